What follows belongs to an exercise in optimizing a design on an open flow for a short achievable clock period and few clock cycles; a production flow would make more cautious choices. At most, simulation tests tie the RTL to the original design; equivalence was not proved. Order is by start time. A run may have started before the one above it ended, and the first run may already hold edits. Not every run is shown, and edits may drop behaviour that the tests do not exercise. Function not checked in runs 2 to 7, 11, 12, 14 to 20, 23, 29, 30, 35 to 37, 40 to 42, 44 to 47, 50 to 54, 57 and 60 to 66: the RTL went through the layout flow alone. The flow treats the clock pin as an ideal source, which a real chip does not have. No activity file was given, so power comes from the tool's default toggle rates.

$ cat flow/config.mk
export PLATFORM = sky130hd
export DESIGN_NAME = ARMLEG
export DESIGN_NICKNAME = ARMLEG
export VERILOG_FILES = /design/flow/design.v
export SDC_FILE = /design/flow/constraint.sdc
export NUM_CORES = 8
export LEC_CHECK = 0
export CAP_MARGIN = 20
export CORE_MARGIN = 2
export CORE_UTILIZATION = 40
export SLEW_MARGIN = 20
$ cat flow/constraint.sdc
create_clock -name core_clock -period 8.0 [get_ports {CLOCK}]
set_input_delay 1.6000 -clock core_clock [delete_from_list [all_inputs] [get_ports {CLOCK}]]
set_output_delay 1.6000 -clock core_clock [all_outputs]
set_load 0.01 [all_outputs]
$ cat flow/design.v
module ALU
(
	input [63:0] A,
	input [63:0] B,
	input [3:0] control,
	output reg [63:0] result,
	output reg zeroFlag
);
	always @(*) begin
		case (control)
			4'b0000 : result = A & B;
			4'b0001 : result = A | B;
			4'b0010 : result = A + B;
			4'b0110 : result = A - B;
			4'b0111 : result = B;
			4'b1100 : result = ~(A | B);
			default : result = B;
		endcase
		if (result == 0) begin
			zeroFlag = 1'b1;
		end else begin
			zeroFlag = 1'b0;
		end
	end
endmodule
module ALUControl
(
	input [1:0] ALUop,
	input [10:0] opcodeField,
	output reg [3:0] ALUoperation
);
	always @(*) case (ALUop)
		2'b00 : ALUoperation = 4'b0010;  
		2'b01 : ALUoperation = 4'b0111;
		2'b10 : case (opcodeField)
			11'b10001011000 : ALUoperation = 4'b0010;  
			11'b11001011000 : ALUoperation = 4'b0110;  
			11'b10001010000 : ALUoperation = 4'b0000;  
			11'b10101010000 : ALUoperation = 4'b0001;  
			default : ALUoperation = 4'b0010;
		endcase
		default : ALUoperation = 4'b0010;
	endcase
endmodule
module ALUMux
(
	input [63:0] registerData,
	input [63:0] signExtendedData,
	input ALUsrc,
	output reg [63:0] ALUMUXout
);
	always @(*) case (ALUsrc)
		0: ALUMUXout = registerData;
		1: ALUMUXout = signExtendedData;
		default: ALUMUXout = registerData;
	endcase
endmodule
module Adder (
	input [63:0] incrementBy,
	input [63:0] programCounter,
	output reg[63:0] adderResult
);
	always @ (*) begin
		adderResult = programCounter + incrementBy;
	end
endmodule
module ControlUnit(
	input [10:0] controlInstruction_in,
	output reg reg2Loc,
	output reg ALUsrc,
	output reg memtoReg,
	output reg regWrite,
	output reg memRead,
	output reg memWrite,
	output reg branch,
	output reg uncondBranch,
	output reg [1:0] ALUop
);
	always @(*) begin
		if (controlInstruction_in[10:5] == 6'b000101) begin  
			reg2Loc = 0;
			ALUsrc = 0;
			memtoReg = 0;
			regWrite = 0;
			memRead = 0;
			memWrite = 0;
			branch = 0;
			uncondBranch = 1;
			ALUop = 2'b01;
		end else if (controlInstruction_in[10:3] == 8'b10110100) begin  
			reg2Loc = 1;
			ALUsrc = 0;
			memtoReg = 0;
			regWrite = 0;
			memRead = 0;
			memWrite = 0;
			branch = 1;
			uncondBranch = 0;
			ALUop = 2'b01;
		end else case(controlInstruction_in)	
			'b11111000010: begin              
				reg2Loc = 1;
				ALUsrc = 1;
				memtoReg = 1;
				regWrite = 1;
				memRead = 1;
				memWrite = 0;
				branch = 0;
				uncondBranch = 0;
				ALUop = 2'b00;
			end
			'b11111000000: begin	             
				reg2Loc = 1;
				ALUsrc = 1;
				memtoReg = 0;
				regWrite = 0;
				memRead = 0;
				memWrite = 1;
				branch = 0;
				uncondBranch = 0;
				ALUop = 2'b00;
			end
			'b10001011000,
			'b11001011000,
			'b10001010000,
			'b10101010000: begin                
				reg2Loc = 0;
				ALUsrc = 0;
				memtoReg = 0;
				regWrite = 1;
				memRead = 0;
				memWrite = 0;
				branch = 0;
				uncondBranch = 0;
				ALUop = 2'b10;
			end
			default: begin
				reg2Loc = 1'h0;
				ALUsrc = 1'h0;
				memtoReg = 1'h0;
				regWrite = 1'h0;
				memRead = 1'h0;
				memWrite = 1'h0;
				branch = 1'h0;
				uncondBranch = 1'h0;
				ALUop = 2'h0;
			end
		endcase
	end
endmodule
module ControlUnitMUX
(
	input [10:0] controlInstruction_in,
	input ControlWire,
	output reg [10:0] controlMuxout
);
	wire [10:0] zeroData = 11'b0;
	always @(*)  case (ControlWire)
		0: controlMuxout = zeroData;
		1: controlMuxout = controlInstruction_in;
		default: controlMuxout = controlInstruction_in;
	endcase
endmodule
module DataMemoryMUX
(
	input [63:0] readData,
	input [63:0] ALUresult,
	input memToReg,
	output reg [63:0] dataMemoryMUXout
);
	always @(*) case (memToReg)
		0: dataMemoryMUXout = ALUresult;
		1: dataMemoryMUXout = readData;
		default: dataMemoryMUXout = ALUresult;
	endcase
endmodule
module EXMEM
(
	input CLOCK,
	input RESET,
	input flush,
	input isBranch_in,  
	input uncondBranch_in,  
	input memRead_in,  
	input memWrite_in,  
	input regWrite_in,  
	input memToReg_in,  
	input [63:0] shiftedProgramCounter_in,
	input ALUzero_in,
	input [63:0] ALUresult_in,
	input [63:0] writeDataMem_in,
	input [4:0] writeReg_in,
	output reg isBranch_out,  
	output reg uncondBranch_out,  
	output reg memRead_out,  
	output reg memWrite_out,  
	output reg regWrite_out,  
	output reg memToReg_out,  
	output reg [63:0] shiftedProgramCounter_out,
	output reg ALUzero_out,
	output reg [63:0] ALUresult_out,
	output reg [63:0] writeDataMem_out,
	output reg [4:0] writeReg_out
);
	always @(posedge CLOCK) begin
		isBranch_out <= isBranch_in;
		uncondBranch_out <= uncondBranch_in;
		memRead_out <= memRead_in;
		memWrite_out <= memWrite_in;
		regWrite_out <= regWrite_in;
		memToReg_out <= memToReg_in;
		shiftedProgramCounter_out <= shiftedProgramCounter_in;
		ALUzero_out <= ALUzero_in;
		ALUresult_out <= ALUresult_in;
		writeDataMem_out <= writeDataMem_in;
		writeReg_out <= writeReg_in;
		if (RESET || flush) begin
			isBranch_out <= 1'b0;
			uncondBranch_out <= 1'b0;
			memRead_out <= 1'b0;
			memWrite_out <= 1'b0;
			regWrite_out <= 1'b0;
		end
	end
endmodule
module ForwardingUnit
(
	input [4:0] IDEX_RegisterRm,
	input [4:0] IDEX_RegisterRn,
	input [4:0] EXMEM_RegisterRd,
	input [4:0] MEMWB_RegisterRd,
	input EXMEM_RegWrite,
	input MEMWB_RegWrite,
	output reg [1:0] ForwardA,
	output reg [1:0] ForwardB
);
	always @(*) begin
		ForwardA = 2'b00;
		ForwardB = 2'b00;
		if ((MEMWB_RegWrite) && (MEMWB_RegisterRd != 31) && (MEMWB_RegisterRd == IDEX_RegisterRn)) begin
			ForwardA = 2'b01;
		end
		if ((MEMWB_RegWrite) && (MEMWB_RegisterRd != 31) && (MEMWB_RegisterRd == IDEX_RegisterRm)) begin
			ForwardB = 2'b01;
		end
		if ((EXMEM_RegWrite) && (EXMEM_RegisterRd != 31) && (EXMEM_RegisterRd == IDEX_RegisterRn)) begin
			ForwardA = 2'b10;
		end
		if ((EXMEM_RegWrite) && (EXMEM_RegisterRd != 31) && (EXMEM_RegisterRd == IDEX_RegisterRm)) begin
			ForwardB = 2'b10;
		end
	end
endmodule
module ForwardingUnitALUMuxA
(
	input [63:0] regData1,
	input [63:0] dataMemoryMUXout,
	input [63:0] EXMEM_InputAddress,
	input [1:0] ForwardA,
	output reg [63:0] ForwardingUnitALUMUXoutA
);
	always @(*) case (ForwardA)
		2'b00: ForwardingUnitALUMUXoutA = regData1;
		2'b01: ForwardingUnitALUMUXoutA = dataMemoryMUXout;
		2'b10: ForwardingUnitALUMUXoutA = EXMEM_InputAddress;
		default: ForwardingUnitALUMUXoutA = regData1;
	endcase
endmodule
module ForwardingUnitALUMuxB
(
	input [63:0] regData2,
	input [63:0] dataMemoryMUXout,
	input [63:0] EXMEM_InputAddress,
	input [1:0] ForwardB,
	output reg [63:0] ForwardingUnitALUMUXoutB
);
	always @(*) case (ForwardB)
		2'b00: ForwardingUnitALUMUXoutB = regData2;
		2'b01: ForwardingUnitALUMUXoutB = dataMemoryMUXout;
		2'b10: ForwardingUnitALUMUXoutB = EXMEM_InputAddress;
		default: ForwardingUnitALUMUXoutB = regData2;
	endcase
endmodule
module HazardDetectionUnit
(
	input IDEX_MemRead,
	input [4:0] IDEX_RegisterRd,
	input [4:0] IFID_RegisterRm,
	input [4:0] IFID_RegisterRn,
	output reg IFID_Write,
	output reg PCWire,
	output reg ControlWire
);
	always @(*) begin
		if (IDEX_MemRead && ((IDEX_RegisterRd == IFID_RegisterRn) || (IDEX_RegisterRd == IFID_RegisterRm))) begin
			IFID_Write = 1'b0;
			PCWire = 1'b0;
			ControlWire = 1'b0;
		end else begin
			IFID_Write = 1'b1;
			PCWire = 1'b1;
			ControlWire = 1'b1;
		end
	end
endmodule
module IDEX
(
	input CLOCK,
	input RESET,
	input flush,
	input [1:0] ALUop_in,  
	input ALUsrc_in,  
	input isBranch_in,  
	input uncondBranch_in,  
	input memRead_in,  
	input memWrite_in,  
	input regWrite_in,  
	input memToReg_in,  
	input [63:0] programCounter_in,
	input [63:0] regData1_in,
	input [63:0] regData2_in,
	input [63:0] signExtend_in,
	input [10:0] ALUcontrol_in,
	input [4:0] registerRm_in,
	input [4:0] registerRn_in,
	input [4:0] writeReg_in,
	(* fsm_encoding = "none" *) output reg [1:0] ALUop_out,  
	output reg ALUsrc_out,  
	output reg isBranch_out,  
	output reg uncondBranch_out,  
	output reg memRead_out,  
	output reg memWrite_out,  
	output reg regWrite_out,  
	output reg memToReg_out,  
	output reg [63:0] programCounter_out,
	output reg [63:0] regData1_out,
	output reg [63:0] regData2_out,
	output reg [63:0] signExtend_out,
	output reg [10:0] ALUcontrol_out,
	output reg [4:0] registerRm_out,
	output reg [4:0] registerRn_out,
	output reg [4:0] writeReg_out
);
	always @(posedge CLOCK) begin
		ALUop_out <= ALUop_in;
		ALUsrc_out <= ALUsrc_in;
		isBranch_out <= isBranch_in;
		uncondBranch_out <= uncondBranch_in;
		memRead_out <= memRead_in;
		memWrite_out <= memWrite_in;
		regWrite_out <= regWrite_in;
		memToReg_out <= memToReg_in;
		if (RESET || flush) begin
			isBranch_out <= 1'b0;
			uncondBranch_out <= 1'b0;
			memRead_out <= 1'b0;
			memWrite_out <= 1'b0;
			regWrite_out <= 1'b0;
		end
		programCounter_out <= programCounter_in;
		regData1_out <= regData1_in;
		regData2_out <= regData2_in;
		signExtend_out <= signExtend_in;
		ALUcontrol_out <= ALUcontrol_in;
		writeReg_out <= writeReg_in;
		registerRm_out <= registerRm_in;
	    registerRn_out <= registerRn_in;
	end
endmodule
module IFID
(
	input CLOCK,
	input RESET,
	input flush,
	input IFID_Write,
	input [63:0] programCounter_in,
	input [31:0] CPUInstruction_in,
	output reg [63:0] programCounter_out,
	output reg [31:0] CPUInstruction_out
);
	always @(posedge CLOCK) begin
		if (RESET || flush) begin
			CPUInstruction_out <= 32'b0;
		end else if(IFID_Write) begin
			programCounter_out <= programCounter_in;
			CPUInstruction_out <= CPUInstruction_in;
		end
	end
endmodule
module MEMWB
(
	input CLOCK,
	input RESET,
	input [63:0] memAddress_in,
	input [63:0] memData_in,
	input [4:0] writeReg_in,
	input regWrite_in,
	input memToReg_in,
	output reg [63:0] memAddress_out,
	output reg [63:0] memData_out,
	output reg [4:0] writeReg_out,
	output reg regWrite_out,
	output reg memToReg_out
);
	always @(posedge CLOCK) begin
		regWrite_out <= regWrite_in;
		memToReg_out <= memToReg_in;
		memAddress_out <= memAddress_in;
		memData_out <= memData_in;
		writeReg_out <= writeReg_in;
		if (RESET) begin
			regWrite_out <= 1'b0;
		end
	end
endmodule
module ProgramCounter
(
	input CLOCK,
	input RESET,
	input PCWire,
	input [63:0] programCounter_in,
	output reg [63:0] programCounter_out
);
	always @(posedge CLOCK) begin
		if (RESET) begin
			programCounter_out <= 0;
		end else if (PCWire) begin
			programCounter_out <= programCounter_in;
		end
	end
endmodule
module ProgramCounterMUX
(
	input [63:0] adderResult,
	input [63:0] branch,
	input PCsrc,
	output reg [63:0] programCounterMUXout
);
	always @(*) case (PCsrc)
		0: programCounterMUXout = adderResult;
		1: programCounterMUXout = branch;
		default: programCounterMUXout = adderResult;
	endcase
endmodule
module RegisterModule
(
	input CLOCK,
	input [4:0] readAddress1,
	input [4:0] readAddress2,
	input [4:0] writeAddress,
	input [63:0] writeData,
	input regWrite,
	output reg [63:0] regData1,
	output reg [63:0] regData2
);
	reg [63:0] registerData[30:0];
	always @(posedge CLOCK) begin
		if (regWrite == 1 && writeAddress != 31) begin
			registerData[writeAddress] <= writeData;
		end
	end
	always @(*) begin
		if (readAddress1 == 31)
			regData1 = 64'b0;
		else if (regWrite == 1 && writeAddress == readAddress1)
			regData1 = writeData;
		else
			regData1 = registerData[readAddress1];
		if (readAddress2 == 31)
			regData2 = 64'b0;
		else if (regWrite == 1 && writeAddress == readAddress2)
			regData2 = writeData;
		else
			regData2 = registerData[readAddress2];
	end
endmodule
module RegisterMux
(
	input [4:0] instructionMemory,
	input [4:0] targetAddress,
	input reg2Loc,
	output reg [4:0] registerMUXout
);
	always @(*) case (reg2Loc)
		0: registerMUXout = instructionMemory;
		1: registerMUXout = targetAddress;
		default: registerMUXout = instructionMemory;
	endcase
endmodule
module ShiftLeft2
(
	input [63:0] inputData,
	output reg [63:0] outputData
);
	always @(*) begin
		outputData = inputData << 2;
	end
endmodule
module SignExtend
(
	input [31:0] inputInstruction,
	output reg [63:0] signExtendedInstruction
);
	always @(*) begin
		if (inputInstruction[31:26] == 6'b000101) begin  
			signExtendedInstruction[25:0] = inputInstruction[25:0];
			signExtendedInstruction[63:26] = {38{inputInstruction[25]}};
		end else if (inputInstruction[31:24] == 8'b10110100) begin  
			signExtendedInstruction[18:0] = inputInstruction[23:5];
			signExtendedInstruction[63:19] = {45{inputInstruction[23]}};
		end else begin  
			signExtendedInstruction[8:0] = inputInstruction[20:12];
			signExtendedInstruction[63:9] = {55{inputInstruction[20]}};
		end
	end
endmodule
module ARMLEG (
	input CLOCK,
	input RESET,
	output [63:0] imem_addr,
	input [31:0] imem_data,
	output [63:0] dmem_addr,
	output [63:0] dmem_wdata,
	output dmem_we,
	output dmem_re,
	input [63:0] dmem_rdata
);
	wire reg2Loc;
	wire ALUsrc;
	wire memToReg;
	wire regWrite;
	wire memRead;
	wire memWrite;
	wire branch;
	wire uncondBranch;
	wire zeroFlag;
	wire [63:0] adderResult;
	wire [31:0] CPUInstruction;
	wire [1:0] ALUop;
	wire [4:0] regMUX;
	wire [63:0] regData1;
	wire [63:0] regData2;
	wire [63:0] signExtendedResult;
	wire [3:0] ALUoperation;
	wire [63:0] ALUmux;
	wire [63:0] ALUresult;
	wire [63:0] shiftedResult;
	wire [63:0] branchAddress;
	wire [63:0] readData;
	wire [63:0] dataMemoryMUXresult;
	wire [63:0] programCounter_in;
	wire [63:0] programCounter_out;
	wire [10:0] ControlUnitMUXout;
	wire PCsrc;
	wire [63:0] IFID_ProgramCounter;
	wire [31:0] IFID_CPUInstruction;
	wire [1:0] IDEX_ALUop;  
	wire IDEX_ALUsrc;  
	wire IDEX_isBranch;  
	wire IDEX_uncondBranch;  
	wire IDEX_MemRead;  
	wire IDEX_MemWrite;  
	wire IDEX_RegWrite;  
	wire IDEX_MemToReg;  
	wire [63:0] IDEX_ProgramCounter;
	wire [63:0] IDEX_RegData1;
	wire [63:0] IDEX_RegData2;
	wire [63:0] IDEX_SignExtend;
	wire [10:0] IDEX_ALUcontrol;
	wire  [4:0] IDEX_WriteReg;
	wire  [4:0] IDEX_RegisterRm;
	wire  [4:0] IDEX_RegisterRn;
	wire EXMEM_MemRead;  
	wire EXMEM_MemWrite;  
	wire EXMEM_RegWrite;  
	wire EXMEM_MemToReg;  
	wire EXMEM_ALUzero;  
	wire EXMEM_isBranch;  
	wire EXMEM_uncondBranch;  
	wire [63:0] EXMEM_shiftedprogramCounter_out;  
	wire [63:0] EXMEM_InputAddress;
	wire [63:0] EXMEM_InputData;
	wire  [4:0] EXMEM_WriteReg;
	wire [63:0] MEMWB_Address;
	wire [63:0] MEMWB_ReadData;
	wire  [4:0] MEMWB_WriteAddress;
	wire MEMWB_RegWrite;
	wire MEMWB_MemToReg;
	wire [1:0] ForwardA;
	wire [1:0] ForwardB;
	wire [63:0] ForwardingUnitALUMUXoutA;
	wire [63:0] ForwardingUnitALUMUXoutB;
	wire IFID_Write;
	wire PCWire;
	wire ControlWire;
	assign imem_addr = programCounter_out;
	assign CPUInstruction = imem_data;
	assign dmem_addr = EXMEM_InputAddress;
	assign dmem_wdata = EXMEM_InputData;
	assign dmem_we = EXMEM_MemWrite;
	assign dmem_re = EXMEM_MemRead;
	assign readData = dmem_rdata;
	assign PCsrc = (EXMEM_isBranch & EXMEM_ALUzero) | EXMEM_uncondBranch;
	HazardDetectionUnit hazardDetectionUnit(IDEX_MemRead, IDEX_WriteReg, regMUX, IFID_CPUInstruction[9:5], IFID_Write, PCWire, ControlWire);
	ForwardingUnit forwardingUnit(IDEX_RegisterRm, IDEX_RegisterRn, EXMEM_WriteReg, MEMWB_WriteAddress, EXMEM_RegWrite, MEMWB_RegWrite, ForwardA, ForwardB);
	ForwardingUnitALUMuxA forwardingUnitALUMuxA(IDEX_RegData1, dataMemoryMUXresult, EXMEM_InputAddress, ForwardA, ForwardingUnitALUMUXoutA);
	ForwardingUnitALUMuxB forwardingUnitALUMuxB(IDEX_RegData2, dataMemoryMUXresult, EXMEM_InputAddress, ForwardB, ForwardingUnitALUMUXoutB);
	ProgramCounter programCounter (CLOCK, RESET, PCWire | PCsrc, programCounter_in, programCounter_out);
	Adder fourAdder (64'b0100, programCounter_out, adderResult);
	ProgramCounterMUX programCounterMUX(adderResult, EXMEM_shiftedprogramCounter_out, PCsrc, programCounter_in);
	IFID IFID (CLOCK, RESET, PCsrc, IFID_Write, programCounter_out, CPUInstruction,
		IFID_ProgramCounter, IFID_CPUInstruction
	);
	ControlUnit controlUnit(IFID_CPUInstruction[31:21], reg2Loc, ALUsrc, memToReg, regWrite, memRead, memWrite, branch, uncondBranch, ALUop);
	ControlUnitMUX controlUnitMUX({2'b0, ALUop, ALUsrc, branch, uncondBranch, memRead, memWrite, regWrite, memToReg}, ControlWire, ControlUnitMUXout);
	RegisterMux registerMUX(IFID_CPUInstruction[20:16], IFID_CPUInstruction[4:0], reg2Loc, regMUX);
	RegisterModule registerModule(CLOCK, IFID_CPUInstruction[9:5], regMUX, MEMWB_WriteAddress, dataMemoryMUXresult, MEMWB_RegWrite, regData1, regData2);
	SignExtend signExtend(IFID_CPUInstruction, signExtendedResult);
	IDEX IDEX(CLOCK, RESET, PCsrc, ControlUnitMUXout[8:7], ControlUnitMUXout[6], ControlUnitMUXout[5], ControlUnitMUXout[4], ControlUnitMUXout[3], ControlUnitMUXout[2], ControlUnitMUXout[1], ControlUnitMUXout[0],
		IFID_ProgramCounter, regData1, regData2, signExtendedResult, IFID_CPUInstruction[31:21], regMUX, IFID_CPUInstruction[9:5], IFID_CPUInstruction[4:0],
		IDEX_ALUop, IDEX_ALUsrc, IDEX_isBranch, IDEX_uncondBranch, IDEX_MemRead, IDEX_MemWrite, IDEX_RegWrite, IDEX_MemToReg, IDEX_ProgramCounter, IDEX_RegData1, IDEX_RegData2, IDEX_SignExtend, IDEX_ALUcontrol, IDEX_RegisterRm, IDEX_RegisterRn, IDEX_WriteReg
	);
	ALUControl ALUcontrol(IDEX_ALUop, IDEX_ALUcontrol, ALUoperation);
	ALUMux ALUMUX(ForwardingUnitALUMUXoutB, IDEX_SignExtend, IDEX_ALUsrc, ALUmux);
	ALU ALU(ForwardingUnitALUMUXoutA, ALUmux, ALUoperation, ALUresult, zeroFlag);
	ShiftLeft2 shiftLeft2(IDEX_SignExtend, shiftedResult);
	Adder branchAdder(IDEX_ProgramCounter, shiftedResult,  branchAddress);
	EXMEM EXMEM(CLOCK, RESET, PCsrc, IDEX_isBranch, IDEX_uncondBranch, IDEX_MemRead, IDEX_MemWrite, IDEX_RegWrite, IDEX_MemToReg, branchAddress, zeroFlag, ALUresult, ForwardingUnitALUMUXoutB, IDEX_WriteReg,
		EXMEM_isBranch, EXMEM_uncondBranch, EXMEM_MemRead, EXMEM_MemWrite, EXMEM_RegWrite, EXMEM_MemToReg, EXMEM_shiftedprogramCounter_out, EXMEM_ALUzero, EXMEM_InputAddress, EXMEM_InputData, EXMEM_WriteReg
	);
	MEMWB MEMWB(CLOCK, RESET, EXMEM_InputAddress, readData, EXMEM_WriteReg, EXMEM_RegWrite, EXMEM_MemToReg,
		MEMWB_Address, MEMWB_ReadData, MEMWB_WriteAddress, MEMWB_RegWrite, MEMWB_MemToReg
	);
	DataMemoryMUX dataMemoryMUX(MEMWB_ReadData, MEMWB_Address, MEMWB_MemToReg, dataMemoryMUXresult);
endmodule
$ cat flow/run.sh
#!/bin/bash
# synth_recipe.tcl (not shown) runs the flow's synth.tcl, then flattens the netlist and writes it again
# the make line also repeats each setting of config.mk as NAME=value (left out here)
make -C /OpenROAD-flow-scripts/flow DESIGN_CONFIG=/design/flow/config.mk WORK_HOME=/design/flow/orfs CLKGATE_MAP_FILE= SYNTH_SCRIPT=/design/flow/synth_recipe.tcl finish
==> flow_metrics.env, run 1 <==
export IMPL_status="complete, no violations"
export IMPL_port_buffer_count=291
export IMPL_fin_skew_ns=0.0710
export IMPL_dominantRegCellSynth="edfxtp_1"
export IMPL_layout_drive_gt1_share_pct=15.5
export IMPL_top_register="registerModule.registerData"
export IMPL_fin_crit_ns=7.72
export IMPL_critPathArrivalTime_ns=8.54
export IMPL_cp_start_kind="flip-flop"
export IMPL_clk_latency_ns=0.91
export IMPL_rsz0062_at_grt="no"
export IMPL_grt_max_degree=147
export IMPL_cts_root_buf="clkbuf_16"
export IMPL_syn_to_final_growth_pct=14.9
export IMPL_crit_fanout=25
export IMPL_antenna_found_initial=37
export IMPL_grt_overflow_total=0
export IMPL_syn_cell_area_um2=129000
export IMPL_largest_reg_flops=1984
export IMPL_critPathMaxStageDelay_ns=0.60
export IMPL_dp_hpwl_um=296000
export IMPL_max_freq_mhz=129
export IMPL_dieArea_um2=328000
export IMPL_p_leak_nw=50.7
export IMPL_postSynthCellCount=10500
export IMPL_setup_viol=0
export IMPL_cts_tree="built"
export IMPL_grt_total_usage_pct=28.9
export IMPL_grt_pass1_vias=92700
export IMPL_synth_edf_count=2048
export IMPL_grt_pass1_wl_um=685000
export IMPL_cts_sinks=2736
export IMPL_yosysSeqAreaShare_pct=58.2
export IMPL_muxShareOfSynthArea_pct=14.3
export IMPL_drt_iter0_drc=13400
export IMPL_gp_congestion=0.989
export IMPL_drv_slew=0
export IMPL_dieWidth_um=573
export IMPL_dr_total_vias=97000
export IMPL_rows=208
export IMPL_num_io_pins=292
export IMPL_htree_num_levels=5
export IMPL_cp_end_kind="flip-flop"
export IMPL_yosys_area_share_xor_xnor_pct=1.75
export IMPL_design_core_area_um2=321000
export IMPL_async_flop_share_pct=0
export IMPL_drc_errors=0
export IMPL_ant_nets=0
export IMPL_worst_setup_path_type="reg -> reg"
export IMPL_cts_buffers=298
export IMPL_viasPerCell=6.35
export IMPL_hold_violations=0
export IMPL_synthAdderAreaFrac_pct=1.42
export IMPL_synth_compound_area_share_pct=9.81
export IMPL_path_clk_slew_ns=0.06
export IMPL_power_total_mw=39.4
export IMPL_cts_buffer_depth=4
export IMPL_synth_seq_cells=2736
export IMPL_dr_pass1_iters=6
export IMPL_synth_area_per_cell_um2=12.3
export IMPL_drv_cap=0
export IMPL_start_util_pct=40.2
export IMPL_powerDensity_nw_per_um2=265
export IMPL_synth_warnings=21
export IMPL_ir_worst_vdd_mv=0.254
export IMPL_synth_top_family_by_area="multiplexers"
export IMPL_nets=11000
export IMPL_synth_simple_gate_area_share_pct=12.0
export IMPL_worst_r2r_setup_slack_ns=0.28
export IMPL_synth_distinct_cells=92
export IMPL_holdWs_ns=0.326
export IMPL_hp_class="reg -> reg"
export IMPL_slew_headroom_pct=15.9
export IMPL_die_h_um=573
export IMPL_wire_per_inst_um=32.0
export IMPL_period_share_pct=96.5
export IMPL_slowest_stage="or4b_4"
export IMPL_routed_wl_um=488000
export IMPL_cp_required_ns=8.82
export IMPL_worstMarginPinSlew_ns=1.25
==> worst paths after layout <==
kind                                            startpoint                                  to  cells after the start
worst min register to register  IDEX.programCounter_out[1]  EXMEM.shiftedProgramCounter_out[1]                      0
worst min-delay path            IDEX.programCounter_out[1]  EXMEM.shiftedProgramCounter_out[1]                      0
worst max-delay path                 MEMWB.writeReg_out[3]                   EXMEM.ALUzero_out                     29
worst max register to register       MEMWB.writeReg_out[3]                   EXMEM.ALUzero_out                     29
==> synth_stat cells, drive strengths merged (17+ instances only) <==
master | count | area [µm²]
xor2 | 118 | 1030
a221o | 18 | 180
a221oi | 59 | 517
nand2 | 2024 | 7600
a311oi | 241 | 2110
buf | 128 | 507
nor2 | 492 | 1850
o211ai | 29 | 223
mux2 | 82 | 923
nand2b | 27 | 176
mux4 | 665 | 15000
o21ai | 406 | 2030
nand3 | 531 | 2660
mux2i | 261 | 2610
a21oi | 473 | 2370
a22oi | 19 | 143
a21boi | 17 | 128
inv | 85 | 319
clkbuf | 636 | 2390
ha | 140 | 1750
o21a | 23 | 173
nand4 | 75 | 475
and2 | 28 | 175
nor3 | 81 | 405
o21bai | 21 | 158
a2111oi | 61 | 534
and3 | 192 | 1200
nor4 | 24 | 180
nor2b | 25 | 156
o31ai | 50 | 380
edfxtp | 2048 | 61500
a31oi | 105 | 657
xnor2 | 140 | 1230
dfxtp | 688 | 13800
a211o | 20 | 175
a21o | 94 | 706
or3 | 30 | 188
a211oi | 162 | 1220
==> worst max-delay path: cells and delay by family, from the launching register on <==
family,cells,cell delay [ns]
AO/OA/AOI/OAI,9,2.22
adder cells (fa/ha/maj),1,0.32
AND/OR/NAND/NOR,15,3.88
XOR/XNOR,1,0.18
buffers and inverters,3,0.68
flip-flops,1,0.41
==> cells in the final DEF (no fill, tap or decap), types with 94 or more instances in the layout <==
master and count:
o21ai_0 393, a31oi_1 103, xnor2_1 140, clkbuf_16 309, buf_4 361, edfxtp_1 2048, a21o_1 94, nand2_1 2024
nand3_1 528, ha_1 140, a211oi_1 161, dfxtp_1 680, clkdlybuf4s50_1 290, a21oi_1 472, mux2i_1 252, nor2_1 454
and3_1 190, a311oi_1 240, mux4_2 665, xor2_1 118
==> per-stage QoR <==
stage / utilization (%) / area (µm²) / setup TNS (ns) / cells / setup WS, ns
after floorplan: - / 129000 / 0 / 10500 / 0.717
after global placement: 43.2 / 139000 / -0.428 / 14700 / -0.428
after detailed placement: 43.2 / 139000 / -0.120 / 14700 / -0.120
after CTS: 46.2 / 148000 / 0 / 15300 / 0.0730
after global routing: 46.2 / 149000 / 0 / 15300 / 0.0371
final: 46.2 / 149000 / 0 / 15300 / 0.277
==> kinds of logic (layout without fill, tap and decap cells) <==
group / count (synthesis) / in the layout
AOI/OAI and AO/OA: 1908 / 1908
xor gates and xnor gates: 258 / 258
adders and majority gates: 147 / 147
buffers and inverters: 849 / 1313
DFF: 2736 / 2736
muxes: 1008 / 1008
other: 0 / 11
and+or+nand+nor: 3588 / 3588
==> repair_timing <==
action / in CTS / in global routing
buffers inserted: 0 / 1
endpoints found under the setup margin: 1 / 3
pin swaps: 0 / 1
hold buffers: 0 / 0
gates resized for setup: 2 / 11
==> metal layers <==
layer,wire length [µm],GRT usage (%)
met1,191000,39.7
met5,83,0
met4,21800,11.5
met3,60300,7.33
met2,215000,43.8
==> power breakdown <==
part / switching (mW) / internal, mW / total [mW]
Combinational: 5.17 / 2.27 / 7.44
Clock: 5.83 / 7.98 / 13.8
Sequential: 0.741 / 17.4 / 18.1
Total: 11.7 / 27.6 / 39.4
==> final cells by class <==
class,instances,area [µm²]
Clock buffer,391,8230
Fill cell,28300,173000
Sequential cell,2736,75300
Timing Repair Buffer,696,6510
Tap cell,4305,5390
Antenna cell,11,27.5
Multi-Input combinational cell,6909,51500
Inverter,85,347
Clock inverter,141,1360
Testbench counts, summed over its fixed seeds: cycles 172,792.
==> inputs of run 2 (changes only) <==
==> flow/design.v (replaced) <==
module ARMLEG (
	input CLOCK,
	input RESET,
	output [63:0] imem_addr,
	input [31:0] imem_data,
	output [63:0] dmem_addr,
	output [63:0] dmem_wdata,
	output dmem_we,
	output dmem_re,
	input [63:0] dmem_rdata
);
	reg [9:0] pc;
	assign imem_addr = {52'b0, pc, 2'b00};
	wire [31:0] inst = imem_data;
	wire [10:0] op11 = inst[31:21];
	wire f_isB   = inst[31:26] == 6'b000101;
	wire f_isCBZ = inst[31:24] == 8'hB4;
	wire f_rt31  = inst[4:0] == 5'd31;
	wire f_isADD = op11 == 11'h458;
	wire f_isSUB = op11 == 11'h658;
	wire f_isAND = op11 == 11'h450;
	wire f_isORR = op11 == 11'h550;
	wire f_isLD  = op11 == 11'h7C2;
	wire f_isST  = op11 == 11'h7C0;
	wire f_isR   = f_isADD | f_isSUB | f_isAND | f_isORR;
	wire f_take = f_isB | (f_isCBZ & f_rt31);
	wire [9:0] f_off = f_isB ? inst[9:0] : inst[14:5];
	wire [9:0] f_tgt = pc + f_off;
	wire [9:0] f_seq = pc + 10'd1;
	reg d_isR, d_sub, d_and, d_orr, d_isLD, d_isST, d_isCBZ, d_wr;
	reg [4:0] d_rn, d_r2, d_rd;
	reg [8:0] d_imm;
	reg [9:0] d_tgt;
	reg x_isLD, x_isST, x_sub, x_and, x_orr, x_wr;
	reg [4:0] x_rd;
	reg [63:0] x_a, x_b, x_addr;
	reg w_wr;
	reg [4:0] w_rd;
	reg [63:0] w_res;
	reg w_z;
	reg [63:0] rf [0:30];
	reg [30:0] zf;
	wire [63:0] x_beff = x_b ^ {64{x_sub}};
	wire [63:0] x_sum = x_a + x_beff + {63'b0, x_sub};
	wire [63:0] x_andv = x_a & x_b;
	wire [63:0] x_orv = x_a | x_b;
	wire [63:0] x_out = x_isLD ? dmem_rdata : x_and ? x_andv : x_orr ? x_orv : x_sum;
	wire [63:0] x_p = x_a ^ x_beff;
	wire [63:0] x_g = x_a | x_beff;
	wire x_zsum = (x_p[0] == x_sub) & (&(x_p[63:1] ~^ x_g[62:0]));
	wire x_z = x_isLD ? ~|dmem_rdata : x_and ? ~|x_andv : x_orr ? ~|x_orv : x_zsum;
	assign dmem_addr = x_addr;
	assign dmem_wdata = x_b;
	assign dmem_we = x_isST;
	assign dmem_re = x_isLD;
	wire fx1 = x_wr & (x_rd == d_rn);
	wire fx2 = x_wr & (x_rd == d_r2);
	wire fw1 = w_wr & (w_rd == d_rn);
	wire fw2 = w_wr & (w_rd == d_r2);
	wire [63:0] rd1 = (d_rn == 5'd31) ? 64'b0 : fw1 ? w_res : rf[d_rn];
	wire [63:0] rd2 = (d_r2 == 5'd31) ? 64'b0 : fw2 ? w_res : rf[d_r2];
	wire [63:0] opa = fx1 ? x_out : rd1;
	wire [63:0] opb = fx2 ? x_out : rd2;
	wire stall = (d_isLD | d_isST) & fx1;
	wire [63:0] addr = rd1 + {{55{d_imm[8]}}, d_imm};
	wire zt = fx2 ? x_z : fw2 ? w_z : zf[d_r2];
	wire redirect = d_isCBZ & zt;
	always @(posedge CLOCK) begin
		if (RESET)
			pc <= 10'd0;
		else if (redirect)
			pc <= d_tgt;
		else if (!stall)
			pc <= f_take ? f_tgt : f_seq;
		if (RESET || redirect) begin
			d_isR <= 1'b0;
			d_isLD <= 1'b0;
			d_isST <= 1'b0;
			d_isCBZ <= 1'b0;
			d_wr <= 1'b0;
		end else if (!stall) begin
			d_isR <= f_isR;
			d_isLD <= f_isLD;
			d_isST <= f_isST;
			d_isCBZ <= f_isCBZ & ~f_rt31;
			d_wr <= (f_isR | f_isLD) & ~f_rt31;
		end
		if (!stall) begin
			d_sub <= f_isSUB;
			d_and <= f_isAND;
			d_orr <= f_isORR;
			d_rn <= inst[9:5];
			d_r2 <= f_isR ? inst[20:16] : inst[4:0];
			d_rd <= inst[4:0];
			d_imm <= inst[20:12];
			d_tgt <= f_tgt;
		end
		if (RESET || stall) begin
			x_isLD <= 1'b0;
			x_isST <= 1'b0;
			x_wr <= 1'b0;
		end else begin
			x_isLD <= d_isLD;
			x_isST <= d_isST;
			x_wr <= d_wr;
		end
		x_sub <= d_sub;
		x_and <= d_and;
		x_orr <= d_orr;
		x_rd <= d_rd;
		x_a <= opa;
		x_b <= opb;
		x_addr <= addr;
		if (RESET)
			w_wr <= 1'b0;
		else
			w_wr <= x_wr;
		w_rd <= x_rd;
		w_res <= x_out;
		w_z <= x_z;
		if (w_wr) begin
			rf[w_rd] <= w_res;
			zf[w_rd] <= w_z;
		end
	end
endmodule
==> flow_metrics.env, run 2 <==
export IMPL_status="complete, no violations"
export IMPL_met1_usage_pct=36.6
export IMPL_cts_root_buf="clkbuf_16"
export IMPL_met2_usage_pct=40.2
export IMPL_syn_cell_area_um2=117000
export IMPL_grt_total_usage_pct=26.1
export IMPL_cts_tree="built"
export IMPL_viasPerCell=6.39
export IMPL_synth_top_area_cell="edfxtp_1"
export IMPL_grt_use_met3_pct=6.11
export IMPL_nets=7801
export IMPL_power_internal_mw=23.9
export IMPL_switching_share_pct=29.5
export IMPL_port_buffer_count=237
export IMPL_num_io_pins=292
export IMPL_synth_distinct_cells=94
export IMPL_ir_worst_vdd_mv=0.172
export IMPL_yosysTopAreaCellShare_pct=52.5
export IMPL_cts_buffer_depth=4
export IMPL_drc_errors=0
export IMPL_post_route_util_pct=45.5
export IMPL_p_leak_nw=44.4
export IMPL_design_core_area_um2=292000
export IMPL_grt_pass1_vias=72300
export IMPL_top_layer="met5"
export IMPL_cp_required_ns=8.73
export IMPL_busiest_layer="met2"
export IMPL_dieArea_um2=298000
export IMPL_start_util_pct=40.3
export IMPL_max_freq_mhz=146
export IMPL_crit_fanout=52
export IMPL_powerSeq_mw=16.8
export IMPL_path_clk_slew_ns=0.07
export IMPL_period_share_pct=85.6
export IMPL_layout_commonest_cell="edfxtp_1"
export IMPL_worst_setup_path_type="reg -> reg"
export IMPL_largestPowerGroup="sequential cells"
export IMPL_clk_latency_ns=0.95
export IMPL_async_flop_share_pct=0
export IMPL_pg_clk_mw=11.4
export IMPL_htree_num_levels=4
export IMPL_cts_sinks=2350
export IMPL_gp_congestion=0.984
export IMPL_synth_simple_gate_area_share_pct=4.28
export IMPL_routed_wl_um=398000
export IMPL_ant_nets=0
export IMPL_netlist_top_cells_count="edfxtp_1 (2052), mux4_2 (1157), nand2_1 (500)"
export IMPL_antenna_found_initial=16
export IMPL_multi_input_area_um2=47100
export IMPL_largest_reg_flops=1984
export IMPL_postSynthCellCount=7365
export IMPL_synth_seq_cells=2350
export IMPL_syn_to_final_growth_pct=12.9
export IMPL_yosysSeqAreaShare_pct=57.6
export IMPL_grt_pass1_wl_um=557000
export IMPL_synth_warnings=1
export IMPL_cts_buffers=241
export IMPL_dr_total_vias=74100
export IMPL_cp_end_kind="flip-flop"
export IMPL_yosysMostFrequentCell="edfxtp_1"
export IMPL_hp_class="reg -> reg"
export IMPL_final_cell_mix="edfxtp_1 (2052), mux4_2 (1157), nand2_1 (500)"
export IMPL_fin_crit_ns=6.85
export IMPL_dominantRegCellSynth="edfxtp_1"
export IMPL_critPathArrivalTime_ns=7.57
export IMPL_powerDensity_nw_per_um2=256
export IMPL_netlist_top_cells_area="edfxtp_1 (52%), mux4_2 (22%), dfxtp_1 (5.1%), mux2i_1 (2.3%), ha_1 (2.2%)"
export IMPL_p_comb_mw=5.67
export IMPL_rsz0062_at_grt="no"
export IMPL_post_cts_buffers=0
export IMPL_drt_iter0_drc=10500
-- run 2: cell types whose count changed after synthesis, moves of 83 or more --
cell      delta
a21oi_1    -182
a311oi_1   -241
a31oi_1     -83
and3_1     -176
clkbuf_1   -287
dfxtp_1    -390
inv_1      +124
mux4_2     +492
nand2_1   -1524
nand3_1    -494
nor2_1     -209
-- run 2: path summary, 6_finish.rpt --
| path | end | slack (ns) | depth (start not counted) |
|---|---|---|---|
| setup / recovery | x_addr[63] | 1.15 | 18 |
| setup reg to reg | x_addr[63] | 1.15 | 18 |
| hold reg to reg | x_rd[4] | 0.34 | 0 |
| hold / removal | x_rd[4] | 0.34 | 0 |
-- run 2: area by class of cell --
cell class | count | share of cell area (%)
antenna | 3 | 0.00566
clock buffer | 292 | 4.76
clock inverter | 146 | 1.19
inverter | 208 | 0.590
multi-input combinational | 4280 | 35.5
sequential | 2350 | 51.0
tap | 3900 | 3.68
timing repair buffer | 417 | 3.22
-- run 2: worst max-delay path: stages (launching register included) --
cell and delay (ns):
dfxtp_4 0.86, buf_12 0.34, mux4_2 0.35, mux4_2 0.48
mux2i_1 0.76, a211oi_1 0.26, ha_1 0.49, nand3_1 0.12
o211ai_1 0.34, a41o_1 0.30, o21ai_1 0.16, a2111oi_1 0.46
buf_4 0.21, o31a_1 0.34, o21a_1 0.28, a31oi_2 0.25
o31ai_1 0.27, a21oi_1 0.12, xnor2_1 0.13
-- run 2: stage by stage --
stage	worst slack, ns	cells	hold WS [ns]	area [µm²]
global placement	1.32	11200	0.329	125000
detailed placement	1.43	11200	0.327	125000
CTS	1.33	11600	0.339	133000
finish	1.15	11600	0.339	133000
floorplan	1.55	7418	0.323	118000
global route	0.852	11600	0.348	133000
==> inputs of run 3 (changes only) <==
--- a/flow/config.mk
+++ b/flow/config.mk
@@ -5,7 +5,10 @@
 export SDC_FILE = /design/flow/constraint.sdc
 export NUM_CORES = 8
 export LEC_CHECK = 0
+export ABC_CLOCK_PERIOD_IN_PS = 2500
 export CAP_MARGIN = 20
 export CORE_MARGIN = 2
 export CORE_UTILIZATION = 40
+export GPL_TIMING_DRIVEN = 1
+export SETUP_SLACK_MARGIN = 5
 export SLEW_MARGIN = 20
==> flow_metrics.env, run 3 <==
export IMPL_synth_distinct_cells=94
export IMPL_dominantRegCellSynth="edfxtp_1"
export IMPL_post_cts_buffers=475
export IMPL_synth_seq_cells=2350
export IMPL_setup_viol=0
export IMPL_yosysSeqAreaShare_pct=57.6
export IMPL_grt_pass1_vias=77300
export IMPL_worst_setup_path_type="reg -> reg"
export IMPL_yosysTopAreaCellShare_pct=52.5
export IMPL_p_comb_mw=8.67
export IMPL_yosysMostFrequentCell="edfxtp_1"
export IMPL_fin_ws_ns=2.49
export IMPL_pg_clk_mw=11.6
export IMPL_dr_total_vias=79300
export IMPL_max_freq_mhz=181
export IMPL_path_delay_family="compound AO/OA/AOI/OAI gates"
export IMPL_final_cell_mix="edfxtp_1 (2052), mux4_2 (1157), buf_4 (488)"
export IMPL_p_leak_nw=50.7
export IMPL_switching_share_pct=30.4
export IMPL_design_core_area_um2=292000
export IMPL_cp_end_kind="flip-flop"
export IMPL_finalSetupTns_ns=0
export IMPL_crit_fanout=11
export IMPL_rsz0062_at_grt="yes"
export IMPL_grt_pass1_wl_um=606000
export IMPL_cts_root_buf="clkbuf_16"
export IMPL_ir_worst_vdd_mv=0.208
export IMPL_critPathArrivalTime_ns=6.29
export IMPL_cts_buffer_depth=4
export IMPL_crit_buf_inv=4
export IMPL_synth_warnings=1
export IMPL_drt_iter0_drc=11100
export IMPL_postSynthCellCount=7365
export IMPL_async_flop_share_pct=0
export IMPL_netlist_top_cells_count="edfxtp_1 (2052), mux4_2 (1157), nand2_1 (500)"
export IMPL_status="complete, no violations"
export IMPL_path_clk_slew_ns=0.07
export IMPL_worst_r2r_setup_slack_ns=2.49
export IMPL_pre_cts_ws_ns=1.51
export IMPL_htree_num_levels=4
export IMPL_drc_errors=0
export IMPL_cts_buffers=247
export IMPL_gp_congestion=1.01
export IMPL_hp_class="reg -> reg"
export IMPL_viasPerCell=6.42
export IMPL_layout_commonest_cell="edfxtp_1"
export IMPL_powerSeq_mw=16.7
export IMPL_antenna_found_initial=17
export IMPL_syn_to_final_growth_pct=26.0
export IMPL_netlist_top_cells_area="edfxtp_1 (52%), mux4_2 (22%), dfxtp_1 (5.1%), mux2i_1 (2.3%), ha_1 (2.2%)"
export IMPL_num_io_pins=292
export IMPL_dieArea_um2=298000
export IMPL_cts_sinks=2350
export IMPL_synth_top_area_cell="edfxtp_1"
export IMPL_powerDensity_nw_per_um2=250
export IMPL_cts_tree="built"
export IMPL_syn_cell_area_um2=117000
export IMPL_largest_reg_flops=1984
export IMPL_period_share_pct=68.9
export IMPL_grt_total_usage_pct=28.7
export IMPL_clk_latency_ns=0.96
export IMPL_port_buffer_count=237
export IMPL_routed_wl_um=441000
export IMPL_top_register="rf"
export IMPL_nets=8546
export IMPL_ant_nets=0
export IMPL_path_cells="buf_12 -> buf_16 -> buf_12 -> mux4_2 -> mux4_2 -> mux2i_4 -> a211oi_2 -> ha_1 -> and4_1 -> a41o_1 -> o21ai_2 -> a2111oi_2 -> buf_4 -> o31a_1 -> o21a_4 -> a31oi_4 -> o21bai_2 -> a31oi_1 -> xnor2_1"
export IMPL_slowest_stage="mux4_2"
export IMPL_critPathMaxStageDelay_ns=0.52
export IMPL_cp_required_ns=8.78
export IMPL_largestPowerGroup="sequential cells"
==> run 3: per-stage QoR <==
| stage | power, mW | utilization (%) | hold slack [ns] | cell area (µm²) | cells |
|---|---|---|---|---|---|
| 2_1_floorplan | 19.6 | - | 0.322 | 119000 | 7418 |
| 3_3_place_gp | 22.6 | 43.0 | 0.328 | 125000 | 11200 |
| 3_5_place_dp | 22.7 | 43.0 | 0.334 | 125000 | 11200 |
| 4_1_cts | 36.0 | 49.4 | 0.350 | 144000 | 12100 |
| 5_1_grt | 37.9 | 50.7 | 0.358 | 148000 | 12300 |
| 6_report | 37.0 | 50.7 | 0.347 | 148000 | 12400 |
==> run 3: cells by family after synthesis <==
logic type	share of synthesized area, %
xor+xnor	2.07
fa+ha+maj	2.20
mux	24.9
simple gates	4.28
flops	57.6
other cells	0.00319
buf+inv	2.75
compound gates	6.19
==> run 3: path summary, 6_finish.rpt <==
path	startpoint	end	cells after the start
max	flip-flop	x_addr[57]	19
min	d_rd[0]	x_rd[0]	0
max reg2reg	flip-flop	x_addr[57]	19
min reg2reg	d_rd[0]	x_rd[0]	0
==> run 3: routing by layer <==
metal  global-route usage (%)  routed length (µm)  vias to the layer above
li1                         -                   -                    31500
met1                     39.3              168000                    41600
met2                     44.3              201000                     5279
met3                     6.11               49300                      972
met4                     12.4               23300                        6
met5                        0                  34                        -
==> run 3: cell type report <==
cell class / instances / area [µm²]
tap: 3900 / 4880
multi-input combinational: 4285 / 53100
clock buffer: 302 / 6600
inverter: 208 / 783
fill: 23600 / 144000
timing repair buffer: 1151 / 13000
antenna: 5 / 12.5
sequential: 2350 / 68100
clock inverter: 150 / 1460
--- run 4: outline of the changes from run 3 ---
flow/design.v: 126 -> 167 lines; modules unchanged: 0
  ARMLEG: edited, 126 -> 167 lines, not shown
--- a/flow/config.mk
+++ b/flow/config.mk
@@ -5,7 +5,7 @@
 export SDC_FILE = /design/flow/constraint.sdc
 export NUM_CORES = 8
 export LEC_CHECK = 0
-export ABC_CLOCK_PERIOD_IN_PS = 2500
+export ABC_CLOCK_PERIOD_IN_PS = 1000
 export CAP_MARGIN = 20
 export CORE_MARGIN = 2
 export CORE_UTILIZATION = 40
==> flow_metrics.env, run 4 <==
export IMPL_status="complete, no violations"
export IMPL_async_flop_share_pct=0
export IMPL_synth_seq_cells=2494
export IMPL_cts_buffer_depth=4
export IMPL_synth_compound_area_share_pct=19.3
export IMPL_cp_required_ns=8.83
export IMPL_cts_tree="built"
export IMPL_drv_slew=0
export IMPL_timing_rr_end="x_addr[27]"
export IMPL_synth_top_family_by_area="compound AO/OA/AOI/OAI gates"
export IMPL_synth_top_area_cell="edfxtp_1"
export IMPL_dieArea_um2=279000
export IMPL_post_cts_buffers=427
export IMPL_design_core_area_um2=274000
export IMPL_layout_commonest_cell="edfxtp_1"
export IMPL_viasPerCell=7.78
export IMPL_yosysMostFrequentCell="edfxtp_1"
export IMPL_cp_end_kind="flip-flop"
export IMPL_final_cell_mix="edfxtp_1 (2078), a22oi_1 (1262), buf_4 (581)"
export IMPL_syn_to_final_growth_pct=26.1
export IMPL_grt_total_usage_pct=45.3
export IMPL_p_clk_share_pct=42.0
export IMPL_netlist_top_cells_count="edfxtp_1 (2078), a22oi_1 (1270), dfxtp_1 (416)"
export IMPL_setup_viol=0
export IMPL_cts_root_buf="clkbuf_16"
export IMPL_grt_pass1_vias=92600
export IMPL_htree_num_levels=5
export IMPL_grt_pass1_wl_um=850000
export IMPL_clk_latency_ns=0.92
export IMPL_pre_cts_ws_ns=2.41
export IMPL_nets=9316
export IMPL_crit_fanout=14
export IMPL_power_total_mw=31.9
export IMPL_postSynthCellCount=8239
export IMPL_synth_simple_gate_area_share_pct=7.55
export IMPL_synth_warnings=1
export IMPL_yosys_area_share_xor_xnor_pct=2.17
export IMPL_max_freq_mhz=227
export IMPL_yosysTopAreaCellShare_pct=56.7
export IMPL_switching_share_pct=26.9
export IMPL_whs_path_depth=0
export IMPL_powerDensity_nw_per_um2=230
export IMPL_worst_r2r_setup_slack_ns=3.60
export IMPL_ant_nets=0
export IMPL_hp_class="reg -> reg"
export IMPL_fin_ws_ns=3.60
export IMPL_period_share_pct=55.0
export IMPL_path_clk_slew_ns=0.06
export IMPL_routed_wl_um=658000
export IMPL_cts_sinks=2494
export IMPL_critPathArrivalTime_ns=5.23
export IMPL_gp_congestion=1.03
export IMPL_placed_cells=11800
export IMPL_num_io_pins=292
export IMPL_holdWs_ns=0.419
export IMPL_layoutNonFillerInstCount=12900
export IMPL_place_area_um2=117000
export IMPL_muxShareOfSynthArea_pct=0.717
export IMPL_drt_iter0_drc=24500
export IMPL_syn_cell_area_um2=110000
export IMPL_top_register="rf"
export IMPL_timing_rr_start="d_sel1[10]"
export IMPL_p_leak_nw=46.6
export IMPL_reg2regPathDepth=17
export IMPL_dominantRegCellSynth="edfxtp_1"
export IMPL_holdPathEnd="x_and"
export IMPL_stdcell_area_um2=139000
export IMPL_largest_reg_flops=1984
export IMPL_start_util_pct=40.2
export IMPL_ir_worst_vdd_mv=0.144
export IMPL_yosysSeqAreaShare_pct=64.3
==> run 4: area by class of cell <==
type	count	area, µm²	share of cell area, %
inverter	232	1000	0.723
sequential	2494	71600	51.6
tap	3589	4490	3.24
clock inverter	139	1710	1.23
antenna	81	203	0.146
clock buffer	347	7480	5.39
multi-input combinational	4906	40600	29.3
timing repair buffer	1145	11700	8.41
==> run 4: how the worst max path moves through the flow <==
stage,start,slack (ns),cells after the start,end
after floorplan,d_sel1[23],3.37,22,x_addr[58]
after global placement,dmem_rdata[15],2.28,8,pc[9]
after detailed placement,w_res[0],2.41,15,x_addr[58]
after CTS,rf[14][1],3.77,16,x_addr[38]
after global routing,d_sel1[22],3.59,17,x_addr[60]
final,d_sel1[10],3.60,17,x_addr[27]
==> run 4: metal layers <==
metal | global-route usage [%] | wire [µm] | vias to the layer above
li1 | - | - | 35400
met1 | 50.1 | 204000 | 48900
met2 | 63.2 | 262000 | 12200
met3 | 23.9 | 116000 | 4042
met4 | 39.0 | 74800 | 50
met5 | 0.519 | 778 | -
==> run 4: worst max-delay path, cell delays in order, from the launching register on <==
cell and delay [ns]:
dfxtp_4 0.50, buf_6 0.27, a22oi_1 0.20, nand3_1 0.12, or4_4 0.58, ha_4 0.25
nor2_1 0.23, nor2_4 0.09, nor2_4 0.39, o31a_4 0.40, buf_12 0.15, buf_6 0.09
nand3_4 0.10, buf_12 0.16, nor3_4 0.19, nand2_2 0.13, o32ai_2 0.27, xnor2_1 0.17
==> run 4: power by group through the flow <==
stage               clock network (mW)  registers [mW]  logic (mW)
detailed placement                   0            14.7        2.84
floorplan                            0            14.5        1.39
CTS                               13.3            14.4        3.61
global placement                     0            14.7        2.84
global route                      13.8            14.4        4.07
finish                            13.4            14.4        4.07
==> inputs of run 5 (changes only) <==
--- a/flow/config.mk
+++ b/flow/config.mk
@@ -5,7 +5,7 @@
 export SDC_FILE = /design/flow/constraint.sdc
 export NUM_CORES = 8
 export LEC_CHECK = 0
-export ABC_CLOCK_PERIOD_IN_PS = 1000
+export ABC_CLOCK_PERIOD_IN_PS = 2500
 export CAP_MARGIN = 20
 export CORE_MARGIN = 2
 export CORE_UTILIZATION = 40
==> flow_metrics.env, run 5 <==
export IMPL_port_buffer_count=237
export IMPL_p_leak_nw=46.6
export IMPL_final_cell_mix="edfxtp_1 (2078), a22oi_1 (1262), buf_4 (581)"
export IMPL_yosysMostFrequentCell="edfxtp_1"
export IMPL_grt_pass1_vias=92600
export IMPL_clk_latency_ns=0.92
export IMPL_cts_buffer_depth=4
export IMPL_cts_tree="built"
export IMPL_largest_reg_flops=1984
export IMPL_n_fill_cell=22900
export IMPL_fin_ws_ns=3.60
export IMPL_hp_class="reg -> reg"
export IMPL_grt_pass1_wl_um=850000
export IMPL_num_io_pins=292
export IMPL_stdcell_area_um2=139000
export IMPL_synth_seq_cells=2494
export IMPL_drv_cap=0
export IMPL_design_core_area_um2=274000
export IMPL_path_cells="buf_6 -> a22oi_1 -> nand3_1 -> or4_4 -> ha_4 -> nor2_1 -> nor2_4 -> nor2_4 -> o31a_4 -> buf_12 -> buf_6 -> nand3_4 -> buf_12 -> nor3_4 -> nand2_2 -> o32ai_2 -> xnor2_1"
export IMPL_drv_slew=0
export IMPL_cts_root_buf="clkbuf_16"
export IMPL_synth_warnings=1
export IMPL_critPathArrivalTime_ns=5.23
export IMPL_dr_total_vias=101000
export IMPL_dominantRegCellSynth="edfxtp_1"
export IMPL_critPathMaxStageDelay_ns=0.58
export IMPL_fin_skew_ns=0.0715
export IMPL_setup_viol=0
export IMPL_layout_commonest_cell="edfxtp_1"
export IMPL_syn_cell_area_um2=110000
export IMPL_yosysSeqAreaShare_pct=64.3
export IMPL_netlist_top_cells_count="edfxtp_1 (2078), a22oi_1 (1270), dfxtp_1 (416)"
export IMPL_routed_wl_um=658000
export IMPL_post_cts_buffers=427
export IMPL_grt_total_usage_pct=45.3
export IMPL_placed_cells=11800
export IMPL_period_share_pct=55.0
export IMPL_path_clk_slew_ns=0.06
export IMPL_slowest_stage="or4_4"
export IMPL_dieArea_um2=279000
export IMPL_cp_end_kind="flip-flop"
export IMPL_postSynthCellCount=8239
export IMPL_htree_num_levels=5
export IMPL_async_flop_share_pct=0
export IMPL_yosysTopAreaCellShare_pct=56.7
export IMPL_cp_required_ns=8.83
export IMPL_layout_drive_gt1_share_pct=27.6
export IMPL_syn_to_final_growth_pct=26.1
export IMPL_ant_nets=0
export IMPL_nets=9316
export IMPL_gp_congestion=1.03
export IMPL_antenna_found_initial=57
export IMPL_top_register="rf"
export IMPL_holdWs_ns=0.419
export IMPL_cts_sinks=2494
export IMPL_powerDensity_nw_per_um2=230
export IMPL_start_util_pct=40.2
export IMPL_drt_iter0_drc=24500
export IMPL_viasPerCell=7.78
export IMPL_pre_cts_ws_ns=2.41
export IMPL_layoutNonFillerInstCount=12900
export IMPL_crit_fanout=14
export IMPL_ir_worst_vdd_mv=0.144
export IMPL_whs_path_depth=0
export IMPL_status="complete, no violations"
export IMPL_rows=192
export IMPL_place_area_um2=117000
export IMPL_reg2regPathDepth=17
export IMPL_synth_top_area_cell="edfxtp_1"
export IMPL_max_freq_mhz=227
export IMPL_power_total_mw=31.9
run 5: cells by family after synthesis:
group	after synthesis	share of synthesized area, %
flops	2494	64.3
compound gates	2831	19.3
simple gates	1506	7.55
buf+inv	893	4.04
other cells	1	0.00341
xor+xnor	272	2.17
fa+ha+maj	166	1.92
mux	76	0.717
run 5: worst paths after layout:
check,from,to,slack [ns]
worst max-delay path,d_sel1[10],x_addr[27],3.60
worst min-delay path,d_and,x_and,0.42
worst max register to register,d_sel1[10],x_addr[27],3.60
worst min register to register,d_and,x_and,0.42
run 5: report_power, final:
part           internal (mW)  leakage, nW  switching (mW)  total (mW)
clock network           7.76         4.45            5.62        13.4
logic                   1.48         20.2            2.59        4.07
registers               14.1         22.0           0.358        14.4
total                   23.3         46.6            8.57        31.9
run 5: worst max-delay path, delay by kind of cell (launching register included):
| family | cells | cell delay [ns] |
|---|---|---|
| AOI/OAI and AO/OA | 3 | 0.87 |
| adders and majority gates | 1 | 0.25 |
| DFF | 1 | 0.50 |
| buffers and inverters | 4 | 0.67 |
| xor gates and xnor gates | 1 | 0.17 |
| and+or+nand+nor | 8 | 1.83 |
run 5: layout make-up:
cell class                      instances  area (µm²)  share of cell area, %
Antenna cell                           81         203                  0.146
Clock buffer                          347        7480                   5.39
Clock inverter                        139        1710                   1.23
Inverter                              232        1000                  0.723
Multi-Input combinational cell       4906       40600                   29.3
Sequential cell                      2494       71600                   51.6
Tap cell                             3589        4490                   3.24
Timing Repair Buffer                 1145       11700                   8.41
run 5: metal layers:
layer	part of all wire [%]	GRT usage (%)	routed length, µm	up-vias
met5	0.12	0.519	778	-
met1	31	50.1	204000	48900
met3	18	23.9	116000	4042
met2	40	63.2	262000	12200
li1	-	-	-	35400
met4	11	39.0	74800	50
--- run 6: outline of the changes from run 5 ---
flow/design.v: 167 -> 299 lines; modules unchanged: 0
  ALU: new, 48 lines, not shown
  Adder: new, 31 lines, not shown
  RegisterModule: new, 25 lines, not shown
  PreI: new, 4 lines, not shown
  PreN: new, 4 lines, not shown
  GenI: new, 3 lines, not shown
  GenN: new, 3 lines, not shown
  AndI: new, 3 lines
  AndN: new, 3 lines
  ARMLEG: edited, 167 -> 175 lines, not shown
==> module AndI as of run 6 <==
module AndI (input a1, input a0, output yn);
	assign yn = ~(a1 & a0);
endmodule
==> module AndN as of run 6 <==
module AndN (input an1, input an0, output y);
	assign y = ~(an1 | an0);
endmodule
==> flow/config.mk (replaced) <==
export PLATFORM = sky130hd
export DESIGN_NAME = ARMLEG
export DESIGN_NICKNAME = ARMLEG
export VERILOG_FILES = /design/flow/design.v
export SDC_FILE = /design/flow/constraint.sdc
export NUM_CORES = 8
export LEC_CHECK = 0
export CAP_MARGIN = 20
export CORE_MARGIN = 2
export CORE_UTILIZATION = 30
export GPL_TIMING_DRIVEN = 1
export SETUP_SLACK_MARGIN = 5
export SLEW_MARGIN = 20
export SYNTH_HIERARCHICAL = 1
==> flow_metrics.env, run 6 <==
export IMPL_placed_cells=16600
export IMPL_syn_to_final_growth_pct=23.5
export IMPL_layoutNonFillerInstCount=17600
export IMPL_cp_end_kind="flip-flop"
export IMPL_critPathArrivalTime_ns=4.38
export IMPL_antenna_found_initial=72
export IMPL_crit_buf_inv=3
export IMPL_routed_wl_um=644000
export IMPL_holdPathEnd="x_orr"
export IMPL_port_buffer_count=237
export IMPL_wl_met1_um=231000
export IMPL_worst_r2r_setup_slack_ns=4.49
export IMPL_timing_rr_end="pc[2]"
export IMPL_num_io_pins=292
export IMPL_dp_hpwl_um=379000
export IMPL_pre_cts_ws_ns=1.97
export IMPL_timing_rr_start="x_a[41]"
export IMPL_largest_reg_flops=1984
export IMPL_ir_worst_vdd_mv=0.180
export IMPL_top_layer="met5"
export IMPL_hp_class="reg -> reg"
export IMPL_synth_warnings=8
export IMPL_n_fill_cell=42400
export IMPL_design_core_area_um2=442000
export IMPL_holdWs_ns=0.350
export IMPL_path_clk_slew_ns=0.06
export IMPL_powerDensity_nw_per_um2=216
export IMPL_drt_iter0_drc=18100
export IMPL_path_cells="dlygate4sd2_1 -> nor4_2 -> nand2_2 -> nor4_4 -> nand4_1 -> o211ai_1 -> buf_4 -> buf_6 -> nor4b_4 -> or4_1 -> a31oi_1 -> nor4_1"
export IMPL_setup_viol=0
export IMPL_place_area_um2=143000
export IMPL_max_freq_mhz=280
export IMPL_cts_tree="built"
export IMPL_fin_ws_ns=4.43
export IMPL_status="complete, no violations"
export IMPL_start_util_pct=30.2
export IMPL_rows=244
export IMPL_clk_latency_ns=0.93
export IMPL_cp_required_ns=8.82
export IMPL_dr_total_vias=109000
export IMPL_stdcell_area_um2=165000
export IMPL_layout_commonest_cell="edfxtp_1"
export IMPL_syn_cell_area_um2=133000
export IMPL_cts_root_buf="clkbuf_16"
export IMPL_nets=11700
export IMPL_ant_nets=0
export IMPL_crit_fanout=6
export IMPL_min_delay_start="d_orr"
export IMPL_p_leak_nw=60.1
export IMPL_dieArea_um2=450000
export IMPL_critPathMaxStageDelay_ns=0.48
export IMPL_cts_buffer_depth=4
export IMPL_gp_congestion=1.01
export IMPL_whs_path_depth=0
export IMPL_power_total_mw=35.5
export IMPL_hold_violations=0
export IMPL_fin_skew_ns=0.0714
export IMPL_cts_sinks=2607
export IMPL_period_share_pct=44.6
export IMPL_slowest_stage="or4_1"
export IMPL_postSynthCellCount=10900
export IMPL_viasPerCell=6.17
export IMPL_path_delay_family="simple AND/OR/NAND/NOR gates"
export IMPL_final_seq_area_um2=72900
export IMPL_layout_drive_gt1_share_pct=25.7
export IMPL_grt_pass1_wl_um=852000
export IMPL_htree_num_levels=5
export IMPL_grt_total_usage_pct=27.0
export IMPL_drv_slew=0
export IMPL_wl_met3_um=78900
export IMPL_reg2regPathDepth=12
run 6: cell type report:
class | count | share of cell area (%)
diodes | 33 | 0.0501
multi-input cells | 7054 | 36.7
inverters | 491 | 1.20
clock buffers | 388 | 4.89
well taps | 5904 | 4.49
flip-flops and latches | 2607 | 44.3
repair inverters | 10 | 0.0836
clock inverters | 142 | 0.898
repair buffers | 1005 | 7.41
run 6: repair_timing:
item,CTS,global route
endpoints found under the setup margin,1587,471
resized for setup,2051,425
cloned,81,29
pin swaps,165,141
hold buffers,0,0
setup buffers,300,95
run 6: worst max-delay path by stage:
stage	slack [ns]	to	from	depth (start not counted)
floorplan	4.15	pc[4]	imem_data[0]	12
global placement	1.93	pc[9]	dmem_rdata[13]	10
detailed placement	1.97	pc[9]	dmem_rdata[13]	10
CTS	4.50	pc[2]	dmem_rdata[13]	11
global route	4.40	pc[2]	dmem_rdata[56]	11
finish	4.43	pc[2]	dmem_rdata[56]	12
run 6: metal layers:
| metal | vias up | GRT usage, % |
|---|---|---|
| met4 | 22 | 18.7 |
| met2 | 8268 | 41.2 |
| met5 | - | 0 |
| li1 | 43600 | - |
| met1 | 55000 | 33.0 |
| met3 | 1896 | 7.37 |
run 6: worst register-to-register path: stages (launching register included):
cell,delay (ns)
dfxtp_2,0.46
inv_1,0.11
ha_2,0.52
o22ai_1,0.15
a221o_1,0.28
nor4_1,0.39
nand4b_1,0.22
nor3_4,0.19
buf_12,0.15
nor4b_4,0.07
or3_4,0.46
and3b_1,0.20
nor4_1,0.23
run 6: power breakdown:
group / leakage [nW] / internal, mW / total, mW / switching [mW]
registers: 27.9 / 14.7 / 15.2 / 0.482
logic: 27.5 / 2.38 / 6.71 / 4.33
clock network: 4.66 / 7.80 / 13.7 / 5.88
==> inputs of run 7 (changes only) <==
--- a/flow/config.mk
+++ b/flow/config.mk
@@ -7,7 +7,7 @@
 export LEC_CHECK = 0
 export CAP_MARGIN = 20
 export CORE_MARGIN = 2
-export CORE_UTILIZATION = 30
+export CORE_UTILIZATION = 40
 export GPL_TIMING_DRIVEN = 1
 export SETUP_SLACK_MARGIN = 5
 export SLEW_MARGIN = 20
==> flow_metrics.env, run 7 <==
export IMPL_cts_buffers=288
export IMPL_fin_ws_ns=4.22
export IMPL_top_register="rf"
export IMPL_port_buffer_count=237
export IMPL_postSynthCellCount=10900
export IMPL_finalSetupTns_ns=0
export IMPL_design_core_area_um2=333000
export IMPL_ir_worst_vdd_mv=0.165
export IMPL_drv_cap=0
export IMPL_dr_pass1_iters=14
export IMPL_cts_tree="built"
export IMPL_p_leak_nw=61.1
export IMPL_postCtsHoldBufs=0
export IMPL_path_cells="nor4_4 -> nand4_1 -> nor4_4 -> nand3_1 -> o211ai_1 -> clkbuf_16 -> nor4b_2 -> buf_4 -> or3_4 -> a221o_1 -> o21ai_2"
export IMPL_cts_sinks=2607
export IMPL_start_util_pct=40.1
export IMPL_syn_cell_area_um2=133000
export IMPL_rsz0062_at_grt="yes"
export IMPL_drt_iter0_drc=20500
export IMPL_routed_wl_um=667000
export IMPL_post_route_util_pct=49.9
export IMPL_path_delay_family="simple AND/OR/NAND/NOR gates"
export IMPL_dr_total_vias=112000
export IMPL_wire_per_inst_um=41.0
export IMPL_path_clk_slew_ns=0.06
export IMPL_setup_viol=0
export IMPL_layoutNonFillerInstCount=16300
export IMPL_place_area_um2=141000
export IMPL_viasPerCell=6.88
export IMPL_crit_buf_inv=2
export IMPL_worst_setup_path_type="reg -> reg"
export IMPL_grt_total_usage_pct=37.4
export IMPL_num_io_pins=292
export IMPL_switching_share_pct=30.3
export IMPL_critPathMaxStageDelay_ns=0.66
export IMPL_antenna_found_initial=45
export IMPL_gp_congestion=1.08
export IMPL_grt_overflow_total=0
export IMPL_final_cell_mix="edfxtp_1 (2015), mux2i_1 (1383), nand2_1 (721)"
export IMPL_power_internal_mw=24.8
export IMPL_fin_crit_ns=3.78
export IMPL_cts_buffer_depth=4
export IMPL_holdWs_ns=0.388
export IMPL_cts_resized_gates=2171
export IMPL_grt_max_degree=118
export IMPL_dieArea_um2=338000
export IMPL_rows=212
export IMPL_cp_end_kind="flip-flop"
export IMPL_htree_num_levels=5
export IMPL_die_h_um=581
export IMPL_largest_reg_flops=1984
export IMPL_nets=11900
export IMPL_power_total_mw=35.6
export IMPL_critPathArrivalTime_ns=4.64
export IMPL_hold_violations=0
export IMPL_fin_skew_ns=0.0798
export IMPL_period_share_pct=47.2
export IMPL_cp_start_kind="flip-flop"
export IMPL_placed_cells=15100
export IMPL_p_sw_mw=10.8
export IMPL_syn_to_final_growth_pct=24.4
export IMPL_worstMarginPinSlew_ns=1.17
export IMPL_drc_errors=0
export IMPL_powerDensity_nw_per_um2=215
export IMPL_slowest_stage="nor4_4"
export IMPL_layout_commonest_cell="edfxtp_1"
export IMPL_synth_area_per_cell_um2=12.2
export IMPL_status="complete, no violations"
export IMPL_cp_required_ns=8.86
export IMPL_grt_pass1_wl_um=879000
export IMPL_ant_nets=0
export IMPL_grt_pass1_vias=106000
export IMPL_synth_warnings=8
export IMPL_hp_class="reg -> reg"
export IMPL_dieWidth_um=581
export IMPL_post_cts_buffers=376
export IMPL_max_freq_mhz=265
export IMPL_drv_slew=0
export IMPL_combinationalPowerShare_pct=19.8
export IMPL_layout_drive_gt1_share_pct=28.9
export IMPL_slew_headroom_pct=21.7
export IMPL_p_seq_share_pct=42.5
export IMPL_pre_cts_ws_ns=2.01
export IMPL_stdcell_area_um2=166000
export IMPL_p_clk_share_pct=37.7
export IMPL_crit_fanout=7
export IMPL_cp_common_cell="nor4_4"
export IMPL_clk_latency_ns=0.96
export IMPL_dp_hpwl_um=375000
export IMPL_cts_root_buf="clkbuf_16"
==> run 7: cell count changes in the layout (fill, tap and decap cells not counted), moves of 35 or more <==
cell,previous run,this run
buf_4,448,563
nor2_1,384,333
a21oi_2,136,186
a21oi_1,355,307
inv_1,469,426
nor2_2,45,87
dfxtp_2,121,84
o22ai_1,485,448
o221ai_1,332,296
buf_2,43,78
==> run 7: layout make-up <==
type	count	area, µm²
multi-input cells	7048	62000
fillers	28500	167000
repair inverters	12	181
clock buffers	389	7940
diodes	26	65.1
flip-flops and latches	2607	72900
well taps	4387	5490
clock inverters	132	1270
inverters	491	2060
repair buffers	1179	14100
==> run 7: per-layer routing <==
layer  track usage, %  wire length [µm]  vias up
li1                 -                 -    44000
met3             11.5             94900     2454
met1             45.9            228000    55800
met5                0               125        -
met4             27.7             61000       20
met2             55.3            284000     9707
==> run 7: power by group through the flow <==
| stage | clock network [mW] | logic [mW] | registers (mW) |
|---|---|---|---|
| 4_1_cts | 13.4 | 6.15 | 15.1 |
| 2_1_floorplan | 0 | 2.85 | 15.1 |
| 5_1_grt | 13.9 | 7.09 | 15.1 |
| 3_3_place_gp | 0 | 4.90 | 15.4 |
| 6_report | 13.4 | 7.05 | 15.1 |
| 3_5_place_dp | 0 | 4.91 | 15.4 |
==> run 7: final timing paths <==
| check | startpoint | endpoint | slack, ns | cells after the start |
|---|---|---|---|---|
| setup / recovery | x_b[16] | pc[9] | 4.22 | 11 |
| hold reg to reg | d_and | x_and | 0.39 | 0 |
| hold / removal | d_and | x_and | 0.39 | 0 |
| setup reg to reg | x_b[16] | pc[9] | 4.22 | 11 |
==> inputs of run 8 (changes only) <==
--- a/flow/design.v
+++ b/flow/design.v
@@ -46,6 +46,25 @@
 	wire down = ~c9 & imm[8];
 	assign addr = {hi ^ (({55{up}} & ones) | ({55{down}} & zeros)), lo_sum};
 endmodule
+module ALUControl (
+	input [63:0] a,
+	input [63:0] b,       
+	input [63:0] braw,    
+	input cin,
+	input add,
+	input and_,
+	input orr,
+	output z
+);
+	wire [63:0] p = a ^ b;
+	wire [63:0] g = a | b;
+	wire [63:0] bad = {p[63:1] ^ g[62:0], p[0] ^ cin};
+	wire nz_add, nz_and, nz_orr;
+	SignExtend t_add (.v(bad), .nz(nz_add));
+	SignExtend t_and (.v(a & braw), .nz(nz_and));
+	SignExtend t_orr (.v(a | braw), .nz(nz_orr));
+	assign z = (add & ~nz_add) | (and_ & ~nz_and) | (orr & ~nz_orr);
+endmodule
 module Adder (
 	input [63:0] a,
 	input [63:0] b,
@@ -77,6 +96,29 @@
 	assign sum = p ^ g6;
 	assign sumn = ~p ^ g6;
 endmodule
+module ProgramCounter (
+	input [9:0] a,
+	input [9:0] b,
+	output [9:0] sum
+);
+	wire [9:0] p = a ^ b;
+	wire [9:0] g = a & b;
+	wire [9:0] g1, p1, g2, p2, g3, p3, c;
+	genvar i;
+	generate
+		for (i = 0; i < 10; i = i + 1) begin : l
+			if (i >= 1) PreI c1 (g[i], p[i], g[i-1], p[i-1], g1[i], p1[i]);
+			else begin assign g1[i] = ~g[i]; assign p1[i] = ~p[i]; end
+			if (i >= 2) PreN c2 (g1[i], p1[i], g1[i-2], p1[i-2], g2[i], p2[i]);
+			else begin assign g2[i] = ~g1[i]; assign p2[i] = ~p1[i]; end
+			if (i >= 4) PreI c3 (g2[i], p2[i], g2[i-4], p2[i-4], g3[i], p3[i]);
+			else begin assign g3[i] = ~g2[i]; assign p3[i] = ~p2[i]; end
+			if (i >= 8) GenN c4 (g3[i], p3[i], g3[i-8], c[i]);
+			else assign c[i] = ~g3[i];
+		end
+	endgenerate
+	assign sum = p ^ {c[8:0], 1'b0};
+endmodule
 module RegisterModule (
 	input [31*64-1:0] regs,
 	input [4:0] sel,
@@ -122,6 +164,35 @@
 module AndN (input an1, input an0, output y);
 	assign y = ~(an1 | an0);
 endmodule
+module SignExtend (
+	input [63:0] v,
+	output nz
+);
+	wire [31:0] l1;
+	wire [15:0] l2;
+	wire [7:0] l3;
+	wire [3:0] l4;
+	wire [1:0] l5;
+	genvar i;
+	generate
+		for (i = 0; i < 32; i = i + 1) begin : a
+			AndN c (v[2*i], v[2*i+1], l1[i]);         
+		end
+		for (i = 0; i < 16; i = i + 1) begin : b
+			AndI c (l1[2*i], l1[2*i+1], l2[i]);       
+		end
+		for (i = 0; i < 8; i = i + 1) begin : c
+			AndN c (l2[2*i], l2[2*i+1], l3[i]);
+		end
+		for (i = 0; i < 4; i = i + 1) begin : d
+			AndI c (l3[2*i], l3[2*i+1], l4[i]);
+		end
+		for (i = 0; i < 2; i = i + 1) begin : e
+			AndN c (l4[2*i], l4[2*i+1], l5[i]);
+		end
+	endgenerate
+	AndI f (l5[0], l5[1], nz);
+endmodule
 module ARMLEG (
 	input CLOCK,
 	input RESET,
@@ -160,10 +231,10 @@
 	wire [63:0] x_orv = x_a | x_b;
 	wire [63:0] x_out = ({64{x_isLD}} & dmem_rdata) | ({64{x_and}} & x_andv) |
 	                    ({64{x_orr}} & x_orv) | ({64{x_add}} & x_sum);
-	wire [63:0] x_p = x_a ^ x_bi;
-	wire [63:0] x_g = x_a | x_bi;
-	wire x_zsum = (x_p[0] == x_sub) & (&(x_p[63:1] ~^ x_g[62:0]));
-	wire x_z = (x_isLD & ~|dmem_rdata) | (x_and & ~|x_andv) | (x_orr & ~|x_orv) | (x_add & x_zsum);
+	wire x_zalu, rdata_nz;
+	ALUControl zt_alu (.a(x_a), .b(x_bi), .braw(x_b), .cin(x_sub), .add(x_add), .and_(x_and), .orr(x_orr), .z(x_zalu));
+	SignExtend zt_ld (.v(dmem_rdata), .nz(rdata_nz));
+	wire x_z = x_zalu | (x_isLD & ~rdata_nz);
 	assign dmem_addr = x_addr;
 	assign dmem_wdata = x_b;
 	assign dmem_we = x_isST;
@@ -224,8 +295,9 @@
 	wire f_cbzD = f_isCBZ & ~f_rt31 & f_xt;    
 	wire f_take = f_isB | (f_isCBZ & (f_rt31 | (~f_xt & f_zt)));
 	wire stall = (f_isLD | f_isST) & f_xa;
-	wire [9:0] f_tgtB = pc + inst[9:0];
-	wire [9:0] f_tgtC = pc + inst[14:5];
+	wire [9:0] f_tgtB, f_tgtC;
+	ProgramCounter add_b (.a(pc), .b(inst[9:0]), .sum(f_tgtB));
+	ProgramCounter add_c (.a(pc), .b(inst[14:5]), .sum(f_tgtC));
 	wire [9:0] f_seq = pc + 10'd1;
 	always @(posedge CLOCK) begin
 		if (RESET)
==> flow_metrics.env, run 8 <==
export IMPL_slew_headroom_pct=9.74
export IMPL_worstMarginPinSlew_ns=1.34
export IMPL_whs_path_depth=0
export IMPL_cts_root_buf="clkbuf_16"
export IMPL_non_clock_buffer_area_share_pct=7.45
export IMPL_status="complete, no violations"
export IMPL_p_leak_nw=61.7
export IMPL_n_fill_cell=28700
export IMPL_met2WireLength_um=268000
export IMPL_critPathArrivalTime_ns=4.18
export IMPL_rows=212
export IMPL_die_h_um=582
export IMPL_min_delay_start="d_add"
export IMPL_inverters=540
export IMPL_wire_per_inst_um=38.2
export IMPL_place_area_um2=141000
export IMPL_gp_congestion=0.994
export IMPL_htree_num_levels=5
export IMPL_drc_errors=0
export IMPL_port_buffer_count=237
export IMPL_postSynthCellCount=10900
export IMPL_dieWidth_um=582
export IMPL_cp_end_kind="flip-flop"
export IMPL_cp_start_kind="flip-flop"
export IMPL_setup_worst_path_start="x_b[55]"
export IMPL_layout_drive_gt1_share_pct=27.5
export IMPL_reg2regPathDepth=18
export IMPL_cts_buffers=288
export IMPL_routed_wl_um=619000
export IMPL_placed_cells=15000
export IMPL_synth_area_per_cell_um2=12.2
export IMPL_stdcell_area_um2=162000
export IMPL_drv_slew=0
export IMPL_num_io_pins=292
export IMPL_wl_met3_um=81700
export IMPL_wl_met1_um=216000
export IMPL_ant_nets=0
export IMPL_grt_max_degree=75
export IMPL_multi_input_area_um2=59800
export IMPL_top_register="rf"
export IMPL_fin_skew_ns=0.0758
export IMPL_cts_sinks=2607
export IMPL_top_layer="met5"
export IMPL_cts_buffer_depth=4
export IMPL_grt_pass1_vias=106000
export IMPL_dp_hpwl_um=341000
export IMPL_fin_crit_ns=3.37
export IMPL_layoutNonFillerInstCount=16200
export IMPL_grt_pass1_wl_um=831000
export IMPL_layout_commonest_cell="edfxtp_1"
export IMPL_synth_warnings=8
export IMPL_period_share_pct=42.2
export IMPL_path_clk_slew_ns=0.06
export IMPL_area_share_clock_buf_inv_pct=5.85
export IMPL_n_all_buffers=1067
export IMPL_dr_total_vias=110000
export IMPL_nWellTaps=4387
export IMPL_syn_cell_area_um2=134000
export IMPL_rsz0062_at_grt="yes"
export IMPL_drv_cap=0
export IMPL_holdWs_ns=0.362
export IMPL_hp_class="reg -> reg"
export IMPL_cp_required_ns=8.81
export IMPL_antenna_found_initial=42
export IMPL_powerDensity_nw_per_um2=225
export IMPL_hold_violations=0
export IMPL_multi_input_area_share_pct=36.8
export IMPL_dieArea_um2=339000
export IMPL_timing_rr_start="x_b[55]"
export IMPL_drt_iter0_drc=18800
export IMPL_finalSetupTns_ns=0
export IMPL_worst_r2r_setup_slack_ns=4.63
export IMPL_final_cell_mix="edfxtp_1 (2015), mux2i_1 (1378), nand2_1 (727)"
export IMPL_design_core_area_um2=333000
export IMPL_viasPerCell=6.77
export IMPL_crit_fanout=7
export IMPL_syn_to_final_growth_pct=21.5
export IMPL_clkbuf_count=387
export IMPL_n_antenna_cell=24
export IMPL_postCtsHoldBufs=0
export IMPL_setup_viol=0
export IMPL_cts_tree="built"
export IMPL_comb_multi_input_count=7031
export IMPL_start_util_pct=40.1
export IMPL_dr_pass1_iters=13
export IMPL_seq_area_share_pct=45.0
export IMPL_nets=11800
export IMPL_ir_worst_vdd_mv=0.160
export IMPL_largest_reg_flops=1984
export IMPL_grt_overflow_total=0
export IMPL_grt_total_usage_pct=34.9
export IMPL_largest_class="registers"
export IMPL_nFlopsAndLatches=2607
export IMPL_max_freq_mhz=296
export IMPL_final_seq_area_um2=73000
export IMPL_worst_setup_path_type="reg -> reg"
export IMPL_clk_latency_ns=0.96
[run 8: through the flow]
step | util, % | setup slack [ns] | power (mW)
floorplan | - | 4.59 | 18.8
global placement | 42.3 | 2.15 | 21.1
detailed placement | 42.3 | 2.04 | 21.1
CTS | 48.0 | 4.80 | 35.8
global route | 48.8 | 4.61 | 37.2
finish | 48.8 | 4.63 | 36.5
[run 8: critical path, cell delays in order, from the launching register on]
cell and delay [ns]:
dfxtp_4 0.36, buf_4 0.16, and2_1 0.15, nor2_1 0.10, nand2_1 0.07, nor2_2 0.27
nand2_2 0.18, nor2_4 0.27, nand2_2 0.10, o221ai_4 0.29, buf_6 0.20, buf_6 0.11
a211o_1 0.13, buf_6 0.11, nor3_4 0.04, buf_4 0.14, o32a_1 0.30, nor3_2 0.15
nor3_1 0.08
[run 8: repair_timing]
action / CTS / global route
cloned: 89 / 16
setup endpoints to repair: 1627 / 508
pin swaps: 249 / 84
hold endpoints to repair: 0 / 0
gates resized for setup: 1994 / 377
setup buffers: 425 / 66
[run 8: routing by layer]
metal / up-vias / global-route usage, %
met2: 8884 / 52.6
met5: - / 0
met4: 18 / 25.6
li1: 43600 / -
met1: 54700 / 42.3
met3: 2269 / 10.3
[run 8: power by group]
| group | switching (mW) | internal (mW) | total (mW) |
|---|---|---|---|
| clock | 5.85 | 7.85 | 13.7 |
| combinational | 4.76 | 2.83 | 7.59 |
| sequential | 0.494 | 14.7 | 15.2 |
[run 8: final timing paths]
| path | end |
|---|---|
| min | x_add |
| min reg2reg | x_add |
| max reg2reg | pc[7] |
| max | pc[7] |
Testbench counts for the RTL of run 8, summed over its fixed seeds: cycles 124,386.
==> inputs of run 9 (changes only) <==
--- a/flow/design.v
+++ b/flow/design.v
@@ -253,6 +253,9 @@
 	wire [63:0] addr;
 	ALU agu (.base(va), .imm(d_imm), .addr(addr));
 	wire redirect = d_valid & d_cbz & x_z;
+	wire d_zv;
+	ALUControl zt_d (.a(va), .b(vb ^ {64{d_sub}}), .braw(vb), .cin(d_sub), .add(d_add), .and_(d_and), .orr(d_orr), .z(d_zv));
+	wire d_zok = ~d_xa & ~d_xb & (d_add | d_and | d_orr);
 	assign imem_addr = {52'b0, pc, 2'b00};
 	wire [31:0] inst = imem_data;
 	wire [10:0] op11 = inst[31:21];
@@ -292,8 +295,8 @@
 	wire f_w2t = w_wr & (w_rd == f_rt);
 	wire zf_rt = (f_rt == 5'd31) | zf[f_rt];
 	wire f_zt = f_wt ? x_z : f_w2t ? w_z : zf_rt;
-	wire f_cbzD = f_isCBZ & ~f_rt31 & f_xt;    
-	wire f_take = f_isB | (f_isCBZ & (f_rt31 | (~f_xt & f_zt)));
+	wire f_cbzD = f_isCBZ & ~f_rt31 & f_xt & ~d_zok;    
+	wire f_take = f_isB | (f_isCBZ & (f_rt31 | (f_xt ? (d_zok & d_zv) : f_zt)));
 	wire stall = (f_isLD | f_isST) & f_xa;
 	wire [9:0] f_tgtB, f_tgtC;
 	ProgramCounter add_b (.a(pc), .b(inst[9:0]), .sum(f_tgtB));
==> flow/flow/run.sh (new file) <==
#!/bin/bash
# Layout flow: the standard synthesis, unchanged, then the standard ORFS
# steps with one setting changed: the resizer may swap a cell for one of the
# same function with another footprint (the platform default allows only the
# same footprint, which keeps the slow delay cells that port buffering puts in).
# Each step's output is kept in a log of its own here.
set -euo pipefail
bash standard.sh synth > synth.log 2>&1
bash standard.sh MATCH_CELL_FOOTPRINT=0 finish > layout.log 2>&1
==> flow/standard.sh (new file) <==
#!/bin/bash
# synth_recipe.tcl (not shown) runs the flow's synth.tcl, then flattens the netlist and writes it again
# the make line also repeats each setting of config.mk as NAME=value (left out here)
make -C /OpenROAD-flow-scripts/flow DESIGN_CONFIG=/design/flow/config.mk WORK_HOME=/design/flow/orfs CLKGATE_MAP_FILE= SYNTH_SCRIPT=/design/flow/synth_recipe.tcl "${@:-finish}"
removed: flow/run.sh
==> flow_metrics.env, run 9 <==
export IMPL_htree_num_levels=5
export IMPL_crit_fanout=15
export IMPL_path_delay_family="compound AO/OA/AOI/OAI gates"
export IMPL_antenna_found_initial=59
export IMPL_p_leak_nw=63.3
export IMPL_critPathMaxStageDelay_ns=0.64
export IMPL_cts_root_buf="clkbuf_16"
export IMPL_hold_violations=0
export IMPL_clk_latency_ns=0.95
export IMPL_dp_hpwl_um=354000
export IMPL_fin_ws_ns=3.90
export IMPL_grt_total_usage_pct=33.9
export IMPL_ir_worst_vdd_mv=0.164
export IMPL_cts_tree="built"
export IMPL_path_clk_slew_ns=0.06
export IMPL_dieArea_um2=348000
export IMPL_finalSetupTns_ns=0
export IMPL_drt_iter0_drc=19800
export IMPL_routed_wl_um=622000
export IMPL_largest_reg_flops=1984
export IMPL_holdWs_ns=0.429
export IMPL_place_area_um2=145000
export IMPL_gp_congestion=0.979
export IMPL_cts_resized_gates=1500
export IMPL_postCtsHoldBufs=0
export IMPL_viasPerCell=6.66
export IMPL_hp_class="reg -> reg"
export IMPL_slew_headroom_pct=17.5
export IMPL_grt_overflow_total=0
export IMPL_num_io_pins=292
export IMPL_die_h_um=590
export IMPL_design_core_area_um2=342000
export IMPL_rows=215
export IMPL_drv_slew=0
export IMPL_grt_max_degree=96
export IMPL_cts_buffers=298
export IMPL_p_seq_share_pct=42.6
export IMPL_dr_pass1_iters=13
export IMPL_ant_nets=0
export IMPL_cts_buffer_depth=4
export IMPL_layout_commonest_cell="edfxtp_1"
export IMPL_crit_buf_inv=4
export IMPL_rsz0062_at_grt="yes"
export IMPL_syn_cell_area_um2=137000
export IMPL_start_util_pct=40.1
export IMPL_p_sw_mw=10.6
export IMPL_layout_drive_gt1_share_pct=24.9
export IMPL_switching_share_pct=29.6
export IMPL_drc_errors=0
export IMPL_status="complete, no violations"
export IMPL_cp_required_ns=8.86
export IMPL_worst_setup_path_type="reg -> reg"
export IMPL_final_cell_mix="edfxtp_1 (2015), mux2i_1 (1379), nand2_1 (895)"
export IMPL_postSynthCellCount=11600
export IMPL_stdcell_area_um2=165000
export IMPL_p_clk_share_pct=39.1
export IMPL_drv_cap=0
export IMPL_placed_cells=15800
export IMPL_grt_pass1_wl_um=836000
export IMPL_cp_end_kind="flip-flop"
export IMPL_wire_per_inst_um=36.7
export IMPL_slowest_stage="a222oi_1"
export IMPL_powerDensity_nw_per_um2=216
export IMPL_dieWidth_um=590
export IMPL_worstMarginPinSlew_ns=1.23
export IMPL_setup_viol=0
export IMPL_layoutNonFillerInstCount=17000
export IMPL_period_share_pct=51.3
export IMPL_max_freq_mhz=244
export IMPL_cts_sinks=2607
export IMPL_top_register="rf"
==> run 9: routing by layer <==
| metal | track usage [%] | vias up | part of all wire, % |
|---|---|---|---|
| li1 | - | 45300 | - |
| met1 | 42.3 | 56200 | 35 |
| met2 | 50.8 | 9235 | 43 |
| met3 | 9.48 | 2341 | 14 |
| met4 | 24.1 | 48 | 8.5 |
| met5 | 0 | - | 0.057 |
==> run 9: area by class of cell <==
| cell class | count | area [µm²] |
|---|---|---|
| well taps | 4557 | 5700 |
| clock buffers | 394 | 8210 |
| inverters | 770 | 3070 |
| multi-input cells | 7427 | 62100 |
| flip-flops and latches | 2607 | 72900 |
| diodes | 21 | 52.6 |
| repair buffers | 1036 | 11700 |
| clock inverters | 155 | 1510 |
| repair inverters | 12 | 139 |
| fillers | 29900 | 177000 |
==> run 9: final timing paths <==
check | startpoint | endpoint | slack, ns | cells after the start
worst max register to register | d_wb | pc[9] | 3.90 | 20
worst min register to register | x_rd[0] | w_rd[0] | 0.43 | 0
worst max-delay path | d_wb | pc[9] | 3.90 | 20
worst min-delay path | x_rd[0] | w_rd[0] | 0.43 | 0
==> run 9: power groups by stage <==
stage / Clock, mW / Combinational, mW / Sequential (mW)
2_1_floorplan: 0 / 3.37 / 15.1
3_3_place_gp: 0 / 5.05 / 15.4
3_5_place_dp: 0 / 5.10 / 15.4
4_1_cts: 13.9 / 5.93 / 15.2
5_1_grt: 14.5 / 6.74 / 15.2
6_report: 13.9 / 6.54 / 15.2
==> run 9: stage by stage <==
stage	power (mW)	util [%]
2_1_floorplan	18.5	-
3_3_place_gp	20.5	42.2
3_5_place_dp	20.5	42.2
4_1_cts	35.0	47.3
5_1_grt	36.4	48.3
6_report	35.7	48.3
Testbench counts for the RTL of run 9, summed over its fixed seeds: cycles 121,474.
==> inputs of run 10 (changes only) <==
==> flow/run.sh (new file) <==
#!/bin/bash
# synth_recipe.tcl (not shown) runs the flow's synth.tcl, then flattens the netlist and writes it again
# the make line also repeats each setting of config.mk as NAME=value (left out here)
make -C /OpenROAD-flow-scripts/flow DESIGN_CONFIG=/design/flow/config.mk WORK_HOME=/design/flow/orfs CLKGATE_MAP_FILE= SYNTH_SCRIPT=/design/flow/synth_recipe.tcl finish
removed: flow/flow/run.sh
removed: flow/standard.sh
==> flow_metrics.env, run 10 <==
export IMPL_status="complete, no violations"
export IMPL_stdcell_area_um2=170000
export IMPL_cts_tree="built"
export IMPL_path_clk_slew_ns=0.07
export IMPL_cts_root_buf="clkbuf_16"
export IMPL_drv_cap=0
export IMPL_n_fill_cell=29300
export IMPL_rows=215
export IMPL_cp_depth=18
export IMPL_slowest_stage="nor2_2"
export IMPL_max_freq_mhz=237
export IMPL_routed_wl_um=655000
export IMPL_cp_common_cell="nand2_1"
export IMPL_grt_max_degree=72
export IMPL_grt_overflow_total=0
export IMPL_dieArea_um2=348000
export IMPL_grt_total_usage_pct=35.3
export IMPL_finalSetupTns_ns=0
export IMPL_top_register="rf"
export IMPL_dr_pass1_iters=12
export IMPL_hold_violations=0
export IMPL_largest_reg_flops=1984
export IMPL_powerDensity_nw_per_um2=214
export IMPL_slew_headroom_pct=16.2
export IMPL_crit_buf_inv=5
export IMPL_path_cells="buf_6 -> buf_16 -> a222oi_1 -> buf_4 -> inv_1 -> and2_1 -> nor2_1 -> nand2_1 -> nor2_1 -> nand2_1 -> nor2_2 -> nand2_1 -> o221ai_4 -> buf_12 -> a31o_4 -> nor2_4 -> or2_1 -> o221ai_1"
export IMPL_clk_latency_ns=0.96
export IMPL_final_cell_mix="edfxtp_1 (2015), mux2i_1 (1383), nand2_1 (866)"
export IMPL_rsz0062_at_grt="yes"
export IMPL_critPathArrivalTime_ns=5.01
export IMPL_cp_end_kind="flip-flop"
export IMPL_fin_ws_ns=3.79
export IMPL_drt_iter0_drc=21800
export IMPL_pre_cts_ws_ns=2.07
export IMPL_hp_class="reg -> reg"
export IMPL_whs_path_depth=0
export IMPL_final_seq_area_um2=73000
export IMPL_critPathMaxStageDelay_ns=0.48
export IMPL_gp_congestion=1.10
export IMPL_nets=12700
export IMPL_reg2regPathDepth=18
export IMPL_port_buffer_count=237
export IMPL_antenna_found_initial=60
export IMPL_worstMarginPinSlew_ns=1.26
export IMPL_setup_viol=0
export IMPL_cts_buffer_depth=4
export IMPL_dp_hpwl_um=367000
export IMPL_cts_sinks=2607
export IMPL_die_h_um=590
export IMPL_num_io_pins=292
export IMPL_dieWidth_um=590
export IMPL_cts_buffers=290
export IMPL_fin_skew_ns=0.0754
export IMPL_design_core_area_um2=342000
export IMPL_syn_cell_area_um2=137000
export IMPL_layout_drive_gt1_share_pct=27.1
export IMPL_place_area_um2=144000
export IMPL_viasPerCell=6.71
export IMPL_htree_num_levels=5
export IMPL_cp_required_ns=8.80
export IMPL_p_leak_nw=65.0
export IMPL_wire_per_inst_um=38.1
export IMPL_drc_errors=0
export IMPL_drv_slew=0
export IMPL_grt_pass1_wl_um=862000
export IMPL_synth_area_per_cell_um2=11.8
export IMPL_layoutNonFillerInstCount=17200
export IMPL_syn_to_final_growth_pct=23.6
export IMPL_crit_fanout=17
export IMPL_synth_warnings=8
export IMPL_path_delay_family="simple AND/OR/NAND/NOR gates"
export IMPL_power_total_mw=36.3
export IMPL_dr_total_vias=115000
export IMPL_cp_start_kind="flip-flop"
export IMPL_multi_input_area_um2=63500
export IMPL_fin_crit_ns=4.21
export IMPL_postSynthCellCount=11600
export IMPL_period_share_pct=52.7
export IMPL_start_util_pct=40.1
export IMPL_ir_worst_vdd_mv=0.147
export IMPL_ant_nets=0
export IMPL_placed_cells=15800
export IMPL_worst_setup_path_type="reg -> reg"
export IMPL_layout_commonest_cell="edfxtp_1"
export IMPL_grt_pass1_vias=108000
==> run 10: stage by stage <==
stage	hold slack (ns)	utilization [%]
floorplan	0.367	-
global placement	0.414	42.2
detailed placement	0.412	42.2
CTS	0.420	48.0
global route	0.432	49.5
finish	0.421	49.6
==> run 10: what timing repair did <==
action | 4_1_cts | 5_1_grt
setup buffers | 440 | 206
gates resized for setup | 1908 | 538
cloned | 84 | 36
hold buffers | 0 | 0
pin swaps | 232 | 223
setup endpoints to repair | 1448 | 615
==> run 10: final cells by class <==
class	count	share of cell area (%)
well taps	4557	3.36
repair inverters	13	0.0989
clock buffers	393	4.80
inverters	770	1.85
multi-input cells	7427	37.4
flip-flops and latches	2607	43.1
diodes	39	0.0575
repair buffers	1219	8.46
clock inverters	141	0.883
==> run 10: where the power goes <==
group	internal, mW	leakage, nW	switching (mW)
clock network	7.96	4.66	5.90
logic	2.81	32.4	4.38
registers	14.7	27.9	0.539
==> run 10: path summary, 6_finish.rpt <==
path	start	slack, ns	endpoint
min	d_rd[3]	0.42	x_rd[3]
max reg2reg	d_wa	3.79	pc[2]
min reg2reg	d_rd[3]	0.42	x_rd[3]
max	d_wa	3.79	pc[2]
==> run 10: routing by layer <==
layer  up-vias  global-route usage [%]  routed length (µm)
met5         -                       0                 149
met4        24                    26.8               62500
met3      2575                    10.7               91800
met2      9643                    54.3              283000
met1     57100                    41.6              217000
li1      45800                       -                   -
--- run 11: outline of the changes from run 10 ---
flow/design.v: 374 -> 424 lines; modules unchanged: 12
  DataMemoryMUX: new, 18 lines, not shown
  MEMWB: new, 8 lines
  ProgramCounterMUX: new, 8 lines
  ARMLEG: edited, 179 -> 195 lines, not shown
==> module MEMWB as of run 11 <==
module MEMWB (
	input CLOCK,
	input [63:0] d,
	output reg [63:0] q
);
	always @(posedge CLOCK)
		q <= d;
endmodule
==> module ProgramCounterMUX as of run 11 <==
module ProgramCounterMUX (
	input [10:0] if_zero,
	input [10:0] if_nonzero,
	input zero,
	output [10:0] out
);
	assign out = zero ? if_zero : if_nonzero;
endmodule
==> flow_metrics.env, run 11 <==
export IMPL_hp_class="reg -> reg"
export IMPL_final_cell_mix="edfxtp_1 (2015), mux2i_1 (1396), nand2_1 (785)"
export IMPL_timing_rr_start="x_a[32]"
export IMPL_syn_to_final_growth_pct=21.9
export IMPL_dp_hpwl_um=357000
export IMPL_n_fill_cell=29900
export IMPL_drv_slew=0
export IMPL_postCtsHoldBufs=0
export IMPL_dieWidth_um=595
export IMPL_timing_rr_end="pc[4]"
export IMPL_dieArea_um2=354000
export IMPL_grt_pass1_wl_um=850000
export IMPL_slew_headroom_pct=13.0
export IMPL_dr_pass1_iters=11
export IMPL_cts_tree="built"
export IMPL_max_freq_mhz=263
export IMPL_p_leak_nw=65.0
export IMPL_critPathArrivalTime_ns=4.53
export IMPL_ant_nets=0
export IMPL_critPathCapture="pc[4]"
export IMPL_cts_sinks=2672
export IMPL_path_cells="buf_4 -> and2_1 -> nor2_1 -> nand2_1 -> nor2_2 -> nand2_1 -> nor2_4 -> nand2_1 -> o221ai_4 -> buf_12 -> nor2_4 -> nor4_4 -> o31ai_4 -> buf_12 -> mux2_4 -> a22o_1 -> mux2_4 -> nor2b_1"
export IMPL_fin_skew_ns=0.0713
export IMPL_layoutNonFillerInstCount=17200
export IMPL_num_io_pins=292
export IMPL_wire_per_inst_um=36.6
export IMPL_ir_worst_vdd_mv=0.167
export IMPL_synth_area_per_cell_um2=11.9
export IMPL_period_share_pct=47.5
export IMPL_drc_errors=0
export IMPL_drt_iter0_drc=19200
export IMPL_die_h_um=595
export IMPL_cp_depth=18
export IMPL_synth_warnings=9
export IMPL_worst_r2r_setup_slack_ns=4.20
export IMPL_drv_cap=0
export IMPL_syn_cell_area_um2=140000
export IMPL_grt_total_usage_pct=33.9
export IMPL_setup_worst_path_start="x_a[32]"
export IMPL_min_delay_start="w_res[39]"
export IMPL_placed_cells=16000
export IMPL_cp_end_kind="flip-flop"
export IMPL_top_register="rf"
export IMPL_path_delay_family="simple AND/OR/NAND/NOR gates"
export IMPL_cts_root_buf="clkbuf_16"
export IMPL_postSynthCellCount=11800
export IMPL_viasPerCell=6.62
export IMPL_setup_viol=0
export IMPL_whs_path_depth=0
export IMPL_cts_buffers=295
export IMPL_dr_total_vias=114000
export IMPL_rsz0062_at_grt="yes"
export IMPL_start_util_pct=40.2
export IMPL_design_core_area_um2=347000
export IMPL_worstMarginPinSlew_ns=1.30
export IMPL_crit_buf_inv=3
export IMPL_reg2regPathDepth=18
export IMPL_power_total_mw=36.7
export IMPL_antenna_found_initial=77
export IMPL_finalSetupTns_ns=0
export IMPL_holdPathEnd="w2_res[39]"
export IMPL_slowest_stage="dfxtp_4"
export IMPL_grt_pass1_vias=110000
export IMPL_layout_commonest_cell="edfxtp_1"
export IMPL_clk_latency_ns=0.92
export IMPL_grt_max_degree=97
export IMPL_port_buffer_count=237
export IMPL_largest_reg_flops=1984
export IMPL_routed_wl_um=629000
export IMPL_critPathMaxStageDelay_ns=0.36
export IMPL_fin_crit_ns=3.80
export IMPL_powerDensity_nw_per_um2=216
export IMPL_hold_violations=0
export IMPL_crit_fanout=5
export IMPL_status="complete, no violations"
export IMPL_cp_common_cell="nand2_1"
export IMPL_holdWs_ns=0.349
export IMPL_gp_congestion=1.00
export IMPL_path_clk_slew_ns=0.06
export IMPL_worst_setup_path_type="reg -> reg"
export IMPL_layout_drive_gt1_share_pct=26.2
export IMPL_cp_required_ns=8.73
export IMPL_rows=216
export IMPL_cp_start_kind="flip-flop"
export IMPL_nets=12700
export IMPL_cts_buffer_depth=4
export IMPL_grt_overflow_total=0
export IMPL_htree_num_levels=5
[run 11: cell types whose count changed in the layout (fill, tap and decap cells not counted), sizes merged, moves of 64 or more]
cell    change
a222oi     -64
and2       -72
buf       -143
dfxtp      +65
ha         +65
nor2      +134
nor2b      +73
o22ai      +69
xnor2     -130
[run 11: metrics by stage]
| step | setup WS, ns | util [%] | area (µm²) |
|---|---|---|---|
| floorplan | 3.89 | - | 141000 |
| global placement | 1.97 | 42.3 | 147000 |
| detailed placement | 1.92 | 42.3 | 147000 |
| CTS | 4.37 | 48.3 | 167000 |
| global route | 4.22 | 49.0 | 170000 |
| finish | 4.20 | 49.0 | 170000 |
[run 11: per-layer routing]
metal / global-route usage, % / part of all wire (%)
met4: 24.4 / 8.8
met2: 52.4 / 44
met1: 40.3 / 34
met3: 9.77 / 13
met5: 0 / 0.029
[run 11: report_power, final]
| part | total (mW) | switching [mW] | internal [mW] |
|---|---|---|---|
| registers | 15.5 | 0.525 | 15.0 |
| logic | 6.85 | 4.20 | 2.65 |
| clock network | 14.3 | 5.93 | 8.34 |
| total | 36.7 | 10.7 | 26.0 |
[run 11: area by class of cell]
type	instances	area, µm²	share of cell area, %
timing repair buffer	1055	12000	7.08
multi-input combinational	7582	65000	38.2
antenna	35	87.6	0.0515
sequential	2672	74400	43.7
clock buffer	395	8180	4.81
timing repair inverter	15	191	0.113
clock inverter	138	1670	0.984
inverter	710	2810	1.65
tap	4578	5730	3.37
[run 11: repair_timing]
action,in CTS,in global routing
cloned,92,11
pin swaps,251,199
gates resized for setup,2182,308
endpoints found under the setup margin,1666,429
setup buffers,412,112
hold endpoints to repair,0,0
==> run 12: too many edits to list; what changed since run 11 <==
flow/design.v: 424 -> 458 lines; modules unchanged: 12
  ALUControl: edited, 19 -> 17 lines
  ControlUnit: new, 45 lines, not shown
  DataMemoryMUX: edited, 18 -> 17 lines, not shown
  ProgramCounterMUX: edited, 8 -> 22 lines, not shown
  ARMLEG: edited, 195 -> 173 lines, not shown
==> module ALUControl as of run 12 <==
module ALUControl (
	input [63:0] a,
	input [63:0] b,       
	input cin,
	input add,
	input and_,
	input orr,
	output z
);
	wire [63:0] p = a ^ b;
	wire [63:0] g = a | b;
	wire [63:0] bad_add = {p[63:1] ^ g[62:0], p[0] ^ cin};
	wire [63:0] bad = ({64{add}} & bad_add) | ({64{and_}} & (a & b)) | ({64{orr}} & g);
	wire nz;
	SignExtend t (.v(bad), .nz(nz));
	assign z = (add | and_ | orr) & ~nz;
endmodule
--- a/flow/config.mk
+++ b/flow/config.mk
@@ -7,7 +7,7 @@
 export LEC_CHECK = 0
 export CAP_MARGIN = 20
 export CORE_MARGIN = 2
-export CORE_UTILIZATION = 40
+export CORE_UTILIZATION = 30
 export GPL_TIMING_DRIVEN = 1
 export SETUP_SLACK_MARGIN = 5
 export SLEW_MARGIN = 20
==> flow_metrics.env, run 12 <==
export IMPL_powerDensity_nw_per_um2=209
export IMPL_cp_end_kind="flip-flop"
export IMPL_fin_crit_ns=3.37
export IMPL_synth_area_per_cell_um2=12.1
export IMPL_grt_pass1_wl_um=817000
export IMPL_syn_to_final_growth_pct=22.6
export IMPL_slowest_stage="dfxtp_4"
export IMPL_finalSetupTns_ns=0
export IMPL_period_share_pct=42.2
export IMPL_port_buffer_count=237
export IMPL_power_total_mw=35.5
export IMPL_cts_tree="built"
export IMPL_final_cell_mix="edfxtp_1 (2015), mux2i_1 (1396), inv_1 (671)"
export IMPL_wire_per_inst_um=33.3
export IMPL_postCtsHoldBufs=0
export IMPL_dieWidth_um=683
export IMPL_clk_latency_ns=0.93
export IMPL_design_core_area_um2=460000
export IMPL_p_comb_mw=6.37
export IMPL_met1_usage_pct=30.3
export IMPL_p_leak_nw=64.1
export IMPL_dieArea_um2=467000
export IMPL_worstMarginPinSlew_ns=1.33
export IMPL_syn_cell_area_um2=138000
export IMPL_ir_worst_vdd_mv=0.179
export IMPL_synth_warnings=9
export IMPL_grt_use_met3_pct=7.28
export IMPL_grt_overflow_total=0
export IMPL_worst_setup_path_type="reg -> reg"
export IMPL_timing_rr_end="pc[2]"
export IMPL_cp_required_ns=8.83
export IMPL_hold_violations=0
export IMPL_antenna_found_initial=54
export IMPL_cp_start_kind="flip-flop"
export IMPL_fin_ws_ns=4.63
export IMPL_path_cells="buf_16 -> a221o_1 -> nor2_1 -> nand2_1 -> nor2_4 -> nand2_4 -> nor2_4 -> nand2_4 -> nor2_4 -> a21o_1 -> a221oi_2 -> buf_4 -> buf_8 -> mux2i_1 -> a21oi_1 -> nor2b_1"
export IMPL_dr_pass1_iters=11
export IMPL_crit_fanout=24
export IMPL_critPathMaxStageDelay_ns=0.52
export IMPL_ant_nets=0
export IMPL_postSynthCellCount=11400
export IMPL_dp_hpwl_um=343000
export IMPL_critPathArrivalTime_ns=4.20
export IMPL_pg_clk_mw=13.9
export IMPL_busiest_layer="met2"
export IMPL_p_sw_mw=10.3
export IMPL_routed_wl_um=610000
export IMPL_path_clk_slew_ns=0.07
export IMPL_cts_buffers=287
export IMPL_powerSeq_mw=15.2
export IMPL_gp_congestion=0.990
export IMPL_start_util_pct=30.1
export IMPL_cp_common_cell="nor2_4"
export IMPL_worst_r2r_setup_slack_ns=4.63
export IMPL_grt_total_usage_pct=24.5
export IMPL_cts_buffer_depth=4
export IMPL_setup_viol=0
export IMPL_crit_buf_inv=3
export IMPL_drt_iter0_drc=18400
export IMPL_cp_depth=16
export IMPL_nets=12400
export IMPL_cts_root_buf="clkbuf_16"
export IMPL_drc_errors=0
export IMPL_htree_num_levels=5
export IMPL_die_h_um=683
export IMPL_rows=249
export IMPL_cts_sinks=2607
export IMPL_p_seq_share_pct=42.8
export IMPL_pre_cts_ws_ns=2.26
export IMPL_p_clk_share_pct=39.3
export IMPL_status="complete, no violations"
-- run 12: final cells by class --
class / count / area [µm²] / share of cell area, %
diodes: 22 / 55.1 / 0.0324
clock buffers: 395 / 8260 / 4.86
clock inverters: 131 / 1470 / 0.868
inverters: 710 / 2840 / 1.67
multi-input cells: 7300 / 64000 / 37.7
flip-flops and latches: 2607 / 73100 / 43.0
well taps: 6149 / 7690 / 4.53
repair buffers: 1015 / 12200 / 7.20
repair inverters: 14 / 225 / 0.133
-- run 12: how the worst min path moves through the flow --
| stage | end | slack [ns] | cells after the start |
|---|---|---|---|
| after CTS | w2_res[6] | 0.36 | 0 |
| after floorplan | w2_res[62] | 0.35 | 0 |
| after global placement | w2_res[61] | 0.35 | 0 |
| final | w2_res[58] | 0.36 | 0 |
| after global routing | w2_res[46] | 0.37 | 0 |
| after detailed placement | w2_res[52] | 0.36 | 0 |
-- run 12: timing repair --
action | in CTS | in global routing
buffers inserted | 347 | 140
pin swaps | 117 | 214
cloned | 73 | 22
setup endpoints to repair | 1432 | 722
endpoints found under the hold margin | 0 | 0
resized for setup | 1835 | 696
-- run 12: stage by stage --
| step | hold slack, ns | area, µm² |
|---|---|---|
| 5_1_grt | 0.370 | 170000 |
| 2_1_floorplan | 0.349 | 140000 |
| 3_5_place_dp | 0.357 | 147000 |
| 3_3_place_gp | 0.353 | 147000 |
| 6_report | 0.356 | 170000 |
| 4_1_cts | 0.356 | 165000 |
-- run 12: metal layers --
layer,routed length [µm],up-vias
met1,221000,55000
met2,265000,7751
met3,77800,1719
met4,46100,14
met5,88,-
li1,-,45200
-- run 12: worst reg2reg max path: cells and delay by family, from the launching register on --
family,cells,cell delay (ns)
simple gates,8,1.27
compound gates,4,0.79
buf+inv,3,0.59
flops,1,0.52
mux,1,0.12
==> inputs of run 13 (changes only) <==
--- a/flow/design.v
+++ b/flow/design.v
@@ -49,6 +49,7 @@
 module ALUControl (
 	input [63:0] a,
 	input [63:0] b,       
+	input [63:0] braw,    
 	input cin,
 	input add,
 	input and_,
@@ -57,11 +58,12 @@
 );
 	wire [63:0] p = a ^ b;
 	wire [63:0] g = a | b;
-	wire [63:0] bad_add = {p[63:1] ^ g[62:0], p[0] ^ cin};
-	wire [63:0] bad = ({64{add}} & bad_add) | ({64{and_}} & (a & b)) | ({64{orr}} & g);
-	wire nz;
-	SignExtend t (.v(bad), .nz(nz));
-	assign z = (add | and_ | orr) & ~nz;
+	wire [63:0] bad = {p[63:1] ^ g[62:0], p[0] ^ cin};
+	wire nz_add, nz_and, nz_orr;
+	SignExtend t_add (.v(bad), .nz(nz_add));
+	SignExtend t_and (.v(a & braw), .nz(nz_and));
+	SignExtend t_orr (.v(a | braw), .nz(nz_orr));
+	assign z = (add & ~nz_add) | (and_ & ~nz_and) | (orr & ~nz_orr);
 endmodule
 module Adder (
 	input [63:0] a,
@@ -150,11 +152,12 @@
 );
 	wire [63:0] p = a ^ b;
 	wire [63:0] g = (a | b) & {64{~sub}};
-	wire [63:0] bad_as = {p[63:1] ^ g[62:0], p[0]};
-	wire [63:0] bad = ({64{add}} & bad_as) | ({64{and_}} & (a & b)) | ({64{orr}} & (a | b));
-	wire nz;
-	SignExtend t (.v(bad), .nz(nz));
-	assign z = (add | and_ | orr) & ~nz;
+	wire [63:0] bad = {p[63:1] ^ g[62:0], p[0]};
+	wire nz_as, nz_and, nz_orr;
+	SignExtend t_as (.v(bad), .nz(nz_as));
+	SignExtend t_and (.v(a & b), .nz(nz_and));
+	SignExtend t_orr (.v(a | b), .nz(nz_orr));
+	assign z = (add & ~nz_as) | (and_ & ~nz_and) | (orr & ~nz_orr);
 endmodule
 module MEMWB (
 	input CLOCK,
@@ -303,13 +306,13 @@
 	reg d_xa, d_wa, d_w2a, d_ra;    
 	reg d_xb, d_wb, d_w2b, d_rb;    
 	reg d_xa_add, d_xa_and, d_xa_orr, d_xa_ld;    
-	reg d_xb_and, d_xb_orr, d_xb_ld, d_xb_addp, d_xb_addn;
+	reg d_xb_add, d_xb_and, d_xb_orr, d_xb_ld, d_xb_addp, d_xb_addn;
 	reg [8:0] d_imm;
 	reg [9:0] d_tgt;
 	reg d_zok;
 	reg x_isLD, x_isST, x_add, x_and, x_orr, x_sub, x_wr;
 	reg [4:0] x_rd;
-	reg [63:0] x_a, x_bi, x_addr;     
+	reg [63:0] x_a, x_b, x_bi, x_addr;
 	reg w_wr, w2_wr;
 	reg [4:0] w_rd, w2_rd;
 	reg [63:0] w_res, w2_res;
@@ -319,17 +322,17 @@
 	reg [30:0] zf;
 	wire [63:0] x_sum, x_sumn;
 	Adder alu_add (.a(x_a), .b(x_bi), .cin(x_sub), .sum(x_sum), .sumn(x_sumn));
-	wire [63:0] x_andv = x_a & x_bi;
-	wire [63:0] x_orv = x_a | x_bi;
+	wire [63:0] x_andv = x_a & x_b;
+	wire [63:0] x_orv = x_a | x_b;
 	wire [63:0] x_out = ({64{x_isLD}} & dmem_rdata) | ({64{x_and}} & x_andv) |
 	                    ({64{x_orr}} & x_orv) | ({64{x_add}} & x_sum);
 	wire x_zalu, rdata_nz;
-	ALUControl zt_alu (.a(x_a), .b(x_bi), .cin(x_sub), .add(x_add), .and_(x_and), .orr(x_orr), .z(x_zalu));
+	ALUControl zt_alu (.a(x_a), .b(x_bi), .braw(x_b), .cin(x_sub), .add(x_add), .and_(x_and), .orr(x_orr), .z(x_zalu));
 	SignExtend zt_ld (.v(dmem_rdata), .nz(rdata_nz));
 	wire x_ldz = ~rdata_nz;
 	wire x_z = x_zalu | (x_isLD & x_ldz);
 	assign dmem_addr = x_addr;
-	assign dmem_wdata = x_bi;    
+	assign dmem_wdata = x_b;
 	assign dmem_we = x_isST;
 	assign dmem_re = x_isLD;
 	MEMWB w_copy (.CLOCK(CLOCK), .d(x_out), .q(w_data));
@@ -338,8 +341,11 @@
 	wire [63:0] sub64 = {64{d_sub}};
 	wire [63:0] opa = ({64{d_xa_add}} & x_sum) | ({64{d_xa_and}} & x_andv) |
 	                  ({64{d_xa_orr}} & x_orv) | ({64{d_xa_ld}} & dmem_rdata) | ({64{~d_xa}} & va);
+	wire [63:0] opb_early = ({64{d_xb_and}} & x_andv) | ({64{d_xb_orr}} & x_orv) |
+	                        ({64{d_xb_ld}} & dmem_rdata) | ({64{~d_xb}} & vb);
 	wire [63:0] opbi_early = ({64{d_xb_and}} & (x_andv ^ sub64)) | ({64{d_xb_orr}} & (x_orv ^ sub64)) |
 	                         ({64{d_xb_ld}} & (dmem_rdata ^ sub64)) | ({64{~d_xb}} & (vb ^ sub64));
+	wire [63:0] opb = opb_early | ({64{d_xb_add}} & x_sum);
 	wire [63:0] opbi = opbi_early | ({64{d_xb_addp}} & x_sum) | ({64{d_xb_addn}} & x_sumn);
 	wire [63:0] addr;
 	ALU agu (.base(va), .imm(d_imm), .addr(addr));
@@ -418,6 +424,7 @@
 		d_xa_and <= f_xa & d_and;
 		d_xa_orr <= f_xa & d_orr;
 		d_xa_ld <= f_xa & d_isLD;
+		d_xb_add <= f_xb & d_add;
 		d_xb_and <= f_xb & d_and;
 		d_xb_orr <= f_xb & d_orr;
 		d_xb_ld <= f_xb & d_isLD;
@@ -441,6 +448,7 @@
 		x_orr <= d_orr;
 		x_rd <= d_rd;
 		x_a <= opa;
+		x_b <= opb;
 		x_bi <= opbi;
 		x_addr <= addr;
 		w_wr <= ~RESET & x_wr;
==> flow_metrics.env, run 13 <==
export IMPL_dp_hpwl_um=349000
export IMPL_drc_errors=0
export IMPL_postSynthCellCount=11700
export IMPL_design_core_area_um2=463000
export IMPL_cts_sinks=2672
export IMPL_combinationalPowerShare_pct=18.3
export IMPL_routed_wl_um=618000
export IMPL_grt_pass1_vias=104000
export IMPL_status="complete, no violations"
export IMPL_fin_skew_ns=0.0712
export IMPL_final_cell_mix="edfxtp_1 (2015), mux2i_1 (1394), nor2_1 (821)"
export IMPL_finalSetupTns_ns=0
export IMPL_layout_drive_gt1_share_pct=26.0
export IMPL_rsz0062_at_grt="yes"
export IMPL_largest_reg_flops=1984
export IMPL_nets=12600
export IMPL_layout_commonest_cell="edfxtp_1"
export IMPL_timing_rr_end="x_addr[63]"
export IMPL_hp_class="reg -> reg"
export IMPL_drt_iter0_drc=19600
export IMPL_cts_buffers=299
export IMPL_viasPerCell=5.94
export IMPL_worstMarginPinSlew_ns=1.33
export IMPL_postCtsHoldBufs=0
export IMPL_period_share_pct=41.0
export IMPL_grt_total_usage_pct=24.8
export IMPL_grt_overflow_total=0
export IMPL_reg2regPathDepth=13
export IMPL_dieArea_um2=469000
export IMPL_layoutNonFillerInstCount=18700
export IMPL_wire_per_inst_um=33.1
export IMPL_setup_worst_path_start="d_ra"
export IMPL_whs_path_depth=0
export IMPL_synth_warnings=9
export IMPL_ir_worst_vdd_mv=0.161
export IMPL_crit_fanout=38
export IMPL_clk_latency_ns=0.97
export IMPL_stdcell_area_um2=171000
export IMPL_powerDensity_nw_per_um2=214
export IMPL_port_buffer_count=237
export IMPL_hold_violations=0
export IMPL_drv_cap=0
export IMPL_cp_start_kind="flip-flop"
export IMPL_synth_area_per_cell_um2=11.9
export IMPL_grt_use_met3_pct=7.83
export IMPL_antenna_found_initial=69
export IMPL_num_io_pins=292
export IMPL_cp_end_kind="flip-flop"
export IMPL_rows=250
export IMPL_power_total_mw=36.7
export IMPL_start_util_pct=30.1
export IMPL_p_clk_share_pct=39.3
export IMPL_dr_total_vias=111000
export IMPL_gp_congestion=0.988
export IMPL_ant_nets=0
export IMPL_syn_cell_area_um2=139000
export IMPL_grt_max_degree=66
export IMPL_place_area_um2=148000
export IMPL_drv_slew=0
export IMPL_placed_cells=17500
export IMPL_critPathArrivalTime_ns=4.11
export IMPL_timing_rr_start="d_ra"
export IMPL_htree_num_levels=5
export IMPL_dieWidth_um=685
export IMPL_setup_viol=0
export IMPL_p_sw_mw=10.6
export IMPL_top_register="rf"
export IMPL_multi_input_area_um2=64200
export IMPL_dr_pass1_iters=15
export IMPL_syn_to_final_growth_pct=23.3
export IMPL_cp_required_ns=8.83
export IMPL_n_fill_cell=44100
export IMPL_worst_r2r_setup_slack_ns=4.72
export IMPL_switching_share_pct=29.0
export IMPL_p_leak_nw=64.6
export IMPL_holdPathEnd="w2_res[20]"
export IMPL_min_delay_start="w_res[20]"
export IMPL_busiest_layer="met2"
export IMPL_worst_setup_path_type="reg -> reg"
export IMPL_path_clk_slew_ns=0.06
export IMPL_cts_root_buf="clkbuf_16"
export IMPL_die_h_um=685
export IMPL_met1_usage_pct=30.5
export IMPL_slew_headroom_pct=11.2
export IMPL_met2_usage_pct=37.1
export IMPL_fin_crit_ns=3.28
export IMPL_cts_tree="built"
export IMPL_power_internal_mw=26.1
export IMPL_cts_buffer_depth=4
export IMPL_max_freq_mhz=305
export IMPL_critPathCapture="x_addr[63]"
export IMPL_grt_pass1_wl_um=826000
export IMPL_p_seq_share_pct=42.4
export IMPL_final_seq_area_um2=74400
==> run 13: routing by layer <==
metal,vias up,wire length [µm],share of wire [%]
li1,45700,-,-
met2,8233,264000,43
met1,55300,220000,36
met3,1900,84100,14
met5,-,234,0.038
met4,32,50200,8.1
==> run 13: layout make-up <==
cell class              count  share of cell area [%]
clock inverters           143                   0.983
multi-input cells        7507                    37.4
diodes                     38                  0.0555
clock buffers             409                    4.91
repair buffers           1042                    6.97
well taps                6174                    4.51
repair inverters           11                  0.0810
inverters                 713                    1.65
flip-flops and latches   2672                    43.4
==> run 13: what timing repair did <==
action	in CTS	in global routing
cloned	81	20
pin swaps	176	192
gates resized for setup	1995	526
setup buffers	344	182
setup endpoints to repair	1471	767
==> run 13: through the flow <==
step	setup slack (ns)	utilization [%]	hold WS (ns)
after detailed placement	2.29	32.0	0.356
after floorplan	4.49	-	0.349
final	4.72	37.1	0.346
after global routing	4.66	37.1	0.365
after global placement	2.34	32.0	0.355
after CTS	4.75	36.1	0.351
==> run 13: power by group through the flow <==
stage | Combinational (mW) | Sequential, mW | Clock (mW)
after floorplan | 3.29 | 15.5 | 0
after global placement | 4.90 | 15.8 | 0
after detailed placement | 4.93 | 15.8 | 0
after CTS | 6.02 | 15.5 | 14.5
after global routing | 6.93 | 15.6 | 15.0
final | 6.71 | 15.6 | 14.4
==> run 13: critical path: stages (launching register included) <==
cell and delay, ns:
dfxtp_4 0.40, buf_4 0.16, buf_6 0.18, a222oi_1 1.12
inv_1 0.32, inv_1 0.13, nand2_1 0.07, nor2_1 0.13
nand2_1 0.09, nor2_1 0.10, nand2_1 0.08, nor2_1 0.12
a22oi_2 0.08, xnor2_1 0.13
Testbench counts for the RTL of run 13, summed over its fixed seeds: cycles 121,605.
--- run 14: outline of the changes from run 13 ---
flow/design.v: 466 -> 483 lines; modules unchanged: 14
  ALUControl: edited, 19 -> 17 lines, not shown
  DataMemoryMUX: edited, 18 -> 17 lines, not shown
  ForwardingUnitALUMuxA: new, 17 lines
  Nand3: new, 3 lines
  ARMLEG: edited, 178 -> 178 lines, not shown
==> module ForwardingUnitALUMuxA as of run 14 <==
module ForwardingUnitALUMuxA (
	input s0, input [63:0] d0,
	input s1, input [63:0] d1,
	input s2, input [63:0] d2,
	output [63:0] y
);
	wire [63:0] n0, n1, n2;
	genvar i;
	generate
		for (i = 0; i < 64; i = i + 1) begin : b
			AndI c0 (s0, d0[i], n0[i]);
			AndI c1 (s1, d1[i], n1[i]);
			AndI c2 (s2, d2[i], n2[i]);
			Nand3 o (n0[i], n1[i], n2[i], y[i]);
		end
	endgenerate
endmodule
==> module Nand3 as of run 14 <==
module Nand3 (input a, input b, input c, output y);
	assign y = ~(a & b & c);
endmodule
==> flow_metrics.env, run 14 <==
export IMPL_rows=249
export IMPL_layoutNonFillerInstCount=18600
export IMPL_final_seq_area_um2=73800
export IMPL_rsz0062_at_grt="yes"
export IMPL_worstMarginPinSlew_ns=1.29
export IMPL_port_buffer_count=237
export IMPL_htree_num_levels=5
export IMPL_multi_input_area_um2=65600
export IMPL_fin_ws_ns=4.77
export IMPL_num_io_pins=292
export IMPL_grt_max_degree=92
export IMPL_viasPerCell=5.97
export IMPL_postSynthCellCount=11600
export IMPL_p_seq_share_pct=43.2
export IMPL_max_freq_mhz=310
export IMPL_largest_reg_flops=1984
export IMPL_drc_errors=0
export IMPL_p_leak_nw=64.7
export IMPL_p_comb_mw=6.64
export IMPL_cp_required_ns=8.80
export IMPL_setup_viol=0
export IMPL_cts_buffer_depth=4
export IMPL_ant_nets=0
export IMPL_drv_cap=0
export IMPL_period_share_pct=40.4
export IMPL_clk_latency_ns=0.95
export IMPL_routed_wl_um=609000
export IMPL_die_h_um=684
export IMPL_setup_worst_path_start="imem_data[0]"
export IMPL_powerSeq_mw=15.3
export IMPL_cp_end_kind="flip-flop"
export IMPL_worst_setup_path_type="in -> reg"
export IMPL_cts_tree="built"
export IMPL_p_sw_mw=10.4
export IMPL_syn_to_final_growth_pct=23.4
export IMPL_drt_iter0_drc=17000
export IMPL_grt_overflow_total=0
export IMPL_n_fill_cell=43800
export IMPL_slew_headroom_pct=13.6
export IMPL_start_util_pct=30.1
export IMPL_cts_buffers=285
export IMPL_powerDensity_nw_per_um2=207
export IMPL_dr_total_vias=111000
export IMPL_cts_root_buf="clkbuf_16"
export IMPL_wire_per_inst_um=32.8
export IMPL_status="complete, no violations"
export IMPL_synth_warnings=10
export IMPL_switching_share_pct=29.2
export IMPL_dieWidth_um=684
export IMPL_gp_congestion=0.969
export IMPL_finalSetupTns_ns=0
export IMPL_placed_cells=17400
export IMPL_layout_commonest_cell="edfxtp_1"
export IMPL_hold_violations=0
export IMPL_synth_area_per_cell_um2=11.9
export IMPL_p_clk_share_pct=38.1
export IMPL_combinationalPowerShare_pct=18.7
export IMPL_cp_start_kind="input port"
export IMPL_whs_path_depth=0
export IMPL_layout_drive_gt1_share_pct=25.9
export IMPL_critPathArrivalTime_ns=4.02
export IMPL_reg2regPathDepth=16
export IMPL_power_internal_mw=25.1
export IMPL_min_delay_start="w_res[15]"
export IMPL_antenna_found_initial=60
export IMPL_cts_sinks=2638
export IMPL_largestPowerGroup="sequential cells"
export IMPL_top_register="rf"
export IMPL_fin_crit_ns=3.23
export IMPL_dieArea_um2=468000
export IMPL_nets=12600
export IMPL_dr_pass1_iters=7
export IMPL_ir_worst_vdd_mv=0.169
export IMPL_pg_clk_mw=13.5
export IMPL_fin_skew_ns=0.0810
export IMPL_timing_rr_start="x_orr"
export IMPL_grt_pass1_wl_um=808000
export IMPL_pre_cts_ws_ns=2.33
export IMPL_dp_hpwl_um=339000
export IMPL_final_cell_mix="edfxtp_1 (2015), mux2i_1 (1397), nand2_1 (972)"
export IMPL_grt_total_usage_pct=24.1
export IMPL_drv_slew=0
export IMPL_hp_class="reg -> reg"
export IMPL_syn_cell_area_um2=139000
export IMPL_design_core_area_um2=460000
export IMPL_crit_fanout=9
export IMPL_path_clk_slew_ns=0.06
export IMPL_grt_pass1_vias=104000
## run 14: worst max-delay path: stages
cell and delay (ns):
buf_12 0.11, buf_16 0.12, buf_4 0.14, mux2i_4 0.20, buf_6 0.14, buf_12 0.13, buf_12 0.17, clkinv_16 0.09
buf_12 0.14, buf_4 0.15, nand2_8 0.19, buf_4 0.25, o22ai_1 0.10, nor3_1 0.36, a211oi_2 0.07
## run 14: what timing repair did
action / CTS / global route
setup buffers: 301 / 173
gates cloned: 81 / 39
endpoints found under the setup margin: 543 / 301
hold buffers: 0 / 0
gates resized for setup: 1994 / 571
endpoints found under the hold margin: 0 / 0
pin swaps: 134 / 229
## run 14: per-stage QoR
stage | util (%) | hold slack, ns | instance area (µm²) | total power, mW
floorplan | - | 0.351 | 140000 | 18.5
global placement | 32.0 | 0.353 | 147000 | 20.3
detailed placement | 32.0 | 0.356 | 147000 | 20.4
CTS | 36.0 | 0.349 | 166000 | 34.7
global route | 37.2 | 0.357 | 171000 | 36.2
finish | 37.2 | 0.353 | 171000 | 35.5
## run 14: cell type report
class                   count  share of cell area [%]
inverters                 579                    1.36
well taps                6149                    4.50
clock buffers             390                    4.68
clock inverters           126                   0.753
repair inverters           11                  0.0885
repair buffers           1001                    7.08
diodes                     32                  0.0468
multi-input cells        7639                    38.3
flip-flops and latches   2638                    43.2
## run 14: per-layer routing
metal,part of all wire (%),vias to the layer above,GRT usage [%]
met5,0.026,-,0
met4,7.7,24,15.0
met3,12,1823,5.88
met2,44,7901,37.8
met1,36,55600,29.7
li1,-,45500,-
## run 14: worst paths after layout
path                endpoint  slack [ns]
setup / recovery     d_vb[5]        4.77
hold / removal    w2_res[15]        0.35
setup reg to reg       pc[3]        4.79
hold reg to reg   w2_res[15]        0.35
==> inputs of run 15 (changes only) <==
--- a/flow/design.v
+++ b/flow/design.v
@@ -363,8 +363,11 @@
 	wire [63:0] opbi_early = ({64{d_xb_and}} & (x_andv ^ sub64)) | ({64{d_xb_orr}} & (x_orv ^ sub64)) |
 	                         ({64{d_xb_ld}} & (dmem_rdata ^ sub64)) | ({64{~d_xb}} & (vb ^ sub64));
 	wire [63:0] opbi = opbi_early | ({64{d_xb_addp}} & x_sum) | ({64{d_xb_addn}} & x_sumn);
-	wire [63:0] addr;
-	ALU agu (.base(va), .imm(d_imm), .addr(addr));
+	wire [63:0] addr, addr_w, addr_w2, addr_rf;
+	ALU agu_w (.base(w_res), .imm(d_imm), .addr(addr_w));
+	ALU agu_w2 (.base(w2_res), .imm(d_imm), .addr(addr_w2));
+	ALU agu_rf (.base(d_vn), .imm(d_imm), .addr(addr_rf));
+	ForwardingUnitALUMuxA mux_addr (.s0(d_wa), .d0(addr_w), .s1(d_w2a), .d1(addr_w2), .s2(d_ra), .d2(addr_rf), .y(addr));
 	wire d_zv;
 	DataMemoryMUX zt_d (.a(d_vn), .b(d_vb), .add(d_add), .sub(d_sub), .and_(d_and), .orr(d_orr), .z(d_zv));
 	assign imem_addr = {52'b0, pc, 2'b00};
==> flow_metrics.env, run 15 <==
export IMPL_status="complete, no violations"
export IMPL_p_clk_share_pct=38.4
export IMPL_p_seq_share_pct=43.3
export IMPL_postSynthCellCount=13500
export IMPL_multi_input_area_um2=72000
export IMPL_drt_iter0_drc=18400
export IMPL_drc_errors=0
export IMPL_grt_overflow_total=0
export IMPL_path_clk_slew_ns=0.06
export IMPL_slew_headroom_pct=16.7
export IMPL_synth_area_per_cell_um2=11.0
export IMPL_critPathArrivalTime_ns=1.60
export IMPL_start_util_pct=30.1
export IMPL_period_share_pct=40.0
export IMPL_fin_crit_ns=3.20
export IMPL_dieArea_um2=497000
export IMPL_dr_pass1_iters=8
export IMPL_htree_num_levels=5
export IMPL_cts_tree="built"
export IMPL_drv_cap=0
export IMPL_n_fill_cell=47700
export IMPL_critPathMaxStageDelay_ns=0.37
export IMPL_fin_ws_ns=4.80
export IMPL_syn_cell_area_um2=147000
export IMPL_hp_class="reg -> reg"
export IMPL_path_delay_family="flip-flops"
export IMPL_combinationalPowerShare_pct=18.4
export IMPL_pre_cts_ws_ns=2.26
export IMPL_worst_r2r_setup_slack_ns=4.85
export IMPL_dieWidth_um=705
export IMPL_worst_setup_path_type="reg -> out"
export IMPL_largest_reg_flops=1984
export IMPL_fin_skew_ns=0.0842
export IMPL_syn_to_final_growth_pct=20.2
export IMPL_wire_per_inst_um=33.0
export IMPL_ir_worst_vdd_mv=0.198
export IMPL_ant_nets=0
export IMPL_path_cells="buf_6 -> buf_6"
export IMPL_viasPerCell=5.91
export IMPL_p_leak_nw=67.8
export IMPL_postCtsHoldBufs=0
export IMPL_setup_viol=0
export IMPL_final_cell_mix="edfxtp_1 (2015), nand2_1 (1753), mux2i_1 (1401)"
export IMPL_crit_fanout=8
export IMPL_slowest_stage="dfxtp_4"
export IMPL_dr_total_vias=122000
export IMPL_cts_root_buf="clkbuf_16"
export IMPL_synth_warnings=10
export IMPL_cp_common_cell="buf_6"
export IMPL_top_register="rf"
export IMPL_dp_hpwl_um=414000
export IMPL_crit_buf_inv=2
export IMPL_cp_start_kind="flip-flop"
export IMPL_cp_end_kind="primary output"
export IMPL_finalSetupTns_ns=0
export IMPL_num_io_pins=292
export IMPL_design_core_area_um2=490000
export IMPL_cp_required_ns=6.40
export IMPL_power_internal_mw=25.1
export IMPL_rows=257
export IMPL_die_h_um=705
export IMPL_layout_drive_gt1_share_pct=22.7
export IMPL_powerDensity_nw_per_um2=201
export IMPL_routed_wl_um=679000
export IMPL_hold_violations=0
export IMPL_max_freq_mhz=313
export IMPL_worstMarginPinSlew_ns=1.25
export IMPL_drv_slew=0
export IMPL_antenna_found_initial=63
export IMPL_layout_commonest_cell="edfxtp_1"
export IMPL_cts_buffers=284
export IMPL_p_sw_mw=10.5
export IMPL_cts_buffer_depth=4
export IMPL_gp_congestion=1.03
export IMPL_cts_sinks=2638
export IMPL_final_seq_area_um2=73900
export IMPL_switching_share_pct=29.4
export IMPL_grt_max_degree=110
export IMPL_clk_latency_ns=1.00
export IMPL_rsz0062_at_grt="yes"
export IMPL_port_buffer_count=237
export IMPL_grt_pass1_vias=116000
export IMPL_grt_total_usage_pct=25.8
export IMPL_grt_pass1_wl_um=918000
export IMPL_nets=14300
[run 15: metrics by stage]
step	hold slack, ns	power (mW)	instance area (µm²)	cells	utilization (%)
final	0.375	35.6	177000	20600	36.2
after CTS	0.391	35.0	174000	20400	35.5
after global routing	0.402	36.4	177000	20600	36.2
after detailed placement	0.383	20.7	156000	19600	31.9
after floorplan	0.362	18.7	148000	13500	-
after global placement	0.380	20.7	156000	19600	31.9
[run 15: worst paths after layout]
kind / startpoint / to / cells after the start
hold / removal: d_orr / x_orr / 0
setup reg to reg: x_a[29] / w_copy.q[33] / 10
setup / recovery: x_bi[17] / dmem_wdata[17] / 2
hold reg to reg: d_orr / x_orr / 0
[run 15: layout make-up]
type                            count  share of cell area, %
Inverter                          759                   1.71
Tap cell                         6475                   4.57
Timing Repair inverter             14                 0.0840
Clock buffer                      396                   4.52
Clock inverter                    123                  0.777
Timing Repair Buffer              880                   5.92
Antenna cell                       29                 0.0410
Sequential cell                  2638                   41.7
Multi-Input combinational cell   9264                   40.6
[run 15: what timing repair did]
item,4_1_cts,5_1_grt
gates resized for setup,2023,477
endpoints found under the setup margin,560,358
setup buffers,248,114
cloned,82,12
pin swaps,94,112
[run 15: power groups by stage]
stage / clock (mW) / combinational (mW) / sequential, mW
floorplan: 0 / 3.36 / 15.3
global route: 14.2 / 6.75 / 15.4
global placement: 0 / 5.02 / 15.7
finish: 13.6 / 6.53 / 15.4
CTS: 13.7 / 5.95 / 15.4
detailed placement: 0 / 5.07 / 15.7
[run 15: layer usage]
metal,track usage [%],vias up,wire [µm]
li1,-,50800,-
met4,18.1,34,59000
met1,31.0,60400,243000
met2,40.0,8305,296000
met5,0,-,359
met3,7.27,2077,79900
==> inputs of run 16 (changes only) <==
--- a/flow/design.v
+++ b/flow/design.v
@@ -363,11 +363,8 @@
 	wire [63:0] opbi_early = ({64{d_xb_and}} & (x_andv ^ sub64)) | ({64{d_xb_orr}} & (x_orv ^ sub64)) |
 	                         ({64{d_xb_ld}} & (dmem_rdata ^ sub64)) | ({64{~d_xb}} & (vb ^ sub64));
 	wire [63:0] opbi = opbi_early | ({64{d_xb_addp}} & x_sum) | ({64{d_xb_addn}} & x_sumn);
-	wire [63:0] addr, addr_w, addr_w2, addr_rf;
-	ALU agu_w (.base(w_res), .imm(d_imm), .addr(addr_w));
-	ALU agu_w2 (.base(w2_res), .imm(d_imm), .addr(addr_w2));
-	ALU agu_rf (.base(d_vn), .imm(d_imm), .addr(addr_rf));
-	ForwardingUnitALUMuxA mux_addr (.s0(d_wa), .d0(addr_w), .s1(d_w2a), .d1(addr_w2), .s2(d_ra), .d2(addr_rf), .y(addr));
+	wire [63:0] addr;
+	ALU agu (.base(va), .imm(d_imm), .addr(addr));
 	wire d_zv;
 	DataMemoryMUX zt_d (.a(d_vn), .b(d_vb), .add(d_add), .sub(d_sub), .and_(d_and), .orr(d_orr), .z(d_zv));
 	assign imem_addr = {52'b0, pc, 2'b00};
==> flow/flow/run.sh (new file) <==
#!/bin/bash
# Layout flow: the standard synthesis, unchanged, then the standard ORFS
# steps with two settings changed:
#  - ports are buffered with a plain buffer (by default the port buffering
#    picks a delay cell, which the footprint-bound sizing then mostly keeps);
#  - the resizer may swap a cell for one of the same function with another
#    footprint.
# Each step's output is kept in a log of its own here.
set -euo pipefail
bash standard.sh synth > synth.log 2>&1
bash standard.sh "BUFFER_PORTS_ARGS=-buffer_cell sky130_fd_sc_hd__buf_6" MATCH_CELL_FOOTPRINT=0 finish > layout.log 2>&1
==> flow/standard.sh (new file) <==
#!/bin/bash
# synth_recipe.tcl (not shown) runs the flow's synth.tcl, then flattens the netlist and writes it again
# the make line also repeats each setting of config.mk as NAME=value (left out here)
make -C /OpenROAD-flow-scripts/flow DESIGN_CONFIG=/design/flow/config.mk WORK_HOME=/design/flow/orfs CLKGATE_MAP_FILE= SYNTH_SCRIPT=/design/flow/synth_recipe.tcl "${@:-finish}"
removed: flow/run.sh
==> flow_metrics.env, run 16 <==
export IMPL_period_share_pct=40.1
export IMPL_largest_class="registers"
export IMPL_clk_latency_ns=0.92
export IMPL_grt_overflow_total=0
export IMPL_setup_worst_path_start="x_bi[51]"
export IMPL_postCtsHoldBufs=0
export IMPL_layout_drive_gt1_share_pct=24.2
export IMPL_n_fill_cell=44100
export IMPL_worst_setup_path_type="reg -> reg"
export IMPL_cts_tree="built"
export IMPL_cp_start_kind="flip-flop"
export IMPL_ant_nets=0
export IMPL_slew_headroom_pct=18.9
export IMPL_cts_root_buf="clkbuf_16"
export IMPL_start_util_pct=30.1
export IMPL_cp_depth=11
export IMPL_inverters=588
export IMPL_drv_slew=0
export IMPL_crit_fanout=5
export IMPL_multi_input_area_share_pct=38.0
export IMPL_fin_skew_ns=0.0651
export IMPL_grt_use_met3_pct=5.75
export IMPL_path_delay_family="compound AO/OA/AOI/OAI gates"
export IMPL_p_sw_mw=10.2
export IMPL_rows=249
export IMPL_grt_pass1_wl_um=801000
export IMPL_hold_violations=0
export IMPL_ir_worst_vdd_mv=0.184
export IMPL_critPathMaxStageDelay_ns=0.54
export IMPL_nFlopsAndLatches=2638
export IMPL_cts_sinks=2638
export IMPL_layout_commonest_cell="edfxtp_1"
export IMPL_busiest_layer="met2"
export IMPL_grt_max_degree=118
export IMPL_viasPerCell=5.93
export IMPL_final_cell_mix="edfxtp_1 (2015), mux2i_1 (1400), nand2_1 (980)"
export IMPL_top_register="rf"
export IMPL_cp_end_kind="flip-flop"
export IMPL_grt_pass1_vias=103000
export IMPL_dieWidth_um=684
export IMPL_path_clk_slew_ns=0.06
export IMPL_dp_hpwl_um=342000
export IMPL_fin_crit_ns=3.21
export IMPL_design_core_area_um2=460000
export IMPL_status="complete, no violations"
export IMPL_power_total_mw=35.4
export IMPL_worstMarginPinSlew_ns=1.21
export IMPL_cts_buffers=289
export IMPL_dr_total_vias=109000
export IMPL_cp_required_ns=8.68
export IMPL_syn_cell_area_um2=139000
export IMPL_p_seq_share_pct=43.4
export IMPL_antenna_found_initial=43
export IMPL_non_clock_buffer_area_share_pct=5.97
export IMPL_switching_share_pct=28.7
export IMPL_nets=12500
export IMPL_met2_usage_pct=37.5
export IMPL_rsz0062_at_grt="yes"
export IMPL_finalSetupTns_ns=0
export IMPL_layoutNonFillerInstCount=18400
export IMPL_comb_multi_input_count=7644
export IMPL_post_route_util_pct=36.4
export IMPL_wire_per_inst_um=32.2
export IMPL_area_share_clock_buf_inv_pct=5.73
export IMPL_max_freq_mhz=312
export IMPL_critPathCapture="w_res[59]"
export IMPL_n_antenna_cell=25
export IMPL_cts_buffer_depth=4
export IMPL_drt_iter0_drc=16400
export IMPL_p_clk_share_pct=39.2
export IMPL_grt_total_usage_pct=23.8
-- run 16: metal layers --
layer | vias to the layer above | wire length, µm
met3 | 1815 | 71300
met5 | - | 346
li1 | 45200 | -
met4 | 22 | 45600
met1 | 54400 | 212000
met2 | 7779 | 264000
-- run 16: power groups by stage --
stage	clock network, mW	registers (mW)	logic [mW]
final	13.9	15.4	6.18
after global routing	14.5	15.4	6.40
after CTS	13.9	15.3	5.59
after detailed placement	0	15.7	4.71
after global placement	0	15.7	4.67
after floorplan	0	15.3	3.19
-- run 16: worst min path at each step --
stage	from	to	slack (ns)	cells past startpoint
floorplan	w_res[0]	w2_res[0]	0.35	0
global placement	w_res[30]	w2_res[30]	0.35	0
detailed placement	w_res[15]	w2_res[15]	0.36	0
CTS	w_res[10]	w2_res[10]	0.35	0
global route	w_res[55]	w2_res[55]	0.37	0
finish	w_res[6]	w2_res[6]	0.35	0
-- run 16: worst reg2reg max path: stages, from the launching register on --
cell,delay [ns]
dfxtp_4,0.37
ha_2,0.44
nand2_2,0.16
nor2_4,0.23
nand2_2,0.20
nor2_2,0.21
nand2_1,0.12
o21ai_4,0.18
buf_12,0.15
xor2_1,0.12
a222oi_1,0.54
o21ai_4,0.28
-- run 16: through the flow --
step,instance area [µm²],setup slack (ns),hold slack (ns)
after floorplan,139000,4.55,0.351
after global placement,147000,3.01,0.354
final,167000,4.79,0.353
after global routing,167000,4.75,0.371
after CTS,164000,4.81,0.348
after detailed placement,147000,2.99,0.356
-- run 16: repair_timing --
| item | CTS | global route |
|---|---|---|
| hold endpoints to repair | 0 | 0 |
| setup endpoints to repair | 519 | 321 |
| buffers inserted | 250 | 109 |
| pin swaps | 65 | 106 |
| resized for setup | 1017 | 440 |
| cloned | 77 | 21 |
--- run 17: outline of the changes from run 16 ---
flow/design.v: 483 -> 535 lines; modules unchanged: 16
  ALU: edited, 48 -> 49 lines, not shown
  Adder: edited, 31 -> 41 lines, not shown
  ForwardingUnitALUMuxB: new, 24 lines, not shown
  Xor2: new, 3 lines
  Xnor2: new, 3 lines
  And2: new, 3 lines
  And4: new, 3 lines
  ARMLEG: edited, 178 -> 183 lines, not shown
==> module Xor2 as of run 17 <==
module Xor2 (input a, input b, output y);
	assign y = a ^ b;
endmodule
==> module Xnor2 as of run 17 <==
module Xnor2 (input a, input b, output y);
	assign y = ~(a ^ b);
endmodule
==> module And2 as of run 17 <==
module And2 (input a, input b, output y);
	assign y = a & b;
endmodule
==> module And4 as of run 17 <==
module And4 (input a, input b, input c, input d, output y);
	assign y = a & b & c & d;
endmodule
removed: flow/flow/run.sh
removed: flow/standard.sh
==> flow/run.sh (new file) <==
#!/bin/bash
# synth_recipe.tcl (not shown) runs the flow's synth.tcl, then flattens the netlist and writes it again
# the make line also repeats each setting of config.mk as NAME=value (left out here)
make -C /OpenROAD-flow-scripts/flow DESIGN_CONFIG=/design/flow/config.mk WORK_HOME=/design/flow/orfs CLKGATE_MAP_FILE= SYNTH_SCRIPT=/design/flow/synth_recipe.tcl finish
==> flow_metrics.env, run 17 <==
export IMPL_status="complete, no violations"
export IMPL_cp_end_kind="primary output"
export IMPL_ir_worst_vdd_mv=0.170
export IMPL_clk_latency_ns=1.01
export IMPL_htree_num_levels=5
export IMPL_crit_fanout=3
export IMPL_ant_nets=0
export IMPL_powerDensity_nw_per_um2=216
export IMPL_drv_cap=0
export IMPL_grt_pass1_wl_um=934000
export IMPL_n_fill_cell=48600
export IMPL_fin_crit_ns=3.22
export IMPL_cts_buffers=287
export IMPL_crit_buf_inv=1
export IMPL_cts_tree="built"
export IMPL_routed_wl_um=698000
export IMPL_drv_slew=0
export IMPL_hp_class="reg -> reg"
export IMPL_p_leak_nw=66.9
export IMPL_grt_max_degree=126
export IMPL_final_cell_mix="nand2_1 (2878), edfxtp_1 (2015), mux2i_1 (1402)"
export IMPL_fin_skew_ns=0.0961
export IMPL_cts_sinks=2638
export IMPL_cts_root_buf="clkbuf_16"
export IMPL_slowest_stage="dfxtp_4"
export IMPL_fin_ws_ns=4.78
export IMPL_layout_drive_gt1_share_pct=21.1
export IMPL_holdWs_ns=0.399
export IMPL_worst_setup_path_type="reg -> out"
export IMPL_rsz0062_at_grt="yes"
export IMPL_grt_pass1_vias=117000
export IMPL_cts_buffer_depth=4
export IMPL_syn_to_final_growth_pct=22.4
export IMPL_post_route_util_pct=36.8
export IMPL_critPathMaxStageDelay_ns=0.43
export IMPL_hold_violations=0
export IMPL_cp_start_kind="flip-flop"
export IMPL_grt_overflow_total=0
export IMPL_viasPerCell=5.65
export IMPL_num_io_pins=292
export IMPL_design_core_area_um2=497000
export IMPL_postSynthCellCount=14100
export IMPL_start_util_pct=30.1
export IMPL_power_total_mw=39.6
export IMPL_period_share_pct=40.3
export IMPL_worstMarginPinSlew_ns=1.29
export IMPL_path_cells="buf_6"
export IMPL_cp_required_ns=6.40
export IMPL_drt_iter0_drc=17200
export IMPL_synth_warnings=10
export IMPL_finalSetupTns_ns=0
export IMPL_dieArea_um2=504000
export IMPL_gp_congestion=1.02
export IMPL_nets=15500
export IMPL_port_buffer_count=237
export IMPL_dp_hpwl_um=423000
export IMPL_die_h_um=710
export IMPL_setup_viol=0
export IMPL_max_freq_mhz=311
export IMPL_path_clk_slew_ns=0.06
export IMPL_layout_commonest_cell="nand2_1"
export IMPL_worst_r2r_setup_slack_ns=4.91
export IMPL_drc_errors=0
export IMPL_dieWidth_um=710
export IMPL_dr_pass1_iters=28
export IMPL_critPathArrivalTime_ns=1.62
export IMPL_syn_cell_area_um2=150000
export IMPL_largest_reg_flops=1984
export IMPL_grt_total_usage_pct=26.2
export IMPL_synth_area_per_cell_um2=10.6
export IMPL_rows=259
export IMPL_slew_headroom_pct=14.2
export IMPL_dr_total_vias=125000
export IMPL_path_delay_family="flip-flops"
export IMPL_top_register="rf"
export IMPL_postCtsHoldBufs=0
export IMPL_pre_cts_ws_ns=2.29
export IMPL_antenna_found_initial=68
export IMPL_wire_per_inst_um=31.7
==> run 17: through the flow <==
stage	cells	instance area, µm²
after floorplan	14600	152000
after global placement	21000	161000
after detailed placement	21000	161000
after CTS	21800	178000
after global routing	22000	183000
final	22000	183000
==> run 17: cell type report <==
type	instances	area, µm²	area share, %
Multi-Input combinational cell	10600	77200	42.2
Sequential cell	2638	73800	40.3
Timing Repair Buffer	896	11000	6.03
Tap cell	6655	8330	4.55
Clock buffer	378	7850	4.29
Inverter	710	2900	1.58
Clock inverter	143	1730	0.943
Timing Repair inverter	14	140	0.0766
Antenna cell	38	95.1	0.0520
==> run 17: power by group <==
| group | internal [mW] | switching, mW | total [mW] |
|---|---|---|---|
| Clock | 7.97 | 5.94 | 13.9 |
| Combinational | 3.57 | 5.87 | 9.44 |
| Sequential | 15.2 | 1.02 | 16.2 |
| Total | 26.7 | 12.8 | 39.6 |
==> run 17: routing by layer <==
metal / vias up / GRT usage, % / part of all wire [%]
met5: - / 0 / 0.020
met2: 8260 / 40.2 / 43
li1: 52500 / - / -
met1: 61700 / 32.0 / 36
met4: 22 / 18.4 / 8.7
met3: 2100 / 6.98 / 12
==> run 17: repair_timing <==
| item | in CTS | in global routing |
|---|---|---|
| cloned | 75 | 27 |
| resized for setup | 1896 | 554 |
| buffers inserted | 204 | 150 |
| pin swaps | 71 | 155 |
| endpoints found under the setup margin | 569 | 441 |
==> run 17: worst paths after layout <==
kind / endpoint / depth (start not counted) / from
max: dmem_re / 1 / x_isLD
min reg2reg: w2_res[1] / 0 / w_res[1]
min: w2_res[1] / 0 / w_res[1]
max reg2reg: pc[4] / 17 / d_sub
==> inputs of run 18 (changes only) <==
--- a/flow/design.v
+++ b/flow/design.v
@@ -377,6 +377,7 @@
 	reg x_isLD, x_isST, x_add, x_and, x_orr, x_sub, x_wr;
 	reg [4:0] x_rd;
 	reg [63:0] x_a, x_bi, x_addr;     
+	wire [63:0] x_wd;                 
 	reg w_wr, w2_wr;
 	reg [4:0] w_rd, w2_rd;
 	reg [63:0] w_res, w2_res;
@@ -398,7 +399,7 @@
 	wire x_ldz = ~rdata_nz;
 	wire x_z = x_zalu | (x_isLD & x_ldz);
 	assign dmem_addr = x_addr;
-	assign dmem_wdata = x_bi;    
+	assign dmem_wdata = x_wd;
 	assign dmem_we = x_isST;
 	assign dmem_re = x_isLD;
 	MEMWB w_copy (.CLOCK(CLOCK), .d(x_out), .q(w_data));
@@ -412,6 +413,7 @@
 	ForwardingUnitALUMuxB mux_opb (.e0s(d_xb_and), .e0(x_andv ^ sub64), .e1s(d_xb_orr), .e1(x_orv ^ sub64),
 		.e2s(d_xb_ld), .e2(dmem_rdata ^ sub64), .e3s(~d_xb), .e3(vb ^ sub64),
 		.l0s(d_xb_addp), .l0(x_sum), .l1s(d_xb_addn), .l1(x_sumn), .y(opbi));
+	MEMWB wd_copy (.CLOCK(CLOCK), .d(opbi), .q(x_wd));    
 	wire [63:0] addr, addr_w, addr_w2, addr_rf;
 	ALU agu_w (.base(w_res), .imm(d_imm), .addr(addr_w));
 	ALU agu_w2 (.base(w2_res), .imm(d_imm), .addr(addr_w2));
==> flow/flow/run.sh (new file) <==
#!/bin/bash
# Layout flow: the standard synthesis, unchanged, then the standard ORFS
# steps with two settings changed:
#  - ports are buffered with a plain buffer (by default the port buffering
#    picks a delay cell, which the footprint-bound sizing then mostly keeps);
#  - the resizer may swap a cell for one of the same function with another
#    footprint.
# Each step's output is kept in a log of its own here.
set -euo pipefail
bash standard.sh synth > synth.log 2>&1
bash standard.sh "BUFFER_PORTS_ARGS=-buffer_cell sky130_fd_sc_hd__buf_6" MATCH_CELL_FOOTPRINT=0 finish > layout.log 2>&1
==> flow/standard.sh (new file) <==
#!/bin/bash
# synth_recipe.tcl (not shown) runs the flow's synth.tcl, then flattens the netlist and writes it again
# the make line also repeats each setting of config.mk as NAME=value (left out here)
make -C /OpenROAD-flow-scripts/flow DESIGN_CONFIG=/design/flow/config.mk WORK_HOME=/design/flow/orfs CLKGATE_MAP_FILE= SYNTH_SCRIPT=/design/flow/synth_recipe.tcl "${@:-finish}"
removed: flow/run.sh
==> flow_metrics.env, run 18 <==
export IMPL_dr_total_vias=124000
export IMPL_cp_required_ns=8.81
export IMPL_placed_cells=21100
export IMPL_hp_class="reg -> reg"
export IMPL_layout_commonest_cell="nand2_1"
export IMPL_top_layer="met5"
export IMPL_critPathArrivalTime_ns=4.06
export IMPL_met2WireLength_um=301000
export IMPL_dieArea_um2=508000
export IMPL_finalSetupTns_ns=0
export IMPL_powerSeq_mw=16.7
export IMPL_grt_max_degree=121
export IMPL_layoutNonFillerInstCount=22000
export IMPL_postSynthCellCount=14200
export IMPL_setup_viol=0
export IMPL_drc_errors=0
export IMPL_p_seq_share_pct=41.8
export IMPL_p_leak_nw=66.1
export IMPL_top_register="rf"
export IMPL_path_delay_family="compound AO/OA/AOI/OAI gates"
export IMPL_post_route_util_pct=36.3
export IMPL_largest_reg_flops=1984
export IMPL_power_internal_mw=26.9
export IMPL_cts_sinks=2702
export IMPL_wl_met3_um=80100
export IMPL_max_freq_mhz=308
export IMPL_p_sw_mw=12.9
export IMPL_period_share_pct=40.6
export IMPL_die_h_um=713
export IMPL_p_comb_mw=9.03
export IMPL_worstMarginPinSlew_ns=1.25
export IMPL_rows=260
export IMPL_final_cell_mix="nand2_1 (2890), edfxtp_1 (2015), mux2i_1 (1401)"
export IMPL_cts_buffer_depth=4
export IMPL_num_io_pins=292
export IMPL_fin_ws_ns=4.75
export IMPL_start_util_pct=30.1
export IMPL_dr_pass1_iters=6
export IMPL_dieWidth_um=713
export IMPL_slowest_stage="o221ai_1"
export IMPL_slew_headroom_pct=16.9
export IMPL_design_core_area_um2=501000
export IMPL_cts_tree="built"
export IMPL_drv_cap=0
export IMPL_grt_total_usage_pct=25.8
export IMPL_path_cells="buf_8 -> mux2i_4 -> buf_12 -> clkinv_16 -> nand2b_4 -> buf_12 -> o221ai_1 -> o211ai_1 -> a211oi_2"
export IMPL_wire_per_inst_um=31.5
export IMPL_combinationalPowerShare_pct=22.7
export IMPL_status="complete, no violations"
export IMPL_clk_latency_ns=0.99
export IMPL_power_total_mw=39.9
export IMPL_ir_worst_vdd_mv=0.159
export IMPL_grt_pass1_wl_um=932000
export IMPL_synth_area_per_cell_um2=10.6
export IMPL_fin_skew_ns=0.100
export IMPL_path_clk_slew_ns=0.06
export IMPL_hold_violations=0
export IMPL_crit_fanout=56
export IMPL_rsz0062_at_grt="yes"
export IMPL_dp_hpwl_um=429000
export IMPL_htree_num_levels=5
export IMPL_worst_setup_path_type="in -> reg"
export IMPL_synth_warnings=10
export IMPL_syn_cell_area_um2=151000
export IMPL_routed_wl_um=693000
export IMPL_critPathMaxStageDelay_ns=0.42
export IMPL_ant_nets=0
export IMPL_cp_start_kind="input port"
export IMPL_cts_root_buf="clkbuf_16"
export IMPL_p_clk_share_pct=35.5
export IMPL_nets=15400
[run 18: cell count changes in the layout (fill, tap and decap cells not counted), sizes merged, moves of 4 or more]
cell,delta
buf,-51
bufbuf,-25
bufinv,-10
clkbuf,+27
clkdlybuf4s15,-16
clkdlybuf4s50,-11
clkinv,+12
clkinvlp,+4
dfxtp,+64
diode,-7
dlygate4sd2,-48
[run 18: area by class of cell]
cell class / instances / area (µm²)
fill: 49100 / 319000
multi-input combinational: 10600 / 76100
sequential: 2702 / 75300
timing repair buffer: 761 / 9320
tap: 6681 / 8360
clock buffer: 386 / 8160
inverter: 710 / 2840
clock inverter: 156 / 1650
timing repair inverter: 8 / 82.6
antenna: 31 / 77.6
[run 18: worst paths after layout]
kind / from / end / slack, ns / depth (start not counted)
max: imem_data[28] / d_vb[28] / 4.75 / 9
min: w_res[63] / w2_res[63] / 0.40 / 0
max reg2reg: x_add / pc[0] / 4.82 / 15
min reg2reg: w_res[63] / w2_res[63] / 0.40 / 0
[run 18: timing repair]
action                                  4_1_cts  5_1_grt
pin swaps                                    50      110
gates resized for setup                     934      578
endpoints found under the setup margin      558      413
hold endpoints to repair                      0        0
hold buffers                                  0        0
setup buffers                               113      125
cloned                                       62       17
[run 18: worst register-to-register path: stages, from the launching register on]
cell,delay (ns)
dfxtp_4,0.35
buf_12,0.15
a221o_1,0.65
nor2_1,0.14
nand2_1,0.10
nor2_4,0.20
nand2_8,0.14
nor2_4,0.20
nand2_4,0.10
nor2_4,0.19
a21o_1,0.17
a221oi_4,0.10
buf_6,0.19
mux2i_1,0.16
a21oi_1,0.08
nor2b_2,0.15
[run 18: metal layers]
layer  global-route usage (%)  vias up
li1                         -    52400
met3                     6.67     1920
met2                     39.7     8002
met5                        0        -
met1                     31.6    61600
met4                     17.9       14
==> inputs of run 19 (changes only) <==
--- a/flow/design.v
+++ b/flow/design.v
@@ -59,10 +59,11 @@
 	wire [63:0] p = a ^ b;
 	wire [63:0] g = a | b;
 	wire [63:0] bad_add = {p[63:1] ^ g[62:0], p[0] ^ cin};
-	wire [63:0] bad = ({64{add}} & bad_add) | ({64{and_}} & (a & b)) | ({64{orr}} & g);
-	wire nz;
-	SignExtend t (.v(bad), .nz(nz));
-	assign z = (add | and_ | orr) & ~nz;
+	wire nz_add, nz_and, nz_orr;
+	SignExtend t_add (.v(bad_add), .nz(nz_add));
+	SignExtend t_and (.v(a & b), .nz(nz_and));
+	SignExtend t_orr (.v(g), .nz(nz_orr));
+	assign z = (add & ~nz_add) | (and_ & ~nz_and) | (orr & ~nz_orr);
 endmodule
 module Adder (
 	input [63:0] a,
@@ -160,12 +161,14 @@
 	output z
 );
 	wire [63:0] p = a ^ b;
-	wire [63:0] g = (a | b) & {64{~sub}};
-	wire [63:0] bad_as = {p[63:1] ^ g[62:0], p[0]};
-	wire [63:0] bad = ({64{add}} & bad_as) | ({64{and_}} & (a & b)) | ({64{orr}} & (a | b));
-	wire nz;
-	SignExtend t (.v(bad), .nz(nz));
-	assign z = (add | and_ | orr) & ~nz;
+	wire [63:0] g = a | b;
+	wire [63:0] bad_add = {p[63:1] ^ g[62:0], p[0]};
+	wire nz_add, nz_sub, nz_and, nz_orr;
+	SignExtend t_add (.v(bad_add), .nz(nz_add));
+	SignExtend t_sub (.v(p), .nz(nz_sub));
+	SignExtend t_and (.v(a & b), .nz(nz_and));
+	SignExtend t_orr (.v(g), .nz(nz_orr));
+	assign z = (add & ~nz_add) | (sub & ~nz_sub) | (and_ & ~nz_and) | (orr & ~nz_orr);
 endmodule
 module ForwardingUnitALUMuxA (
 	input s0, input [63:0] d0,
@@ -420,7 +423,7 @@
 	ALU agu_rf (.base(d_vn), .imm(d_imm), .addr(addr_rf));
 	ForwardingUnitALUMuxA mux_addr (.s0(d_wa), .d0(addr_w), .s1(d_w2a), .d1(addr_w2), .s2(d_ra), .d2(addr_rf), .y(addr));
 	wire d_zv;
-	DataMemoryMUX zt_d (.a(d_vn), .b(d_vb), .add(d_add), .sub(d_sub), .and_(d_and), .orr(d_orr), .z(d_zv));
+	DataMemoryMUX zt_d (.a(d_vn), .b(d_vb), .add(d_add & ~d_sub), .sub(d_sub), .and_(d_and), .orr(d_orr), .z(d_zv));
 	assign imem_addr = {52'b0, pc, 2'b00};
 	wire [31:0] inst = imem_data;
 	wire [10:0] op11 = inst[31:21];
==> flow_metrics.env, run 19 <==
export IMPL_critPathMaxStageDelay_ns=0.46
export IMPL_grt_use_met3_pct=6.20
export IMPL_drv_cap=0
export IMPL_syn_cell_area_um2=150000
export IMPL_slew_headroom_pct=14.7
export IMPL_rows=259
export IMPL_num_io_pins=292
export IMPL_design_core_area_um2=497000
export IMPL_pre_cts_ws_ns=2.72
export IMPL_finalSetupTns_ns=0
export IMPL_met2_usage_pct=39.5
export IMPL_grt_overflow_total=0
export IMPL_fin_crit_ns=3.17
export IMPL_status="complete, no violations"
export IMPL_antenna_found_initial=57
export IMPL_hp_class="reg -> reg"
export IMPL_path_delay_family="flip-flops"
export IMPL_wl_met1_um=246000
export IMPL_period_share_pct=39.6
export IMPL_port_buffer_count=237
export IMPL_viasPerCell=5.55
export IMPL_start_util_pct=30.1
export IMPL_die_h_um=710
export IMPL_postSynthCellCount=14200
export IMPL_cp_required_ns=6.40
export IMPL_setup_viol=0
export IMPL_synth_area_per_cell_um2=10.5
export IMPL_wl_met3_um=74700
export IMPL_dieWidth_um=710
export IMPL_path_clk_slew_ns=0.06
export IMPL_max_freq_mhz=316
export IMPL_htree_num_levels=5
export IMPL_hold_violations=0
export IMPL_grt_max_degree=99
export IMPL_routed_wl_um=676000
export IMPL_critPathArrivalTime_ns=1.57
export IMPL_drt_iter0_drc=16900
export IMPL_grt_pass1_wl_um=907000
export IMPL_syn_to_final_growth_pct=20.2
export IMPL_top_register="rf"
export IMPL_cts_root_buf="clkbuf_16"
export IMPL_dr_total_vias=122000
export IMPL_path_cells="buf_6"
export IMPL_powerDensity_nw_per_um2=222
export IMPL_cts_sinks=2702
export IMPL_gp_congestion=1.01
export IMPL_ir_worst_vdd_mv=0.185
export IMPL_largest_reg_flops=1984
export IMPL_clk_latency_ns=1.01
export IMPL_p_leak_nw=65.6
export IMPL_ant_nets=0
export IMPL_worstMarginPinSlew_ns=1.28
export IMPL_cp_end_kind="primary output"
export IMPL_rsz0062_at_grt="yes"
export IMPL_cts_tree="built"
export IMPL_dieArea_um2=504000
export IMPL_dr_pass1_iters=30
export IMPL_cts_buffer_depth=4
export IMPL_grt_total_usage_pct=25.4
export IMPL_layout_drive_gt1_share_pct=19.5
export IMPL_cp_start_kind="flip-flop"
export IMPL_cts_buffers=290
export IMPL_grt_pass1_vias=116000
export IMPL_final_cell_mix="nand2_1 (2937), edfxtp_1 (2015), mux2i_1 (1400)"
export IMPL_crit_buf_inv=1
export IMPL_nets=15400
export IMPL_wire_per_inst_um=30.8
export IMPL_drc_errors=0
export IMPL_layout_commonest_cell="nand2_1"
export IMPL_met2WireLength_um=296000
export IMPL_postCtsHoldBufs=0
export IMPL_top_layer="met5"
export IMPL_crit_fanout=2
export IMPL_busiest_layer="met2"
export IMPL_drv_slew=0
export IMPL_dp_hpwl_um=424000
export IMPL_slowest_stage="dfxtp_4"
export IMPL_fin_ws_ns=4.83
export IMPL_worst_setup_path_type="reg -> out"
export IMPL_synth_warnings=10
export IMPL_met1_usage_pct=31.0
export IMPL_fin_skew_ns=0.115
-- run 19: repair_timing --
| item | CTS | global route |
|---|---|---|
| endpoints found under the setup margin | 566 | 408 |
| cloned | 53 | 17 |
| setup buffers | 120 | 62 |
| gates resized for setup | 1117 | 325 |
| pin swaps | 68 | 75 |
-- run 19: cell type report --
cell class              instances  area [µm²]
repair buffers                686        8400
inverters                     840        3320
fillers                     49000      317000
clock buffers                 382        8100
repair inverters                7        61.3
multi-input cells           10500       74500
diodes                         28        70.1
clock inverters               151        1750
well taps                    6655        8330
flip-flops and latches       2702       75200
-- run 19: per-stage QoR --
stage / cells / hold slack [ns] / instance area, µm² / util (%) / total power [mW]
finish: 22000 / 0.378 / 180000 / 36.2 / 40.0
global route: 21900 / 0.377 / 180000 / 36.2 / 41.0
CTS: 21800 / 0.379 / 177000 / 35.6 / 39.4
detailed placement: 21100 / 0.377 / 161000 / 32.4 / 24.4
global placement: 21100 / 0.378 / 161000 / 32.4 / 24.4
floorplan: 14600 / 0.331 / 152000 / - / 21.2
-- run 19: report_power, final --
| group | total [mW] | internal, mW | switching, mW |
|---|---|---|---|
| clock | 14.3 | 8.22 | 6.05 |
| sequential | 16.7 | 15.6 | 1.13 |
| combinational | 8.98 | 3.28 | 5.69 |
| total | 40.0 | 27.1 | 12.9 |
-- run 19: final timing paths --
| check | cells after the start | from | slack (ns) | endpoint |
|---|---|---|---|---|
| max | 1 | x_isLD | 4.83 | dmem_re |
| min | 0 | d_add | 0.38 | x_add |
| max reg2reg | 18 | x_a[15] | 4.92 | pc[3] |
| min reg2reg | 0 | d_add | 0.38 | x_add |
==> inputs of run 20 (changes only) <==
==> flow/flow/run.sh (replaced) <==
#!/bin/bash
# Layout flow: the standard synthesis, unchanged, then the standard ORFS
# steps with these settings changed:
#  - ports are buffered with a plain buffer (by default the port buffering
#    picks a delay cell, which the footprint-bound sizing then mostly keeps);
#  - the resizer may swap a cell for one of the same function with another
#    footprint;
set -euo pipefail
bash standard.sh synth > synth.log 2>&1
bash standard.sh "BUFFER_PORTS_ARGS=-buffer_cell sky130_fd_sc_hd__buf_6" MATCH_CELL_FOOTPRINT=0 SETUP_SLACK_MARGIN=5.3 finish > layout.log 2>&1
==> flow_metrics.env, run 20 <==
export IMPL_p_seq_share_pct=39.5
export IMPL_drv_slew=0
export IMPL_dieArea_um2=504000
export IMPL_dr_total_vias=128000
export IMPL_postCtsHoldBufs=0
export IMPL_p_clk_share_pct=33.9
export IMPL_start_util_pct=30.1
export IMPL_hold_violations=0
export IMPL_stdcell_area_um2=194000
export IMPL_routed_wl_um=721000
export IMPL_period_share_pct=39.9
export IMPL_p_sw_mw=14.0
export IMPL_cts_root_buf="clkbuf_16"
export IMPL_layoutNonFillerInstCount=22500
export IMPL_cts_buffer_depth=4
export IMPL_fin_ws_ns=4.81
export IMPL_max_freq_mhz=313
export IMPL_cp_required_ns=6.40
export IMPL_ant_nets=0
export IMPL_power_total_mw=42.3
export IMPL_port_buffer_count=237
export IMPL_cp_end_kind="primary output"
export IMPL_synth_warnings=10
export IMPL_holdWs_ns=0.345
export IMPL_setup_viol=0
export IMPL_nets=16000
export IMPL_multi_input_area_um2=80300
export IMPL_grt_overflow_total=0
export IMPL_worst_setup_path_type="reg -> out"
export IMPL_drc_errors=0
export IMPL_gp_congestion=1.02
export IMPL_status="complete, no violations"
export IMPL_antenna_found_initial=53
export IMPL_design_core_area_um2=497000
export IMPL_path_cells="buf_8"
export IMPL_htree_num_levels=5
export IMPL_die_h_um=710
export IMPL_p_leak_nw=71.0
export IMPL_crit_fanout=2
export IMPL_ir_worst_vdd_mv=0.172
export IMPL_cts_buffers=293
export IMPL_post_route_util_pct=39.0
export IMPL_power_internal_mw=28.3
export IMPL_largest_reg_flops=1984
export IMPL_dr_pass1_iters=27
export IMPL_layout_commonest_cell="nand2_1"
export IMPL_postSynthCellCount=14200
export IMPL_syn_cell_area_um2=150000
export IMPL_worstMarginPinSlew_ns=1.24
export IMPL_place_area_um2=161000
export IMPL_rsz0062_at_grt="yes"
export IMPL_clk_latency_ns=1.01
export IMPL_n_fill_cell=47400
export IMPL_placed_cells=21100
export IMPL_powerDensity_nw_per_um2=218
export IMPL_cp_start_kind="flip-flop"
export IMPL_wire_per_inst_um=32.0
export IMPL_top_register="rf"
export IMPL_grt_pass1_wl_um=947000
export IMPL_cts_sinks=2702
export IMPL_critPathArrivalTime_ns=1.59
export IMPL_grt_max_degree=107
export IMPL_cts_tree="built"
export IMPL_path_clk_slew_ns=0.06
export IMPL_fin_crit_ns=3.19
export IMPL_combinationalPowerShare_pct=26.6
export IMPL_drv_cap=0
export IMPL_dieWidth_um=710
export IMPL_viasPerCell=5.67
export IMPL_crit_buf_inv=1
export IMPL_fin_skew_ns=0.0820
export IMPL_finalSetupTns_ns=0
export IMPL_final_cell_mix="nand2_1 (2797), edfxtp_1 (2015), mux2i_1 (1383)"
export IMPL_switching_share_pct=33.1
export IMPL_num_io_pins=292
export IMPL_drt_iter0_drc=18700
export IMPL_final_seq_area_um2=75400
export IMPL_hp_class="reg -> reg"
export IMPL_grt_total_usage_pct=26.7
export IMPL_critPathMaxStageDelay_ns=0.44
export IMPL_syn_to_final_growth_pct=29.7
export IMPL_rows=259
export IMPL_dp_hpwl_um=415000
export IMPL_pre_cts_ws_ns=2.85
export IMPL_slew_headroom_pct=17.2
export IMPL_slowest_stage="dfxtp_4"
export IMPL_path_delay_family="flip-flops"
export IMPL_grt_pass1_vias=119000
export IMPL_synth_area_per_cell_um2=10.5
export IMPL_layout_drive_gt1_share_pct=26.8
==> run 20: worst paths after layout <==
path             from          to  slack, ns  cells past startpoint
max            x_isLD     dmem_re       4.81                      1
min             d_add       x_add       0.34                      0
max reg2reg  d_imm[6]  x_addr[52]       4.92                     15
min reg2reg     d_add       x_add       0.34                      0
==> run 20: worst register-to-register path, stage by stage (launching register included) <==
cell and delay, ns:
dfxtp_4 0.49, xor2_4 0.26, nand2_4 0.09, nor2_4 0.14, buf_6 0.11, a21oi_4 0.05
o21ai_4 0.07, buf_12 0.15, clkinv_4 0.05, ha_4 0.19, clkbuf_16 0.18, buf_6 0.12
a22oi_2 0.54, xnor2_1 0.16, nand2_1 0.15, nand3_4 0.16
==> run 20: repair_timing <==
item | 4_1_cts | 5_1_grt
gates resized for setup | 1773 | 1048
pin swaps | 281 | 449
setup endpoints to repair | 621 | 505
cloned | 135 | 42
setup buffers | 369 | 329
==> run 20: layer usage <==
metal  share of wire (%)  vias up  track usage [%]
met5               0.017        -                0
met1                  35    63000             32.9
met2                  42     9358             40.2
met4                 9.2       16             19.2
met3                  13     2339             7.19
li1                    -    53100                -
==> run 20: layout make-up <==
class                           count  area share [%]
Inverter                          840            1.75
Multi-Input combinational cell  10500            41.4
Timing Repair Buffer             1282            8.39
Tap cell                         6655            4.29
Clock buffer                      376            4.17
Antenna cell                       20          0.0258
Sequential cell                  2702            38.9
Timing Repair inverter             18           0.135
Clock inverter                    155           0.929
==> run 20: power by group through the flow <==
stage	sequential [mW]	combinational (mW)	clock, mW
after global routing	16.7	11.6	14.9
after floorplan	16.3	4.89	0
after CTS	16.7	9.43	14.4
after global placement	16.8	7.48	0
final	16.7	11.2	14.3
after detailed placement	16.8	7.51	0
==> inputs of run 21 (changes only) <==
--- a/flow/design.v
+++ b/flow/design.v
@@ -170,6 +170,14 @@
 	SignExtend t_orr (.v(g), .nz(nz_orr));
 	assign z = (add & ~nz_add) | (sub & ~nz_sub) | (and_ & ~nz_and) | (orr & ~nz_orr);
 endmodule
+module EXMEM (
+	input CLOCK,
+	input d,
+	output reg q
+);
+	always @(posedge CLOCK)
+		q <= d;
+endmodule
 module ForwardingUnitALUMuxA (
 	input s0, input [63:0] d0,
 	input s1, input [63:0] d1,
@@ -211,6 +219,14 @@
 		end
 	endgenerate
 endmodule
+module IFID (
+	input CLOCK,
+	input [9:0] d,
+	output reg [9:0] q
+);
+	always @(posedge CLOCK)
+		q <= d;
+endmodule
 module MEMWB (
 	input CLOCK,
 	input [63:0] d,
@@ -381,6 +397,8 @@
 	reg [4:0] x_rd;
 	reg [63:0] x_a, x_bi, x_addr;     
 	wire [63:0] x_wd;                 
+	wire x_we, x_re;                  
+	wire [9:0] pc_out;                
 	reg w_wr, w2_wr;
 	reg [4:0] w_rd, w2_rd;
 	reg [63:0] w_res, w2_res;
@@ -403,8 +421,8 @@
 	wire x_z = x_zalu | (x_isLD & x_ldz);
 	assign dmem_addr = x_addr;
 	assign dmem_wdata = x_wd;
-	assign dmem_we = x_isST;
-	assign dmem_re = x_isLD;
+	assign dmem_we = x_we;
+	assign dmem_re = x_re;
 	MEMWB w_copy (.CLOCK(CLOCK), .d(x_out), .q(w_data));
 	wire [63:0] va, vb;
 	ForwardingUnitALUMuxA mux_a (.s0(d_wa), .d0(w_res), .s1(d_w2a), .d1(w2_res), .s2(d_ra), .d2(d_vn), .y(va));
@@ -424,7 +442,7 @@
 	ForwardingUnitALUMuxA mux_addr (.s0(d_wa), .d0(addr_w), .s1(d_w2a), .d1(addr_w2), .s2(d_ra), .d2(addr_rf), .y(addr));
 	wire d_zv;
 	DataMemoryMUX zt_d (.a(d_vn), .b(d_vb), .add(d_add & ~d_sub), .sub(d_sub), .and_(d_and), .orr(d_orr), .z(d_zv));
-	assign imem_addr = {52'b0, pc, 2'b00};
+	assign imem_addr = {52'b0, pc_out, 2'b00};
 	wire [31:0] inst = imem_data;
 	wire [10:0] op11 = inst[31:21];
 	wire f_isB   = inst[31:26] == 6'b000101;
@@ -468,11 +486,14 @@
 	ProgramCounterMUX pc_mux (.q_t(q_t), .q_nt(q_nt), .d_tgt(d_tgt), .t0(c_t0), .ta(c_ta), .tb(c_tb),
 		.r1(d_valid & d_cbz), .stall(stall), .d_zv(d_zv), .x_zalu(x_zalu), .x_isLD(x_isLD), .x_ldz(x_ldz),
 		.pc_next(pc_next), .d_valid_next(dv_next));
+	wire x_ld_next = ~RESET & d_valid & d_isLD;
+	wire x_st_next = ~RESET & d_valid & d_isST;
+	wire [9:0] pc_d = RESET ? 10'd0 : pc_next;
+	EXMEM re_copy (.CLOCK(CLOCK), .d(x_ld_next), .q(x_re));
+	EXMEM we_copy (.CLOCK(CLOCK), .d(x_st_next), .q(x_we));
+	IFID pc_copy (.CLOCK(CLOCK), .d(pc_d), .q(pc_out));
 	always @(posedge CLOCK) begin
-		if (RESET)
-			pc <= 10'd0;
-		else
-			pc <= pc_next;
+		pc <= pc_d;
 		d_valid <= ~RESET & dv_next;
 		d_isLD <= f_isLD;
 		d_isST <= f_isST;
@@ -505,15 +526,12 @@
 		d_wb <= f_wb;
 		d_w2b <= f_w2b & ~f_wb;
 		d_rb <= ~f_wb & ~f_w2b;
-		if (RESET || !d_valid) begin
-			x_isLD <= 1'b0;
-			x_isST <= 1'b0;
+		x_isLD <= x_ld_next;
+		x_isST <= x_st_next;
+		if (RESET || !d_valid)
 			x_wr <= 1'b0;
-		end else begin
-			x_isLD <= d_isLD;
-			x_isST <= d_isST;
+		else
 			x_wr <= d_wr;
-		end
 		x_add <= d_add;
 		x_sub <= d_sub;
 		x_and <= d_and;
==> flow/flow/run.sh (replaced) <==
#!/bin/bash
# Layout flow: the standard synthesis, unchanged, then the standard ORFS
# steps with two settings changed:
#  - ports are buffered with a plain buffer (by default the port buffering
#    picks a delay cell, which the footprint-bound sizing then mostly keeps);
#  - the resizer may swap a cell for one of the same function with another
#    footprint.
# Each step's output is kept in a log of its own here.
set -euo pipefail
bash standard.sh synth > synth.log 2>&1
bash standard.sh "BUFFER_PORTS_ARGS=-buffer_cell sky130_fd_sc_hd__buf_6" MATCH_CELL_FOOTPRINT=0 finish > layout.log 2>&1
--- a/flow/config.mk
+++ b/flow/config.mk
@@ -9,6 +9,7 @@
 export CORE_MARGIN = 2
 export CORE_UTILIZATION = 30
 export GPL_TIMING_DRIVEN = 1
+export PLACE_DENSITY = 0.7
 export SETUP_SLACK_MARGIN = 5
 export SLEW_MARGIN = 20
 export SYNTH_HIERARCHICAL = 1
==> flow_metrics.env, run 21 <==
export IMPL_p_sw_mw=12.7
export IMPL_cp_required_ns=8.84
export IMPL_crit_buf_inv=4
export IMPL_start_util_pct=30.1
export IMPL_slowest_stage="a22oi_1"
export IMPL_pg_clk_mw=13.9
export IMPL_final_cell_mix="nand2_1 (2956), edfxtp_1 (2015), mux2i_1 (1402)"
export IMPL_cp_start_kind="flip-flop"
export IMPL_worst_setup_path_type="reg -> reg"
export IMPL_power_total_mw=39.7
export IMPL_p_comb_mw=9.02
export IMPL_design_core_area_um2=497000
export IMPL_num_io_pins=292
export IMPL_p_seq_share_pct=42.1
export IMPL_timing_rr_start="d_imm[6]"
export IMPL_antenna_found_initial=57
export IMPL_grt_overflow_total=0
export IMPL_power_internal_mw=26.9
export IMPL_critPathMaxStageDelay_ns=0.54
export IMPL_n_fill_cell=48000
export IMPL_p_leak_nw=65.7
export IMPL_drt_iter0_drc=19400
export IMPL_rows=259
export IMPL_status="complete, no violations"
export IMPL_layout_commonest_cell="nand2_1"
export IMPL_fin_crit_ns=3.19
export IMPL_cts_sinks=2713
export IMPL_stdcell_area_um2=180000
export IMPL_reg2regPathDepth=14
export IMPL_ir_worst_vdd_mv=0.186
export IMPL_grt_total_usage_pct=24.4
export IMPL_path_delay_family="compound AO/OA/AOI/OAI gates"
export IMPL_fin_skew_ns=0.0847
export IMPL_drv_slew=0
export IMPL_hold_violations=0
export IMPL_hp_class="reg -> reg"
export IMPL_timing_rr_end="x_addr[23]"
export IMPL_die_h_um=711
export IMPL_grt_pass1_vias=117000
export IMPL_largest_reg_flops=1984
export IMPL_drv_cap=0
export IMPL_grt_max_degree=104
export IMPL_drc_errors=0
export IMPL_syn_cell_area_um2=150000
export IMPL_post_cts_buffers=51
export IMPL_worst_r2r_setup_slack_ns=4.81
export IMPL_min_delay_start="w_res[63]"
export IMPL_cp_end_kind="flip-flop"
export IMPL_whs_path_depth=0
export IMPL_dp_hpwl_um=412000
export IMPL_dieWidth_um=711
export IMPL_cts_resized_gates=756
export IMPL_port_buffer_count=237
export IMPL_critPathArrivalTime_ns=4.04
export IMPL_synth_area_per_cell_um2=10.5
export IMPL_rsz0062_at_grt="yes"
export IMPL_dr_total_vias=124000
export IMPL_viasPerCell=5.66
export IMPL_worstMarginPinSlew_ns=1.25
export IMPL_largestPowerGroup="sequential cells"
export IMPL_powerDensity_nw_per_um2=220
export IMPL_period_share_pct=39.9
export IMPL_layout_drive_gt1_share_pct=19.6
export IMPL_setup_viol=0
export IMPL_dr_pass1_iters=10
export IMPL_clk_latency_ns=1.01
export IMPL_syn_to_final_growth_pct=20.2
export IMPL_cts_tree="built"
export IMPL_grt_pass1_wl_um=883000
export IMPL_ant_nets=0
export IMPL_synth_warnings=12
run 21: cell count changes in the layout (fill, tap and decap cells not counted), sizes merged, moves of 2 or more:
cell	previous run	this run
buf	1181	686
clkbuf	477	418
clkinv	110	84
clkinvlp	17	19
dfxtp	687	698
nand2	2984	2982
run 21: how the worst max path moves through the flow:
stage | endpoint | slack [ns] | cells after the start | from
detailed placement | d_vb[38] | 2.67 | 8 | imem_data[28]
finish | x_addr[23] | 4.81 | 14 | d_imm[6]
global route | x_addr[23] | 4.73 | 14 | d_imm[6]
CTS | pc_copy.q[8] | 4.86 | 17 | d_vn[30]
global placement | d_vb[38] | 2.75 | 8 | imem_data[28]
floorplan | pc[0] | 4.54 | 11 | imem_data[1]
run 21: per-stage QoR:
stage / util [%] / instances / hold WS [ns] / setup WS, ns
after floorplan: - / 14700 / 0.331 / 4.54
after global routing: 36.2 / 22000 / 0.416 / 4.73
after global placement: 32.4 / 21100 / 0.387 / 2.75
after detailed placement: 32.4 / 21100 / 0.387 / 2.67
final: 36.2 / 22000 / 0.408 / 4.81
after CTS: 35.3 / 21800 / 0.405 / 4.86
run 21: routing by layer:
layer,global-route usage (%),part of all wire (%)
met4,18.8,9.4
met1,29.0,34
met2,37.0,43
met3,7.41,14
met5,0,0.023
run 21: layout make-up:
cell class | count | area [µm²] | area share [%]
Sequential cell | 2713 | 75500 | 41.9
Antenna cell | 21 | 52.6 | 0.0292
Timing Repair Buffer | 721 | 8440 | 4.69
Multi-Input combinational cell | 10500 | 74700 | 41.5
Tap cell | 6655 | 8330 | 4.63
Clock buffer | 383 | 8030 | 4.46
Clock inverter | 138 | 1590 | 0.883
Inverter | 840 | 3350 | 1.86
Timing Repair inverter | 9 | 86.3 | 0.0480
Testbench counts for the RTL of run 21, summed over its fixed seeds: cycles 121,605.
==> inputs of run 22 (changes only) <==
--- a/flow/config.mk
+++ b/flow/config.mk
@@ -9,7 +9,6 @@
 export CORE_MARGIN = 2
 export CORE_UTILIZATION = 30
 export GPL_TIMING_DRIVEN = 1
-export PLACE_DENSITY = 0.7
-export SETUP_SLACK_MARGIN = 5
+export SETUP_SLACK_MARGIN = 4.85
 export SLEW_MARGIN = 20
 export SYNTH_HIERARCHICAL = 1
==> flow_metrics.env, run 22 <==
export IMPL_drv_slew=0
export IMPL_cts_buffer_depth=4
export IMPL_largest_reg_flops=1984
export IMPL_die_h_um=711
export IMPL_crit_buf_inv=3
export IMPL_dr_total_vias=121000
export IMPL_max_freq_mhz=304
export IMPL_layout_drive_gt1_share_pct=17.3
export IMPL_p_leak_nw=64.6
export IMPL_cp_start_kind="input port"
export IMPL_rsz0062_at_grt="yes"
export IMPL_nets=15300
export IMPL_cp_required_ns=8.86
export IMPL_syn_to_final_growth_pct=18.1
export IMPL_grt_max_degree=111
export IMPL_port_buffer_count=237
export IMPL_power_total_mw=39.7
export IMPL_clk_latency_ns=1.01
export IMPL_path_cells="buf_6 -> mux2i_4 -> bufinv_16 -> buf_8 -> or2_2 -> or3_1 -> o211a_1"
export IMPL_grt_overflow_total=0
export IMPL_htree_num_levels=5
export IMPL_dieArea_um2=505000
export IMPL_dr_pass1_iters=6
export IMPL_dp_hpwl_um=438000
export IMPL_cts_tree="built"
export IMPL_stdcell_area_um2=177000
export IMPL_powerDensity_nw_per_um2=225
export IMPL_layoutNonFillerInstCount=21900
export IMPL_grt_pass1_wl_um=910000
export IMPL_grt_total_usage_pct=25.5
export IMPL_synth_warnings=12
export IMPL_setup_viol=0
export IMPL_period_share_pct=41.1
export IMPL_gp_congestion=1.06
export IMPL_wire_per_inst_um=30.9
export IMPL_hp_class="reg -> reg"
export IMPL_final_seq_area_um2=75100
export IMPL_start_util_pct=30.1
export IMPL_post_route_util_pct=35.6
export IMPL_fin_crit_ns=3.29
export IMPL_worst_setup_path_type="in -> reg"
export IMPL_slowest_stage="or2_2"
export IMPL_path_delay_family="simple AND/OR/NAND/NOR gates"
export IMPL_ant_nets=0
export IMPL_cts_root_buf="clkbuf_16"
export IMPL_crit_fanout=39
export IMPL_path_clk_slew_ns=0.06
export IMPL_ir_worst_vdd_mv=0.180
export IMPL_grt_pass1_vias=115000
export IMPL_viasPerCell=5.55
export IMPL_multi_input_area_um2=73300
export IMPL_drt_iter0_drc=16700
export IMPL_layout_commonest_cell="nand2_1"
export IMPL_holdWs_ns=0.384
export IMPL_routed_wl_um=677000
export IMPL_status="complete, no violations"
export IMPL_syn_cell_area_um2=150000
export IMPL_rows=259
export IMPL_dieWidth_um=711
export IMPL_critPathArrivalTime_ns=4.14
export IMPL_antenna_found_initial=66
export IMPL_hold_violations=0
export IMPL_slew_headroom_pct=16.1
export IMPL_drc_errors=0
export IMPL_cts_sinks=2713
export IMPL_critPathMaxStageDelay_ns=0.66
export IMPL_fin_skew_ns=0.107
export IMPL_design_core_area_um2=497000
export IMPL_placed_cells=21200
export IMPL_place_area_um2=161000
export IMPL_cts_buffers=298
export IMPL_final_cell_mix="nand2_1 (2963), edfxtp_1 (2015), mux2i_1 (1401)"
export IMPL_synth_area_per_cell_um2=10.5
export IMPL_finalSetupTns_ns=0
export IMPL_drv_cap=0
export IMPL_top_register="rf"
export IMPL_worstMarginPinSlew_ns=1.26
export IMPL_n_fill_cell=49200
export IMPL_pre_cts_ws_ns=2.82
export IMPL_num_io_pins=292
export IMPL_cp_end_kind="flip-flop"
export IMPL_fin_ws_ns=4.71
export IMPL_postSynthCellCount=14200
run 22: area by class of cell:
class / instances / share of cell area, %
clock inverter: 147 / 0.941
inverter: 840 / 1.87
sequential: 2713 / 42.5
clock buffer: 395 / 4.65
timing repair buffer: 583 / 3.88
tap: 6655 / 4.71
antenna: 25 / 0.0354
multi-input combinational: 10500 / 41.4
timing repair inverter: 8 / 0.0453
run 22: worst paths after layout:
path	start	slack, ns	to	cells past startpoint
setup / recovery	imem_data[28]	4.71	d_vb[51]	7
hold / removal	d_add	0.38	x_add	0
setup reg to reg	x_bi[24]	4.79	w_copy.q[25]	11
hold reg to reg	d_add	0.38	x_add	0
run 22: power breakdown:
group,switching [mW],internal (mW)
logic,5.56,3.06
clock network,6.18,8.17
registers,1.16,15.6
total,12.9,26.9
run 22: repair_timing:
action / CTS / global route
gates resized for setup: 587 / 339
buffers inserted: 51 / 44
pin swaps: 26 / 19
cloned: 39 / 14
setup endpoints to repair: 475 / 278
hold buffers: 0 / 0
run 22: per-layer routing:
| metal | part of all wire [%] | track usage [%] | up-vias |
|---|---|---|---|
| met3 | 11 | 6.03 | 1706 |
| met4 | 7.7 | 16.3 | 26 |
| met1 | 37 | 31.6 | 60400 |
| met5 | 0.024 | 0 | - |
| li1 | - | - | 51700 |
| met2 | 44 | 39.7 | 7604 |
==> inputs of run 23 (changes only) <==
--- a/flow/design.v
+++ b/flow/design.v
@@ -285,25 +285,38 @@
 	input [4:0] sel,
 	output [63:0] q
 );
-	wire [63:0] e [0:31];
-	genvar i;
+	wire [31:0] line;
+	RegisterMux dec (.sel(sel), .line(line));
+	genvar i, j;
 	generate
-		for (i = 0; i < 31; i = i + 1) begin : ent
-			assign e[i] = regs[i*64 +: 64];
+		for (j = 0; j < 64; j = j + 1) begin : b
+			wire [31:0] n;       
+			for (i = 0; i < 31; i = i + 1) begin : r
+				AndI c (line[i], regs[i*64 + j], n[i]);
+			end
+			assign n[31] = 1'b1;
+			wire [7:0] o;        
+			for (i = 0; i < 8; i = i + 1) begin : g4
+				Nand4 c (n[4*i], n[4*i+1], n[4*i+2], n[4*i+3], o[i]);
+			end
+			wire [3:0] p;        
+			for (i = 0; i < 4; i = i + 1) begin : g8
+				Nor2 c (o[2*i], o[2*i+1], p[i]);
+			end
+			Nand4 out (p[0], p[1], p[2], p[3], q[j]);
 		end
 	endgenerate
-	assign e[31] = 64'b0;
-	wire [63:0] m1 [0:7];
-	wire [63:0] m2 [0:1];
+endmodule
+module RegisterMux (
+	input [4:0] sel,
+	output [31:0] line
+);
+	genvar i;
 	generate
-		for (i = 0; i < 8; i = i + 1) begin : l1
-			assign m1[i] = sel[1] ? (sel[0] ? e[4*i+3] : e[4*i+2]) : (sel[0] ? e[4*i+1] : e[4*i]);
-		end
-		for (i = 0; i < 2; i = i + 1) begin : l2
-			assign m2[i] = sel[3] ? (sel[2] ? m1[4*i+3] : m1[4*i+2]) : (sel[2] ? m1[4*i+1] : m1[4*i]);
+		for (i = 0; i < 32; i = i + 1) begin : l
+			assign line[i] = sel == i;
 		end
 	endgenerate
-	assign q = sel[4] ? m2[1] : m2[0];
 endmodule
 module PreI (input g1, input p1, input g0, input p0, output gn, output pn);
 	assign gn = ~(g1 | (p1 & g0));
@@ -340,6 +353,12 @@
 module And4 (input a, input b, input c, input d, output y);
 	assign y = a & b & c & d;
 endmodule
+module Nand4 (input a, input b, input c, input d, output y);
+	assign y = ~(a & b & c & d);
+endmodule
+module Nor2 (input a, input b, output y);
+	assign y = ~(a | b);
+endmodule
 module SignExtend (
 	input [63:0] v,
 	output nz
--- a/flow/config.mk
+++ b/flow/config.mk
@@ -9,6 +9,6 @@
 export CORE_MARGIN = 2
 export CORE_UTILIZATION = 30
 export GPL_TIMING_DRIVEN = 1
-export SETUP_SLACK_MARGIN = 4.85
+export SETUP_SLACK_MARGIN = 5
 export SLEW_MARGIN = 20
 export SYNTH_HIERARCHICAL = 1
==> flow_metrics.env, run 23 <==
export IMPL_status="failed layout checks"
export IMPL_so_violations="antenna violations"
export IMPL_hold_violations=0
export IMPL_rows=251
export IMPL_critPathMaxStageDelay_ns=0.45
export IMPL_grt_overflow_total=0
export IMPL_switching_share_pct=29.8
export IMPL_cts_buffer_depth=4
export IMPL_slew_headroom_pct=19.7
export IMPL_cts_tree="built"
export IMPL_cts_root_buf="clkbuf_16"
export IMPL_p_leak_nw=61.0
export IMPL_worst_r2r_setup_slack_ns=4.92
export IMPL_num_io_pins=292
export IMPL_power_internal_mw=26.3
export IMPL_n_fill_cell=46500
export IMPL_worst_setup_path_type="reg -> out"
export IMPL_dp_hpwl_um=450000
export IMPL_cts_sinks=2713
export IMPL_syn_cell_area_um2=141000
export IMPL_path_cells="buf_6"
export IMPL_combinationalPowerShare_pct=16.6
export IMPL_finalSetupTns_ns=0
export IMPL_clk_latency_ns=0.96
export IMPL_grt_max_degree=130
export IMPL_final_cell_mix="nand2_1 (6899), edfxtp_1 (2015), nor2_1 (1705)"
export IMPL_pre_cts_ws_ns=2.99
export IMPL_dr_total_vias=131000
export IMPL_gp_congestion=1.07
export IMPL_wire_per_inst_um=28.0
export IMPL_drv_slew=0
export IMPL_htree_num_levels=5
export IMPL_start_util_pct=30.2
export IMPL_top_register="rf"
export IMPL_grt_pass1_vias=121000
export IMPL_synth_area_per_cell_um2=8.71
export IMPL_setup_viol=0
export IMPL_crit_fanout=1
export IMPL_postSynthCellCount=16200
export IMPL_fin_skew_ns=0.0491
export IMPL_dr_pass1_iters=13
export IMPL_dieWidth_um=690
export IMPL_period_share_pct=39.3
export IMPL_drt_iter0_drc=19000
export IMPL_postCtsHoldBufs=0
export IMPL_critPathArrivalTime_ns=1.54
export IMPL_cp_start_kind="flip-flop"
export IMPL_nets=18000
export IMPL_rsz0062_at_grt="yes"
export IMPL_p_sw_mw=11.2
export IMPL_path_clk_slew_ns=0.06
export IMPL_crit_buf_inv=1
export IMPL_routed_wl_um=675000
export IMPL_die_h_um=690
export IMPL_design_core_area_um2=468000
export IMPL_slowest_stage="dfxtp_4"
export IMPL_final_seq_area_um2=75500
export IMPL_cp_end_kind="primary output"
export IMPL_max_freq_mhz=318
export IMPL_ant_nets=1
export IMPL_hp_class="reg -> reg"
export IMPL_p_clk_share_pct=39.1
export IMPL_layout_commonest_cell="nand2_1"
export IMPL_multi_input_area_um2=68900
export IMPL_worstMarginPinSlew_ns=1.20
export IMPL_path_delay_family="flip-flops"
export IMPL_layout_drive_gt1_share_pct=14.9
export IMPL_largest_reg_flops=1984
export IMPL_drc_errors=0
export IMPL_viasPerCell=5.41
export IMPL_p_seq_share_pct=44.2
export IMPL_drv_cap=0
export IMPL_grt_pass1_wl_um=916000
export IMPL_fin_ws_ns=4.86
export IMPL_fin_crit_ns=3.14
export IMPL_synth_warnings=11
export IMPL_port_buffer_count=237
export IMPL_antenna_found_initial=50
export IMPL_ir_worst_vdd_mv=0.194
export IMPL_powerDensity_nw_per_um2=216
export IMPL_grt_total_usage_pct=27.0
export IMPL_syn_to_final_growth_pct=22.8
export IMPL_cp_required_ns=6.40
export IMPL_dieArea_um2=476000
export IMPL_cts_buffers=301
[run 23: cell type report]
class / instances / share of cell area [%]
timing repair inverter: 1 / 0.00650
tap: 6198 / 4.48
clock inverter: 157 / 1.12
inverter: 710 / 1.58
timing repair buffer: 715 / 4.54
sequential: 2713 / 43.6
multi-input combinational: 13200 / 39.8
antenna: 44 / 0.0635
clock buffer: 395 / 4.83
[run 23: worst paths after layout]
check / start / to / cells after the start
worst max-delay path: x_addr[63] / dmem_addr[63] / 1
worst min-delay path: d_add / x_add / 0
worst max register to register: x_a[23] / pc[4] / 17
worst min register to register: d_add / x_add / 0
[run 23: repair_timing]
item                        CTS  global route
cloned                        6            13
gates resized for setup    1071           323
pin swaps                    98            75
setup endpoints to repair   583           354
buffers inserted            170            60
[run 23: power groups by stage]
stage          registers [mW]  clock network (mW)  logic (mW)
2_1_floorplan            16.3                   0        3.26
3_3_place_gp             16.8                   0        5.31
3_5_place_dp             16.8                   0        5.33
4_1_cts                  16.5                14.7        5.84
5_1_grt                  16.6                15.3        6.54
6_report                 16.6                14.7        6.23
[run 23: through the flow]
stage | std cells | power, mW | area [µm²] | hold WS (ns) | util, %
floorplan | 16800 | 19.5 | 144000 | 0.331 | -
global placement | 23300 | 22.1 | 155000 | 0.350 | 33.2
detailed placement | 23300 | 22.1 | 155000 | 0.351 | 33.2
CTS | 24000 | 37.1 | 171000 | 0.356 | 36.5
global route | 24100 | 38.4 | 173000 | 0.362 | 37.0
finish | 24100 | 37.5 | 173000 | 0.344 | 37.0
[run 23: routing by layer]
metal | share of wire [%] | vias up | global-route usage, %
met2 | 43 | 9108 | 41.6
met5 | 0.014 | - | 0
met1 | 36 | 62200 | 32.5
met4 | 8.9 | 16 | 19.7
met3 | 12 | 2279 | 7.17
li1 | - | 56900 | -
==> inputs of run 24 (changes only) <==
--- a/flow/design.v
+++ b/flow/design.v
@@ -285,38 +285,25 @@
 	input [4:0] sel,
 	output [63:0] q
 );
-	wire [31:0] line;
-	RegisterMux dec (.sel(sel), .line(line));
-	genvar i, j;
+	wire [63:0] e [0:31];
+	genvar i;
 	generate
-		for (j = 0; j < 64; j = j + 1) begin : b
-			wire [31:0] n;       
-			for (i = 0; i < 31; i = i + 1) begin : r
-				AndI c (line[i], regs[i*64 + j], n[i]);
-			end
-			assign n[31] = 1'b1;
-			wire [7:0] o;        
-			for (i = 0; i < 8; i = i + 1) begin : g4
-				Nand4 c (n[4*i], n[4*i+1], n[4*i+2], n[4*i+3], o[i]);
-			end
-			wire [3:0] p;        
-			for (i = 0; i < 4; i = i + 1) begin : g8
-				Nor2 c (o[2*i], o[2*i+1], p[i]);
-			end
-			Nand4 out (p[0], p[1], p[2], p[3], q[j]);
+		for (i = 0; i < 31; i = i + 1) begin : ent
+			assign e[i] = regs[i*64 +: 64];
 		end
 	endgenerate
-endmodule
-module RegisterMux (
-	input [4:0] sel,
-	output [31:0] line
-);
-	genvar i;
+	assign e[31] = 64'b0;
+	wire [63:0] m1 [0:7];
+	wire [63:0] m2 [0:1];
 	generate
-		for (i = 0; i < 32; i = i + 1) begin : l
-			assign line[i] = sel == i;
+		for (i = 0; i < 8; i = i + 1) begin : l1
+			assign m1[i] = sel[1] ? (sel[0] ? e[4*i+3] : e[4*i+2]) : (sel[0] ? e[4*i+1] : e[4*i]);
+		end
+		for (i = 0; i < 2; i = i + 1) begin : l2
+			assign m2[i] = sel[3] ? (sel[2] ? m1[4*i+3] : m1[4*i+2]) : (sel[2] ? m1[4*i+1] : m1[4*i]);
 		end
 	endgenerate
+	assign q = sel[4] ? m2[1] : m2[0];
 endmodule
 module PreI (input g1, input p1, input g0, input p0, output gn, output pn);
 	assign gn = ~(g1 | (p1 & g0));
@@ -353,12 +340,6 @@
 module And4 (input a, input b, input c, input d, output y);
 	assign y = a & b & c & d;
 endmodule
-module Nand4 (input a, input b, input c, input d, output y);
-	assign y = ~(a & b & c & d);
-endmodule
-module Nor2 (input a, input b, output y);
-	assign y = ~(a | b);
-endmodule
 module SignExtend (
 	input [63:0] v,
 	output nz
==> flow_metrics.env, run 24 <==
export IMPL_drv_slew=0
export IMPL_p_leak_nw=65.9
export IMPL_powerDensity_nw_per_um2=223
export IMPL_dr_total_vias=122000
export IMPL_num_io_pins=292
export IMPL_rows=259
export IMPL_design_core_area_um2=497000
export IMPL_cp_required_ns=6.40
export IMPL_grt_max_degree=111
export IMPL_n_fill_cell=48800
export IMPL_dr_pass1_iters=7
export IMPL_setup_viol=0
export IMPL_layout_drive_gt1_share_pct=20.2
export IMPL_viasPerCell=5.56
export IMPL_cp_end_kind="primary output"
export IMPL_max_freq_mhz=322
export IMPL_cts_buffers=298
export IMPL_cts_root_buf="clkbuf_16"
export IMPL_pre_cts_ws_ns=2.82
export IMPL_path_cells="buf_6"
export IMPL_port_buffer_count=237
export IMPL_syn_to_final_growth_pct=20.7
export IMPL_cts_tree="built"
export IMPL_stdcell_area_um2=181000
export IMPL_power_total_mw=40.4
export IMPL_cp_start_kind="flip-flop"
export IMPL_status="complete, no violations"
export IMPL_crit_buf_inv=1
export IMPL_fin_crit_ns=3.11
export IMPL_synth_area_per_cell_um2=10.5
export IMPL_placed_cells=21200
export IMPL_grt_overflow_total=0
export IMPL_hp_class="reg -> reg"
export IMPL_syn_cell_area_um2=150000
export IMPL_critPathMaxStageDelay_ns=0.39
export IMPL_final_cell_mix="nand2_1 (2955), edfxtp_1 (2015), mux2i_1 (1401)"
export IMPL_fin_ws_ns=4.89
export IMPL_worstMarginPinSlew_ns=1.30
export IMPL_path_delay_family="flip-flops"
export IMPL_post_route_util_pct=36.3
export IMPL_path_clk_slew_ns=0.06
export IMPL_antenna_found_initial=60
export IMPL_synth_warnings=12
export IMPL_largest_reg_flops=1984
export IMPL_place_area_um2=161000
export IMPL_wire_per_inst_um=31.3
export IMPL_rsz0062_at_grt="yes"
export IMPL_layout_commonest_cell="nand2_1"
export IMPL_ant_nets=0
export IMPL_grt_pass1_wl_um=925000
export IMPL_grt_total_usage_pct=26.0
export IMPL_crit_fanout=1
export IMPL_hold_violations=0
export IMPL_ir_worst_vdd_mv=0.179
export IMPL_holdWs_ns=0.385
export IMPL_dieWidth_um=711
export IMPL_finalSetupTns_ns=0
export IMPL_worst_setup_path_type="reg -> out"
export IMPL_die_h_um=711
export IMPL_period_share_pct=38.8
export IMPL_slowest_stage="dfxtp_4"
export IMPL_postCtsHoldBufs=0
export IMPL_drt_iter0_drc=16700
export IMPL_critPathArrivalTime_ns=1.51
export IMPL_cts_buffer_depth=4
export IMPL_drv_cap=0
export IMPL_postSynthCellCount=14200
export IMPL_routed_wl_um=690000
export IMPL_layoutNonFillerInstCount=22000
export IMPL_grt_pass1_vias=116000
export IMPL_slew_headroom_pct=13.1
export IMPL_gp_congestion=1.06
export IMPL_dp_hpwl_um=438000
export IMPL_nets=15500
export IMPL_htree_num_levels=5
export IMPL_clk_latency_ns=1.01
export IMPL_drc_errors=0
export IMPL_top_register="rf"
export IMPL_dieArea_um2=505000
export IMPL_start_util_pct=30.1
export IMPL_cts_sinks=2713
export IMPL_fin_skew_ns=0.112
[run 24: worst paths after layout]
path / startpoint / endpoint / slack [ns] / cells past startpoint
max: x_addr[63] / dmem_addr[63] / 4.89 / 1
max reg2reg: x_bi[3] / w_copy.q[58] / 4.92 / 10
min: d_add / x_add / 0.38 / 0
min reg2reg: d_add / x_add / 0.38 / 0
[run 24: final cells by class]
type	count	area (µm²)	area share, %
antenna	24	60.1	0.0332
clock buffer	395	8220	4.55
timing repair buffer	737	8850	4.90
multi-input combinational	10500	74600	41.3
tap	6655	8330	4.61
inverter	840	3340	1.85
sequential	2713	75600	41.8
clock inverter	147	1660	0.921
timing repair inverter	10	103	0.0568
[run 24: routing by layer]
metal	vias up	part of all wire, %	routed length (µm)	GRT usage (%)
li1	52000	-	-	-
met1	60900	37	253000	31.9
met2	7726	44	303000	40.3
met3	1765	11	77500	6.57
met4	24	8.1	56000	17.3
met5	-	0.023	159	0
[run 24: timing repair]
item	in CTS	in global routing
gates resized for setup	1047	458
pin swaps	71	96
setup endpoints to repair	578	432
buffers inserted	120	116
hold endpoints to repair	0	0
cloned	58	11
[run 24: where the power goes]
group	total (mW)	switching [mW]	internal, mW
registers	16.8	1.12	15.7
clock network	14.3	6.17	8.17
logic	9.22	5.83	3.39
total	40.4	13.1	27.2
Testbench counts for the RTL of run 24, summed over its fixed seeds: cycles 121,605.
==> inputs of run 25 (changes only) <==
--- a/flow/config.mk
+++ b/flow/config.mk
@@ -8,6 +8,8 @@
 export CAP_MARGIN = 20
 export CORE_MARGIN = 2
 export CORE_UTILIZATION = 30
+export CTS_CLUSTER_DIAMETER = 80
+export CTS_CLUSTER_SIZE = 30
 export GPL_TIMING_DRIVEN = 1
 export SETUP_SLACK_MARGIN = 5
 export SLEW_MARGIN = 20
==> flow_metrics.env, run 25 <==
export IMPL_grt_total_usage_pct=25.8
export IMPL_start_util_pct=30.1
export IMPL_grt_overflow_total=0
export IMPL_dp_hpwl_um=438000
export IMPL_num_io_pins=292
export IMPL_post_cts_buffers=112
export IMPL_cp_start_kind="input port"
export IMPL_cts_resized_gates=1020
export IMPL_routed_wl_um=684000
export IMPL_clk_latency_ns=0.95
export IMPL_n_fill_cell=49200
export IMPL_period_share_pct=39.0
export IMPL_synth_warnings=12
export IMPL_worstMarginPinSlew_ns=1.31
export IMPL_drc_errors=0
export IMPL_path_clk_slew_ns=0.11
export IMPL_dieArea_um2=505000
export IMPL_p_leak_nw=63.4
export IMPL_path_delay_family="simple AND/OR/NAND/NOR gates"
export IMPL_dr_pass1_iters=8
export IMPL_cts_buffers=149
export IMPL_ir_worst_vdd_mv=0.158
export IMPL_max_freq_mhz=321
export IMPL_crit_fanout=33
export IMPL_viasPerCell=5.59
export IMPL_slowest_stage="nand2b_2"
export IMPL_largest_reg_flops=1984
export IMPL_worst_r2r_setup_slack_ns=4.94
export IMPL_dr_total_vias=121000
export IMPL_cts_buffer_depth=4
export IMPL_slew_headroom_pct=12.9
export IMPL_design_core_area_um2=497000
export IMPL_cts_sinks=2713
export IMPL_worst_setup_path_type="in -> reg"
export IMPL_synth_area_per_cell_um2=10.5
export IMPL_hp_class="reg -> reg"
export IMPL_cts_tree="built"
export IMPL_wire_per_inst_um=31.5
export IMPL_grt_pass1_wl_um=918000
export IMPL_powerDensity_nw_per_um2=201
export IMPL_status="complete, no violations"
export IMPL_drt_iter0_drc=17100
export IMPL_drv_slew=0
export IMPL_final_cell_mix="nand2_1 (2954), edfxtp_1 (2015), mux2i_1 (1401)"
export IMPL_grt_max_degree=111
export IMPL_nets=15300
export IMPL_layout_drive_gt1_share_pct=18.8
export IMPL_postCtsHoldBufs=0
export IMPL_rsz0062_at_grt="yes"
export IMPL_setup_viol=0
export IMPL_fin_crit_ns=3.12
export IMPL_cp_end_kind="flip-flop"
export IMPL_cp_required_ns=8.82
export IMPL_critPathArrivalTime_ns=3.93
export IMPL_grt_pass1_vias=114000
export IMPL_postSynthCellCount=14200
export IMPL_cts_root_buf="clkbuf_16"
export IMPL_gp_congestion=1.06
export IMPL_top_register="rf"
export IMPL_rows=259
export IMPL_fin_skew_ns=0.130
export IMPL_layout_commonest_cell="nand2_1"
export IMPL_path_cells="buf_8 -> mux2i_4 -> inv_6 -> nand2b_2 -> nor3_1 -> a211oi_2"
export IMPL_port_buffer_count=237
export IMPL_finalSetupTns_ns=0
export IMPL_antenna_found_initial=68
export IMPL_syn_to_final_growth_pct=17.3
export IMPL_dieWidth_um=711
export IMPL_critPathMaxStageDelay_ns=0.75
export IMPL_die_h_um=711
export IMPL_multi_input_area_um2=74700
export IMPL_post_route_util_pct=35.3
export IMPL_drv_cap=0
export IMPL_hold_violations=0
export IMPL_syn_cell_area_um2=150000
export IMPL_ant_nets=0
export IMPL_crit_buf_inv=2
export IMPL_htree_num_levels=4
export IMPL_final_seq_area_um2=75600
==> run 25: per-layer routing <==
| metal | share of wire [%] | GRT usage (%) | vias up |
|---|---|---|---|
| met4 | 8.0 | 16.7 | 28 |
| li1 | - | - | 51500 |
| met3 | 11 | 6.01 | 1734 |
| met5 | 0.027 | 0 | - |
| met2 | 44 | 40.3 | 7534 |
| met1 | 37 | 31.9 | 60500 |
==> run 25: area by class of cell <==
cell class,count,share of cell area [%]
sequential,2713,43.0
multi-input combinational,10500,42.5
timing repair buffer,697,4.84
tap,6655,4.74
clock buffer,195,2.35
inverter,840,1.89
clock inverter,69,0.583
timing repair inverter,9,0.0562
antenna,32,0.0456
==> run 25: final timing paths <==
path	cells past startpoint	end	from
setup / recovery	6	d_vb[36]	imem_data[28]
hold / removal	0	x_add	d_add
setup reg to reg	12	w_res[57]	x_bi[19]
hold reg to reg	0	x_add	d_add
==> run 25: stage by stage <==
| stage | hold slack [ns] | total power [mW] | setup WS, ns | cells | cell area, µm² |
|---|---|---|---|---|---|
| after floorplan | 0.331 | 21.2 | 4.54 | 14700 | 152000 |
| after global placement | 0.368 | 24.6 | 2.82 | 21200 | 161000 |
| after detailed placement | 0.366 | 24.6 | 2.82 | 21200 | 161000 |
| after CTS | 0.360 | 34.6 | 4.90 | 21600 | 173000 |
| after global routing | 0.362 | 36.2 | 4.89 | 21700 | 176000 |
| final | 0.376 | 35.3 | 4.88 | 21700 | 176000 |
==> run 25: power by group <==
group | total (mW) | internal, mW | switching [mW]
combinational | 9.14 | 3.34 | 5.79
clock | 9.37 | 4.05 | 5.32
sequential | 16.8 | 15.6 | 1.14
==> inputs of run 26 (changes only) <==
--- a/flow/config.mk
+++ b/flow/config.mk
@@ -7,9 +7,7 @@
 export LEC_CHECK = 0
 export CAP_MARGIN = 20
 export CORE_MARGIN = 2
-export CORE_UTILIZATION = 30
-export CTS_CLUSTER_DIAMETER = 80
-export CTS_CLUSTER_SIZE = 30
+export CORE_UTILIZATION = 25
 export GPL_TIMING_DRIVEN = 1
 export SETUP_SLACK_MARGIN = 5
 export SLEW_MARGIN = 20
==> flow_metrics.env, run 26 <==
export IMPL_postSynthCellCount=14200
export IMPL_finalSetupTns_ns=0
export IMPL_cp_common_cell="nand2_1"
export IMPL_setup_viol=0
export IMPL_crit_buf_inv=2
export IMPL_slew_headroom_pct=12.3
export IMPL_path_clk_slew_ns=0.06
export IMPL_start_util_pct=25.1
export IMPL_dieWidth_um=778
export IMPL_layout_drive_gt1_share_pct=20.4
export IMPL_final_cell_mix="nand2_1 (2947), edfxtp_1 (2015), mux2i_1 (1402)"
export IMPL_final_seq_area_um2=75600
export IMPL_port_buffer_count=237
export IMPL_grt_max_degree=122
export IMPL_cts_buffers=313
export IMPL_drv_cap=0
export IMPL_pre_cts_ws_ns=2.56
export IMPL_slowest_stage="dfxtp_4"
export IMPL_dp_hpwl_um=442000
export IMPL_worstMarginPinSlew_ns=1.32
export IMPL_grt_pass1_vias=118000
export IMPL_largest_reg_flops=1984
export IMPL_grt_overflow_total=0
export IMPL_cts_root_buf="clkbuf_16"
export IMPL_p_leak_nw=66.3
export IMPL_cp_depth=15
export IMPL_period_share_pct=39.7
export IMPL_drt_iter0_drc=17300
export IMPL_whs_path_depth=0
export IMPL_cts_tree="built"
export IMPL_htree_num_levels=5
export IMPL_n_fill_cell=60900
export IMPL_design_core_area_um2=598000
export IMPL_ant_nets=0
export IMPL_status="complete, no violations"
export IMPL_drc_errors=0
export IMPL_path_cells="buf_4 -> ha_1 -> nor2_1 -> nand2_1 -> nor2_2 -> nand2_1 -> nor2_1 -> nand2_1 -> nand2b_1 -> o2111ai_4 -> a221oi_4 -> buf_6 -> mux2i_1 -> a21oi_1 -> nor2b_4"
export IMPL_synth_area_per_cell_um2=10.5
export IMPL_critPathMaxStageDelay_ns=0.39
export IMPL_dr_pass1_iters=8
export IMPL_reg2regPathDepth=15
export IMPL_hp_class="reg -> reg"
export IMPL_viasPerCell=5.29
export IMPL_cp_start_kind="flip-flop"
export IMPL_num_io_pins=292
export IMPL_critPathArrivalTime_ns=4.04
export IMPL_crit_fanout=5
export IMPL_routed_wl_um=707000
export IMPL_antenna_found_initial=39
export IMPL_cts_buffer_depth=4
export IMPL_ir_worst_vdd_mv=0.181
export IMPL_powerDensity_nw_per_um2=223
export IMPL_syn_to_final_growth_pct=22.2
export IMPL_grt_use_met3_pct=5.57
export IMPL_cp_end_kind="flip-flop"
export IMPL_worst_setup_path_type="reg -> reg"
export IMPL_multi_input_area_um2=74500
export IMPL_cp_required_ns=8.86
export IMPL_hold_violations=0
export IMPL_nets=15500
export IMPL_busiest_layer="met2"
export IMPL_rsz0062_at_grt="yes"
export IMPL_wire_per_inst_um=30.1
export IMPL_dieArea_um2=605000
export IMPL_syn_cell_area_um2=150000
export IMPL_fin_skew_ns=0.0972
export IMPL_drv_slew=0
export IMPL_grt_total_usage_pct=22.0
export IMPL_layout_commonest_cell="nand2_1"
export IMPL_grt_pass1_wl_um=942000
export IMPL_gp_congestion=1.04
export IMPL_die_h_um=778
export IMPL_met2_usage_pct=34.1
export IMPL_met1_usage_pct=26.8
export IMPL_fin_ws_ns=4.82
export IMPL_postCtsHoldBufs=0
export IMPL_synth_warnings=12
export IMPL_max_freq_mhz=315
export IMPL_dr_total_vias=124000
export IMPL_rows=284
export IMPL_cts_sinks=2713
export IMPL_fin_crit_ns=3.18
export IMPL_path_delay_family="simple AND/OR/NAND/NOR gates"
export IMPL_clk_latency_ns=0.98
export IMPL_top_register="rf"
## run 26: layout make-up
cell class,instances,share of cell area (%)
flip-flops and latches,2713,41.3
multi-input cells,10500,40.7
well taps,8008,5.47
repair buffers,783,4.89
clock buffers,408,4.61
inverters,840,1.82
clock inverters,173,1.13
repair inverters,8,0.0424
diodes,27,0.0369
## run 26: what timing repair did
action                                   CTS  global route
buffers inserted                         148           132
pin swaps                                 84            92
gates resized for setup                 1048           437
gates cloned                              56            18
endpoints found under the setup margin   597           372
## run 26: stage by stage
step	cells	cell area (µm²)	hold WS [ns]	utilization, %	power, mW
after floorplan	14700	152000	0.331	-	21.2
after global placement	22500	163000	0.333	27.3	24.5
after detailed placement	22500	163000	0.337	27.3	24.5
after CTS	23300	180000	0.345	30.0	40.0
after global routing	23400	183000	0.358	30.6	41.7
final	23500	183000	0.345	30.6	40.8
## run 26: per-layer routing
| layer | vias up | routed length, µm |
|---|---|---|
| met5 | - | 83 |
| met4 | 12 | 58700 |
| met3 | 2009 | 81500 |
| met2 | 8323 | 308000 |
| met1 | 61700 | 259000 |
| li1 | 52100 | - |
## run 26: final timing paths
kind | slack, ns | start | to
setup / recovery | 4.82 | d_vn[32] | pc[1]
hold / removal | 0.35 | d_add | x_add
setup reg to reg | 4.82 | d_vn[32] | pc[1]
hold reg to reg | 0.35 | d_add | x_add
## run 26: report_power, final
part | switching [mW] | internal [mW] | leakage, nW
combinational | 5.77 | 3.34 | 36.9
clock | 6.37 | 8.54 | 5.09
sequential | 1.12 | 15.7 | 24.3
==> inputs of run 27 (changes only) <==
--- a/flow/config.mk
+++ b/flow/config.mk
@@ -7,7 +7,8 @@
 export LEC_CHECK = 0
 export CAP_MARGIN = 20
 export CORE_MARGIN = 2
-export CORE_UTILIZATION = 25
+export CORE_UTILIZATION = 30
+export GPL_ROUTABILITY_DRIVEN = 0
 export GPL_TIMING_DRIVEN = 1
 export SETUP_SLACK_MARGIN = 5
 export SLEW_MARGIN = 20
==> flow_metrics.env, run 27 <==
export IMPL_drt_iter0_drc=18200
export IMPL_multi_input_area_um2=75000
export IMPL_critPathMaxStageDelay_ns=0.46
export IMPL_synth_area_per_cell_um2=10.5
export IMPL_syn_to_final_growth_pct=20.4
export IMPL_cp_end_kind="primary output"
export IMPL_p_leak_nw=65.6
export IMPL_crit_buf_inv=1
export IMPL_syn_cell_area_um2=150000
export IMPL_design_core_area_um2=497000
export IMPL_cp_depth=1
export IMPL_hold_violations=0
export IMPL_drc_errors=0
export IMPL_cts_buffers=289
export IMPL_finalSetupTns_ns=0
export IMPL_final_cell_mix="nand2_1 (2946), edfxtp_1 (2015), mux2i_1 (1401)"
export IMPL_drv_slew=0
export IMPL_path_delay_family="flip-flops"
export IMPL_nets=15400
export IMPL_grt_pass1_vias=116000
export IMPL_nWellTaps=6655
export IMPL_ant_nets=0
export IMPL_wire_per_inst_um=30.2
export IMPL_rows=259
export IMPL_layout_drive_gt1_share_pct=19.9
export IMPL_nFlopsAndLatches=2713
export IMPL_cts_sinks=2713
export IMPL_inverters=849
export IMPL_htree_num_levels=5
export IMPL_routed_wl_um=662000
export IMPL_worstMarginPinSlew_ns=1.27
export IMPL_setup_viol=0
export IMPL_hp_class="reg -> reg"
export IMPL_dp_hpwl_um=398000
export IMPL_synth_warnings=12
export IMPL_cp_start_kind="flip-flop"
export IMPL_cts_tree="built"
export IMPL_path_cells="buf_6"
export IMPL_path_clk_slew_ns=0.08
export IMPL_ir_worst_vdd_mv=0.163
export IMPL_cts_buffer_depth=4
export IMPL_dr_pass1_iters=10
export IMPL_critPathArrivalTime_ns=1.63
export IMPL_clk_latency_ns=1.03
export IMPL_comb_multi_input_count=10500
export IMPL_slowest_stage="dfxtp_4"
export IMPL_start_util_pct=30.1
export IMPL_dieWidth_um=711
export IMPL_num_io_pins=292
export IMPL_n_fill_cell=48300
export IMPL_multi_input_area_share_pct=41.6
export IMPL_clkbuf_count=386
export IMPL_fin_skew_ns=0.0893
export IMPL_worst_setup_path_type="reg -> out"
export IMPL_powerDensity_nw_per_um2=221
export IMPL_port_buffer_count=237
export IMPL_final_seq_area_um2=75600
export IMPL_postSynthCellCount=14200
export IMPL_layout_commonest_cell="nand2_1"
export IMPL_reg2regPathDepth=11
export IMPL_period_share_pct=40.3
export IMPL_cts_root_buf="clkbuf_16"
export IMPL_n_all_buffers=680
export IMPL_rsz0062_at_grt="yes"
export IMPL_antenna_found_initial=60
export IMPL_slew_headroom_pct=15.5
export IMPL_power_total_mw=39.8
export IMPL_largest_reg_flops=1984
export IMPL_die_h_um=711
export IMPL_dieArea_um2=505000
export IMPL_area_share_clock_buf_inv_pct=5.34
export IMPL_holdWs_ns=0.330
export IMPL_non_clock_buffer_area_share_pct=4.56
export IMPL_grt_overflow_total=0
export IMPL_grt_total_usage_pct=24.6
export IMPL_fin_crit_ns=3.23
export IMPL_largest_class="registers"
export IMPL_crit_fanout=1
export IMPL_seq_area_share_pct=41.9
export IMPL_max_freq_mhz=310
export IMPL_drv_cap=0
export IMPL_whs_path_depth=0
export IMPL_grt_pass1_wl_um=887000
export IMPL_viasPerCell=5.61
export IMPL_dr_total_vias=123000
export IMPL_cp_required_ns=6.40
export IMPL_n_antenna_cell=23
export IMPL_grt_max_degree=118
export IMPL_top_register="rf"
export IMPL_status="complete, no violations"
-- run 27: routing by layer --
layer / track usage, % / up-vias / routed length [µm]
met1: 29.9 / 60200 / 234000
met5: 0 / - / 156
met4: 17.6 / 22 / 58200
met3: 6.96 / 2281 / 86300
li1: - / 51800 / -
met2: 37.6 / 8820 / 283000
-- run 27: through the flow --
stage	instances	utilization [%]	cell area, µm²	setup slack, ns
3_3_place_gp	21100	32.4	161000	2.80
2_1_floorplan	14700	-	152000	4.54
4_1_cts	21800	35.5	176000	4.79
6_report	21900	36.3	180000	4.77
3_5_place_dp	21100	32.4	161000	2.79
5_1_grt	21900	36.2	180000	4.80
-- run 27: power breakdown --
group	internal, mW	total [mW]	switching [mW]	leakage, nW
clock network	8.02	14.0	6.03	4.67
registers	15.7	16.8	1.14	24.3
logic	3.32	8.96	5.64	36.6
-- run 27: repair_timing --
action	in CTS	in global routing
buffers inserted	88	113
hold buffers	0	0
cloned	53	26
resized for setup	1085	441
endpoints found under the setup margin	596	378
pin swaps	105	121
endpoints found under the hold margin	0	0
-- run 27: worst paths after layout --
path	endpoint	slack, ns	start
setup / recovery	dmem_addr[39]	4.77	x_addr[39]
hold / removal	x_add	0.33	d_add
setup reg to reg	wd_copy.q[49]	4.88	x_a[4]
hold reg to reg	x_add	0.33	d_add
-- run 27: worst reg2reg max path: stages, from the launching register on --
cell	delay [ns]
dfxtp_4	0.39
buf_12	0.11
xor2_4	0.26
nand2_1	0.25
nor2_4	0.27
nand2_1	0.15
nor2_1	0.25
a21oi_4	0.17
o21ai_1	0.49
xor2_1	0.34
nand2_1	0.08
nand3_1	0.24
==> inputs of run 28 (changes only) <==
==> flow/flow/run.sh (replaced) <==
#!/bin/bash
# Layout flow: the standard synthesis, unchanged, then the standard ORFS
# steps with two settings changed:
#  - ports are buffered with a plain buffer (by default the port buffering
#    picks a delay cell, which the footprint-bound sizing then mostly keeps);
#  - the resizer may swap a cell for one of the same function with another
#    footprint;
set -euo pipefail
bash standard.sh synth > synth.log 2>&1
bash standard.sh "BUFFER_PORTS_ARGS=-buffer_cell sky130_fd_sc_hd__buf_6" MATCH_CELL_FOOTPRINT=0 SETUP_SLACK_MARGIN=5.3 finish > layout.log 2>&1
--- a/flow/config.mk
+++ b/flow/config.mk
@@ -8,7 +8,6 @@
 export CAP_MARGIN = 20
 export CORE_MARGIN = 2
 export CORE_UTILIZATION = 30
-export GPL_ROUTABILITY_DRIVEN = 0
 export GPL_TIMING_DRIVEN = 1
 export SETUP_SLACK_MARGIN = 5
 export SLEW_MARGIN = 20
==> flow_metrics.env, run 28 <==
export IMPL_critPathMaxStageDelay_ns=0.50
export IMPL_fin_crit_ns=3.22
export IMPL_hp_class="reg -> reg"
export IMPL_cp_depth=1
export IMPL_busiest_layer="met2"
export IMPL_drt_iter0_drc=19200
export IMPL_critPathArrivalTime_ns=1.62
export IMPL_die_h_um=711
export IMPL_status="complete, no violations"
export IMPL_p_clk_share_pct=34.6
export IMPL_holdWs_ns=0.382
export IMPL_dieArea_um2=505000
export IMPL_dieWidth_um=711
export IMPL_cts_root_buf="clkbuf_16"
export IMPL_met2_usage_pct=39.5
export IMPL_cts_tree="built"
export IMPL_grt_overflow_total=0
export IMPL_clk_latency_ns=0.96
export IMPL_critPathCapture="dmem_addr[11]"
export IMPL_combinationalPowerShare_pct=25.2
export IMPL_grt_use_met3_pct=7.32
export IMPL_final_cell_mix="nand2_1 (2851), edfxtp_1 (2015), mux2i_1 (1380)"
export IMPL_largestPowerGroup="sequential cells"
export IMPL_cp_end_kind="primary output"
export IMPL_timing_rr_start="d_imm[4]"
export IMPL_powerSeq_mw=16.8
export IMPL_grt_pass1_vias=118000
export IMPL_num_io_pins=292
export IMPL_setup_worst_path_start="x_addr[11]"
export IMPL_setup_viol=0
export IMPL_ir_worst_vdd_mv=0.167
export IMPL_min_delay_start="d_add"
export IMPL_grt_pass1_wl_um=927000
export IMPL_p_leak_nw=69.8
export IMPL_cts_sinks=2713
export IMPL_ant_nets=0
export IMPL_switching_share_pct=32.3
export IMPL_pg_clk_mw=14.4
export IMPL_path_cells="buf_6"
export IMPL_viasPerCell=5.68
export IMPL_n_fill_cell=47300
export IMPL_nets=15900
export IMPL_crit_fanout=1
export IMPL_powerDensity_nw_per_um2=218
export IMPL_cp_required_ns=6.40
export IMPL_dr_pass1_iters=8
export IMPL_timing_rr_end="x_addr[51]"
export IMPL_slew_headroom_pct=13.3
export IMPL_hold_violations=0
export IMPL_p_sw_mw=13.5
export IMPL_synth_warnings=12
export IMPL_worst_setup_path_type="reg -> out"
export IMPL_start_util_pct=30.1
export IMPL_crit_buf_inv=1
export IMPL_design_core_area_um2=497000
export IMPL_syn_to_final_growth_pct=27.6
export IMPL_power_internal_mw=28.2
export IMPL_layout_commonest_cell="nand2_1"
export IMPL_synth_area_per_cell_um2=10.5
export IMPL_dr_total_vias=128000
export IMPL_drv_cap=0
export IMPL_layout_drive_gt1_share_pct=25.5
export IMPL_p_seq_share_pct=40.2
export IMPL_met1_usage_pct=30.9
export IMPL_wire_per_inst_um=31.2
export IMPL_path_delay_family="flip-flops"
export IMPL_rows=259
export IMPL_port_buffer_count=237
export IMPL_dp_hpwl_um=399000
export IMPL_max_freq_mhz=311
export IMPL_antenna_found_initial=64
[run 28: timing repair]
action / in CTS / in global routing
gates resized for setup: 1658 / 871
pin swaps: 264 / 329
gates cloned: 130 / 37
setup endpoints to repair: 631 / 514
buffers inserted: 334 / 288
[run 28: worst register-to-register path: stages, from the launching register on]
cell       delay (ns)
dfxtp_4          0.41
buf_6            0.13
buf_12           0.09
xor2_4           0.20
nand2_4          0.10
nor2_4           0.13
nand2_2          0.08
o21ai_4          0.15
buf_12           0.16
clkinv_8         0.05
ha_4             0.19
buf_4            0.15
buf_4            0.13
clkbuf_16        0.15
a22oi_2          0.55
xnor2_1          0.17
nand2_1          0.11
nand3_2          0.12
[run 28: worst min-delay path by stage]
stage | end | depth (start not counted)
floorplan | x_add | 0
global placement | x_add | 0
detailed placement | x_add | 0
CTS | x_add | 0
global route | x_add | 0
finish | x_add | 0
[run 28: through the flow]
step	cells	utilization [%]	power, mW	area, µm²	worst slack, ns
global placement	21100	32.4	24.2	161000	2.66
floorplan	14700	-	21.3	153000	4.54
global route	22400	38.4	42.6	191000	4.78
CTS	22100	37.0	40.1	184000	4.76
finish	22500	38.4	41.7	191000	4.78
detailed placement	21100	32.4	24.2	161000	2.66
[run 28: layout make-up]
type,instances,area (µm²),area share [%]
Clock inverter,141,1690,0.885
Tap cell,6655,8330,4.36
Multi-Input combinational cell,10500,79000,41.3
Timing Repair Buffer,1167,14500,7.60
Sequential cell,2713,75700,39.6
Clock buffer,395,8200,4.29
Inverter,840,3420,1.79
Antenna cell,26,65.1,0.0340
Timing Repair inverter,16,216,0.113
[run 28: per-layer routing]
layer	part of all wire (%)	vias to the layer above
met1	34	62500
met5	0.034	-
met2	43	9433
met3	13	2605
met4	9.9	32
li1	-	52900
==> inputs of run 29 (changes only) <==
--- a/flow/design.v
+++ b/flow/design.v
@@ -285,25 +285,39 @@
 	input [4:0] sel,
 	output [63:0] q
 );
-	wire [63:0] e [0:31];
-	genvar i;
+	wire [31:0] line_lo, line_hi;
+	RegisterMux dec_lo (.sel(sel), .line(line_lo));
+	RegisterMux dec_hi (.sel(sel), .line(line_hi));
+	genvar i, j;
 	generate
-		for (i = 0; i < 31; i = i + 1) begin : ent
-			assign e[i] = regs[i*64 +: 64];
+		for (j = 0; j < 64; j = j + 1) begin : b
+			wire [31:0] n;       
+			for (i = 0; i < 31; i = i + 1) begin : r
+				AndI c (j < 32 ? line_lo[i] : line_hi[i], regs[i*64 + j], n[i]);
+			end
+			assign n[31] = 1'b1;
+			wire [7:0] o;        
+			for (i = 0; i < 8; i = i + 1) begin : g4
+				Nand4 c (n[4*i], n[4*i+1], n[4*i+2], n[4*i+3], o[i]);
+			end
+			wire [3:0] p;        
+			for (i = 0; i < 4; i = i + 1) begin : g8
+				Nor2 c (o[2*i], o[2*i+1], p[i]);
+			end
+			Nand4 out (p[0], p[1], p[2], p[3], q[j]);
 		end
 	endgenerate
-	assign e[31] = 64'b0;
-	wire [63:0] m1 [0:7];
-	wire [63:0] m2 [0:1];
+endmodule
+module RegisterMux (
+	input [4:0] sel,
+	output [31:0] line
+);
+	genvar i;
 	generate
-		for (i = 0; i < 8; i = i + 1) begin : l1
-			assign m1[i] = sel[1] ? (sel[0] ? e[4*i+3] : e[4*i+2]) : (sel[0] ? e[4*i+1] : e[4*i]);
-		end
-		for (i = 0; i < 2; i = i + 1) begin : l2
-			assign m2[i] = sel[3] ? (sel[2] ? m1[4*i+3] : m1[4*i+2]) : (sel[2] ? m1[4*i+1] : m1[4*i]);
+		for (i = 0; i < 32; i = i + 1) begin : l
+			assign line[i] = sel == i;
 		end
 	endgenerate
-	assign q = sel[4] ? m2[1] : m2[0];
 endmodule
 module PreI (input g1, input p1, input g0, input p0, output gn, output pn);
 	assign gn = ~(g1 | (p1 & g0));
@@ -340,6 +354,12 @@
 module And4 (input a, input b, input c, input d, output y);
 	assign y = a & b & c & d;
 endmodule
+module Nand4 (input a, input b, input c, input d, output y);
+	assign y = ~(a & b & c & d);
+endmodule
+module Nor2 (input a, input b, output y);
+	assign y = ~(a | b);
+endmodule
 module SignExtend (
 	input [63:0] v,
 	output nz
==> flow/flow/run.sh (replaced) <==
#!/bin/bash
# Layout flow: the standard synthesis, unchanged, then the standard ORFS
# steps with two settings changed:
#  - ports are buffered with a plain buffer (by default the port buffering
#    picks a delay cell, which the footprint-bound sizing then mostly keeps);
#  - the resizer may swap a cell for one of the same function with another
#    footprint.
# Each step's output is kept in a log of its own here.
set -euo pipefail
bash standard.sh synth > synth.log 2>&1
bash standard.sh "BUFFER_PORTS_ARGS=-buffer_cell sky130_fd_sc_hd__buf_6" MATCH_CELL_FOOTPRINT=0 finish > layout.log 2>&1
==> flow_metrics.env, run 29 <==
export IMPL_fin_ws_ns=4.77
export IMPL_design_core_area_um2=470000
export IMPL_dieWidth_um=691
export IMPL_htree_num_levels=5
export IMPL_fin_skew_ns=0.0762
export IMPL_setup_viol=0
export IMPL_drv_cap=0
export IMPL_placed_cells=23400
export IMPL_dp_hpwl_um=446000
export IMPL_dr_pass1_iters=8
export IMPL_nets=18200
export IMPL_die_h_um=691
export IMPL_grt_pass1_wl_um=892000
export IMPL_gp_congestion=1.07
export IMPL_finalSetupTns_ns=0
export IMPL_grt_total_usage_pct=25.7
export IMPL_powerDensity_nw_per_um2=214
export IMPL_path_clk_slew_ns=0.07
export IMPL_cts_sinks=2713
export IMPL_top_register="rf"
export IMPL_wire_per_inst_um=26.5
export IMPL_path_delay_family="flip-flops"
export IMPL_cp_depth=1
export IMPL_multi_input_area_um2=70300
export IMPL_drt_iter0_drc=17500
export IMPL_synth_warnings=11
export IMPL_postSynthCellCount=16300
export IMPL_rows=252
export IMPL_cp_end_kind="primary output"
export IMPL_cts_buffers=294
export IMPL_holdWs_ns=0.376
export IMPL_start_util_pct=30.1
export IMPL_routed_wl_um=645000
export IMPL_worst_setup_path_type="reg -> out"
export IMPL_n_fill_cell=46800
export IMPL_critPathArrivalTime_ns=1.63
export IMPL_drc_errors=0
export IMPL_drv_slew=0
export IMPL_syn_to_final_growth_pct=23.7
export IMPL_final_cell_mix="nand2_1 (6892), edfxtp_1 (2015), nor2_1 (1618)"
export IMPL_ant_nets=0
export IMPL_port_buffer_count=237
export IMPL_cts_buffer_depth=4
export IMPL_rsz0062_at_grt="yes"
export IMPL_ir_worst_vdd_mv=0.155
export IMPL_critPathMaxStageDelay_ns=0.53
export IMPL_pre_cts_ws_ns=2.94
export IMPL_dr_total_vias=129000
export IMPL_power_total_mw=37.5
export IMPL_cp_start_kind="flip-flop"
export IMPL_p_leak_nw=61.4
export IMPL_whs_path_depth=0
export IMPL_fin_crit_ns=3.23
export IMPL_crit_fanout=1
export IMPL_antenna_found_initial=39
export IMPL_worstMarginPinSlew_ns=1.16
export IMPL_crit_buf_inv=1
export IMPL_grt_max_degree=108
export IMPL_synth_area_per_cell_um2=8.69
export IMPL_grt_pass1_vias=120000
export IMPL_num_io_pins=292
export IMPL_cts_tree="built"
export IMPL_grt_overflow_total=0
export IMPL_postCtsHoldBufs=0
export IMPL_hp_class="reg -> reg"
export IMPL_status="complete, no violations"
export IMPL_reg2regPathDepth=17
export IMPL_final_seq_area_um2=75100
export IMPL_period_share_pct=40.3
export IMPL_slew_headroom_pct=22.8
export IMPL_hold_violations=0
export IMPL_viasPerCell=5.32
export IMPL_max_freq_mhz=310
export IMPL_layout_drive_gt1_share_pct=15.0
export IMPL_clk_latency_ns=0.94
export IMPL_layoutNonFillerInstCount=24300
export IMPL_syn_cell_area_um2=142000
export IMPL_slowest_stage="dfxtp_4"
export IMPL_dieArea_um2=477000
export IMPL_cp_required_ns=6.40
export IMPL_layout_commonest_cell="nand2_1"
export IMPL_largest_reg_flops=1984
export IMPL_path_cells="buf_6"
export IMPL_cts_root_buf="clkbuf_16"
==> run 29: metal layers <==
| metal | vias up | wire length [µm] | global-route usage (%) |
|---|---|---|---|
| met3 | 1432 | 72000 | 5.85 |
| li1 | 57400 | - | - |
| met1 | 62500 | 246000 | 32.8 |
| met2 | 7938 | 283000 | 40.1 |
| met5 | - | 154 | 0 |
| met4 | 24 | 44100 | 14.7 |
==> run 29: final cells by class <==
class,instances,area share (%)
clock buffers,385,4.66
inverters,710,1.57
diodes,14,0.0200
well taps,6223,4.45
clock inverters,147,1.12
repair buffers,774,5.16
multi-input cells,13300,40.1
flip-flops and latches,2713,42.9
==> run 29: through the flow <==
stage | util (%) | cell area [µm²]
after global placement | 33.1 | 156000
after global routing | 37.2 | 175000
final | 37.2 | 175000
after detailed placement | 33.2 | 156000
after floorplan | - | 145000
after CTS | 36.7 | 173000
==> run 29: worst paths after layout <==
kind	from	endpoint	slack, ns
setup reg to reg	x_a[26]	pc[3]	4.80
hold reg to reg	d_add	x_add	0.38
hold / removal	d_add	x_add	0.38
setup / recovery	x_addr[12]	dmem_addr[12]	4.77
==> run 29: repair_timing <==
action / 4_1_cts / 5_1_grt
pin swaps: 152 / 67
setup endpoints to repair: 548 / 366
cloned: 59 / 5
resized for setup: 758 / 327
setup buffers: 217 / 103
==> run 29: report_power, final <==
| group | total, mW | switching [mW] | internal, mW | leakage, nW |
|---|---|---|---|---|
| combinational | 6.49 | 4.27 | 2.22 | 32.4 |
| sequential | 16.4 | 0.863 | 15.6 | 24.0 |
| clock | 14.6 | 5.96 | 8.65 | 4.94 |
==> inputs of run 30 (changes only) <==
--- a/flow/config.mk
+++ b/flow/config.mk
@@ -7,7 +7,7 @@
 export LEC_CHECK = 0
 export CAP_MARGIN = 20
 export CORE_MARGIN = 2
-export CORE_UTILIZATION = 30
+export CORE_UTILIZATION = 35
 export GPL_TIMING_DRIVEN = 1
 export SETUP_SLACK_MARGIN = 5
 export SLEW_MARGIN = 20
==> flow_metrics.env, run 30 <==
export IMPL_status="complete, no violations"
export IMPL_dr_pass1_iters=9
export IMPL_design_core_area_um2=403000
export IMPL_cts_sinks=2713
export IMPL_power_total_mw=37.8
export IMPL_cp_end_kind="primary output"
export IMPL_max_freq_mhz=313
export IMPL_grt_total_usage_pct=30.6
export IMPL_layout_drive_gt1_share_pct=17.5
export IMPL_wire_per_inst_um=28.1
export IMPL_drc_errors=0
export IMPL_drv_cap=0
export IMPL_rows=233
export IMPL_crit_fanout=1
export IMPL_wl_met3_um=79200
export IMPL_hold_violations=0
export IMPL_top_layer="met5"
export IMPL_dieWidth_um=640
export IMPL_cts_root_buf="clkbuf_16"
export IMPL_path_delay_family="flip-flops"
export IMPL_p_leak_nw=62.6
export IMPL_grt_overflow_total=0
export IMPL_clk_latency_ns=0.99
export IMPL_place_area_um2=155000
export IMPL_postCtsHoldBufs=0
export IMPL_holdWs_ns=0.358
export IMPL_dp_hpwl_um=440000
export IMPL_gp_congestion=1.05
export IMPL_multi_input_area_um2=71400
export IMPL_pre_cts_ws_ns=2.97
export IMPL_top_register="rf"
export IMPL_wl_met1_um=250000
export IMPL_post_route_util_pct=44.1
export IMPL_syn_cell_area_um2=142000
export IMPL_cp_start_kind="flip-flop"
export IMPL_drv_slew=0
export IMPL_die_h_um=640
export IMPL_port_buffer_count=237
export IMPL_grt_max_degree=102
export IMPL_routed_wl_um=664000
export IMPL_finalSetupTns_ns=0
export IMPL_fin_crit_ns=3.19
export IMPL_postSynthCellCount=16300
export IMPL_syn_to_final_growth_pct=25.4
export IMPL_dieArea_um2=410000
export IMPL_synth_area_per_cell_um2=8.69
export IMPL_hp_class="reg -> reg"
export IMPL_layout_commonest_cell="nand2_1"
export IMPL_synth_warnings=11
export IMPL_crit_buf_inv=1
export IMPL_dr_total_vias=131000
export IMPL_num_io_pins=292
export IMPL_setup_viol=0
export IMPL_period_share_pct=39.9
export IMPL_path_clk_slew_ns=0.06
export IMPL_rsz0062_at_grt="yes"
export IMPL_nets=18400
export IMPL_slowest_stage="dfxtp_4"
export IMPL_grt_pass1_wl_um=898000
export IMPL_worst_setup_path_type="reg -> out"
export IMPL_cts_tree="built"
export IMPL_critPathArrivalTime_ns=1.59
export IMPL_powerDensity_nw_per_um2=213
export IMPL_largest_reg_flops=1984
export IMPL_antenna_found_initial=47
export IMPL_grt_pass1_vias=120000
export IMPL_htree_num_levels=5
export IMPL_n_fill_cell=38300
export IMPL_start_util_pct=35.2
export IMPL_final_seq_area_um2=75600
export IMPL_stdcell_area_um2=178000
export IMPL_fin_ws_ns=4.81
export IMPL_path_cells="buf_6"
export IMPL_ant_nets=0
export IMPL_viasPerCell=5.55
export IMPL_placed_cells=22600
export IMPL_drt_iter0_drc=18600
export IMPL_worstMarginPinSlew_ns=1.24
export IMPL_ir_worst_vdd_mv=0.161
export IMPL_cts_buffers=306
export IMPL_slew_headroom_pct=17.1
export IMPL_cp_required_ns=6.40
export IMPL_cts_buffer_depth=4
export IMPL_final_cell_mix="nand2_1 (6849), edfxtp_1 (2015), nor2_1 (1524)"
export IMPL_met2WireLength_um=289000
export IMPL_layoutNonFillerInstCount=23700
export IMPL_critPathMaxStageDelay_ns=0.47
export IMPL_fin_skew_ns=0.0686
==> run 30: cell count changes in the layout (fill, tap and decap cells not counted), moves of 30 or more <==
cell,change
dfxtp_1,-128
dfxtp_4,+107
diode_2,+33
buf_6,+41
nor2_1,-94
nand2_1,-43
clkbuf_16,+30
nor2_2,+73
buf_4,+34
==> run 30: repair_timing <==
item,4_1_cts,5_1_grt
setup buffers,262,160
setup endpoints to repair,546,405
resized for setup,1020,659
cloned,73,25
pin swaps,171,340
==> run 30: worst paths after layout <==
path,startpoint,cells past startpoint,endpoint,slack [ns]
max,x_addr[11],1,dmem_addr[11],4.81
min,d_add,0,x_add,0.36
max reg2reg,x_a[1],15,pc_copy.q[8],4.86
min reg2reg,d_add,0,x_add,0.36
==> run 30: final cells by class <==
cell class / instances / area share, %
clock inverters: 160 / 1.05
repair buffers: 895 / 6.03
multi-input cells: 13400 / 40.2
clock buffers: 394 / 4.70
well taps: 5405 / 3.81
inverters: 710 / 1.56
flip-flops and latches: 2713 / 42.6
diodes: 47 / 0.0663
==> run 30: report_power, final <==
group | switching (mW) | internal, mW | total, mW
clock | 6.23 | 8.42 | 14.6
combinational | 4.39 | 2.35 | 6.74
sequential | 0.841 | 15.6 | 16.4
==> run 30: routing by layer <==
layer  global-route usage (%)  up-vias
met5                        0        -
met4                     17.4       24
met3                     7.09     1524
met2                     46.9     8709
met1                     39.7    63300
li1                         -    57700
==> inputs of run 31 (changes only) <==
--- a/flow/design.v
+++ b/flow/design.v
@@ -133,16 +133,21 @@
 	wire [4:0] rn = inst[9:5];
 	wire [4:0] rt = inst[4:0];
 	wire rt31 = rt == 5'd31;
-	wire xt = dwr & (d_rd == rt);
-	wire wt = x_wr & (x_rd == rt);
-	wire w2t = w_wr & (w_rd == rt);
+	wire eq_dt, eq_xt, eq_wt, eq_dn;
+	HazardDetectionUnit c_dt (.a(d_rd), .b(rt), .eq(eq_dt));
+	HazardDetectionUnit c_xt (.a(x_rd), .b(rt), .eq(eq_xt));
+	HazardDetectionUnit c_wt (.a(w_rd), .b(rt), .eq(eq_wt));
+	HazardDetectionUnit c_dn (.a(d_rd), .b(rn), .eq(eq_dn));
+	wire xt = dwr & eq_dt;
+	wire wt = x_wr & eq_xt;
+	wire w2t = w_wr & eq_wt;
 	wire zrf = rt31 | zf[rt];
 	wire e = rt31 | (~xt & ~wt & (w2t ? w_z : zrf));
 	assign t0 = isB | (isCBZ & e);
 	assign ta = isCBZ & xt & d_zok;
 	assign tb = isCBZ & ~xt & wt;
 	assign cbz_d = isCBZ & ~rt31 & xt & ~d_zok;
-	assign stall = isLDST & dwr & (d_rd == rn);
+	assign stall = isLDST & dwr & eq_dn;
 	wire [9:0] tgtB, tgtC;
 	ProgramCounter add_b (.a(pc), .b(inst[9:0]), .sum(tgtB));
 	ProgramCounter add_c (.a(pc), .b(inst[14:5]), .sum(tgtC));
@@ -219,6 +224,23 @@
 		end
 	endgenerate
 endmodule
+module HazardDetectionUnit (
+	input [4:0] a,
+	input [4:0] b,
+	output eq
+);
+	wire [4:0] x;
+	genvar i;
+	generate
+		for (i = 0; i < 5; i = i + 1) begin : bt
+			Xnor2 c (a[i], b[i], x[i]);
+		end
+	endgenerate
+	wire n0, n1;
+	Nand3 c0 (x[0], x[1], x[2], n0);
+	AndI c1 (x[3], x[4], n1);
+	Nor2 c2 (n0, n1, eq);
+endmodule
 module IFID (
 	input CLOCK,
 	input [9:0] d,
@@ -285,39 +307,25 @@
 	input [4:0] sel,
 	output [63:0] q
 );
-	wire [31:0] line_lo, line_hi;
-	RegisterMux dec_lo (.sel(sel), .line(line_lo));
-	RegisterMux dec_hi (.sel(sel), .line(line_hi));
-	genvar i, j;
-	generate
-		for (j = 0; j < 64; j = j + 1) begin : b
-			wire [31:0] n;       
-			for (i = 0; i < 31; i = i + 1) begin : r
-				AndI c (j < 32 ? line_lo[i] : line_hi[i], regs[i*64 + j], n[i]);
-			end
-			assign n[31] = 1'b1;
-			wire [7:0] o;        
-			for (i = 0; i < 8; i = i + 1) begin : g4
-				Nand4 c (n[4*i], n[4*i+1], n[4*i+2], n[4*i+3], o[i]);
-			end
-			wire [3:0] p;        
-			for (i = 0; i < 4; i = i + 1) begin : g8
-				Nor2 c (o[2*i], o[2*i+1], p[i]);
-			end
-			Nand4 out (p[0], p[1], p[2], p[3], q[j]);
+	wire [63:0] e [0:31];
+	genvar i;
+	generate
+		for (i = 0; i < 31; i = i + 1) begin : ent
+			assign e[i] = regs[i*64 +: 64];
 		end
 	endgenerate
-endmodule
-module RegisterMux (
-	input [4:0] sel,
-	output [31:0] line
-);
-	genvar i;
+	assign e[31] = 64'b0;
+	wire [63:0] m1 [0:7];
+	wire [63:0] m2 [0:1];
 	generate
-		for (i = 0; i < 32; i = i + 1) begin : l
-			assign line[i] = sel == i;
+		for (i = 0; i < 8; i = i + 1) begin : l1
+			assign m1[i] = sel[1] ? (sel[0] ? e[4*i+3] : e[4*i+2]) : (sel[0] ? e[4*i+1] : e[4*i]);
+		end
+		for (i = 0; i < 2; i = i + 1) begin : l2
+			assign m2[i] = sel[3] ? (sel[2] ? m1[4*i+3] : m1[4*i+2]) : (sel[2] ? m1[4*i+1] : m1[4*i]);
 		end
 	endgenerate
+	assign q = sel[4] ? m2[1] : m2[0];
 endmodule
 module PreI (input g1, input p1, input g0, input p0, output gn, output pn);
 	assign gn = ~(g1 | (p1 & g0));
@@ -354,9 +362,6 @@
 module And4 (input a, input b, input c, input d, output y);
 	assign y = a & b & c & d;
 endmodule
-module Nand4 (input a, input b, input c, input d, output y);
-	assign y = ~(a & b & c & d);
-endmodule
 module Nor2 (input a, input b, output y);
 	assign y = ~(a | b);
 endmodule
--- a/flow/config.mk
+++ b/flow/config.mk
@@ -7,7 +7,7 @@
 export LEC_CHECK = 0
 export CAP_MARGIN = 20
 export CORE_MARGIN = 2
-export CORE_UTILIZATION = 35
+export CORE_UTILIZATION = 30
 export GPL_TIMING_DRIVEN = 1
 export SETUP_SLACK_MARGIN = 5
 export SLEW_MARGIN = 20
==> flow_metrics.env, run 31 <==
export IMPL_status="complete, no violations"
export IMPL_ir_worst_vdd_mv=0.180
export IMPL_switching_share_pct=32.5
export IMPL_final_cell_mix="nand2_1 (2936), edfxtp_1 (2015), mux2i_1 (1405)"
export IMPL_p_clk_share_pct=35.3
export IMPL_p_comb_mw=9.32
export IMPL_worst_setup_path_type="reg -> out"
export IMPL_slowest_stage="dfxtp_4"
export IMPL_powerSeq_mw=16.7
export IMPL_drc_errors=0
export IMPL_layout_commonest_cell="nand2_1"
export IMPL_dieWidth_um=711
export IMPL_setup_viol=0
export IMPL_top_register="rf"
export IMPL_fin_crit_ns=3.12
export IMPL_syn_to_final_growth_pct=21.5
export IMPL_powerDensity_nw_per_um2=221
export IMPL_gp_congestion=1.07
export IMPL_syn_cell_area_um2=150000
export IMPL_dr_pass1_iters=6
export IMPL_drv_slew=0
export IMPL_rows=259
export IMPL_drv_cap=0
export IMPL_grt_pass1_wl_um=919000
export IMPL_n_fill_cell=48500
export IMPL_path_delay_family="flip-flops"
export IMPL_p_leak_nw=66.5
export IMPL_rsz0062_at_grt="yes"
export IMPL_critPathMaxStageDelay_ns=0.45
export IMPL_cp_required_ns=6.40
export IMPL_die_h_um=711
export IMPL_largest_reg_flops=1984
export IMPL_largestPowerGroup="sequential cells"
export IMPL_worstMarginPinSlew_ns=1.21
export IMPL_cts_buffer_depth=4
export IMPL_grt_pass1_vias=116000
export IMPL_cts_root_buf="clkbuf_16"
export IMPL_worst_r2r_setup_slack_ns=4.91
export IMPL_cts_sinks=2713
export IMPL_path_cells="buf_6"
export IMPL_combinationalPowerShare_pct=23.1
export IMPL_drt_iter0_drc=16900
export IMPL_crit_buf_inv=1
export IMPL_synth_warnings=12
export IMPL_design_core_area_um2=497000
export IMPL_post_route_util_pct=36.6
export IMPL_fin_skew_ns=0.0600
export IMPL_grt_total_usage_pct=25.8
export IMPL_place_area_um2=161000
export IMPL_start_util_pct=30.1
export IMPL_wire_per_inst_um=31.3
export IMPL_cts_tree="built"
export IMPL_dieArea_um2=505000
export IMPL_path_clk_slew_ns=0.07
export IMPL_cts_buffers=300
export IMPL_layout_drive_gt1_share_pct=21.0
export IMPL_holdWs_ns=0.351
export IMPL_hold_violations=0
export IMPL_htree_num_levels=5
export IMPL_port_buffer_count=237
export IMPL_max_freq_mhz=320
export IMPL_cp_end_kind="primary output"
export IMPL_ant_nets=0
export IMPL_routed_wl_um=691000
export IMPL_postCtsHoldBufs=0
export IMPL_stdcell_area_um2=182000
export IMPL_cp_start_kind="flip-flop"
export IMPL_clk_latency_ns=0.97
export IMPL_crit_fanout=1
export IMPL_antenna_found_initial=38
export IMPL_grt_overflow_total=0
export IMPL_num_io_pins=292
export IMPL_grt_max_degree=136
export IMPL_hp_class="reg -> reg"
export IMPL_period_share_pct=39.1
export IMPL_synth_area_per_cell_um2=10.5
export IMPL_p_sw_mw=13.1
export IMPL_slew_headroom_pct=19.1
export IMPL_nets=15600
export IMPL_pg_clk_mw=14.2
export IMPL_p_seq_share_pct=41.5
export IMPL_viasPerCell=5.57
export IMPL_postSynthCellCount=14200
export IMPL_dp_hpwl_um=425000
export IMPL_dr_total_vias=123000
export IMPL_finalSetupTns_ns=0
export IMPL_power_internal_mw=27.2
export IMPL_critPathArrivalTime_ns=1.52
run 31: changes by cell type in the layout (fill, tap and decap cells not counted), moves of 241 or more:
cell and change:
mux2i_1 +1380, mux4_2 +254, nand2_1 -3913, nand4_1 -1148
nor2_1 -339, nor2_4 -241, o22ai_1 +469
run 31: metal layers:
layer | wire [µm] | global-route usage (%) | vias up
met2 | 301000 | 39.9 | 7981
met1 | 251000 | 31.5 | 61100
met5 | 72 | 0 | -
li1 | - | - | 52200
met3 | 79700 | 6.73 | 1923
met4 | 59200 | 17.4 | 12
run 31: cell type report:
class	instances	area, µm²	area share, %
Antenna cell	15	37.5	0.0206
Clock buffer	416	8390	4.61
Clock inverter	138	1430	0.787
Inverter	841	3320	1.83
Multi-Input combinational cell	10500	75100	41.3
Sequential cell	2713	75700	41.6
Tap cell	6655	8330	4.58
Timing Repair Buffer	801	9530	5.24
Timing Repair inverter	8	72.6	0.0399
run 31: what timing repair did:
action                     in CTS  in global routing
setup endpoints to repair     589                456
resized for setup            1170                480
pin swaps                      87                128
cloned                         53                 29
setup buffers                 168                122
run 31: worst paths after layout:
kind,startpoint,to,cells after the start
worst min-delay path,d_add,x_add,0
worst min register to register,d_add,x_add,0
worst max-delay path,x_addr[39],dmem_addr[39],1
worst max register to register,d_imm[4],x_addr[12],14
run 31: per-stage QoR:
stage	total power, mW	worst slack (ns)	instances
after global routing	41.2	4.85	22100
after global placement	24.4	2.80	21200
after floorplan	21.2	4.55	14700
after CTS	39.4	4.82	21900
after detailed placement	24.4	2.80	21200
final	40.3	4.88	22100
Testbench counts for the RTL of run 31, summed over its fixed seeds: cycles 121,605.
==> inputs of run 32 (changes only) <==
==> flow/flow/run.sh (replaced) <==
#!/bin/bash
# Layout flow: the standard synthesis, unchanged, then the standard ORFS
# steps with these settings changed:
#  - ports are buffered with a plain buffer (by default the port buffering
#    picks a delay cell, which the footprint-bound sizing then mostly keeps);
#  - the resizer may swap a cell for one of the same function with another
#    footprint;
#  - CTS ends with a second timing repair pass (flow/extra_repair.tcl).
# Each step's output is kept in a log of its own here.
set -euo pipefail
bash standard.sh synth > synth.log 2>&1
bash standard.sh "BUFFER_PORTS_ARGS=-buffer_cell sky130_fd_sc_hd__buf_6" MATCH_CELL_FOOTPRINT=0 \
	"POST_CTS_TCL=$PWD/flow/extra_repair.tcl" finish > layout.log 2>&1
==> flow/flow/extra_repair.tcl (new file) <==
# A second timing repair pass at the end of CTS (the first one, ORFS's own,
# often stops with paths it could still improve), then legalize again.
estimate_parasitics -placement
repair_timing_helper
set result [catch { detailed_placement } msg]
if { $result != 0 } {
  error "Detailed placement failed after the extra repair: $msg"
}
check_placement -verbose
estimate_parasitics -placement
report_worst_slack -max
==> flow_metrics.env, run 32 <==
export IMPL_largest_reg_flops=1984
export IMPL_reg2regPathDepth=14
export IMPL_final_cell_mix="nand2_1 (2935), edfxtp_1 (2015), mux2i_1 (1405)"
export IMPL_p_leak_nw=66.9
export IMPL_cts_sinks=2713
export IMPL_status="complete, no violations"
export IMPL_ant_nets=0
export IMPL_crit_fanout=1
export IMPL_grt_overflow_total=0
export IMPL_hp_class="reg -> reg"
export IMPL_ir_worst_vdd_mv=0.182
export IMPL_max_freq_mhz=319
export IMPL_grt_max_degree=136
export IMPL_gp_congestion=1.07
export IMPL_place_area_um2=161000
export IMPL_syn_cell_area_um2=150000
export IMPL_wire_per_inst_um=31.4
export IMPL_top_register="rf"
export IMPL_dp_hpwl_um=425000
export IMPL_synth_warnings=12
export IMPL_postSynthCellCount=14200
export IMPL_worstMarginPinSlew_ns=1.22
export IMPL_nets=15600
export IMPL_grt_pass1_vias=116000
export IMPL_fin_crit_ns=3.13
export IMPL_cp_start_kind="flip-flop"
export IMPL_design_core_area_um2=497000
export IMPL_hold_violations=0
export IMPL_viasPerCell=5.58
export IMPL_drv_cap=0
export IMPL_worst_r2r_setup_slack_ns=4.90
export IMPL_clk_latency_ns=0.96
export IMPL_stdcell_area_um2=183000
export IMPL_cp_required_ns=6.40
export IMPL_path_delay_family="flip-flops"
export IMPL_drc_errors=0
export IMPL_post_route_util_pct=36.7
export IMPL_timing_rr_start="d_imm[4]"
export IMPL_dr_pass1_iters=6
export IMPL_holdWs_ns=0.350
export IMPL_rows=259
export IMPL_drv_slew=0
export IMPL_grt_pass1_wl_um=922000
export IMPL_period_share_pct=39.2
export IMPL_rsz0062_at_grt="yes"
export IMPL_setup_viol=0
export IMPL_layout_drive_gt1_share_pct=21.3
export IMPL_routed_wl_um=695000
export IMPL_synth_area_per_cell_um2=10.5
export IMPL_whs_path_depth=0
export IMPL_powerDensity_nw_per_um2=221
export IMPL_crit_buf_inv=1
export IMPL_dieWidth_um=711
export IMPL_min_delay_start="d_add"
export IMPL_port_buffer_count=237
export IMPL_timing_rr_end="x_addr[59]"
export IMPL_dr_total_vias=123000
export IMPL_grt_total_usage_pct=25.9
export IMPL_cp_end_kind="primary output"
export IMPL_path_clk_slew_ns=0.07
export IMPL_syn_to_final_growth_pct=22.0
export IMPL_num_io_pins=292
export IMPL_dieArea_um2=505000
export IMPL_drt_iter0_drc=17300
export IMPL_slowest_stage="dfxtp_4"
export IMPL_holdPathEnd="x_add"
export IMPL_slew_headroom_pct=18.4
export IMPL_antenna_found_initial=38
export IMPL_start_util_pct=30.1
export IMPL_die_h_um=711
export IMPL_path_cells="buf_6"
export IMPL_worst_setup_path_type="reg -> out"
export IMPL_critPathMaxStageDelay_ns=0.45
export IMPL_cts_tree="built"
export IMPL_power_total_mw=40.4
export IMPL_layout_commonest_cell="nand2_1"
export IMPL_critPathArrivalTime_ns=1.53
export IMPL_finalSetupTns_ns=0
export IMPL_fin_skew_ns=0.0618
==> run 32: where the power goes <==
part	leakage (nW)	internal [mW]	switching, mW
Combinational	37.8	3.51	5.90
Sequential	24.3	15.7	1.04
Clock	4.79	8.04	6.18
==> run 32: worst max-delay path by stage <==
stage,slack (ns),endpoint,depth (start not counted),startpoint
2_1_floorplan,4.55,pc[0],10,imem_data[0]
5_1_grt,4.84,x_addr[59],14,w2_res[2]
3_3_place_gp,2.80,d_vb[30],9,imem_data[0]
6_report,4.87,dmem_addr[43],1,x_addr[43]
3_5_place_dp,2.80,d_vb[35],8,imem_data[28]
==> run 32: per-layer routing <==
| layer | GRT usage (%) | wire (µm) |
|---|---|---|
| met5 | 0 | 107 |
| met4 | 17.9 | 60800 |
| met3 | 6.84 | 80800 |
| met2 | 40.0 | 302000 |
| met1 | 31.5 | 252000 |
==> run 32: layout make-up <==
type,count,area (µm²)
Clock inverter,138,1430
Inverter,841,3340
Sequential cell,2713,75700
Antenna cell,22,55.1
Timing Repair inverter,7,63.8
Clock buffer,416,8390
Tap cell,6655,8330
Fill cell,48400,315000
Timing Repair Buffer,846,10200
Multi-Input combinational cell,10500,75200
==> run 32: through the flow <==
stage	instances	worst slack (ns)
6_report	22100	4.87
2_1_floorplan	14700	4.55
3_5_place_dp	21200	2.80
5_1_grt	22100	4.84
3_3_place_gp	21200	2.80
==> inputs of run 33 (changes only) <==
--- a/flow/config.mk
+++ b/flow/config.mk
@@ -5,10 +5,10 @@
 export SDC_FILE = /design/flow/constraint.sdc
 export NUM_CORES = 8
 export LEC_CHECK = 0
-export CAP_MARGIN = 20
+export CAP_MARGIN = 50
 export CORE_MARGIN = 2
 export CORE_UTILIZATION = 30
 export GPL_TIMING_DRIVEN = 1
 export SETUP_SLACK_MARGIN = 5
-export SLEW_MARGIN = 20
+export SLEW_MARGIN = 85
 export SYNTH_HIERARCHICAL = 1
==> flow_metrics.env, run 33 <==
export IMPL_status="complete, no violations"
export IMPL_layout_commonest_cell="nand2_1"
export IMPL_cp_start_kind="input port"
export IMPL_rsz0062_at_grt="yes"
export IMPL_ir_worst_vdd_mv=0.160
export IMPL_powerDensity_nw_per_um2=195
export IMPL_dp_hpwl_um=525000
export IMPL_viasPerCell=5.80
export IMPL_reg2regPathDepth=19
export IMPL_dieWidth_um=711
export IMPL_drc_errors=0
export IMPL_whs_path_depth=0
export IMPL_worstMarginPinSlew_ns=0.585
export IMPL_placed_cells=22800
export IMPL_cp_end_kind="flip-flop"
export IMPL_routed_wl_um=787000
export IMPL_worst_setup_path_type="in -> reg"
export IMPL_cts_tree="built"
export IMPL_grt_max_degree=32
export IMPL_postSynthCellCount=14200
export IMPL_rows=259
export IMPL_layoutNonFillerInstCount=24500
export IMPL_drv_slew=0
export IMPL_max_freq_mhz=246
export IMPL_dr_total_vias=142000
export IMPL_gp_congestion=1.07
export IMPL_p_leak_nw=84.7
export IMPL_design_core_area_um2=497000
export IMPL_synth_warnings=12
export IMPL_hold_violations=0
export IMPL_start_util_pct=30.1
export IMPL_finalSetupTns_ns=0
export IMPL_cts_sinks=2713
export IMPL_dieArea_um2=505000
export IMPL_wire_per_inst_um=32.1
export IMPL_setup_viol=0
export IMPL_top_register="rf"
export IMPL_grt_pass1_wl_um=1000000
export IMPL_clk_latency_ns=1.02
export IMPL_antenna_found_initial=55
export IMPL_grt_pass1_vias=133000
export IMPL_crit_fanout=8
export IMPL_layout_drive_gt1_share_pct=45.2
export IMPL_critPathArrivalTime_ns=4.93
export IMPL_largest_reg_flops=1984
export IMPL_post_route_util_pct=47.0
export IMPL_num_io_pins=292
export IMPL_syn_to_final_growth_pct=56.0
export IMPL_path_clk_slew_ns=0.07
export IMPL_dr_pass1_iters=8
export IMPL_cp_required_ns=8.87
export IMPL_ant_nets=0
export IMPL_fin_skew_ns=0.0898
export IMPL_final_cell_mix="nand2_1 (2720), edfxtp_1 (2015), buf_4 (1002)"
export IMPL_nets=18000
export IMPL_period_share_pct=50.8
export IMPL_fin_crit_ns=4.06
export IMPL_hp_class="reg -> reg"
export IMPL_port_buffer_count=237
export IMPL_drt_iter0_drc=20900
export IMPL_grt_overflow_total=0
export IMPL_holdWs_ns=0.353
export IMPL_drv_cap=0
export IMPL_syn_cell_area_um2=150000
export IMPL_slew_headroom_pct=60.2
export IMPL_synth_area_per_cell_um2=10.5
export IMPL_grt_total_usage_pct=27.6
export IMPL_die_h_um=711
## run 33: metal layers
metal	global-route usage, %	share of wire [%]	vias to the layer above	wire length (µm)
li1	-	-	57100	-
met1	32.6	33	69000	263000
met2	43.4	43	12000	340000
met3	6.92	12	4129	96600
met4	20.1	11	30	87700
met5	0	0.046	-	364
## run 33: report_power, final
group          switching, mW  internal, mW  total (mW)
clock                   6.56          8.53        15.1
combinational           7.97          6.13        14.1
sequential             0.790          15.7        16.4
## run 33: cell type report
class                      count  area (µm²)
tap                         6655        8330
inverter                     841        3460
antenna                       23        57.6
timing repair buffer        3221       38400
sequential                  2713       76400
clock buffer                 413        8440
timing repair inverter         4        71.3
clock inverter               147        1790
multi-input combinational  10500       96700
fill                       41500      264000
## run 33: worst paths after layout
kind | slack (ns) | startpoint | to
worst max-delay path | 3.94 | imem_data[28] | d_vb[52]
worst min-delay path | 0.35 | d_add | x_add
worst max register to register | 4.68 | d_imm[4] | x_addr[63]
worst min register to register | 0.35 | d_add | x_add
## run 33: stage by stage
stage          area [µm²]  total power, mW  worst slack, ns
2_1_floorplan      152000             21.2             4.55
3_3_place_gp       161000             24.4             2.80
3_5_place_dp       199000             27.4             1.85
5_1_grt            234000             46.4             3.93
6_report           234000             45.6             3.94
## run 33: worst max-delay path: stages
cell	delay, ns
buf_12	0.11
mux2i_4	0.18
buf_6	0.13
buf_6	0.11
buf_8	0.13
clkinv_16	0.05
buf_16	0.10
buf_12	0.10
buf_8	0.13
buf_16	0.13
buf_6	0.10
buf_8	0.14
buf_6	0.11
buf_12	0.14
or3b_4	0.46
buf_8	0.18
buf_12	0.14
buf_12	0.13
o221ai_1	0.30
a21oi_1	0.13
a211oi_2	0.31
==> inputs of run 34 (changes only) <==
--- a/flow/config.mk
+++ b/flow/config.mk
@@ -10,5 +10,5 @@
 export CORE_UTILIZATION = 30
 export GPL_TIMING_DRIVEN = 1
 export SETUP_SLACK_MARGIN = 5
-export SLEW_MARGIN = 85
+export SLEW_MARGIN = 70
 export SYNTH_HIERARCHICAL = 1
==> flow_metrics.env, run 34 <==
export IMPL_status="complete, no violations"
export IMPL_p_sw_mw=13.2
export IMPL_grt_pass1_wl_um=927000
export IMPL_cp_end_kind="flip-flop"
export IMPL_dieArea_um2=505000
export IMPL_max_freq_mhz=307
export IMPL_crit_fanout=8
export IMPL_ant_nets=0
export IMPL_p_seq_share_pct=40.7
export IMPL_drt_iter0_drc=17000
export IMPL_worst_setup_path_type="in -> reg"
export IMPL_switching_share_pct=32.1
export IMPL_postSynthCellCount=14200
export IMPL_syn_to_final_growth_pct=28.6
export IMPL_drv_cap=0
export IMPL_synth_area_per_cell_um2=10.5
export IMPL_fin_skew_ns=0.0606
export IMPL_timing_rr_start="x_bi[34]"
export IMPL_rsz0062_at_grt="yes"
export IMPL_cp_required_ns=8.88
export IMPL_powerDensity_nw_per_um2=214
export IMPL_period_share_pct=40.7
export IMPL_cts_sinks=2713
export IMPL_met2_usage_pct=40.2
export IMPL_cp_start_kind="input port"
export IMPL_die_h_um=711
export IMPL_slew_headroom_pct=66.1
export IMPL_fin_crit_ns=3.26
export IMPL_power_total_mw=41.1
export IMPL_wire_per_inst_um=30.5
export IMPL_fin_ws_ns=4.74
export IMPL_worstMarginPinSlew_ns=0.508
export IMPL_timing_rr_end="pc_copy.q[7]"
export IMPL_setup_worst_path_start="imem_data[28]"
export IMPL_combinationalPowerShare_pct=23.4
export IMPL_nets=15900
export IMPL_dp_hpwl_um=466000
export IMPL_routed_wl_um=685000
export IMPL_met1_usage_pct=31.6
export IMPL_worst_r2r_setup_slack_ns=4.92
export IMPL_critPathArrivalTime_ns=4.14
export IMPL_drc_errors=0
export IMPL_grt_total_usage_pct=25.8
export IMPL_layout_drive_gt1_share_pct=24.7
export IMPL_dr_total_vias=124000
export IMPL_layout_commonest_cell="nand2_1"
export IMPL_synth_warnings=12
export IMPL_antenna_found_initial=42
export IMPL_gp_congestion=1.07
export IMPL_setup_viol=0
export IMPL_design_core_area_um2=497000
export IMPL_hp_class="reg -> reg"
export IMPL_holdWs_ns=0.363
export IMPL_finalSetupTns_ns=0
export IMPL_cts_tree="built"
export IMPL_top_register="rf"
export IMPL_critPathCapture="d_vb[59]"
export IMPL_pre_cts_ws_ns=2.70
export IMPL_path_clk_slew_ns=0.06
export IMPL_post_route_util_pct=38.7
export IMPL_p_clk_share_pct=36.0
export IMPL_final_cell_mix="nand2_1 (2938), edfxtp_1 (2015), mux2i_1 (1394)"
export IMPL_n_fill_cell=47400
export IMPL_hold_violations=0
export IMPL_busiest_layer="met2"
export IMPL_grt_use_met3_pct=6.09
export IMPL_dieWidth_um=711
export IMPL_dr_pass1_iters=8
export IMPL_clk_latency_ns=0.98
export IMPL_drv_slew=0
export IMPL_grt_overflow_total=0
export IMPL_num_io_pins=292
export IMPL_viasPerCell=5.54
export IMPL_syn_cell_area_um2=150000
export IMPL_power_internal_mw=27.9
export IMPL_ir_worst_vdd_mv=0.154
export IMPL_grt_pass1_vias=119000
export IMPL_p_leak_nw=70.9
export IMPL_grt_max_degree=68
export IMPL_reg2regPathDepth=17
export IMPL_rows=259
export IMPL_largest_reg_flops=1984
export IMPL_port_buffer_count=237
export IMPL_start_util_pct=30.1
## run 34: per-stage QoR
step / std cells / cell area, µm²
3_3_place_gp: 21200 / 161000
5_1_grt: 22500 / 193000
2_1_floorplan: 14700 / 152000
3_5_place_dp: 21400 / 170000
6_report: 22500 / 193000
## run 34: worst min path at each step
stage / from / endpoint / slack [ns] / cells past startpoint
3_5_place_dp: d_add / x_add / 0.35 / 0
6_report: d_add / x_add / 0.36 / 0
2_1_floorplan: d_add / x_add / 0.33 / 0
5_1_grt: d_add / x_add / 0.36 / 0
3_3_place_gp: d_add / x_add / 0.33 / 0
## run 34: final cells by class
class                      instances  area [µm²]  area share, %
inverter                         841        3320           1.72
antenna                           10        25.0         0.0130
clock inverter                   178        2250           1.17
sequential                      2713       75900           39.4
clock buffer                     377        8040           4.17
tap                             6655        8330           4.32
timing repair inverter             4        45.0         0.0234
multi-input combinational      10500       76200           39.5
timing repair buffer            1203       18500           9.62
## run 34: worst max-delay path, cell delays in order
cell and delay (ns):
buf_12 0.09, mux2i_4 0.26, buf_6 0.18, clkinv_16 0.05, buf_16 0.13, buf_16 0.15
buf_16 0.14, buf_12 0.12, buf_4 0.12, buf_6 0.14, clkbuf_16 0.20, clkbuf_16 0.18
o221ai_1 0.18, o211ai_1 0.15, buf_2 0.20, a211oi_2 0.20
## run 34: per-layer routing
metal	share of wire [%]	routed length, µm
met1	36	249000
met2	44	301000
met3	11	76300
met4	8.5	58300
met5	0.020	138
## run 34: power groups by stage
stage / registers, mW / clock network (mW) / logic (mW)
final: 16.7 / 14.8 / 9.62
after global placement: 16.9 / 0 / 7.52
after detailed placement: 16.9 / 0 / 7.92
after global routing: 16.8 / 15.4 / 10.0
after floorplan: 16.4 / 0 / 4.84
==> inputs of run 35 (changes only) <==
--- a/flow/design.v
+++ b/flow/design.v
@@ -307,25 +307,39 @@
 	input [4:0] sel,
 	output [63:0] q
 );
-	wire [63:0] e [0:31];
-	genvar i;
+	wire [31:0] line_lo, line_hi;
+	RegisterMux dec_lo (.sel(sel), .line(line_lo));
+	RegisterMux dec_hi (.sel(sel), .line(line_hi));
+	genvar i, j;
 	generate
-		for (i = 0; i < 31; i = i + 1) begin : ent
-			assign e[i] = regs[i*64 +: 64];
+		for (j = 0; j < 64; j = j + 1) begin : b
+			wire [31:0] n;       
+			for (i = 0; i < 31; i = i + 1) begin : r
+				AndI c (j < 32 ? line_lo[i] : line_hi[i], regs[i*64 + j], n[i]);
+			end
+			assign n[31] = 1'b1;
+			wire [7:0] o;        
+			for (i = 0; i < 8; i = i + 1) begin : g4
+				Nand4 c (n[4*i], n[4*i+1], n[4*i+2], n[4*i+3], o[i]);
+			end
+			wire [3:0] p;        
+			for (i = 0; i < 4; i = i + 1) begin : g8
+				Nor2 c (o[2*i], o[2*i+1], p[i]);
+			end
+			Nand4 out (p[0], p[1], p[2], p[3], q[j]);
 		end
 	endgenerate
-	assign e[31] = 64'b0;
-	wire [63:0] m1 [0:7];
-	wire [63:0] m2 [0:1];
+endmodule
+module RegisterMux (
+	input [4:0] sel,
+	output [31:0] line
+);
+	genvar i;
 	generate
-		for (i = 0; i < 8; i = i + 1) begin : l1
-			assign m1[i] = sel[1] ? (sel[0] ? e[4*i+3] : e[4*i+2]) : (sel[0] ? e[4*i+1] : e[4*i]);
-		end
-		for (i = 0; i < 2; i = i + 1) begin : l2
-			assign m2[i] = sel[3] ? (sel[2] ? m1[4*i+3] : m1[4*i+2]) : (sel[2] ? m1[4*i+1] : m1[4*i]);
+		for (i = 0; i < 32; i = i + 1) begin : l
+			assign line[i] = sel == i;
 		end
 	endgenerate
-	assign q = sel[4] ? m2[1] : m2[0];
 endmodule
 module PreI (input g1, input p1, input g0, input p0, output gn, output pn);
 	assign gn = ~(g1 | (p1 & g0));
@@ -365,6 +379,9 @@
 module Nor2 (input a, input b, output y);
 	assign y = ~(a | b);
 endmodule
+module Nand4 (input a, input b, input c, input d, output y);
+	assign y = ~(a & b & c & d);
+endmodule
 module SignExtend (
 	input [63:0] v,
 	output nz
--- a/flow/config.mk
+++ b/flow/config.mk
@@ -5,10 +5,10 @@
 export SDC_FILE = /design/flow/constraint.sdc
 export NUM_CORES = 8
 export LEC_CHECK = 0
-export CAP_MARGIN = 50
+export CAP_MARGIN = 20
 export CORE_MARGIN = 2
 export CORE_UTILIZATION = 30
 export GPL_TIMING_DRIVEN = 1
 export SETUP_SLACK_MARGIN = 5
-export SLEW_MARGIN = 70
+export SLEW_MARGIN = 35
 export SYNTH_HIERARCHICAL = 1
==> flow_metrics.env, run 35 <==
export IMPL_critPathMaxStageDelay_ns=0.37
export IMPL_crit_fanout=6
export IMPL_worstMarginPinSlew_ns=1.05
export IMPL_viasPerCell=5.29
export IMPL_hp_class="reg -> reg"
export IMPL_powerDensity_nw_per_um2=209
export IMPL_cts_tree="built"
export IMPL_grt_total_usage_pct=24.9
export IMPL_postSynthCellCount=16300
export IMPL_start_util_pct=30.1
export IMPL_grt_pass1_wl_um=871000
export IMPL_grt_max_degree=73
export IMPL_slowest_stage="dfxtp_4"
export IMPL_cp_start_kind="flip-flop"
export IMPL_place_area_um2=159000
export IMPL_synth_warnings=11
export IMPL_gp_congestion=1.09
export IMPL_grt_overflow_total=0
export IMPL_layout_drive_gt1_share_pct=14.9
export IMPL_cp_common_cell="nand2_1"
export IMPL_path_clk_slew_ns=0.07
export IMPL_wire_per_inst_um=25.7
export IMPL_path_delay_family="simple AND/OR/NAND/NOR gates"
export IMPL_period_share_pct=40.1
export IMPL_critPathArrivalTime_ns=4.01
export IMPL_cp_end_kind="flip-flop"
export IMPL_die_h_um=691
export IMPL_fin_skew_ns=0.0654
export IMPL_design_core_area_um2=470000
export IMPL_drc_errors=0
export IMPL_drv_cap=0
export IMPL_routed_wl_um=624000
export IMPL_finalSetupTns_ns=0
export IMPL_top_register="rf"
export IMPL_rows=252
export IMPL_cts_sinks=2713
export IMPL_layout_commonest_cell="nand2_1"
export IMPL_num_io_pins=292
export IMPL_final_cell_mix="nand2_1 (6907), edfxtp_1 (2015), nor2_1 (1643)"
export IMPL_syn_cell_area_um2=142000
export IMPL_dr_pass1_iters=9
export IMPL_dieArea_um2=477000
export IMPL_ant_nets=0
export IMPL_crit_buf_inv=2
export IMPL_nets=18200
export IMPL_antenna_found_initial=30
export IMPL_path_cells="buf_4 -> ha_1 -> nor2_1 -> nand2_1 -> nor2_1 -> nand2_1 -> nor2_4 -> nand2_1 -> o221ai_4 -> a21o_4 -> a221oi_4 -> buf_12 -> mux2i_1 -> a21oi_1 -> nor2b_2"
export IMPL_largest_reg_flops=1984
export IMPL_dp_hpwl_um=457000
export IMPL_hold_violations=0
export IMPL_dieWidth_um=691
export IMPL_max_freq_mhz=312
export IMPL_syn_to_final_growth_pct=23.4
export IMPL_ir_worst_vdd_mv=0.153
export IMPL_dr_total_vias=128000
export IMPL_fin_crit_ns=3.21
export IMPL_clk_latency_ns=0.97
export IMPL_slew_headroom_pct=30.1
export IMPL_stdcell_area_um2=175000
export IMPL_worst_setup_path_type="reg -> reg"
export IMPL_setup_viol=0
export IMPL_cp_required_ns=8.80
export IMPL_status="complete, no violations"
export IMPL_rsz0062_at_grt="yes"
export IMPL_drv_slew=0
export IMPL_port_buffer_count=237
export IMPL_synth_area_per_cell_um2=8.68
export IMPL_grt_pass1_vias=119000
export IMPL_p_leak_nw=61.2
export IMPL_drt_iter0_drc=17200
[run 35: routing by layer]
layer	vias up	GRT usage [%]	routed length (µm)
li1	57200	-	-
met1	62100	32.6	246000
met2	7636	38.0	268000
met3	1366	4.79	64400
met4	6	14.7	45100
met5	-	0	36
[run 35: power breakdown]
| part | total (mW) | switching [mW] | internal (mW) |
|---|---|---|---|
| clock network | 13.8 | 5.98 | 7.80 |
| registers | 16.5 | 0.913 | 15.6 |
| logic | 6.29 | 4.10 | 2.18 |
[run 35: through the flow]
stage | power [mW] | instances | utilization [%] | setup WS [ns] | hold slack [ns]
finish | 36.6 | 24300 | 37.1 | 4.79 | 0.390
global route | 37.6 | 24200 | 37.1 | 4.74 | 0.381
detailed placement | 22.3 | 23500 | 33.8 | 3.15 | 0.339
global placement | 22.2 | 23300 | 33.0 | 3.12 | 0.336
floorplan | 19.6 | 16900 | - | 4.50 | 0.331
[run 35: final cells by class]
cell class                 instances  area, µm²
fill                           46700     296000
inverter                         711       2770
multi-input combinational      13300      69100
tap                             6223       7790
sequential                      2713      75500
antenna                           16       40.0
timing repair buffer             784       9960
clock buffer                     385       8180
clock inverter                   137       1320
[run 35: worst paths after layout]
path / startpoint / to / slack, ns / cells past startpoint
worst max register to register: x_bi[31] / pc_copy.q[8] / 4.79 / 15
worst min-delay path: d_add / x_add / 0.39 / 0
worst min register to register: d_add / x_add / 0.39 / 0
worst max-delay path: x_bi[31] / pc_copy.q[8] / 4.79 / 15
==> inputs of run 36 (changes only) <==
--- a/flow/config.mk
+++ b/flow/config.mk
@@ -10,5 +10,5 @@
 export CORE_UTILIZATION = 30
 export GPL_TIMING_DRIVEN = 1
 export SETUP_SLACK_MARGIN = 5
-export SLEW_MARGIN = 35
+export SLEW_MARGIN = 20
 export SYNTH_HIERARCHICAL = 1
==> flow_metrics.env, run 36 <==
export IMPL_status="complete, no violations"
export IMPL_placed_cells=23300
export IMPL_routed_wl_um=660000
export IMPL_dp_hpwl_um=446000
export IMPL_top_register="rf"
export IMPL_layoutNonFillerInstCount=24400
export IMPL_place_area_um2=155000
export IMPL_hold_violations=0
export IMPL_syn_cell_area_um2=142000
export IMPL_postSynthCellCount=16300
export IMPL_combinationalPowerShare_pct=17.3
export IMPL_drt_iter0_drc=19300
export IMPL_stdcell_area_um2=175000
export IMPL_clk_latency_ns=0.99
export IMPL_cp_required_ns=6.40
export IMPL_num_io_pins=292
export IMPL_power_internal_mw=25.9
export IMPL_largest_reg_flops=1984
export IMPL_drv_slew=0
export IMPL_p_clk_share_pct=38.1
export IMPL_layout_drive_gt1_share_pct=15.2
export IMPL_syn_to_final_growth_pct=23.5
export IMPL_worst_r2r_setup_slack_ns=4.91
export IMPL_drc_errors=0
export IMPL_period_share_pct=40.3
export IMPL_p_seq_share_pct=44.6
export IMPL_pre_cts_ws_ns=3.08
export IMPL_start_util_pct=30.1
export IMPL_powerDensity_nw_per_um2=212
export IMPL_dr_pass1_iters=12
export IMPL_gp_congestion=1.09
export IMPL_dieWidth_um=691
export IMPL_worst_setup_path_type="reg -> out"
export IMPL_switching_share_pct=30.2
export IMPL_cp_start_kind="flip-flop"
export IMPL_cp_end_kind="primary output"
export IMPL_p_leak_nw=60.9
export IMPL_nets=18300
export IMPL_cts_sinks=2713
export IMPL_fin_ws_ns=4.78
export IMPL_ant_nets=0
export IMPL_worstMarginPinSlew_ns=1.19
export IMPL_critPathMaxStageDelay_ns=0.49
export IMPL_path_clk_slew_ns=0.07
export IMPL_crit_buf_inv=1
export IMPL_critPathArrivalTime_ns=1.62
export IMPL_crit_fanout=1
export IMPL_synth_area_per_cell_um2=8.68
export IMPL_grt_max_degree=80
export IMPL_design_core_area_um2=470000
export IMPL_layout_commonest_cell="nand2_1"
export IMPL_antenna_found_initial=32
export IMPL_cts_tree="built"
export IMPL_slowest_stage="dfxtp_4"
export IMPL_fin_crit_ns=3.22
export IMPL_final_cell_mix="nand2_1 (6904), edfxtp_1 (2015), nor2_1 (1654)"
export IMPL_rows=252
export IMPL_dieArea_um2=477000
export IMPL_port_buffer_count=237
export IMPL_synth_warnings=11
export IMPL_die_h_um=691
export IMPL_path_cells="buf_6"
export IMPL_setup_viol=0
export IMPL_grt_overflow_total=0
export IMPL_max_freq_mhz=310
export IMPL_hp_class="reg -> reg"
export IMPL_slew_headroom_pct=20.4
export IMPL_grt_total_usage_pct=26.3
export IMPL_wire_per_inst_um=27.1
export IMPL_viasPerCell=5.39
export IMPL_finalSetupTns_ns=0
export IMPL_grt_pass1_vias=121000
export IMPL_dr_total_vias=131000
export IMPL_grt_pass1_wl_um=911000
export IMPL_path_delay_family="flip-flops"
export IMPL_ir_worst_vdd_mv=0.170
export IMPL_fin_skew_ns=0.0824
export IMPL_drv_cap=0
export IMPL_rsz0062_at_grt="yes"
export IMPL_p_sw_mw=11.2
-- run 36: per-stage QoR --
step	hold WS (ns)	utilization (%)	total power, mW
2_1_floorplan	0.331	-	19.6
3_5_place_dp	0.339	33.0	22.2
3_3_place_gp	0.336	33.0	22.2
5_1_grt	0.359	37.2	38.0
6_report	0.358	37.2	37.1
-- run 36: power by group through the flow --
| stage | Clock [mW] | Combinational [mW] | Sequential (mW) |
|---|---|---|---|
| finish | 14.1 | 6.41 | 16.5 |
| global route | 14.8 | 6.73 | 16.5 |
| detailed placement | 0 | 5.53 | 16.7 |
| global placement | 0 | 5.52 | 16.7 |
| floorplan | 0 | 3.30 | 16.3 |
-- run 36: final timing paths --
path         startpoint             to  cells past startpoint
max reg2reg     d_vn[3]   pc_copy.q[8]                     16
min               d_add          x_add                      0
max          x_addr[34]  dmem_addr[34]                      1
min reg2reg       d_add          x_add                      0
-- run 36: layout make-up --
class | instances | area (µm²)
fillers | 46600 | 296000
multi-input cells | 13400 | 70300
well taps | 6223 | 7790
flip-flops and latches | 2713 | 75300
inverters | 711 | 2760
diodes | 16 | 40.0
repair buffers | 763 | 8970
clock buffers | 366 | 7900
clock inverters | 163 | 1770
-- run 36: per-layer routing --
| metal | vias up | track usage, % | routed length [µm] |
|---|---|---|---|
| met5 | - | 0.0100 | 152 |
| met4 | 18 | 17.0 | 52800 |
| met3 | 1707 | 5.45 | 73400 |
| met2 | 8702 | 40.7 | 286000 |
| met1 | 63300 | 33.4 | 248000 |
| li1 | 57500 | - | - |
==> inputs of run 37 (changes only) <==
--- a/flow/flow/run.sh
+++ b/flow/flow/run.sh
@@ -5,9 +5,11 @@
 #    picks a delay cell, which the footprint-bound sizing then mostly keeps);
 #  - the resizer may swap a cell for one of the same function with another
 #    footprint;
+#  - timing repair does not clone gates (its clones kept a small drive
+#    strength on critical paths);
 #  - CTS ends with a second timing repair pass (flow/extra_repair.tcl).
 # Each step's output is kept in a log of its own here.
 set -euo pipefail
 bash standard.sh synth > synth.log 2>&1
 bash standard.sh "BUFFER_PORTS_ARGS=-buffer_cell sky130_fd_sc_hd__buf_6" MATCH_CELL_FOOTPRINT=0 \
-	"POST_CTS_TCL=$PWD/flow/extra_repair.tcl" finish > layout.log 2>&1
+	SKIP_GATE_CLONING=1 "POST_CTS_TCL=$PWD/flow/extra_repair.tcl" finish > layout.log 2>&1
==> flow_metrics.env, run 37 <==
export IMPL_path_cells="buf_6"
export IMPL_grt_pass1_wl_um=900000
export IMPL_status="complete, no violations"
export IMPL_design_core_area_um2=470000
export IMPL_critPathMaxStageDelay_ns=0.47
export IMPL_ir_worst_vdd_mv=0.167
export IMPL_fin_crit_ns=3.19
export IMPL_finalSetupTns_ns=0
export IMPL_switching_share_pct=30.1
export IMPL_powerDensity_nw_per_um2=211
export IMPL_drt_iter0_drc=19100
export IMPL_path_delay_family="flip-flops"
export IMPL_wire_per_inst_um=26.9
export IMPL_period_share_pct=39.9
export IMPL_p_clk_share_pct=38.1
export IMPL_hp_class="reg -> reg"
export IMPL_grt_total_usage_pct=25.9
export IMPL_layout_drive_gt1_share_pct=15.4
export IMPL_layout_commonest_cell="nand2_1"
export IMPL_rows=252
export IMPL_grt_pass1_vias=121000
export IMPL_max_freq_mhz=313
export IMPL_ant_nets=0
export IMPL_worstMarginPinSlew_ns=1.05
export IMPL_clk_latency_ns=0.97
export IMPL_slew_headroom_pct=29.7
export IMPL_num_io_pins=292
export IMPL_post_route_util_pct=37.4
export IMPL_stdcell_area_um2=176000
export IMPL_cts_tree="built"
export IMPL_fin_skew_ns=0.0806
export IMPL_p_seq_share_pct=44.6
export IMPL_top_layer="met5"
export IMPL_die_h_um=691
export IMPL_holdWs_ns=0.356
export IMPL_hold_violations=0
export IMPL_postSynthCellCount=16300
export IMPL_final_seq_area_um2=75600
export IMPL_synth_warnings=11
export IMPL_combinationalPowerShare_pct=17.3
export IMPL_multi_input_area_um2=69300
export IMPL_power_internal_mw=25.9
export IMPL_top_register="rf"
export IMPL_dp_hpwl_um=446000
export IMPL_final_cell_mix="nand2_1 (6896), edfxtp_1 (2015), nor2_1 (1632)"
export IMPL_synth_area_per_cell_um2=8.68
export IMPL_slowest_stage="dfxtp_4"
export IMPL_crit_buf_inv=1
export IMPL_critPathArrivalTime_ns=1.59
export IMPL_drc_errors=0
export IMPL_grt_max_degree=80
export IMPL_cp_required_ns=6.40
export IMPL_syn_to_final_growth_pct=24.3
export IMPL_cp_end_kind="primary output"
export IMPL_p_sw_mw=11.1
export IMPL_gp_congestion=1.09
export IMPL_wl_met3_um=73500
export IMPL_worst_setup_path_type="reg -> out"
export IMPL_setup_viol=0
export IMPL_p_leak_nw=61.6
export IMPL_grt_overflow_total=0
export IMPL_placed_cells=23300
export IMPL_dr_pass1_iters=11
export IMPL_dieWidth_um=691
export IMPL_port_buffer_count=237
export IMPL_power_total_mw=37.1
export IMPL_nets=18200
export IMPL_viasPerCell=5.37
export IMPL_cp_start_kind="flip-flop"
export IMPL_fin_ws_ns=4.81
export IMPL_routed_wl_um=654000
export IMPL_largest_reg_flops=1984
export IMPL_drv_cap=0
export IMPL_pre_cts_ws_ns=3.08
export IMPL_cts_sinks=2713
export IMPL_antenna_found_initial=35
export IMPL_dieArea_um2=477000
export IMPL_syn_cell_area_um2=142000
export IMPL_dr_total_vias=131000
export IMPL_drv_slew=0
export IMPL_n_fill_cell=46400
export IMPL_place_area_um2=155000
export IMPL_rsz0062_at_grt="yes"
export IMPL_layoutNonFillerInstCount=24300
export IMPL_wl_met1_um=248000
export IMPL_start_util_pct=30.1
export IMPL_met2WireLength_um=284000
export IMPL_path_clk_slew_ns=0.07
export IMPL_crit_fanout=1
==> run 37: area by class of cell <==
type | count | share of cell area [%]
flip-flops and latches | 2713 | 43.0
multi-input cells | 13300 | 39.4
repair buffers | 824 | 6.15
clock buffers | 366 | 4.49
well taps | 6223 | 4.42
inverters | 711 | 1.57
clock inverters | 163 | 1.00
diodes | 17 | 0.0242
==> run 37: power groups by stage <==
stage / Clock (mW) / Sequential, mW / Combinational (mW)
floorplan: 0 / 16.3 / 3.30
global placement: 0 / 16.7 / 5.52
detailed placement: 0 / 16.7 / 5.53
global route: 14.8 / 16.5 / 6.76
finish: 14.1 / 16.5 / 6.42
==> run 37: path summary, 6_finish.rpt <==
path,slack [ns],cells after the start,endpoint,start
worst max register to register,4.86,15,pc_copy.q[8],d_vb[35]
worst min-delay path,0.36,0,x_add,d_add
worst max-delay path,4.81,1,dmem_addr[34],x_addr[34]
worst min register to register,0.36,0,x_add,d_add
==> run 37: metal layers <==
| metal | up-vias | GRT usage (%) |
|---|---|---|
| met2 | 8596 | 40.0 |
| met3 | 1620 | 5.49 |
| met1 | 63100 | 33.2 |
| met4 | 10 | 16.0 |
| met5 | - | 0.0400 |
| li1 | 57400 | - |
==> inputs of run 38 (changes only) <==
--- a/flow/design.v
+++ b/flow/design.v
@@ -307,39 +307,25 @@
 	input [4:0] sel,
 	output [63:0] q
 );
-	wire [31:0] line_lo, line_hi;
-	RegisterMux dec_lo (.sel(sel), .line(line_lo));
-	RegisterMux dec_hi (.sel(sel), .line(line_hi));
-	genvar i, j;
+	wire [63:0] e [0:31];
+	genvar i;
 	generate
-		for (j = 0; j < 64; j = j + 1) begin : b
-			wire [31:0] n;       
-			for (i = 0; i < 31; i = i + 1) begin : r
-				AndI c (j < 32 ? line_lo[i] : line_hi[i], regs[i*64 + j], n[i]);
-			end
-			assign n[31] = 1'b1;
-			wire [7:0] o;        
-			for (i = 0; i < 8; i = i + 1) begin : g4
-				Nand4 c (n[4*i], n[4*i+1], n[4*i+2], n[4*i+3], o[i]);
-			end
-			wire [3:0] p;        
-			for (i = 0; i < 4; i = i + 1) begin : g8
-				Nor2 c (o[2*i], o[2*i+1], p[i]);
-			end
-			Nand4 out (p[0], p[1], p[2], p[3], q[j]);
+		for (i = 0; i < 31; i = i + 1) begin : ent
+			assign e[i] = regs[i*64 +: 64];
 		end
 	endgenerate
-endmodule
-module RegisterMux (
-	input [4:0] sel,
-	output [31:0] line
-);
-	genvar i;
+	assign e[31] = 64'b0;
+	wire [63:0] m1 [0:7];
+	wire [63:0] m2 [0:1];
 	generate
-		for (i = 0; i < 32; i = i + 1) begin : l
-			assign line[i] = sel == i;
+		for (i = 0; i < 8; i = i + 1) begin : l1
+			assign m1[i] = sel[1] ? (sel[0] ? e[4*i+3] : e[4*i+2]) : (sel[0] ? e[4*i+1] : e[4*i]);
+		end
+		for (i = 0; i < 2; i = i + 1) begin : l2
+			assign m2[i] = sel[3] ? (sel[2] ? m1[4*i+3] : m1[4*i+2]) : (sel[2] ? m1[4*i+1] : m1[4*i]);
 		end
 	endgenerate
+	assign q = sel[4] ? m2[1] : m2[0];
 endmodule
 module PreI (input g1, input p1, input g0, input p0, output gn, output pn);
 	assign gn = ~(g1 | (p1 & g0));
@@ -379,9 +365,6 @@
 module Nor2 (input a, input b, output y);
 	assign y = ~(a | b);
 endmodule
-module Nand4 (input a, input b, input c, input d, output y);
-	assign y = ~(a & b & c & d);
-endmodule
 module SignExtend (
 	input [63:0] v,
 	output nz
==> flow_metrics.env, run 38 <==
export IMPL_dieArea_um2=505000
export IMPL_drt_iter0_drc=16800
export IMPL_powerDensity_nw_per_um2=221
export IMPL_slew_headroom_pct=19.3
export IMPL_wire_per_inst_um=30.9
export IMPL_dp_hpwl_um=425000
export IMPL_cp_required_ns=6.40
export IMPL_num_io_pins=292
export IMPL_drv_slew=0
export IMPL_port_buffer_count=237
export IMPL_fin_crit_ns=3.16
export IMPL_dr_total_vias=123000
export IMPL_drv_cap=0
export IMPL_layout_commonest_cell="nand2_1"
export IMPL_crit_fanout=1
export IMPL_ant_nets=0
export IMPL_antenna_found_initial=41
export IMPL_slowest_stage="dfxtp_4"
export IMPL_largest_reg_flops=1984
export IMPL_crit_buf_inv=1
export IMPL_fin_skew_ns=0.0674
export IMPL_status="complete, no violations"
export IMPL_syn_to_final_growth_pct=21.9
export IMPL_path_delay_family="flip-flops"
export IMPL_die_h_um=711
export IMPL_grt_overflow_total=0
export IMPL_start_util_pct=30.1
export IMPL_syn_cell_area_um2=150000
export IMPL_max_freq_mhz=317
export IMPL_ir_worst_vdd_mv=0.181
export IMPL_viasPerCell=5.56
export IMPL_wl_met3_um=76600
export IMPL_path_clk_slew_ns=0.07
export IMPL_drc_errors=0
export IMPL_dr_pass1_iters=8
export IMPL_cts_sinks=2713
export IMPL_wl_met1_um=251000
export IMPL_design_core_area_um2=497000
export IMPL_gp_congestion=1.07
export IMPL_met2WireLength_um=301000
export IMPL_grt_total_usage_pct=25.7
export IMPL_rsz0062_at_grt="yes"
export IMPL_grt_pass1_vias=116000
export IMPL_final_cell_mix="nand2_1 (2929), edfxtp_1 (2015), mux2i_1 (1404)"
export IMPL_finalSetupTns_ns=0
export IMPL_period_share_pct=39.5
export IMPL_cp_end_kind="primary output"
export IMPL_hp_class="reg -> reg"
export IMPL_nets=15600
export IMPL_grt_max_degree=136
export IMPL_rows=259
export IMPL_synth_warnings=12
export IMPL_n_fill_cell=48400
export IMPL_power_total_mw=40.3
export IMPL_p_leak_nw=66.8
export IMPL_cts_tree="built"
export IMPL_hold_violations=0
export IMPL_dieWidth_um=711
export IMPL_top_layer="met5"
export IMPL_grt_pass1_wl_um=918000
export IMPL_clk_latency_ns=1.00
export IMPL_path_cells="buf_6"
export IMPL_setup_viol=0
export IMPL_postSynthCellCount=14200
export IMPL_worstMarginPinSlew_ns=1.21
export IMPL_top_register="rf"
export IMPL_cp_start_kind="flip-flop"
export IMPL_worst_setup_path_type="reg -> out"
export IMPL_routed_wl_um=685000
export IMPL_layout_drive_gt1_share_pct=21.1
export IMPL_critPathMaxStageDelay_ns=0.45
export IMPL_synth_area_per_cell_um2=10.5
export IMPL_critPathArrivalTime_ns=1.56
[run 38: metal layers]
metal  global-route usage [%]  vias up
li1                         -    52200
met5                        0        -
met1                     31.5    61200
met2                     39.9     7843
met3                     6.63     1804
met4                     17.2       22
[run 38: per-stage QoR]
step	setup slack [ns]	instances	hold slack, ns	cell area (µm²)	utilization (%)
2_1_floorplan	4.55	14700	0.331	152000	-
3_3_place_gp	2.80	21200	0.332	161000	32.4
3_5_place_dp	2.80	21200	0.345	161000	32.4
5_1_grt	4.83	22100	0.363	182000	36.7
6_report	4.84	22100	0.351	183000	36.7
[run 38: path summary, 6_finish.rpt]
path                   start            end  slack, ns  depth (start not counted)
setup / recovery  x_addr[43]  dmem_addr[43]       4.84                          1
setup reg to reg    d_imm[3]     x_addr[63]       4.95                         14
hold reg to reg        d_add          x_add       0.35                          0
hold / removal         d_add          x_add       0.35                          0
[run 38: report_power, final]
part	switching (mW)	internal (mW)	total, mW
combinational	5.81	3.51	9.32
clock	6.17	8.04	14.2
sequential	1.06	15.7	16.7
total	13.0	27.2	40.3
[run 38: cell type report]
type / instances / area, µm² / area share [%]
clock inverter: 138 / 1430 / 0.785
inverter: 841 / 3330 / 1.83
antenna: 20 / 50.0 / 0.0274
timing repair buffer: 869 / 10500 / 5.76
tap: 6655 / 8330 / 4.56
clock buffer: 416 / 8390 / 4.60
multi-input combinational: 10500 / 74800 / 41.0
sequential: 2713 / 75700 / 41.5
Testbench counts for the RTL of run 38, summed over its fixed seeds: cycles 121,605.
==> inputs of run 39 (changes only) <==
==> flow/flow/run.sh (replaced) <==
#!/bin/bash
# Layout flow: the standard synthesis, unchanged, then the standard ORFS
# steps with these settings changed:
#  - ports are buffered with a plain buffer (by default the port buffering
#    picks a delay cell, which the footprint-bound sizing then mostly keeps);
#  - the resizer may swap a cell for one of the same function with another
#    footprint;
#  - CTS ends with a second timing repair pass (flow/extra_repair.tcl).
# Each step's output is kept in a log of its own here.
set -euo pipefail
bash standard.sh synth > synth.log 2>&1
bash standard.sh "BUFFER_PORTS_ARGS=-buffer_cell sky130_fd_sc_hd__buf_6" MATCH_CELL_FOOTPRINT=0 \
	"POST_CTS_TCL=$PWD/flow/extra_repair.tcl" finish > layout.log 2>&1
--- a/flow/config.mk
+++ b/flow/config.mk
@@ -8,7 +8,7 @@
 export CAP_MARGIN = 20
 export CORE_MARGIN = 2
 export CORE_UTILIZATION = 30
-export GPL_TIMING_DRIVEN = 1
+export GPL_TIMING_DRIVEN = 0
 export SETUP_SLACK_MARGIN = 5
 export SLEW_MARGIN = 20
 export SYNTH_HIERARCHICAL = 1
==> flow_metrics.env, run 39 <==
export IMPL_layout_commonest_cell="nand2_1"
export IMPL_drc_errors=0
export IMPL_dr_total_vias=122000
export IMPL_fin_crit_ns=3.28
export IMPL_nets=16000
export IMPL_multi_input_area_um2=77400
export IMPL_dr_pass1_iters=8
export IMPL_grt_pass1_vias=117000
export IMPL_port_buffer_count=237
export IMPL_path_clk_slew_ns=0.06
export IMPL_drv_slew=0
export IMPL_ir_worst_vdd_mv=0.204
export IMPL_cts_tree="built"
export IMPL_wire_per_inst_um=29.4
export IMPL_die_h_um=711
export IMPL_grt_overflow_total=0
export IMPL_grt_total_usage_pct=25.2
export IMPL_dp_hpwl_um=496000
export IMPL_final_cell_mix="nand2_1 (2939), edfxtp_1 (2015), mux2i_1 (1386)"
export IMPL_setup_viol=0
export IMPL_grt_pass1_wl_um=901000
export IMPL_ant_nets=0
export IMPL_setup_worst_path_start="imem_data[28]"
export IMPL_cp_end_kind="flip-flop"
export IMPL_cp_start_kind="input port"
export IMPL_num_io_pins=292
export IMPL_min_delay_start="d_add"
export IMPL_synth_warnings=12
export IMPL_switching_share_pct=32.4
export IMPL_top_register="rf"
export IMPL_status="complete, no violations"
export IMPL_clk_latency_ns=1.02
export IMPL_grt_max_degree=64
export IMPL_slew_headroom_pct=21.0
export IMPL_largest_reg_flops=1984
export IMPL_syn_to_final_growth_pct=25.7
export IMPL_cts_sinks=2713
export IMPL_rows=259
export IMPL_fin_ws_ns=4.72
export IMPL_fin_skew_ns=0.125
export IMPL_routed_wl_um=663000
export IMPL_timing_rr_start="x_a[27]"
export IMPL_hp_class="reg -> reg"
export IMPL_combinationalPowerShare_pct=23.3
export IMPL_final_seq_area_um2=75700
export IMPL_worstMarginPinSlew_ns=1.18
export IMPL_p_leak_nw=68.8
export IMPL_finalSetupTns_ns=0
export IMPL_crit_fanout=11
export IMPL_power_internal_mw=27.6
export IMPL_dieWidth_um=711
export IMPL_worst_setup_path_type="in -> reg"
export IMPL_gp_congestion=1.02
export IMPL_layout_drive_gt1_share_pct=24.7
export IMPL_start_util_pct=30.1
export IMPL_dieArea_um2=505000
export IMPL_drv_cap=0
export IMPL_powerDensity_nw_per_um2=216
export IMPL_p_seq_share_pct=41.1
export IMPL_syn_cell_area_um2=150000
export IMPL_design_core_area_um2=497000
export IMPL_drt_iter0_drc=15500
export IMPL_period_share_pct=41.0
export IMPL_postSynthCellCount=14200
export IMPL_cp_required_ns=8.77
export IMPL_n_fill_cell=48100
export IMPL_critPathArrivalTime_ns=4.05
export IMPL_viasPerCell=5.42
export IMPL_antenna_found_initial=77
export IMPL_p_sw_mw=13.2
export IMPL_pre_cts_ws_ns=2.46
export IMPL_max_freq_mhz=305
export IMPL_p_clk_share_pct=35.6
export IMPL_synth_area_per_cell_um2=10.5
export IMPL_rsz0062_at_grt="yes"
export IMPL_hold_violations=0
-- run 39: worst paths after layout --
check,slack (ns),cells past startpoint,end
worst max-delay path,4.72,12,d_vb[24]
worst min-delay path,0.41,0,x_add
worst max register to register,4.87,15,pc_copy.q[6]
worst min register to register,0.41,0,x_add
-- run 39: metrics by stage --
stage	power (mW)	hold WS (ns)	std cells	area [µm²]	utilization (%)
floorplan	21.2	0.331	14700	152000	-
global placement	24.6	0.389	21600	163000	32.7
detailed placement	24.7	0.379	21600	165000	33.2
global route	41.8	0.407	22500	188000	37.8
finish	40.7	0.407	22500	188000	37.8
-- run 39: layer usage --
layer	vias up	GRT usage, %	routed length [µm]	share of wire, %
li1	52900	-	-	-
met1	60700	31.2	250000	38
met2	6952	39.7	294000	44
met3	1435	6.25	71400	11
met4	36	14.8	47100	7.1
met5	-	0.114	270	0.041
-- run 39: layout make-up --
class                           instances  area share, %
Buffer                                625           2.94
Clock buffer                          377           4.29
Inverter                              841           1.70
Multi-Input combinational cell      10500           41.1
Sequential cell                      2713           40.2
Timing Repair Buffer                  637           4.14
Clock inverter                        169           1.07
Tap cell                             6655           4.42
Antenna cell                           36         0.0479
-- run 39: power groups by stage --
stage / Clock [mW] / Combinational [mW] / Sequential, mW
finish: 14.5 / 9.49 / 16.7
global route: 15.1 / 9.90 / 16.7
detailed placement: 0 / 7.70 / 17.0
global placement: 0 / 7.63 / 17.0
floorplan: 0 / 4.84 / 16.4
-- run 39: critical path, cell delays in order --
cell and delay, ns:
buf_8 0.10, buf_12 0.13, buf_4 0.14, mux2i_4 0.21, inv_4 0.13, buf_12 0.18, nand2b_1 0.22, buf_12 0.24
clkbuf_4 0.25, o22ai_1 0.17, nor3_2 0.10, a211oi_4 0.50
==> inputs of run 40 (changes only) <==
--- a/flow/design.v
+++ b/flow/design.v
@@ -65,6 +65,14 @@
 	SignExtend t_orr (.v(g), .nz(nz_orr));
 	assign z = (add & ~nz_add) | (and_ & ~nz_and) | (orr & ~nz_orr);
 endmodule
+module ALUMux (
+	input d0,
+	input d1,
+	input s,
+	output y
+);
+	assign y = s ? d1 : d0;
+endmodule
 module Adder (
 	input [63:0] a,
 	input [63:0] b,
@@ -307,25 +315,32 @@
 	input [4:0] sel,
 	output [63:0] q
 );
-	wire [63:0] e [0:31];
-	genvar i;
+	genvar i, j;
 	generate
-		for (i = 0; i < 31; i = i + 1) begin : ent
-			assign e[i] = regs[i*64 +: 64];
+		for (j = 0; j < 64; j = j + 1) begin : b
+			wire [31:0] e;
+			for (i = 0; i < 31; i = i + 1) begin : ent
+				assign e[i] = regs[i*64 + j];
+			end
+			assign e[31] = 1'b0;
+			wire [7:0] m1;
+			for (i = 0; i < 8; i = i + 1) begin : l1
+				RegisterMux c (.d(e[4*i+3:4*i]), .s(sel[1:0]), .y(m1[i]));
+			end
+			wire [1:0] m2;
+			for (i = 0; i < 2; i = i + 1) begin : l2
+				RegisterMux c (.d(m1[4*i+3:4*i]), .s(sel[3:2]), .y(m2[i]));
+			end
+			ALUMux l3 (.d0(m2[0]), .d1(m2[1]), .s(sel[4]), .y(q[j]));
 		end
 	endgenerate
-	assign e[31] = 64'b0;
-	wire [63:0] m1 [0:7];
-	wire [63:0] m2 [0:1];
-	generate
-		for (i = 0; i < 8; i = i + 1) begin : l1
-			assign m1[i] = sel[1] ? (sel[0] ? e[4*i+3] : e[4*i+2]) : (sel[0] ? e[4*i+1] : e[4*i]);
-		end
-		for (i = 0; i < 2; i = i + 1) begin : l2
-			assign m2[i] = sel[3] ? (sel[2] ? m1[4*i+3] : m1[4*i+2]) : (sel[2] ? m1[4*i+1] : m1[4*i]);
-		end
-	endgenerate
-	assign q = sel[4] ? m2[1] : m2[0];
+endmodule
+module RegisterMux (
+	input [3:0] d,
+	input [1:0] s,
+	output y
+);
+	assign y = s[1] ? (s[0] ? d[3] : d[2]) : (s[0] ? d[1] : d[0]);
 endmodule
 module PreI (input g1, input p1, input g0, input p0, output gn, output pn);
 	assign gn = ~(g1 | (p1 & g0));
--- a/flow/config.mk
+++ b/flow/config.mk
@@ -8,7 +8,7 @@
 export CAP_MARGIN = 20
 export CORE_MARGIN = 2
 export CORE_UTILIZATION = 30
-export GPL_TIMING_DRIVEN = 0
+export GPL_TIMING_DRIVEN = 1
 export SETUP_SLACK_MARGIN = 5
 export SLEW_MARGIN = 20
 export SYNTH_HIERARCHICAL = 1
==> flow_metrics.env, run 40 <==
export IMPL_status="complete, no violations"
export IMPL_hold_violations=0
export IMPL_num_io_pins=292
export IMPL_max_freq_mhz=292
export IMPL_fin_ws_ns=4.58
export IMPL_placed_cells=19200
export IMPL_cp_start_kind="input port"
export IMPL_period_share_pct=42.7
export IMPL_viasPerCell=5.48
export IMPL_drv_cap=0
export IMPL_antenna_found_initial=78
export IMPL_power_total_mw=40.6
export IMPL_wl_met1_um=242000
export IMPL_ir_worst_vdd_mv=0.161
export IMPL_n_fill_cell=46700
export IMPL_layout_drive_gt1_share_pct=30.6
export IMPL_path_clk_slew_ns=0.07
export IMPL_fin_skew_ns=0.118
export IMPL_hp_class="reg -> reg"
export IMPL_whs_path_depth=0
export IMPL_ant_nets=0
export IMPL_holdPathEnd="x_add"
export IMPL_reg2regPathDepth=15
export IMPL_clk_latency_ns=1.02
export IMPL_wl_met3_um=67900
export IMPL_critPathArrivalTime_ns=4.24
export IMPL_syn_to_final_growth_pct=23.8
export IMPL_port_buffer_count=237
export IMPL_fin_crit_ns=3.42
export IMPL_worstMarginPinSlew_ns=1.21
export IMPL_cp_required_ns=8.82
export IMPL_top_layer="met5"
export IMPL_dieArea_um2=497000
export IMPL_rows=257
export IMPL_drv_slew=0
export IMPL_start_util_pct=30.1
export IMPL_grt_total_usage_pct=24.1
export IMPL_layout_commonest_cell="nand2_1"
export IMPL_holdWs_ns=0.359
export IMPL_dr_pass1_iters=6
export IMPL_routed_wl_um=624000
export IMPL_drt_iter0_drc=15700
export IMPL_min_delay_start="d_add"
export IMPL_rsz0062_at_grt="yes"
export IMPL_met2WireLength_um=272000
export IMPL_cp_end_kind="flip-flop"
export IMPL_pre_cts_ws_ns=2.06
export IMPL_design_core_area_um2=490000
export IMPL_gp_congestion=1.01
export IMPL_syn_cell_area_um2=147000
export IMPL_grt_overflow_total=0
export IMPL_post_route_util_pct=37.3
export IMPL_timing_rr_start="d_imm[3]"
export IMPL_setup_viol=0
export IMPL_powerDensity_nw_per_um2=223
export IMPL_grt_max_degree=110
export IMPL_crit_fanout=10
export IMPL_dr_total_vias=110000
export IMPL_worst_setup_path_type="in -> reg"
export IMPL_finalSetupTns_ns=0
export IMPL_synth_warnings=11
export IMPL_largest_reg_flops=1984
export IMPL_worst_r2r_setup_slack_ns=4.78
export IMPL_postSynthCellCount=11900
export IMPL_dieWidth_um=705
export IMPL_cts_tree="built"
export IMPL_layoutNonFillerInstCount=20100
export IMPL_nets=13700
export IMPL_grt_pass1_vias=105000
export IMPL_wire_per_inst_um=31.0
export IMPL_final_cell_mix="nand2_1 (2876), edfxtp_1 (2015), mux4_2 (1284)"
export IMPL_place_area_um2=161000
export IMPL_dp_hpwl_um=401000
export IMPL_slew_headroom_pct=19.1
export IMPL_grt_pass1_wl_um=846000
export IMPL_cts_sinks=2713
export IMPL_top_register="rf"
export IMPL_die_h_um=705
export IMPL_timing_rr_end="x_addr[61]"
export IMPL_stdcell_area_um2=183000
export IMPL_p_leak_nw=63.3
export IMPL_drc_errors=0
export IMPL_synth_area_per_cell_um2=12.4
[run 40: layer usage]
layer / GRT usage [%] / vias up
met4: 14.1 / 30
li1: - / 45700
met1: 32.6 / 56100
met5: 0 / -
met3: 4.77 / 1281
met2: 36.0 / 7090
[run 40: cell type report]
| cell class | count | area (µm²) | share of cell area, % |
|---|---|---|---|
| Multi-Input combinational cell | 8896 | 76200 | 41.8 |
| Timing Repair Buffer | 714 | 9310 | 5.10 |
| Timing Repair inverter | 8 | 111 | 0.0610 |
| Tap cell | 6475 | 8100 | 4.44 |
| Antenna cell | 58 | 145 | 0.0795 |
| Clock buffer | 388 | 8260 | 4.52 |
| Clock inverter | 164 | 2030 | 1.11 |
| Sequential cell | 2713 | 75500 | 41.3 |
| Inverter | 711 | 2880 | 1.58 |
[run 40: power by group]
part | internal [mW] | switching [mW]
combinational | 3.80 | 5.44
clock | 8.38 | 6.27
sequential | 15.7 | 1.05
[run 40: worst max path at each step]
stage / from / slack [ns] / endpoint / cells after the start
3_3_place_gp: imem_data[28] / 2.10 / d_vb[48] / 9
3_5_place_dp: imem_data[28] / 2.06 / d_vb[53] / 9
6_report: imem_data[28] / 4.58 / d_vb[29] / 9
2_1_floorplan: imem_data[28] / -9.07 / d_vb[0] / 6
5_1_grt: imem_data[28] / 4.65 / d_vb[33] / 9
[run 40: worst max-delay path, stage by stage]
cell	delay, ns
buf_16	0.11
mux2i_4	0.26
clkinvlp_4	0.21
buf_16	0.21
buf_16	0.25
clkbuf_16	0.22
mux4_2	0.45
mux4_2	0.48
mux2_4	0.27
==> inputs of run 41 (changes only) <==
--- a/flow/design.v
+++ b/flow/design.v
@@ -65,14 +65,6 @@
 	SignExtend t_orr (.v(g), .nz(nz_orr));
 	assign z = (add & ~nz_add) | (and_ & ~nz_and) | (orr & ~nz_orr);
 endmodule
-module ALUMux (
-	input d0,
-	input d1,
-	input s,
-	output y
-);
-	assign y = s ? d1 : d0;
-endmodule
 module Adder (
 	input [63:0] a,
 	input [63:0] b,
@@ -315,32 +307,49 @@
 	input [4:0] sel,
 	output [63:0] q
 );
-	genvar i, j;
+	wire [4:0] seln;
+	genvar i, k;
 	generate
-		for (j = 0; j < 64; j = j + 1) begin : b
-			wire [31:0] e;
-			for (i = 0; i < 31; i = i + 1) begin : ent
-				assign e[i] = regs[i*64 + j];
-			end
-			assign e[31] = 1'b0;
-			wire [7:0] m1;
-			for (i = 0; i < 8; i = i + 1) begin : l1
-				RegisterMux c (.d(e[4*i+3:4*i]), .s(sel[1:0]), .y(m1[i]));
+		for (i = 0; i < 5; i = i + 1) begin : t1
+			Inv c (sel[i], seln[i]);
+		end
+		for (k = 0; k < 8; k = k + 1) begin : s
+			wire [4:0] sk;
+			for (i = 0; i < 5; i = i + 1) begin : t2
+				Inv c (seln[i], sk[i]);
 			end
-			wire [1:0] m2;
-			for (i = 0; i < 2; i = i + 1) begin : l2
-				RegisterMux c (.d(m1[4*i+3:4*i]), .s(sel[3:2]), .y(m2[i]));
+			wire [31*8-1:0] slice;
+			for (i = 0; i < 31; i = i + 1) begin : r
+				assign slice[i*8 +: 8] = regs[i*64 + k*8 +: 8];
 			end
-			ALUMux l3 (.d0(m2[0]), .d1(m2[1]), .s(sel[4]), .y(q[j]));
+			RegisterMux m (.regs(slice), .sel(sk), .q(q[k*8 +: 8]));
 		end
 	endgenerate
 endmodule
 module RegisterMux (
-	input [3:0] d,
-	input [1:0] s,
-	output y
+	input [31*8-1:0] regs,
+	input [4:0] sel,
+	output [7:0] q
 );
-	assign y = s[1] ? (s[0] ? d[3] : d[2]) : (s[0] ? d[1] : d[0]);
+	wire [7:0] e [0:31];
+	genvar i;
+	generate
+		for (i = 0; i < 31; i = i + 1) begin : ent
+			assign e[i] = regs[i*8 +: 8];
+		end
+	endgenerate
+	assign e[31] = 8'b0;
+	wire [7:0] m1 [0:7];
+	wire [7:0] m2 [0:1];
+	generate
+		for (i = 0; i < 8; i = i + 1) begin : l1
+			assign m1[i] = sel[1] ? (sel[0] ? e[4*i+3] : e[4*i+2]) : (sel[0] ? e[4*i+1] : e[4*i]);
+		end
+		for (i = 0; i < 2; i = i + 1) begin : l2
+			assign m2[i] = sel[3] ? (sel[2] ? m1[4*i+3] : m1[4*i+2]) : (sel[2] ? m1[4*i+1] : m1[4*i]);
+		end
+	endgenerate
+	assign q = sel[4] ? m2[1] : m2[0];
 endmodule
 module PreI (input g1, input p1, input g0, input p0, output gn, output pn);
 	assign gn = ~(g1 | (p1 & g0));
@@ -380,6 +389,9 @@
 module Nor2 (input a, input b, output y);
 	assign y = ~(a | b);
 endmodule
+module Inv (input a, output y);
+	assign y = ~a;
+endmodule
 module SignExtend (
 	input [63:0] v,
 	output nz
==> flow_metrics.env, run 41 <==
export IMPL_path_clk_slew_ns=0.06
export IMPL_slowest_stage="dfxtp_4"
export IMPL_gp_congestion=1.03
export IMPL_path_delay_family="flip-flops"
export IMPL_cp_required_ns=6.40
export IMPL_cts_tree="built"
export IMPL_dieArea_um2=512000
export IMPL_slew_headroom_pct=19.4
export IMPL_postSynthCellCount=14600
export IMPL_cp_end_kind="primary output"
export IMPL_top_register="rf"
export IMPL_drv_cap=0
export IMPL_worst_r2r_setup_slack_ns=4.88
export IMPL_drv_slew=0
export IMPL_hold_violations=0
export IMPL_drt_iter0_drc=14600
export IMPL_worst_setup_path_type="reg -> out"
export IMPL_timing_rr_end="x_addr[62]"
export IMPL_cts_sinks=2713
export IMPL_wire_per_inst_um=28.8
export IMPL_syn_to_final_growth_pct=21.9
export IMPL_final_cell_mix="nand2_1 (2929), edfxtp_1 (2015), mux2i_1 (1435)"
export IMPL_design_core_area_um2=505000
export IMPL_grt_total_usage_pct=24.1
export IMPL_powerDensity_nw_per_um2=220
export IMPL_status="complete, no violations"
export IMPL_holdPathEnd="x_add"
export IMPL_largest_reg_flops=1984
export IMPL_dieWidth_um=715
export IMPL_layout_drive_gt1_share_pct=22.8
export IMPL_dr_total_vias=121000
export IMPL_grt_max_degree=131
export IMPL_crit_fanout=1
export IMPL_start_util_pct=30.1
export IMPL_period_share_pct=39.6
export IMPL_setup_viol=0
export IMPL_min_delay_start="d_add"
export IMPL_place_area_um2=163000
export IMPL_hp_class="reg -> reg"
export IMPL_synth_warnings=12
export IMPL_dr_pass1_iters=8
export IMPL_fin_skew_ns=0.121
export IMPL_stdcell_area_um2=185000
export IMPL_grt_overflow_total=0
export IMPL_rows=261
export IMPL_synth_area_per_cell_um2=10.4
export IMPL_ant_nets=0
export IMPL_antenna_found_initial=54
export IMPL_syn_cell_area_um2=152000
export IMPL_clk_latency_ns=1.04
export IMPL_worstMarginPinSlew_ns=1.21
export IMPL_nets=15800
export IMPL_max_freq_mhz=316
export IMPL_critPathArrivalTime_ns=1.57
export IMPL_timing_rr_start="w2_res[3]"
export IMPL_drc_errors=0
export IMPL_grt_pass1_vias=116000
export IMPL_port_buffer_count=237
export IMPL_crit_buf_inv=1
export IMPL_dp_hpwl_um=458000
export IMPL_ir_worst_vdd_mv=0.191
export IMPL_grt_pass1_wl_um=886000
export IMPL_p_leak_nw=67.2
export IMPL_routed_wl_um=647000
export IMPL_die_h_um=715
export IMPL_critPathMaxStageDelay_ns=0.43
export IMPL_reg2regPathDepth=14
export IMPL_layout_commonest_cell="nand2_1"
export IMPL_post_route_util_pct=36.7
export IMPL_fin_crit_ns=3.17
export IMPL_viasPerCell=5.40
export IMPL_rsz0062_at_grt="yes"
export IMPL_num_io_pins=292
export IMPL_cp_start_kind="flip-flop"
export IMPL_finalSetupTns_ns=0
export IMPL_path_cells="buf_6"
export IMPL_whs_path_depth=0
-- run 41: per-stage QoR --
stage / cells / hold slack (ns) / power, mW / worst slack, ns
6_report: 22500 / 0.348 / 40.7 / 4.83
5_1_grt: 22400 / 0.358 / 41.9 / 4.82
3_5_place_dp: 21500 / 0.340 / 24.4 / 2.60
3_3_place_gp: 21500 / 0.336 / 24.3 / 2.60
2_1_floorplan: 15000 / 0.331 / 21.3 / 4.55
-- run 41: cell type report --
class	count	area, µm²
diodes	34	85.1
clock buffers	412	8600
clock inverters	170	2030
fillers	49600	319000
inverters	929	4130
multi-input cells	10800	77900
flip-flops and latches	2713	75700
well taps	6706	8390
repair buffers	731	8050
repair inverters	10	124
-- run 41: worst max path at each step --
stage                      to           from  cells after the start
2_1_floorplan           pc[0]   imem_data[0]                     10
5_1_grt        dmem_wdata[51]  wd_copy.q[51]                      1
3_3_place_gp         d_vb[48]  imem_data[28]                      9
6_report       dmem_wdata[51]  wd_copy.q[51]                      1
3_5_place_dp         d_vb[48]  imem_data[28]                      9
-- run 41: layer usage --
metal  wire length [µm]  track usage [%]  vias to the layer above
met5                 90                0                        -
met4              44400             13.9                       14
met3              61600             4.71                     1243
met2             280000             36.5                     6573
met1             261000             32.1                    60300
li1                   -                -                    53100
-- run 41: power breakdown --
| part | internal (mW) | switching (mW) |
|---|---|---|
| Sequential | 15.7 | 0.937 |
| Clock | 8.65 | 6.37 |
| Combinational | 3.37 | 5.72 |
| Total | 27.7 | 13.0 |
==> inputs of run 42 (changes only) <==
--- a/flow/design.v
+++ b/flow/design.v
@@ -463,9 +463,11 @@
 	Adder alu_add (.a(x_a), .b(x_bi), .cin(x_sub), .sum(x_sum), .sumn(x_sumn));
 	wire [63:0] x_andv = x_a & x_bi;
 	wire [63:0] x_orv = x_a | x_bi;
-	wire [63:0] x_out;
+	wire [63:0] x_out, x_out2;
 	ForwardingUnitALUMuxB mux_x (.e0s(x_isLD), .e0(dmem_rdata), .e1s(x_and), .e1(x_andv), .e2s(x_orr), .e2(x_orv),
 		.e3s(1'b0), .e3(64'b0), .l0s(x_add), .l0(x_sum), .l1s(1'b0), .l1(64'b0), .y(x_out));
+	ForwardingUnitALUMuxB mux_x2 (.e0s(x_isLD), .e0(dmem_rdata), .e1s(x_and), .e1(x_andv), .e2s(x_orr), .e2(x_orv),
+		.e3s(1'b0), .e3(64'b0), .l0s(x_add), .l0(x_sum), .l1s(1'b0), .l1(64'b0), .y(x_out2));
 	wire x_zalu, rdata_nz;
 	ALUControl zt_alu (.a(x_a), .b(x_bi), .cin(x_sub), .add(x_add), .and_(x_and), .orr(x_orr), .z(x_zalu));
 	SignExtend zt_ld (.v(dmem_rdata), .nz(rdata_nz));
@@ -475,7 +477,7 @@
 	assign dmem_wdata = x_wd;
 	assign dmem_we = x_we;
 	assign dmem_re = x_re;
-	MEMWB w_copy (.CLOCK(CLOCK), .d(x_out), .q(w_data));
+	MEMWB w_copy (.CLOCK(CLOCK), .d(x_out2), .q(w_data));
 	wire [63:0] va, vb;
 	ForwardingUnitALUMuxA mux_a (.s0(d_wa), .d0(w_res), .s1(d_w2a), .d1(w2_res), .s2(d_ra), .d2(d_vn), .y(va));
 	ForwardingUnitALUMuxA mux_b (.s0(d_wb), .d0(w_res), .s1(d_w2b), .d1(w2_res), .s2(d_rb), .d2(d_vb), .y(vb));
==> flow_metrics.env, run 42 <==
export IMPL_status="complete, no violations"
export IMPL_critPathArrivalTime_ns=4.01
export IMPL_gp_congestion=1.02
export IMPL_grt_overflow_total=0
export IMPL_rsz0062_at_grt="yes"
export IMPL_grt_total_usage_pct=24.3
export IMPL_met2WireLength_um=285000
export IMPL_crit_fanout=5
export IMPL_num_io_pins=292
export IMPL_hold_violations=0
export IMPL_hp_class="reg -> reg"
export IMPL_syn_cell_area_um2=154000
export IMPL_syn_to_final_growth_pct=23.1
export IMPL_dieWidth_um=721
export IMPL_finalSetupTns_ns=0
export IMPL_routed_wl_um=664000
export IMPL_drv_slew=0
export IMPL_largest_reg_flops=1984
export IMPL_drv_cap=0
export IMPL_port_buffer_count=237
export IMPL_final_cell_mix="nand2_1 (3288), edfxtp_1 (2015), mux2i_1 (1433)"
export IMPL_timing_rr_start="d_vb[31]"
export IMPL_grt_max_degree=129
export IMPL_start_util_pct=30.1
export IMPL_wl_met1_um=269000
export IMPL_wire_per_inst_um=28.4
export IMPL_viasPerCell=5.39
export IMPL_layout_drive_gt1_share_pct=22.8
export IMPL_ant_nets=0
export IMPL_power_total_mw=41.1
export IMPL_fin_skew_ns=0.0959
export IMPL_rows=263
export IMPL_cp_required_ns=8.86
export IMPL_layout_commonest_cell="nand2_1"
export IMPL_setup_viol=0
export IMPL_cts_sinks=2713
export IMPL_layoutNonFillerInstCount=23400
export IMPL_pre_cts_ws_ns=2.82
export IMPL_dr_total_vias=126000
export IMPL_antenna_found_initial=61
export IMPL_drt_iter0_drc=16100
export IMPL_slew_headroom_pct=19.4
export IMPL_period_share_pct=39.4
export IMPL_post_route_util_pct=37.0
export IMPL_grt_pass1_wl_um=906000
export IMPL_stdcell_area_um2=190000
export IMPL_holdWs_ns=0.342
export IMPL_design_core_area_um2=512000
export IMPL_max_freq_mhz=317
export IMPL_fin_crit_ns=3.15
export IMPL_fin_ws_ns=4.85
export IMPL_placed_cells=22400
export IMPL_nets=16700
export IMPL_cp_end_kind="flip-flop"
export IMPL_wl_met3_um=70900
export IMPL_worst_setup_path_type="reg -> reg"
export IMPL_p_leak_nw=68.9
export IMPL_top_layer="met5"
export IMPL_top_register="rf"
export IMPL_postSynthCellCount=15100
export IMPL_cts_tree="built"
export IMPL_path_clk_slew_ns=0.06
export IMPL_powerDensity_nw_per_um2=217
export IMPL_dieArea_um2=519000
export IMPL_min_delay_start="d_add"
export IMPL_worstMarginPinSlew_ns=1.21
export IMPL_dp_hpwl_um=463000
export IMPL_setup_worst_path_start="d_vb[31]"
export IMPL_drc_errors=0
export IMPL_clk_latency_ns=1.04
export IMPL_synth_area_per_cell_um2=10.2
export IMPL_synth_warnings=12
export IMPL_place_area_um2=166000
export IMPL_dr_pass1_iters=9
export IMPL_grt_pass1_vias=119000
export IMPL_cp_start_kind="flip-flop"
export IMPL_die_h_um=721
export IMPL_ir_worst_vdd_mv=0.156
-- run 42: worst max-delay path, stage by stage, from the launching register on --
cell       delay [ns]
dfxtp_4          0.42
inv_1            0.10
ha_4             0.17
inv_1            0.05
nor2_1           0.05
nand2_1          0.08
nor2_1           0.05
nand2_1          0.35
nor2_1           0.10
nand2_1          0.08
nand2b_1         0.14
o2111ai_4        0.30
a221oi_4         0.46
buf_6            0.21
mux2i_2          0.23
a21oi_1          0.08
nor2b_2          0.16
-- run 42: final cells by class --
type | count | area (µm²)
Antenna cell | 45 | 113
Clock buffer | 438 | 8760
Clock inverter | 147 | 1630
Fill cell | 50300 | 323000
Inverter | 929 | 4080
Multi-Input combinational cell | 11500 | 81800
Sequential cell | 2713 | 75800
Tap cell | 6757 | 8450
Timing Repair Buffer | 829 | 8960
Timing Repair inverter | 5 | 62.6
-- run 42: metal layers --
metal / vias up / global-route usage (%)
met2: 6986 / 36.5
met5: - / 0
met1: 62700 / 32.7
li1: 55200 / -
met3: 1241 / 5.75
met4: 22 / 11.8
-- run 42: path summary, 6_finish.rpt --
path	end	slack, ns	cells past startpoint
setup / recovery	pc_copy.q[6]	4.85	16
hold / removal	x_add	0.34	0
setup reg to reg	pc_copy.q[6]	4.85	16
hold reg to reg	x_add	0.34	0
-- run 42: power by group --
part	switching, mW	internal [mW]
clock network	6.31	8.42
logic	6.14	3.64
registers	0.959	15.7
==> inputs of run 43 (changes only) <==
==> flow/design.v: back to that of run 31 <==
--- a/flow/config.mk
+++ b/flow/config.mk
@@ -5,7 +5,7 @@
 export SDC_FILE = /design/flow/constraint.sdc
 export NUM_CORES = 8
 export LEC_CHECK = 0
-export CAP_MARGIN = 20
+export CAP_MARGIN = 50
 export CORE_MARGIN = 2
 export CORE_UTILIZATION = 30
 export GPL_TIMING_DRIVEN = 1
==> flow_metrics.env, run 43 <==
export IMPL_port_buffer_count=237
export IMPL_p_leak_nw=68.0
export IMPL_dieArea_um2=505000
export IMPL_drv_slew=0
export IMPL_cp_required_ns=6.40
export IMPL_grt_overflow_total=0
export IMPL_cts_sinks=2713
export IMPL_multi_input_area_um2=74600
export IMPL_crit_buf_inv=1
export IMPL_start_util_pct=30.1
export IMPL_powerDensity_nw_per_um2=219
export IMPL_viasPerCell=5.52
export IMPL_cp_end_kind="primary output"
export IMPL_layout_commonest_cell="nand2_1"
export IMPL_largest_reg_flops=1984
export IMPL_fin_crit_ns=3.14
export IMPL_top_register="rf"
export IMPL_holdPathEnd="x_add"
export IMPL_whs_path_depth=0
export IMPL_critPathArrivalTime_ns=1.54
export IMPL_n_fill_cell=48300
export IMPL_place_area_um2=165000
export IMPL_worst_r2r_setup_slack_ns=4.92
export IMPL_period_share_pct=39.3
export IMPL_ir_worst_vdd_mv=0.161
export IMPL_final_seq_area_um2=75700
export IMPL_setup_viol=0
export IMPL_die_h_um=711
export IMPL_syn_cell_area_um2=150000
export IMPL_dr_pass1_iters=6
export IMPL_clk_latency_ns=0.96
export IMPL_postSynthCellCount=14200
export IMPL_grt_pass1_wl_um=910000
export IMPL_design_core_area_um2=497000
export IMPL_dieWidth_um=711
export IMPL_gp_congestion=1.07
export IMPL_path_delay_family="flip-flops"
export IMPL_synth_warnings=12
export IMPL_drt_iter0_drc=16600
export IMPL_worstMarginPinSlew_ns=1.07
export IMPL_cp_depth=1
export IMPL_hold_violations=0
export IMPL_slowest_stage="dfxtp_4"
export IMPL_final_cell_mix="nand2_1 (2930), edfxtp_1 (2015), mux2i_1 (1405)"
export IMPL_reg2regPathDepth=15
export IMPL_grt_total_usage_pct=25.4
export IMPL_cp_start_kind="flip-flop"
export IMPL_path_clk_slew_ns=0.07
export IMPL_path_cells="buf_6"
export IMPL_rsz0062_at_grt="yes"
export IMPL_nets=15700
export IMPL_drc_errors=0
export IMPL_rows=259
export IMPL_hp_class="reg -> reg"
export IMPL_grt_pass1_vias=117000
export IMPL_timing_rr_end="x_addr[57]"
export IMPL_post_route_util_pct=37.2
export IMPL_drv_cap=0
export IMPL_stdcell_area_um2=185000
export IMPL_grt_max_degree=136
export IMPL_power_total_mw=40.5
export IMPL_ant_nets=0
export IMPL_finalSetupTns_ns=0
export IMPL_num_io_pins=292
export IMPL_cts_tree="built"
export IMPL_wire_per_inst_um=30.3
export IMPL_crit_fanout=1
export IMPL_dr_total_vias=123000
export IMPL_status="complete, no violations"
export IMPL_fin_skew_ns=0.0581
export IMPL_slew_headroom_pct=28.7
export IMPL_syn_to_final_growth_pct=23.6
export IMPL_dp_hpwl_um=448000
export IMPL_antenna_found_initial=47
export IMPL_worst_setup_path_type="reg -> out"
export IMPL_critPathMaxStageDelay_ns=0.45
export IMPL_timing_rr_start="d_imm[8]"
export IMPL_min_delay_start="d_add"
export IMPL_synth_area_per_cell_um2=10.5
export IMPL_layout_drive_gt1_share_pct=21.8
export IMPL_routed_wl_um=675000
export IMPL_max_freq_mhz=318
## run 43: cell type report
cell class | count | area share [%]
diodes | 31 | 0.0419
clock buffers | 402 | 4.46
clock inverters | 149 | 0.926
inverters | 841 | 1.80
multi-input cells | 10500 | 40.3
flip-flops and latches | 2713 | 40.9
well taps | 6655 | 4.50
repair buffers | 1012 | 7.02
repair inverters | 9 | 0.0439
## run 43: report_power, final
part           switching, mW  total [mW]  internal (mW)
logic                   5.95        9.55           3.60
registers              0.886        16.6           15.7
clock network           6.13        14.4           8.27
## run 43: metal layers
metal  share of wire [%]  vias up  GRT usage [%]
met5               0.015        -              0
met3                  11     1825           6.18
met2                  44     7870           39.3
met4                 7.9       14           16.7
li1                    -    52600              -
met1                  37    60900           31.4
## run 43: per-stage QoR
step	hold slack [ns]	setup slack [ns]	std cells
6_report	0.348	4.86	22300
5_1_grt	0.360	4.85	22300
3_3_place_gp	0.332	2.80	21200
2_1_floorplan	0.331	4.55	14700
3_5_place_dp	0.345	2.85	21300
## run 43: worst max path at each step
stage	start	to	slack (ns)
2_1_floorplan	imem_data[0]	pc[0]	4.55
3_3_place_gp	imem_data[0]	d_vb[30]	2.80
3_5_place_dp	imem_data[0]	d_vb[0]	2.85
5_1_grt	x_addr[43]	dmem_addr[43]	4.85
6_report	x_addr[43]	dmem_addr[43]	4.86
Testbench counts for the RTL of run 43, summed over its fixed seeds: cycles 121,605.
==> inputs of run 44 (changes only) <==
==> flow/design.v: back to that of run 42 <==
==> flow_metrics.env, run 44 <==
export IMPL_min_delay_start="d_add"
export IMPL_drv_cap=0
export IMPL_rows=263
export IMPL_cts_sinks=2713
export IMPL_slowest_stage="dfxtp_4"
export IMPL_cp_depth=15
export IMPL_drv_slew=0
export IMPL_wire_per_inst_um=28.2
export IMPL_timing_rr_start="x_a[21]"
export IMPL_dieWidth_um=721
export IMPL_layout_drive_gt1_share_pct=23.1
export IMPL_dp_hpwl_um=477000
export IMPL_design_core_area_um2=512000
export IMPL_grt_total_usage_pct=24.2
export IMPL_die_h_um=721
export IMPL_crit_buf_inv=2
export IMPL_multi_input_area_um2=81500
export IMPL_rsz0062_at_grt="yes"
export IMPL_whs_path_depth=0
export IMPL_critPathCapture="pc_copy.q[6]"
export IMPL_hp_class="reg -> reg"
export IMPL_syn_cell_area_um2=154000
export IMPL_fin_skew_ns=0.0923
export IMPL_layout_commonest_cell="nand2_1"
export IMPL_largest_reg_flops=1984
export IMPL_dr_total_vias=126000
export IMPL_ant_nets=0
export IMPL_cts_tree="built"
export IMPL_num_io_pins=292
export IMPL_cp_end_kind="flip-flop"
export IMPL_clk_latency_ns=1.03
export IMPL_p_leak_nw=70.2
export IMPL_max_freq_mhz=316
export IMPL_n_fill_cell=50100
export IMPL_critPathMaxStageDelay_ns=0.37
export IMPL_layoutNonFillerInstCount=23500
export IMPL_grt_max_degree=129
export IMPL_cp_start_kind="flip-flop"
export IMPL_dr_pass1_iters=6
export IMPL_drt_iter0_drc=16000
export IMPL_gp_congestion=1.02
export IMPL_final_cell_mix="nand2_1 (3300), edfxtp_1 (2015), mux2i_1 (1431)"
export IMPL_worst_setup_path_type="reg -> reg"
export IMPL_setup_worst_path_start="x_a[21]"
export IMPL_viasPerCell=5.38
export IMPL_crit_fanout=5
export IMPL_timing_rr_end="pc_copy.q[6]"
export IMPL_path_clk_slew_ns=0.06
export IMPL_hold_violations=0
export IMPL_path_cells="buf_4 -> ha_1 -> nor2_1 -> nand2_1 -> nor2_1 -> nand2_2 -> nor2_1 -> nand2_1 -> o221ai_4 -> a21o_4 -> a221oi_4 -> buf_6 -> mux2i_2 -> a21oi_1 -> nor2b_2"
export IMPL_synth_area_per_cell_um2=10.2
export IMPL_final_seq_area_um2=75700
export IMPL_slew_headroom_pct=18.2
export IMPL_start_util_pct=30.1
export IMPL_cp_required_ns=8.86
export IMPL_nets=16800
export IMPL_cp_common_cell="nor2_1"
export IMPL_powerDensity_nw_per_um2=218
export IMPL_holdPathEnd="x_add"
export IMPL_syn_to_final_growth_pct=24.7
export IMPL_critPathArrivalTime_ns=4.02
export IMPL_worstMarginPinSlew_ns=1.23
export IMPL_post_route_util_pct=37.5
export IMPL_ir_worst_vdd_mv=0.152
export IMPL_fin_crit_ns=3.16
export IMPL_dieArea_um2=519000
export IMPL_setup_viol=0
export IMPL_synth_warnings=12
export IMPL_top_register="rf"
export IMPL_finalSetupTns_ns=0
export IMPL_grt_overflow_total=0
export IMPL_path_delay_family="simple AND/OR/NAND/NOR gates"
export IMPL_grt_pass1_vias=119000
export IMPL_routed_wl_um=661000
export IMPL_placed_cells=22600
export IMPL_worst_r2r_setup_slack_ns=4.84
export IMPL_postSynthCellCount=15100
export IMPL_grt_pass1_wl_um=906000
export IMPL_drc_errors=0
export IMPL_power_total_mw=41.9
export IMPL_antenna_found_initial=74
export IMPL_period_share_pct=39.5
export IMPL_status="complete, no violations"
export IMPL_reg2regPathDepth=15
export IMPL_port_buffer_count=237
-- run 44: cell types whose count changed in the layout (fill, tap and decap cells not counted), moves of 56 or more --
cell	before	now
and4_1	194	258
conb_1	438	694
nand2_1	2930	3300
nor2_1	1188	1294
nor3_1	222	128
nor4_1	9	65
nor4_2	3	74
o21ai_0	16	128
o22ai_1	481	380
-- run 44: power breakdown --
part / leakage (nW) / internal (mW) / switching [mW]
clock: 5.28 / 8.95 / 6.44
combinational: 40.6 / 3.71 / 6.24
sequential: 24.3 / 15.7 / 0.840
total: 70.2 / 28.3 / 13.5
-- run 44: cell type report --
| cell class | instances | share of cell area [%] |
|---|---|---|
| sequential | 2713 | 39.4 |
| timing repair buffer | 954 | 5.99 |
| clock inverter | 165 | 1.14 |
| multi-input combinational | 11500 | 42.4 |
| clock buffer | 421 | 4.53 |
| inverter | 929 | 2.05 |
| timing repair inverter | 2 | 0.0143 |
| antenna | 34 | 0.0443 |
| tap | 6757 | 4.40 |
-- run 44: metrics by stage --
stage               worst slack, ns  area [µm²]  hold slack (ns)
floorplan                      4.55      157000            0.331
global placement               2.88      166000            0.333
detailed placement             3.01      169000            0.335
global route                   4.83      192000            0.347
finish                         4.84      192000            0.342
-- run 44: per-layer routing --
metal  vias to the layer above  routed length, µm  global-route usage [%]  share of wire (%)
met5                         -                182                       0              0.028
met3                      1191              68200                    4.96                 10
met1                     62800             268000                    32.8                 41
met2                      6957             288000                    36.8                 44
li1                      55400                  -                       -                  -
met4                        24              37000                    11.8                5.6
==> inputs of run 45 (changes only) <==
--- a/flow/design.v
+++ b/flow/design.v
@@ -183,19 +183,36 @@
 	always @(posedge CLOCK)
 		q <= d;
 endmodule
+module ForwardingUnit (
+	input a,
+	output [3:0] y
+);
+	wire an;
+	Inv c0 (a, an);
+	genvar i;
+	generate
+		for (i = 0; i < 4; i = i + 1) begin : t
+			Inv c (an, y[i]);
+		end
+	endgenerate
+endmodule
 module ForwardingUnitALUMuxA (
 	input s0, input [63:0] d0,
 	input s1, input [63:0] d1,
 	input s2, input [63:0] d2,
 	output [63:0] y
 );
+	wire [3:0] c0, c1, c2;
+	ForwardingUnit t0 (.a(s0), .y(c0));
+	ForwardingUnit t1 (.a(s1), .y(c1));
+	ForwardingUnit t2 (.a(s2), .y(c2));
 	wire [63:0] n0, n1, n2;
 	genvar i;
 	generate
 		for (i = 0; i < 64; i = i + 1) begin : b
-			AndI c0 (s0, d0[i], n0[i]);
-			AndI c1 (s1, d1[i], n1[i]);
-			AndI c2 (s2, d2[i], n2[i]);
+			AndI g0 (c0[i/16], d0[i], n0[i]);
+			AndI g1 (c1[i/16], d1[i], n1[i]);
+			AndI g2 (c2[i/16], d2[i], n2[i]);
 			Nand3 o (n0[i], n1[i], n2[i], y[i]);
 		end
 	endgenerate
@@ -209,17 +226,24 @@
 	input l1s, input [63:0] l1,
 	output [63:0] y
 );
+	wire [3:0] ce0, ce1, ce2, ce3, cl0, cl1;
+	ForwardingUnit t0 (.a(e0s), .y(ce0));
+	ForwardingUnit t1 (.a(e1s), .y(ce1));
+	ForwardingUnit t2 (.a(e2s), .y(ce2));
+	ForwardingUnit t3 (.a(e3s), .y(ce3));
+	ForwardingUnit t4 (.a(l0s), .y(cl0));
+	ForwardingUnit t5 (.a(l1s), .y(cl1));
 	genvar i;
 	generate
 		for (i = 0; i < 64; i = i + 1) begin : b
 			wire n0, n1, n2, n3, en, m0, m1;
-			AndI c0 (e0s, e0[i], n0);
-			AndI c1 (e1s, e1[i], n1);
-			AndI c2 (e2s, e2[i], n2);
-			AndI c3 (e3s, e3[i], n3);
+			AndI c0 (ce0[i/16], e0[i], n0);
+			AndI c1 (ce1[i/16], e1[i], n1);
+			AndI c2 (ce2[i/16], e2[i], n2);
+			AndI c3 (ce3[i/16], e3[i], n3);
 			And4 ce (n0, n1, n2, n3, en);      
-			AndI d0 (l0s, l0[i], m0);
-			AndI d1 (l1s, l1[i], m1);
+			AndI d0 (cl0[i/16], l0[i], m0);
+			AndI d1 (cl1[i/16], l1[i], m1);
 			Nand3 o (en, m0, m1, y[i]);
 		end
 	endgenerate
@@ -481,7 +505,9 @@
 	wire [63:0] va, vb;
 	ForwardingUnitALUMuxA mux_a (.s0(d_wa), .d0(w_res), .s1(d_w2a), .d1(w2_res), .s2(d_ra), .d2(d_vn), .y(va));
 	ForwardingUnitALUMuxA mux_b (.s0(d_wb), .d0(w_res), .s1(d_w2b), .d1(w2_res), .s2(d_rb), .d2(d_vb), .y(vb));
-	wire [63:0] sub64 = {64{d_sub}};
+	wire [3:0] sub4;
+	ForwardingUnit t_sub (.a(d_sub), .y(sub4));
+	wire [63:0] sub64 = {{16{sub4[3]}}, {16{sub4[2]}}, {16{sub4[1]}}, {16{sub4[0]}}};
 	wire [63:0] opa, opbi;
 	ForwardingUnitALUMuxB mux_opa (.e0s(d_xa_and), .e0(x_andv), .e1s(d_xa_orr), .e1(x_orv), .e2s(d_xa_ld), .e2(dmem_rdata),
 		.e3s(~d_xa), .e3(va), .l0s(d_xa_add), .l0(x_sum), .l1s(1'b0), .l1(64'b0), .y(opa));
--- a/flow/config.mk
+++ b/flow/config.mk
@@ -5,7 +5,7 @@
 export SDC_FILE = /design/flow/constraint.sdc
 export NUM_CORES = 8
 export LEC_CHECK = 0
-export CAP_MARGIN = 50
+export CAP_MARGIN = 20
 export CORE_MARGIN = 2
 export CORE_UTILIZATION = 30
 export GPL_TIMING_DRIVEN = 1
==> flow_metrics.env, run 45 <==
export IMPL_start_util_pct=30.1
export IMPL_fin_skew_ns=0.144
export IMPL_syn_to_final_growth_pct=21.6
export IMPL_layout_commonest_cell="nand2_1"
export IMPL_synth_area_per_cell_um2=10.1
export IMPL_drv_cap=0
export IMPL_grt_overflow_total=0
export IMPL_layout_drive_gt1_share_pct=22.1
export IMPL_cp_end_kind="primary output"
export IMPL_ir_worst_vdd_mv=0.182
export IMPL_worst_setup_path_type="reg -> out"
export IMPL_whs_path_depth=0
export IMPL_syn_cell_area_um2=155000
export IMPL_viasPerCell=5.44
export IMPL_drv_slew=0
export IMPL_port_buffer_count=237
export IMPL_reg2regPathDepth=16
export IMPL_design_core_area_um2=513000
export IMPL_cts_sinks=2713
export IMPL_grt_pass1_vias=119000
export IMPL_rsz0062_at_grt="yes"
export IMPL_dr_total_vias=126000
export IMPL_max_freq_mhz=315
export IMPL_slew_headroom_pct=19.3
export IMPL_rows=263
export IMPL_wire_per_inst_um=28.9
export IMPL_holdWs_ns=0.354
export IMPL_crit_buf_inv=1
export IMPL_setup_viol=0
export IMPL_fin_crit_ns=3.18
export IMPL_path_clk_slew_ns=0.06
export IMPL_finalSetupTns_ns=0
export IMPL_period_share_pct=39.7
export IMPL_stdcell_area_um2=188000
export IMPL_worstMarginPinSlew_ns=1.21
export IMPL_grt_total_usage_pct=24.4
export IMPL_synth_warnings=12
export IMPL_postSynthCellCount=15300
export IMPL_cp_start_kind="flip-flop"
export IMPL_num_io_pins=292
export IMPL_die_h_um=722
export IMPL_largest_reg_flops=1984
export IMPL_grt_max_degree=65
export IMPL_critPathMaxStageDelay_ns=0.44
export IMPL_cts_tree="built"
export IMPL_cp_required_ns=6.40
export IMPL_p_leak_nw=68.8
export IMPL_dieArea_um2=521000
export IMPL_nets=16500
export IMPL_path_delay_family="flip-flops"
export IMPL_powerDensity_nw_per_um2=219
export IMPL_slowest_stage="dfxtp_4"
export IMPL_gp_congestion=1.02
export IMPL_path_cells="buf_6"
export IMPL_ant_nets=0
export IMPL_n_fill_cell=50500
export IMPL_cp_depth=1
export IMPL_top_register="rf"
export IMPL_dp_hpwl_um=489000
export IMPL_dr_pass1_iters=8
export IMPL_drt_iter0_drc=16200
export IMPL_clk_latency_ns=1.04
export IMPL_antenna_found_initial=77
export IMPL_final_cell_mix="nand2_1 (3298), edfxtp_1 (2015), mux2i_1 (1433)"
export IMPL_dieWidth_um=722
export IMPL_critPathArrivalTime_ns=1.58
export IMPL_routed_wl_um=670000
export IMPL_place_area_um2=165000
export IMPL_drc_errors=0
export IMPL_hp_class="reg -> reg"
export IMPL_crit_fanout=1
export IMPL_hold_violations=0
export IMPL_status="complete, no violations"
export IMPL_grt_pass1_wl_um=915000
## run 45: path summary, 6_finish.rpt
path | from | to | slack [ns]
worst max-delay path | pc_copy.q[9] | imem_addr[11] | 4.82
worst min register to register | d_add | x_add | 0.35
worst min-delay path | d_add | x_add | 0.35
worst max register to register | d_imm[6] | x_addr[56] | 4.86
## run 45: area by class of cell
type	count	area [µm²]	share of cell area, %
antenna	38	95.1	0.0505
clock buffer	390	8430	4.48
clock inverter	188	2150	1.14
inverter	1099	4800	2.55
multi-input combinational	11200	80400	42.7
sequential	2713	75500	40.1
tap	6757	8450	4.49
timing repair buffer	767	8290	4.41
timing repair inverter	6	55.1	0.0293
## run 45: report_power, final
part           internal, mW  total, mW  switching (mW)
logic                  3.50       9.66            6.15
registers              15.7       16.6           0.963
clock network          8.69       15.0            6.32
total                  27.9       41.3            13.4
## run 45: layer usage
layer / vias to the layer above / GRT usage, % / part of all wire [%] / wire length [µm]
met5: - / 0 / 0.017 / 111
met4: 18 / 12.3 / 5.9 / 39600
met3: 1261 / 5.18 / 10 / 69600
met2: 7149 / 36.2 / 42 / 284000
met1: 62500 / 33.6 / 41 / 276000
li1: 55100 / - / - / -
## run 45: stage by stage
| step | instances | utilization (%) | power, mW | setup slack (ns) |
|---|---|---|---|---|
| global placement | 22200 | 32.2 | 24.7 | 2.78 |
| detailed placement | 22200 | 32.2 | 24.7 | 2.75 |
| floorplan | 15600 | - | 21.4 | 4.55 |
| finish | 23200 | 36.7 | 41.3 | 4.82 |
| global route | 23100 | 36.6 | 42.5 | 4.78 |
==> inputs of run 46 (changes only) <==
==> flow/design.v: back to that of run 42 <==
--- a/flow/config.mk
+++ b/flow/config.mk
@@ -9,6 +9,7 @@
 export CORE_MARGIN = 2
 export CORE_UTILIZATION = 30
 export GPL_TIMING_DRIVEN = 1
+export PLACE_DENSITY = 0.55
 export SETUP_SLACK_MARGIN = 5
 export SLEW_MARGIN = 20
 export SYNTH_HIERARCHICAL = 1
==> flow_metrics.env, run 46 <==
export IMPL_hold_violations=0
export IMPL_design_core_area_um2=512000
export IMPL_p_sw_mw=13.4
export IMPL_layoutNonFillerInstCount=23300
export IMPL_start_util_pct=30.1
export IMPL_p_clk_share_pct=36.9
export IMPL_top_register="rf"
export IMPL_finalSetupTns_ns=0
export IMPL_power_total_mw=41.5
export IMPL_fin_skew_ns=0.0774
export IMPL_fin_crit_ns=3.34
export IMPL_power_internal_mw=28.1
export IMPL_whs_path_depth=1
export IMPL_grt_pass1_vias=119000
export IMPL_dp_hpwl_um=473000
export IMPL_num_io_pins=292
export IMPL_n_fill_cell=50400
export IMPL_ant_nets=0
export IMPL_routed_wl_um=662000
export IMPL_crit_fanout=1
export IMPL_nets=16600
export IMPL_grt_overflow_total=0
export IMPL_dr_total_vias=125000
export IMPL_path_clk_slew_ns=0.06
export IMPL_multi_input_area_um2=81200
export IMPL_critPathArrivalTime_ns=1.74
export IMPL_ir_worst_vdd_mv=0.181
export IMPL_critPathMaxStageDelay_ns=0.53
export IMPL_viasPerCell=5.35
export IMPL_combinationalPowerShare_pct=22.8
export IMPL_dr_pass1_iters=6
export IMPL_antenna_found_initial=87
export IMPL_cp_start_kind="flip-flop"
export IMPL_worstMarginPinSlew_ns=1.17
export IMPL_p_seq_share_pct=40.2
export IMPL_slowest_stage="dfxtp_4"
export IMPL_largest_reg_flops=1984
export IMPL_path_cells="buf_6"
export IMPL_dieWidth_um=721
export IMPL_dieArea_um2=519000
export IMPL_final_cell_mix="nand2_1 (3319), edfxtp_1 (2015), mux2i_1 (1434)"
export IMPL_timing_rr_start="x_a[2]"
export IMPL_status="complete, no violations"
export IMPL_worst_setup_path_type="reg -> out"
export IMPL_period_share_pct=41.7
export IMPL_drt_iter0_drc=14400
export IMPL_postSynthCellCount=15100
export IMPL_cp_required_ns=6.40
export IMPL_grt_pass1_wl_um=912000
export IMPL_syn_cell_area_um2=154000
export IMPL_grt_total_usage_pct=24.4
export IMPL_rows=263
export IMPL_setup_viol=0
export IMPL_layout_drive_gt1_share_pct=22.0
export IMPL_placed_cells=22400
export IMPL_synth_warnings=12
export IMPL_min_delay_start="d_isST"
export IMPL_timing_rr_end="w_copy.q[27]"
export IMPL_drc_errors=0
export IMPL_grt_max_degree=100
export IMPL_drv_cap=0
export IMPL_clk_latency_ns=1.01
export IMPL_crit_buf_inv=1
export IMPL_final_seq_area_um2=75800
export IMPL_cp_end_kind="primary output"
export IMPL_rsz0062_at_grt="yes"
export IMPL_powerDensity_nw_per_um2=220
export IMPL_syn_to_final_growth_pct=22.2
export IMPL_worst_r2r_setup_slack_ns=4.83
export IMPL_gp_congestion=1.02
export IMPL_max_freq_mhz=300
export IMPL_cts_sinks=2713
export IMPL_reg2regPathDepth=13
export IMPL_port_buffer_count=237
export IMPL_wire_per_inst_um=28.4
export IMPL_switching_share_pct=32.3
export IMPL_p_leak_nw=68.3
export IMPL_drv_slew=0
export IMPL_synth_area_per_cell_um2=10.2
export IMPL_hp_class="reg -> reg"
export IMPL_path_delay_family="flip-flops"
export IMPL_die_h_um=721
export IMPL_slew_headroom_pct=22.2
export IMPL_holdPathEnd="we_copy.q"
export IMPL_layout_commonest_cell="nand2_1"
export IMPL_cts_tree="built"
[run 46: metrics by stage]
step           utilization (%)  setup slack [ns]  cell area [µm²]  hold slack [ns]
2_1_floorplan                -              4.55           157000            0.331
3_3_place_gp              32.4              2.34           166000            0.447
6_report                  36.7              4.66           188000            0.439
3_5_place_dp              32.4              2.81           166000            0.446
5_1_grt                   36.7              4.68           188000            0.455
[run 46: worst max path at each step]
stage                  start       endpoint  slack, ns  cells past startpoint
3_5_place_dp   imem_data[28]       d_vb[35]       2.81                     10
6_report          x_addr[29]  dmem_addr[29]       4.66                      1
3_3_place_gp    imem_data[6]       d_vn[34]       2.34                      7
5_1_grt           x_addr[41]  dmem_addr[41]       4.68                      1
2_1_floorplan   imem_data[0]          pc[0]       4.55                     10
[run 46: routing by layer]
metal	wire length [µm]	global-route usage, %	vias to the layer above
met5	218	0	-
met4	34900	11.2	32
met3	63300	5.21	1198
met2	287000	37.2	6221
li1	-	-	55000
met1	277000	33.3	62300
[run 46: layout make-up]
type	count	area share [%]
antenna	64	0.0851
clock buffer	409	4.66
clock inverter	185	1.10
inverter	929	2.16
multi-input combinational	11500	43.1
sequential	2713	40.2
tap	6757	4.49
timing repair buffer	720	4.11
timing repair inverter	7	0.0419
[run 46: power by group through the flow]
stage	clock, mW	sequential, mW	combinational [mW]
final	15.3	16.7	9.48
after detailed placement	0	16.9	7.83
after global placement	0	16.9	7.81
after floorplan	0	16.4	5.06
after global routing	16.1	16.7	9.97
==> inputs of run 47 (changes only) <==
--- a/flow/config.mk
+++ b/flow/config.mk
@@ -7,9 +7,8 @@
 export LEC_CHECK = 0
 export CAP_MARGIN = 20
 export CORE_MARGIN = 2
-export CORE_UTILIZATION = 30
+export CORE_UTILIZATION = 35
 export GPL_TIMING_DRIVEN = 1
-export PLACE_DENSITY = 0.55
 export SETUP_SLACK_MARGIN = 5
 export SLEW_MARGIN = 20
 export SYNTH_HIERARCHICAL = 1
==> flow_metrics.env, run 47 <==
export IMPL_drv_cap=0
export IMPL_final_cell_mix="nand2_1 (3311), edfxtp_1 (2015), mux2i_1 (1435)"
export IMPL_crit_buf_inv=4
export IMPL_layout_drive_gt1_share_pct=21.2
export IMPL_placed_cells=21500
export IMPL_holdWs_ns=0.365
export IMPL_n_fill_cell=41500
export IMPL_grt_overflow_total=0
export IMPL_slew_headroom_pct=24.2
export IMPL_grt_max_degree=75
export IMPL_grt_pass1_vias=118000
export IMPL_num_io_pins=292
export IMPL_synth_area_per_cell_um2=10.2
export IMPL_cp_depth=14
export IMPL_timing_rr_end="x_addr[57]"
export IMPL_layout_commonest_cell="nand2_1"
export IMPL_hold_violations=0
export IMPL_fin_ws_ns=4.88
export IMPL_power_total_mw=40.7
export IMPL_port_buffer_count=237
export IMPL_drc_errors=0
export IMPL_p_leak_nw=67.9
export IMPL_critPathMaxStageDelay_ns=0.45
export IMPL_post_route_util_pct=42.5
export IMPL_cp_start_kind="flip-flop"
export IMPL_power_internal_mw=27.7
export IMPL_pre_cts_ws_ns=2.88
export IMPL_syn_cell_area_um2=154000
export IMPL_critPathArrivalTime_ns=3.86
export IMPL_rsz0062_at_grt="yes"
export IMPL_combinationalPowerShare_pct=23.0
export IMPL_status="complete, no violations"
export IMPL_ir_worst_vdd_mv=0.198
export IMPL_p_sw_mw=13.1
export IMPL_cts_sinks=2713
export IMPL_routed_wl_um=641000
export IMPL_critPathCapture="x_addr[57]"
export IMPL_setup_worst_path_start="d_imm[3]"
export IMPL_drv_slew=0
export IMPL_grt_pass1_wl_um=885000
export IMPL_nets=16500
export IMPL_cp_end_kind="flip-flop"
export IMPL_max_freq_mhz=321
export IMPL_place_area_um2=165000
export IMPL_dr_total_vias=124000
export IMPL_drt_iter0_drc=15100
export IMPL_largest_reg_flops=1984
export IMPL_gp_congestion=1.05
export IMPL_postSynthCellCount=15100
export IMPL_timing_rr_start="d_imm[3]"
export IMPL_p_clk_share_pct=36.1
export IMPL_cp_required_ns=8.74
export IMPL_finalSetupTns_ns=0
export IMPL_path_clk_slew_ns=0.06
export IMPL_fin_skew_ns=0.0782
export IMPL_period_share_pct=38.9
export IMPL_dr_pass1_iters=6
export IMPL_fin_crit_ns=3.12
export IMPL_switching_share_pct=32.1
export IMPL_worst_r2r_setup_slack_ns=4.88
export IMPL_wire_per_inst_um=28.6
export IMPL_top_register="rf"
export IMPL_crit_fanout=17
export IMPL_worstMarginPinSlew_ns=1.14
export IMPL_setup_viol=0
export IMPL_syn_to_final_growth_pct=20.9
export IMPL_dieWidth_um=667
export IMPL_grt_total_usage_pct=27.6
export IMPL_worst_setup_path_type="reg -> reg"
export IMPL_cts_tree="built"
export IMPL_powerDensity_nw_per_um2=219
export IMPL_p_seq_share_pct=40.9
export IMPL_antenna_found_initial=62
export IMPL_clk_latency_ns=0.99
export IMPL_rows=243
export IMPL_dp_hpwl_um=457000
export IMPL_path_cells="buf_4 -> xor2_4 -> nand2_2 -> nor2_2 -> nand2_1 -> o21ai_4 -> buf_12 -> inv_1 -> ha_4 -> buf_12 -> a22oi_2 -> xnor2_1 -> nand2_1 -> nand3_4"
export IMPL_ant_nets=0
export IMPL_start_util_pct=35.2
export IMPL_layoutNonFillerInstCount=22400
export IMPL_die_h_um=667
export IMPL_slowest_stage="dfxtp_4"
export IMPL_reg2regPathDepth=14
export IMPL_viasPerCell=5.56
export IMPL_stdcell_area_um2=186000
export IMPL_path_delay_family="simple AND/OR/NAND/NOR gates"
export IMPL_synth_warnings=12
export IMPL_design_core_area_um2=438000
export IMPL_hp_class="reg -> reg"
export IMPL_dieArea_um2=446000
-- run 47: how the worst min path moves through the flow --
stage          startpoint     to  slack, ns  cells after the start
2_1_floorplan       d_add  x_add       0.33                      0
3_3_place_gp        d_add  x_add       0.34                      0
3_5_place_dp        d_add  x_add       0.35                      0
5_1_grt             d_add  x_add       0.37                      0
6_report            d_add  x_add       0.37                      0
-- run 47: power groups by stage --
stage	logic, mW	clock network [mW]	registers [mW]
after global placement	7.71	0	16.9
final	9.36	14.7	16.7
after detailed placement	7.73	0	16.9
after global routing	9.83	15.5	16.7
after floorplan	5.06	0	16.4
-- run 47: layout make-up --
class | instances | area, µm² | area share, %
well taps | 5880 | 7360 | 3.95
repair inverters | 7 | 65.1 | 0.0349
flip-flops and latches | 2713 | 75700 | 40.6
diodes | 72 | 180 | 0.0967
multi-input cells | 11500 | 80900 | 43.4
clock inverters | 147 | 1550 | 0.833
repair buffers | 682 | 7580 | 4.07
clock buffers | 434 | 8870 | 4.76
inverters | 929 | 4140 | 2.22
-- run 47: metal layers --
metal | up-vias | GRT usage [%] | routed length (µm) | part of all wire (%)
met5 | - | 0 | 260 | 0.041
met4 | 24 | 14.4 | 38300 | 6.0
met3 | 1284 | 5.90 | 61900 | 9.6
met2 | 6456 | 42.4 | 283000 | 44
met1 | 61700 | 36.5 | 258000 | 40
li1 | 54900 | - | - | -
==> inputs of run 48 (changes only) <==
--- a/flow/design.v
+++ b/flow/design.v
@@ -56,12 +56,20 @@
 	input orr,
 	output z
 );
-	wire [63:0] p = a ^ b;
-	wire [63:0] g = a | b;
-	wire [63:0] bad_add = {p[63:1] ^ g[62:0], p[0] ^ cin};
+	wire [63:0] p, g, an, bad_add;
+	genvar i;
+	generate
+		for (i = 0; i < 64; i = i + 1) begin : bt
+			Xor2 cp (a[i], b[i], p[i]);
+			Or2 cg (a[i], b[i], g[i]);
+			And2 ca (a[i], b[i], an[i]);
+			if (i == 0) Xor2 cb (p[i], cin, bad_add[i]);
+			else Xor2 cb (p[i], g[i-1], bad_add[i]);
+		end
+	endgenerate
 	wire nz_add, nz_and, nz_orr;
 	SignExtend t_add (.v(bad_add), .nz(nz_add));
-	SignExtend t_and (.v(a & b), .nz(nz_and));
+	SignExtend t_and (.v(an), .nz(nz_and));
 	SignExtend t_orr (.v(g), .nz(nz_orr));
 	assign z = (add & ~nz_add) | (and_ & ~nz_and) | (orr & ~nz_orr);
 endmodule
@@ -165,13 +173,21 @@
 	input orr,
 	output z
 );
-	wire [63:0] p = a ^ b;
-	wire [63:0] g = a | b;
-	wire [63:0] bad_add = {p[63:1] ^ g[62:0], p[0]};
+	wire [63:0] p, g, an, bad_add;
+	genvar i;
+	generate
+		for (i = 0; i < 64; i = i + 1) begin : bt
+			Xor2 cp (a[i], b[i], p[i]);
+			Or2 cg (a[i], b[i], g[i]);
+			And2 ca (a[i], b[i], an[i]);
+			if (i == 0) assign bad_add[i] = p[i];
+			else Xor2 cb (p[i], g[i-1], bad_add[i]);
+		end
+	endgenerate
 	wire nz_add, nz_sub, nz_and, nz_orr;
 	SignExtend t_add (.v(bad_add), .nz(nz_add));
 	SignExtend t_sub (.v(p), .nz(nz_sub));
-	SignExtend t_and (.v(a & b), .nz(nz_and));
+	SignExtend t_and (.v(an), .nz(nz_and));
 	SignExtend t_orr (.v(g), .nz(nz_orr));
 	assign z = (add & ~nz_add) | (sub & ~nz_sub) | (and_ & ~nz_and) | (orr & ~nz_orr);
 endmodule
@@ -392,6 +408,9 @@
 module Inv (input a, output y);
 	assign y = ~a;
 endmodule
+module Or2 (input a, input b, output y);
+	assign y = a | b;
+endmodule
 module SignExtend (
 	input [63:0] v,
 	output nz
@@ -537,12 +556,12 @@
 		.x_wr(x_wr), .x_rd(x_rd), .w_wr(w_wr), .w_rd(w_rd), .w_z(w_z), .zf(zf),
 		.t0(c_t0), .ta(c_ta), .tb(c_tb), .stall(stall), .cbz_d(f_cbzD),
 		.q_t(q_t), .q_nt(q_nt), .tgt_cbz(f_tgtC));
-	ProgramCounterMUX pc_mux (.q_t(q_t), .q_nt(q_nt), .d_tgt(d_tgt), .t0(c_t0), .ta(c_ta), .tb(c_tb),
+	ProgramCounterMUX pc_mux (.q_t(q_t & {10{~RESET}}), .q_nt(q_nt & {10{~RESET}}), .d_tgt(d_tgt & {10{~RESET}}), .t0(c_t0), .ta(c_ta), .tb(c_tb),
 		.r1(d_valid & d_cbz), .stall(stall), .d_zv(d_zv), .x_zalu(x_zalu), .x_isLD(x_isLD), .x_ldz(x_ldz),
 		.pc_next(pc_next), .d_valid_next(dv_next));
 	wire x_ld_next = ~RESET & d_valid & d_isLD;
 	wire x_st_next = ~RESET & d_valid & d_isST;
-	wire [9:0] pc_d = RESET ? 10'd0 : pc_next;
+	wire [9:0] pc_d = pc_next;    
 	EXMEM re_copy (.CLOCK(CLOCK), .d(x_ld_next), .q(x_re));
 	EXMEM we_copy (.CLOCK(CLOCK), .d(x_st_next), .q(x_we));
 	IFID pc_copy (.CLOCK(CLOCK), .d(pc_d), .q(pc_out));
==> flow_metrics.env, run 48 <==
export IMPL_drt_iter0_drc=15300
export IMPL_status="complete, no violations"
export IMPL_synth_area_per_cell_um2=10.2
export IMPL_max_freq_mhz=316
export IMPL_cp_end_kind="primary output"
export IMPL_multi_input_area_um2=80200
export IMPL_rsz0062_at_grt="yes"
export IMPL_critPathMaxStageDelay_ns=0.44
export IMPL_worst_setup_path_type="reg -> out"
export IMPL_antenna_found_initial=74
export IMPL_syn_cell_area_um2=152000
export IMPL_port_buffer_count=237
export IMPL_top_register="rf"
export IMPL_rows=242
export IMPL_viasPerCell=5.64
export IMPL_hold_violations=0
export IMPL_holdWs_ns=0.336
export IMPL_num_io_pins=292
export IMPL_n_fill_cell=41100
export IMPL_design_core_area_um2=434000
export IMPL_wire_per_inst_um=29.4
export IMPL_ir_worst_vdd_mv=0.162
export IMPL_path_cells="buf_6"
export IMPL_cp_start_kind="flip-flop"
export IMPL_routed_wl_um=645000
export IMPL_worstMarginPinSlew_ns=1.12
export IMPL_cts_tree="built"
export IMPL_postSynthCellCount=14900
export IMPL_finalSetupTns_ns=0
export IMPL_grt_max_degree=113
export IMPL_synth_warnings=12
export IMPL_fin_crit_ns=3.17
export IMPL_start_util_pct=35.1
export IMPL_largest_reg_flops=1984
export IMPL_path_delay_family="flip-flops"
export IMPL_die_h_um=664
export IMPL_dieArea_um2=440000
export IMPL_p_leak_nw=65.7
export IMPL_crit_buf_inv=1
export IMPL_drv_slew=0
export IMPL_dieWidth_um=664
export IMPL_syn_to_final_growth_pct=20.8
export IMPL_slowest_stage="dfxtp_4"
export IMPL_path_clk_slew_ns=0.07
export IMPL_clk_latency_ns=0.99
export IMPL_drc_errors=0
export IMPL_critPathArrivalTime_ns=1.57
export IMPL_nets=16100
export IMPL_setup_viol=0
export IMPL_gp_congestion=1.02
export IMPL_dr_total_vias=124000
export IMPL_ant_nets=0
export IMPL_final_cell_mix="nand2_1 (3318), edfxtp_1 (2015), mux2i_1 (1429)"
export IMPL_final_seq_area_um2=75300
export IMPL_grt_pass1_vias=118000
export IMPL_fin_skew_ns=0.0874
export IMPL_post_route_util_pct=42.4
export IMPL_crit_fanout=1
export IMPL_grt_pass1_wl_um=888000
export IMPL_drv_cap=0
export IMPL_slew_headroom_pct=25.5
export IMPL_grt_total_usage_pct=27.9
export IMPL_dp_hpwl_um=453000
export IMPL_hp_class="reg -> reg"
export IMPL_powerDensity_nw_per_um2=220
export IMPL_cts_sinks=2713
export IMPL_grt_overflow_total=0
export IMPL_period_share_pct=39.6
export IMPL_layout_drive_gt1_share_pct=20.8
export IMPL_dr_pass1_iters=8
export IMPL_cp_required_ns=6.40
export IMPL_layout_commonest_cell="nand2_1"
[run 48: cell types whose count changed in the layout (fill, tap and decap cells not counted), sizes merged, moves of 126 or more]
cell and delta:
inv -366, ha -256, xor2 +254, or2 +128, and2 +127, xnor2 -126
[run 48: worst paths after layout]
kind | startpoint | endpoint | slack (ns) | depth (start not counted)
worst max-delay path | wd_copy.q[56] | dmem_wdata[56] | 4.83 | 1
worst min-delay path | d_add | x_add | 0.34 | 0
worst max register to register | d_imm[4] | x_addr[22] | 4.90 | 15
worst min register to register | d_add | x_add | 0.34 | 0
[run 48: cell type report]
class,instances,area share (%)
Sequential cell,2713,40.9
Tap cell,5734,3.90
Timing Repair inverter,9,0.0483
Clock buffer,405,4.63
Timing Repair Buffer,685,4.45
Multi-Input combinational cell,11700,43.6
Clock inverter,155,1.00
Antenna cell,42,0.0571
Inverter,545,1.39
[run 48: metal layers]
layer	part of all wire, %	vias to the layer above	global-route usage [%]
met4	6.2	24	14.8
met1	40	61200	36.9
met5	0.024	-	0
met2	44	6773	43.1
li1	-	54400	-
met3	9.7	1364	5.34
[run 48: metrics by stage]
stage | worst slack, ns | instance area (µm²) | power, mW | instances
after detailed placement | 2.36 | 163000 | 24.3 | 21100
after global placement | 2.43 | 163000 | 24.3 | 21100
after global routing | 4.82 | 184000 | 41.6 | 21900
final | 4.83 | 184000 | 40.4 | 22000
after floorplan | 4.67 | 155000 | 21.3 | 15600
[run 48: power breakdown]
group	total [mW]	switching [mW]	internal, mW
combinational	8.79	5.53	3.26
clock	14.8	6.26	8.54
sequential	16.8	1.20	15.6
total	40.4	13.0	27.4
Testbench counts for the RTL of run 48, summed over its fixed seeds: cycles 121,605.
==> inputs of run 49 (changes only) <==
--- a/flow/config.mk
+++ b/flow/config.mk
@@ -7,7 +7,7 @@
 export LEC_CHECK = 0
 export CAP_MARGIN = 20
 export CORE_MARGIN = 2
-export CORE_UTILIZATION = 35
+export CORE_UTILIZATION = 30
 export GPL_TIMING_DRIVEN = 1
 export SETUP_SLACK_MARGIN = 5
 export SLEW_MARGIN = 20
==> flow_metrics.env, run 49 <==
export IMPL_status="complete, no violations"
export IMPL_start_util_pct=30.1
export IMPL_synth_area_per_cell_um2=10.2
export IMPL_grt_max_degree=102
export IMPL_gp_congestion=1.04
export IMPL_drv_cap=0
export IMPL_period_share_pct=39.9
export IMPL_layout_drive_gt1_share_pct=21.0
export IMPL_slew_headroom_pct=21.0
export IMPL_post_route_util_pct=36.7
export IMPL_synth_warnings=12
export IMPL_postSynthCellCount=14900
export IMPL_rsz0062_at_grt="yes"
export IMPL_antenna_found_initial=56
export IMPL_dr_pass1_iters=8
export IMPL_layoutNonFillerInstCount=22900
export IMPL_routed_wl_um=650000
export IMPL_top_register="rf"
export IMPL_path_cells="buf_6"
export IMPL_layout_commonest_cell="nand2_1"
export IMPL_fin_skew_ns=0.148
export IMPL_power_total_mw=40.9
export IMPL_crit_fanout=1
export IMPL_cp_required_ns=6.40
export IMPL_finalSetupTns_ns=0
export IMPL_cp_start_kind="flip-flop"
export IMPL_critPathArrivalTime_ns=1.59
export IMPL_path_delay_family="flip-flops"
export IMPL_crit_buf_inv=1
export IMPL_grt_total_usage_pct=24.2
export IMPL_hold_violations=0
export IMPL_fin_ws_ns=4.81
export IMPL_cts_sinks=2713
export IMPL_viasPerCell=5.39
export IMPL_fin_crit_ns=3.19
export IMPL_worst_setup_path_type="reg -> out"
export IMPL_cp_depth=1
export IMPL_cts_tree="built"
export IMPL_design_core_area_um2=506000
export IMPL_dp_hpwl_um=464000
export IMPL_setup_viol=0
export IMPL_wire_per_inst_um=28.3
export IMPL_largest_reg_flops=1984
export IMPL_num_io_pins=292
export IMPL_die_h_um=716
export IMPL_syn_cell_area_um2=152000
export IMPL_path_clk_slew_ns=0.06
export IMPL_critPathMaxStageDelay_ns=0.44
export IMPL_syn_to_final_growth_pct=21.8
export IMPL_dieWidth_um=716
export IMPL_placed_cells=22100
export IMPL_port_buffer_count=237
export IMPL_reg2regPathDepth=15
export IMPL_drt_iter0_drc=15600
export IMPL_whs_path_depth=0
export IMPL_drc_errors=0
export IMPL_ant_nets=0
export IMPL_slowest_stage="dfxtp_4"
export IMPL_grt_overflow_total=0
export IMPL_p_leak_nw=65.6
export IMPL_cp_end_kind="primary output"
export IMPL_hp_class="reg -> reg"
export IMPL_ir_worst_vdd_mv=0.178
export IMPL_pre_cts_ws_ns=2.74
export IMPL_powerDensity_nw_per_um2=220
export IMPL_grt_pass1_wl_um=894000
export IMPL_clk_latency_ns=1.06
export IMPL_rows=261
export IMPL_max_freq_mhz=314
export IMPL_grt_pass1_vias=119000
export IMPL_dr_total_vias=124000
export IMPL_final_cell_mix="nand2_1 (3298), edfxtp_1 (2015), mux2i_1 (1432)"
export IMPL_drv_slew=0
export IMPL_dieArea_um2=513000
export IMPL_worstMarginPinSlew_ns=1.18
export IMPL_nets=16000
## run 49: per-stage QoR
step	instance area [µm²]	hold WS [ns]
global route	185000	0.360
floorplan	155000	0.331
finish	185000	0.356
detailed placement	164000	0.337
global placement	164000	0.337
## run 49: worst paths after layout
check	start	endpoint	slack [ns]
min reg2reg	d_add	x_add	0.36
min	d_add	x_add	0.36
max reg2reg	d_imm[6]	x_addr[18]	4.90
max	x_addr[60]	dmem_addr[60]	4.81
## run 49: cell type report
type / instances / area (µm²)
antenna: 43 / 108
sequential: 2713 / 75400
fill: 49700 / 320000
clock buffer: 409 / 8520
inverter: 545 / 2530
multi-input combinational: 11700 / 80700
clock inverter: 175 / 2190
timing repair inverter: 5 / 52.6
timing repair buffer: 669 / 7650
tap: 6706 / 8390
## run 49: metal layers
layer | global-route usage, % | share of wire (%)
met2 | 37.5 | 44
met3 | 5.36 | 10
met4 | 12.3 | 5.8
met1 | 31.9 | 40
met5 | 0 | 0.010
## run 49: report_power, final
group	internal (mW)	switching, mW	leakage [nW]
registers	15.6	1.17	24.3
clock network	8.66	6.42	5.18
logic	3.30	5.66	36.2
total	27.6	13.2	65.6
==> inputs of run 50 (changes only) <==
--- a/flow/design.v
+++ b/flow/design.v
@@ -73,6 +73,14 @@
 	SignExtend t_orr (.v(g), .nz(nz_orr));
 	assign z = (add & ~nz_add) | (and_ & ~nz_and) | (orr & ~nz_orr);
 endmodule
+module ALUMux (
+	input d0,
+	input d1,
+	input s,
+	output y
+);
+	assign y = s ? d1 : d0;
+endmodule
 module Adder (
 	input [63:0] a,
 	input [63:0] b,
@@ -257,6 +265,13 @@
 	AndI c1 (x[3], x[4], n1);
 	Nor2 c2 (n0, n1, eq);
 endmodule
+module IDEX (
+	input [3:0] d,
+	input [1:0] s,
+	output y
+);
+	assign y = s[1] ? (s[0] ? d[3] : d[2]) : (s[0] ? d[1] : d[0]);
+endmodule
 module IFID (
 	input CLOCK,
 	input [9:0] d,
@@ -347,25 +362,25 @@
 	input [4:0] sel,
 	output [7:0] q
 );
-	wire [7:0] e [0:31];
-	genvar i;
-	generate
-		for (i = 0; i < 31; i = i + 1) begin : ent
-			assign e[i] = regs[i*8 +: 8];
-		end
-	endgenerate
-	assign e[31] = 8'b0;
-	wire [7:0] m1 [0:7];
-	wire [7:0] m2 [0:1];
+	genvar i, j;
 	generate
-		for (i = 0; i < 8; i = i + 1) begin : l1
-			assign m1[i] = sel[1] ? (sel[0] ? e[4*i+3] : e[4*i+2]) : (sel[0] ? e[4*i+1] : e[4*i]);
-		end
-		for (i = 0; i < 2; i = i + 1) begin : l2
-			assign m2[i] = sel[3] ? (sel[2] ? m1[4*i+3] : m1[4*i+2]) : (sel[2] ? m1[4*i+1] : m1[4*i]);
+		for (j = 0; j < 8; j = j + 1) begin : b
+			wire [31:0] e;
+			for (i = 0; i < 31; i = i + 1) begin : ent
+				assign e[i] = regs[i*8 + j];
+			end
+			assign e[31] = 1'b0;
+			wire [7:0] m1;
+			for (i = 0; i < 8; i = i + 1) begin : l1
+				IDEX c (.d(e[4*i+3:4*i]), .s(sel[1:0]), .y(m1[i]));
+			end
+			wire [1:0] m2;
+			for (i = 0; i < 2; i = i + 1) begin : l2
+				IDEX c (.d(m1[4*i+3:4*i]), .s(sel[3:2]), .y(m2[i]));
+			end
+			ALUMux l3 (.d0(m2[0]), .d1(m2[1]), .s(sel[4]), .y(q[j]));
 		end
 	endgenerate
-	assign q = sel[4] ? m2[1] : m2[0];
 endmodule
 module PreI (input g1, input p1, input g0, input p0, output gn, output pn);
 	assign gn = ~(g1 | (p1 & g0));
==> flow_metrics.env, run 50 <==
export IMPL_largest_reg_flops=1984
export IMPL_num_io_pins=292
export IMPL_crit_fanout=9
export IMPL_critPathArrivalTime_ns=4.21
export IMPL_nWellTaps=6500
export IMPL_comb_multi_input_count=9808
export IMPL_ir_worst_vdd_mv=0.171
export IMPL_cp_end_kind="flip-flop"
export IMPL_p_leak_nw=62.5
export IMPL_fin_skew_ns=0.147
export IMPL_worstMarginPinSlew_ns=1.23
export IMPL_grt_max_degree=121
export IMPL_hold_violations=0
export IMPL_finalSetupTns_ns=0
export IMPL_setup_worst_path_start="imem_data[28]"
export IMPL_path_clk_slew_ns=0.06
export IMPL_worst_setup_path_type="in -> reg"
export IMPL_grt_pass1_wl_um=849000
export IMPL_die_h_um=707
export IMPL_cp_required_ns=8.86
export IMPL_rsz0062_at_grt="yes"
export IMPL_layout_commonest_cell="nand2_1"
export IMPL_max_freq_mhz=299
export IMPL_n_antenna_cell=72
export IMPL_seq_area_share_pct=40.7
export IMPL_dr_total_vias=112000
export IMPL_drc_errors=0
export IMPL_holdWs_ns=0.347
export IMPL_viasPerCell=5.40
export IMPL_inverters=429
export IMPL_n_all_buffers=719
export IMPL_stdcell_area_um2=185000
export IMPL_cts_tree="built"
export IMPL_ant_nets=0
export IMPL_synth_area_per_cell_um2=12.1
export IMPL_slew_headroom_pct=18.2
export IMPL_post_route_util_pct=37.5
export IMPL_clk_latency_ns=1.07
export IMPL_clkbuf_count=384
export IMPL_dieArea_um2=500000
export IMPL_synth_warnings=11
export IMPL_largest_class="multi-input combinational cells"
export IMPL_grt_overflow_total=0
export IMPL_dieWidth_um=707
export IMPL_multi_input_area_um2=79000
export IMPL_power_total_mw=40.9
export IMPL_dp_hpwl_um=418000
export IMPL_period_share_pct=41.9
export IMPL_final_cell_mix="nand2_1 (3276), edfxtp_1 (2015), mux4_2 (1286)"
export IMPL_setup_viol=0
export IMPL_postSynthCellCount=12300
export IMPL_port_buffer_count=237
export IMPL_design_core_area_um2=493000
export IMPL_area_share_clock_buf_inv_pct=5.68
export IMPL_rows=258
export IMPL_timing_rr_start="x_a[61]"
export IMPL_min_delay_start="d_add"
export IMPL_non_clock_buffer_area_share_pct=5.04
export IMPL_nets=14100
export IMPL_n_fill_cell=46800
export IMPL_powerDensity_nw_per_um2=222
export IMPL_nFlopsAndLatches=2713
export IMPL_cp_start_kind="input port"
export IMPL_drt_iter0_drc=15500
export IMPL_status="complete, no violations"
export IMPL_place_area_um2=163000
export IMPL_start_util_pct=30.1
export IMPL_gp_congestion=1.04
export IMPL_dr_pass1_iters=6
export IMPL_grt_total_usage_pct=24.1
export IMPL_routed_wl_um=623000
export IMPL_top_register="rf"
export IMPL_syn_to_final_growth_pct=24.5
export IMPL_multi_input_area_share_pct=42.8
export IMPL_layout_drive_gt1_share_pct=29.1
export IMPL_wire_per_inst_um=29.9
export IMPL_antenna_found_initial=88
export IMPL_grt_pass1_vias=107000
export IMPL_cts_sinks=2713
export IMPL_fin_crit_ns=3.35
export IMPL_hp_class="reg -> reg"
export IMPL_drv_cap=0
export IMPL_syn_cell_area_um2=148000
export IMPL_drv_slew=0
export IMPL_final_seq_area_um2=75200
[run 50: changes by cell type in the layout (fill, tap and decap cells not counted), sizes merged, moves of 126 or more]
cell    previous run  this run
nor3             144        16
o211ai           129         3
conb             694       822
a21oi            385       257
inv              528       399
mux4             261      1286
nor2            1384      1254
a211oi           128         0
nor4             141        15
o22ai            447        63
mux2               2       128
o21ai            319       192
mux2i           1442        32
o221ai           259         1
[run 50: metrics by stage]
step / setup slack [ns] / std cells
final: 4.65 / 20800
after detailed placement: 2.22 / 19800
after global routing: 4.64 / 20800
after global placement: 2.23 / 19800
after floorplan: 2.55 / 13100
[run 50: path summary, 6_finish.rpt]
path | end | slack (ns) | cells after the start
setup / recovery | d_vb[18] | 4.65 | 12
hold / removal | x_add | 0.35 | 0
setup reg to reg | pc_copy.q[1] | 4.89 | 15
hold reg to reg | x_add | 0.35 | 0
[run 50: layer usage]
layer  vias up  part of all wire (%)  routed length [µm]  global-route usage, %
li1      47400                     -                   -                      -
met1     56700                    39              241000                   32.2
met2      6910                    44              273000                   36.3
met3      1303                    11               68300                   5.28
met4        34                   6.5               40700                   13.2
met5         -                 0.034                 214                      0
[run 50: worst max-delay path, cell delays in order]
cell	delay, ns
buf_12	0.12
mux2i_4	0.19
inv_2	0.10
clkinvlp_4	0.10
buf_12	0.17
buf_12	0.15
clkinvlp_4	0.07
buf_12	0.17
clkbuf_16	0.21
mux4_2	0.51
mux4_2	0.49
mux2_4	0.27
[run 50: report_power, final]
| group | switching, mW | internal (mW) |
|---|---|---|
| clock network | 6.36 | 8.43 |
| registers | 1.23 | 15.7 |
| logic | 5.46 | 3.75 |
==> inputs of run 51 (changes only) <==
--- a/flow/design.v
+++ b/flow/design.v
@@ -73,14 +73,6 @@
 	SignExtend t_orr (.v(g), .nz(nz_orr));
 	assign z = (add & ~nz_add) | (and_ & ~nz_and) | (orr & ~nz_orr);
 endmodule
-module ALUMux (
-	input d0,
-	input d1,
-	input s,
-	output y
-);
-	assign y = s ? d1 : d0;
-endmodule
 module Adder (
 	input [63:0] a,
 	input [63:0] b,
@@ -141,7 +133,10 @@
 	output cbz_d,           
 	output [9:0] q_t,
 	output [9:0] q_nt,
-	output [9:0] tgt_cbz
+	output [9:0] tgt_cbz,
+	input btb_hit,
+	input [9:0] btb_tgt,
+	output [9:0] tgt_b      
 );
 	wire isB = inst[31:26] == 6'b000101;
 	wire isCBZ = inst[31:24] == 8'hB4;
@@ -170,7 +165,8 @@
 	wire [9:0] seq = pc + 10'd1;
 	assign tgt_cbz = tgtC;
 	assign q_t = stall ? pc : isB ? tgtB : tgtC;
-	assign q_nt = stall ? pc : seq;
+	assign q_nt = stall ? pc : btb_hit ? btb_tgt : seq;
+	assign tgt_b = tgtB;
 endmodule
 module DataMemoryMUX (
 	input [63:0] a,
@@ -265,13 +261,6 @@
 	AndI c1 (x[3], x[4], n1);
 	Nor2 c2 (n0, n1, eq);
 endmodule
-module IDEX (
-	input [3:0] d,
-	input [1:0] s,
-	output y
-);
-	assign y = s[1] ? (s[0] ? d[3] : d[2]) : (s[0] ? d[1] : d[0]);
-endmodule
 module IFID (
 	input CLOCK,
 	input [9:0] d,
@@ -362,25 +351,25 @@
 	input [4:0] sel,
 	output [7:0] q
 );
-	genvar i, j;
+	wire [7:0] e [0:31];
+	genvar i;
 	generate
-		for (j = 0; j < 8; j = j + 1) begin : b
-			wire [31:0] e;
-			for (i = 0; i < 31; i = i + 1) begin : ent
-				assign e[i] = regs[i*8 + j];
-			end
-			assign e[31] = 1'b0;
-			wire [7:0] m1;
-			for (i = 0; i < 8; i = i + 1) begin : l1
-				IDEX c (.d(e[4*i+3:4*i]), .s(sel[1:0]), .y(m1[i]));
-			end
-			wire [1:0] m2;
-			for (i = 0; i < 2; i = i + 1) begin : l2
-				IDEX c (.d(m1[4*i+3:4*i]), .s(sel[3:2]), .y(m2[i]));
-			end
-			ALUMux l3 (.d0(m2[0]), .d1(m2[1]), .s(sel[4]), .y(q[j]));
+		for (i = 0; i < 31; i = i + 1) begin : ent
+			assign e[i] = regs[i*8 +: 8];
+		end
+	endgenerate
+	assign e[31] = 8'b0;
+	wire [7:0] m1 [0:7];
+	wire [7:0] m2 [0:1];
+	generate
+		for (i = 0; i < 8; i = i + 1) begin : l1
+			assign m1[i] = sel[1] ? (sel[0] ? e[4*i+3] : e[4*i+2]) : (sel[0] ? e[4*i+1] : e[4*i]);
+		end
+		for (i = 0; i < 2; i = i + 1) begin : l2
+			assign m2[i] = sel[3] ? (sel[2] ? m1[4*i+3] : m1[4*i+2]) : (sel[2] ? m1[4*i+1] : m1[4*i]);
 		end
 	endgenerate
+	assign q = sel[4] ? m2[1] : m2[0];
 endmodule
 module PreI (input g1, input p1, input g0, input p0, output gn, output pn);
 	assign gn = ~(g1 | (p1 & g0));
@@ -564,13 +553,21 @@
 	wire f_xb = dwr & (d_rd == f_rb);
 	wire f_wb = x_wr & (x_rd == f_rb);
 	wire f_w2b = w_wr & (w_rd == f_rb);
+	reg [15:0] btb_v;
+	reg [5:0] btb_tag [0:15];
+	reg [9:0] btb_tg [0:15];
+	wire btb_hit = btb_v[pc[3:0]] & (btb_tag[pc[3:0]] == pc[9:4]);
+	wire [9:0] btb_t = btb_tg[pc[3:0]];
+	wire [9:0] f_tgtB;
+	wire [9:0] btb_key = pc - 10'd1;    
 	wire c_t0, c_ta, c_tb, stall, f_cbzD;
 	wire [9:0] q_t, q_nt, f_tgtC, pc_next;
 	wire dv_next;
 	ControlUnit fctl (.inst(inst), .pc(pc), .dwr(dwr), .d_rd(d_rd), .d_zok(d_zok),
 		.x_wr(x_wr), .x_rd(x_rd), .w_wr(w_wr), .w_rd(w_rd), .w_z(w_z), .zf(zf),
 		.t0(c_t0), .ta(c_ta), .tb(c_tb), .stall(stall), .cbz_d(f_cbzD),
-		.q_t(q_t), .q_nt(q_nt), .tgt_cbz(f_tgtC));
+		.q_t(q_t), .q_nt(q_nt), .tgt_cbz(f_tgtC),
+		.btb_hit(btb_hit), .btb_tgt(btb_t), .tgt_b(f_tgtB));
 	ProgramCounterMUX pc_mux (.q_t(q_t & {10{~RESET}}), .q_nt(q_nt & {10{~RESET}}), .d_tgt(d_tgt & {10{~RESET}}), .t0(c_t0), .ta(c_ta), .tb(c_tb),
 		.r1(d_valid & d_cbz), .stall(stall), .d_zv(d_zv), .x_zalu(x_zalu), .x_isLD(x_isLD), .x_ldz(x_ldz),
 		.pc_next(pc_next), .d_valid_next(dv_next));
@@ -582,6 +579,13 @@
 	IFID pc_copy (.CLOCK(CLOCK), .d(pc_d), .q(pc_out));
 	always @(posedge CLOCK) begin
 		pc <= pc_d;
+		if (RESET)
+			btb_v <= 16'b0;
+		else if (f_isB) begin
+			btb_v[btb_key[3:0]] <= 1'b1;
+			btb_tag[btb_key[3:0]] <= btb_key[9:4];
+			btb_tg[btb_key[3:0]] <= f_tgtB;
+		end
 		d_valid <= ~RESET & dv_next;
 		d_isLD <= f_isLD;
 		d_isST <= f_isST;
==> flow_metrics.env, run 51 <==
export IMPL_wire_per_inst_um=28.5
export IMPL_synth_warnings=12
export IMPL_drt_iter0_drc=15900
export IMPL_hold_violations=0
export IMPL_nets=16500
export IMPL_path_clk_slew_ns=0.06
export IMPL_placed_cells=23100
export IMPL_crit_fanout=5
export IMPL_postSynthCellCount=15400
export IMPL_critPathArrivalTime_ns=4.18
export IMPL_hp_class="reg -> reg"
export IMPL_design_core_area_um2=541000
export IMPL_powerDensity_nw_per_um2=225
export IMPL_fin_crit_ns=3.32
export IMPL_dr_pass1_iters=6
export IMPL_grt_max_degree=112
export IMPL_drv_cap=0
export IMPL_antenna_found_initial=88
export IMPL_max_freq_mhz=301
export IMPL_routed_wl_um=682000
export IMPL_p_clk_share_pct=37.6
export IMPL_syn_cell_area_um2=163000
export IMPL_holdWs_ns=0.374
export IMPL_setup_viol=0
export IMPL_start_util_pct=30.1
export IMPL_gp_congestion=1.02
export IMPL_combinationalPowerShare_pct=20.7
export IMPL_stdcell_area_um2=197000
export IMPL_status="complete, no violations"
export IMPL_worstMarginPinSlew_ns=1.13
export IMPL_grt_pass1_vias=123000
export IMPL_num_io_pins=292
export IMPL_cts_tree="built"
export IMPL_slew_headroom_pct=25.0
export IMPL_largest_reg_flops=1984
export IMPL_power_internal_mw=30.3
export IMPL_place_area_um2=176000
export IMPL_port_buffer_count=237
export IMPL_rsz0062_at_grt="yes"
export IMPL_layout_drive_gt1_share_pct=20.0
export IMPL_viasPerCell=5.39
export IMPL_die_h_um=741
export IMPL_post_route_util_pct=36.4
export IMPL_grt_total_usage_pct=23.8
export IMPL_power_total_mw=44.2
export IMPL_dp_hpwl_um=483000
export IMPL_p_leak_nw=68.9
export IMPL_pre_cts_ws_ns=2.81
export IMPL_cp_end_kind="flip-flop"
export IMPL_dr_total_vias=129000
export IMPL_rows=270
export IMPL_final_cell_mix="nand2_1 (3354), edfxtp_1 (2271), mux2i_1 (1448)"
export IMPL_cts_sinks=2985
export IMPL_drc_errors=0
export IMPL_period_share_pct=41.5
export IMPL_p_seq_share_pct=41.7
export IMPL_p_sw_mw=14.0
export IMPL_layoutNonFillerInstCount=23900
export IMPL_fin_skew_ns=0.108
export IMPL_ir_worst_vdd_mv=0.191
export IMPL_switching_share_pct=31.6
export IMPL_syn_to_final_growth_pct=20.6
export IMPL_drv_slew=0
export IMPL_dieWidth_um=741
export IMPL_cp_start_kind="input port"
export IMPL_layout_commonest_cell="nand2_1"
export IMPL_dieArea_um2=550000
export IMPL_worst_setup_path_type="in -> reg"
export IMPL_clk_latency_ns=1.03
export IMPL_fin_ws_ns=4.68
export IMPL_cp_required_ns=8.86
export IMPL_n_fill_cell=53200
export IMPL_ant_nets=0
export IMPL_finalSetupTns_ns=0
export IMPL_synth_area_per_cell_um2=10.6
export IMPL_grt_pass1_wl_um=943000
export IMPL_grt_overflow_total=0
export IMPL_top_register="rf"
## run 51: routing by layer
| metal | track usage (%) | up-vias | share of wire (%) |
|---|---|---|---|
| met5 | 0 | - | 0.054 |
| met2 | 36.3 | 6875 | 44 |
| met4 | 13.3 | 52 | 6.5 |
| met1 | 31.6 | 64200 | 40 |
| li1 | - | 56500 | - |
| met3 | 4.74 | 1418 | 9.3 |
## run 51: power by group through the flow
stage / clock network [mW] / logic [mW] / registers [mW]
after floorplan: 0 / 5.14 / 18.0
after global placement: 0 / 7.85 / 18.6
after detailed placement: 0 / 7.87 / 18.6
after global routing: 17.4 / 9.62 / 18.5
final: 16.6 / 9.15 / 18.5
## run 51: worst paths after layout
path,slack [ns],from,cells past startpoint,end
worst max-delay path,4.68,dmem_rdata[29],14,pc[0]
worst min register to register,0.37,d_add,0,x_add
worst max register to register,4.71,x_bi[23],16,pc[0]
worst min-delay path,0.37,d_add,0,x_add
## run 51: layout make-up
class                   instances  area, µm²  share of cell area [%]
flip-flops and latches       2985      83200                    42.3
clock inverters               184       2320                    1.18
clock buffers                 451       9500                    4.83
repair buffers                624       7260                    3.69
multi-input cells           11900      82600                    42.0
diodes                         44        110                  0.0560
well taps                    7208       9020                    4.58
repair inverters                4       26.3                  0.0134
inverters                     547       2670                    1.36
## run 51: critical path, stage by stage
cell	delay, ns
buf_6	0.10
nor2_1	0.11
nand2_1	0.09
nor2_2	0.41
nand2_1	0.31
nor2_1	0.30
nand2_1	0.17
inv_1	0.13
a21o_4	0.23
a221oi_4	0.10
buf_12	0.17
buf_8	0.15
mux2i_1	0.12
a21oi_1	0.17
==> inputs of run 52 (changes only) <==
--- a/flow/config.mk
+++ b/flow/config.mk
@@ -7,7 +7,7 @@
 export LEC_CHECK = 0
 export CAP_MARGIN = 20
 export CORE_MARGIN = 2
-export CORE_UTILIZATION = 30
+export CORE_UTILIZATION = 35
 export GPL_TIMING_DRIVEN = 1
 export SETUP_SLACK_MARGIN = 5
 export SLEW_MARGIN = 20
==> flow_metrics.env, run 52 <==
export IMPL_place_area_um2=175000
export IMPL_rsz0062_at_grt="yes"
export IMPL_top_layer="met5"
export IMPL_reg2regPathDepth=13
export IMPL_clk_latency_ns=1.01
export IMPL_syn_to_final_growth_pct=20.8
export IMPL_dieArea_um2=472000
export IMPL_num_io_pins=292
export IMPL_grt_max_degree=113
export IMPL_dieWidth_um=687
export IMPL_syn_cell_area_um2=163000
export IMPL_dp_hpwl_um=479000
export IMPL_layout_commonest_cell="nand2_1"
export IMPL_worst_setup_path_type="in -> reg"
export IMPL_cp_depth=13
export IMPL_dr_pass1_iters=6
export IMPL_max_freq_mhz=280
export IMPL_setup_viol=0
export IMPL_cp_required_ns=8.87
export IMPL_path_cells="buf_6 -> nor2_1 -> nand2_1 -> nor2_1 -> nand2_1 -> nor2_1 -> nand2_1 -> inv_1 -> a21o_4 -> a221oi_4 -> buf_6 -> mux2i_1 -> a21oi_1"
export IMPL_hold_violations=0
export IMPL_grt_overflow_total=0
export IMPL_dr_total_vias=130000
export IMPL_synth_area_per_cell_um2=10.6
export IMPL_grt_total_usage_pct=27.9
export IMPL_postSynthCellCount=15400
export IMPL_critPathMaxStageDelay_ns=0.47
export IMPL_viasPerCell=5.64
export IMPL_ir_worst_vdd_mv=0.167
export IMPL_routed_wl_um=684000
export IMPL_cp_start_kind="input port"
export IMPL_busiest_layer="met2"
export IMPL_path_clk_slew_ns=0.06
export IMPL_worstMarginPinSlew_ns=1.15
export IMPL_stdcell_area_um2=197000
export IMPL_cts_tree="built"
export IMPL_cts_sinks=2985
export IMPL_design_core_area_um2=464000
export IMPL_ant_nets=0
export IMPL_synth_warnings=12
export IMPL_layout_drive_gt1_share_pct=21.4
export IMPL_critPathArrivalTime_ns=4.43
export IMPL_met2WireLength_um=298000
export IMPL_largest_reg_flops=1984
export IMPL_final_cell_mix="nand2_1 (3313), edfxtp_1 (2271), mux2i_1 (1450)"
export IMPL_wl_met1_um=277000
export IMPL_wire_per_inst_um=29.7
export IMPL_die_h_um=687
export IMPL_powerDensity_nw_per_um2=224
export IMPL_crit_fanout=10
export IMPL_whs_path_depth=0
export IMPL_n_fill_cell=43900
export IMPL_port_buffer_count=237
export IMPL_drc_errors=0
export IMPL_nets=16600
export IMPL_status="complete, no violations"
export IMPL_p_leak_nw=69.7
export IMPL_drt_iter0_drc=15100
export IMPL_grt_pass1_wl_um=944000
export IMPL_path_delay_family="simple AND/OR/NAND/NOR gates"
export IMPL_slowest_stage="nor2_1"
export IMPL_fin_crit_ns=3.57
export IMPL_gp_congestion=1.04
export IMPL_hp_class="reg -> reg"
export IMPL_wl_met3_um=64800
export IMPL_crit_buf_inv=3
export IMPL_finalSetupTns_ns=0
export IMPL_drv_cap=0
export IMPL_slew_headroom_pct=23.6
export IMPL_antenna_found_initial=78
export IMPL_fin_skew_ns=0.0736
export IMPL_top_register="rf"
export IMPL_drv_slew=0
export IMPL_met1_usage_pct=37.0
export IMPL_cp_end_kind="flip-flop"
export IMPL_rows=250
export IMPL_start_util_pct=35.2
export IMPL_met2_usage_pct=42.3
export IMPL_grt_use_met3_pct=5.97
export IMPL_period_share_pct=44.6
export IMPL_grt_pass1_vias=124000
-- run 52: cell types whose count changed in the layout (fill, tap and decap cells not counted), sizes merged --
| cell | change |
|---|---|
| diode | +5 |
| nand2b | +1 |
| buf | +80 |
| clkinvlp | +8 |
| clkbuf | +9 |
| clkinv | -16 |
| bufinv | -5 |
| inv | +13 |
-- run 52: area by class of cell --
class	instances	area [µm²]	area share, %
multi-input combinational	11900	83600	42.4
sequential	2985	83200	42.2
clock buffer	451	9480	4.81
timing repair buffer	713	8220	4.17
tap	6174	7720	3.92
inverter	547	2660	1.35
clock inverter	179	2040	1.03
antenna	49	123	0.0622
timing repair inverter	9	96.3	0.0489
-- run 52: report_power, final --
group / internal (mW) / total (mW) / switching, mW / leakage (nW)
Clock: 9.46 / 16.3 / 6.84 / 5.62
Combinational: 3.43 / 9.31 / 5.88 / 37.4
Sequential: 17.2 / 18.5 / 1.27 / 26.7
Total: 30.1 / 44.1 / 14.0 / 69.7
-- run 52: worst paths after layout --
kind | slack (ns) | endpoint | startpoint
worst max-delay path | 4.43 | pc_copy.q[5] | dmem_rdata[38]
worst min-delay path | 0.45 | w2_res[33] | w_res[33]
worst max register to register | 4.49 | pc_copy.q[5] | d_vn[61]
worst min register to register | 0.45 | w2_res[33] | w_res[33]
-- run 52: stage by stage --
step	worst slack, ns	total power, mW	instances	util, %	hold slack [ns]
after global routing	4.50	45.4	23000	42.5	0.456
after global placement	2.87	26.5	22000	37.6	0.428
after floorplan	4.60	23.2	16100	-	0.339
after detailed placement	2.85	26.5	22000	37.6	0.427
final	4.43	44.1	23000	42.5	0.454
==> inputs of run 53 (changes only) <==
--- a/flow/design.v
+++ b/flow/design.v
@@ -131,6 +131,10 @@
 	output tb,
 	output stall,
 	output cbz_d,           
+	output cbz_w,           
+	output cbz_l,           
+	input d_isLD,           
+	input x_isLD,           
 	output [9:0] q_t,
 	output [9:0] q_nt,
 	output [9:0] tgt_cbz,
@@ -156,8 +160,10 @@
 	wire e = rt31 | (~xt & ~wt & (w2t ? w_z : zrf));
 	assign t0 = isB | (isCBZ & e);
 	assign ta = isCBZ & xt & d_zok;
-	assign tb = isCBZ & ~xt & wt;
-	assign cbz_d = isCBZ & ~rt31 & xt & ~d_zok;
+	assign tb = isCBZ & ~xt & wt & ~x_isLD;
+	assign cbz_w = isCBZ & ~xt & wt & x_isLD;
+	assign cbz_d = isCBZ & ~rt31 & xt & ~d_zok & ~d_isLD;
+	assign cbz_l = isCBZ & ~rt31 & xt & d_isLD;
 	assign stall = isLDST & dwr & eq_dn;
 	wire [9:0] tgtB, tgtC;
 	ProgramCounter add_b (.a(pc), .b(inst[9:0]), .sum(tgtB));
@@ -304,23 +310,23 @@
 	input [9:0] q_t,
 	input [9:0] q_nt,
 	input [9:0] d_tgt,
+	input [9:0] x_tgt,
 	input t0,
 	input ta,
 	input tb,
 	input r1,               
+	input r2,               
+	input rx,               
 	input stall,
 	input d_zv,
 	input x_zalu,
-	input x_isLD,
-	input x_ldz,
 	output [9:0] pc_next,
 	output d_valid_next
 );
-	wire xz = x_zalu | (x_isLD & x_ldz);
-	wire take = t0 | (ta & d_zv) | (tb & xz);
-	wire red = r1 & xz;
-	assign pc_next = red ? d_tgt : take ? q_t : q_nt;
-	assign d_valid_next = ~red & ~stall;
+	wire take = t0 | (ta & d_zv) | (tb & x_zalu);
+	wire red = (r1 & x_zalu) | r2;
+	assign pc_next = rx ? x_tgt : red ? d_tgt : take ? q_t : q_nt;
+	assign d_valid_next = ~rx & ~red & ~stall;
 endmodule
 module RegisterModule (
 	input [31*64-1:0] regs,
@@ -459,6 +465,7 @@
 	reg [9:0] pc;
 	reg d_valid;
 	reg d_isLD, d_isST, d_add, d_sub, d_and, d_orr, d_cbz, d_wr;
+	reg d_cbzW, d_cbzL;             
 	reg [4:0] d_rd;
 	reg [63:0] d_vn, d_vb;          
 	reg d_xa, d_wa, d_w2a, d_ra;    
@@ -469,6 +476,8 @@
 	reg [9:0] d_tgt;
 	reg d_zok;
 	reg x_isLD, x_isST, x_add, x_and, x_orr, x_sub, x_wr;
+	reg x_cbzL;
+	reg [9:0] x_tgt;
 	reg [4:0] x_rd;
 	reg [63:0] x_a, x_bi, x_addr;     
 	wire [63:0] x_wd;                 
@@ -560,19 +569,22 @@
 	wire [9:0] btb_t = btb_tg[pc[3:0]];
 	wire [9:0] f_tgtB;
 	wire [9:0] btb_key = pc - 10'd1;    
-	wire c_t0, c_ta, c_tb, stall, f_cbzD;
+	wire c_t0, c_ta, c_tb, stall, f_cbzD, f_cbzW, f_cbzL;
 	wire [9:0] q_t, q_nt, f_tgtC, pc_next;
 	wire dv_next;
 	ControlUnit fctl (.inst(inst), .pc(pc), .dwr(dwr), .d_rd(d_rd), .d_zok(d_zok),
 		.x_wr(x_wr), .x_rd(x_rd), .w_wr(w_wr), .w_rd(w_rd), .w_z(w_z), .zf(zf),
 		.t0(c_t0), .ta(c_ta), .tb(c_tb), .stall(stall), .cbz_d(f_cbzD),
+		.cbz_w(f_cbzW), .cbz_l(f_cbzL), .d_isLD(d_isLD), .x_isLD(x_isLD),
 		.q_t(q_t), .q_nt(q_nt), .tgt_cbz(f_tgtC),
 		.btb_hit(btb_hit), .btb_tgt(btb_t), .tgt_b(f_tgtB));
+	wire redx = x_cbzL & w_z;
 	ProgramCounterMUX pc_mux (.q_t(q_t & {10{~RESET}}), .q_nt(q_nt & {10{~RESET}}), .d_tgt(d_tgt & {10{~RESET}}), .t0(c_t0), .ta(c_ta), .tb(c_tb),
-		.r1(d_valid & d_cbz), .stall(stall), .d_zv(d_zv), .x_zalu(x_zalu), .x_isLD(x_isLD), .x_ldz(x_ldz),
+		.x_tgt(x_tgt & {10{~RESET}}),
+		.r1(d_valid & d_cbz), .r2(d_valid & d_cbzW & w_z), .rx(redx), .stall(stall), .d_zv(d_zv), .x_zalu(x_zalu),
 		.pc_next(pc_next), .d_valid_next(dv_next));
-	wire x_ld_next = ~RESET & d_valid & d_isLD;
-	wire x_st_next = ~RESET & d_valid & d_isST;
+	wire x_ld_next = ~RESET & d_valid & ~redx & d_isLD;
+	wire x_st_next = ~RESET & d_valid & ~redx & d_isST;
 	wire [9:0] pc_d = pc_next;    
 	EXMEM re_copy (.CLOCK(CLOCK), .d(x_ld_next), .q(x_re));
 	EXMEM we_copy (.CLOCK(CLOCK), .d(x_st_next), .q(x_we));
@@ -594,6 +606,8 @@
 		d_and <= f_isAND;
 		d_orr <= f_isORR;
 		d_cbz <= f_cbzD;
+		d_cbzW <= f_cbzW;
+		d_cbzL <= f_cbzL;
 		d_wr <= (f_isR | f_isLD) & ~f_rt31;
 		d_rd <= f_rt;
 		d_imm <= inst[20:12];
@@ -620,10 +634,12 @@
 		d_rb <= ~f_wb & ~f_w2b;
 		x_isLD <= x_ld_next;
 		x_isST <= x_st_next;
-		if (RESET || !d_valid)
+		if (RESET || !d_valid || redx)
 			x_wr <= 1'b0;
 		else
 			x_wr <= d_wr;
+		x_cbzL <= ~RESET & d_valid & ~redx & d_cbzL;
+		x_tgt <= d_tgt;
 		x_add <= d_add;
 		x_sub <= d_sub;
 		x_and <= d_and;
--- a/flow/config.mk
+++ b/flow/config.mk
@@ -7,7 +7,7 @@
 export LEC_CHECK = 0
 export CAP_MARGIN = 20
 export CORE_MARGIN = 2
-export CORE_UTILIZATION = 35
+export CORE_UTILIZATION = 30
 export GPL_TIMING_DRIVEN = 1
 export SETUP_SLACK_MARGIN = 5
 export SLEW_MARGIN = 20
==> flow_metrics.env, run 53 <==
export IMPL_syn_to_final_growth_pct=21.1
export IMPL_grt_overflow_total=0
export IMPL_slew_headroom_pct=17.1
export IMPL_antenna_found_initial=70
export IMPL_drv_cap=0
export IMPL_dr_pass1_iters=12
export IMPL_grt_pass1_vias=125000
export IMPL_synth_warnings=12
export IMPL_layout_commonest_cell="nand2_1"
export IMPL_holdWs_ns=0.344
export IMPL_largest_reg_flops=1984
export IMPL_dieArea_um2=552000
export IMPL_slowest_stage="mux4_2"
export IMPL_rows=271
export IMPL_p_clk_share_pct=37.2
export IMPL_post_route_util_pct=36.4
export IMPL_drv_slew=0
export IMPL_cts_sinks=2998
export IMPL_max_freq_mhz=305
export IMPL_cp_end_kind="flip-flop"
export IMPL_drc_errors=0
export IMPL_stdcell_area_um2=198000
export IMPL_timing_rr_start="pc[2]"
export IMPL_layout_drive_gt1_share_pct=21.0
export IMPL_top_register="rf"
export IMPL_p_sw_mw=14.0
export IMPL_grt_pass1_wl_um=943000
export IMPL_setup_worst_path_start="pc[2]"
export IMPL_placed_cells=23200
export IMPL_p_seq_share_pct=41.8
export IMPL_fin_ws_ns=4.73
export IMPL_power_total_mw=44.2
export IMPL_period_share_pct=40.9
export IMPL_viasPerCell=5.37
export IMPL_critPathMaxStageDelay_ns=0.52
export IMPL_drt_iter0_drc=15600
export IMPL_hold_violations=0
export IMPL_worstMarginPinSlew_ns=1.24
export IMPL_wire_per_inst_um=28.3
export IMPL_min_delay_start="d_tgt[8]"
export IMPL_finalSetupTns_ns=0
export IMPL_cp_start_kind="flip-flop"
export IMPL_nets=16700
export IMPL_die_h_um=743
export IMPL_dieWidth_um=743
export IMPL_ant_nets=0
export IMPL_hp_class="reg -> reg"
export IMPL_postSynthCellCount=15500
export IMPL_status="complete, no violations"
export IMPL_powerDensity_nw_per_um2=223
export IMPL_design_core_area_um2=545000
export IMPL_fin_crit_ns=3.27
export IMPL_final_cell_mix="nand2_1 (3324), edfxtp_1 (2271), mux2i_1 (1455)"
export IMPL_cts_tree="built"
export IMPL_port_buffer_count=237
export IMPL_gp_congestion=1.02
export IMPL_switching_share_pct=31.8
export IMPL_crit_fanout=16
export IMPL_fin_skew_ns=0.102
export IMPL_worst_setup_path_type="reg -> reg"
export IMPL_grt_total_usage_pct=23.7
export IMPL_start_util_pct=30.1
export IMPL_power_internal_mw=30.1
export IMPL_pre_cts_ws_ns=2.86
export IMPL_place_area_um2=177000
export IMPL_p_leak_nw=69.7
export IMPL_num_io_pins=292
export IMPL_routed_wl_um=683000
export IMPL_layoutNonFillerInstCount=24100
export IMPL_synth_area_per_cell_um2=10.6
export IMPL_path_clk_slew_ns=0.06
export IMPL_critPathArrivalTime_ns=4.16
export IMPL_dp_hpwl_um=480000
export IMPL_dr_total_vias=130000
export IMPL_rsz0062_at_grt="yes"
export IMPL_clk_latency_ns=1.05
export IMPL_cp_required_ns=8.89
export IMPL_setup_viol=0
export IMPL_combinationalPowerShare_pct=21.0
export IMPL_path_cells="buf_16 -> mux4_2 -> nand2_1 -> nand2_1 -> a21oi_1 -> xnor2_1 -> nor4_4 -> buf_6 -> buf_6 -> nor3b_2 -> a21oi_1 -> o21ai_1 -> nor2b_2 -> nand4_1 -> nand3_2"
export IMPL_grt_max_degree=115
export IMPL_syn_cell_area_um2=164000
export IMPL_ir_worst_vdd_mv=0.173
-- run 53: cell types whose count changed in the layout (fill, tap and decap cells not counted), moves of 15 or more --
cell,previous run,this run
buf_4,297,317
nand3_1,372,357
diode_2,49,31
nand4_1,7,24
dfxtp_1,322,344
buf_12,94,71
-- run 53: worst max-delay path, delay by kind of cell, from the launching register on --
family                    cells  cell delay [ns]
AOI/OAI and AO/OA             3             0.47
xor gates and xnor gates      1             0.15
buffers and inverters         3             0.52
DFF                           1             0.46
muxes                         1             0.52
and+or+nand+nor               7             0.98
-- run 53: final timing paths --
kind | endpoint | slack (ns) | cells after the start
worst min-delay path | x_tgt[8] | 0.34 | 0
worst max-delay path | pc_copy.q[2] | 4.73 | 15
worst max register to register | pc_copy.q[2] | 4.73 | 15
worst min register to register | x_tgt[8] | 0.34 | 0
-- run 53: per-layer routing --
metal | track usage (%) | up-vias | share of wire [%]
met1 | 31.2 | 64400 | 40
li1 | - | 57000 | -
met3 | 5.10 | 1371 | 9.5
met5 | 0 | - | 0.025
met2 | 36.5 | 6706 | 44
met4 | 12.7 | 26 | 6.4
-- run 53: layout make-up --
type                    count  area, µm²
repair inverters            5       37.5
fillers                 53600     346000
diodes                     31       77.6
clock inverters           188       2230
multi-input cells       12000      83900
repair buffers            701       7730
clock buffers             449       9380
inverters                 542       2600
flip-flops and latches   2998      83400
well taps                7234       9050
-- run 53: power by group through the flow --
stage / Clock (mW) / Sequential, mW / Combinational, mW
6_report: 16.4 / 18.5 / 9.26
3_5_place_dp: 0 / 18.6 / 7.92
3_3_place_gp: 0 / 18.6 / 7.91
2_1_floorplan: 0 / 18.1 / 5.14
5_1_grt: 17.3 / 18.5 / 9.72
==> inputs of run 54 (changes only) <==
--- a/flow/config.mk
+++ b/flow/config.mk
@@ -7,7 +7,7 @@
 export LEC_CHECK = 0
 export CAP_MARGIN = 20
 export CORE_MARGIN = 2
-export CORE_UTILIZATION = 30
+export CORE_UTILIZATION = 35
 export GPL_TIMING_DRIVEN = 1
 export SETUP_SLACK_MARGIN = 5
 export SLEW_MARGIN = 20
==> flow_metrics.env, run 54 <==
export IMPL_status="complete, no violations"
export IMPL_top_register="rf"
export IMPL_p_seq_share_pct=42.5
export IMPL_dr_pass1_iters=8
export IMPL_reg2regPathDepth=16
export IMPL_hp_class="reg -> reg"
export IMPL_power_total_mw=43.6
export IMPL_wire_per_inst_um=29.1
export IMPL_gp_congestion=1.04
export IMPL_fin_crit_ns=3.33
export IMPL_cts_tree="built"
export IMPL_grt_max_degree=124
export IMPL_power_internal_mw=29.9
export IMPL_num_io_pins=292
export IMPL_place_area_um2=175000
export IMPL_multi_input_area_um2=83200
export IMPL_design_core_area_um2=467000
export IMPL_antenna_found_initial=73
export IMPL_dieArea_um2=474000
export IMPL_die_h_um=688
export IMPL_rows=251
export IMPL_ir_worst_vdd_mv=0.185
export IMPL_cp_start_kind="flip-flop"
export IMPL_path_clk_slew_ns=0.06
export IMPL_largest_reg_flops=1984
export IMPL_grt_overflow_total=0
export IMPL_layoutNonFillerInstCount=23000
export IMPL_layout_commonest_cell="nand2_1"
export IMPL_cp_required_ns=8.87
export IMPL_rsz0062_at_grt="yes"
export IMPL_dr_total_vias=130000
export IMPL_crit_fanout=12
export IMPL_pre_cts_ws_ns=2.90
export IMPL_grt_pass1_wl_um=926000
export IMPL_placed_cells=22100
export IMPL_p_sw_mw=13.8
export IMPL_dieWidth_um=688
export IMPL_synth_area_per_cell_um2=10.6
export IMPL_worst_setup_path_type="reg -> reg"
export IMPL_combinationalPowerShare_pct=20.7
export IMPL_cp_end_kind="flip-flop"
export IMPL_drc_errors=0
export IMPL_p_clk_share_pct=36.8
export IMPL_critPathArrivalTime_ns=4.19
export IMPL_syn_to_final_growth_pct=19.4
export IMPL_drt_iter0_drc=15500
export IMPL_period_share_pct=41.6
export IMPL_worstMarginPinSlew_ns=1.17
export IMPL_drv_slew=0
export IMPL_holdWs_ns=0.347
export IMPL_syn_cell_area_um2=164000
export IMPL_powerDensity_nw_per_um2=223
export IMPL_viasPerCell=5.64
export IMPL_nets=16600
export IMPL_postSynthCellCount=15500
export IMPL_fin_ws_ns=4.67
export IMPL_final_cell_mix="nand2_1 (3346), edfxtp_1 (2271), mux2i_1 (1457)"
export IMPL_stdcell_area_um2=196000
export IMPL_drv_cap=0
export IMPL_clk_latency_ns=1.03
export IMPL_max_freq_mhz=301
export IMPL_post_route_util_pct=41.9
export IMPL_dp_hpwl_um=464000
export IMPL_n_fill_cell=44100
export IMPL_finalSetupTns_ns=0
export IMPL_cts_sinks=2998
export IMPL_layout_drive_gt1_share_pct=20.0
export IMPL_hold_violations=0
export IMPL_grt_total_usage_pct=27.2
export IMPL_fin_skew_ns=0.108
export IMPL_p_leak_nw=69.0
export IMPL_port_buffer_count=237
export IMPL_switching_share_pct=31.5
export IMPL_routed_wl_um=669000
export IMPL_setup_viol=0
export IMPL_final_seq_area_um2=83500
export IMPL_synth_warnings=12
export IMPL_whs_path_depth=0
export IMPL_start_util_pct=35.1
export IMPL_grt_pass1_vias=123000
export IMPL_slew_headroom_pct=21.7
export IMPL_ant_nets=0
-- run 54: cell count changes in the layout (fill, tap and decap cells not counted), moves of 22 or more --
cell / delta
buf_4: -49
dfxtp_2: -33
a22oi_1: +31
a22oi_2: -31
nand3_4: -29
nand3_1: +27
nand2_1: +22
-- run 54: worst paths after layout --
kind              slack, ns  startpoint  endpoint
hold / removal         0.35    d_tgt[9]  x_tgt[9]
setup / recovery       4.67       pc[0]     pc[4]
hold reg to reg        0.35    d_tgt[9]  x_tgt[9]
setup reg to reg       4.67       pc[0]     pc[4]
-- run 54: layout make-up --
class	count	share of cell area [%]
diodes	31	0.0397
clock buffers	459	4.82
clock inverters	165	0.943
inverters	542	1.33
multi-input cells	12000	42.5
flip-flops and latches	2998	42.7
well taps	6198	3.96
repair buffers	640	3.70
repair inverters	6	0.0166
-- run 54: power groups by stage --
stage	sequential [mW]	combinational [mW]	clock (mW)
final	18.6	9.01	16.0
after global routing	18.6	9.47	16.8
after detailed placement	18.7	7.76	0
after global placement	18.7	7.76	0
after floorplan	18.1	5.14	0
-- run 54: worst max-delay path, cell delays in order, from the launching register on --
cell and delay [ns]:
dfxtp_4 0.36, buf_12 0.15, buf_12 0.13, buf_8 0.11, mux2i_1 0.11, mux4_2 0.50
xnor2_2 0.23, nor4_4 0.07, a41oi_4 0.28, nor4_4 0.07, buf_12 0.18, nor4b_1 0.28
a21oi_1 0.07, o21ai_0 0.16, nor2b_1 0.18, nand4_1 0.11, nand3_2 0.16
-- run 54: per-layer routing --
layer  wire length [µm]  share of wire [%]  up-vias  track usage [%]
met3              67100                 10     1515             5.90
li1                   -                  -    56800                -
met5                373              0.056        -                0
met1             270000                 40    64400             36.3
met4              40600                6.1       48             13.9
met2             292000                 44     6942             41.5
==> inputs of run 55 (changes only) <==
--- a/flow/design.v
+++ b/flow/design.v
@@ -562,13 +562,28 @@
 	wire f_xb = dwr & (d_rd == f_rb);
 	wire f_wb = x_wr & (x_rd == f_rb);
 	wire f_w2b = w_wr & (w_rd == f_rb);
-	reg [15:0] btb_v;
-	reg [5:0] btb_tag [0:15];
-	reg [9:0] btb_tg [0:15];
-	wire btb_hit = btb_v[pc[3:0]] & (btb_tag[pc[3:0]] == pc[9:4]);
-	wire [9:0] btb_t = btb_tg[pc[3:0]];
+	reg [3:0] btb_v;
+	reg [9:0] btb_key [0:3];
+	reg [9:0] btb_tg [0:3];
+	reg [1:0] btb_next;
+	wire [9:0] pc_prev = pc - 10'd1;    
+	reg btb_hit, btb_known;
+	reg [9:0] btb_t;
+	integer bi;
+	always @(*) begin
+		btb_hit = 1'b0;
+		btb_known = 1'b0;
+		btb_t = 10'b0;
+		for (bi = 0; bi < 4; bi = bi + 1) begin
+			if (btb_v[bi] && btb_key[bi] == pc) begin
+				btb_hit = 1'b1;
+				btb_t = btb_t | btb_tg[bi];
+			end
+			if (btb_v[bi] && btb_key[bi] == pc_prev)
+				btb_known = 1'b1;
+		end
+	end
 	wire [9:0] f_tgtB;
-	wire [9:0] btb_key = pc - 10'd1;    
 	wire c_t0, c_ta, c_tb, stall, f_cbzD, f_cbzW, f_cbzL;
 	wire [9:0] q_t, q_nt, f_tgtC, pc_next;
 	wire dv_next;
@@ -591,12 +606,14 @@
 	IFID pc_copy (.CLOCK(CLOCK), .d(pc_d), .q(pc_out));
 	always @(posedge CLOCK) begin
 		pc <= pc_d;
-		if (RESET)
-			btb_v <= 16'b0;
-		else if (f_isB) begin
-			btb_v[btb_key[3:0]] <= 1'b1;
-			btb_tag[btb_key[3:0]] <= btb_key[9:4];
-			btb_tg[btb_key[3:0]] <= f_tgtB;
+		if (RESET) begin
+			btb_v <= 4'b0;
+			btb_next <= 2'd0;
+		end else if (f_isB && !btb_known) begin
+			btb_v[btb_next] <= 1'b1;
+			btb_key[btb_next] <= pc_prev;
+			btb_tg[btb_next] <= f_tgtB;
+			btb_next <= btb_next + 2'd1;
 		end
 		d_valid <= ~RESET & dv_next;
 		d_isLD <= f_isLD;
==> flow_metrics.env, run 55 <==
export IMPL_dp_hpwl_um=458000
export IMPL_hp_class="reg -> reg"
export IMPL_rsz0062_at_grt="yes"
export IMPL_timing_rr_end="pc_copy.q[1]"
export IMPL_timing_rr_start="d_vn[55]"
export IMPL_num_io_pins=292
export IMPL_slew_headroom_pct=22.9
export IMPL_grt_pass1_vias=120000
export IMPL_p_leak_nw=66.9
export IMPL_top_layer="met5"
export IMPL_viasPerCell=5.60
export IMPL_gp_congestion=1.06
export IMPL_pre_cts_ws_ns=2.74
export IMPL_powerDensity_nw_per_um2=219
export IMPL_setup_viol=0
export IMPL_dr_pass1_iters=7
export IMPL_worst_r2r_setup_slack_ns=4.78
export IMPL_min_delay_start="d_tgt[3]"
export IMPL_routed_wl_um=639000
export IMPL_port_buffer_count=237
export IMPL_p_clk_share_pct=37.0
export IMPL_drt_iter0_drc=15100
export IMPL_grt_total_usage_pct=27.0
export IMPL_wl_met1_um=258000
export IMPL_drc_errors=0
export IMPL_drv_slew=0
export IMPL_setup_worst_path_start="d_vn[55]"
export IMPL_layout_commonest_cell="nand2_1"
export IMPL_rows=246
export IMPL_status="complete, no violations"
export IMPL_max_freq_mhz=310
export IMPL_switching_share_pct=31.9
export IMPL_cp_start_kind="flip-flop"
export IMPL_largest_reg_flops=1984
export IMPL_critPathCapture="pc_copy.q[1]"
export IMPL_hold_violations=0
export IMPL_syn_cell_area_um2=157000
export IMPL_grt_pass1_wl_um=891000
export IMPL_synth_area_per_cell_um2=10.3
export IMPL_layout_drive_gt1_share_pct=19.7
export IMPL_dieArea_um2=455000
export IMPL_fin_crit_ns=3.22
export IMPL_combinationalPowerShare_pct=20.8
export IMPL_holdPathEnd="x_tgt[3]"
export IMPL_antenna_found_initial=59
export IMPL_cp_end_kind="flip-flop"
export IMPL_critPathArrivalTime_ns=4.09
export IMPL_path_clk_slew_ns=0.06
export IMPL_synth_warnings=12
export IMPL_p_sw_mw=13.1
export IMPL_dieWidth_um=675
export IMPL_ir_worst_vdd_mv=0.177
export IMPL_crit_fanout=8
export IMPL_period_share_pct=40.3
export IMPL_dr_total_vias=126000
export IMPL_finalSetupTns_ns=0
export IMPL_drv_cap=0
export IMPL_design_core_area_um2=448000
export IMPL_power_internal_mw=28.1
export IMPL_fin_skew_ns=0.0715
export IMPL_wire_per_inst_um=28.3
export IMPL_cp_required_ns=8.86
export IMPL_grt_overflow_total=0
export IMPL_die_h_um=675
export IMPL_start_util_pct=35.1
export IMPL_cts_sinks=2812
export IMPL_postSynthCellCount=15300
export IMPL_final_cell_mix="nand2_1 (3338), edfxtp_1 (2095), mux2i_1 (1429)"
export IMPL_whs_path_depth=0
export IMPL_nets=16400
export IMPL_n_fill_cell=42600
export IMPL_clk_latency_ns=0.97
export IMPL_p_seq_share_pct=42.2
export IMPL_fin_ws_ns=4.78
export IMPL_power_total_mw=41.2
export IMPL_reg2regPathDepth=14
export IMPL_worst_setup_path_type="reg -> reg"
export IMPL_holdWs_ns=0.342
export IMPL_syn_to_final_growth_pct=19.5
export IMPL_worstMarginPinSlew_ns=1.16
export IMPL_top_register="rf"
export IMPL_grt_max_degree=114
export IMPL_cts_tree="built"
export IMPL_ant_nets=0
export IMPL_met2WireLength_um=284000
export IMPL_wl_met3_um=56800
## run 55: critical path, stage by stage (launching register included)
cell and delay, ns:
dfxtp_4 0.43, or2_4 0.33, nor2_1 0.12, nand2_1 0.09, nor2_4 0.25, nand2_1 0.18, nor2_4 0.31, nand2_2 0.18
nand2b_1 0.22, o2111ai_4 0.12, buf_12 0.15, buf_4 0.13, a221o_2 0.25, nand4_1 0.18, nand3_4 0.17
## run 55: per-stage QoR
stage,instances,util (%),instance area (µm²)
6_report,22600,42.0,188000
5_1_grt,22500,41.9,188000
3_5_place_dp,21700,37.6,168000
3_3_place_gp,21700,37.6,168000
2_1_floorplan,16000,-,161000
## run 55: power groups by stage
stage          clock (mW)  sequential, mW  combinational [mW]
6_report             15.2            17.4                8.58
5_1_grt              16.0            17.4                9.03
3_5_place_dp            0            17.5                7.53
3_3_place_gp            0            17.5                7.52
2_1_floorplan           0            17.0                5.02
## run 55: final cells by class
| cell class | count | area (µm²) | area share [%] |
|---|---|---|---|
| clock buffers | 416 | 8720 | 4.63 |
| multi-input cells | 12000 | 82200 | 43.7 |
| repair inverters | 7 | 47.5 | 0.0253 |
| well taps | 5952 | 7450 | 3.96 |
| clock inverters | 169 | 2100 | 1.12 |
| repair buffers | 606 | 6720 | 3.57 |
| diodes | 74 | 185 | 0.0984 |
| inverters | 553 | 2750 | 1.46 |
| flip-flops and latches | 2812 | 78000 | 41.5 |
## run 55: metal layers
layer | up-vias | GRT usage [%]
met3 | 1253 | 4.76
met1 | 62800 | 35.9
met4 | 22 | 15.4
li1 | 55900 | -
met2 | 6408 | 41.7
met5 | - | 0
Testbench counts for the RTL of run 55, summed over its fixed seeds: cycles 115,668.
==> inputs of run 56 (changes only) <==
--- a/flow/config.mk
+++ b/flow/config.mk
@@ -7,7 +7,7 @@
 export LEC_CHECK = 0
 export CAP_MARGIN = 20
 export CORE_MARGIN = 2
-export CORE_UTILIZATION = 35
+export CORE_UTILIZATION = 30
 export GPL_TIMING_DRIVEN = 1
 export SETUP_SLACK_MARGIN = 5
 export SLEW_MARGIN = 20
==> flow_metrics.env, run 56 <==
export IMPL_period_share_pct=40.5
export IMPL_powerDensity_nw_per_um2=218
export IMPL_top_layer="met5"
export IMPL_cp_depth=1
export IMPL_reg2regPathDepth=15
export IMPL_synth_area_per_cell_um2=10.3
export IMPL_fin_skew_ns=0.0873
export IMPL_grt_overflow_total=0
export IMPL_rsz0062_at_grt="yes"
export IMPL_timing_rr_end="x_addr[58]"
export IMPL_critPathMaxStageDelay_ns=0.48
export IMPL_gp_congestion=1.02
export IMPL_slowest_stage="dfxtp_4"
export IMPL_design_core_area_um2=524000
export IMPL_grt_max_degree=116
export IMPL_num_io_pins=292
export IMPL_drv_slew=0
export IMPL_wl_met1_um=276000
export IMPL_ant_nets=0
export IMPL_path_clk_slew_ns=0.07
export IMPL_setup_viol=0
export IMPL_hold_violations=0
export IMPL_worst_r2r_setup_slack_ns=4.95
export IMPL_port_buffer_count=237
export IMPL_n_fill_cell=51700
export IMPL_viasPerCell=5.39
export IMPL_final_seq_area_um2=78100
export IMPL_path_delay_family="flip-flops"
export IMPL_fin_crit_ns=3.24
export IMPL_cp_end_kind="primary output"
export IMPL_synth_warnings=12
export IMPL_timing_rr_start="d_imm[5]"
export IMPL_path_cells="buf_6"
export IMPL_final_cell_mix="nand2_1 (3341), edfxtp_1 (2095), mux2i_1 (1418)"
export IMPL_wl_met3_um=62200
export IMPL_hp_class="reg -> reg"
export IMPL_postSynthCellCount=15300
export IMPL_p_leak_nw=67.6
export IMPL_layout_commonest_cell="nand2_1"
export IMPL_fin_ws_ns=4.76
export IMPL_status="complete, no violations"
export IMPL_crit_fanout=1
export IMPL_dr_pass1_iters=8
export IMPL_clk_latency_ns=1.01
export IMPL_routed_wl_um=680000
export IMPL_max_freq_mhz=309
export IMPL_start_util_pct=30.1
export IMPL_dp_hpwl_um=489000
export IMPL_largest_reg_flops=1984
export IMPL_worst_setup_path_type="reg -> out"
export IMPL_drc_errors=0
export IMPL_grt_pass1_vias=122000
export IMPL_cts_tree="built"
export IMPL_nets=16500
export IMPL_multi_input_area_um2=82800
export IMPL_whs_path_depth=0
export IMPL_ir_worst_vdd_mv=0.210
export IMPL_crit_buf_inv=1
export IMPL_slew_headroom_pct=22.7
export IMPL_top_register="rf"
export IMPL_die_h_um=728
export IMPL_cp_required_ns=6.40
export IMPL_setup_worst_path_start="x_addr[38]"
export IMPL_syn_cell_area_um2=157000
export IMPL_drv_cap=0
export IMPL_cts_sinks=2812
export IMPL_cp_start_kind="flip-flop"
export IMPL_grt_pass1_wl_um=940000
export IMPL_dr_total_vias=128000
export IMPL_critPathArrivalTime_ns=1.64
export IMPL_antenna_found_initial=80
export IMPL_dieWidth_um=728
export IMPL_wire_per_inst_um=28.7
export IMPL_critPathCapture="dmem_addr[38]"
export IMPL_grt_total_usage_pct=24.5
export IMPL_finalSetupTns_ns=0
export IMPL_pre_cts_ws_ns=2.72
export IMPL_rows=266
export IMPL_drt_iter0_drc=15200
export IMPL_power_total_mw=41.7
export IMPL_worstMarginPinSlew_ns=1.16
export IMPL_dieArea_um2=531000
export IMPL_layout_drive_gt1_share_pct=21.2
export IMPL_syn_to_final_growth_pct=21.4
export IMPL_met2WireLength_um=299000
run 56: where the power goes:
part           total [mW]  switching, mW  internal [mW]
logic                8.98           5.77           3.22
clock network        15.2           6.59           8.63
registers            17.5           1.26           16.2
total                41.7           13.6           28.1
run 56: layer usage:
layer / global-route usage, % / up-vias
li1: - / 56100
met1: 32.6 / 63600
met2: 37.8 / 6712
met3: 4.78 / 1270
met4: 13.2 / 22
met5: 0 / -
run 56: worst min-delay path by stage:
stage | startpoint | end | slack (ns)
finish | d_tgt[1] | x_tgt[1] | 0.33
floorplan | d_tgt[0] | x_tgt[0] | 0.32
global route | d_tgt[1] | x_tgt[1] | 0.34
detailed placement | d_tgt[8] | x_tgt[8] | 0.33
global placement | d_tgt[7] | x_tgt[7] | 0.33
run 56: through the flow:
stage	cell area (µm²)	util, %	hold slack (ns)	instances
after global routing	191000	36.5	0.340	23700
after floorplan	161000	-	0.324	16000
after detailed placement	170000	32.4	0.329	22800
final	191000	36.5	0.332	23700
after global placement	170000	32.4	0.327	22800
run 56: cell type report:
| class | count | area share, % |
|---|---|---|
| well taps | 6968 | 4.56 |
| repair buffers | 734 | 4.08 |
| flip-flops and latches | 2812 | 40.9 |
| multi-input cells | 12000 | 43.3 |
| diodes | 51 | 0.0668 |
| clock inverters | 175 | 1.12 |
| clock buffers | 404 | 4.44 |
| inverters | 553 | 1.47 |
| repair inverters | 9 | 0.0497 |
==> inputs of run 57 (changes only) <==
--- a/flow/design.v
+++ b/flow/design.v
@@ -562,10 +562,10 @@
 	wire f_xb = dwr & (d_rd == f_rb);
 	wire f_wb = x_wr & (x_rd == f_rb);
 	wire f_w2b = w_wr & (w_rd == f_rb);
-	reg [3:0] btb_v;
-	reg [9:0] btb_key [0:3];
-	reg [9:0] btb_tg [0:3];
-	reg [1:0] btb_next;
+	reg [7:0] btb_v;
+	reg [9:0] btb_key [0:7];
+	reg [9:0] btb_tg [0:7];
+	reg [2:0] btb_next;
 	wire [9:0] pc_prev = pc - 10'd1;    
 	reg btb_hit, btb_known;
 	reg [9:0] btb_t;
@@ -574,7 +574,7 @@
 		btb_hit = 1'b0;
 		btb_known = 1'b0;
 		btb_t = 10'b0;
-		for (bi = 0; bi < 4; bi = bi + 1) begin
+		for (bi = 0; bi < 8; bi = bi + 1) begin
 			if (btb_v[bi] && btb_key[bi] == pc) begin
 				btb_hit = 1'b1;
 				btb_t = btb_t | btb_tg[bi];
@@ -593,6 +593,9 @@
 		.cbz_w(f_cbzW), .cbz_l(f_cbzL), .d_isLD(d_isLD), .x_isLD(x_isLD),
 		.q_t(q_t), .q_nt(q_nt), .tgt_cbz(f_tgtC),
 		.btb_hit(btb_hit), .btb_tgt(btb_t), .tgt_b(f_tgtB));
+	wire f_isNOP = ~f_isB & ~f_isCBZ & ~f_isR & ~f_isLD & ~f_isST;
+	wire f_fold = f_isB | (f_isCBZ & f_rt31) | f_isNOP;
+	wire [9:0] f_fold_tgt = f_isB ? f_tgtB : f_isCBZ ? f_tgtC : (pc + 10'd1);
 	wire redx = x_cbzL & w_z;
 	ProgramCounterMUX pc_mux (.q_t(q_t & {10{~RESET}}), .q_nt(q_nt & {10{~RESET}}), .d_tgt(d_tgt & {10{~RESET}}), .t0(c_t0), .ta(c_ta), .tb(c_tb),
 		.x_tgt(x_tgt & {10{~RESET}}),
@@ -607,13 +610,13 @@
 	always @(posedge CLOCK) begin
 		pc <= pc_d;
 		if (RESET) begin
-			btb_v <= 4'b0;
-			btb_next <= 2'd0;
-		end else if (f_isB && !btb_known) begin
+			btb_v <= 8'b0;
+			btb_next <= 3'd0;
+		end else if (f_fold && !btb_known) begin
 			btb_v[btb_next] <= 1'b1;
 			btb_key[btb_next] <= pc_prev;
-			btb_tg[btb_next] <= f_tgtB;
-			btb_next <= btb_next + 2'd1;
+			btb_tg[btb_next] <= f_fold_tgt;
+			btb_next <= btb_next + 3'd1;
 		end
 		d_valid <= ~RESET & dv_next;
 		d_isLD <= f_isLD;
==> flow_metrics.env, run 57 <==
export IMPL_start_util_pct=30.1
export IMPL_worst_setup_path_type="reg -> reg"
export IMPL_path_cells="clkbuf_8 -> or4_4 -> or3_4 -> a2111oi_4 -> o2111ai_2 -> o32ai_4 -> nor4_4 -> buf_4 -> nand2_4 -> nor4_4 -> buf_4 -> clkbuf_16"
export IMPL_critPathArrivalTime_ns=4.21
export IMPL_hp_class="reg -> reg"
export IMPL_ir_worst_vdd_mv=0.161
export IMPL_cp_required_ns=8.73
export IMPL_finalSetupTns_ns=0
export IMPL_dr_total_vias=131000
export IMPL_holdWs_ns=0.344
export IMPL_post_route_util_pct=36.9
export IMPL_cts_tree="built"
export IMPL_rsz0062_at_grt="yes"
export IMPL_power_total_mw=42.7
export IMPL_setup_viol=0
export IMPL_routed_wl_um=666000
export IMPL_whs_path_depth=0
export IMPL_crit_fanout=31
export IMPL_min_delay_start="d_tgt[9]"
export IMPL_p_leak_nw=70.1
export IMPL_timing_rr_end="btb_tg[1][1]"
export IMPL_multi_input_area_um2=84800
export IMPL_fin_crit_ns=3.48
export IMPL_top_register="rf"
export IMPL_holdPathEnd="x_tgt[9]"
export IMPL_cp_end_kind="flip-flop"
export IMPL_fin_skew_ns=0.0740
export IMPL_postSynthCellCount=15600
export IMPL_pre_cts_ws_ns=2.08
export IMPL_synth_warnings=12
export IMPL_cts_sinks=2897
export IMPL_powerDensity_nw_per_um2=216
export IMPL_grt_pass1_wl_um=918000
export IMPL_layout_drive_gt1_share_pct=21.4
export IMPL_worstMarginPinSlew_ns=1.19
export IMPL_largest_reg_flops=1984
export IMPL_slew_headroom_pct=20.4
export IMPL_num_io_pins=292
export IMPL_n_fill_cell=52600
export IMPL_slowest_stage="or4_4"
export IMPL_syn_to_final_growth_pct=22.4
export IMPL_gp_congestion=1.05
export IMPL_period_share_pct=43.5
export IMPL_critPathMaxStageDelay_ns=0.62
export IMPL_layout_commonest_cell="nand2_1"
export IMPL_drv_slew=0
export IMPL_hold_violations=0
export IMPL_timing_rr_start="pc[3]"
export IMPL_placed_cells=23300
export IMPL_grt_pass1_vias=124000
export IMPL_antenna_found_initial=83
export IMPL_synth_area_per_cell_um2=10.3
export IMPL_viasPerCell=5.39
export IMPL_place_area_um2=174000
export IMPL_clk_latency_ns=1.00
export IMPL_rows=269
export IMPL_layoutNonFillerInstCount=24400
export IMPL_ant_nets=0
export IMPL_fin_ws_ns=4.52
export IMPL_grt_total_usage_pct=23.2
export IMPL_final_seq_area_um2=80500
export IMPL_status="complete, no violations"
export IMPL_dieArea_um2=545000
export IMPL_stdcell_area_um2=198000
export IMPL_wire_per_inst_um=27.4
export IMPL_drt_iter0_drc=16000
export IMPL_path_clk_slew_ns=0.07
export IMPL_drc_errors=0
export IMPL_reg2regPathDepth=12
export IMPL_final_cell_mix="nand2_1 (3334), edfxtp_1 (2175), mux2i_1 (1432)"
export IMPL_grt_overflow_total=0
export IMPL_dp_hpwl_um=465000
export IMPL_drv_cap=0
export IMPL_syn_cell_area_um2=162000
export IMPL_max_freq_mhz=287
export IMPL_worst_r2r_setup_slack_ns=4.52
export IMPL_cp_start_kind="flip-flop"
export IMPL_design_core_area_um2=536000
export IMPL_die_h_um=738
export IMPL_grt_max_degree=103
export IMPL_dieWidth_um=738
export IMPL_dr_pass1_iters=8
export IMPL_port_buffer_count=237
export IMPL_nets=16900
## run 57: final cells by class
| cell class | instances | area share (%) |
|---|---|---|
| antenna | 100 | 0.126 |
| clock buffer | 393 | 4.36 |
| clock inverter | 192 | 1.15 |
| inverter | 547 | 1.36 |
| multi-input combinational | 12200 | 42.9 |
| sequential | 2897 | 40.7 |
| tap | 7181 | 4.54 |
| timing repair buffer | 819 | 4.83 |
| timing repair inverter | 14 | 0.0778 |
## run 57: worst max path at each step
stage | startpoint | to | slack [ns] | cells past startpoint
finish | pc[3] | btb_tg[1][1] | 4.52 | 12
global route | pc[1] | btb_key[1][9] | 4.44 | 16
detailed placement | imem_data[0] | d_vb[18] | 2.08 | 9
global placement | imem_data[0] | d_vb[19] | 2.08 | 9
floorplan | imem_data[28] | btb_key[0][0] | 4.01 | 9
## run 57: report_power, final
| part | internal (mW) | switching (mW) | total [mW] |
|---|---|---|---|
| combinational | 3.38 | 5.78 | 9.15 |
| clock | 9.05 | 6.55 | 15.6 |
| sequential | 16.7 | 1.20 | 17.9 |
## run 57: metal layers
layer,part of all wire (%),vias to the layer above,track usage (%)
li1,-,57700,-
met3,9.6,1401,4.47
met4,6.7,22,13.5
met1,40,64900,30.5
met5,0.020,-,0
met2,44,7244,35.4
## run 57: critical path: cells and delay by family, from the launching register on
kind	cells	cell delay [ns]
compound gates	3	0.80
buf+inv	4	0.78
flops	1	0.31
simple gates	5	1.29
==> inputs of run 58 (changes only) <==
--- a/flow/design.v
+++ b/flow/design.v
@@ -567,6 +567,8 @@
 	reg [9:0] btb_tg [0:7];
 	reg [2:0] btb_next;
 	wire [9:0] pc_prev = pc - 10'd1;    
+	reg ins_v;
+	reg [9:0] ins_key, ins_tgt;
 	reg btb_hit, btb_known;
 	reg [9:0] btb_t;
 	integer bi;
@@ -579,7 +581,7 @@
 				btb_hit = 1'b1;
 				btb_t = btb_t | btb_tg[bi];
 			end
-			if (btb_v[bi] && btb_key[bi] == pc_prev)
+			if (btb_v[bi] && btb_key[bi] == ins_key)
 				btb_known = 1'b1;
 		end
 	end
@@ -612,12 +614,15 @@
 		if (RESET) begin
 			btb_v <= 8'b0;
 			btb_next <= 3'd0;
-		end else if (f_fold && !btb_known) begin
+		end else if (ins_v && !btb_known) begin
 			btb_v[btb_next] <= 1'b1;
-			btb_key[btb_next] <= pc_prev;
-			btb_tg[btb_next] <= f_fold_tgt;
+			btb_key[btb_next] <= ins_key;
+			btb_tg[btb_next] <= ins_tgt;
 			btb_next <= btb_next + 3'd1;
 		end
+		ins_v <= ~RESET & f_fold;
+		ins_key <= pc_prev;
+		ins_tgt <= f_fold_tgt;
 		d_valid <= ~RESET & dv_next;
 		d_isLD <= f_isLD;
 		d_isST <= f_isST;
==> flow_metrics.env, run 58 <==
export IMPL_stdcell_area_um2=196000
export IMPL_grt_total_usage_pct=24.0
export IMPL_dieArea_um2=546000
export IMPL_antenna_found_initial=67
export IMPL_hp_class="reg -> reg"
export IMPL_wire_per_inst_um=28.3
export IMPL_die_h_um=739
export IMPL_ant_nets=0
export IMPL_cp_end_kind="primary output"
export IMPL_fin_ws_ns=4.67
export IMPL_dieWidth_um=739
export IMPL_wl_met1_um=278000
export IMPL_crit_fanout=1
export IMPL_grt_max_degree=97
export IMPL_hold_violations=0
export IMPL_cts_sinks=2918
export IMPL_finalSetupTns_ns=0
export IMPL_grt_pass1_vias=124000
export IMPL_dp_hpwl_um=492000
export IMPL_period_share_pct=41.6
export IMPL_syn_to_final_growth_pct=20.8
export IMPL_fin_skew_ns=0.129
export IMPL_path_delay_family="flip-flops"
export IMPL_drt_iter0_drc=14800
export IMPL_slowest_stage="dfxtp_4"
export IMPL_grt_pass1_wl_um=949000
export IMPL_final_cell_mix="nand2_1 (3321), edfxtp_1 (2175), mux2i_1 (1422)"
export IMPL_cts_tree="built"
export IMPL_fin_crit_ns=3.33
export IMPL_drc_errors=0
export IMPL_path_cells="buf_6"
export IMPL_wl_met3_um=61200
export IMPL_viasPerCell=5.37
export IMPL_rsz0062_at_grt="yes"
export IMPL_worstMarginPinSlew_ns=1.16
export IMPL_dr_total_vias=130000
export IMPL_pre_cts_ws_ns=2.72
export IMPL_path_clk_slew_ns=0.06
export IMPL_nets=16800
export IMPL_critPathMaxStageDelay_ns=0.53
export IMPL_crit_buf_inv=1
export IMPL_clk_latency_ns=1.05
export IMPL_dr_pass1_iters=8
export IMPL_ir_worst_vdd_mv=0.181
export IMPL_slew_headroom_pct=22.9
export IMPL_status="complete, no violations"
export IMPL_start_util_pct=30.1
export IMPL_gp_congestion=1.05
export IMPL_final_seq_area_um2=81100
export IMPL_syn_cell_area_um2=162000
export IMPL_cp_start_kind="flip-flop"
export IMPL_top_layer="met5"
export IMPL_routed_wl_um=683000
export IMPL_drv_cap=0
export IMPL_rows=269
export IMPL_critPathArrivalTime_ns=1.73
export IMPL_place_area_um2=175000
export IMPL_met2WireLength_um=300000
export IMPL_n_fill_cell=53000
export IMPL_synth_area_per_cell_um2=10.4
export IMPL_layout_commonest_cell="nand2_1"
export IMPL_layout_drive_gt1_share_pct=20.7
export IMPL_top_register="rf"
export IMPL_largest_reg_flops=1984
export IMPL_max_freq_mhz=301
export IMPL_powerDensity_nw_per_um2=220
export IMPL_synth_warnings=12
export IMPL_p_leak_nw=68.7
export IMPL_worst_setup_path_type="reg -> out"
export IMPL_port_buffer_count=237
export IMPL_cp_required_ns=6.40
export IMPL_holdWs_ns=0.342
export IMPL_grt_overflow_total=0
export IMPL_postSynthCellCount=15600
export IMPL_multi_input_area_um2=83900
export IMPL_drv_slew=0
export IMPL_setup_viol=0
export IMPL_num_io_pins=292
export IMPL_design_core_area_um2=537000
run 58: per-stage QoR:
step	total power, mW	util (%)	instances
2_1_floorplan	22.8	-	16300
3_3_place_gp	26.1	32.5	23300
3_5_place_dp	26.1	32.5	23300
5_1_grt	44.3	36.4	24100
6_report	43.1	36.4	24100
run 58: cell type report:
cell class	count	area share, %
inverters	554	1.42
well taps	7181	4.59
clock inverters	158	1.00
repair buffers	677	3.86
diodes	44	0.0563
repair inverters	7	0.0365
clock buffers	451	4.74
flip-flops and latches	2918	41.4
multi-input cells	12200	42.9
run 58: worst paths after layout:
check | startpoint | end | slack, ns | cells after the start
setup / recovery | x_addr[48] | dmem_addr[48] | 4.67 | 1
hold / removal | d_tgt[0] | x_tgt[0] | 0.34 | 0
setup reg to reg | d_imm[4] | x_addr[23] | 4.89 | 15
hold reg to reg | d_tgt[0] | x_tgt[0] | 0.34 | 0
run 58: routing by layer:
| layer | up-vias | GRT usage [%] |
|---|---|---|
| met5 | - | 0 |
| met4 | 18 | 13.1 |
| met3 | 1288 | 4.50 |
| met2 | 6503 | 37.1 |
| met1 | 64700 | 31.7 |
| li1 | 57100 | - |
run 58: power by group:
group / switching (mW) / internal (mW) / total [mW]
clock: 6.70 / 9.25 / 15.9
sequential: 1.40 / 16.9 / 18.3
combinational: 5.66 / 3.23 / 8.89
total: 13.8 / 29.3 / 43.1
Testbench counts for the RTL of run 58, summed over its fixed seeds: cycles 113,600.
==> inputs of run 59 (changes only) <==
--- a/flow/config.mk
+++ b/flow/config.mk
@@ -7,7 +7,7 @@
 export LEC_CHECK = 0
 export CAP_MARGIN = 20
 export CORE_MARGIN = 2
-export CORE_UTILIZATION = 30
+export CORE_UTILIZATION = 35
 export GPL_TIMING_DRIVEN = 1
 export SETUP_SLACK_MARGIN = 5
 export SLEW_MARGIN = 20
==> flow_metrics.env, run 59 <==
export IMPL_drc_errors=0
export IMPL_hp_class="reg -> reg"
export IMPL_post_route_util_pct=42.2
export IMPL_period_share_pct=40.6
export IMPL_largest_reg_flops=1984
export IMPL_syn_to_final_growth_pct=19.9
export IMPL_min_delay_start="d_tgt[5]"
export IMPL_syn_cell_area_um2=162000
export IMPL_design_core_area_um2=460000
export IMPL_status="complete, no violations"
export IMPL_worst_r2r_setup_slack_ns=4.88
export IMPL_drv_cap=0
export IMPL_cp_end_kind="primary output"
export IMPL_synth_area_per_cell_um2=10.4
export IMPL_hold_violations=0
export IMPL_antenna_found_initial=85
export IMPL_max_freq_mhz=308
export IMPL_final_cell_mix="nand2_1 (3344), edfxtp_1 (2175), mux2i_1 (1422)"
export IMPL_ant_nets=0
export IMPL_num_io_pins=292
export IMPL_dieArea_um2=468000
export IMPL_fin_crit_ns=3.25
export IMPL_cts_tree="built"
export IMPL_cp_depth=1
export IMPL_powerDensity_nw_per_um2=221
export IMPL_dieWidth_um=684
export IMPL_dp_hpwl_um=485000
export IMPL_grt_max_degree=116
export IMPL_cp_start_kind="flip-flop"
export IMPL_routed_wl_um=680000
export IMPL_dr_total_vias=129000
export IMPL_drv_slew=0
export IMPL_top_layer="met5"
export IMPL_timing_rr_start="d_imm[4]"
export IMPL_top_register="rf"
export IMPL_wl_met1_um=273000
export IMPL_drt_iter0_drc=15100
export IMPL_port_buffer_count=237
export IMPL_ir_worst_vdd_mv=0.172
export IMPL_grt_total_usage_pct=27.8
export IMPL_layout_drive_gt1_share_pct=20.4
export IMPL_clk_latency_ns=1.01
export IMPL_start_util_pct=35.2
export IMPL_nets=16800
export IMPL_setup_viol=0
export IMPL_crit_buf_inv=1
export IMPL_worstMarginPinSlew_ns=1.17
export IMPL_grt_pass1_vias=124000
export IMPL_rsz0062_at_grt="yes"
export IMPL_postSynthCellCount=15600
export IMPL_timing_rr_end="x_addr[50]"
export IMPL_slew_headroom_pct=22.3
export IMPL_wire_per_inst_um=29.4
export IMPL_path_delay_family="flip-flops"
export IMPL_met2WireLength_um=299000
export IMPL_dr_pass1_iters=6
export IMPL_whs_path_depth=0
export IMPL_cp_required_ns=6.40
export IMPL_power_total_mw=42.9
export IMPL_grt_pass1_wl_um=940000
export IMPL_viasPerCell=5.59
export IMPL_worst_setup_path_type="reg -> out"
export IMPL_fin_skew_ns=0.0551
export IMPL_layout_commonest_cell="nand2_1"
export IMPL_grt_overflow_total=0
export IMPL_finalSetupTns_ns=0
export IMPL_die_h_um=684
export IMPL_critPathArrivalTime_ns=1.65
export IMPL_critPathMaxStageDelay_ns=0.51
export IMPL_synth_warnings=12
export IMPL_cts_sinks=2918
export IMPL_crit_fanout=1
export IMPL_gp_congestion=1.03
export IMPL_path_clk_slew_ns=0.06
export IMPL_path_cells="buf_6"
export IMPL_wl_met3_um=60400
export IMPL_p_leak_nw=68.5
export IMPL_reg2regPathDepth=14
export IMPL_holdPathEnd="x_tgt[5]"
export IMPL_slowest_stage="dfxtp_4"
export IMPL_rows=249
-- run 59: worst max-delay path by stage --
| stage | startpoint | endpoint | slack (ns) |
|---|---|---|---|
| after floorplan | imem_data[0] | pc[8] | 4.52 |
| after global placement | imem_data[5] | d_vn[42] | 2.69 |
| after detailed placement | imem_data[28] | d_vb[4] | 2.75 |
| after global routing | x_addr[38] | dmem_addr[38] | 4.73 |
| final | x_addr[29] | dmem_addr[29] | 4.75 |
-- run 59: metrics by stage --
stage                     hold slack, ns  setup slack [ns]  cell area, µm²  instances
final                              0.343              4.75          194000      23100
after detailed placement           0.331              2.75          173000      22200
after global placement             0.329              2.69          173000      22200
after floorplan                    0.324              4.52          165000      16300
after global routing               0.350              4.73          194000      23100
-- run 59: per-layer routing --
metal | global-route usage (%) | vias up
met2 | 42.7 | 6748
met4 | 17.2 | 6
met3 | 4.50 | 1284
li1 | - | 57100
met1 | 36.8 | 64300
met5 | 0 | -
-- run 59: layout make-up --
| class | instances | area, µm² |
|---|---|---|
| fill | 43800 | 266000 |
| multi-input combinational | 12200 | 83900 |
| antenna | 69 | 173 |
| inverter | 554 | 2700 |
| clock inverter | 173 | 2080 |
| clock buffer | 440 | 9080 |
| sequential | 2918 | 81000 |
| timing repair buffer | 680 | 7460 |
| timing repair inverter | 8 | 71.3 |
| tap | 6149 | 7690 |
-- run 59: where the power goes --
part           switching [mW]  internal (mW)  total, mW
logic                    5.59           3.22       8.81
registers                1.36           16.9       18.2
clock network            6.80           9.02       15.8
total                    13.7           29.1       42.9
==> inputs of run 60 (changes only) <==
--- a/flow/design.v
+++ b/flow/design.v
@@ -562,29 +562,42 @@
 	wire f_xb = dwr & (d_rd == f_rb);
 	wire f_wb = x_wr & (x_rd == f_rb);
 	wire f_w2b = w_wr & (w_rd == f_rb);
-	reg [7:0] btb_v;
-	reg [9:0] btb_key [0:7];
-	reg [9:0] btb_tg [0:7];
-	reg [2:0] btb_next;
+	reg [11:0] btb_v;
+	reg [9:0] btb_key [0:11];
+	reg [9:0] btb_tg [0:11];
+	reg [11:0] btb_c;                   
+	reg [4:0] btb_rt [0:11];            
+	reg [3:0] btb_next;
 	wire [9:0] pc_prev = pc - 10'd1;    
-	reg ins_v;
+	reg ins_v, ins_c;
 	reg [9:0] ins_key, ins_tgt;
-	reg btb_hit, btb_known;
+	reg [4:0] ins_rt;
+	reg btb_hit, btb_known, btb_cc;
 	reg [9:0] btb_t;
+	reg [4:0] btb_r;
 	integer bi;
 	always @(*) begin
 		btb_hit = 1'b0;
 		btb_known = 1'b0;
+		btb_cc = 1'b0;
 		btb_t = 10'b0;
-		for (bi = 0; bi < 8; bi = bi + 1) begin
+		btb_r = 5'b0;
+		for (bi = 0; bi < 12; bi = bi + 1) begin
 			if (btb_v[bi] && btb_key[bi] == pc) begin
 				btb_hit = 1'b1;
+				btb_cc = btb_cc | btb_c[bi];
 				btb_t = btb_t | btb_tg[bi];
+				btb_r = btb_r | btb_rt[bi];
 			end
 			if (btb_v[bi] && btb_key[bi] == ins_key)
 				btb_known = 1'b1;
 		end
 	end
+	wire btb_z = (w_wr && w_rd == btb_r) ? w_z : zf[btb_r];
+	wire btb_busy = (dwr && d_rd == btb_r) || (x_wr && x_rd == btb_r) ||
+	                ((f_isR | f_isLD) && !f_rt31 && f_rt == btb_r);
+	wire fold = btb_hit & ~(btb_cc & btb_busy);
+	wire [9:0] fold_tgt = (btb_cc & ~btb_z) ? (pc + 10'd2) : btb_t;
 	wire [9:0] f_tgtB;
 	wire c_t0, c_ta, c_tb, stall, f_cbzD, f_cbzW, f_cbzL;
 	wire [9:0] q_t, q_nt, f_tgtC, pc_next;
@@ -594,9 +607,9 @@
 		.t0(c_t0), .ta(c_ta), .tb(c_tb), .stall(stall), .cbz_d(f_cbzD),
 		.cbz_w(f_cbzW), .cbz_l(f_cbzL), .d_isLD(d_isLD), .x_isLD(x_isLD),
 		.q_t(q_t), .q_nt(q_nt), .tgt_cbz(f_tgtC),
-		.btb_hit(btb_hit), .btb_tgt(btb_t), .tgt_b(f_tgtB));
+		.btb_hit(fold), .btb_tgt(fold_tgt), .tgt_b(f_tgtB));
 	wire f_isNOP = ~f_isB & ~f_isCBZ & ~f_isR & ~f_isLD & ~f_isST;
-	wire f_fold = f_isB | (f_isCBZ & f_rt31) | f_isNOP;
+	wire f_fold = f_isB | f_isCBZ | f_isNOP;
 	wire [9:0] f_fold_tgt = f_isB ? f_tgtB : f_isCBZ ? f_tgtC : (pc + 10'd1);
 	wire redx = x_cbzL & w_z;
 	ProgramCounterMUX pc_mux (.q_t(q_t & {10{~RESET}}), .q_nt(q_nt & {10{~RESET}}), .d_tgt(d_tgt & {10{~RESET}}), .t0(c_t0), .ta(c_ta), .tb(c_tb),
@@ -612,17 +625,21 @@
 	always @(posedge CLOCK) begin
 		pc <= pc_d;
 		if (RESET) begin
-			btb_v <= 8'b0;
-			btb_next <= 3'd0;
+			btb_v <= 12'b0;
+			btb_next <= 4'd0;
 		end else if (ins_v && !btb_known) begin
 			btb_v[btb_next] <= 1'b1;
 			btb_key[btb_next] <= ins_key;
 			btb_tg[btb_next] <= ins_tgt;
-			btb_next <= btb_next + 3'd1;
+			btb_c[btb_next] <= ins_c;
+			btb_rt[btb_next] <= ins_rt;
+			btb_next <= (btb_next == 4'd11) ? 4'd0 : btb_next + 4'd1;
 		end
 		ins_v <= ~RESET & f_fold;
 		ins_key <= pc_prev;
 		ins_tgt <= f_fold_tgt;
+		ins_c <= f_isCBZ & ~f_rt31;
+		ins_rt <= f_rt;
 		d_valid <= ~RESET & dv_next;
 		d_isLD <= f_isLD;
 		d_isST <= f_isST;
==> flow_metrics.env, run 60 <==
export IMPL_dieWidth_um=700
export IMPL_dr_pass1_iters=8
export IMPL_start_util_pct=35.1
export IMPL_drv_slew=0
export IMPL_powerSeq_mw=19.0
export IMPL_pg_clk_mw=16.8
export IMPL_largest_reg_flops=1984
export IMPL_finalSetupTns_ns=0
export IMPL_holdPathEnd="x_tgt[9]"
export IMPL_slew_headroom_pct=23.9
export IMPL_design_core_area_um2=482000
export IMPL_layout_commonest_cell="nand2_1"
export IMPL_stdcell_area_um2=206000
export IMPL_synth_area_per_cell_um2=10.5
export IMPL_postSynthCellCount=16200
export IMPL_drv_cap=0
export IMPL_combinationalPowerShare_pct=21.3
export IMPL_p_leak_nw=73.0
export IMPL_status="complete, no violations"
export IMPL_syn_to_final_growth_pct=21.8
export IMPL_ant_nets=0
export IMPL_antenna_found_initial=67
export IMPL_worst_setup_path_type="reg -> reg"
export IMPL_ir_worst_vdd_mv=0.176
export IMPL_crit_fanout=10
export IMPL_grt_max_degree=129
export IMPL_grt_pass1_vias=130000
export IMPL_reg2regPathDepth=18
export IMPL_met1_usage_pct=36.8
export IMPL_drt_iter0_drc=17400
export IMPL_cp_start_kind="flip-flop"
export IMPL_layoutNonFillerInstCount=24200
export IMPL_worstMarginPinSlew_ns=1.14
export IMPL_cts_sinks=3076
export IMPL_switching_share_pct=32.0
export IMPL_cp_end_kind="flip-flop"
export IMPL_port_buffer_count=237
export IMPL_die_h_um=700
export IMPL_synth_warnings=12
export IMPL_drc_errors=0
export IMPL_setup_viol=0
export IMPL_rsz0062_at_grt="yes"
export IMPL_worst_r2r_setup_slack_ns=3.57
export IMPL_hold_violations=0
export IMPL_critPathMaxStageDelay_ns=0.55
export IMPL_fin_skew_ns=0.0944
export IMPL_dieArea_um2=490000
export IMPL_n_fill_cell=45200
export IMPL_clk_latency_ns=1.06
export IMPL_critPathArrivalTime_ns=5.31
export IMPL_num_io_pins=292
export IMPL_path_cells="xor2_1 -> or4b_1 -> nor3b_2 -> and2_4 -> buf_4 -> a221oi_1 -> and4b_4 -> buf_4 -> a2111oi_4 -> nor4_2 -> o31ai_4 -> buf_12 -> mux2_4 -> mux2i_1 -> a21oi_2 -> nor2b_1 -> nand4_1 -> nand3_1"
export IMPL_powerDensity_nw_per_um2=220
export IMPL_syn_cell_area_um2=169000
export IMPL_timing_rr_end="pc[8]"
export IMPL_path_clk_slew_ns=0.06
export IMPL_met2_usage_pct=41.6
export IMPL_p_clk_share_pct=36.9
export IMPL_wire_per_inst_um=28.9
export IMPL_top_register="rf"
export IMPL_p_sw_mw=14.6
export IMPL_gp_congestion=1.00
export IMPL_grt_use_met3_pct=5.40
export IMPL_largestPowerGroup="sequential cells"
export IMPL_nets=17500
export IMPL_layout_drive_gt1_share_pct=21.2
export IMPL_min_delay_start="d_tgt[9]"
export IMPL_busiest_layer="met2"
export IMPL_path_delay_family="simple AND/OR/NAND/NOR gates"
export IMPL_cp_required_ns=8.88
export IMPL_p_seq_share_pct=41.8
-- run 60: cell types whose count changed in the layout (fill, tap and decap cells not counted), moves of 26 or more --
cell	before	now
xnor2_2	8	35
dfxtp_2	321	286
edfxtp_1	2175	2327
clkbuf_16	345	386
o21ai_0	149	175
diode_2	69	37
dfxtp_4	121	92
nor2_1	1313	1354
dfxtp_1	301	371
buf_12	66	106
xor2_1	581	650
buf_4	311	389
-- run 60: final cells by class --
cell class	instances	area, µm²	area share, %
Antenna cell	37	92.6	0.0449
Clock buffer	458	9730	4.72
Clock inverter	193	2140	1.04
Inverter	565	2830	1.37
Multi-Input combinational cell	12500	87800	42.6
Sequential cell	3076	85600	41.5
Tap cell	6425	8040	3.90
Timing Repair Buffer	853	9850	4.78
Timing Repair inverter	14	210	0.102
-- run 60: worst max-delay path by stage --
stage                        startpoint      endpoint  slack, ns  depth (start not counted)
final                     btb_key[0][8]         pc[8]       3.57                         18
after global routing      btb_key[0][8]  pc_copy.q[1]       3.45                         18
after detailed placement          pc[4]         pc[8]       2.39                         17
after global placement            pc[4]         pc[0]       2.45                         17
after floorplan                   pc[9]         pc[8]       4.05                         19
-- run 60: per-stage QoR --
step	setup WS, ns	hold WS [ns]	utilization (%)
floorplan	4.05	0.324	-
global placement	2.45	0.328	37.6
detailed placement	2.39	0.332	37.6
global route	3.45	0.357	42.8
finish	3.57	0.345	42.8
-- run 60: metal layers --
metal | wire length, µm | share of wire (%) | vias to the layer above
met2 | 305000 | 44 | 7681
met4 | 39500 | 5.6 | 34
met3 | 69800 | 10 | 1523
met1 | 285000 | 41 | 68200
met5 | 208 | 0.030 | -
li1 | - | - | 59800
==> inputs of run 61 (changes only) <==
--- a/flow/design.v
+++ b/flow/design.v
@@ -174,6 +174,43 @@
 	assign q_nt = stall ? pc : btb_hit ? btb_tgt : seq;
 	assign tgt_b = tgtB;
 endmodule
+module ControlUnitMUX (
+	input [9:0] pc,
+	input [11:0] v,
+	input [12*10-1:0] key,
+	input [12*10-1:0] tg,
+	input [12*10-1:0] ft,
+	input [11:0] c,
+	input [12*5-1:0] rt,
+	input [11:0] pw,
+	input [11:0] busy,
+	input [11:0] zr,
+	input w_wr, input [4:0] w_rd, input w_z,
+	input [9:0] ins_key,
+	output reg fold,
+	output reg [9:0] fold_tgt,
+	output reg known           
+);
+	reg hit, z;
+	reg [4:0] r;
+	integer i;
+	always @(*) begin
+		fold = 1'b0;
+		known = 1'b0;
+		fold_tgt = 10'b0;
+		for (i = 0; i < 12; i = i + 1) begin
+			r = rt[i*5 +: 5];
+			hit = v[i] && key[i*10 +: 10] == pc;
+			z = (w_wr && w_rd == r) ? w_z : zr[i];
+			if (hit && !(c[i] && (pw[i] || busy[i])))
+				fold = 1'b1;
+			if (hit)
+				fold_tgt = fold_tgt | ((c[i] && !z) ? ft[i*10 +: 10] : tg[i*10 +: 10]);
+			if (v[i] && key[i*10 +: 10] == ins_key)
+				known = 1'b1;
+		end
+	end
+endmodule
 module DataMemoryMUX (
 	input [63:0] a,
 	input [63:0] b,
@@ -474,6 +511,7 @@
 	reg d_xb_and, d_xb_orr, d_xb_ld, d_xb_addp, d_xb_addn;
 	reg [8:0] d_imm;
 	reg [9:0] d_tgt;
+	reg [9:0] d_pc;                 
 	reg d_zok;
 	reg x_isLD, x_isST, x_add, x_and, x_orr, x_sub, x_wr;
 	reg x_cbzL;
@@ -567,37 +605,42 @@
 	reg [9:0] btb_tg [0:11];
 	reg [11:0] btb_c;                   
 	reg [4:0] btb_rt [0:11];            
+	reg [11:0] btb_pw;                  
+	reg [9:0] btb_ft [0:11];            
+	reg [11:0] btb_zr;                  
+	reg [11:0] btb_busy;                
 	reg [3:0] btb_next;
 	wire [9:0] pc_prev = pc - 10'd1;    
-	reg ins_v, ins_c;
+	reg ins_v, ins_c, ins_pw;
 	reg [9:0] ins_key, ins_tgt;
 	reg [4:0] ins_rt;
-	reg btb_hit, btb_known, btb_cc;
-	reg [9:0] btb_t;
-	reg [4:0] btb_r;
-	integer bi;
-	always @(*) begin
-		btb_hit = 1'b0;
-		btb_known = 1'b0;
-		btb_cc = 1'b0;
-		btb_t = 10'b0;
-		btb_r = 5'b0;
-		for (bi = 0; bi < 12; bi = bi + 1) begin
-			if (btb_v[bi] && btb_key[bi] == pc) begin
-				btb_hit = 1'b1;
-				btb_cc = btb_cc | btb_c[bi];
-				btb_t = btb_t | btb_tg[bi];
-				btb_r = btb_r | btb_rt[bi];
-			end
-			if (btb_v[bi] && btb_key[bi] == ins_key)
-				btb_known = 1'b1;
+	wire fold, btb_known;
+	wire [9:0] fold_tgt;
+	wire [12*10-1:0] btb_key_f, btb_tg_f, btb_ft_f;
+	wire [12*5-1:0] btb_rt_f;
+	genvar gb;
+	generate
+		for (gb = 0; gb < 12; gb = gb + 1) begin : bf
+			assign btb_key_f[gb*10 +: 10] = btb_key[gb];
+			assign btb_tg_f[gb*10 +: 10] = btb_tg[gb];
+			assign btb_ft_f[gb*10 +: 10] = btb_ft[gb];
+			assign btb_rt_f[gb*5 +: 5] = btb_rt[gb];
+		end
+	endgenerate
+	ControlUnitMUX fold_lookup (.pc(pc), .v(btb_v), .key(btb_key_f), .tg(btb_tg_f), .ft(btb_ft_f),
+		.c(btb_c), .rt(btb_rt_f), .pw(btb_pw), .busy(btb_busy), .zr(btb_zr), .w_wr(w_wr), .w_rd(w_rd), .w_z(w_z),
+		.ins_key(ins_key),
+		.fold(fold), .fold_tgt(fold_tgt), .known(btb_known));
+	wire f_wr = (f_isR | f_isLD) & ~f_rt31;    
+	reg [4:0] zr_rt;
+	integer bj;
+	always @(posedge CLOCK) begin
+		for (bj = 0; bj < 12; bj = bj + 1) begin
+			zr_rt = (ins_v && !btb_known && btb_next == bj) ? ins_rt : btb_rt[bj];
+			btb_zr[bj] <= (w_wr && w_rd == zr_rt) ? w_z : zf[zr_rt];
+			btb_busy[bj] <= (f_wr && f_rt == zr_rt) || (dwr && d_rd == zr_rt);
 		end
 	end
-	wire btb_z = (w_wr && w_rd == btb_r) ? w_z : zf[btb_r];
-	wire btb_busy = (dwr && d_rd == btb_r) || (x_wr && x_rd == btb_r) ||
-	                ((f_isR | f_isLD) && !f_rt31 && f_rt == btb_r);
-	wire fold = btb_hit & ~(btb_cc & btb_busy);
-	wire [9:0] fold_tgt = (btb_cc & ~btb_z) ? (pc + 10'd2) : btb_t;
 	wire [9:0] f_tgtB;
 	wire c_t0, c_ta, c_tb, stall, f_cbzD, f_cbzW, f_cbzL;
 	wire [9:0] q_t, q_nt, f_tgtC, pc_next;
@@ -633,13 +676,16 @@
 			btb_tg[btb_next] <= ins_tgt;
 			btb_c[btb_next] <= ins_c;
 			btb_rt[btb_next] <= ins_rt;
+			btb_pw[btb_next] <= ins_pw;
+			btb_ft[btb_next] <= ins_key + 10'd2;
 			btb_next <= (btb_next == 4'd11) ? 4'd0 : btb_next + 4'd1;
 		end
-		ins_v <= ~RESET & f_fold;
+		ins_v <= ~RESET & f_fold & (~(f_isCBZ & ~f_rt31) | (d_valid & (d_pc == pc_prev)));
 		ins_key <= pc_prev;
 		ins_tgt <= f_fold_tgt;
 		ins_c <= f_isCBZ & ~f_rt31;
 		ins_rt <= f_rt;
+		ins_pw <= d_wr & (d_rd == f_rt);
 		d_valid <= ~RESET & dv_next;
 		d_isLD <= f_isLD;
 		d_isST <= f_isST;
@@ -654,6 +700,7 @@
 		d_rd <= f_rt;
 		d_imm <= inst[20:12];
 		d_tgt <= f_tgtC;
+		d_pc <= pc;
 		d_vn <= f_vn;
 		d_vb <= f_vb;
 		d_xa <= f_xa;
==> flow_metrics.env, run 61 <==
export IMPL_p_leak_nw=79.6
export IMPL_worstMarginPinSlew_ns=1.29
export IMPL_p_sw_mw=15.2
export IMPL_ant_nets=0
export IMPL_routed_wl_um=804000
export IMPL_stdcell_area_um2=225000
export IMPL_cp_required_ns=8.91
export IMPL_largestPowerGroup="sequential cells"
export IMPL_drc_errors=0
export IMPL_viasPerCell=5.78
export IMPL_largest_reg_flops=1984
export IMPL_wire_per_inst_um=30.5
export IMPL_grt_total_usage_pct=29.0
export IMPL_syn_to_final_growth_pct=23.0
export IMPL_layoutNonFillerInstCount=26400
export IMPL_holdWs_ns=0.330
export IMPL_final_cell_mix="nand2_1 (3490), edfxtp_1 (2447), mux2i_1 (1508)"
export IMPL_hold_violations=0
export IMPL_top_register="rf"
export IMPL_drv_cap=0
export IMPL_fin_crit_ns=3.88
export IMPL_max_freq_mhz=258
export IMPL_cp_start_kind="flip-flop"
export IMPL_path_clk_slew_ns=0.07
export IMPL_place_area_um2=195000
export IMPL_worst_setup_path_type="reg -> reg"
export IMPL_grt_pass1_wl_um=1110000
export IMPL_dieArea_um2=528000
export IMPL_powerSeq_mw=20.2
export IMPL_period_share_pct=48.5
export IMPL_hp_class="reg -> reg"
export IMPL_layout_drive_gt1_share_pct=22.4
export IMPL_rsz0062_at_grt="yes"
export IMPL_drt_iter0_drc=20200
export IMPL_p_clk_share_pct=37.8
export IMPL_final_seq_area_um2=90000
export IMPL_synth_warnings=13
export IMPL_setup_worst_path_start="ins_key[1]"
export IMPL_antenna_found_initial=73
export IMPL_combinationalPowerShare_pct=20.4
export IMPL_grt_pass1_vias=144000
export IMPL_grt_max_degree=122
export IMPL_syn_cell_area_um2=183000
export IMPL_n_fill_cell=48600
export IMPL_synth_area_per_cell_um2=10.4
export IMPL_dieWidth_um=726
export IMPL_multi_input_area_um2=97300
export IMPL_clk_latency_ns=1.07
export IMPL_setup_viol=0
export IMPL_layout_commonest_cell="nand2_1"
export IMPL_reg2regPathDepth=18
export IMPL_start_util_pct=35.1
export IMPL_gp_congestion=1.07
export IMPL_port_buffer_count=237
export IMPL_nets=19200
export IMPL_critPathCapture="btb_zr[11]"
export IMPL_num_io_pins=292
export IMPL_ir_worst_vdd_mv=0.201
export IMPL_fin_ws_ns=4.12
export IMPL_cts_sinks=3231
export IMPL_power_total_mw=48.2
export IMPL_grt_overflow_total=0
export IMPL_pre_cts_ws_ns=2.64
export IMPL_p_seq_share_pct=41.8
export IMPL_crit_fanout=7
export IMPL_cp_end_kind="flip-flop"
export IMPL_drv_slew=0
export IMPL_status="complete, no violations"
export IMPL_finalSetupTns_ns=0
export IMPL_rows=265
export IMPL_p_comb_mw=9.81
export IMPL_timing_rr_end="btb_zr[11]"
export IMPL_die_h_um=726
export IMPL_post_route_util_pct=43.2
export IMPL_cts_tree="built"
export IMPL_pg_clk_mw=18.2
export IMPL_critPathArrivalTime_ns=4.79
export IMPL_slew_headroom_pct=13.8
export IMPL_dr_total_vias=152000
export IMPL_placed_cells=24900
export IMPL_powerDensity_nw_per_um2=215
export IMPL_postSynthCellCount=17600
export IMPL_timing_rr_start="ins_key[1]"
export IMPL_power_internal_mw=32.9
export IMPL_design_core_area_um2=520000
export IMPL_switching_share_pct=31.6
export IMPL_min_delay_start="d_tgt[1]"
export IMPL_dp_hpwl_um=553000
export IMPL_dr_pass1_iters=8
export IMPL_fin_skew_ns=0.123
export IMPL_worst_r2r_setup_slack_ns=4.12
## run 61: area by class of cell
| class | instances | area share, % |
|---|---|---|
| multi-input cells | 13700 | 43.3 |
| diodes | 45 | 0.0501 |
| repair inverters | 11 | 0.0485 |
| repair buffers | 1152 | 5.59 |
| inverters | 567 | 1.29 |
| clock buffers | 453 | 4.47 |
| well taps | 6942 | 3.87 |
| clock inverters | 221 | 1.26 |
| flip-flops and latches | 3231 | 40.1 |
## run 61: routing by layer
| metal | vias to the layer above | part of all wire (%) | GRT usage, % |
|---|---|---|---|
| met5 | - | 0.022 | 0 |
| met4 | 26 | 7.3 | 17.2 |
| met3 | 1915 | 11 | 7.45 |
| met2 | 9303 | 42 | 43.0 |
| met1 | 75500 | 39 | 38.2 |
| li1 | 65600 | - | - |
## run 61: critical path: stages (launching register included)
cell	delay, ns
dfxtp_4	0.41
buf_6	0.16
buf_4	0.15
xnor2_2	0.13
nand4_1	0.10
nor3_2	0.07
nor3_4	0.20
buf_6	0.13
nand3_4	0.13
and3b_4	0.42
buf_4	0.18
buf_6	0.12
nand2_8	0.08
a2bb2oi_4	0.30
buf_4	0.19
nor2_1	0.04
a21oi_1	0.18
o22ai_1	0.19
o41ai_4	0.54
## run 61: how the worst min path moves through the flow
| stage | slack, ns | to | cells after the start |
|---|---|---|---|
| after floorplan | 0.32 | x_tgt[0] | 0 |
| after global placement | 0.33 | x_tgt[3] | 0 |
| after detailed placement | 0.33 | x_tgt[7] | 0 |
| after global routing | 0.34 | x_tgt[0] | 0 |
| final | 0.33 | x_tgt[1] | 0 |
==> inputs of run 62 (changes only) <==
--- a/flow/config.mk
+++ b/flow/config.mk
@@ -7,7 +7,7 @@
 export LEC_CHECK = 0
 export CAP_MARGIN = 20
 export CORE_MARGIN = 2
-export CORE_UTILIZATION = 35
+export CORE_UTILIZATION = 30
 export GPL_TIMING_DRIVEN = 1
 export SETUP_SLACK_MARGIN = 5
 export SLEW_MARGIN = 20
==> flow_metrics.env, run 62 <==
export IMPL_dr_pass1_iters=8
export IMPL_grt_pass1_wl_um=1120000
export IMPL_start_util_pct=30.1
export IMPL_routed_wl_um=823000
export IMPL_ant_nets=0
export IMPL_worst_setup_path_type="reg -> reg"
export IMPL_period_share_pct=48.5
export IMPL_cp_end_kind="flip-flop"
export IMPL_max_freq_mhz=258
export IMPL_cp_required_ns=8.88
export IMPL_design_core_area_um2=607000
export IMPL_antenna_found_initial=86
export IMPL_drc_errors=0
export IMPL_grt_max_degree=112
export IMPL_rsz0062_at_grt="yes"
export IMPL_synth_area_per_cell_um2=10.4
export IMPL_stdcell_area_um2=224000
export IMPL_drv_cap=0
export IMPL_ir_worst_vdd_mv=0.203
export IMPL_postSynthCellCount=17600
export IMPL_hold_violations=0
export IMPL_port_buffer_count=237
export IMPL_final_cell_mix="nand2_1 (3494), edfxtp_1 (2447), mux2i_1 (1512)"
export IMPL_finalSetupTns_ns=0
export IMPL_worstMarginPinSlew_ns=1.21
export IMPL_status="complete, no violations"
export IMPL_drv_slew=0
export IMPL_dieWidth_um=784
export IMPL_clk_latency_ns=1.05
export IMPL_slew_headroom_pct=19.0
export IMPL_cts_sinks=3231
export IMPL_cts_tree="built"
export IMPL_layout_drive_gt1_share_pct=21.6
export IMPL_grt_total_usage_pct=25.3
export IMPL_largest_reg_flops=1984
export IMPL_setup_worst_path_start="ins_key[7]"
export IMPL_viasPerCell=5.53
export IMPL_fin_crit_ns=3.88
export IMPL_nets=19100
export IMPL_dieArea_um2=615000
export IMPL_path_clk_slew_ns=0.06
export IMPL_fin_skew_ns=0.101
export IMPL_post_route_util_pct=37.0
export IMPL_powerDensity_nw_per_um2=210
export IMPL_gp_congestion=1.05
export IMPL_p_leak_nw=78.8
export IMPL_grt_overflow_total=0
export IMPL_rows=286
export IMPL_wire_per_inst_um=30.0
export IMPL_grt_pass1_vias=143000
export IMPL_place_area_um2=196000
export IMPL_drt_iter0_drc=20600
export IMPL_power_total_mw=47.1
export IMPL_timing_rr_start="ins_key[7]"
export IMPL_die_h_um=784
export IMPL_setup_viol=0
export IMPL_cp_start_kind="flip-flop"
export IMPL_dr_total_vias=152000
export IMPL_top_register="rf"
export IMPL_synth_warnings=13
export IMPL_dp_hpwl_um=570000
export IMPL_critPathArrivalTime_ns=4.76
export IMPL_crit_fanout=6
export IMPL_num_io_pins=292
export IMPL_layout_commonest_cell="nand2_1"
export IMPL_n_fill_cell=59300
export IMPL_min_delay_start="d_tgt[8]"
export IMPL_syn_cell_area_um2=183000
export IMPL_hp_class="reg -> reg"
export IMPL_holdWs_ns=0.339
export IMPL_syn_to_final_growth_pct=22.9
==> run 62: critical path, stage by stage, from the launching register on <==
cell      delay, ns
dfxtp_4        0.40
xor2_1         0.19
nor4_2         0.32
nand4_1        0.25
o22ai_2        0.30
nor2_4         0.09
nand3_4        0.15
nand3b_1       0.21
buf_6          0.16
nor2_4         0.06
buf_6          0.17
a21oi_4        0.25
mux2i_1        0.22
a211oi_1       0.12
or4_4          0.57
o31ai_4        0.08
mux2i_4        0.15
==> run 62: layout make-up <==
class,instances,area (µm²),area share [%]
Antenna cell,57,143,0.0635
Inverter,567,2800,1.25
Clock buffer,472,9750,4.34
Clock inverter,194,2160,0.964
Multi-Input combinational cell,13700,96900,43.2
Tap cell,8064,10100,4.50
Timing Repair inverter,7,76.3,0.0340
Timing Repair Buffer,1085,12500,5.55
Sequential cell,3231,90100,40.1
==> run 62: layer usage <==
layer | vias to the layer above | wire length, µm | GRT usage, %
li1 | 65400 | - | -
met1 | 75200 | 326000 | 33.4
met2 | 9008 | 352000 | 37.8
met3 | 1862 | 84200 | 5.40
met4 | 42 | 61300 | 15.9
met5 | - | 267 | 0
==> run 62: per-stage QoR <==
step           setup WS [ns]  instances
6_report                4.12      27400
3_5_place_dp            2.35      26100
3_3_place_gp            2.43      26100
5_1_grt                 3.97      27400
2_1_floorplan           4.63      18300
==> run 62: where the power goes <==
part	switching, mW	internal [mW]
Sequential	1.46	18.7
Combinational	6.26	3.60
Clock	7.48	9.63
==> run 62: path summary, 6_finish.rpt <==
path,cells after the start,to,slack [ns]
setup / recovery,16,btb_zr[4],4.12
setup reg to reg,16,btb_zr[4],4.12
hold / removal,0,x_tgt[8],0.34
hold reg to reg,0,x_tgt[8],0.34
==> inputs of run 63 (changes only) <==
--- a/flow/design.v
+++ b/flow/design.v
@@ -181,31 +181,26 @@
 	input [12*10-1:0] tg,
 	input [12*10-1:0] ft,
 	input [11:0] c,
-	input [12*5-1:0] rt,
 	input [11:0] pw,
 	input [11:0] busy,
 	input [11:0] zr,
-	input w_wr, input [4:0] w_rd, input w_z,
 	input [9:0] ins_key,
 	output reg fold,
 	output reg [9:0] fold_tgt,
 	output reg known           
 );
-	reg hit, z;
-	reg [4:0] r;
+	reg hit;
 	integer i;
 	always @(*) begin
 		fold = 1'b0;
 		known = 1'b0;
 		fold_tgt = 10'b0;
 		for (i = 0; i < 12; i = i + 1) begin
-			r = rt[i*5 +: 5];
 			hit = v[i] && key[i*10 +: 10] == pc;
-			z = (w_wr && w_rd == r) ? w_z : zr[i];
 			if (hit && !(c[i] && (pw[i] || busy[i])))
 				fold = 1'b1;
 			if (hit)
-				fold_tgt = fold_tgt | ((c[i] && !z) ? ft[i*10 +: 10] : tg[i*10 +: 10]);
+				fold_tgt = fold_tgt | ((c[i] && !zr[i]) ? ft[i*10 +: 10] : tg[i*10 +: 10]);
 			if (v[i] && key[i*10 +: 10] == ins_key)
 				known = 1'b1;
 		end
@@ -617,28 +612,26 @@
 	wire fold, btb_known;
 	wire [9:0] fold_tgt;
 	wire [12*10-1:0] btb_key_f, btb_tg_f, btb_ft_f;
-	wire [12*5-1:0] btb_rt_f;
 	genvar gb;
 	generate
 		for (gb = 0; gb < 12; gb = gb + 1) begin : bf
 			assign btb_key_f[gb*10 +: 10] = btb_key[gb];
 			assign btb_tg_f[gb*10 +: 10] = btb_tg[gb];
 			assign btb_ft_f[gb*10 +: 10] = btb_ft[gb];
-			assign btb_rt_f[gb*5 +: 5] = btb_rt[gb];
 		end
 	endgenerate
 	ControlUnitMUX fold_lookup (.pc(pc), .v(btb_v), .key(btb_key_f), .tg(btb_tg_f), .ft(btb_ft_f),
-		.c(btb_c), .rt(btb_rt_f), .pw(btb_pw), .busy(btb_busy), .zr(btb_zr), .w_wr(w_wr), .w_rd(w_rd), .w_z(w_z),
+		.c(btb_c), .pw(btb_pw), .busy(btb_busy), .zr(btb_zr),
 		.ins_key(ins_key),
 		.fold(fold), .fold_tgt(fold_tgt), .known(btb_known));
 	wire f_wr = (f_isR | f_isLD) & ~f_rt31;    
-	reg [4:0] zr_rt;
 	integer bj;
 	always @(posedge CLOCK) begin
 		for (bj = 0; bj < 12; bj = bj + 1) begin
-			zr_rt = (ins_v && !btb_known && btb_next == bj) ? ins_rt : btb_rt[bj];
-			btb_zr[bj] <= (w_wr && w_rd == zr_rt) ? w_z : zf[zr_rt];
-			btb_busy[bj] <= (f_wr && f_rt == zr_rt) || (dwr && d_rd == zr_rt);
+			btb_zr[bj] <= zf[btb_rt[bj]];
+			btb_busy[bj] <= (f_wr && f_rt == btb_rt[bj]) || (dwr && d_rd == btb_rt[bj]) ||
+			                (x_wr && x_rd == btb_rt[bj]) || (w_wr && w_rd == btb_rt[bj]) ||
+			                (ins_v && btb_next == bj);
 		end
 	end
 	wire [9:0] f_tgtB;
--- a/flow/config.mk
+++ b/flow/config.mk
@@ -7,7 +7,7 @@
 export LEC_CHECK = 0
 export CAP_MARGIN = 20
 export CORE_MARGIN = 2
-export CORE_UTILIZATION = 30
+export CORE_UTILIZATION = 35
 export GPL_TIMING_DRIVEN = 1
 export SETUP_SLACK_MARGIN = 5
 export SLEW_MARGIN = 20
==> flow_metrics.env, run 63 <==
export IMPL_layout_commonest_cell="nand2_1"
export IMPL_dieWidth_um=722
export IMPL_nWellTaps=6757
export IMPL_n_all_buffers=812
export IMPL_cp_required_ns=6.40
export IMPL_met2WireLength_um=327000
export IMPL_cts_tree="built"
export IMPL_cp_end_kind="primary output"
export IMPL_postSynthCellCount=17100
export IMPL_ant_nets=0
export IMPL_place_area_um2=192000
export IMPL_holdWs_ns=0.321
export IMPL_port_buffer_count=237
export IMPL_max_freq_mhz=297
export IMPL_critPathArrivalTime_ns=1.77
export IMPL_path_clk_slew_ns=0.06
export IMPL_ir_worst_vdd_mv=0.199
export IMPL_rows=263
export IMPL_worst_setup_path_type="reg -> out"
export IMPL_syn_cell_area_um2=181000
export IMPL_drt_iter0_drc=18100
export IMPL_non_clock_buffer_area_share_pct=4.30
export IMPL_final_seq_area_um2=90000
export IMPL_fin_ws_ns=4.63
export IMPL_top_register="rf"
export IMPL_fin_crit_ns=3.37
export IMPL_antenna_found_initial=68
export IMPL_dieArea_um2=522000
export IMPL_drc_errors=0
export IMPL_slew_headroom_pct=22.4
export IMPL_largest_reg_flops=1984
export IMPL_synth_warnings=13
export IMPL_setup_viol=0
export IMPL_slowest_stage="dfxtp_4"
export IMPL_clk_latency_ns=1.05
export IMPL_start_util_pct=35.2
export IMPL_post_route_util_pct=42.1
export IMPL_period_share_pct=42.1
export IMPL_dr_pass1_iters=6
export IMPL_p_leak_nw=76.2
export IMPL_inverters=565
export IMPL_critPathMaxStageDelay_ns=0.55
export IMPL_holdPathEnd="x_tgt[0]"
export IMPL_final_cell_mix="nand2_1 (3399), edfxtp_1 (2447), mux2i_1 (1552)"
export IMPL_grt_max_degree=107
export IMPL_grt_pass1_wl_um=1040000
export IMPL_timing_rr_start="pc[3]"
export IMPL_area_share_clock_buf_inv_pct=5.62
export IMPL_stdcell_area_um2=216000
export IMPL_hold_violations=0
export IMPL_fin_skew_ns=0.117
export IMPL_layout_drive_gt1_share_pct=21.0
export IMPL_hp_class="reg -> reg"
export IMPL_nFlopsAndLatches=3231
export IMPL_design_core_area_um2=513000
export IMPL_grt_pass1_vias=136000
export IMPL_cts_sinks=3231
export IMPL_grt_total_usage_pct=27.8
export IMPL_num_io_pins=292
export IMPL_status="complete, no violations"
export IMPL_syn_to_final_growth_pct=19.8
export IMPL_seq_area_share_pct=41.6
export IMPL_whs_path_depth=0
export IMPL_finalSetupTns_ns=0
export IMPL_reg2regPathDepth=17
export IMPL_top_layer="met5"
export IMPL_multi_input_area_share_pct=43.2
export IMPL_dr_total_vias=144000
export IMPL_wire_per_inst_um=30.1
export IMPL_multi_input_area_um2=93400
export IMPL_gp_congestion=1.03
-- run 63: worst max-delay path by stage --
stage	endpoint	slack [ns]	startpoint	depth (start not counted)
finish	dmem_addr[61]	4.63	x_addr[61]	1
global route	dmem_addr[57]	4.65	x_addr[57]	1
detailed placement	d_vb[20]	2.76	imem_data[0]	10
global placement	d_vb[43]	2.84	imem_data[0]	10
floorplan	pc[8]	4.52	imem_data[0]	10
-- run 63: power breakdown --
| part | total, mW | internal (mW) | leakage [nW] | switching [mW] |
|---|---|---|---|---|
| Sequential | 20.1 | 18.7 | 28.9 | 1.34 |
| Combinational | 9.67 | 3.48 | 41.3 | 6.19 |
| Clock | 17.3 | 9.92 | 5.95 | 7.40 |
| Total | 47.0 | 32.1 | 76.2 | 14.9 |
-- run 63: metal layers --
| metal | vias up | track usage [%] |
|---|---|---|
| li1 | 62600 | - |
| met1 | 71800 | 38.0 |
| met2 | 7940 | 42.0 |
| met3 | 1623 | 5.29 |
| met4 | 20 | 14.2 |
| met5 | - | 0 |
-- run 63: worst reg2reg max path, cell delays in order, from the launching register on --
cell      delay (ns)
dfxtp_4         0.37
buf_12          0.14
buf_6           0.12
xnor2_2         0.12
nand4_1         0.11
or4_4           0.63
o22ai_2         0.21
a211oi_2        0.07
nand3_4         0.15
buf_6           0.12
buf_6           0.09
buf_6           0.10
nor2_4          0.04
a21oi_4         0.20
a21oi_2         0.08
nor2b_1         0.13
nand4_1         0.15
nand3_4         0.15
==> inputs of run 64 (changes only) <==
--- a/flow/config.mk
+++ b/flow/config.mk
@@ -7,7 +7,7 @@
 export LEC_CHECK = 0
 export CAP_MARGIN = 20
 export CORE_MARGIN = 2
-export CORE_UTILIZATION = 35
+export CORE_UTILIZATION = 30
 export GPL_TIMING_DRIVEN = 1
 export SETUP_SLACK_MARGIN = 5
 export SLEW_MARGIN = 20
==> flow_metrics.env, run 64 <==
export IMPL_synth_warnings=13
export IMPL_path_clk_slew_ns=0.07
export IMPL_worst_setup_path_type="reg -> out"
export IMPL_drt_iter0_drc=18400
export IMPL_dieArea_um2=608000
export IMPL_crit_fanout=1
export IMPL_hp_class="reg -> reg"
export IMPL_fin_skew_ns=0.150
export IMPL_path_cells="buf_6"
export IMPL_dp_hpwl_um=534000
export IMPL_die_h_um=780
export IMPL_grt_pass1_vias=137000
export IMPL_grt_overflow_total=0
export IMPL_drv_slew=0
export IMPL_slew_headroom_pct=23.1
export IMPL_dieWidth_um=780
export IMPL_design_core_area_um2=599000
export IMPL_status="complete, no violations"
export IMPL_slowest_stage="dfxtp_4"
export IMPL_hold_violations=0
export IMPL_powerDensity_nw_per_um2=216
export IMPL_critPathArrivalTime_ns=1.69
export IMPL_dr_pass1_iters=8
export IMPL_cp_required_ns=6.40
export IMPL_period_share_pct=41.2
export IMPL_setup_viol=0
export IMPL_cp_end_kind="primary output"
export IMPL_final_cell_mix="nand2_1 (3392), edfxtp_1 (2447), mux2i_1 (1548)"
export IMPL_layout_drive_gt1_share_pct=20.8
export IMPL_nets=18200
export IMPL_layout_commonest_cell="nand2_1"
export IMPL_dr_total_vias=144000
export IMPL_ant_nets=0
export IMPL_path_delay_family="flip-flops"
export IMPL_synth_area_per_cell_um2=10.6
export IMPL_cts_tree="built"
export IMPL_crit_buf_inv=1
export IMPL_syn_to_final_growth_pct=20.7
export IMPL_syn_cell_area_um2=181000
export IMPL_critPathMaxStageDelay_ns=0.49
export IMPL_p_leak_nw=76.1
export IMPL_num_io_pins=292
export IMPL_largest_reg_flops=1984
export IMPL_grt_total_usage_pct=23.9
export IMPL_grt_max_degree=130
export IMPL_rsz0062_at_grt="yes"
export IMPL_power_total_mw=47.2
export IMPL_start_util_pct=30.2
export IMPL_worstMarginPinSlew_ns=1.15
export IMPL_pre_cts_ws_ns=2.73
export IMPL_clk_latency_ns=1.07
export IMPL_finalSetupTns_ns=0
export IMPL_cts_sinks=3231
export IMPL_drc_errors=0
export IMPL_port_buffer_count=237
export IMPL_fin_crit_ns=3.29
export IMPL_viasPerCell=5.46
export IMPL_drv_cap=0
export IMPL_max_freq_mhz=304
export IMPL_rows=284
export IMPL_routed_wl_um=769000
export IMPL_top_register="rf"
export IMPL_grt_pass1_wl_um=1060000
export IMPL_cp_start_kind="flip-flop"
export IMPL_antenna_found_initial=64
export IMPL_postSynthCellCount=17100
export IMPL_gp_congestion=1.02
export IMPL_wire_per_inst_um=29.1
export IMPL_ir_worst_vdd_mv=0.213
export IMPL_fin_ws_ns=4.71
run 64: path summary, 6_finish.rpt:
kind / start / to / slack (ns) / depth (start not counted)
worst max register to register: d_vb[39] / pc_copy.q[7] / 4.93 / 14
worst max-delay path: x_addr[52] / dmem_addr[52] / 4.71 / 1
worst min-delay path: d_tgt[4] / x_tgt[4] / 0.28 / 0
worst min register to register: d_tgt[4] / x_tgt[4] / 0.28 / 0
run 64: routing by layer:
| layer | vias to the layer above | track usage, % | wire length [µm] |
|---|---|---|---|
| li1 | 62500 | - | - |
| met1 | 71800 | 31.7 | 308000 |
| met2 | 8134 | 36.8 | 336000 |
| met3 | 1703 | 4.67 | 74200 |
| met4 | 18 | 13.0 | 51000 |
| met5 | - | 0 | 130 |
run 64: per-stage QoR:
stage	utilization (%)	area, µm²	hold slack (ns)	std cells
after floorplan	-	184000	0.324	17800
after global placement	32.4	194000	0.328	25400
final	36.4	218000	0.281	26400
after global routing	36.4	218000	0.303	26400
after detailed placement	32.4	194000	0.330	25400
run 64: cell type report:
| cell class | count | area, µm² |
|---|---|---|
| Timing Repair Buffer | 792 | 9130 |
| Tap cell | 8008 | 10000 |
| Inverter | 558 | 2920 |
| Multi-Input combinational cell | 13100 | 93600 |
| Sequential cell | 3231 | 90000 |
| Antenna cell | 38 | 95.1 |
| Clock buffer | 461 | 9650 |
| Timing Repair inverter | 7 | 75.1 |
| Fill cell | 58600 | 381000 |
| Clock inverter | 187 | 2410 |
run 64: report_power, final:
group	leakage [nW]	switching, mW	internal (mW)	total, mW
Combinational	41.4	6.33	3.58	9.92
Clock	5.85	7.34	9.94	17.3
Sequential	28.9	1.28	18.7	20.0
Total	76.1	15.0	32.2	47.2
--- run 65: outline of the changes from run 64 ---
flow/design.v: 748 -> 707 lines; modules unchanged: 29
  IDEX: new, 11 lines
  RegisterMux: edited, 25 -> 27 lines, not shown
  Nand4: new, 3 lines
  ARMLEG: edited, 264 -> 239 lines, not shown
  removed: ControlUnitMUX
==> module IDEX as of run 65 <==
module IDEX (
	input [4:0] sel,
	output [31:0] line
);
	genvar i;
	generate
		for (i = 0; i < 32; i = i + 1) begin : l
			assign line[i] = sel == i;
		end
	endgenerate
endmodule
==> module Nand4 as of run 65 <==
module Nand4 (input a, input b, input c, input d, output y);
	assign y = ~(a & b & c & d);
endmodule
==> flow_metrics.env, run 65 <==
export IMPL_pg_clk_mw=15.7
export IMPL_setup_viol=0
export IMPL_critPathMaxStageDelay_ns=0.48
export IMPL_syn_cell_area_um2=155000
export IMPL_combinationalPowerShare_pct=17.4
export IMPL_design_core_area_um2=513000
export IMPL_die_h_um=722
export IMPL_viasPerCell=5.32
export IMPL_crit_fanout=1
export IMPL_crit_buf_inv=1
export IMPL_clk_latency_ns=1.00
export IMPL_final_seq_area_um2=80900
export IMPL_post_route_util_pct=37.2
export IMPL_p_seq_share_pct=43.9
export IMPL_syn_to_final_growth_pct=23.3
export IMPL_grt_total_usage_pct=24.7
export IMPL_power_internal_mw=28.2
export IMPL_antenna_found_initial=66
export IMPL_dieArea_um2=521000
export IMPL_holdWs_ns=0.343
export IMPL_ir_worst_vdd_mv=0.174
export IMPL_fin_crit_ns=3.23
export IMPL_power_total_mw=40.4
export IMPL_largestPowerGroup="sequential cells"
export IMPL_dieWidth_um=722
export IMPL_slew_headroom_pct=25.3
export IMPL_grt_pass1_vias=131000
export IMPL_gp_congestion=1.07
export IMPL_top_register="rf"
export IMPL_dr_pass1_iters=12
export IMPL_grt_max_degree=131
export IMPL_status="complete, no violations"
export IMPL_drv_cap=0
export IMPL_drc_errors=0
export IMPL_slowest_stage="dfxtp_4"
export IMPL_synth_warnings=11
export IMPL_cts_tree="built"
export IMPL_grt_pass1_wl_um=942000
export IMPL_synth_area_per_cell_um2=8.60
export IMPL_switching_share_pct=30.4
export IMPL_multi_input_area_um2=81800
export IMPL_worst_setup_path_type="reg -> out"
export IMPL_layout_commonest_cell="nand2_1"
export IMPL_largest_reg_flops=1984
export IMPL_powerDensity_nw_per_um2=212
export IMPL_path_clk_slew_ns=0.06
export IMPL_wire_per_inst_um=25.5
export IMPL_worstMarginPinSlew_ns=1.12
export IMPL_final_cell_mix="nand2_1 (7257), edfxtp_1 (2175), nor2_1 (1750)"
export IMPL_postSynthCellCount=18000
export IMPL_critPathArrivalTime_ns=1.63
export IMPL_num_io_pins=292
export IMPL_n_fill_cell=51300
export IMPL_grt_overflow_total=0
export IMPL_hp_class="reg -> reg"
export IMPL_finalSetupTns_ns=0
export IMPL_start_util_pct=30.1
export IMPL_hold_violations=0
export IMPL_rsz0062_at_grt="yes"
export IMPL_p_clk_share_pct=38.7
export IMPL_nets=19600
export IMPL_drt_iter0_drc=18500
export IMPL_p_comb_mw=7.04
export IMPL_port_buffer_count=237
export IMPL_cp_end_kind="primary output"
export IMPL_max_freq_mhz=310
export IMPL_routed_wl_um=679000
export IMPL_worst_r2r_setup_slack_ns=4.84
export IMPL_ant_nets=0
export IMPL_path_delay_family="flip-flops"
export IMPL_drv_slew=0
export IMPL_cp_start_kind="flip-flop"
export IMPL_fin_skew_ns=0.0559
export IMPL_period_share_pct=40.3
export IMPL_path_cells="buf_6"
export IMPL_p_sw_mw=12.3
export IMPL_p_leak_nw=63.6
export IMPL_cp_required_ns=6.40
export IMPL_dp_hpwl_um=486000
export IMPL_layout_drive_gt1_share_pct=16.2
export IMPL_powerSeq_mw=17.7
export IMPL_dr_total_vias=141000
export IMPL_rows=263
export IMPL_cts_sinks=2918
==> run 65: final timing paths <==
kind              start             to  cells past startpoint
min reg2reg    d_tgt[0]       x_tgt[0]                      0
max reg2reg    d_imm[6]     x_addr[56]                     15
min            d_tgt[0]       x_tgt[0]                      0
max          x_addr[41]  dmem_addr[41]                      1
==> run 65: area by class of cell <==
cell class	count	area share, %
Antenna cell	44	0.0577
Clock buffer	399	4.59
Clock inverter	191	1.17
Inverter	430	0.978
Multi-Input combinational cell	15200	42.9
Sequential cell	2918	42.4
Tap cell	6757	4.43
Timing Repair Buffer	626	3.48
Timing Repair inverter	5	0.0472
==> run 65: through the flow <==
step	cell area [µm²]	worst slack, ns	instances
after floorplan	160000	4.52	18800
after detailed placement	171000	3.23	25700
final	191000	4.77	26600
after global placement	171000	3.27	25700
after global routing	191000	4.71	26500
==> run 65: worst register-to-register path, cell delays in order, from the launching register on <==
cell	delay, ns
dfxtp_4	0.46
buf_6	0.16
buf_12	0.10
xor2_4	0.18
nand2_2	0.10
nor2_4	0.11
nand2_2	0.07
o21ai_4	0.28
inv_2	0.08
ha_4	0.22
buf_6	0.15
buf_12	0.13
a22oi_2	0.51
xnor2_1	0.15
nand2_1	0.12
nand3_4	0.18
==> run 65: routing by layer <==
| layer | vias to the layer above | GRT usage, % | wire length, µm |
|---|---|---|---|
| li1 | 63100 | - | - |
| met4 | 24 | 14.5 | 45000 |
| met2 | 8299 | 36.8 | 288000 |
| met5 | - | 0 | 163 |
| met1 | 68500 | 32.9 | 272000 |
| met3 | 1523 | 5.61 | 73400 |
==> inputs of run 66 (changes only) <==
--- a/flow/config.mk
+++ b/flow/config.mk
@@ -7,7 +7,7 @@
 export LEC_CHECK = 0
 export CAP_MARGIN = 20
 export CORE_MARGIN = 2
-export CORE_UTILIZATION = 30
+export CORE_UTILIZATION = 35
 export GPL_TIMING_DRIVEN = 1
 export SETUP_SLACK_MARGIN = 5
 export SLEW_MARGIN = 20
==> flow_metrics.env, run 66 <==
export IMPL_stdcell_area_um2=190000
export IMPL_pg_clk_mw=15.6
export IMPL_period_share_pct=39.9
export IMPL_place_area_um2=170000
export IMPL_layout_drive_gt1_share_pct=16.4
export IMPL_ant_nets=0
export IMPL_antenna_found_initial=60
export IMPL_cp_end_kind="primary output"
export IMPL_drc_errors=0
export IMPL_layout_commonest_cell="nand2_1"
export IMPL_syn_to_final_growth_pct=22.9
export IMPL_port_buffer_count=237
export IMPL_rsz0062_at_grt="yes"
export IMPL_synth_warnings=11
export IMPL_timing_rr_start="d_imm[6]"
export IMPL_cp_required_ns=6.40
export IMPL_worst_setup_path_type="reg -> out"
export IMPL_slew_headroom_pct=24.4
export IMPL_cts_tree="built"
export IMPL_grt_total_usage_pct=29.3
export IMPL_largestPowerGroup="sequential cells"
export IMPL_grt_overflow_total=0
export IMPL_dr_total_vias=141000
export IMPL_dp_hpwl_um=487000
export IMPL_path_clk_slew_ns=0.06
export IMPL_rows=244
export IMPL_p_sw_mw=12.4
export IMPL_ir_worst_vdd_mv=0.155
export IMPL_hold_violations=0
export IMPL_grt_pass1_wl_um=950000
export IMPL_start_util_pct=35.1
export IMPL_n_fill_cell=42600
export IMPL_fin_crit_ns=3.20
export IMPL_p_leak_nw=63.6
export IMPL_p_seq_share_pct=43.7
export IMPL_setup_viol=0
export IMPL_dieArea_um2=447000
export IMPL_crit_fanout=1
export IMPL_setup_worst_path_start="x_addr[61]"
export IMPL_p_clk_share_pct=38.5
export IMPL_drv_slew=0
export IMPL_grt_pass1_vias=129000
export IMPL_powerSeq_mw=17.8
export IMPL_slowest_stage="dfxtp_4"
export IMPL_cts_sinks=2918
export IMPL_power_internal_mw=28.2
export IMPL_min_delay_start="d_tgt[2]"
export IMPL_path_delay_family="flip-flops"
export IMPL_routed_wl_um=685000
export IMPL_die_h_um=669
export IMPL_synth_area_per_cell_um2=8.60
export IMPL_fin_skew_ns=0.0709
export IMPL_combinationalPowerShare_pct=17.8
export IMPL_nets=19700
export IMPL_dieWidth_um=669
export IMPL_multi_input_area_um2=82200
export IMPL_hp_class="reg -> reg"
export IMPL_wire_per_inst_um=26.6
export IMPL_grt_max_degree=125
export IMPL_status="complete, no violations"
export IMPL_postSynthCellCount=18000
export IMPL_drt_iter0_drc=19000
export IMPL_gp_congestion=1.04
export IMPL_crit_buf_inv=1
export IMPL_top_register="rf"
export IMPL_largest_reg_flops=1984
export IMPL_clk_latency_ns=0.99
export IMPL_path_cells="buf_6"
export IMPL_final_cell_mix="nand2_1 (7268), edfxtp_1 (2175), nor2_1 (1698)"
export IMPL_syn_cell_area_um2=155000
export IMPL_design_core_area_um2=441000
export IMPL_dr_pass1_iters=6
export IMPL_p_comb_mw=7.23
export IMPL_critPathArrivalTime_ns=1.60
export IMPL_drv_cap=0
export IMPL_max_freq_mhz=313
export IMPL_viasPerCell=5.48
export IMPL_worstMarginPinSlew_ns=1.13
export IMPL_critPathMaxStageDelay_ns=0.47
export IMPL_powerDensity_nw_per_um2=214
export IMPL_finalSetupTns_ns=0
export IMPL_final_seq_area_um2=80900
export IMPL_num_io_pins=292
export IMPL_switching_share_pct=30.6
export IMPL_cp_start_kind="flip-flop"
## run 66: cell types whose count changed in the layout (fill, tap and decap cells not counted), sizes merged
| cell | previous run | this run |
|---|---|---|
| nand3 | 521 | 520 |
| diode | 44 | 39 |
| nor3 | 39 | 38 |
| clkbuf | 412 | 433 |
| buf | 613 | 631 |
| clkinv | 117 | 110 |
| clkinvlp | 29 | 38 |
| inv | 444 | 428 |
## run 66: layout make-up
class | instances | share of cell area [%]
diodes | 39 | 0.0513
clock buffers | 418 | 4.65
multi-input cells | 15200 | 43.2
repair buffers | 646 | 3.48
clock inverters | 181 | 1.14
repair inverters | 1 | 0.00592
inverters | 430 | 0.980
flip-flops and latches | 2918 | 42.6
well taps | 5904 | 3.89
## run 66: metrics by stage
step,total power [mW],hold WS [ns],std cells,setup slack [ns],util (%)
after floorplan,21.2,0.324,18800,4.52,-
after global placement,24.1,0.328,24900,3.19,38.5
after detailed placement,24.1,0.329,24900,3.13,38.5
after global routing,41.8,0.358,25700,4.79,43.1
final,40.7,0.343,25700,4.80,43.1
## run 66: final timing paths
check             cells past startpoint  slack (ns)       endpoint
hold / removal                        0        0.34       x_tgt[2]
hold reg to reg                       0        0.34       x_tgt[2]
setup / recovery                      1        4.80  dmem_addr[61]
setup reg to reg                     13        4.95     x_addr[44]
## run 66: per-layer routing
| metal | wire length (µm) | track usage (%) | vias to the layer above |
|---|---|---|---|
| met5 | 186 | 0 | - |
| met4 | 39600 | 14.3 | 28 |
| met3 | 69900 | 5.74 | 1353 |
| met2 | 294000 | 44.2 | 8156 |
| met1 | 281000 | 40.2 | 68500 |
| li1 | - | - | 63200 |

## what the ideal ports hide
Ports are ideal in the flow. The routed layouts listed here were re-timed in OpenROAD. Step 1: set_driving_cell puts a clkbuf_16 on CLOCK and a buf_2 on each other input, an assumption about the parent block. Step 2 moves the port delays by t, midway between the first and last clock arrival at a register: inputs arrive t later, outputs are due t later. That takes back most of the time a late clock gives input paths. Slacks: ideal / step 1 / step 2; pairs: ideal / step 1.
run | t (ns) | setup WS [ns] | pins driven straight from the clock port
run 1 | 0.988 | 0.277 / 0.277 / 0.277 | 1
run 2 | 0.986 | 1.154 / 1.154 / 1.154 | 1
run 3 | 1.003 | 2.486 / 2.486 / 2.486 | 1
run 4 | 1.005 | 3.597 / 3.597 / 3.518 | 1
run 5 | 1.005 | 3.597 / 3.597 / 3.518 | 1
run 6 | 1.023 | 4.431 / 4.445 / 3.421 | 1
run 7 | 1.027 | 4.220 / 4.220 / 3.423 | 1
run 8 | 1.034 | 4.625 / 4.625 / 3.603 | 1
run 9 | 1.035 | 3.899 / 3.899 / 3.323 | 1
run 10 | 1.034 | 3.787 / 3.787 / 3.152 | 1
run 11 | 1.011 | 4.200 / 4.168 / 3.157 | 1
run 12 | 1.028 | 4.626 / 4.626 / 3.636 | 1
run 13 | 1.043 | 4.722 / 4.633 / 3.590 | 1
run 14 | 1.008 | 4.771 / 4.729 / 3.812 | 1
run 15 | 1.062 | 4.803 / 4.704 / 3.743 | 1
run 16 | 1.002 | 4.793 / 4.680 / 3.755 | 1
run 17 | 1.079 | 4.780 / 4.662 / 3.826 | 1
run 18 | 1.056 | 4.751 / 4.743 / 3.759 | 1
run 19 | 1.088 | 4.835 / 4.701 / 3.844 | 1
run 20 | 1.087 | 4.806 / 4.676 / 3.861 | 1
run 21 | 1.076 | 4.806 / 4.747 / 3.701 | 1
run 22 | 1.070 | 4.713 / 4.714 / 3.645 | 1
run 23 | 1.054 | 4.857 / 4.739 / 3.883 | 1
run 24 | 1.066 | 4.894 / 4.778 / 3.825 | 1
run 25 | 1.002 | 4.882 / 4.842 / 3.870 | 1
run 26 | 1.062 | 4.822 / 4.765 / 3.736 | 1
run 27 | 1.082 | 4.774 / 4.674 / 3.817 | 1
run 28 | 1.062 | 4.781 / 4.651 / 3.856 | 1
run 29 | 1.016 | 4.773 / 4.660 / 3.827 | 1
run 30 | 1.075 | 4.808 / 4.690 / 3.791 | 1
run 31 | 1.056 | 4.876 / 4.674 / 3.618 | 1
run 32 | 1.056 | 4.866 / 4.726 / 3.669 | 1
run 33 | 1.102 | 3.940 / 4.005 / 2.903 | 1
run 34 | 1.065 | 4.743 / 4.726 / 3.733 | 1
run 35 | 1.036 | 4.794 / 4.727 / 3.818 | 1
run 36 | 1.048 | 4.777 / 4.676 / 3.857 | 1
run 37 | 1.032 | 4.809 / 4.705 / 3.906 | 1
run 38 | 1.070 | 4.840 / 4.738 / 3.869 | 1
run 39 | 1.071 | 4.716 / 4.784 / 3.714 | 1
run 40 | 1.082 | 4.581 / 4.531 / 3.449 | 1
run 41 | 1.089 | 4.835 / 4.721 / 3.887 | 1
run 42 | 1.099 | 4.846 / 4.738 / 3.816 | 1
run 43 | 1.066 | 4.857 / 4.725 / 3.685 | 1
run 44 | 1.101 | 4.839 / 4.732 / 3.838 | 1
run 45 | 1.069 | 4.824 / 4.723 / 3.919 | 1
run 46 | 1.092 | 4.661 / 4.539 / 3.776 | 1
run 47 | 1.072 | 4.884 / 4.856 / 3.903 | 1
run 48 | 1.055 | 4.834 / 4.731 / 3.932 | 1
run 49 | 1.097 | 4.810 / 4.699 / 3.903 | 1
run 50 | 1.109 | 4.651 / 4.692 / 3.582 | 1
run 51 | 1.099 | 4.681 / 4.598 / 3.677 | 1
run 52 | 1.101 | 4.434 / 4.311 / 3.211 | 1
run 53 | 1.131 | 4.726 / 4.715 / 3.741 | 1
run 54 | 1.081 | 4.675 / 4.642 / 3.803 | 1
run 55 | 1.057 | 4.776 / 4.776 / 3.927 | 1
run 56 | 1.091 | 4.760 / 4.635 / 3.856 | 1
run 57 | 1.085 | 4.517 / 4.517 / 3.573 | 1
run 58 | 1.115 | 4.673 / 4.548 / 3.837 | 1
run 59 | 1.099 | 4.753 / 4.633 / 3.835 | 1
run 60 | 1.138 | 3.567 / 3.567 / 3.149 | 1
run 61 | 1.150 | 4.121 / 4.121 / 3.451 | 1
run 62 | 1.143 | 4.118 / 4.118 / 3.501 | 1
run 63 | 1.120 | 4.634 / 4.508 / 3.791 | 1
run 64 | 1.125 | 4.708 / 4.578 / 3.807 | 1
run 65 | 1.098 | 4.773 / 4.648 / 3.852 | 1
run 66 | 1.075 | 4.805 / 4.680 / 3.864 | 1
The setup slack of run 31, which loses most, moves by -0.202 ns with the drivers and by -1.258 ns with both steps.
